Context: an optimization exercise on an open-source flow, tuned for small area, a short achievable clock period and few clock cycles. The choices shown serve that exercise and are no tape-out recipe.
Where RTL was checked, it was by simulation tests only, not by an equivalence proof against the original.
The runs stand in the order in which they began. Some may have run side by side, so a run need not build on the results above it, and the first need not be the original design.
Some runs may be left out. An edit can pass the tests and still lose a function that they never use.
For runs 5, 6, 9, 11, 13 to 16, 19, 25, 27, 32, 33, 37, 52, 54 and 61, only the layout was checked, not whether the RTL still works.
Power figures rest on the tool's default switching activity, not on a simulated workload.

--- design.v ---
module demosaic(clk, reset, in_en, data_in, wr_r, addr_r, wdata_r, rdata_r, wr_g, addr_g, wdata_g, rdata_g, wr_b, addr_b, wdata_b, rdata_b, done);
input clk;
input reset;
input in_en;
input [7:0] data_in;
output reg wr_r;
output reg [13:0] addr_r;
output reg [7:0] wdata_r;
input [7:0] rdata_r;
output reg wr_g;
output reg [13:0] addr_g;
output reg [7:0] wdata_g;
input [7:0] rdata_g;
output reg wr_b;
output reg [13:0] addr_b;
output reg [7:0] wdata_b;
input [7:0] rdata_b;
output reg done;
reg [2:0] Currentstate, Nextstate;
localparam CHECK_IMG_RD = 3'd0;
localparam RED_BLUE_MODE = 3'd1;
localparam GREEN_MODE= 3'd2;
localparam WRITE_IN_MEM = 3'd3;
localparam CHECK_NEXT_PIXEL = 3'd4;
localparam DONE = 3'd5;
reg [13:0] center_pixel;
reg [2:0] counter_for_2;
reg [3:0] counter_for_4;
reg [9:0] sum1, sum2;
wire [6:0] row_add1, row_minus1, col_add1, col_minus1;
assign row_add1 = center_pixel[13:7] + 7'd1;
assign row_minus1 = center_pixel[13:7] - 7'd1;
assign col_add1 = center_pixel[6:0] + 7'd1 ;
assign col_minus1 = center_pixel[6:0] - 7'd1;
always @(posedge clk) begin
	if (reset) begin
		Currentstate <= CHECK_IMG_RD;
	end
	else begin
		Currentstate <= Nextstate;
	end 
end
always @(*) begin
    case (Currentstate)
        CHECK_IMG_RD : begin
            if ((in_en) && (center_pixel == 16383)) begin 
                Nextstate <= GREEN_MODE;
            end
            else begin
                Nextstate <= CHECK_IMG_RD;
            end
        end
        GREEN_MODE : begin
            if (counter_for_2 == 2) begin
                Nextstate <= WRITE_IN_MEM;
            end 
            else begin
                Nextstate <= GREEN_MODE;
            end
        end
        RED_BLUE_MODE : begin
            if (counter_for_4 == 4) begin
                Nextstate <= WRITE_IN_MEM;
            end 
            else begin
                Nextstate <= RED_BLUE_MODE;
            end
        end
        WRITE_IN_MEM : begin
            if (center_pixel == 16383) begin
                Nextstate <= DONE;
            end
            else begin
                Nextstate <= CHECK_NEXT_PIXEL;
            end
        end
        CHECK_NEXT_PIXEL : begin
            if (center_pixel[7] == center_pixel[0]) begin
                Nextstate <= GREEN_MODE;
            end
            else begin
                Nextstate <= RED_BLUE_MODE;
            end
        end
        DONE : begin
            Nextstate <= CHECK_IMG_RD;
        end
        default: begin
            Nextstate <= CHECK_IMG_RD;
        end
    endcase
end
always @(posedge clk) begin
    if (reset) begin
		counter_for_2 <= 0;
		counter_for_4 <= 0;
        center_pixel <= 0;
        wr_r <= 0;
        wr_g <= 0;
        wr_b <= 0;
        addr_r <= 0;
        addr_g <= 0;
        addr_b <= 0;
        sum1 <= 0;  
        sum2 <= 0;  
        done <= 0;
	end
	else begin
        case (Currentstate)
            CHECK_IMG_RD : begin
                if (in_en) begin
                    case ({center_pixel[7], center_pixel[0]})
                        0, 3: begin
                            wr_g <= 1;
                            addr_g <= center_pixel;
                            wdata_g <= data_in;
                        end
                        1: begin
                            wr_r <= 1'd1;
                            addr_r <= center_pixel;
                            wdata_r <= data_in;
                        end
                        2: begin
                            wr_b <= 1'd1;
                            addr_b <= center_pixel;
                            wdata_b <= data_in;
                        end
                    endcase
                    center_pixel <= center_pixel + 1;
                end
                else begin
                end
            end
            GREEN_MODE : begin
                counter_for_2 <= counter_for_2 + 1;   
                case (counter_for_2)
                    0 : begin
                        wr_g <= 1'd0;
                        wr_r <= 1'd0;
                        wr_b <= 1'd0;
                        sum1 <= 0;
                        sum2 <= 0;
                        if ({center_pixel[7], center_pixel[0]}) begin
                            addr_r <= {row_minus1, center_pixel[6:0]};
                            addr_b <= {center_pixel[13:7], col_minus1};
                        end 
                        else begin
                            addr_r <= {center_pixel[13:7], col_minus1};
                            addr_b <= {row_minus1, center_pixel[6:0]};
                        end
                    end
                    1 : begin
                        sum1 <= rdata_r;
                        sum2 <= rdata_b;
                        if ({center_pixel[7], center_pixel[0]}) begin
                            addr_r <= {row_add1, center_pixel[6:0]};
                            addr_b <= {center_pixel[13:7], col_add1};
                        end 
                        else begin
                            addr_r <= {center_pixel[13:7], col_add1};
                            addr_b <= {row_add1, center_pixel[6:0]};
                        end
                    end
                    2 : begin
                        sum1 <= (sum1 + rdata_r) >> 1;
                        sum2 <= (sum2 + rdata_b) >> 1;
                    end
                    default: begin
                    end
                endcase
            end
            RED_BLUE_MODE : begin
                counter_for_4 <= counter_for_4 + 1;
                case (counter_for_4)
                    0 : begin
                        wr_g <= 1'd0;
                        wr_r <= 1'd0;
                        wr_b <= 1'd0;
                        sum1 <= 0;
                        sum2 <= 0;
                        addr_g <= {row_minus1, center_pixel[6:0]};
                        if ({center_pixel[7], center_pixel[0]} == 2'd1) begin
                            addr_b <= {row_minus1, col_minus1};
                        end 
                        else begin
                            addr_r <= {row_minus1, col_minus1};
                        end
                    end
                    1 : begin
                        sum1 <= rdata_g;
                        addr_g <= {center_pixel[13:7], col_minus1};
                        if ({center_pixel[7], center_pixel[0]} == 2'd1) begin
                            addr_b <= {row_minus1, col_add1};
                            sum2 <= rdata_b;
                        end 
                        else begin
                            addr_r <= {row_minus1, col_add1};
                            sum2 <= rdata_r;
                        end
                    end
                    2 : begin
                        sum1 <= sum1 + rdata_g;
                        addr_g <= {center_pixel[13:7], col_add1};
                        if ({center_pixel[7], center_pixel[0]} == 2'd1) begin
                            addr_b <= {row_add1, col_minus1};
                            sum2 <= sum2 + rdata_b;
                        end 
                        else begin
                            addr_r <= {row_add1, col_minus1};
                            sum2 <= sum2 + rdata_r;
                        end
                    end
                    3 : begin
                        sum1 <= sum1 + rdata_g; 
                        addr_g <= {row_add1, center_pixel[6:0]};
                        if ({center_pixel[7], center_pixel[0]} == 2'd1) begin
                            addr_b <= {row_add1, col_add1};
                            sum2 <= sum2 + rdata_b;
                        end 
                        else begin
                            addr_r <= {row_add1, col_add1};
                            sum2 <= sum2 + rdata_r;
                        end
                    end
                    4 : begin
                        sum1 <= (sum1 + rdata_g) >> 2;
                        if ({center_pixel[7], center_pixel[0]} == 2'd1) begin
                            sum2 <= (sum2 + rdata_b) >> 2;
                        end 
                        else begin
                            sum2 <= (sum2 + rdata_r) >> 2;
                        end
                    end
                    default: begin
                    end
                endcase
            end
            WRITE_IN_MEM : begin   
                case ({center_pixel[7], center_pixel[0]})
                    0, 3 : begin
                        wr_r <= 1'd1;
                        wr_b <= 1'd1;
                        addr_r <= center_pixel;
                        wdata_r <= sum1[7:0];
                        addr_b <= center_pixel;
                        wdata_b <= sum2[7:0];
                    end
                    1 : begin
                        wr_g <= 1'd1;
                        wr_b <= 1'd1;
                        addr_g <= center_pixel;
                        wdata_g <= sum1[7:0];
                        addr_b <= center_pixel;
                        wdata_b <= sum2[7:0];
                    end
                    2 : begin
                        wr_g <= 1'd1;
                        wr_r <= 1'd1;
                        addr_g <= center_pixel;
                        wdata_g <= sum1[7:0];
                        addr_r <= center_pixel;
                        wdata_r <= sum2[7:0];
                    end
                endcase
                counter_for_4 <= 0;
                counter_for_2 <= 0;
                sum1 <= 0;
                sum2 <= 0;
                center_pixel <= center_pixel + 1;
            end
            CHECK_NEXT_PIXEL : begin
                wr_r <= 1'd0;
                wr_g <= 1'd0;
                wr_b <= 1'd0;
            end
            DONE : begin
                done <= 1;
            end
            default: begin
            end
        endcase
    end
end
endmodule
--- run.sh ---
#!/bin/bash
# synth_recipe.tcl (not shown) runs the flow's synth.tcl, then flattens the netlist and writes it again
# the make line also repeats each setting of config.mk as NAME=value (left out here)
make -C /OpenROAD-flow-scripts/flow DESIGN_CONFIG=/design/flow/config.mk WORK_HOME=/design/flow/orfs CLKGATE_MAP_FILE= SYNTH_SCRIPT=/design/flow/synth_recipe.tcl finish
--- config.mk ---
export PLATFORM = sky130hd
export DESIGN_NAME = demosaic
export DESIGN_NICKNAME = demosaic
export VERILOG_FILES = /design/flow/design.v
export SDC_FILE = /design/flow/constraint.sdc
export NUM_CORES = 4
export LEC_CHECK = 0
export CAP_MARGIN = 20
export CORE_MARGIN = 2
export CORE_UTILIZATION = 40
export PLACE_DENSITY = 0.6
export SLEW_MARGIN = 20
--- constraint.sdc ---
create_clock -name core_clock -period 5.0 [get_ports {clk}]
set_input_delay 1.0000 -clock core_clock [delete_from_list [all_inputs] [get_ports {clk}]]
set_output_delay 1.0000 -clock core_clock [all_outputs]
set_load 0.01 [all_outputs]
==> summary.txt, run 1 <==
Die ar.=0.0240 mm^2; top cells by area, synth=dfxtp_1 20%, edfxtp_1 7.9%, ha_1 6.6%; Pwr Density=229 mW/mm^2; worst setup path category=reg -> reg; Seq cells post-synth=114; Max Root-Sink Buffers=2; Avg Cell Area, Syn=7.83 um^2; final hold vios=0; CTS Hold Bufs=0; Root Driver=clkbuf_16; number of flops mapped to enable cells by yosys=24; cell family with the largest share of critical-path delay=compound AO/OA/AOI/OAI gates; worst hold margin=0.468 ns; initial antenna violation count=0; Final #Nets=1309; Final min period=3.34 ns; startpoint types=flip-flop; f_max=299 MHz; DR DRC count=0; CP max stage cell=ha_1; crit-path cells=inv_1, ha_1, a211o_1, a21oi_1, a211oi_4, buf_4, o21ai_0, a41oi_1; Async S/R FF share, synth=0%; cell taking the most area after synthesis=dfxtp_1; Skew-Pair Late Insertion Delay=0.44 ns; Worst EP arrival=3.70 ns; row count=55; grt ovf=0; Clock Sinks=114; list of most frequent post-synthesis cells=110 x nor2_1, 110 x o21ai_0, 104 x a21oi_1; via count=9382; Ant. Diodes=0; unrepaired setup endpoints after global routing=false; Num CTS Buffers=17; share of cells above drive strength 1=6.88%; first-pass GRT wire length=49100 um; CTS resizes=0; number of global-route vias before repair=8840; chip width=155 um; Buf/Inv on CP=2; Die Ht=155 um; Reg clk slew, reported paths=0.06 ns; First-pass DRT Iterations=5; CTS tree=built; Final Skew=0.0130 ns; Core Region=0.0225 mm^2; distinct cell type count after synthesis=84; port buffer count=104; P_leak=3.96 nW; sequential share of the synthesized area=27.6%; Hold Crit Class=reg -> reg; Syn Nets=1252; Antenna Violating Nets Remaining=0; Slew HR=28.4%; post-route setup TNS=0 ns; final setup violation count=0; Yosys warning count=1; Top Ports=105; Placer Congestion=0.957; period utilization=66.9%; Yosys top cell area share=19.7%; Syn Std Cell Area=0.00912 mm^2; post-DP HPWL=22700 um; max incr delay on CP=0.80 ns; number of vias per cell=6.17; post-route design area=0.0109 mm^2; largest net degree at the start of global routing=38; Worst-Margin Slew=1.07 ns; WL/cell=20.6 um; status=timing/DRC/antenna clean; drt initial violations=917; Worst setup EP type=flip-flop; Peak supply drop=0.205 mV; placed cell area=0.0103 mm^2; fill cell count=2245; Post-CTS Repair Setup Buffers=0; H-tree levels=4; WP data required=5.35 ns; Syn Inst Count=1165; area grow syn2layout=19.1%; leading register cell type out of synthesis=dfxtp_1; Worst Path Max Fanout=20; Overall Power=0.00249 W; Total Routed Length=31300 um; final max-slew violation count=0; # Max-Cap Violations=0; GRT Overall Usage=26.0%; Initial Utilization=40.5%
-- sequential cells by signal (all words and copies together), names as in the netlist --
name and flops:
addr_r 14, Currentstate 3, addr_b 14, center_pixel 14, wdata_b 8, counter_for_4 4, wr_b 1, addr_g 14
wdata_r 8, wdata_g 8, sum2 10, wr_g 1, done 1, counter_for_2 3, wr_r 1, sum1 10
-- placed cells by master, fill, tap and decap left out, types with 14 or more instances in the layout --
cell type          n
buf_4             20
nand2b_1          14
nand2_1          101
a211oi_1          20
nand3_1           30
xnor2_1           25
a221oi_1          16
inv_1             28
dfxtp_1           90
a31oi_1           20
a21oi_1          104
xor2_1            15
edfxtp_1          24
nor2_1           110
o21ai_0          110
mux2i_1           29
o211ai_1          17
nor3_1            31
ha_1              48
clkdlybuf4s50_1  103
clkbuf_16         17
-- final cells by class --
cell class	instances	area [um^2]	share of cell area (%)
inverter	28	105	0.967
timing repair buffer	124	1190	10.9
clock buffer	17	425	3.91
tap	285	357	3.28
sequential	114	2520	23.2
clock inverter	15	130	1.20
multi-input combinational	937	6140	56.5
-- final timing paths --
kind                                start                      end  slack, ns  depth (start not counted)
max reg2reg  center_pixel[0]$_SDFFE_PP0P_  addr_b[10]$_SDFFE_PP0P_       1.66                          8
min reg2reg             wr_g$_SDFFE_PP0P_        wr_g$_SDFFE_PP0P_       0.47                          1
min                     wr_g$_SDFFE_PP0P_        wr_g$_SDFFE_PP0P_       0.47                          1
max          center_pixel[0]$_SDFFE_PP0P_  addr_b[10]$_SDFFE_PP0P_       1.66                          8
-- through the flow --
stage,cells,util (%),worst slack (ns)
floorplan,1165,-,1.90
CTS,1520,48.3,1.69
finish,1520,48.3,1.66
global route,1520,48.3,1.46
global placement,1488,45.8,1.51
detailed placement,1488,45.8,1.51
-- worst reg2reg max path: cells and delay by family (launching register included) --
family	cells	cell delay, ns
fa+ha+maj	1	0.80
buf+inv	2	0.59
compound gates	5	1.35
flops	1	0.54
-- metal layers --
layer  up-vias  share of wire (%)  global-route usage, %
met2       404                 46                   42.7
met4         0                3.8                   10.5
met1      4409                 43                   33.1
li1       4486                  -                      -
met5         -                  0                      0
met3        83                7.2                   5.77
-- cells by family (layout without fill, tap and decap cells) --
kind of cell	count (synthesis)	in the layout	synth area share [%]
compound gates	422	422	30.7
simple gates	390	390	21.2
flops	114	114	27.6
buf+inv	114	184	5.36
fa+ha+maj	52	52	7.46
xor+xnor	40	40	3.84
mux	33	33	3.80
-- report_power, final --
group / total, W / leakage [nW] / internal [W] / switching, W
combinational: 0.000331 / 2.74 / 0.000147 / 0.000184
sequential: 0.000986 / 0.948 / 0.000964 / 0.0000213
clock: 0.00118 / 0.274 / 0.000685 / 0.000491
total: 0.00249 / 3.96 / 0.00180 / 0.000697
Testbench counts, summed over its fixed seeds: cycles 1,835,008.
==> run 2, diff against run 1 <==
==> design.v (replaced) <==
module demosaic(clk, reset, in_en, data_in, wr_r, addr_r, wdata_r, rdata_r, wr_g, addr_g, wdata_g, rdata_g, wr_b, addr_b, wdata_b, rdata_b, done);
input clk;
input reset;
input in_en;
input [7:0] data_in;
output reg wr_r;
output reg [13:0] addr_r;
output reg [7:0] wdata_r;
input [7:0] rdata_r;
output reg wr_g;
output reg [13:0] addr_g;
output reg [7:0] wdata_g;
input [7:0] rdata_g;
output reg wr_b;
output reg [13:0] addr_b;
output reg [7:0] wdata_b;
input [7:0] rdata_b;
output reg done;
reg        fill;
reg [13:0] cnt;           
reg [6:0]  r;             
reg [7:0]  q;             
reg [1:0]  ph;            
reg        first;         
reg [7:0]  xq;            
reg [9:0]  p;             
reg [8:0]  yq, yq_prev;   
reg [7:0]  xn;            
wire       odd   = r[0];
wire [7:0] rd_v  = odd ? rdata_r : rdata_b;
wire [7:0] rd_h  = odd ? rdata_b : rdata_r;
wire [6:0] rm1 = r - 7'd1;
wire [6:0] rp1 = r + 7'd1;
wire [6:0] qc  = q[6:0];
wire [6:0] qm2 = qc - 7'd2;
wire [6:0] qm1 = qc - 7'd1;
wire [6:0] qp1 = qc + 7'd1;
wire       last  = q[7];
wire [6:0] r_n   = last ? rp1 : r;
wire [7:0] q_n   = last ? {7'd0, rp1[0]} : q + 8'd2;
wire       odd_n = r_n[0];
wire [9:0] g_sum  = p + {2'b0, rdata_g};
wire [9:0] v_sum  = {1'b0, yq_prev} + {1'b0, yq};
wire [8:0] h_sum  = {1'b0, xn} + {1'b0, rd_h};
reg        v_wr, h_wr;
reg [13:0] v_addr, h_addr;
reg [7:0]  v_wdata, h_wdata;
always @(*) begin
    v_wr = 1'b0; h_wr = 1'b0;
    v_addr = {rm1, qc}; h_addr = {r, qp1};
    v_wdata = 8'd0; h_wdata = h_sum[8:1];
    case (ph)
        2'd0: begin
            v_addr = {rp1, qc};
            h_wr = !first; h_addr = {r, qc};
        end
        2'd1: begin
            v_wr = !first; v_addr = {r, qm2}; v_wdata = yq_prev[8:1];
        end
        2'd2: begin
            v_wr = !first; v_addr = {r, qm1}; v_wdata = v_sum[9:2];
        end
        default: begin
            v_addr = {(last ? r : rm1), q_n[6:0]};
            h_addr = {r_n, q_n[6:0] + 7'd1};
        end
    endcase
end
always @(posedge clk) begin
    if (reset) begin
        fill <= 1'b0;
        cnt <= 14'd0;
        r <= 7'd0;
        q <= 8'd0;
        ph <= 2'd0;
        first <= 1'b1;
        done <= 1'b0;
        wr_r <= 1'b0;
        wr_g <= 1'b0;
        wr_b <= 1'b0;
        addr_r <= 14'd0;
        addr_g <= 14'd0;
        addr_b <= 14'd0;
    end else if (!fill) begin
        wr_r <= 1'b0;
        wr_g <= 1'b0;
        wr_b <= 1'b0;
        if (in_en) begin
            addr_r <= cnt;
            addr_g <= cnt;
            addr_b <= cnt;
            wdata_r <= data_in;
            wdata_g <= data_in;
            wdata_b <= data_in;
            case ({cnt[7], cnt[0]})
                2'b00, 2'b11: wr_g <= 1'b1;
                2'b01: wr_r <= 1'b1;
                default: wr_b <= 1'b1;
            endcase
            cnt <= cnt + 14'd1;
            if (cnt == 14'h3fff) begin
                fill <= 1'b1;
                ph <= 2'd3;
                r <= 7'd127;
                q <= 8'h80;
            end
        end
    end else if (!done) begin
        ph <= ph + 2'd1;
        case (ph)
            2'd0: begin
                xq <= rdata_g;
                wdata_g <= g_sum[9:2];
                wr_g <= !first;
                addr_g <= {r, qm1};
            end
            2'd1: begin
                wr_g <= 1'b0;
                addr_g <= {rm1, qp1};
            end
            2'd2: begin
                p <= {2'b0, xq} + {2'b0, rdata_g};
                addr_g <= {rp1, qp1};
            end
            default: begin
                p <= g_sum;
                wr_g <= 1'b0;
                addr_g <= {r_n, q_n[6:0]};
            end
        endcase
        case (ph)
            2'd0: begin
                yq_prev <= yq;
                yq <= {1'b0, rd_v};
                xn <= rd_h;
            end
            2'd1: yq <= yq + {1'b0, rd_v};
            default: ;
        endcase
        if (ph == 2'd3) begin
            q <= q_n;
            r <= r_n;
            first <= last;
            if (last && r == 7'd127 && !first) done <= 1'b1;
        end
        if ((ph == 2'd3) ? odd_n : odd) begin
            wr_r <= v_wr; addr_r <= v_addr; if (v_wr) wdata_r <= v_wdata;
            wr_b <= h_wr; addr_b <= h_addr; if (h_wr) wdata_b <= h_wdata;
        end else begin
            wr_b <= v_wr; addr_b <= v_addr; if (v_wr) wdata_b <= v_wdata;
            wr_r <= h_wr; addr_r <= h_addr; if (h_wr) wdata_r <= h_wdata;
        end
        if (ph == 2'd3 && last && r == 7'd127 && !first) begin
            wr_r <= 1'b0; wr_g <= 1'b0; wr_b <= 1'b0;
        end
    end
end
endmodule
==> run 2 against run 1 <==
Net effect:
- still clean
- combinational power fell by 23%
- fmax shrank 7.0%
- sequential power increased by 31%
- largest cell class unchanged
- highest routed layer unchanged
==> summary.txt, run 2 <==
Placer Congestion=0.923; Overall Power=0.00285 W; number of vias per cell=6.01; Internal=0.00213 W; clock share of power=45.8%; logic gate share of total power=8.9%; CP Launch Point=ph[0]$_SDFFE_PP0P_; Slew HR=31.1%; Worst Hold Launch=addr_b[11]$_SDFFE_PP0P_; WP depth=8; WL/cell=20.0 um; Worst-Margin Slew=1.03 ns; CTS resizes=0; period utilization=71.9%; cell family with the largest share of critical-path delay=buffers and inverters; row count=57; status=timing/DRC/antenna clean; Skew-Pair Late Insertion Delay=0.43 ns; Peak supply drop=0.185 mV; final setup violation count=0; Post-Synth Adder-Cell Area=7.62%; Initial Utilization=40.8%; Core Region=0.0243 mm^2; Num CTS Buffers=17; grt ovf=0; area share of and/or/nand/nor cells after synthesis=18.3%; number of global-route vias before repair=8436; Yosys warning count=1; count leader, synth=nor2_1; worst setup path category=reg -> reg; cell taking the most area after synthesis=edfxtp_1; Total Routed Length=30800 um; CTS Hold Bufs=0; Multi-input gate area=0.00584 mm^2; First-pass DRT Iterations=6; Async S/R FF share, synth=0%; top cells by area, synth=edfxtp_1 21%, dfxtp_1 16%, ha_1 6.8%; Worst Path Max Fanout=19; switch share=25.4%; Syn Inst Count=1133; initial antenna violation count=0; WP data required=5.34 ns; share of cells above drive strength 1=9.55%; Worst setup EP type=flip-flop; Post-CTS Repair Setup Buffers=0; Yosys top cell area share=20.6%; drt initial violations=871; first-pass GRT wire length=48800 um; chip width=161 um; CP max stage cell=clkinv_1; Clock Sinks=147; f_max=278 MHz; final hold vios=0; Final Skew=0.00906 ns; Compound-Gate Fraction of Synth Area=23.0%; commonest non-fill, non-tap cell in the layout=nor2_1; Top Ports=105; distinct cell type count after synthesis=79; Reg2Reg Depth=8; number of flops mapped to enable cells by yosys=68; Die Ht=161 um; DR DRC count=0; Root Driver=clkbuf_16; crit-path cells=inv_1, ha_1, clkinv_1, a21o_1, o2111a_1, o31a_1, mux2_2, a211oi_1; Final min period=3.60 ns; H-tree levels=4; # Max-Cap Violations=0; Reg-to-Reg Start=ph[0]$_SDFFE_PP0P_; flop-to-flop setup slack=1.40 ns; post-DP HPWL=22100 um; Die ar.=0.0261 mm^2; Ant. Diodes=0; startpoint types=flip-flop; Final #Nets=1295; fill cell count=2334; Critical Path End=addr_b[3]$_SDFFE_PP0P_; Synth Area in XOR/XNOR=4.32%; leading register cell type out of synthesis=dfxtp_1; R2R Path End=addr_b[3]$_SDFFE_PP0P_; CTS tree=built; Max Root-Sink Buffers=2; sequential share of the synthesized area=36.5%; final max-slew violation count=0; register area=0.00362 mm^2; hold path depth=2; largest net degree at the start of global routing=49; sequential share of power=45.3%; Syn Std Cell Area=0.00992 mm^2; Syn Nets=1226; max incr delay on CP=0.96 ns; unrepaired setup endpoints after global routing=false; Reg clk slew, reported paths=0.07 ns; Net Sw Power=0.000726 W; most frequent cells in the layout=119 x nor2_1, 108 x nand2_1, 103 x clkdlybuf4s50_1; list of most frequent post-synthesis cells=120 x nor2_1, 108 x nand2_1, 84 x a21oi_1; post-route setup TNS=0 ns; WHS Endpoint=addr_b[11]$_SDFFE_PP0P_; GRT Overall Usage=23.7%; Buf/Inv on CP=2; Seq cells post-synth=147; via count=9250; Worst EP arrival=3.94 ns; Avg Cell Area, Syn=8.75 um^2; Pwr Density=242 mW/mm^2; Antenna Violating Nets Remaining=0; mux contribution to synthesized area=5.49%; P_leak=4.31 nW; largest family of logic cells by synthesized area=compound AO/OA/AOI/OAI gates; port buffer count=104; area grow syn2layout=19.1%; Hold Crit Class=reg -> reg
## run 2: changes by cell type after synthesis, moves of 11 or more
| cell | delta |
|---|---|
| o21ai_0 | -50 |
| edfxtp_1 | +44 |
| mux2_2 | +32 |
| a21oi_1 | -20 |
| clkbuf_1 | -15 |
| mux2i_1 | -14 |
| dfxtp_1 | -11 |
## run 2: stage by stage
step	setup slack (ns)	instance area, um^2	std cells	util, %	hold WS [ns]
2_1_floorplan	1.81	9920	1133	-	0.464
3_3_place_gp	1.25	11200	1506	46.1	0.468
3_5_place_dp	1.24	11200	1506	46.1	0.475
4_1_cts	1.38	11800	1538	48.5	0.484
5_1_grt	1.25	11800	1539	48.6	0.497
6_report	1.40	11800	1539	48.6	0.483
## run 2: routing by layer
metal,track usage [%],wire [um],vias up
met5,0,0,-
met4,5.88,450,0
met3,4.11,2230,37
met2,35.9,13500,325
met1,35.0,14600,4529
li1,-,-,4359
## run 2: cell type report
| type | instances | area share [%] |
|---|---|---|
| multi-input cells | 873 | 49.5 |
| inverters | 36 | 1.14 |
| clock inverters | 12 | 0.880 |
| flip-flops and latches | 147 | 30.7 |
| repair buffers | 127 | 10.2 |
| well taps | 324 | 3.43 |
| clock buffers | 20 | 4.14 |
## run 2: worst reg2reg max path, delay by kind of cell (launching register included)
kind            cells  cell delay, ns
flops               1            0.33
compound gates      4            1.07
fa+ha+maj           1            0.77
mux                 1            0.28
buf+inv             2            1.08
## run 2: power by group through the flow
stage / registers, W / clock network, W / logic, W
after global routing: 0.00129 / 0.00137 / 0.000281
final: 0.00129 / 0.00131 / 0.000255
after CTS: 0.00129 / 0.00132 / 0.000254
after global placement: 0.00132 / 0 / 0.000251
after detailed placement: 0.00132 / 0 / 0.000252
after floorplan: 0.00133 / 0 / 0.000131
Testbench counts for the RTL of run 2, summed over its fixed seeds: cycles 794,640.
==> run 3, diff against run 2 <==
--- a/design.v
+++ b/design.v
@@ -19,3 +19,2 @@
 reg        fill;
-reg [13:0] cnt;           
 reg [6:0]  r;             
@@ -50,3 +49,3 @@
     v_addr = {rm1, qc}; h_addr = {r, qp1};
-    v_wdata = 8'd0; h_wdata = h_sum[8:1];
+    v_wdata = v_sum[9:2]; h_wdata = h_sum[8:1];
     case (ph)
@@ -60,3 +59,3 @@
         2'd2: begin
-            v_wr = !first; v_addr = {r, qm1}; v_wdata = v_sum[9:2];
+            v_wr = !first; v_addr = {r, qm1};
         end
@@ -71,3 +70,2 @@
         fill <= 1'b0;
-        cnt <= 14'd0;
         r <= 7'd0;
@@ -84,23 +82,20 @@
     end else if (!fill) begin
-        wr_r <= 1'b0;
-        wr_g <= 1'b0;
-        wr_b <= 1'b0;
+        addr_r <= {r, qc};
+        addr_g <= {r, qc};
+        addr_b <= {r, qc};
+        wdata_r <= data_in;
+        wdata_g <= data_in;
+        wdata_b <= data_in;
+        wr_g <= in_en & (r[0] == qc[0]);
+        wr_r <= in_en & !r[0] & qc[0];
+        wr_b <= in_en & r[0] & !qc[0];
         if (in_en) begin
-            addr_r <= cnt;
-            addr_g <= cnt;
-            addr_b <= cnt;
-            wdata_r <= data_in;
-            wdata_g <= data_in;
-            wdata_b <= data_in;
-            case ({cnt[7], cnt[0]})
-                2'b00, 2'b11: wr_g <= 1'b1;
-                2'b01: wr_r <= 1'b1;
-                default: wr_b <= 1'b1;
-            endcase
-            cnt <= cnt + 14'd1;
-            if (cnt == 14'h3fff) begin
-                fill <= 1'b1;
-                ph <= 2'd3;
-                r <= 7'd127;
-                q <= 8'h80;
+            q[6:0] <= qp1;
+            if (qc == 7'd127) begin
+                if (r == 7'd127) begin
+                    fill <= 1'b1;
+                    ph <= 2'd3;
+                    q <= 8'h80;
+                end else
+                    r <= rp1;
             end
@@ -109,2 +104,3 @@
         ph <= ph + 2'd1;
+        wdata_g <= g_sum[9:2];
         case (ph)
@@ -112,3 +108,2 @@
                 xq <= rdata_g;
-                wdata_g <= g_sum[9:2];
                 wr_g <= !first;
@@ -146,7 +141,7 @@
         if ((ph == 2'd3) ? odd_n : odd) begin
-            wr_r <= v_wr; addr_r <= v_addr; if (v_wr) wdata_r <= v_wdata;
-            wr_b <= h_wr; addr_b <= h_addr; if (h_wr) wdata_b <= h_wdata;
+            wr_r <= v_wr; addr_r <= v_addr; wdata_r <= v_wdata;
+            wr_b <= h_wr; addr_b <= h_addr; wdata_b <= h_wdata;
         end else begin
-            wr_b <= v_wr; addr_b <= v_addr; if (v_wr) wdata_b <= v_wdata;
-            wr_r <= h_wr; addr_r <= h_addr; if (h_wr) wdata_r <= h_wdata;
+            wr_b <= v_wr; addr_b <= v_addr; wdata_b <= v_wdata;
+            wr_r <= h_wr; addr_r <= h_addr; wdata_r <= h_wdata;
         end
==> run 3 against run 2 <==
Net effect:
- synthesized cell count is 3.2% lower
- worst hold slack better by 0.0021 ns
- largest cell class unchanged
- power is 1.9% lower
- global-route usage is 0.56 points lower
- still clean on timing, DRC and antenna
==> summary.txt, run 3 <==
status=timing/DRC/antenna clean; Met1 Wirelength=13100 um; switch share=23.9%; distinct cell type count after synthesis=88; commonest non-fill, non-tap cell in the layout=clkdlybuf4s50_1; final setup margin=1.57 ns; Peak supply drop=0.222 mV; GRT Overall Usage=23.2%; via count=8651; Pwr Density=246 mW/mm^2; flop-to-flop setup slack=1.77 ns; top cells by area, synth=edfxtp_1 21%, dfxtp_1 14%, ha_1 6.8%; post-DP HPWL=19800 um; Yosys warning count=1; CP Launch Point=rdata_r[0]; Max Root-Sink Buffers=2; Final min period=3.43 ns; period utilization=68.7%; Top Ports=105; Largest regs=addr_b x14, addr_g x14, addr_r x14; Num CTS Buffers=17; post-route setup TNS=0 ns; area grow syn2layout=19.3%; Seq cells post-synth=133; Syn Nets=1188; cell taking the most area after synthesis=edfxtp_1; H-tree levels=4; grt ovf=0; met2 wire length=13100 um; clock share of power=47.9%; placed cell area=0.0108 mm^2; Slew HR=34.8%; Buf/Inv on CP=1; logic gate share of total power=9.8%; Worst-Margin Slew=0.977 ns; gr busiest metal=met2; non-filler cells, final=1484; leading register cell type out of synthesis=edfxtp_1; Reg2Reg Depth=9; R2R Path End=yq[8]$_SDFFCE_PN0P_; number of flops mapped to enable cells by yosys=68; Avg Cell Area, Syn=8.70 um^2; final setup violation count=0; chip width=158 um; Die Ht=158 um; number of global-route vias before repair=8163; Die ar.=0.0251 mm^2; # Max-Cap Violations=0; Reg clk slew, reported paths=0.06 ns; crit-path cells=clkdlybuf4s50_1, mux2_2, ha_1, fa_1, a21o_1, a21oi_1, o21bai_1, a2111oi_0, o311ai_0, o41ai_1; row count=56; WL/cell=19.2 um; final hold vios=0; Post-CTS Repair Setup Buffers=0; Internal=0.00213 W; WP depth=10; first-pass GRT wire length=44700 um; Core Region=0.0235 mm^2; Syn Inst Count=1097; f_max=291 MHz; Antenna Violating Nets Remaining=0; P_leak=4.15 nW; final max-slew violation count=0; port buffer count=104; Total Routed Length=28500 um; Worst setup EP type=flip-flop; highest metal used=met4; startpoint types=input pin; post-route design area=0.0114 mm^2; worst hold margin=0.485 ns; met2 Usage GRT=36.9%; list of most frequent post-synthesis cells=102 x nor2_1, 100 x a21oi_1, 96 x nand2_1; share of cells above drive strength 1=9.70%; Hold Crit Class=reg -> reg; Clock Sinks=133; worst setup path category=in -> reg; DR DRC count=0; Placed Cells=1454; Placer Congestion=0.867; Worst Path Max Fanout=2; Net Sw Power=0.000667 W; met3 GRT Util=4.25%; sequential share of the synthesized area=35.0%; Skew-Pair Late Insertion Delay=0.44 ns; cell family with the largest share of critical-path delay=compound AO/OA/AOI/OAI gates; Async S/R FF share, synth=0%; Reg-to-Reg Start=r[0]$_SDFFE_PP0P_; max incr delay on CP=0.53 ns; Worst EP arrival=3.69 ns; Overall Power=0.00280 W; Final Util=48.5%; Syn Std Cell Area=0.00954 mm^2; initial antenna violation count=0; Critical Path End=yq[8]$_SDFFCE_PN0P_; Final #Nets=1245; met1 Track Usage GR=31.8%; CTS Hold Bufs=0; most frequent cells in the layout=103 x clkdlybuf4s50_1, 100 x nor2_1, 100 x a21oi_1; drt initial violations=889; Yosys top cell area share=21.4%; Initial Utilization=40.6%; Ant. Diodes=0; Root Driver=clkbuf_16; count leader, synth=nor2_1; CP max stage cell=a2111oi_0; post-placement worst setup slack=1.14 ns; unrepaired setup endpoints after global routing=false; First-pass DRT Iterations=5; number of vias per cell=5.83; CTS resizes=0; fill cell count=2251; largest net degree at the start of global routing=82; Final Skew=0.0119 ns; CTS tree=built; WL met3=1820 um; WP data required=5.26 ns; sequential share of power=42.3%
## run 3: cell types whose count changed after synthesis, moves of 12 or more
cell,change
nor2_1,-18
o21ai_1,+13
a21oi_1,+16
nand2_1,-12
o21ai_0,-13
dfxtp_1,-14
## run 3: worst min path at each step
stage                                 from  cells past startpoint                     end
finish              addr_b[7]$_SDFFE_PP0N_                      2  addr_b[7]$_SDFFE_PP0N_
global route        addr_r[7]$_SDFFE_PP0N_                      2  addr_r[7]$_SDFFE_PP0N_
detailed placement  addr_b[7]$_SDFFE_PP0N_                      2  addr_b[7]$_SDFFE_PP0N_
floorplan               first$_SDFFE_PP1P_                      1      first$_SDFFE_PP1P_
global placement    addr_b[7]$_SDFFE_PP0N_                      2  addr_b[7]$_SDFFE_PP0N_
CTS                 addr_b[7]$_SDFFE_PP0N_                      2  addr_b[7]$_SDFFE_PP0N_
## run 3: power by group through the flow
stage	sequential (W)	clock, W	combinational [W]
3_3_place_gp	0.00121	0	0.000268
5_1_grt	0.00118	0.00140	0.000303
2_1_floorplan	0.00120	0	0.000172
6_report	0.00118	0.00134	0.000274
3_5_place_dp	0.00121	0	0.000272
4_1_cts	0.00118	0.00136	0.000274
## run 3: layout make-up
class | instances | area [um^2] | share of cell area (%)
multi-input cells | 843 | 5720 | 50.3
flip-flops and latches | 133 | 3340 | 29.4
repair buffers | 121 | 1160 | 10.2
clock buffers | 17 | 425 | 3.74
well taps | 319 | 399 | 3.51
clock inverters | 13 | 184 | 1.62
inverters | 38 | 143 | 1.25
## run 3: kinds of logic (layout without fill, tap and decap cells)
logic type	after synthesis	in the layout	synth area share, %
buf+inv	121	189	5.42
fa+ha+maj	56	56	7.66
simple gates	330	330	16.4
compound gates	364	364	25.7
xor+xnor	42	42	4.01
mux	51	51	5.80
flops	133	133	35.0
Testbench counts for the RTL of run 3, summed over its fixed seeds: cycles 794,640.
==> run 4, diff against run 3 <==
--- a/config.mk
+++ b/config.mk
@@ -7,2 +7,3 @@
 export LEC_CHECK = 0
+export ABC_CLOCK_PERIOD_IN_PS = 2500
 export CAP_MARGIN = 20
@@ -11,2 +12,3 @@
 export PLACE_DENSITY = 0.6
+export SETUP_SLACK_MARGIN = 2.5
 export SLEW_MARGIN = 20
==> run 4 against run 3 <==
Net effect:
- flip-flop and latch count unchanged
- sequential power hardly changed
- worst setup slack improved by 0.76 ns
- fmax increased by 28%
- critical path depth unchanged
- power down 1.1%
- die area is the same
- via count rose by 2.7%
- register-to-register slack better by 0.61 ns
- still clean
- sequential share of layout area fell by 1.9 points
- design area rose by 7.3%
- synthesized area did not move
==> summary.txt, run 4 <==
status=timing/DRC/antenna clean; list of most frequent post-synthesis cells=102 x nor2_1, 100 x a21oi_1, 96 x nand2_1; H-tree levels=4; Die Ht=158 um; Worst EP arrival=2.92 ns; logic gate share of total power=11.3%; period utilization=53.5%; most frequent cells in the layout=97 x nor2_1, 95 x a21oi_1, 94 x nand2_1; largest net degree at the start of global routing=58; post-DP HPWL=20000 um; grt ovf=0; f_max=374 MHz; CTS tree=built; Net Sw Power=0.000705 W; Top Ports=105; Ant. Diodes=0; placed cell area=0.0109 mm^2; Peak supply drop=0.183 mV; leading register cell type out of synthesis=edfxtp_1; P_leak=4.41 nW; final hold vios=0; GRT Overall Usage=23.8%; worst setup path category=in -> reg; Async S/R FF share, synth=0%; Clock Sinks=133; row count=56; CP max stage cell=a2111oi_4; share of cells above drive strength 1=19.6%; Yosys top cell area share=21.4%; first-pass GRT wire length=45900 um; Root Driver=clkbuf_16; DR DRC count=0; sequential share of power=42.7%; number of global-route vias before repair=8164; post-route setup TNS=0 ns; Seq cells post-synth=133; crit-path cells=buf_6, mux2_4, ha_4, fa_2, a21o_1, a21oi_2, o21bai_2, a2111oi_4, o311ai_2, o41ai_2; Reg-to-Reg Start=r[0]$_SDFFE_PP0P_; Initial Utilization=40.6%; Overall Power=0.00277 W; cell family with the largest share of critical-path delay=compound AO/OA/AOI/OAI gates; area grow syn2layout=28.0%; sequential share of the synthesized area=35.0%; unrepaired setup endpoints after global routing=true; Worst Hold Launch=addr_b[0]$_SDFFE_PP0N_; # Max-Cap Violations=0; Num CTS Buffers=17; non-filler cells, final=1520; drt initial violations=846; Final Skew=0.0119 ns; CTS Hold Bufs=0; Skew-Pair Late Insertion Delay=0.43 ns; Largest regs=addr_b x14, addr_g x14, addr_r x14; cell taking the most area after synthesis=edfxtp_1; Hold Crit Class=reg -> reg; Syn Nets=1188; post-placement worst setup slack=1.50 ns; clock share of power=46.0%; chip width=158 um; switch share=25.5%; Syn Std Cell Area=0.00954 mm^2; Worst setup EP type=flip-flop; number of vias per cell=5.84; number of flops mapped to enable cells by yosys=68; Worst-Margin Slew=0.929 ns; Worst Path Max Fanout=2; initial antenna violation count=0; WP data required=5.25 ns; Antenna Violating Nets Remaining=0; count leader, synth=nor2_1; Final min period=2.68 ns; Internal=0.00206 W; Buf/Inv on CP=1; Pwr Density=226 mW/mm^2; top cells by area, synth=edfxtp_1 21%, dfxtp_1 14%, ha_1 6.8%; Final Util=52.0%; First-pass DRT Iterations=5; Avg Cell Area, Syn=8.70 um^2; via count=8884; Slew HR=37.7%; startpoint types=input pin; post-route design area=0.0122 mm^2; final max-slew violation count=0; Core Region=0.0235 mm^2; Max Root-Sink Buffers=2; final setup margin=2.32 ns; Yosys warning count=1; Reg clk slew, reported paths=0.06 ns; port buffer count=104; Placer Congestion=0.833; Die ar.=0.0251 mm^2; CP Launch Point=rdata_b[0]; distinct cell type count after synthesis=88; Final #Nets=1280; WL/cell=19.6 um; Total Routed Length=29800 um; Placed Cells=1455; final setup violation count=0; Syn Inst Count=1097; commonest non-fill, non-tap cell in the layout=nor2_1; worst hold margin=0.474 ns; max incr delay on CP=0.36 ns
==> run 4: cell counts after synthesis <==
Identical to the previous run, type by type.
==> run 4: final timing paths <==
kind,slack (ns),cells past startpoint,to
worst max-delay path,2.32,10,yq[8]$_SDFFCE_PN0P_
worst min-delay path,0.47,2,addr_b[0]$_SDFFE_PP0N_
worst max register to register,2.38,10,yq[8]$_SDFFCE_PN0P_
worst min register to register,0.47,2,addr_b[0]$_SDFFE_PP0N_
==> run 4: area by class of cell <==
| cell class | instances | area [um^2] |
|---|---|---|
| clock buffer | 18 | 429 |
| timing repair inverter | 1 | 5.00 |
| fill | 2092 | 11300 |
| clock inverter | 13 | 151 |
| sequential | 133 | 3360 |
| timing repair buffer | 153 | 1440 |
| inverter | 38 | 150 |
| tap | 319 | 399 |
| multi-input combinational | 845 | 6290 |
==> run 4: power by group through the flow <==
stage	sequential, W	clock (W)	combinational, W
2_1_floorplan	0.00120	0	0.000181
3_3_place_gp	0.00121	0	0.000281
3_5_place_dp	0.00121	0	0.000286
4_1_cts	0.00118	0.00129	0.000300
5_1_grt	0.00118	0.00134	0.000340
6_report	0.00118	0.00127	0.000313
==> run 4: routing by layer <==
layer  vias to the layer above  GRT usage (%)  part of all wire (%)
met3                        26           3.38                   6.7
met1                      4267           34.7                    46
li1                       4275              -                     -
met5                         -              0                     0
met4                         0           5.96                   1.2
met2                       316           37.2                    46
==> run 4: repair_timing <==
action / CTS / global route
gates resized for setup: 100 / 48
endpoints found under the setup margin: 118 / 103
pin swaps: 31 / 34
buffers inserted: 18 / 13
cloned: 2 / 1
==> run 4: logic make-up after synthesis <==
logic type	Yosys count	share of synthesized area [%]
simple gates	330	16.4
mux	51	5.80
fa+ha+maj	56	7.66
xor+xnor	42	4.01
buf+inv	121	5.42
compound gates	364	25.7
flops	133	35.0
==> run 5, diff against run 4 <==
==> design.v (replaced) <==
module demosaic(clk, reset, in_en, data_in, wr_r, addr_r, wdata_r, rdata_r, wr_g, addr_g, wdata_g, rdata_g, wr_b, addr_b, wdata_b, rdata_b, done);
input clk;
input reset;
input in_en;
input [7:0] data_in;
output reg wr_r;
output reg [13:0] addr_r;
output reg [7:0] wdata_r;
input [7:0] rdata_r;
output reg wr_g;
output reg [13:0] addr_g;
output reg [7:0] wdata_g;
input [7:0] rdata_g;
output reg wr_b;
output reg [13:0] addr_b;
output reg [7:0] wdata_b;
input [7:0] rdata_b;
output reg done;
reg        fill;
reg [6:0]  r;             
reg [7:0]  q;             
reg [3:0]  ph;            
reg        first;         
reg [7:0]  rg, rv, rh;    
reg [7:0]  xq;            
reg [9:0]  p;             
reg [8:0]  yq;            
reg [9:0]  d;             
reg [7:0]  xn;            
wire       odd   = r[0];
wire [6:0] rm1 = r - 7'd1;
wire [6:0] rp1 = r + 7'd1;
wire [6:0] qc  = q[6:0];
wire [6:0] qm2 = qc - 7'd2;
wire [6:0] qm1 = qc - 7'd1;
wire [6:0] qp1 = qc + 7'd1;
wire       last  = q[7];
wire [6:0] r_n   = last ? rp1 : r;
wire [7:0] q_n   = last ? {7'd0, rp1[0]} : q + 8'd2;
wire       odd_n = r_n[0];
wire [9:0] g_sum  = p + {2'b0, rg};
wire [9:0] v_sum  = {1'b0, yq} + {2'b0, rv};
wire [9:0] d_sum  = d + {2'b0, rv};
wire [8:0] h_sum  = {1'b0, xn} + {1'b0, rh};
reg        v_wr, h_wr;
reg [13:0] v_addr, h_addr;
wire [7:0] v_wdata = ph[1] ? yq[8:1] : d_sum[9:2];
wire [7:0] h_wdata = h_sum[8:1];
always @(*) begin
    v_wr = 1'b0; h_wr = 1'b0;
    v_addr = {r, qm1}; h_addr = {r, qc};
    if (ph[0]) begin
        v_addr = {rp1, qc};
    end
    if (ph[1]) begin
        v_wr = !first; v_addr = {r, qm2};
        h_wr = !first;
    end
    if (ph[2]) begin
        v_wr = !first;
    end
    if (ph[3]) begin
        v_addr = {(last ? r : rm1), q_n[6:0]};
        h_addr = {r_n, q_n[6:0] + 7'd1};
    end
end
always @(posedge clk) begin
    if (reset) begin
        fill <= 1'b0;
        r <= 7'd0;
        q <= 8'd0;
        ph <= 4'd0;
        first <= 1'b1;
        done <= 1'b0;
        wr_r <= 1'b0;
        wr_g <= 1'b0;
        wr_b <= 1'b0;
        addr_r <= 14'd0;
        addr_g <= 14'd0;
        addr_b <= 14'd0;
    end else if (!fill) begin
        addr_r <= {r, qc};
        addr_g <= {r, qc};
        addr_b <= {r, qc};
        wdata_r <= data_in;
        wdata_g <= data_in;
        wdata_b <= data_in;
        wr_g <= in_en & (r[0] == qc[0]);
        wr_r <= in_en & !r[0] & qc[0];
        wr_b <= in_en & r[0] & !qc[0];
        if (in_en) begin
            q[6:0] <= qp1;
            if (qc == 7'd127) begin
                if (r == 7'd127) begin
                    fill <= 1'b1;
                    ph <= 4'b1000;
                    q <= 8'h80;
                end else
                    r <= rp1;
            end
        end
    end else if (!done) begin
        ph <= {ph[2:0], ph[3]};
        rg <= rdata_g;
        rv <= odd ? rdata_r : rdata_b;
        rh <= odd ? rdata_b : rdata_r;
        wdata_g <= g_sum[9:2];
        if (ph[0]) begin
            p <= g_sum;
            addr_g <= {rm1, qp1};
        end
        if (ph[1]) begin
            xq <= rg;
            wr_g <= !first;
            addr_g <= {r, qm1};
        end
        if (ph[2]) begin
            p <= {2'b0, xq} + {2'b0, rg};
            wr_g <= 1'b0;
            addr_g <= {rp1, qp1};
        end
        if (ph[3]) begin
            wr_g <= 1'b0;
            addr_g <= {r_n, q_n[6:0]};
        end
        if (ph[1]) begin
            d <= v_sum;
            yq <= {1'b0, rv};
            xn <= rh;
        end
        if (ph[2]) yq <= v_sum[8:0];
        if (ph[3]) begin
            q <= q_n;
            r <= r_n;
            first <= last;
            if (last && r == 7'd127 && !first) done <= 1'b1;
        end
        if (ph[3] ? odd_n : odd) begin
            wr_r <= v_wr; addr_r <= v_addr; wdata_r <= v_wdata;
            wr_b <= h_wr; addr_b <= h_addr; wdata_b <= h_wdata;
        end else begin
            wr_b <= v_wr; addr_b <= v_addr; wdata_b <= v_wdata;
            wr_r <= h_wr; addr_r <= h_addr; wdata_r <= h_wdata;
        end
        if (ph[3] && last && r == 7'd127 && !first) begin
            wr_r <= 1'b0; wr_g <= 1'b0; wr_b <= 1'b0;
        end
    end
end
endmodule
--- a/config.mk
+++ b/config.mk
@@ -7,3 +7,3 @@
 export LEC_CHECK = 0
-export ABC_CLOCK_PERIOD_IN_PS = 2500
+export ABC_CLOCK_PERIOD_IN_PS = 2400
 export CAP_MARGIN = 20
@@ -12,3 +12,3 @@
 export PLACE_DENSITY = 0.6
-export SETUP_SLACK_MARGIN = 2.5
+export SETUP_SLACK_MARGIN = 2.6
 export SLEW_MARGIN = 20
==> run 5 against run 4 <==
Net effect:
- sequential share of layout area increased by 7.0 points
- critical endpoint is now wdata_r[5]
- first-iteration DRC count down 27%
- design area down 1.4%
- core utilization shrank 2.1 points
==> summary.txt, run 5 <==
flop-to-flop setup slack=2.65 ns; R2R Path End=wdata_g[6]$_DFFE_PP_; Comb. pwr=0.000162 W; Initial Utilization=40.5%; Syn Nets=1108; leading register cell type out of synthesis=edfxtp_1; # Max-Cap Violations=0; list of most frequent post-synthesis cells=93 x edfxtp_1, 91 x a21oi_1, 90 x nor2_1; Critical Path End=wdata_r[5]; Placed Cells=1393; cell taking the most area after synthesis=edfxtp_1; Slew HR=44.1%; drt initial violations=620; Final Skew=0.0129 ns; WP depth=1; status=timing/DRC/antenna clean; Pwr top=sequential cells; commonest non-fill, non-tap cell in the layout=clkdlybuf4s50_1; largest net degree at the start of global routing=39; CTS tree=built; hold path depth=2; Avg Cell Area, Syn=9.53 um^2; Syn Inst Count=1023; Worst EP arrival=1.38 ns; Worst Hold Launch=addr_g[2]$_SDFFE_PP0P_; number of vias per cell=5.70; max incr delay on CP=0.56 ns; final hold vios=0; Largest regs=addr_b x14, addr_g x14, addr_r x14; logic gate share of total power=5.5%; Root Driver=clkbuf_16; WHS Endpoint=addr_g[2]$_SDFFE_PP0P_; non-filler cells, final=1454; grt ovf=0; Buf/Inv on CP=1; Final min period=2.38 ns; sequential share of power=48.4%; WP data required=4.00 ns; number of flops mapped to enable cells by yosys=93; Reg clk slew, reported paths=0.07 ns; initial antenna violation count=0; Max Root-Sink Buffers=2; Reg2Reg Depth=8; port buffer count=104; Placer Congestion=0.898; Antenna Violating Nets Remaining=0; Internal=0.00220 W; CP max stage cell=clkdlybuf4s50_1; final max-slew violation count=0; most frequent cells in the layout=96 x clkdlybuf4s50_1, 93 x edfxtp_1, 86 x nor2_1; Core Region=0.0241 mm^2; CP Launch Point=wdata_r[5]$_DFFE_PP_; Hold Crit Class=reg -> reg; Yosys top cell area share=28.6%; Peak supply drop=0.181 mV; CTS Hold Bufs=0; sequential share of the synthesized area=42.4%; Ant. Diodes=0; chip width=160 um; via count=8289; final setup violation count=0; count leader, synth=edfxtp_1; Reg-to-Reg Start=rg[0]$_DFFE_PP_; distinct cell type count after synthesis=85; first-pass GRT wire length=42700 um; H-tree levels=4; post-route setup TNS=0 ns; top cells by area, synth=edfxtp_1 29%, dfxtp_1 14%, ha_1 5.9%; Worst Path Max Fanout=1; Worst-Margin Slew=0.834 ns; row count=57; unrepaired setup endpoints after global routing=true; Skew-Pair Late Insertion Delay=0.44 ns; number of global-route vias before repair=7749; Net Sw Power=0.000725 W; GRT Overall Usage=21.0%; Seq cells post-synth=160; sequential power=0.00142 W; crit-path cells=clkdlybuf4s50_1; post-DP HPWL=19100 um; Final #Nets=1202; Top Ports=105; clock share of power=46.1%; P_leak=4.28 nW; WL/cell=19.0 um; Die Ht=160 um; startpoint types=flip-flop; Total Routed Length=27600 um; area grow syn2layout=23.5%; Clock Sinks=160; share of cells above drive strength 1=16.8%; Async S/R FF share, synth=0%; DR DRC count=0; Yosys warning count=1; Die ar.=0.0256 mm^2; switch share=24.8%; First-pass DRT Iterations=5; Pwr Density=243 mW/mm^2; Num CTS Buffers=17; Worst setup EP type=output pin; Clk power=0.00135 W; Syn Std Cell Area=0.00975 mm^2; worst setup path category=reg -> out; f_max=420 MHz; period utilization=47.6%; cell family with the largest share of critical-path delay=buffers and inverters
-- run 5: changes by cell type in the layout (fill, tap and decap cells not counted), moves of 15 or more --
cell / previous run / this run
o21ai_1: 21 / 6
edfxtp_1: 68 / 93
o21ai_0: 40 / 58
ha_4: 17 / 2
xnor2_1: 26 / 49
-- run 5: routing by layer --
metal	share of wire (%)	vias up	track usage, %
met1	46	3944	29.3
met5	0	-	0
met2	46	292	33.5
met4	1.9	0	6.67
li1	-	4014	-
met3	5.7	39	3.66
-- run 5: worst min-delay path, cell delays in order (launching register included) --
cell and delay (ns):
dfxtp_1 0.31, nand2_1 0.05, a21oi_1 0.05
-- run 5: layout make-up --
type,count,area [um^2]
well taps,324,405
repair buffers,147,1390
clock inverters,14,164
fillers,2285,12100
repair inverters,1,5.00
inverters,24,101
multi-input cells,766,5390
clock buffers,18,429
flip-flops and latches,160,4160
-- run 5: cells by family after synthesis --
family                     share of synthesized area (%)
AOI/OAI and AO/OA                                   21.1
and+or+nand+nor                                     14.4
DFF                                                 42.4
buffers and inverters                               4.49
xor gates and xnor gates                            6.36
adders and majority gates                           6.72
muxes                                               4.53
-- run 5: what timing repair did --
action,in CTS,in global routing
gates cloned,0,1
endpoints found under the hold margin,0,0
pin swaps,9,16
gates resized for setup,31,41
endpoints found under the setup margin,121,97
buffers inserted,7,21
-- run 5: metrics by stage --
stage          power (W)  area, um^2  util (%)  setup slack (ns)  hold slack (ns)
6_report         0.00293       12000      50.0              2.62            0.453
5_1_grt          0.00302       12000      50.0              2.56            0.488
4_1_cts          0.00295       11700      48.6              2.49            0.454
3_5_place_dp     0.00161       11000      45.6              2.19            0.444
3_3_place_gp     0.00161       11000      45.6              2.21            0.441
2_1_floorplan    0.00152        9770         -              2.57            0.433
==> run 6, diff against run 5 <==
--- a/config.mk
+++ b/config.mk
@@ -7,3 +7,3 @@
 export LEC_CHECK = 0
-export ABC_CLOCK_PERIOD_IN_PS = 2400
+export ABC_CLOCK_PERIOD_IN_PS = 2100
 export CAP_MARGIN = 20
@@ -12,3 +12,3 @@
 export PLACE_DENSITY = 0.6
-export SETUP_SLACK_MARGIN = 2.6
+export SETUP_SLACK_MARGIN = 2.9
 export SLEW_MARGIN = 20
==> run 6 against run 5 <==
Net effect:
- critical endpoint is now wdata_b[3]$_DFFE_PP_
- final cell count grew 2.6%
- largest power group unchanged
- core utilization grew 3.5 points
- die area is the same
- critical path depth grew 8
- worst setup slack gained 0.045 ns
- first-iteration DRC count grew 34%
- power grew 0.16%
- sequential share of layout area shrank 2.1 points
- clock power is essentially flat
- still clean on timing, DRC and antenna
- non-clock buffer count grew 35
==> summary.txt, run 6 <==
WP data required=5.19 ns; First-pass DRT Iterations=5; invs w/o clock=25; drt initial violations=830; final hold vios=0; chip width=160 um; post-route setup TNS=0 ns; Die Ht=160 um; commonest non-fill, non-tap cell in the layout=edfxtp_1; Seq/total area=32.5%; clock share of power=45.9%; sequential share of power=48.1%; Placer Congestion=0.909; cell family with the largest share of critical-path delay=compound AO/OA/AOI/OAI gates; first-pass GRT wire length=47300 um; Final #Nets=1240; Root Driver=clkbuf_16; Reg2Reg Depth=9; crit-path cells=buf_4, buf_6, ha_4, a31oi_4, nand2_2, a31oi_2, xor2_1, o211ai_1, o221a_2; Worst setup EP type=flip-flop; number of flops mapped to enable cells by yosys=93; row count=57; logic gate share of total power=6.0%; met2 Usage GRT=38.1%; hold path depth=2; WHS Endpoint=addr_g[5]$_SDFFE_PP0P_; most frequent cells in the layout=93 x edfxtp_1, 83 x nor2_1, 80 x nand2_1; Syn Std Cell Area=0.00975 mm^2; Max Root-Sink Buffers=2; Met1 Wirelength=13600 um; startpoint types=flip-flop; Buf/Inv on CP=2; Non-Clock Buffer Area Fraction=13.0%; Avg Cell Area, Syn=9.53 um^2; fill cell count=2182; Worst EP arrival=2.52 ns; count leader, synth=edfxtp_1; grt ovf=0; Net Sw Power=0.000735 W; worst setup path category=reg -> reg; Syn Nets=1108; WL met3=1910 um; Peak supply drop=0.198 mV; Yosys warning count=1; number of vias per cell=5.91; number of signal-net buffers in the layout=182; Num CTS Buffers=17; top cells by area, synth=edfxtp_1 29%, dfxtp_1 14%, ha_1 5.9%; unrepaired setup endpoints after global routing=true; Reg clk slew, reported paths=0.08 ns; Final Skew=0.0138 ns; share of cells above drive strength 1=27.7%; # Max-Cap Violations=0; final max-slew violation count=0; met3 GRT Util=4.44%; leading register cell type out of synthesis=edfxtp_1; Largest regs=addr_b x14, addr_g x14, addr_r x14; largest net degree at the start of global routing=56; number of sequential cells=160; period utilization=46.7%; fraction of area in multi-input gates=45.9%; highest metal used=met4; list of most frequent post-synthesis cells=93 x edfxtp_1, 91 x a21oi_1, 90 x nor2_1; flop-to-flop setup slack=2.66 ns; Skew-Pair Late Insertion Delay=0.44 ns; WL/cell=20.9 um; Yosys top cell area share=28.6%; Reg-to-Reg Start=rv[1]$_DFFE_PP_; final setup violation count=0; R2R Path End=wdata_b[3]$_DFFE_PP_; Core Region=0.0241 mm^2; met1 Track Usage GR=31.3%; post-DP HPWL=19200 um; gr busiest metal=met2; status=timing/DRC/antenna clean; dominant kind of cell by area=multi-input gates; Multi-input gate area=0.00592 mm^2; CTS tree=built; cell taking the most area after synthesis=edfxtp_1; CP max stage cell=edfxtp_1; distinct cell type count after synthesis=85; Initial Utilization=40.5%; Worst Hold Launch=addr_g[5]$_SDFFE_PP0P_; via count=8816; area grow syn2layout=32.2%; GRT Overall Usage=23.4%; register area=0.00418 mm^2; Final Util=53.5%; Hold Crit Class=reg -> reg; met2 wire length=14700 um; Internal=0.00220 W; CTS Hold Bufs=0; post-route design area=0.0129 mm^2; Worst-Margin Slew=0.786 ns; Pwr Density=227 mW/mm^2; P_leak=4.72 nW; CLK BUF=17; #MultiIn Comb=769; port buffer count=104; f_max=428 MHz; Clock buf/inv share=4.60%; number of global-route vias before repair=8350
## run 6: cell counts after synthesis
No cell type changed its count.
## run 6: power by group through the flow
stage          registers [W]  clock network (W)   logic, W
2_1_floorplan        0.00145                  0  0.0000819
3_3_place_gp         0.00145                  0   0.000160
3_5_place_dp         0.00145                  0   0.000160
4_1_cts              0.00141            0.00136   0.000163
5_1_grt              0.00141            0.00142   0.000188
6_report             0.00141            0.00135   0.000175
## run 6: kinds of logic after synthesis
kind of cell / Yosys count / synth area share [%]
XOR/XNOR: 70 / 6.36
buffers and inverters: 97 / 4.49
adder cells (fa/ha/maj): 50 / 6.72
AO/OA/AOI/OAI: 314 / 21.1
multiplexers: 40 / 4.53
flip-flops: 160 / 42.4
AND/OR/NAND/NOR: 292 / 14.4
## run 6: worst max path at each step
stage                         start              endpoint  slack (ns)  cells after the start
CTS                 rg[0]$_DFFE_PP_  wdata_g[6]$_DFFE_PP_        2.67                      8
global placement    fill$_SDFF_PP0_     q[2]$_SDFFE_PP0P_        2.02                      7
detailed placement  fill$_SDFF_PP0_     q[6]$_SDFFE_PP0P_        1.91                      7
finish              rv[1]$_DFFE_PP_  wdata_b[3]$_DFFE_PP_        2.66                      9
floorplan           rg[0]$_DFFE_PP_  wdata_g[6]$_DFFE_PP_        2.73                      8
global route        rv[1]$_DFFE_PP_  wdata_b[3]$_DFFE_PP_        2.55                      9
## run 6: timing repair
action | 4_1_cts | 5_1_grt
setup endpoints to repair | 265 | 123
gates cloned | 6 | 2
buffers inserted | 38 | 23
hold endpoints to repair | 0 | 0
gates resized for setup | 250 | 84
pin swaps | 35 | 25
## run 6: metrics by stage
stage                     std cells  setup WS (ns)  total power, W
after floorplan                1023           2.73         0.00153
after global placement         1391           2.02         0.00161
after detailed placement       1391           1.91         0.00161
after CTS                      1467           2.67         0.00294
after global routing           1492           2.55         0.00302
final                          1492           2.66         0.00293
==> run 7, diff against run 6 <==
--- a/design.v
+++ b/design.v
@@ -67,2 +67,7 @@
 always @(posedge clk) begin
+    rg <= rdata_g;
+    rv <= odd ? rdata_r : rdata_b;
+    rh <= odd ? rdata_b : rdata_r;
+end
+always @(posedge clk) begin
     if (reset) begin
@@ -101,7 +106,4 @@
         end
-    end else if (!done) begin
+    end else begin
         ph <= {ph[2:0], ph[3]};
-        rg <= rdata_g;
-        rv <= odd ? rdata_r : rdata_b;
-        rh <= odd ? rdata_b : rdata_r;
         wdata_g <= g_sum[9:2];
@@ -144,3 +146,3 @@
         end
-        if (ph[3] && last && r == 7'd127 && !first) begin
+        if (done || (ph[3] && last && r == 7'd127 && !first)) begin
             wr_r <= 1'b0; wr_g <= 1'b0; wr_b <= 1'b0;
--- a/config.mk
+++ b/config.mk
@@ -7,3 +7,3 @@
 export LEC_CHECK = 0
-export ABC_CLOCK_PERIOD_IN_PS = 2100
+export ABC_CLOCK_PERIOD_IN_PS = 2300
 export CAP_MARGIN = 20
@@ -12,3 +12,3 @@
 export PLACE_DENSITY = 0.6
-export SETUP_SLACK_MARGIN = 2.9
+export SETUP_SLACK_MARGIN = 2.7
 export SLEW_MARGIN = 20
==> run 7 against run 6 <==
Net effect:
- still clean
- die area down 4.4%
- global-route usage decreased by 1.3 points
- non-clock buffer count fell by 53
- worst hold slack worse by 0.0097 ns
- synthesized area shrank 4.6%
- via count is 9.7% lower
- largest cell class unchanged
==> summary.txt, run 7 <==
Hold Crit Class=reg -> reg; Root Driver=clkbuf_16; hold path depth=0; number of flops mapped to enable cells by yosys=69; post-placement worst setup slack=2.18 ns; Worst setup EP type=flip-flop; final setup margin=2.53 ns; Post-CTS Repair Setup Buffers=6; Total Routed Length=26800 um; Placer Congestion=0.883; Worst EP arrival=2.66 ns; met2 Usage GRT=34.3%; R2R Path End=wdata_r[4]$_DFFE_PN_; number of global-route vias before repair=7686; worst hold margin=0.445 ns; H-tree levels=4; area grow syn2layout=25.5%; final setup violation count=0; grt ovf=0; Clock Sinks=160; most frequent cells in the layout=94 x nand2_1, 86 x nor2_1, 72 x dfxtp_1; Critical Path End=wdata_r[4]$_DFFE_PN_; initial antenna violation count=0; row count=55; Yosys top cell area share=22.3%; Skew-Pair Late Insertion Delay=0.44 ns; Slew HR=42.2%; register area=0.00394 mm^2; startpoint types=flip-flop; Seq cells post-synth=160; DR DRC count=0; f_max=404 MHz; Core Region=0.0227 mm^2; top cells by area, synth=edfxtp_1 22%, dfxtp_1 20%, ha_1 6.2%; Syn Inst Count=1007; leading register cell type out of synthesis=dfxtp_1; Pwr Density=277 mW/mm^2; Reg clk slew, reported paths=0.07 ns; Final Skew=0.0116 ns; Max Root-Sink Buffers=2; WHS Endpoint=xn[4]$_DFFE_PP_; flop-to-flop setup slack=2.53 ns; met1 Track Usage GR=30.4%; gr busiest metal=met2; Syn Std Cell Area=0.00931 mm^2; final max-slew violation count=0; Placed Cells=1336; Largest regs=addr_b x14, addr_g x14, addr_r x14; Die Ht=157 um; via count=7961; WL/cell=19.4 um; post-DP HPWL=18100 um; Yosys warning count=1; status=timing/DRC/antenna clean; non-filler cells, final=1381; count leader, synth=nand2_1; distinct cell type count after synthesis=75; CTS Hold Bufs=0; chip width=157 um; worst setup path category=reg -> reg; share of cells above drive strength 1=16.9%; drt initial violations=666; Reg2Reg Depth=8; Final #Nets=1168; Final min period=2.47 ns; Reg-to-Reg Start=d[1]$_DFFE_PP_; # Max-Cap Violations=0; placed cell area=0.0106 mm^2; commonest non-fill, non-tap cell in the layout=nand2_1; Antenna Violating Nets Remaining=0; Initial Utilization=41.0%; Syn Nets=1092; CP Launch Point=d[1]$_DFFE_PP_; post-route setup TNS=0 ns; Async S/R FF share, synth=0%; GRT Overall Usage=22.2%; Worst Path Max Fanout=3; final hold vios=0; Peak supply drop=0.207 mV; Overall Power=0.00323 W; fill cell count=2100; Avg Cell Area, Syn=9.24 um^2; CTS resizes=98; First-pass DRT Iterations=5; Multi-input gate area=0.00537 mm^2; P_leak=4.69 nW; first-pass GRT wire length=41900 um; sequential share of the synthesized area=41.8%; unrepaired setup endpoints after global routing=true; WP data required=5.19 ns; Worst-Margin Slew=0.865 ns; period utilization=49.5%; port buffer count=104; met3 GRT Util=5.21%; Num CTS Buffers=17; CTS tree=built; number of vias per cell=5.76; list of most frequent post-synthesis cells=98 x nand2_1, 91 x dfxtp_1, 91 x nor2_1; Die ar.=0.0245 mm^2; Ant. Diodes=0; Final Util=51.4%; Top Ports=105; largest net degree at the start of global routing=51; cell taking the most area after synthesis=edfxtp_1; post-route design area=0.0117 mm^2; Worst Hold Launch=rh[4]$_DFF_P_
[run 7: cell count changes in the layout (fill, tap and decap cells not counted), moves of 10 or more]
cell | previous run | this run
nand3_1 | 20 | 33
buf_2 | 14 | 1
edfxtp_1 | 93 | 69
ha_4 | 12 | 2
a21oi_1 | 72 | 59
a21oi_2 | 18 | 7
dfxtp_1 | 49 | 72
buf_4 | 58 | 19
dlygate4sd2_1 | 30 | 52
nand2_1 | 80 | 94
clkdlybuf4s15_1 | 20 | 0
dlymetal6s2s_1 | 0 | 16
[run 7: layer usage]
layer / wire (um) / part of all wire, %
met2: 12200 / 45
met4: 680 / 2.5
met5: 0 / 0
met1: 12200 / 46
met3: 1700 / 6.3
[run 7: critical path, cell delays in order (launching register included)]
cell       delay [ns]
edfxtp_1         0.41
ha_4             0.30
nand3_4          0.09
a2111oi_4        0.39
buf_4            0.18
o21a_1           0.17
mux2i_1          0.12
or3_1            0.33
a31o_2           0.23
[run 7: cell type report]
cell class | instances | share of cell area, %
inverter | 27 | 0.964
clock inverter | 9 | 1.18
sequential | 160 | 33.7
clock buffer | 23 | 4.55
timing repair buffer | 129 | 10.6
tap | 285 | 3.05
multi-input combinational | 748 | 46.0
[run 7: cells by family (layout without fill, tap and decap cells)]
group / Yosys count / count (layout) / synth area share [%]
adder cells (fa/ha/maj): 50 / 50 / 7.04
XOR/XNOR: 66 / 66 / 6.21
AND/OR/NAND/NOR: 308 / 308 / 15.3
buffers and inverters: 99 / 188 / 4.15
flip-flops: 160 / 160 / 41.8
AO/OA/AOI/OAI: 280 / 280 / 20.4
multiplexers: 44 / 44 / 5.13
[run 7: report_power, final]
group | internal (W) | switching, W
logic | 0.000155 | 0.000163
clock network | 0.000909 | 0.000576
registers | 0.00140 | 0.0000333
total | 0.00246 | 0.000773
Testbench counts for the RTL of run 7, summed over its fixed seeds: cycles 794,640.
==> run 8, diff against run 7 <==
--- a/config.mk
+++ b/config.mk
@@ -7,3 +7,3 @@
 export LEC_CHECK = 0
-export ABC_CLOCK_PERIOD_IN_PS = 2300
+export ABC_CLOCK_PERIOD_IN_PS = 2000
 export CAP_MARGIN = 20
@@ -12,3 +12,3 @@
 export PLACE_DENSITY = 0.6
-export SETUP_SLACK_MARGIN = 2.7
+export SETUP_SLACK_MARGIN = 3.0
 export SLEW_MARGIN = 20
==> run 8 against run 7 <==
Net effect:
- register-to-register slack gained 0.02 ns
- flip-flop and latch count stayed put
- highest routed layer unchanged
- worst setup slack better by 0.017 ns
- global-route usage up 1.0 points
- worst hold slack better by 0.0024 ns
- die area stayed put
==> summary.txt, run 8 <==
number of signal-net buffers in the layout=183; Die ar.=0.0245 mm^2; Multi-input gate area=0.00578 mm^2; Non-Clock Buffer Area Fraction=11.5%; Clock Sinks=160; CTS Hold Bufs=0; Final Util=54.0%; most frequent cells in the layout=92 x nand2_1, 81 x nor2_1, 69 x edfxtp_1; DR DRC count=0; first-pass GRT wire length=43700 um; Avg Cell Area, Syn=9.24 um^2; Max Root-Sink Buffers=2; Skew-Pair Late Insertion Delay=0.44 ns; Ant. Diodes=0; Largest regs=addr_b x14, addr_g x14, addr_r x14; Reg2Reg Depth=7; placed cell area=0.0107 mm^2; #MultiIn Comb=749; Root Driver=clkbuf_16; Num CTS Buffers=17; CP Launch Point=d[1]$_DFFE_PP_; period utilization=49.2%; Placed Cells=1337; Reg-to-Reg Start=d[1]$_DFFE_PP_; post-route design area=0.0123 mm^2; Top Ports=105; CTS tree=built; Final Skew=0.0107 ns; Worst-Margin Slew=0.654 ns; initial antenna violation count=0; Hold Crit Class=reg -> reg; post-placement worst setup slack=2.09 ns; unrepaired setup endpoints after global routing=true; number of vias per cell=5.83; sequential share of the synthesized area=41.8%; invs w/o clock=27; Seq/total area=32.3%; commonest non-fill, non-tap cell in the layout=nand2_1; Yosys top cell area share=22.3%; Overall Power=0.00316 W; fill cell count=2025; register area=0.00396 mm^2; number of global-route vias before repair=7817; Final #Nets=1223; post-route setup TNS=0 ns; Well Taps=285; Async S/R FF share, synth=0%; Total Routed Length=29000 um; final setup violation count=0; Slew HR=56.3%; final hold vios=0; Worst EP arrival=2.72 ns; drt initial violations=729; Initial Utilization=41.0%; f_max=407 MHz; First-pass DRT Iterations=6; Placer Congestion=0.891; chip width=157 um; H-tree levels=4; top cells by area, synth=edfxtp_1 22%, dfxtp_1 20%, ha_1 6.2%; WL/cell=20.2 um; dominant kind of cell by area=multi-input gates; startpoint types=flip-flop; count leader, synth=nand2_1; WP data required=5.26 ns; # Max-Cap Violations=0; Antenna Violating Nets Remaining=0; Worst Path Max Fanout=4; Syn Nets=1092; Yosys warning count=1; non-filler cells, final=1436; port buffer count=104; row count=55; share of cells above drive strength 1=33.1%; area grow syn2layout=31.6%; worst hold margin=0.448 ns; Pwr Density=257 mW/mm^2; final max-slew violation count=0; Die Ht=157 um; leading register cell type out of synthesis=dfxtp_1; Reg clk slew, reported paths=0.07 ns; Syn Inst Count=1007; R2R Path End=wdata_r[7]$_DFFE_PN_; Seq cells post-synth=160; largest net degree at the start of global routing=51; number of flops mapped to enable cells by yosys=69; GRT Overall Usage=23.2%; Peak supply drop=0.186 mV; grt ovf=0; cell taking the most area after synthesis=edfxtp_1; fraction of area in multi-input gates=47.2%; worst setup path category=reg -> reg; list of most frequent post-synthesis cells=98 x nand2_1, 91 x dfxtp_1, 91 x nor2_1; number of sequential cells=160; via count=8371; post-DP HPWL=18500 um; CLK BUF=19; final setup margin=2.54 ns; Clock buf/inv share=4.90%; status=timing/DRC/antenna clean; distinct cell type count after synthesis=75; Critical Path End=wdata_r[7]$_DFFE_PN_; flop-to-flop setup slack=2.54 ns; Worst setup EP type=flip-flop; Core Region=0.0227 mm^2; Syn Std Cell Area=0.00931 mm^2; Final min period=2.46 ns; P_leak=4.72 nW
==> run 8: cell counts after synthesis <==
Identical to the previous run, type by type.
==> run 8: layer usage <==
layer	track usage [%]	vias up	routed length, um
li1	-	3956	-
met1	31.8	3997	12600
met2	36.6	367	13500
met3	5.01	51	2230
met4	7.51	0	589
met5	0	-	0
==> run 8: where the power goes <==
| group | total [W] | switching, W | leakage, nW | internal, W |
|---|---|---|---|---|
| clock network | 0.00136 | 0.000565 | 0.294 | 0.000799 |
| logic | 0.000366 | 0.000188 | 3.03 | 0.000178 |
| registers | 0.00142 | 0.0000298 | 1.41 | 0.00139 |
==> run 8: kinds of logic after synthesis <==
logic type	count (synthesis)	synth area share, %
AND/OR/NAND/NOR	308	15.3
AO/OA/AOI/OAI	280	20.4
flip-flops	160	41.8
buffers and inverters	99	4.15
XOR/XNOR	66	6.21
adder cells (fa/ha/maj)	50	7.04
multiplexers	44	5.13
==> run 8: worst max-delay path, stage by stage (launching register included) <==
cell       delay, ns
edfxtp_1        0.41
ha_4            0.30
nand3_4         0.09
a2111oi_4       0.44
a41oi_2         0.18
or3_4           0.35
a31o_4          0.26
a221oi_2        0.24
==> run 8: worst min path at each step <==
stage	startpoint	to	cells after the start
final	rh[6]$_DFF_P_	xn[6]$_DFFE_PP_	0
after global routing	rh[4]$_DFF_P_	xn[4]$_DFFE_PP_	0
after floorplan	rh[2]$_DFF_P_	xn[2]$_DFFE_PP_	0
after detailed placement	rh[6]$_DFF_P_	xn[6]$_DFFE_PP_	0
after CTS	rh[6]$_DFF_P_	xn[6]$_DFFE_PP_	0
after global placement	rh[6]$_DFF_P_	xn[6]$_DFFE_PP_	0
==> run 8: what timing repair did <==
action	4_1_cts	5_1_grt
gates cloned	2	1
endpoints found under the setup margin	204	117
pin swaps	55	43
buffers inserted	45	19
resized for setup	364	89
==> run 9, diff against run 8 <==
--- a/design.v
+++ b/design.v
@@ -23,3 +23,4 @@
 reg        first;         
-reg [7:0]  rg, rv, rh;    
+reg        fin;           
+reg [7:0]  rg, rr, rb;    
 reg [7:0]  xq;            
@@ -30,2 +31,4 @@
 wire       odd   = r[0];
+wire [7:0] rv    = odd ? rr : rb;
+wire [7:0] rh    = odd ? rb : rr;
 wire [6:0] rm1 = r - 7'd1;
@@ -36,30 +39,23 @@
 wire [6:0] qp1 = qc + 7'd1;
-wire       last  = q[7];
-wire [6:0] r_n   = last ? rp1 : r;
-wire [7:0] q_n   = last ? {7'd0, rp1[0]} : q + 8'd2;
-wire       odd_n = r_n[0];
+wire       last = q[7];
 wire [9:0] g_sum  = p + {2'b0, rg};
 wire [9:0] v_sum  = {1'b0, yq} + {2'b0, rv};
-wire [9:0] d_sum  = d + {2'b0, rv};
-wire [8:0] h_sum  = {1'b0, xn} + {1'b0, rh};
+wire [9:0] ar = odd ? (ph[1] ? {yq, 1'b0} : d) : {1'b0, xn, 1'b0};
+wire [9:0] br = odd ? (ph[1] ? 10'd0 : {2'b0, rr}) : {1'b0, rr, 1'b0};
+wire [9:0] ab = odd ? {1'b0, xn, 1'b0} : (ph[1] ? {yq, 1'b0} : d);
+wire [9:0] bb = odd ? {1'b0, rb, 1'b0} : (ph[1] ? 10'd0 : {2'b0, rb});
+wire [9:0] r_sum = ar + br;
+wire [9:0] b_sum = ab + bb;
 reg        v_wr, h_wr;
 reg [13:0] v_addr, h_addr;
-wire [7:0] v_wdata = ph[1] ? yq[8:1] : d_sum[9:2];
-wire [7:0] h_wdata = h_sum[8:1];
 always @(*) begin
     v_wr = 1'b0; h_wr = 1'b0;
-    v_addr = {r, qm1}; h_addr = {r, qc};
-    if (ph[0]) begin
-        v_addr = {rp1, qc};
-    end
+    v_addr = {rm1, qc}; h_addr = {r, qp1};
+    if (ph[0]) v_addr = {rp1, qc};
     if (ph[1]) begin
         v_wr = !first; v_addr = {r, qm2};
-        h_wr = !first;
+        h_wr = !first; h_addr = {r, qc};
     end
     if (ph[2]) begin
-        v_wr = !first;
-    end
-    if (ph[3]) begin
-        v_addr = {(last ? r : rm1), q_n[6:0]};
-        h_addr = {r_n, q_n[6:0] + 7'd1};
+        v_wr = !first; v_addr = {r, qm1};
     end
@@ -68,4 +64,7 @@
     rg <= rdata_g;
-    rv <= odd ? rdata_r : rdata_b;
-    rh <= odd ? rdata_b : rdata_r;
+    rr <= rdata_r;
+    rb <= rdata_b;
+    wdata_g <= fill ? g_sum[9:2] : data_in;
+    wdata_r <= fill ? r_sum[9:2] : data_in;
+    wdata_b <= fill ? b_sum[9:2] : data_in;
 end
@@ -78,2 +77,3 @@
         first <= 1'b1;
+        fin <= 1'b0;
         done <= 1'b0;
@@ -89,5 +89,2 @@
         addr_b <= {r, qc};
-        wdata_r <= data_in;
-        wdata_g <= data_in;
-        wdata_b <= data_in;
         wr_g <= in_en & (r[0] == qc[0]);
@@ -98,2 +95,3 @@
             if (qc == 7'd127) begin
+                r <= rp1;
                 if (r == 7'd127) begin
@@ -101,5 +99,3 @@
                     ph <= 4'b1000;
-                    q <= 8'h80;
-                end else
-                    r <= rp1;
+                end
             end
@@ -108,3 +104,3 @@
         ph <= {ph[2:0], ph[3]};
-        wdata_g <= g_sum[9:2];
+        done <= fin;
         if (ph[0]) begin
@@ -125,3 +121,3 @@
             wr_g <= 1'b0;
-            addr_g <= {r_n, q_n[6:0]};
+            addr_g <= {r, qc};
         end
@@ -132,17 +128,17 @@
         end
-        if (ph[2]) yq <= v_sum[8:0];
-        if (ph[3]) begin
-            q <= q_n;
-            r <= r_n;
+        if (ph[2]) begin
+            yq <= v_sum[8:0];
+            q <= last ? {7'd0, rp1[0]} : q + 8'd2;
+            if (last) r <= rp1;
             first <= last;
-            if (last && r == 7'd127 && !first) done <= 1'b1;
+            if (last && r == 7'd127 && !first) fin <= 1'b1;
         end
-        if (ph[3] ? odd_n : odd) begin
-            wr_r <= v_wr; addr_r <= v_addr; wdata_r <= v_wdata;
-            wr_b <= h_wr; addr_b <= h_addr; wdata_b <= h_wdata;
+        if (odd) begin
+            wr_r <= v_wr; addr_r <= v_addr;
+            wr_b <= h_wr; addr_b <= h_addr;
         end else begin
-            wr_b <= v_wr; addr_b <= v_addr; wdata_b <= v_wdata;
-            wr_r <= h_wr; addr_r <= h_addr; wdata_r <= h_wdata;
+            wr_b <= v_wr; addr_b <= v_addr;
+            wr_r <= h_wr; addr_r <= h_addr;
         end
-        if (done || (ph[3] && last && r == 7'd127 && !first)) begin
+        if (fin) begin
             wr_r <= 1'b0; wr_g <= 1'b0; wr_b <= 1'b0;
--- a/config.mk
+++ b/config.mk
@@ -7,3 +7,3 @@
 export LEC_CHECK = 0
-export ABC_CLOCK_PERIOD_IN_PS = 2000
+export ABC_CLOCK_PERIOD_IN_PS = 2200
 export CAP_MARGIN = 20
@@ -12,3 +12,3 @@
 export PLACE_DENSITY = 0.6
-export SETUP_SLACK_MARGIN = 3.0
+export SETUP_SLACK_MARGIN = 2.8
 export SLEW_MARGIN = 20
==> run 9 against run 8 <==
Net effect:
- via count decreased by 5.3%
- highest routed layer unchanged
- sequential power barely moved
- combinational power fell by 22%
- die area shrank 3.9%
==> summary.txt, run 9 <==
most frequent cells in the layout=114 x nand2_1, 108 x dfxtp_1, 99 x nor2_1; number of vias per cell=5.60; area grow syn2layout=34.1%; grt ovf=0; Placer Congestion=0.823; Final min period=2.56 ns; worst hold margin=0.492 ns; clock share of power=45.5%; CLK BUF=17; largest family of logic cells by synthesized area=simple AND/OR/NAND/NOR gates; number of global-route vias before repair=7584; period utilization=51.2%; post-route design area=0.0120 mm^2; Internal=0.00230 W; status=timing/DRC/antenna clean; chip width=153 um; GRT Overall Usage=21.7%; share of cells above drive strength 1=21.2%; WL met3=1160 um; mux contribution to synthesized area=6.24%; Max Root-Sink Buffers=2; Synth Area in XOR/XNOR=5.00%; Seq/total area=30.9%; CTS tree=built; fraction of area in multi-input gates=47.5%; non-filler cells, final=1416; Syn Std Cell Area=0.00894 mm^2; Post-CTS Repair Setup Buffers=26; Core Region=0.0219 mm^2; Ant. Diodes=0; met2 Usage GRT=36.4%; leading register cell type out of synthesis=dfxtp_1; f_max=391 MHz; Slew HR=42.1%; Worst Path Max Fanout=6; Die ar.=0.0236 mm^2; final max-slew violation count=0; final setup margin=2.44 ns; register area=0.00370 mm^2; H-tree levels=4; initial antenna violation count=0; Worst EP arrival=2.76 ns; Multi-input gate area=0.00569 mm^2; commonest non-fill, non-tap cell in the layout=nand2_1; startpoint types=flip-flop; Yosys warning count=1; Reg clk slew, reported paths=0.07 ns; Hold Crit Class=reg -> reg; #MultiIn Comb=761; area share of and/or/nand/nor cells after synthesis=18.8%; Final Skew=0.00833 ns; worst setup path category=reg -> reg; sequential share of the synthesized area=41.1%; post-placement worst setup slack=1.94 ns; row count=54; port buffer count=104; Peak supply drop=0.211 mV; DR DRC count=0; WP data required=5.20 ns; Largest regs=addr_b x14, addr_g x14, addr_r x14; Yosys top cell area share=26.0%; met3 GRT Util=3.95%; Post-Synth Adder-Cell Area=7.53%; sequential share of power=45.2%; Final #Nets=1210; Worst-Margin Slew=0.868 ns; Met1 Wirelength=11800 um; Num CTS Buffers=17; top cells by area, synth=dfxtp_1 26%, edfxtp_1 15%, ha_1 6.9%; P_leak=4.73 nW; list of most frequent post-synthesis cells=118 x nand2_1, 116 x dfxtp_1, 113 x nor2_1; unrepaired setup endpoints after global routing=true; Async S/R FF share, synth=0%; Clock Sinks=161; final setup violation count=0; drt initial violations=464; post-DP HPWL=17100 um; fill cell count=1986; First-pass DRT Iterations=5; via count=7929; Total Routed Length=26300 um; Die Ht=153 um; logic gate share of total power=9.3%; highest metal used=met4; CTS resizes=144; distinct cell type count after synthesis=70; Initial Utilization=40.8%; cell taking the most area after synthesis=dfxtp_1; Avg Cell Area, Syn=8.90 um^2; post-route setup TNS=0 ns; Syn Nets=1091; number of flops mapped to enable cells by yosys=45; CTS Hold Bufs=0; count leader, synth=nand2_1; Well Taps=280; Antenna Violating Nets Remaining=0; # Max-Cap Violations=0; gr busiest metal=met2; Overall Power=0.00307 W; WL/cell=18.6 um; Worst setup EP type=flip-flop; Syn Inst Count=1004; Non-Clock Buffer Area Fraction=12.9%; met1 Track Usage GR=28.4%; Skew-Pair Late Insertion Delay=0.45 ns; number of signal-net buffers in the layout=161; Root Driver=clkbuf_16; Compound-Gate Fraction of Synth Area=17.8%; Placed Cells=1333; final hold vios=0; Seq cells post-synth=161; Top Ports=105; placed cell area=0.0103 mm^2; number of sequential cells=161; switch share=25.0%; largest net degree at the start of global routing=70; Clock buf/inv share=5.17%; Pwr Density=256 mW/mm^2; first-pass GRT wire length=40900 um; Final Util=54.8%; invs w/o clock=21; Net Sw Power=0.000767 W; met2 wire length=12700 um; dominant kind of cell by area=multi-input gates
run 9: cell count changes in the layout (fill, tap and decap cells not counted), sizes merged, moves of 8 or more:
| cell | change |
|---|---|
| a221oi | -8 |
| mux2 | +8 |
| dlygate4sd2 | +69 |
| edfxtp | -24 |
| dfxtp | +25 |
| buf | -74 |
| clkbuf | -18 |
| nand2 | +20 |
| nor2 | +22 |
| nand3 | -8 |
| xnor2 | -10 |
| o21ai | -8 |
run 9: final timing paths:
kind / start / slack, ns / to / cells past startpoint
hold / removal: addr_g[5]$_SDFFE_PP0P_ / 0.49 / addr_g[5]$_SDFFE_PP0P_ / 2
setup / recovery: r[0]$_SDFFE_PP0P_ / 2.44 / yq[8]$_SDFFCE_PN0P_ / 8
setup reg to reg: r[0]$_SDFFE_PP0P_ / 2.44 / yq[8]$_SDFFCE_PN0P_ / 8
hold reg to reg: addr_g[5]$_SDFFE_PP0P_ / 0.49 / addr_g[5]$_SDFFE_PP0P_ / 2
run 9: critical path, stage by stage, from the launching register on:
cell     delay, ns
dfxtp_4       0.41
mux2_4        0.33
ha_4          0.17
fa_2          0.33
a21o_1        0.18
a221o_1       0.35
o41ai_2       0.24
xnor2_1       0.14
and2_1        0.17
run 9: kinds of logic after synthesis:
group                      after synthesis
AOI/OAI and AO/OA                      241
xor gates and xnor gates                51
adders and majority gates               52
buffers and inverters                   83
DFF                                    161
muxes                                   51
and+or+nand+nor                        365
run 9: power groups by stage:
stage	registers [W]	clock network [W]	logic, W
final	0.00139	0.00140	0.000287
after global placement	0.00142	0	0.000254
after floorplan	0.00141	0	0.000160
after global routing	0.00139	0.00147	0.000312
after detailed placement	0.00142	0	0.000256
after CTS	0.00139	0.00142	0.000268
==> run 10, diff against run 9 <==
--- a/design.v
+++ b/design.v
@@ -24,3 +24,3 @@
 reg        fin;           
-reg [7:0]  rg, rr, rb;    
+reg [7:0]  rg, rv, rh;    
 reg [7:0]  xq;            
@@ -31,4 +31,2 @@
 wire       odd   = r[0];
-wire [7:0] rv    = odd ? rr : rb;
-wire [7:0] rh    = odd ? rb : rr;
 wire [6:0] rm1 = r - 7'd1;
@@ -42,10 +40,8 @@
 wire [9:0] v_sum  = {1'b0, yq} + {2'b0, rv};
-wire [9:0] ar = odd ? (ph[1] ? {yq, 1'b0} : d) : {1'b0, xn, 1'b0};
-wire [9:0] br = odd ? (ph[1] ? 10'd0 : {2'b0, rr}) : {1'b0, rr, 1'b0};
-wire [9:0] ab = odd ? {1'b0, xn, 1'b0} : (ph[1] ? {yq, 1'b0} : d);
-wire [9:0] bb = odd ? {1'b0, rb, 1'b0} : (ph[1] ? 10'd0 : {2'b0, rb});
-wire [9:0] r_sum = ar + br;
-wire [9:0] b_sum = ab + bb;
+wire [9:0] d_sum  = d + {2'b0, rv};
+wire [8:0] h_sum  = {1'b0, xn} + {1'b0, rh};
 reg        v_wr, h_wr;
 reg [13:0] v_addr, h_addr;
+wire [7:0] v_wdata = ph[1] ? yq[8:1] : d_sum[9:2];
+wire [7:0] h_wdata = h_sum[8:1];
 always @(*) begin
@@ -64,7 +60,4 @@
     rg <= rdata_g;
-    rr <= rdata_r;
-    rb <= rdata_b;
-    wdata_g <= fill ? g_sum[9:2] : data_in;
-    wdata_r <= fill ? r_sum[9:2] : data_in;
-    wdata_b <= fill ? b_sum[9:2] : data_in;
+    rv <= odd ? rdata_r : rdata_b;
+    rh <= odd ? rdata_b : rdata_r;
 end
@@ -89,2 +82,5 @@
         addr_b <= {r, qc};
+        wdata_r <= data_in;
+        wdata_g <= data_in;
+        wdata_b <= data_in;
         wr_g <= in_en & (r[0] == qc[0]);
@@ -105,2 +101,3 @@
         done <= fin;
+        wdata_g <= g_sum[9:2];
         if (ph[0]) begin
@@ -136,7 +133,7 @@
         if (odd) begin
-            wr_r <= v_wr; addr_r <= v_addr;
-            wr_b <= h_wr; addr_b <= h_addr;
+            wr_r <= v_wr; addr_r <= v_addr; wdata_r <= v_wdata;
+            wr_b <= h_wr; addr_b <= h_addr; wdata_b <= h_wdata;
         end else begin
-            wr_b <= v_wr; addr_b <= v_addr;
-            wr_r <= h_wr; addr_r <= h_addr;
+            wr_b <= v_wr; addr_b <= v_addr; wdata_b <= v_wdata;
+            wr_r <= h_wr; addr_r <= h_addr; wdata_r <= h_wdata;
         end
==> run 10 against run 9 <==
Net effect:
- critical path depth grew 2
- core utilization shrank 2.3 points
- register-to-register slack gained 0.28 ns
- combinational power grew 2%
- wire length shrank 8.1%
- worst setup slack gained 0.28 ns
==> summary.txt, run 10 <==
status=timing/DRC/antenna clean; final setup margin=2.72 ns; Seq cells post-synth=161; CP Launch Point=yq[0]$_DFFE_PP_; count leader, synth=nor2_1; Syn Inst Count=916; Overall Power=0.00306 W; invs w/o clock=24; final max-slew violation count=0; switch share=24.8%; f_max=438 MHz; Yosys warning count=1; flop-to-flop setup slack=2.72 ns; Syn Nets=1002; worst hold margin=0.444 ns; CLK BUF=18; number of signal-net buffers in the layout=141; Final Skew=0.0117 ns; Async S/R FF share, synth=0%; Total Routed Length=24200 um; fill cell count=2006; DR DRC count=0; logic gate share of total power=9.6%; number of vias per cell=5.55; number of global-route vias before repair=6711; Ant. Diodes=0; period utilization=45.6%; H-tree levels=4; Worst setup EP type=flip-flop; Yosys top cell area share=23.7%; sequential share of power=46.7%; Largest regs=addr_b x14, addr_g x14, addr_r x14; post-route design area=0.0113 mm^2; sequential share of the synthesized area=44.8%; fraction of area in multi-input gates=44.3%; Net Sw Power=0.000758 W; Clock Sinks=161; chip width=152 um; non-filler cells, final=1317; list of most frequent post-synthesis cells=97 x nor2_1, 92 x dfxtp_1, 79 x a21oi_1, 79 x nand2_1, 69 x edfxtp_1; number of sequential cells=161; Worst Hold Launch=rh[4]$_DFF_P_; Initial Utilization=40.4%; Clock buf/inv share=5.24%; Final #Nets=1110; clock share of power=43.7%; largest net degree at the start of global routing=64; row count=54; Max Root-Sink Buffers=2; final setup violation count=0; Die Ht=152 um; dominant kind of cell by area=multi-input gates; Hold Crit Class=reg -> reg; Well Taps=280; leading register cell type out of synthesis=dfxtp_1; top cells by area, synth=edfxtp_1 24%, dfxtp_1 21%, ha_1 6.7%; cell taking the most area after synthesis=edfxtp_1; Post-CTS Repair Setup Buffers=13; CTS tree=built; grt ovf=0; Non-Clock Buffer Area Fraction=11.6%; commonest non-fill, non-tap cell in the layout=nor2_1; register area=0.00393 mm^2; Root Driver=clkbuf_16; placed cell area=0.0100 mm^2; post-DP HPWL=15400 um; unrepaired setup endpoints after global routing=true; Antenna Violating Nets Remaining=0; Num CTS Buffers=17; Core Region=0.0216 mm^2; drt initial violations=594; post-route setup TNS=0 ns; area grow syn2layout=29.8%; #MultiIn Comb=679; most frequent cells in the layout=90 x nor2_1, 82 x dfxtp_1, 77 x nand2_1; Worst-Margin Slew=0.679 ns; initial antenna violation count=0; Die ar.=0.0230 mm^2; first-pass GRT wire length=37200 um; P_leak=4.44 nW; WL/cell=18.4 um; Multi-input gate area=0.00502 mm^2; share of cells above drive strength 1=20.7%; Final Util=52.5%; number of flops mapped to enable cells by yosys=69; # Max-Cap Violations=0; Worst Path Max Fanout=2; via count=7315; Top Ports=105; Reg-to-Reg Start=yq[0]$_DFFE_PP_; Reg clk slew, reported paths=0.07 ns; CTS Hold Bufs=0; startpoint types=flip-flop; Worst EP arrival=2.47 ns; port buffer count=104; Syn Std Cell Area=0.00874 mm^2; First-pass DRT Iterations=7; Internal=0.00230 W; post-placement worst setup slack=2.03 ns; WP data required=5.19 ns; Skew-Pair Late Insertion Delay=0.44 ns; GRT Overall Usage=21.1%; Pwr Density=270 mW/mm^2; distinct cell type count after synthesis=63; Placed Cells=1252; final hold vios=0; Final min period=2.28 ns; Placer Congestion=0.901; worst setup path category=reg -> reg; Seq/total area=34.7%; Slew HR=54.5%; Avg Cell Area, Syn=9.54 um^2; CTS resizes=133; Peak supply drop=0.196 mV
-- run 10: changes by cell type after synthesis, sizes merged, moves of 9 or more --
cell,delta
nand2,-39
dfxtp,-24
edfxtp,+24
nor2,-15
a21oi,+14
a211oi,+12
clkbuf,-12
o21ai,-11
nor2b,-9
-- run 10: power groups by stage --
| stage | logic [W] | clock network, W | registers [W] |
|---|---|---|---|
| 6_report | 0.000294 | 0.00134 | 0.00143 |
| 5_1_grt | 0.000320 | 0.00141 | 0.00143 |
| 4_1_cts | 0.000264 | 0.00136 | 0.00143 |
| 3_5_place_dp | 0.000256 | 0 | 0.00146 |
| 3_3_place_gp | 0.000254 | 0 | 0.00146 |
| 2_1_floorplan | 0.000152 | 0 | 0.00145 |
-- run 10: kinds of logic after synthesis --
| group | share of synthesized area [%] |
|---|---|
| simple gates | 14.9 |
| compound gates | 17.6 |
| flops | 44.8 |
| buf+inv | 3.44 |
| mux | 6.59 |
| fa+ha+maj | 7.65 |
| xor+xnor | 5.01 |
-- run 10: path summary, 6_finish.rpt --
path / endpoint / cells past startpoint
max: yq[4]$_DFFE_PP_ / 10
min: xn[4]$_DFFE_PP_ / 0
max reg2reg: yq[4]$_DFFE_PP_ / 10
min reg2reg: xn[4]$_DFFE_PP_ / 0
-- run 10: per-layer routing --
layer | share of wire (%) | GRT usage [%]
met1 | 47 | 29.5
met2 | 47 | 34.1
met3 | 4.7 | 4.25
met4 | 1.1 | 4.17
met5 | 0 | 0
-- run 10: worst max-delay path, cell delays in order (launching register included) --
cell and delay, ns:
edfxtp_1 0.38, ha_2 0.20, fa_2 0.34, a21o_1 0.20, a21oi_4 0.20, buf_4 0.14, buf_6 0.08, buf_6 0.08
buf_6 0.10, xnor2_4 0.06, mux2_4 0.26
Testbench counts for the RTL of run 10, summed over its fixed seeds: cycles 794,640.
==> run 11, diff against run 10 <==
==> design.v (replaced) <==
module demosaic(clk, reset, in_en, data_in, wr_r, addr_r, wdata_r, rdata_r, wr_g, addr_g, wdata_g, rdata_g, wr_b, addr_b, wdata_b, rdata_b, done);
input clk;
input reset;
input in_en;
input [7:0] data_in;
output reg wr_r;
output [13:0] addr_r;
output reg [7:0] wdata_r;
input [7:0] rdata_r;
output reg wr_g;
output reg [13:0] addr_g;
output reg [7:0] wdata_g;
input [7:0] rdata_g;
output reg wr_b;
output [13:0] addr_b;
output reg [7:0] wdata_b;
input [7:0] rdata_b;
output reg done;
reg        fill;
reg [6:0]  r;             
reg [7:0]  q;             
reg [3:0]  ph;            
reg        first;         
reg        second;        
reg [7:0]  rg, rr, rb;    
reg [7:0]  xb;            
reg [9:0]  p;             
reg [8:0]  ya;            
reg [7:0]  half;          
reg [9:0]  d;             
reg [7:0]  xn;            
reg [13:0] addr_rb;
assign addr_r = addr_rb;
assign addr_b = addr_rb;
wire       odd  = r[0];
wire [7:0] rv   = odd ? rr : rb;
wire [7:0] rh   = odd ? rb : rr;
wire [6:0] rm1 = r - 7'd1;
wire [6:0] rp1 = r + 7'd1;
wire [6:0] qc  = q[6:0];
wire [6:0] qm4 = qc - 7'd4;
wire [6:0] qm1 = qc - 7'd1;
wire [6:0] qp1 = qc + 7'd1;
wire [6:0] qp2 = qc + 7'd2;
wire       last = q[7] & (q[6:1] == 6'd1);
wire       endc = ph[2] & last & (r == 7'd127);
wire [9:0] g_sum = p + {2'b0, rg};
wire [9:0] v_sum = {1'b0, ya} + {2'b0, rv};
wire [9:0] v_a = ph[1] ? {half, 2'b0} : d;
wire [9:0] h_a = {1'b0, xn, 1'b0};
wire [9:0] ar = odd ? v_a : h_a;
wire [9:0] br = odd ? (ph[1] ? 10'd0 : {2'b0, rr}) : {1'b0, rr, 1'b0};
wire [9:0] ab = odd ? h_a : v_a;
wire [9:0] bb = odd ? {1'b0, rb, 1'b0} : (ph[1] ? 10'd0 : {2'b0, rb});
wire [9:0] r_sum = ar + br;
wire [9:0] b_sum = ab + bb;
always @(posedge clk) begin
    rg <= rdata_g;
    rr <= rdata_r;
    rb <= rdata_b;
    wdata_g <= fill ? g_sum[9:2] : data_in;
    if (!fill || odd || ph[0]) wdata_r <= fill ? r_sum[9:2] : data_in;
    if (!fill || !odd || ph[0]) wdata_b <= fill ? b_sum[9:2] : data_in;
end
always @(posedge clk) begin
    if (reset) begin
        fill <= 1'b0;
        r <= 7'd0;
        q <= 8'd0;
        ph <= 4'd0;
        first <= 1'b1;
        second <= 1'b0;
        done <= 1'b0;
        wr_r <= 1'b0;
        wr_g <= 1'b0;
        wr_b <= 1'b0;
        addr_g <= 14'd0;
        addr_rb <= 14'd0;
    end else if (!fill) begin
        addr_g <= {r, qc};
        addr_rb <= {r, qc};
        wr_g <= in_en & (r[0] == qc[0]);
        wr_r <= in_en & !r[0] & qc[0];
        wr_b <= in_en & r[0] & !qc[0];
        if (in_en) begin
            q[6:0] <= qp1;
            if (qc == 7'd127) begin
                r <= rp1;
                if (r == 7'd127) begin
                    fill <= 1'b1;
                    ph <= 4'b1000;
                end
            end
        end
    end else begin
        ph <= {ph[2:0], ph[3]};
        wr_r <= 1'b0;
        wr_g <= 1'b0;
        wr_b <= 1'b0;
        if (ph[3]) addr_g <= first ? {r, qc} : {rm1, qm1};
        if (ph[0]) addr_g <= {rp1, qm1};
        if (ph[1]) begin
            addr_g <= {r, qp2};
            if (first) xb <= rg; else p <= g_sum;
        end
        if (ph[2]) begin
            addr_g <= {r, qm1};
            wr_g <= !first;
        end
        if (ph[3]) begin
            p <= {2'b0, xb} + {2'b0, rg};
            xb <= rg;
        end
        if (ph[3]) addr_rb <= {rm1, qc};
        if (ph[0]) begin
            addr_rb <= {rp1, qc};
            xn <= rh;
        end
        if (ph[1]) begin
            addr_rb <= {r, qm4};
            wr_r <= !first & !second;
            wr_b <= !first & !second;
            d <= v_sum;
            half <= ya[8:1];
            ya <= {1'b0, rv};
        end
        if (ph[2]) begin
            addr_rb <= {r, qm1};
            wr_r <= !first & odd;
            wr_b <= !first & !odd;
            ya <= v_sum[8:0];
            q <= last ? {7'd0, rp1[0]} : q + 8'd2;
            if (last) r <= rp1;
            first <= last;
            second <= first;
        end
        if (done || endc) begin
            wr_r <= 1'b0; wr_g <= 1'b0; wr_b <= 1'b0;
        end
        if (endc) done <= 1'b1;
    end
end
endmodule
==> run 11 against run 10 <==
Net effect:
- still clean
- sequential share of layout area fell by 2.4 points
- first-iteration DRC count down 20%
- worst setup slack worse by 0.35 ns
- critical path type unchanged
- largest cell class unchanged
- highest routed layer unchanged
==> summary.txt, run 11 <==
status=timing/DRC/antenna clean; number of flops mapped to enable cells by yosys=69; GRT Overall Usage=20.1%; Hold Crit Class=reg -> reg; f_max=380 MHz; Peak supply drop=0.161 mV; grt ovf=0; area share of and/or/nand/nor cells after synthesis=16.3%; CTS tree=built; largest family of logic cells by synthesized area=compound AO/OA/AOI/OAI gates; Synth Area in XOR/XNOR=4.77%; met2 Usage GRT=31.6%; worst setup path category=reg -> reg; post-DP HPWL=15600 um; DR DRC count=0; Root Driver=clkbuf_16; Worst Path Max Fanout=7; Yosys warning count=1; First-pass DRT Iterations=5; WL/cell=17.5 um; mux contribution to synthesized area=5.13%; logic gate share of total power=9.5%; drt initial violations=476; Num CTS Buffers=17; Post-CTS Repair Setup Buffers=32; Reg clk slew, reported paths=0.07 ns; met1 Track Usage GR=28.4%; count leader, synth=nand2_1; chip width=152 um; Total Routed Length=23600 um; highest metal used=met4; Die ar.=0.0232 mm^2; Top Ports=105; Antenna Violating Nets Remaining=0; Slew HR=45.4%; met3 GRT Util=3.70%; clock share of power=43.6%; Final Skew=0.0119 ns; fill cell count=1930; Reg2Reg Depth=10; WL met3=1040 um; startpoint types=flip-flop; final hold vios=0; list of most frequent post-synthesis cells=114 x nand2_1, 86 x dfxtp_1, 86 x nor2_1; WP data required=5.16 ns; sequential share of power=46.8%; Worst EP arrival=2.79 ns; Net Sw Power=0.000713 W; Pwr top=sequential cells; Worst-Margin Slew=0.817 ns; hold path depth=2; Avg Cell Area, Syn=9.46 um^2; area grow syn2layout=34.1%; register area=0.00382 mm^2; Largest regs=addr_g x14, addr_rb x14; Post-Synth Adder-Cell Area=8.07%; switch share=24.4%; share of cells above drive strength 1=23.7%; distinct cell type count after synthesis=72; gr busiest metal=met2; largest net degree at the start of global routing=46; Syn Nets=1021; period utilization=52.6%; H-tree levels=4; final max-slew violation count=0; Final Util=54.5%; top cells by area, synth=edfxtp_1 24%, dfxtp_1 20%, ha_1 7.4%; Comb. pwr=0.000278 W; Multi-input gate area=0.00538 mm^2; post-route setup TNS=0 ns; row count=54; met2 wire length=11100 um; # Max-Cap Violations=0; Final #Nets=1144; final setup violation count=0; initial antenna violation count=0; CTS resizes=150; Placer Congestion=0.840; most frequent cells in the layout=107 x nand2_1, 76 x dfxtp_1, 75 x nor2_1; cell taking the most area after synthesis=edfxtp_1; Syn Std Cell Area=0.00881 mm^2; Pwr Density=247 mW/mm^2; port buffer count=104; Seq cells post-synth=155; Clk power=0.00127 W; sequential power=0.00137 W; unrepaired setup endpoints after global routing=true; Async S/R FF share, synth=0%; Syn Inst Count=931; CTS Hold Bufs=0; Max Root-Sink Buffers=2; Worst setup EP type=flip-flop; Ant. Diodes=0; P_leak=4.72 nW; Skew-Pair Late Insertion Delay=0.43 ns; Final min period=2.63 ns; Die Ht=152 um; number of vias per cell=5.47; Core Region=0.0217 mm^2; leading register cell type out of synthesis=dfxtp_1; commonest non-fill, non-tap cell in the layout=nand2_1; Clock Sinks=155; Met1 Wirelength=11300 um; sequential share of the synthesized area=43.1%; Initial Utilization=40.6%; first-pass GRT wire length=37700 um; number of global-route vias before repair=6993; Compound-Gate Fraction of Synth Area=17.9%; via count=7373; Yosys top cell area share=23.5%; Internal=0.00220 W
==> run 11: changes by cell type in the layout (fill, tap and decap cells not counted), moves of 9 or more <==
cell | previous run | this run
mux2_2 | 35 | 23
nor2_1 | 90 | 75
nand2_1 | 77 | 107
mux2_4 | 1 | 10
nor3_1 | 23 | 11
a21oi_1 | 63 | 40
buf_4 | 28 | 46
ha_4 | 1 | 14
==> run 11: path summary, 6_finish.rpt <==
path                                           from                   to  slack, ns
worst min-delay path            second$_SDFFE_PP0P_  second$_SDFFE_PP0P_       0.46
worst max register to register    r[0]$_SDFFE_PP0P_      ya[6]$_DFFE_PP_       2.37
worst min register to register  second$_SDFFE_PP0P_  second$_SDFFE_PP0P_       0.46
worst max-delay path              r[0]$_SDFFE_PP0P_      ya[6]$_DFFE_PP_       2.37
==> run 11: cell type report <==
cell class              count  share of cell area, %
clock buffers              21                   3.90
repair buffers            170                   13.6
well taps                 280                   2.97
clock inverters            11                  0.943
multi-input cells         691                   45.6
inverters                  19                  0.710
flip-flops and latches    155                   32.3
==> run 11: stage by stage <==
stage / cells / cell area [um^2] / total power [W] / hold WS, ns / setup slack (ns)
2_1_floorplan: 931 / 9020 / 0.00154 / 0.433 / 2.38
3_3_place_gp: 1256 / 10100 / 0.00163 / 0.446 / 1.93
3_5_place_dp: 1256 / 10100 / 0.00163 / 0.451 / 1.91
4_1_cts: 1322 / 11200 / 0.00291 / 0.462 / 2.48
5_1_grt: 1347 / 11800 / 0.00303 / 0.486 / 2.31
6_report: 1347 / 11800 / 0.00292 / 0.463 / 2.37
==> run 11: worst max-delay path, cell delays in order, from the launching register on <==
cell,delay (ns)
dfxtp_4,0.43
buf_12,0.15
mux2_4,0.32
ha_4,0.17
fa_2,0.34
a21o_1,0.19
a21oi_4,0.21
buf_6,0.14
o21ai_4,0.05
mux2i_1,0.24
a31oi_1,0.13
==> run 12, diff against run 11 <==
==> design.v: back to that of run 10 <==
==> flow/run.sh (new file) <==
#!/bin/bash
# The standard layout (standard.sh, unchanged synthesis), except that
# the port buffers that global placement inserts on every input and output
# are sky130_fd_sc_hd__buf_2 rather than the default cell.
set -euo pipefail
export BUFFER_PORTS_ARGS="-buffer_cell sky130_fd_sc_hd__buf_2"
bash standard.sh finish > make_finish.log 2>&1
==> standard.sh (new file) <==
#!/bin/bash
# synth_recipe.tcl (not shown) runs the flow's synth.tcl, then flattens the netlist and writes it again
# the make line also repeats each setting of config.mk as NAME=value (left out here)
make -C /OpenROAD-flow-scripts/flow DESIGN_CONFIG=/design/flow/config.mk WORK_HOME=/design/flow/orfs CLKGATE_MAP_FILE= SYNTH_SCRIPT=/design/flow/synth_recipe.tcl "${@:-finish}"
removed: run.sh
==> run 12 against run 11 <==
Net effect:
- design area down 9.3%
- still clean
- via count decreased by 2.7%
- global-route usage fell by 0.11 points
- combinational power fell by 5%
- power is 3.8% higher
- critical path depth unchanged
- clock power rose by 6%
- worst setup slack improved by 0.42 ns
- first-iteration DRC count up 11%
- synthesized cell count fell by 1.6%
- critical path type unchanged
- fmax up 19%
- clock skew about the same
==> summary.txt, run 12 <==
Final Util=49.5%; Final #Nets=1097; number of flops mapped to enable cells by yosys=69; grt ovf=0; GRT Overall Usage=20.0%; clock share of power=44.2%; Avg Cell Area, Syn=9.54 um^2; Final Skew=0.0122 ns; Placer Congestion=0.862; Reg-to-Reg Start=yq[0]$_DFFE_PP_; Async S/R FF share, synth=0%; commonest non-fill, non-tap cell in the layout=buf_2; WHS Endpoint=xn[7]$_DFFE_PP_; initial antenna violation count=1; CP most frequent cell=buf_6; Net Sw Power=0.000715 W; H-tree levels=4; Comb. pwr=0.000264 W; Worst Hold Launch=rh[7]$_DFF_P_; Clock Sinks=161; Antenna Violating Nets Remaining=0; distinct cell type count after synthesis=63; Core Region=0.0216 mm^2; first-pass GRT wire length=35300 um; row count=54; R2R Path End=yq[4]$_DFFE_PP_; Total Routed Length=23300 um; chip width=152 um; number of global-route vias before repair=6673; cell taking the most area after synthesis=edfxtp_1; most frequent cells in the layout=104 x buf_2, 91 x nor2_1, 81 x dfxtp_1; Critical Path End=yq[4]$_DFFE_PP_; sequential power=0.00143 W; # Max-Cap Violations=0; period utilization=44.3%; Syn Nets=1002; share of cells above drive strength 1=28.4%; Pwr Density=283 mW/mm^2; First-pass DRT Iterations=6; final setup violation count=0; worst setup path category=reg -> reg; Syn Std Cell Area=0.00874 mm^2; Largest regs=addr_b x14, addr_g x14, addr_r x14; hold path depth=0; number of vias per cell=5.50; f_max=452 MHz; Syn Inst Count=916; list of most frequent post-synthesis cells=97 x nor2_1, 92 x dfxtp_1, 79 x a21oi_1, 79 x nand2_1, 69 x edfxtp_1; CP max stage cell=edfxtp_1; final max-slew violation count=0; Worst EP arrival=2.40 ns; Yosys top cell area share=23.7%; post-DP HPWL=15200 um; Reg clk slew, reported paths=0.06 ns; Root Driver=clkbuf_16; Post-CTS Repair Setup Buffers=11; Clk power=0.00134 W; Initial Utilization=40.4%; Worst-Margin Slew=0.709 ns; unrepaired setup endpoints after global routing=true; Pwr top=sequential cells; CTS tree=built; Die ar.=0.0230 mm^2; Max Root-Sink Buffers=2; status=timing/DRC/antenna clean; via count=7171; Internal=0.00231 W; Yosys warning count=1; WL/cell=17.8 um; sequential share of power=47.1%; Num CTS Buffers=17; startpoint types=flip-flop; area grow syn2layout=22.5%; non-filler cells, final=1304; Placed Cells=1250; WP data required=5.19 ns; Die Ht=152 um; Slew HR=52.5%; Seq cells post-synth=161; Buf/Inv on CP=4; top cells by area, synth=edfxtp_1 24%, dfxtp_1 21%, ha_1 6.7%; fill cell count=2030; crit-path cells=ha_2, fa_2, a21o_1, a21oi_2, buf_4, buf_6, buf_6, buf_6, xnor2_2, mux2_4; Peak supply drop=0.195 mV; Final min period=2.21 ns; WP depth=10; drt initial violations=529; Skew-Pair Late Insertion Delay=0.44 ns; sequential share of the synthesized area=44.8%; count leader, synth=nor2_1; Worst setup EP type=flip-flop; post-route setup TNS=0 ns; Hold Crit Class=reg -> reg; CTS resizes=51; CTS Hold Bufs=0; logic gate share of total power=8.7%; CP Launch Point=yq[0]$_DFFE_PP_; P_leak=4.18 nW; largest net degree at the start of global routing=64; leading register cell type out of synthesis=dfxtp_1; DR DRC count=0; port buffer count=104; Reg2Reg Depth=10; max incr delay on CP=0.37 ns; Top Ports=105; flop-to-flop setup slack=2.79 ns; switch share=23.6%; cell family with the largest share of critical-path delay=adder cells; final hold vios=0; Worst Path Max Fanout=2; Ant. Diodes=0
[run 12: cell count changes after synthesis, sizes merged, moves of 7 or more]
cell / previous run / this run
nand2: 114 / 79
buf: 39 / 20
nor3: 15 / 26
nor2: 87 / 98
mux2i: 8 / 17
a21oi: 50 / 79
clkbuf: 28 / 35
[run 12: metal layers]
layer / GRT usage (%) / wire, um / up-vias
met5: 0 / 0 / -
met4: 6.67 / 354 / 0
met3: 3.23 / 1050 / 29
met2: 31.9 / 10800 / 192
met1: 27.6 / 11100 / 3412
li1: - / - / 3538
[run 12: metrics by stage]
stage	hold slack [ns]	instance area (um^2)	total power [W]	setup slack [ns]
final	0.449	10700	0.00303	2.79
after global routing	0.466	10700	0.00312	2.69
after CTS	0.447	10400	0.00302	2.72
after detailed placement	0.435	9490	0.00168	2.05
after floorplan	0.415	8840	0.00161	2.56
after global placement	0.430	9490	0.00168	2.09
[run 12: area by class of cell]
| cell class | count | area, um^2 | share of cell area (%) |
|---|---|---|---|
| Multi-Input combinational cell | 679 | 4940 | 46.1 |
| Sequential cell | 161 | 3940 | 36.8 |
| Tap cell | 280 | 350 | 3.27 |
| Clock inverter | 8 | 101 | 0.947 |
| Clock buffer | 24 | 493 | 4.60 |
| Timing Repair Buffer | 128 | 762 | 7.12 |
| Inverter | 22 | 108 | 1.01 |
| Timing Repair inverter | 2 | 16.3 | 0.152 |
[run 12: cells by family (layout without fill, tap and decap cells)]
kind of cell / after synthesis / in the layout / synth area share, %
and+or+nand+nor: 285 / 286 / 14.9
adders and majority gates: 51 / 51 / 7.65
AOI/OAI and AO/OA: 239 / 239 / 17.6
buffers and inverters: 77 / 184 / 3.44
xor gates and xnor gates: 50 / 50 / 5.01
muxes: 53 / 53 / 6.59
DFF: 161 / 161 / 44.8
Testbench counts for the RTL of run 12, summed over its fixed seeds: cycles 794,640.
==> run 13, diff against run 12 <==
==> design.v (replaced) <==
module demosaic(clk, reset, in_en, data_in, wr_r, addr_r, wdata_r, rdata_r, wr_g, addr_g, wdata_g, rdata_g, wr_b, addr_b, wdata_b, rdata_b, done);
input clk;
input reset;
input in_en;
input [7:0] data_in;
output reg wr_r;
output [13:0] addr_r;
output reg [7:0] wdata_r;
input [7:0] rdata_r;
output reg wr_g;
output reg [13:0] addr_g;
output reg [7:0] wdata_g;
input [7:0] rdata_g;
output reg wr_b;
output [13:0] addr_b;
output reg [7:0] wdata_b;
input [7:0] rdata_b;
output reg done;
reg        fill;
reg [6:0]  r;             
reg [7:0]  q;             
reg [3:0]  ph;            
reg        first;         
reg        second;        
reg [7:0]  rg, rx;        
reg [7:0]  xb;            
reg [9:0]  p;             
reg [8:0]  ya;            
reg [7:0]  half;          
reg [9:0]  d;             
reg [7:0]  xn;            
reg [13:0] addr_rb;
assign addr_r = addr_rb;
assign addr_b = addr_rb;
wire       odd  = r[0];
wire [7:0] rv   = rx;
wire [7:0] rh   = rx;
wire [6:0] rm1 = r - 7'd1;
wire [6:0] rp1 = r + 7'd1;
wire [6:0] qc  = q[6:0];
wire [6:0] qm4 = qc - 7'd4;
wire [6:0] qm1 = qc - 7'd1;
wire [6:0] qp1 = qc + 7'd1;
wire [6:0] qp2 = qc + 7'd2;
wire       last = q[7] & (q[6:1] == 6'd1);
wire       endc = ph[2] & last & (r == 7'd127);
wire [9:0] g_sum = p + {2'b0, rg};
wire [9:0] v_sum = {1'b0, ya} + {2'b0, rv};
wire [9:0] d_sum = d + {2'b0, rv};
wire [8:0] h_sum = {1'b0, xn} + {1'b0, rh};
wire [7:0] v_wdata = ph[1] ? half : d_sum[9:2];
wire [7:0] h_wdata = h_sum[8:1];
always @(posedge clk) begin
    rg <= rdata_g;
    rx <= (odd ^ ph[3]) ? rdata_r : rdata_b;
    wdata_g <= fill ? g_sum[9:2] : data_in;
    if (!fill || odd || ph[0]) wdata_r <= !fill ? data_in : odd ? v_wdata : h_wdata;
    if (!fill || !odd || ph[0]) wdata_b <= !fill ? data_in : odd ? h_wdata : v_wdata;
end
always @(posedge clk) begin
    if (reset) begin
        fill <= 1'b0;
        r <= 7'd0;
        q <= 8'd0;
        ph <= 4'd0;
        first <= 1'b1;
        second <= 1'b0;
        done <= 1'b0;
        wr_r <= 1'b0;
        wr_g <= 1'b0;
        wr_b <= 1'b0;
        addr_g <= 14'd0;
        addr_rb <= 14'd0;
    end else if (!fill) begin
        addr_g <= {r, qc};
        addr_rb <= {r, qc};
        wr_g <= in_en & (r[0] == qc[0]);
        wr_r <= in_en & !r[0] & qc[0];
        wr_b <= in_en & r[0] & !qc[0];
        if (in_en) begin
            q[6:0] <= qp1;
            if (qc == 7'd127) begin
                r <= rp1;
                if (r == 7'd127) begin
                    fill <= 1'b1;
                    ph <= 4'b1000;
                end
            end
        end
    end else begin
        ph <= {ph[2:0], ph[3]};
        wr_r <= 1'b0;
        wr_g <= 1'b0;
        wr_b <= 1'b0;
        if (ph[3]) addr_g <= first ? {r, qc} : {rm1, qm1};
        if (ph[0]) addr_g <= {rp1, qm1};
        if (ph[1]) begin
            addr_g <= {r, qp2};
            if (first) xb <= rg; else p <= g_sum;
        end
        if (ph[2]) begin
            addr_g <= {r, qm1};
            wr_g <= !first;
        end
        if (ph[3]) begin
            p <= {2'b0, xb} + {2'b0, rg};
            xb <= rg;
        end
        if (ph[3]) addr_rb <= {rm1, qc};
        if (ph[0]) begin
            addr_rb <= {rp1, qc};
            xn <= rh;
        end
        if (ph[1]) begin
            addr_rb <= {r, qm4};
            wr_r <= !first & !second;
            wr_b <= !first & !second;
            d <= v_sum;
            half <= ya[8:1];
            ya <= {1'b0, rv};
        end
        if (ph[2]) begin
            addr_rb <= {r, qm1};
            wr_r <= !first & odd;
            wr_b <= !first & !odd;
            ya <= v_sum[8:0];
            q <= last ? {7'd0, rp1[0]} : q + 8'd2;
            if (last) r <= rp1;
            first <= last;
            second <= first;
        end
        if (done || endc) begin
            wr_r <= 1'b0; wr_g <= 1'b0; wr_b <= 1'b0;
        end
        if (endc) done <= 1'b1;
    end
end
endmodule
==> run 13 against run 12 <==
Net effect:
- flip-flop and latch count is 14 lower
- largest cell class unchanged
- critical endpoint is now ya[4]$_DFFE_PP_
- critical path type unchanged
- highest routed layer unchanged
- clock skew grew 0.0069 ns
- largest power group unchanged
- final cell count shrank 6.5%
- count of clock-buffer cells in the layout decreased by 5
==> summary.txt, run 13 <==
Pwr Density=276 mW/mm^2; DR DRC count=0; met2 wire length=9900 um; CTS tree=built; post-route setup TNS=0 ns; Final #Nets=1025; Clock Sinks=147; post-DP HPWL=14300 um; WL/cell=17.0 um; P_leak=3.85 nW; status=timing/DRC/antenna clean; port buffer count=104; Worst Hold Launch=addr_g[2]$_SDFFE_PP0P_; Met1 Wirelength=9610 um; Worst Path Max Fanout=6; worst setup path category=reg -> reg; cell family with the largest share of critical-path delay=adder cells; switch share=25.3%; Yosys top cell area share=25.5%; cell taking the most area after synthesis=edfxtp_1; highest metal used=met4; sequential power=0.00130 W; final hold vios=0; Total Routed Length=20800 um; Antenna Violating Nets Remaining=0; Worst-Margin Slew=0.822 ns; number of global-route vias before repair=6194; Skew-Pair Late Insertion Delay=0.43 ns; flop-to-flop setup slack=2.78 ns; Hold Crit Class=reg -> reg; Worst EP arrival=2.40 ns; grt ovf=0; most frequent cells in the layout=104 x buf_2, 88 x nand2_1, 86 x nor2_1; Syn Std Cell Area=0.00812 mm^2; crit-path cells=ha_2, fa_2, a21o_1, a21oi_2, buf_4, buf_6, buf_6, buf_6, xnor2_4, mux2_4; Syn Nets=936; count leader, synth=nor2_1; commonest non-fill, non-tap cell in the layout=buf_2; Num CTS Buffers=17; met1 Track Usage GR=25.7%; Core Region=0.0201 mm^2; share of cells above drive strength 1=29.2%; Die ar.=0.0215 mm^2; leading register cell type out of synthesis=dfxtp_1; final max-slew violation count=0; Clk power=0.00118 W; initial antenna violation count=0; Comb. pwr=0.000233 W; Post-Synth Adder-Cell Area=8.69%; Root Driver=clkbuf_16; drt initial violations=558; Worst setup EP type=flip-flop; mux contribution to synthesized area=2.99%; Seq cells post-synth=147; met2 Usage GRT=31.0%; max incr delay on CP=0.38 ns; chip width=146 um; met3 GRT Util=3.75%; Initial Utilization=40.4%; gr busiest metal=met2; Reg2Reg Depth=10; Yosys warning count=1; Final min period=2.22 ns; Internal=0.00203 W; First-pass DRT Iterations=5; Reg clk slew, reported paths=0.06 ns; top cells by area, synth=edfxtp_1 26%, dfxtp_1 19%, ha_1 7.7%; Top Ports=105; logic gate share of total power=8.6%; Die Ht=146 um; Peak supply drop=0.220 mV; WP data required=5.18 ns; Placer Congestion=0.846; Slew HR=45.2%; via count=6624; largest family of logic cells by synthesized area=compound AO/OA/AOI/OAI gates; number of vias per cell=5.43; number of flops mapped to enable cells by yosys=69; Ant. Diodes=0; GRT Overall Usage=19.0%; final setup violation count=0; Syn Inst Count=847; period utilization=44.3%; Async S/R FF share, synth=0%; f_max=451 MHz; sequential share of the synthesized area=44.8%; list of most frequent post-synthesis cells=93 x nor2_1, 88 x nand2_1, 78 x dfxtp_1; unrepaired setup endpoints after global routing=true; sequential share of power=47.8%; Reg-to-Reg Start=rx[0]$_DFF_P_; H-tree levels=4; hold path depth=2; Final Util=49.0%; largest net degree at the start of global routing=55; CP most frequent cell=buf_6; first-pass GRT wire length=32400 um; R2R Path End=ya[4]$_DFFE_PP_; # Max-Cap Violations=0; Final Skew=0.0191 ns; clock share of power=43.6%; Synth Area in XOR/XNOR=5.18%; CP max stage cell=dfxtp_2
-- run 13: worst max-delay path by stage --
stage | startpoint | endpoint | slack [ns] | depth (start not counted)
final | rx[0]$_DFF_P_ | ya[4]$_DFFE_PP_ | 2.78 | 10
after global routing | ya[0]$_DFFE_PP_ | ya[8]$_SDFFCE_PN0P_ | 2.67 | 8
after CTS | ya[0]$_DFFE_PP_ | d[8]$_DFFE_PP_ | 2.68 | 8
after detailed placement | ph[2]$_SDFFE_PP0P_ | addr_rb[1]$_SDFFE_PP0P_ | 2.19 | 4
after global placement | ph[2]$_SDFFE_PP0P_ | addr_rb[1]$_SDFFE_PP0P_ | 2.25 | 4
after floorplan | reset | xb[0]$_DFFE_PP_ | 2.77 | 3
-- run 13: metrics by stage --
step           std cells  power, W  hold WS (ns)  area [um^2]  setup slack, ns
2_1_floorplan        847   0.00145         0.433         8150             2.77
5_1_grt             1219   0.00282         0.478         9850             2.67
3_3_place_gp        1167   0.00152         0.447         8750             2.25
6_report            1219   0.00272         0.462         9850             2.78
3_5_place_dp        1167   0.00152         0.454         8750             2.19
4_1_cts             1212   0.00271         0.463         9540             2.68
-- run 13: timing repair --
item,4_1_cts,5_1_grt
cloned,0,0
hold buffers,0,0
pin swaps,18,33
gates resized for setup,41,59
buffers inserted,13,7
setup endpoints to repair,89,58
-- run 13: cell type report --
type | count | area [um^2]
clock inverters | 13 | 104
repair buffers | 130 | 727
fillers | 1871 | 10300
well taps | 270 | 338
flip-flops and latches | 147 | 3660
multi-input cells | 617 | 4500
clock buffers | 19 | 433
inverters | 23 | 90.1
-- run 13: worst reg2reg max path, delay by kind of cell, from the launching register on --
kind	cells	cell delay (ns)
XOR/XNOR	1	0.08
AO/OA/AOI/OAI	2	0.34
buffers and inverters	4	0.39
adder cells (fa/ha/maj)	2	0.53
multiplexers	1	0.26
flip-flops	1	0.38
==> run 14, diff against run 13 <==
==> flow/run.sh (replaced) <==
#!/bin/bash
# The standard layout (standard.sh, unchanged synthesis), except that
# the port buffers that global placement inserts on every input and output
# are sky130_fd_sc_hd__buf_1 rather than the default cell.
set -euo pipefail
export BUFFER_PORTS_ARGS="-buffer_cell sky130_fd_sc_hd__buf_1"
bash standard.sh finish > make_finish.log 2>&1
==> run 14 against run 13 <==
Net effect:
- via count down 1.2%
- worst hold slack worse by 0.0045 ns
- final cell count up 0.16%
- fmax up 0.43%
- largest cell class unchanged
==> summary.txt, run 14 <==
non-filler cells, final=1221; CTS tree=built; via count=6546; period utilization=44.1%; Yosys top cell area share=25.5%; WL/cell=16.6 um; Syn Nets=936; number of global-route vias before repair=6059; Total Routed Length=20300 um; Root Driver=clkbuf_16; final setup margin=2.79 ns; Yosys warning count=1; GRT Overall Usage=18.8%; Slew HR=47.9%; Initial Utilization=40.4%; sequential share of the synthesized area=44.8%; first-pass GRT wire length=32100 um; flop-to-flop setup slack=2.79 ns; distinct cell type count after synthesis=70; Worst EP arrival=2.38 ns; Antenna Violating Nets Remaining=0; WP data required=5.17 ns; hold path depth=2; f_max=453 MHz; post-route design area=0.00983 mm^2; Final Util=48.9%; Seq cells post-synth=147; Reg clk slew, reported paths=0.06 ns; Syn Inst Count=847; Worst Path Max Fanout=2; startpoint types=flip-flop; port buffer count=104; Overall Power=0.00284 W; grt ovf=0; Reg-to-Reg Start=p[0]$_DFFE_PP_; crit-path cells=ha_4, fa_2, a21o_1, a21oi_2, o21ai_1, o41ai_2, xor2_1, mux2i_1; Core Region=0.0201 mm^2; initial antenna violation count=0; DR DRC count=0; H-tree levels=4; leading register cell type out of synthesis=dfxtp_1; First-pass DRT Iterations=6; Final #Nets=1027; max incr delay on CP=0.41 ns; Worst setup EP type=flip-flop; final setup violation count=0; Final Skew=0.00885 ns; P_leak=3.52 nW; chip width=146 um; Syn Std Cell Area=0.00812 mm^2; Ant. Diodes=0; count leader, synth=nor2_1; Worst Hold Launch=second$_SDFFE_PP0P_; Reg2Reg Depth=8; Placed Cells=1168; Peak supply drop=0.217 mV; Skew-Pair Late Insertion Delay=0.42 ns; final hold vios=0; final max-slew violation count=0; Top Ports=105; Async S/R FF share, synth=0%; number of flops mapped to enable cells by yosys=69; worst setup path category=reg -> reg; row count=52; post-placement worst setup slack=2.04 ns; list of most frequent post-synthesis cells=93 x nor2_1, 88 x nand2_1, 78 x dfxtp_1; # Max-Cap Violations=0; Avg Cell Area, Syn=9.59 um^2; Worst-Margin Slew=0.780 ns; Hold Crit Class=reg -> reg; Largest regs=addr_g x14, addr_rb x14; status=timing/DRC/antenna clean; Max Root-Sink Buffers=2; number of vias per cell=5.36; unrepaired setup endpoints after global routing=true; Die Ht=146 um; cell taking the most area after synthesis=edfxtp_1; area grow syn2layout=21.1%; placed cell area=0.00863 mm^2; share of cells above drive strength 1=18.5%; Die ar.=0.0215 mm^2; Num CTS Buffers=17; largest net degree at the start of global routing=56; CP max stage cell=edfxtp_1; Clock Sinks=147; Final min period=2.21 ns; Placer Congestion=0.837; top cells by area, synth=edfxtp_1 26%, dfxtp_1 19%, ha_1 7.7%; most frequent cells in the layout=103 x buf_1, 86 x nand2_1, 83 x nor2_1; post-route setup TNS=0 ns; CP Launch Point=p[0]$_DFFE_PP_; drt initial violations=471; post-DP HPWL=13900 um; commonest non-fill, non-tap cell in the layout=buf_1; Pwr Density=289 mW/mm^2; worst hold margin=0.457 ns
run 14: area by class of cell:
class	count	area, um^2
Fill cell	1870	10300
Multi-Input combinational cell	617	4530
Sequential cell	147	3650
Timing Repair Buffer	132	618
Clock buffer	20	447
Tap cell	270	338
Clock inverter	12	154
Inverter	23	92.6
run 14: repair_timing:
action,4_1_cts,5_1_grt
setup buffers,11,10
gates cloned,0,0
pin swaps,13,32
hold buffers,0,0
resized for setup,42,58
endpoints found under the setup margin,107,95
hold endpoints to repair,0,0
run 14: report_power, final:
| part | leakage, nW | switching, W | internal [W] |
|---|---|---|---|
| Clock | 0.289 | 0.000512 | 0.000800 |
| Sequential | 1.29 | 0.0000220 | 0.00128 |
| Combinational | 1.94 | 0.000122 | 0.000101 |
| Total | 3.52 | 0.000657 | 0.00218 |
run 14: path summary, 6_finish.rpt:
path,endpoint
worst max-delay path,p[8]$_DFFE_PP_
worst min-delay path,second$_SDFFE_PP0P_
worst max register to register,p[8]$_DFFE_PP_
worst min register to register,second$_SDFFE_PP0P_
run 14: metal layers:
metal	share of wire (%)	wire, um	track usage (%)	vias up
li1	-	-	-	3261
met1	46	9280	25.5	3087
met2	48	9800	30.4	171
met3	4.8	965	3.91	27
met4	1.3	266	5.63	0
met5	0	0	0	-
run 14: cell families (layout without fill, tap and decap cells):
group,after synthesis,in the layout,synth area share [%]
adder cells (fa/ha/maj),54,54,8.69
buffers and inverters,83,187,4.85
AND/OR/NAND/NOR,256,256,14.1
multiplexers,22,22,2.99
XOR/XNOR,48,48,5.18
flip-flops,147,147,44.8
AO/OA/AOI/OAI,237,237,19.4
run 14: worst max-delay path: cells and delay by family, from the launching register on:
kind | cells | cell delay, ns
compound gates | 4 | 0.68
fa+ha+maj | 2 | 0.52
flops | 1 | 0.41
xor+xnor | 1 | 0.23
mux | 1 | 0.10
==> run 15, diff against run 14 <==
--- a/design.v
+++ b/design.v
@@ -11,3 +11,3 @@
 output reg [13:0] addr_g;
-output reg [7:0] wdata_g;
+output [7:0] wdata_g;
 input [7:0] rdata_g;
@@ -32,2 +32,3 @@
 reg [13:0] addr_rb;
+assign wdata_g = p[9:2];
 assign addr_r = addr_rb;
@@ -46,3 +47,3 @@
 wire       endc = ph[2] & last & (r == 7'd127);
-wire [9:0] g_sum = p + {2'b0, rg};
+wire [9:0] g_sum = (ph[3] ? {2'b0, xb} : p) + {2'b0, rg};
 wire [9:0] v_sum = {1'b0, ya} + {2'b0, rv};
@@ -55,3 +56,2 @@
     rx <= (odd ^ ph[3]) ? rdata_r : rdata_b;
-    wdata_g <= fill ? g_sum[9:2] : data_in;
     if (!fill || odd || ph[0]) wdata_r <= !fill ? data_in : odd ? v_wdata : h_wdata;
@@ -76,2 +76,3 @@
         addr_rb <= {r, qc};
+        p <= {data_in, 2'b00};
         wr_g <= in_en & (r[0] == qc[0]);
@@ -103,5 +104,6 @@
             wr_g <= !first;
+            p <= g_sum;
         end
         if (ph[3]) begin
-            p <= {2'b0, xb} + {2'b0, rg};
+            p <= g_sum;
             xb <= rg;
--- a/config.mk
+++ b/config.mk
@@ -14 +14,2 @@
 export SLEW_MARGIN = 20
+export TNS_END_PERCENT = 10
==> run 15 against run 14 <==
Net effect:
- clock skew grew 0.0028 ns
- synthesized cell count is 7.4% lower
- wire length shrank 7.7%
- count of clock-buffer cells in the layout is 4 higher
==> summary.txt, run 15 <==
met2 Usage GRT=30.4%; largest net degree at the start of global routing=46; sequential share of power=44.8%; Reg-to-Reg Start=ph[3]$_SDFFE_PP0P_; DR DRC count=0; initial antenna violation count=0; Syn Std Cell Area=0.00770 mm^2; sequential power=0.00124 W; mux contribution to synthesized area=4.87%; number of flops mapped to enable cells by yosys=69; Internal=0.00212 W; Final Util=48.2%; Peak supply drop=0.227 mV; Max Root-Sink Buffers=2; Pwr top=clock; unrepaired setup endpoints after global routing=true; WHS Endpoint=xb[3]$_DFFE_PP_; met1 Track Usage GR=24.9%; top cells by area, synth=edfxtp_1 27%, dfxtp_1 18%, ha_1 6.8%; Worst Path Max Fanout=4; crit-path cells=mux2_4, ha_4, fa_2, a21o_1, a21oi_2, o21bai_2, a21oi_2, xnor2_1, mux2_4; Die ar.=0.0204 mm^2; Clock Sinks=139; WP data required=5.18 ns; port buffer count=104; Top Ports=105; Final #Nets=941; Antenna Violating Nets Remaining=0; list of most frequent post-synthesis cells=85 x nor2_1, 70 x dfxtp_1, 69 x edfxtp_1; First-pass DRT Iterations=5; CTS Hold Bufs=0; Worst Hold Launch=rg[3]$_DFF_P_; logic gate share of total power=8.2%; Skew-Pair Late Insertion Delay=0.43 ns; largest family of logic cells by synthesized area=compound AO/OA/AOI/OAI gates; # Max-Cap Violations=0; f_max=419 MHz; CP max stage cell=dfxtp_4; Clk power=0.00130 W; Worst setup EP type=flip-flop; P_leak=3.34 nW; Worst-Margin Slew=1.09 ns; flop-to-flop setup slack=2.61 ns; cell taking the most area after synthesis=edfxtp_1; commonest non-fill, non-tap cell in the layout=buf_1; CTS resizes=21; Final min period=2.39 ns; area share of and/or/nand/nor cells after synthesis=14.0%; Avg Cell Area, Syn=9.83 um^2; via count=5982; startpoint types=flip-flop; Reg2Reg Depth=9; period utilization=47.8%; met3 GRT Util=3.05%; Largest regs=addr_g x14, addr_rb x14; post-DP HPWL=13100 um; Num CTS Buffers=17; max incr delay on CP=0.39 ns; Slew HR=26.5%; count leader, synth=nor2_1; hold path depth=0; WL met3=647 um; distinct cell type count after synthesis=71; most frequent cells in the layout=103 x buf_1, 85 x nor2_1, 69 x edfxtp_1; Worst EP arrival=2.57 ns; Initial Utilization=40.9%; gr busiest metal=met2; number of global-route vias before repair=5647; Core Region=0.0188 mm^2; chip width=143 um; final max-slew violation count=0; first-pass GRT wire length=29400 um; CTS tree=built; final hold vios=0; Total Routed Length=18700 um; GRT Overall Usage=18.6%; switch share=23.3%; R2R Path End=p[6]$_DFFE_PP_; highest metal used=met4; worst setup path category=reg -> reg; Net Sw Power=0.000643 W; Pwr Density=304 mW/mm^2; area grow syn2layout=17.8%; Final Skew=0.0117 ns; share of cells above drive strength 1=14.2%; sequential share of the synthesized area=45.1%; Placer Congestion=0.838; grt ovf=0; Comb. pwr=0.000225 W; Yosys top cell area share=26.9%; met2 wire length=8850 um; Seq cells post-synth=139; post-route setup TNS=0 ns; Post-Synth Adder-Cell Area=7.60%; Syn Inst Count=784; Synth Area in XOR/XNOR=5.68%; H-tree levels=4; row count=50; Post-CTS Repair Setup Buffers=12; Hold Crit Class=reg -> reg; Async S/R FF share, synth=0%; Root Driver=clkbuf_16; Die Ht=143 um; WL/cell=16.5 um; Yosys warning count=1; Compound-Gate Fraction of Synth Area=17.4%; Reg clk slew, reported paths=0.06 ns; clock share of power=47.0%; status=timing/DRC/antenna clean; number of vias per cell=5.28; drt initial violations=377; Syn Nets=864; leading register cell type out of synthesis=dfxtp_1; Met1 Wirelength=8910 um; final setup violation count=0; Ant. Diodes=0
[run 15: critical path: cells and delay by family (launching register included)]
family,cells,cell delay (ns)
adder cells (fa/ha/maj),2,0.49
XOR/XNOR,1,0.08
multiplexers,2,0.57
flip-flops,1,0.39
AO/OA/AOI/OAI,4,0.59
[run 15: worst max-delay path by stage]
stage / startpoint / endpoint / slack [ns]
after floorplan: ph[3]$_SDFFE_PP0P_ / p[6]$_DFFE_PP_ / 2.39
after global placement: ph[3]$_SDFFE_PP0P_ / p[6]$_DFFE_PP_ / 2.30
after detailed placement: ph[3]$_SDFFE_PP0P_ / p[6]$_DFFE_PP_ / 2.25
after CTS: ph[3]$_SDFFE_PP0P_ / p[6]$_DFFE_PP_ / 2.59
after global routing: ph[3]$_SDFFE_PP0P_ / p[8]$_DFFE_PP_ / 2.52
final: ph[3]$_SDFFE_PP0P_ / p[6]$_DFFE_PP_ / 2.61
[run 15: metrics by stage]
stage	power (W)	hold slack, ns	setup slack (ns)	cell area [um^2]	instances
CTS	0.00278	0.442	2.59	8970	1132
global route	0.00285	0.466	2.52	9080	1134
floorplan	0.00141	0.415	2.39	7770	784
global placement	0.00147	0.443	2.30	8180	1088
detailed placement	0.00147	0.432	2.25	8180	1088
finish	0.00276	0.446	2.61	9080	1134
[run 15: kinds of logic after synthesis]
logic type / Yosys count
and+or+nand+nor: 229
AOI/OAI and AO/OA: 201
DFF: 139
buffers and inverters: 86
xor gates and xnor gates: 50
adders and majority gates: 45
muxes: 34
[run 15: layout make-up]
type	count	area, um^2
Fill cell	1770	9750
Multi-Input combinational cell	559	4000
Sequential cell	139	3490
Timing Repair Buffer	126	569
Clock buffer	24	536
Tap cell	260	325
Clock inverter	8	77.6
Inverter	18	71.3
==> run 16, diff against run 15 <==
--- a/config.mk
+++ b/config.mk
@@ -14,2 +14 @@
 export SLEW_MARGIN = 20
-export TNS_END_PERCENT = 10
==> run 16 against run 15 <==
Net effect:
- synthesized cell count unchanged
- register-to-register slack lost 0.06 ns
- wire length is 5.2% higher
- still clean
- largest power group is now sequential cells
- clock power down 6%
- clock skew is 0.00074 ns lower
- sequential power about the same
- critical path depth unchanged
- combinational power rose by 12%
- worst hold slack better by 0.015 ns
- synthesized area unchanged
- first-iteration DRC count decreased by 18%
- power is 1.9% lower
==> summary.txt, run 16 <==
status=timing/DRC/antenna clean; Antenna Violating Nets Remaining=0; via count=6150; Final min period=2.45 ns; Reg-to-Reg Start=ph[3]$_SDFFE_PP0P_; unrepaired setup endpoints after global routing=true; post-route design area=0.00939 mm^2; logic gate share of total power=9.3%; Hold Crit Class=reg -> reg; Worst EP arrival=2.61 ns; area grow syn2layout=21.9%; Internal=0.00202 W; top cells by area, synth=edfxtp_1 27%, dfxtp_1 18%, ha_1 6.8%; post-route setup TNS=0 ns; Reg2Reg Depth=9; sequential share of the synthesized area=45.1%; worst setup path category=reg -> reg; First-pass DRT Iterations=5; CTS Hold Bufs=0; hold path depth=2; clock share of power=45.0%; WL/cell=17.2 um; Buf/Inv on CP=0; largest net degree at the start of global routing=54; flop-to-flop setup slack=2.55 ns; row count=50; initial antenna violation count=0; Worst Hold Launch=second$_SDFFE_PP0P_; worst hold margin=0.461 ns; count leader, synth=nor2_1; sequential share of power=45.7%; Num CTS Buffers=17; max incr delay on CP=0.40 ns; Initial Utilization=40.9%; Critical Path End=p[8]$_DFFE_PP_; number of global-route vias before repair=5691; placed cell area=0.00820 mm^2; P_leak=3.42 nW; CP max stage cell=dfxtp_4; Largest regs=addr_g x14, addr_rb x14; Async S/R FF share, synth=0%; highest metal used=met4; final max-slew violation count=0; WL met3=820 um; startpoint types=flip-flop; Final #Nets=954; Pwr Density=288 mW/mm^2; number of vias per cell=5.36; cell taking the most area after synthesis=edfxtp_1; Avg Cell Area, Syn=9.83 um^2; share of cells above drive strength 1=19.6%; Placer Congestion=0.911; Ant. Diodes=0; Die ar.=0.0204 mm^2; Slew HR=29.7%; Skew-Pair Late Insertion Delay=0.43 ns; first-pass GRT wire length=30700 um; final hold vios=0; Clock Sinks=139; Peak supply drop=0.239 mV; period utilization=48.9%; CTS tree=built; Syn Nets=864; Syn Std Cell Area=0.00770 mm^2; distinct cell type count after synthesis=71; Met1 Wirelength=8930 um; drt initial violations=309; f_max=409 MHz; Root Driver=clkbuf_16; # Max-Cap Violations=0; most frequent cells in the layout=103 x buf_1, 83 x nor2_1, 69 x edfxtp_1; GRT Overall Usage=19.5%; Overall Power=0.00271 W; Net Sw Power=0.000688 W; Final Skew=0.0109 ns; leading register cell type out of synthesis=dfxtp_1; WP depth=9; Worst-Margin Slew=1.05 ns; chip width=143 um; cell family with the largest share of critical-path delay=compound AO/OA/AOI/OAI gates; R2R Path End=p[8]$_DFFE_PP_; Top Ports=105; Seq cells post-synth=139; DR DRC count=0; final setup violation count=0; Core Region=0.0188 mm^2; grt ovf=0; Yosys warning count=1; CP Launch Point=ph[3]$_SDFFE_PP0P_; post-DP HPWL=13400 um; WHS Endpoint=second$_SDFFE_PP0P_; port buffer count=104; crit-path cells=mux2_4, ha_4, fa_2, a21o_1, a21oi_2, o21bai_2, a221oi_2, xnor2_1, o21ai_1; Max Root-Sink Buffers=2; Final Util=49.9%; switch share=25.4%; Yosys top cell area share=26.9%; list of most frequent post-synthesis cells=85 x nor2_1, 70 x dfxtp_1, 69 x edfxtp_1; fill cell count=1753; Worst Path Max Fanout=4; number of flops mapped to enable cells by yosys=69; met2 wire length=9600 um; Worst setup EP type=flip-flop; Reg clk slew, reported paths=0.06 ns; Syn Inst Count=784; Die Ht=143 um; WP data required=5.17 ns; Total Routed Length=19700 um; H-tree levels=4; commonest non-fill, non-tap cell in the layout=buf_1
-- run 16: changes by cell type in the layout (fill, tap and decap cells not counted), sizes merged --
cell      before  now
clkinvlp       2    3
bufinv         1    0
inv           19   22
clkinv         4    5
buf          125  138
clkbuf        25   21
-- run 16: repair_timing --
item	in CTS	in global routing
endpoints found under the hold margin	0	0
buffers inserted	17	12
pin swaps	21	37
endpoints found under the setup margin	88	53
resized for setup	38	47
-- run 16: cells by family (layout without fill, tap and decap cells) --
kind of cell,after synthesis,after routing,synth area share (%)
adder cells (fa/ha/maj),45,45,7.60
buffers and inverters,86,189,5.39
XOR/XNOR,50,50,5.68
AND/OR/NAND/NOR,229,229,14.0
AO/OA/AOI/OAI,201,201,17.4
flip-flops,139,139,45.1
multiplexers,34,34,4.87
-- run 16: layout make-up --
cell class	instances	area, um^2	share of cell area [%]
clock buffers	20	467	4.97
clock inverters	12	104	1.11
inverters	18	73.8	0.786
multi-input cells	559	4240	45.1
flip-flops and latches	139	3500	37.2
well taps	260	325	3.46
repair buffers	139	688	7.33
-- run 16: power groups by stage --
stage / clock network [W] / logic, W / registers, W
after floorplan: 0 / 0.000155 / 0.00126
after global placement: 0 / 0.000206 / 0.00126
after detailed placement: 0 / 0.000207 / 0.00126
after CTS: 0.00124 / 0.000225 / 0.00124
after global routing: 0.00129 / 0.000276 / 0.00124
final: 0.00122 / 0.000252 / 0.00124
-- run 16: per-layer routing --
metal / global-route usage (%) / vias to the layer above
met2: 31.1 / 155
li1: - / 3036
met4: 7.97 / 0
met3: 3.69 / 28
met1: 26.2 / 2931
met5: 0 / -
-- run 16: stage by stage --
step	worst slack, ns	std cells
after floorplan	2.39	784
after global placement	2.13	1086
after detailed placement	2.04	1086
after CTS	2.57	1135
after global routing	2.46	1147
final	2.55	1147
==> run 17, diff against run 16 <==
--- a/design.v
+++ b/design.v
@@ -47,3 +47,3 @@
 wire       endc = ph[2] & last & (r == 7'd127);
-wire [9:0] g_sum = (ph[3] ? {2'b0, xb} : p) + {2'b0, rg};
+wire [9:0] g_sum = p + {2'b0, rg};
 wire [9:0] v_sum = {1'b0, ya} + {2'b0, rv};
@@ -107,3 +107,3 @@
         if (ph[3]) begin
-            p <= g_sum;
+            p <= {2'b0, xb} + {2'b0, rg};
             xb <= rg;
--- a/config.mk
+++ b/config.mk
@@ -7,3 +7,3 @@
 export LEC_CHECK = 0
-export ABC_CLOCK_PERIOD_IN_PS = 2200
+export ABC_CLOCK_PERIOD_IN_PS = 1700
 export CAP_MARGIN = 20
@@ -14 +14,2 @@
 export SLEW_MARGIN = 20
+export TNS_END_PERCENT = 10
==> run 17 against run 16 <==
Net effect:
- non-clock buffer count down 24
- still clean
- power grew 0.65%
- final cell count rose by 1.7%
- largest power group is now clock
- via count increased by 1.4%
- fmax is 6.9% higher
- critical endpoint is now xb[7]$_DFFE_PP_
- core utilization down 2.8 points
- global-route usage decreased by 1.2 points
==> summary.txt, run 17 <==
flop-to-flop setup slack=2.79 ns; final hold vios=0; Total Routed Length=18900 um; initial antenna violation count=0; sequential share of the synthesized area=43.8%; Internal=0.00209 W; share of cells above drive strength 1=12.0%; chip width=145 um; via count=6238; port buffer count=104; dominant kind of cell by area=multi-input gates; Placer Congestion=0.837; post-route setup TNS=0 ns; sequential share of power=45.5%; non-filler cells, final=1167; Worst setup EP type=flip-flop; Worst Hold Launch=addr_g[1]$_SDFFE_PP0P_; worst hold margin=0.459 ns; Buf/Inv on CP=2; Avg Cell Area, Syn=9.63 um^2; Post-CTS Repair Setup Buffers=1; most frequent cells in the layout=103 x buf_1, 74 x nor2_1, 69 x edfxtp_1; leading register cell type out of synthesis=dfxtp_1; startpoint types=input pin; post-DP HPWL=13800 um; register area=0.00348 mm^2; WP data required=5.05 ns; Pwr top=clock; status=timing/DRC/antenna clean; Final Skew=0.0104 ns; Core Region=0.0195 mm^2; cell family with the largest share of critical-path delay=simple AND/OR/NAND/NOR gates; invs w/o clock=21; DR DRC count=0; switch share=23.2%; Worst EP arrival=2.34 ns; commonest non-fill, non-tap cell in the layout=buf_1; drt initial violations=399; Reg2Reg Depth=6; CTS tree=built; Synth Area in XOR/XNOR=5.52%; first-pass GRT wire length=29800 um; # Max-Cap Violations=0; number of signal-net buffers in the layout=115; P_leak=3.34 nW; largest family of logic cells by synthesized area=compound AO/OA/AOI/OAI gates; Non-Clock Buffer Area Fraction=5.25%; Largest regs=addr_g x14, addr_rb x14; Placed Cells=1130; CTS resizes=5; Final #Nets=978; CLK BUF=21; Syn Inst Count=824; Syn Nets=913; Hold Crit Class=reg -> reg; count leader, synth=nor2_1; grt ovf=0; mux contribution to synthesized area=3.39%; Syn Std Cell Area=0.00794 mm^2; GRT Overall Usage=18.4%; Ant. Diodes=0; number of vias per cell=5.35; Well Taps=265; CTS Hold Bufs=0; Compound-Gate Fraction of Synth Area=17.9%; Top Ports=105; Reg clk slew, reported paths=0.06 ns; Num CTS Buffers=17; Die Ht=145 um; top cells by area, synth=edfxtp_1 26%, dfxtp_1 18%, ha_1 7.9%; number of flops mapped to enable cells by yosys=69; fraction of area in multi-input gates=45.8%; Root Driver=clkbuf_16; WL/cell=16.2 um; worst setup path category=in -> reg; Seq cells post-synth=139; hold path depth=2; Clock Sinks=139; f_max=437 MHz; Max Root-Sink Buffers=2; area share of and/or/nand/nor cells after synthesis=15.0%; number of global-route vias before repair=5748; unrepaired setup endpoints after global routing=true; Yosys warning count=1; max incr delay on CP=0.57 ns; period utilization=45.8%; sequential power=0.00124 W; area grow syn2layout=15.6%; crit-path cells=clkbuf_2, buf_4, nand2b_1, nor2_1; Net Sw Power=0.000632 W; H-tree levels=4; Pwr Density=297 mW/mm^2; Worst Path Max Fanout=55; R2R Path End=addr_g[13]$_SDFFE_PP0P_; Peak supply drop=0.256 mV; distinct cell type count after synthesis=65; Multi-input gate area=0.00420 mm^2; logic gate share of total power=8.0%; Post-Synth Adder-Cell Area=8.89%; Initial Utilization=40.8%; Comb. pwr=0.000218 W; Clock buf/inv share=6.40%
[run 17: cell count changes in the layout (fill, tap and decap cells not counted), moves of 9 or more]
cell	change
buf_4	-17
ha_1	+15
nand2_1	+10
nor2_1	-9
nor3_1	+15
o21ai_0	+13
[run 17: worst min-delay path, cell delays in order (launching register included)]
cell and delay (ns):
dfxtp_1 0.31, nand2_1 0.06, a21oi_1 0.05
[run 17: worst max-delay path by stage]
stage                            from                      end  slack (ns)  depth (start not counted)
finish                          reset          xb[7]$_DFFE_PP_        2.71                          4
global route                    reset          xb[4]$_DFFE_PP_        2.62                          4
CTS                 r[0]$_SDFFE_PP0P_       ph[2]$_SDFFE_PP0P_        2.66                          6
detailed placement              reset          ya[7]$_DFFE_PP_        2.21                          4
global placement                reset      ya[8]$_SDFFCE_PN0P_        2.24                          4
floorplan           r[0]$_SDFFE_PP0P_  addr_g[13]$_SDFFE_PP0P_        2.70                         10
[run 17: metrics by stage]
step                      setup WS (ns)  power [W]  util [%]  cell area (um^2)
final                              2.71    0.00273      47.1              9170
after global routing               2.62    0.00283      47.1              9170
after CTS                          2.66    0.00274      46.1              8960
after detailed placement           2.21    0.00147      42.9              8350
after global placement             2.24    0.00147      42.9              8350
after floorplan                    2.70    0.00141         -              7950
[run 17: metal layers]
metal	routed length, um	GRT usage (%)
met1	9070	25.8
met2	8670	28.1
met3	908	4.18
met4	266	5.98
met5	0	0
[run 17: cell families (layout without fill, tap and decap cells)]
| family | count (synthesis) | count (layout) |
|---|---|---|
| AO/OA/AOI/OAI | 217 | 217 |
| adder cells (fa/ha/maj) | 54 | 54 |
| multiplexers | 25 | 25 |
| AND/OR/NAND/NOR | 249 | 249 |
| XOR/XNOR | 50 | 50 |
| flip-flops | 139 | 139 |
| buffers and inverters | 90 | 168 |
Testbench counts for the RTL of run 17, summed over its fixed seeds: cycles 802,816.
==> run 18, diff against run 17 <==
--- a/config.mk
+++ b/config.mk
@@ -7,3 +7,3 @@
 export LEC_CHECK = 0
-export ABC_CLOCK_PERIOD_IN_PS = 1700
+export ABC_CLOCK_PERIOD_IN_PS = 2200
 export CAP_MARGIN = 20
==> run 18 against run 17 <==
Net effect:
- first-iteration DRC count unchanged
- wire length did not move
- power unchanged
- clock power about the same
- design area is the same
- register-to-register slack hardly changed
- flip-flop and latch count did not move
- sequential share of layout area stayed put
- worst setup slack is the same
- synthesized cell count unchanged
==> summary.txt, run 18 <==
Syn Std Cell Area=0.00794 mm^2; Syn Inst Count=824; Reg-to-Reg Start=ph[0]$_SDFFE_PP0P_; most frequent cells in the layout=103 x buf_1, 74 x nor2_1, 69 x edfxtp_1; Num CTS Buffers=17; Syn Nets=913; flop-to-flop setup slack=2.79 ns; Overall Power=0.00273 W; number of vias per cell=5.35; H-tree levels=4; Pwr top=clock; final setup violation count=0; commonest non-fill, non-tap cell in the layout=buf_1; final max-slew violation count=0; sequential share of power=45.5%; list of most frequent post-synthesis cells=76 x nor2_1, 70 x dfxtp_1, 69 x edfxtp_1, 69 x nand2_1, 51 x a21oi_1; Clock Sinks=139; unrepaired setup endpoints after global routing=true; Core Region=0.0195 mm^2; CTS tree=built; Yosys warning count=1; Final min period=2.29 ns; final hold vios=0; met3 GRT Util=4.18%; Clk power=0.00127 W; top cells by area, synth=edfxtp_1 26%, dfxtp_1 18%, ha_1 7.9%; # Max-Cap Violations=0; WL met3=908 um; period utilization=45.8%; R2R Path End=addr_g[13]$_SDFFE_PP0P_; CTS Hold Bufs=0; Peak supply drop=0.256 mV; Pwr Density=297 mW/mm^2; sequential share of the synthesized area=43.8%; highest metal used=met4; met2 wire length=8670 um; Worst Hold Launch=addr_g[1]$_SDFFE_PP0P_; Seq cells post-synth=139; largest net degree at the start of global routing=56; Worst Path Max Fanout=55; switch share=23.2%; port buffer count=104; Avg Cell Area, Syn=9.63 um^2; initial antenna violation count=0; Largest regs=addr_g x14, addr_rb x14; row count=51; share of cells above drive strength 1=12.0%; WP data required=5.05 ns; count leader, synth=nor2_1; P_leak=3.34 nW; Async S/R FF share, synth=0%; cell taking the most area after synthesis=edfxtp_1; Max Root-Sink Buffers=2; grt ovf=0; Antenna Violating Nets Remaining=0; Die Ht=145 um; Post-CTS Repair Setup Buffers=1; Reg2Reg Depth=6; Worst EP arrival=2.34 ns; drt initial violations=399; gr busiest metal=met2; CTS resizes=5; post-DP HPWL=13800 um; first-pass GRT wire length=29800 um; Worst-Margin Slew=0.993 ns; Worst setup EP type=flip-flop; Met1 Wirelength=9070 um; f_max=437 MHz; fill cell count=1833; number of global-route vias before repair=5748; Yosys top cell area share=26.1%; met2 Usage GRT=28.1%; status=timing/DRC/antenna clean; Internal=0.00209 W; Ant. Diodes=0; Die ar.=0.0210 mm^2; Total Routed Length=18900 um; Net Sw Power=0.000632 W; Final Skew=0.0104 ns; chip width=145 um; number of flops mapped to enable cells by yosys=69; Top Ports=105; leading register cell type out of synthesis=dfxtp_1; DR DRC count=0; post-route setup TNS=0 ns; logic gate share of total power=8.0%; clock share of power=46.5%; Placer Congestion=0.837; Reg clk slew, reported paths=0.06 ns; worst setup path category=in -> reg; via count=6238; WHS Endpoint=addr_g[1]$_SDFFE_PP0P_; WL/cell=16.2 um; area grow syn2layout=15.6%; met1 Track Usage GR=25.8%; Root Driver=clkbuf_16; Hold Crit Class=reg -> reg; startpoint types=input pin; Final #Nets=978; Skew-Pair Late Insertion Delay=0.42 ns; sequential power=0.00124 W; Comb. pwr=0.000218 W; distinct cell type count after synthesis=65; hold path depth=2; GRT Overall Usage=18.4%; Initial Utilization=40.8%; First-pass DRT Iterations=5; Slew HR=33.3%
==> run 18: critical path, stage by stage <==
cell and delay, ns:
clkbuf_2 0.08, buf_4 0.30, nand2b_1 0.37, nor2_1 0.57
==> run 18: through the flow <==
stage / setup WS (ns) / util, % / hold WS (ns) / instance area (um^2) / cells
after CTS: 2.66 / 46.1 / 0.462 / 8960 / 1163
final: 2.71 / 47.1 / 0.459 / 9170 / 1167
after detailed placement: 2.21 / 42.9 / 0.453 / 8350 / 1130
after global placement: 2.24 / 42.9 / 0.447 / 8350 / 1130
after floorplan: 2.70 / - / 0.433 / 7950 / 824
after global routing: 2.62 / 47.1 / 0.485 / 9170 / 1167
==> run 18: worst max-delay path by stage <==
stage	from	to	slack (ns)	depth (start not counted)
floorplan	r[0]$_SDFFE_PP0P_	addr_g[13]$_SDFFE_PP0P_	2.70	10
global placement	reset	ya[8]$_SDFFCE_PN0P_	2.24	4
detailed placement	reset	ya[7]$_DFFE_PP_	2.21	4
CTS	r[0]$_SDFFE_PP0P_	ph[2]$_SDFFE_PP0P_	2.66	6
global route	reset	xb[4]$_DFFE_PP_	2.62	4
finish	reset	xb[7]$_DFFE_PP_	2.71	4
==> run 18: layout make-up <==
type	instances	area, um^2	share of cell area, %
well taps	265	332	3.62
multi-input cells	595	4200	45.8
clock buffers	21	440	4.80
inverters	21	82.6	0.901
flip-flops and latches	139	3480	38.0
repair buffers	115	482	5.25
clock inverters	11	146	1.60
==> run 18: kinds of logic (layout without fill, tap and decap cells) <==
group | after synthesis | after routing | synth area share, %
simple gates | 249 | 249 | 15.0
compound gates | 217 | 217 | 17.9
flops | 139 | 139 | 43.8
buf+inv | 90 | 168 | 5.53
fa+ha+maj | 54 | 54 | 8.89
xor+xnor | 50 | 50 | 5.52
mux | 25 | 25 | 3.39
==> run 19, diff against run 18 <==
--- a/design.v
+++ b/design.v
@@ -60,2 +60,20 @@
 always @(posedge clk) begin
+    if (!fill) p <= {data_in, 2'b00};
+    if (ph[1]) begin
+        if (first) xb <= rg; else p <= g_sum;
+    end
+    if (ph[2]) p <= g_sum;
+    if (ph[3]) begin
+        p <= {2'b0, xb} + {2'b0, rg};
+        xb <= rg;
+    end
+    if (ph[0]) xn <= rh;
+    if (ph[1]) begin
+        d <= v_sum;
+        half <= ya[8:1];
+        ya <= {1'b0, rv};
+    end
+    if (ph[2]) ya <= v_sum[8:0];
+end
+always @(posedge clk) begin
     if (reset) begin
@@ -76,3 +94,2 @@
         addr_rb <= {r, qc};
-        p <= {data_in, 2'b00};
         wr_g <= in_en & (r[0] == qc[0]);
@@ -97,6 +114,3 @@
         if (ph[0]) addr_g <= {rp1, qm1};
-        if (ph[1]) begin
-            addr_g <= {r, qp2};
-            if (first) xb <= rg; else p <= g_sum;
-        end
+        if (ph[1]) addr_g <= {r, qp2};
         if (ph[2]) begin
@@ -104,13 +118,5 @@
             wr_g <= !first;
-            p <= g_sum;
-        end
-        if (ph[3]) begin
-            p <= {2'b0, xb} + {2'b0, rg};
-            xb <= rg;
         end
         if (ph[3]) addr_rb <= {rm1, qc};
-        if (ph[0]) begin
-            addr_rb <= {rp1, qc};
-            xn <= rh;
-        end
+        if (ph[0]) addr_rb <= {rp1, qc};
         if (ph[1]) begin
@@ -119,5 +125,2 @@
             wr_b <= !first & !second;
-            d <= v_sum;
-            half <= ya[8:1];
-            ya <= {1'b0, rv};
         end
@@ -127,3 +130,2 @@
             wr_b <= !first & !odd;
-            ya <= v_sum[8:0];
             q <= last ? {7'd0, rp1[0]} : q + 8'd2;
==> run 19 against run 18 <==
Net effect:
- core utilization up 0.60 points
- die area up 0.64%
- power up 3.5%
- global-route usage up 1.0 points
- largest cell class unchanged
==> summary.txt, run 19 <==
status=timing/DRC/antenna clean; Syn Nets=963; sequential share of the synthesized area=42.2%; post-route design area=0.00932 mm^2; Yosys top cell area share=22.2%; largest family of logic cells by synthesized area=compound AO/OA/AOI/OAI gates; Num CTS Buffers=17; Overall Power=0.00282 W; CTS Hold Bufs=0; register area=0.00339 mm^2; fraction of area in multi-input gates=46.6%; post-placement worst setup slack=2.32 ns; fill cell count=1919; Peak supply drop=0.220 mV; Worst-Margin Slew=0.943 ns; worst setup path category=reg -> reg; Max Root-Sink Buffers=2; chip width=145 um; area share of and/or/nand/nor cells after synthesis=15.2%; count leader, synth=nor2_1; top cells by area, synth=edfxtp_1 22%, dfxtp_1 20%, ha_1 7.8%; via count=6615; Root Driver=clkbuf_16; Seq cells post-synth=139; post-route setup TNS=0 ns; Die ar.=0.0211 mm^2; crit-path cells=ha_1, nor3_2, a211oi_4, buf_4, a31oi_4, mux2_2, or3_1, a31oi_1; Reg-to-Reg Start=d[2]$_DFFE_PP_; drt initial violations=433; Antenna Violating Nets Remaining=0; Largest regs=addr_g x14, addr_rb x14; non-filler cells, final=1220; startpoint types=flip-flop; Die Ht=145 um; #MultiIn Comb=640; mux contribution to synthesized area=2.87%; Placer Congestion=0.861; dominant kind of cell by area=multi-input gates; grt ovf=0; WP data required=5.27 ns; number of vias per cell=5.42; final setup violation count=0; P_leak=3.40 nW; port buffer count=104; Post-Synth Adder-Cell Area=8.83%; Final min period=2.33 ns; Reg2Reg Depth=8; list of most frequent post-synthesis cells=89 x nor2_1, 86 x nand2_1, 80 x dfxtp_1; area grow syn2layout=16.6%; number of flops mapped to enable cells by yosys=59; first-pass GRT wire length=32700 um; Final #Nets=1031; H-tree levels=4; share of cells above drive strength 1=11.5%; unrepaired setup endpoints after global routing=true; Multi-input gate area=0.00434 mm^2; Clock buf/inv share=6.78%; worst hold margin=0.465 ns; WL/cell=16.8 um; cell taking the most area after synthesis=edfxtp_1; Non-Clock Buffer Area Fraction=5.65%; number of signal-net buffers in the layout=121; Hold Crit Class=reg -> reg; Placed Cells=1180; row count=51; CP max stage cell=edfxtp_1; First-pass DRT Iterations=5; Top Ports=105; CLK BUF=19; DR DRC count=0; commonest non-fill, non-tap cell in the layout=buf_1; final hold vios=0; initial antenna violation count=0; WHS Endpoint=half[5]$_DFFE_PP_; final setup margin=2.67 ns; Pwr Density=303 mW/mm^2; number of sequential cells=139; Compound-Gate Fraction of Synth Area=19.6%; Avg Cell Area, Syn=9.14 um^2; R2R Path End=wdata_r[4]$_DFFE_PP_; Async S/R FF share, synth=0%; Core Region=0.0195 mm^2; cell family with the largest share of critical-path delay=simple AND/OR/NAND/NOR gates; max incr delay on CP=0.36 ns; Syn Std Cell Area=0.00799 mm^2; distinct cell type count after synthesis=65; Final Util=47.7%; most frequent cells in the layout=103 x buf_1, 87 x nor2_1, 85 x nand2_1; Total Routed Length=20400 um; flop-to-flop setup slack=2.67 ns; post-DP HPWL=14100 um; Yosys warning count=1; Buf/Inv on CP=1; # Max-Cap Violations=0; invs w/o clock=23; GRT Overall Usage=19.4%; Reg clk slew, reported paths=0.06 ns; Ant. Diodes=0; Seq/total area=36.4%; leading register cell type out of synthesis=dfxtp_1; largest net degree at the start of global routing=55; Worst Hold Launch=ya[6]$_DFFE_PP_
-- run 19: changes by cell type in the layout (fill, tap and decap cells not counted), sizes merged, moves of 6 or more --
cell	previous run	this run
nand2	69	86
dfxtp	70	80
nor2	76	90
a22oi	1	10
a21oi	51	73
edfxtp	69	59
o21ai	47	54
buf	114	120
nor3	27	21
nor4	7	0
nand3	12	18
-- run 19: worst max path at each step --
stage,startpoint,to,depth (start not counted),slack (ns)
final,d[2]$_DFFE_PP_,wdata_r[4]$_DFFE_PP_,8,2.67
after global routing,ya[0]$_DFFE_PP_,d[8]$_DFFE_PP_,8,2.55
after CTS,rx[1]$_DFF_P_,wdata_r[7]$_DFFE_PP_,7,2.56
after detailed placement,r[0]$_SDFFE_PP0P_,addr_g[13]$_SDFFE_PP0P_,9,2.32
after global placement,r[0]$_SDFFE_PP0P_,addr_g[13]$_SDFFE_PP0P_,9,2.37
after floorplan,r[0]$_SDFFE_PP0P_,addr_g[13]$_SDFFE_PP0P_,9,2.76
-- run 19: timing repair --
action / CTS / global route
pin swaps: 1 / 6
endpoints found under the setup margin: 77 / 77
gates resized for setup: 18 / 29
buffers inserted: 1 / 7
-- run 19: where the power goes --
part / switching (W) / leakage [nW] / internal (W)
Combinational: 0.000127 / 1.87 / 0.0000975
Sequential: 0.0000272 / 1.22 / 0.00120
Clock: 0.000485 / 0.310 / 0.000880
-- run 19: routing by layer --
layer	part of all wire [%]	vias up	track usage [%]
li1	-	3293	-
met1	44	3102	25.2
met2	49	187	32.3
met3	5.2	33	3.74
met4	1.8	0	6.57
met5	0	-	0
-- run 19: worst reg2reg max path: stages, from the launching register on --
cell	delay [ns]
edfxtp_1	0.36
ha_1	0.35
nor3_2	0.20
a211oi_4	0.07
buf_4	0.16
a31oi_4	0.22
mux2_2	0.36
or3_1	0.31
a31oi_1	0.15
==> run 20, diff against run 19 <==
--- a/design.v
+++ b/design.v
@@ -60,20 +60,2 @@
 always @(posedge clk) begin
-    if (!fill) p <= {data_in, 2'b00};
-    if (ph[1]) begin
-        if (first) xb <= rg; else p <= g_sum;
-    end
-    if (ph[2]) p <= g_sum;
-    if (ph[3]) begin
-        p <= {2'b0, xb} + {2'b0, rg};
-        xb <= rg;
-    end
-    if (ph[0]) xn <= rh;
-    if (ph[1]) begin
-        d <= v_sum;
-        half <= ya[8:1];
-        ya <= {1'b0, rv};
-    end
-    if (ph[2]) ya <= v_sum[8:0];
-end
-always @(posedge clk) begin
     if (reset) begin
@@ -94,2 +76,3 @@
         addr_rb <= {r, qc};
+        p <= {data_in, 2'b00};
         wr_g <= in_en & (r[0] == qc[0]);
@@ -114,3 +97,6 @@
         if (ph[0]) addr_g <= {rp1, qm1};
-        if (ph[1]) addr_g <= {r, qp2};
+        if (ph[1]) begin
+            addr_g <= {r, qp2};
+            if (first) xb <= rg; else p <= g_sum;
+        end
         if (ph[2]) begin
@@ -118,5 +104,13 @@
             wr_g <= !first;
+            p <= g_sum;
+        end
+        if (ph[3]) begin
+            p <= {2'b0, xb} + {2'b0, rg};
+            xb <= rg;
         end
         if (ph[3]) addr_rb <= {rm1, qc};
-        if (ph[0]) addr_rb <= {rp1, qc};
+        if (ph[0]) begin
+            addr_rb <= {rp1, qc};
+            xn <= rh;
+        end
         if (ph[1]) begin
@@ -125,2 +119,5 @@
             wr_b <= !first & !second;
+            d <= v_sum;
+            half <= ya[8:1];
+            ya <= {1'b0, rv};
         end
@@ -130,2 +127,3 @@
             wr_b <= !first & !odd;
+            ya <= v_sum[8:0];
             q <= last ? {7'd0, rp1[0]} : q + 8'd2;
--- a/config.mk
+++ b/config.mk
@@ -7,3 +7,2 @@
 export LEC_CHECK = 0
-export ABC_CLOCK_PERIOD_IN_PS = 2200
 export CAP_MARGIN = 20
@@ -12,3 +11,3 @@
 export PLACE_DENSITY = 0.6
-export SETUP_SLACK_MARGIN = 2.8
+export SETUP_SLACK_MARGIN = 2.5
 export SLEW_MARGIN = 20
==> run 20 against run 19 <==
Net effect:
- worst setup slack lost 0.051 ns
- clock skew grew 0.0040 ns
- synthesized area shrank 0.66%
- critical path depth shrank 1
- synthesized cell count shrank 5.7%
- non-clock buffer count shrank 11
- first-iteration DRC count shrank 6.9%
- flip-flop and latch count is the same
- highest routed layer unchanged
==> summary.txt, run 20 <==
final setup violation count=0; Antenna Violating Nets Remaining=0; max incr delay on CP=0.50 ns; number of vias per cell=5.34; initial antenna violation count=0; Seq/total area=38.5%; Clock Sinks=139; Clock buf/inv share=7.39%; Initial Utilization=40.8%; Final #Nets=973; drt initial violations=403; Pwr Density=317 mW/mm^2; largest net degree at the start of global routing=56; most frequent cells in the layout=103 x buf_1, 75 x nor2_1, 70 x dfxtp_1; cell taking the most area after synthesis=edfxtp_1; Async S/R FF share, synth=0%; via count=6203; CLK BUF=20; Die ar.=0.0210 mm^2; fill cell count=1821; Hold Crit Class=reg -> reg; Yosys warning count=1; Syn Std Cell Area=0.00794 mm^2; Well Taps=265; Reg2Reg Depth=7; Multi-input gate area=0.00404 mm^2; CP max stage cell=dfxtp_1; Largest regs=addr_g x14, addr_rb x14; chip width=145 um; Worst-Margin Slew=0.984 ns; post-DP HPWL=13900 um; crit-path cells=ha_1, a31o_2, a21oi_1, o21ai_0, nand2_1, mux2i_1, o211ai_1; CTS Hold Bufs=0; Post-CTS Repair Setup Buffers=0; cell family with the largest share of critical-path delay=compound AO/OA/AOI/OAI gates; fraction of area in multi-input gates=44.7%; post-route setup TNS=0 ns; CTS resizes=0; Slew HR=33.9%; Worst setup EP type=flip-flop; distinct cell type count after synthesis=65; Non-Clock Buffer Area Fraction=4.88%; Die Ht=145 um; Num CTS Buffers=17; grt ovf=0; number of signal-net buffers in the layout=110; worst hold margin=0.452 ns; Final Skew=0.0121 ns; GRT Overall Usage=18.5%; DR DRC count=0; Final min period=2.39 ns; number of flops mapped to enable cells by yosys=69; Ant. Diodes=0; share of cells above drive strength 1=7.25%; f_max=419 MHz; Avg Cell Area, Syn=9.63 um^2; top cells by area, synth=edfxtp_1 26%, dfxtp_1 18%, ha_1 7.9%; WP data required=5.15 ns; WL/cell=16.2 um; row count=51; Seq cells post-synth=139; final hold vios=0; Buf/Inv on CP=0; worst setup path category=reg -> reg; register area=0.00347 mm^2; leading register cell type out of synthesis=dfxtp_1; Reg clk slew, reported paths=0.06 ns; WP depth=7; Total Routed Length=18800 um; final max-slew violation count=0; Root Driver=clkbuf_16; number of global-route vias before repair=5774; count leader, synth=nor2_1; First-pass DRT Iterations=5; area grow syn2layout=13.8%; commonest non-fill, non-tap cell in the layout=buf_1; H-tree levels=4; period utilization=47.7%; Worst EP arrival=2.54 ns; sequential share of the synthesized area=43.8%; Core Region=0.0195 mm^2; list of most frequent post-synthesis cells=76 x nor2_1, 70 x dfxtp_1, 69 x edfxtp_1, 69 x nand2_1, 51 x a21oi_1; Worst Path Max Fanout=6; invs w/o clock=21; number of sequential cells=139; Peak supply drop=0.244 mV; # Max-Cap Violations=0; P_leak=3.33 nW; Top Ports=105; Skew-Pair Late Insertion Delay=0.42 ns; CTS tree=built; port buffer count=104; Max Root-Sink Buffers=2; Syn Nets=913; hold path depth=2; Syn Inst Count=824; Yosys top cell area share=26.1%; #MultiIn Comb=595; status=timing/DRC/antenna clean; Placer Congestion=0.869; startpoint types=flip-flop; dominant kind of cell by area=multi-input gates; first-pass GRT wire length=30000 um; unrepaired setup endpoints after global routing=true
==> run 20: cell count changes in the layout (fill, tap and decap cells not counted), sizes merged, moves of 7 or more <==
cell / change
nand2: -17
nor2: -14
a22oi: -9
edfxtp: +10
dfxtp: -10
a21oi: -22
buf: -11
o21ai: -7
clkinv: -7
nor4: +7
==> run 20: where the power goes <==
group	switching [W]	internal, W
clock	0.000471	0.000947
combinational	0.000119	0.0000877
sequential	0.0000226	0.00122
total	0.000613	0.00225
==> run 20: path summary, 6_finish.rpt <==
path | end | startpoint | slack [ns]
worst max-delay path | wdata_b[6]$_DFFE_PP_ | rx[1]$_DFF_P_ | 2.61
worst min-delay path | addr_g[5]$_SDFFE_PP0P_ | addr_g[5]$_SDFFE_PP0P_ | 0.45
worst max register to register | wdata_b[6]$_DFFE_PP_ | rx[1]$_DFF_P_ | 2.61
worst min register to register | addr_g[5]$_SDFFE_PP0P_ | addr_g[5]$_SDFFE_PP0P_ | 0.45
==> run 20: layer usage <==
metal / GRT usage [%] / part of all wire, %
met5: 0 / 0
met4: 5.16 / 1.6
met3: 3.88 / 4.7
met2: 29.0 / 46
met1: 25.9 / 48
==> run 20: kinds of logic after synthesis <==
group / share of synthesized area (%)
AND/OR/NAND/NOR: 15.0
AO/OA/AOI/OAI: 17.9
flip-flops: 43.8
buffers and inverters: 5.53
adder cells (fa/ha/maj): 8.89
XOR/XNOR: 5.52
multiplexers: 3.39
==> run 20: through the flow <==
step           worst slack (ns)  utilization, %  instances  cell area [um^2]  power (W)
2_1_floorplan              2.53               -        824              7940    0.00141
3_3_place_gp               2.16            42.9       1130              8350    0.00147
3_5_place_dp               2.19            42.9       1130              8350    0.00147
4_1_cts                    2.57            46.3       1162              9010    0.00289
5_1_grt                    2.43            46.4       1162              9030    0.00297
6_report                   2.61            46.4       1162              9030    0.00286
Testbench counts for the RTL of run 20, summed over its fixed seeds: cycles 802,816.
==> run 21, diff against run 20 <==
--- a/config.mk
+++ b/config.mk
@@ -11,3 +11,3 @@
 export PLACE_DENSITY = 0.6
-export SETUP_SLACK_MARGIN = 2.5
+export SETUP_SLACK_MARGIN = 3.0
 export SLEW_MARGIN = 20
==> run 21 against run 20 <==
Net effect:
- synthesized area unchanged
- synthesized cell count unchanged
- flip-flop and latch count unchanged
- worst hold slack better by 0.00089 ns
- sequential share of layout area down 1.7 points
- global-route usage up 1.0 points
- core utilization up 2.6 points
- via count up 2.0%
- final cell count up 1.5%
- critical path depth up 1
- power down 1.9%
- critical endpoint is now p[8]$_DFFE_PP_
- largest cell class unchanged
- largest power group unchanged
==> summary.txt, run 21 <==
period utilization=43.0%; Total Routed Length=20200 um; # Max-Cap Violations=0; met2 Usage GRT=29.5%; worst setup path category=reg -> reg; Peak supply drop=0.220 mV; WL/cell=17.1 um; Placer Congestion=0.875; fill cell count=1840; Largest regs=addr_g x14, addr_rb x14; clock share of power=47.4%; status=timing/DRC/antenna clean; Final Util=49.0%; area grow syn2layout=20.2%; Worst-Margin Slew=1.04 ns; Internal=0.00215 W; Pwr Density=295 mW/mm^2; Yosys warning count=1; via count=6328; Reg clk slew, reported paths=0.06 ns; Hold Crit Class=reg -> reg; Syn Std Cell Area=0.00794 mm^2; distinct cell type count after synthesis=65; Worst EP arrival=2.32 ns; number of vias per cell=5.36; Net Sw Power=0.000656 W; First-pass DRT Iterations=6; Final #Nets=991; share of cells above drive strength 1=17.3%; Die Ht=145 um; Worst Path Max Fanout=3; P_leak=3.47 nW; Skew-Pair Late Insertion Delay=0.43 ns; WP data required=5.17 ns; drt initial violations=474; CP Launch Point=rg[0]$_DFF_P_; count leader, synth=nor2_1; H-tree levels=4; Top Ports=105; row count=51; Worst Hold Launch=addr_g[1]$_SDFFE_PP0P_; Num CTS Buffers=17; top cells by area, synth=edfxtp_1 26%, dfxtp_1 18%, ha_1 7.9%; number of flops mapped to enable cells by yosys=69; Die ar.=0.0210 mm^2; Core Region=0.0195 mm^2; Final Skew=0.0183 ns; Final min period=2.15 ns; Max Root-Sink Buffers=2; sequential power=0.00124 W; CTS Hold Bufs=0; sequential share of the synthesized area=43.8%; unrepaired setup endpoints after global routing=true; final hold vios=0; gr busiest metal=met2; Worst setup EP type=flip-flop; most frequent cells in the layout=103 x buf_1, 69 x nor2_1, 69 x edfxtp_1; Clk power=0.00133 W; Syn Nets=913; Met1 Wirelength=9610 um; highest metal used=met4; WL met3=1170 um; met3 GRT Util=4.05%; Overall Power=0.00281 W; Yosys top cell area share=26.1%; Comb. pwr=0.000238 W; Avg Cell Area, Syn=9.63 um^2; Seq cells post-synth=139; Syn Inst Count=824; Root Driver=clkbuf_16; final max-slew violation count=0; met1 Track Usage GR=28.3%; Slew HR=30.3%; Clock Sinks=139; leading register cell type out of synthesis=dfxtp_1; chip width=145 um; cell taking the most area after synthesis=edfxtp_1; final setup violation count=0; Pwr top=clock; commonest non-fill, non-tap cell in the layout=buf_1; initial antenna violation count=0; DR DRC count=0; port buffer count=104; placed cell area=0.00838 mm^2; largest net degree at the start of global routing=47; Initial Utilization=40.8%; switch share=23.4%; sequential share of power=44.1%; post-route design area=0.00954 mm^2; logic gate share of total power=8.5%; startpoint types=flip-flop; number of global-route vias before repair=5866; list of most frequent post-synthesis cells=76 x nor2_1, 70 x dfxtp_1, 69 x edfxtp_1, 69 x nand2_1, 51 x a21oi_1; Antenna Violating Nets Remaining=0; grt ovf=0; first-pass GRT wire length=31500 um; GRT Overall Usage=19.5%; Async S/R FF share, synth=0%; post-DP HPWL=14200 um; post-route setup TNS=0 ns; Ant. Diodes=0; f_max=465 MHz; Reg-to-Reg Start=rg[0]$_DFF_P_; met2 wire length=9240 um; CTS tree=built
run 21: cell counts after synthesis:
No cell type changed its count.
run 21: repair_timing:
action | 4_1_cts | 5_1_grt
buffers inserted | 11 | 8
setup endpoints to repair | 104 | 168
gates resized for setup | 51 | 43
pin swaps | 16 | 13
run 21: kinds of logic (layout without fill, tap and decap cells):
logic type | count (synthesis) | after routing | synth area share [%]
AO/OA/AOI/OAI | 217 | 217 | 17.9
AND/OR/NAND/NOR | 249 | 249 | 15.0
multiplexers | 25 | 25 | 3.39
adder cells (fa/ha/maj) | 54 | 54 | 8.89
XOR/XNOR | 50 | 50 | 5.52
flip-flops | 139 | 139 | 43.8
buffers and inverters | 90 | 181 | 5.53
run 21: path summary, 6_finish.rpt:
check | endpoint | slack [ns] | cells after the start
max | p[8]$_DFFE_PP_ | 2.85 | 8
min | addr_g[1]$_SDFFE_PP0P_ | 0.45 | 2
max reg2reg | p[8]$_DFFE_PP_ | 2.85 | 8
min reg2reg | addr_g[1]$_SDFFE_PP0P_ | 0.45 | 2
run 21: area by class of cell:
type	count	area (um^2)	area share, %
clock buffers	17	425	4.46
multi-input cells	595	4390	46.0
clock inverters	15	194	2.03
flip-flops and latches	139	3510	36.8
repair buffers	128	604	6.33
well taps	265	332	3.48
inverters	21	90.1	0.944
run 21: per-stage QoR:
step	instances	hold slack, ns	setup slack (ns)
finish	1180	0.453	2.85
detailed placement	1129	0.444	2.41
global route	1180	0.476	2.76
CTS	1172	0.452	2.82
floorplan	824	0.433	2.82
global placement	1129	0.444	2.45
run 21: critical path: stages (launching register included):
cell     delay [ns]
dfxtp_1        0.35
ha_2           0.23
fa_2           0.35
a21o_1         0.18
a21oi_2        0.19
o21ai_0        0.12
a31oi_1        0.21
xnor2_1        0.16
a21oi_1        0.09
==> run 22, diff against run 21 <==
--- a/config.mk
+++ b/config.mk
@@ -9,5 +9,5 @@
 export CORE_MARGIN = 2
-export CORE_UTILIZATION = 40
-export PLACE_DENSITY = 0.6
-export SETUP_SLACK_MARGIN = 3.0
+export CORE_UTILIZATION = 55
+export PLACE_DENSITY = 0.75
+export SETUP_SLACK_MARGIN = 2.8
 export SLEW_MARGIN = 20
==> run 22 against run 21 <==
Net effect:
- non-clock buffer count decreased by 18
- highest routed layer unchanged
- via count increased by 1.2%
- fmax decreased by 6.1%
- first-iteration DRC count increased by 46%
- sequential power about the same
- count of clock-buffer cells in the layout unchanged
- critical path depth decreased by 4
- flip-flop and latch count unchanged
- die area decreased by 27%
- design area decreased by 6.3%
- still clean on timing, DRC and antenna
- combinational power decreased by 9.2%
- final cell count decreased by 8.7%
==> summary.txt, run 22 <==
Net Sw Power=0.000647 W; final hold vios=0; Syn Std Cell Area=0.00794 mm^2; Yosys warning count=1; met3 GRT Util=5.49%; Initial Utilization=56.7%; Non-Clock Buffer Area Fraction=4.93%; Async S/R FF share, synth=0%; Core Region=0.0140 mm^2; Worst setup EP type=flip-flop; Skew-Pair Late Insertion Delay=0.43 ns; chip width=124 um; GRT Overall Usage=24.2%; number of signal-net buffers in the layout=110; Syn Nets=913; drt initial violations=691; status=timing/DRC/antenna clean; switch share=24.1%; # Max-Cap Violations=0; Clock Sinks=139; Max Root-Sink Buffers=2; dominant kind of cell by area=multi-input gates; largest net degree at the start of global routing=56; number of flops mapped to enable cells by yosys=69; via count=6405; Antenna Violating Nets Remaining=0; logic gate share of total power=8.0%; CLK BUF=17; gr busiest metal=met2; Met1 Wirelength=8550 um; Avg Cell Area, Syn=9.63 um^2; Pwr top=sequential cells; P_leak=3.29 nW; Clk power=0.00123 W; met2 Usage GRT=36.0%; Placed Cells=1045; f_max=437 MHz; Clock buf/inv share=6.46%; Internal=0.00204 W; Worst EP arrival=2.35 ns; sequential share of the synthesized area=43.8%; row count=43; Num CTS Buffers=17; startpoint types=input pin; final max-slew violation count=0; first-pass GRT wire length=28600 um; Yosys top cell area share=26.1%; invs w/o clock=21; Seq/total area=39.0%; Worst-Margin Slew=0.948 ns; Hold Crit Class=reg -> reg; WP data required=5.06 ns; Seq cells post-synth=139; Die Ht=124 um; met1 Track Usage GR=35.1%; share of cells above drive strength 1=10.9%; count leader, synth=nor2_1; Syn Inst Count=824; Placer Congestion=0.852; WL met3=1280 um; port buffer count=104; list of most frequent post-synthesis cells=76 x nor2_1, 70 x dfxtp_1, 69 x edfxtp_1, 69 x nand2_1, 51 x a21oi_1; CTS tree=built; clock share of power=45.8%; Post-CTS Repair Setup Buffers=0; number of global-route vias before repair=5629; highest metal used=met4; cell taking the most area after synthesis=edfxtp_1; Root Driver=clkbuf_16; leading register cell type out of synthesis=dfxtp_1; Reg clk slew, reported paths=0.06 ns; post-route setup TNS=0 ns; final setup violation count=0; top cells by area, synth=edfxtp_1 26%, dfxtp_1 18%, ha_1 7.9%; commonest non-fill, non-tap cell in the layout=buf_1; H-tree levels=4; post-DP HPWL=12900 um; initial antenna violation count=0; Top Ports=105; First-pass DRT Iterations=5; unrepaired setup endpoints after global routing=true; Slew HR=36.4%; Final min period=2.29 ns; Multi-input gate area=0.00412 mm^2; period utilization=45.8%; fill cell count=1161; #MultiIn Comb=595; Worst Path Max Fanout=55; Peak supply drop=0.249 mV; most frequent cells in the layout=103 x buf_1, 73 x nor2_1, 69 x nand2_1, 69 x edfxtp_1, 64 x dfxtp_1; DR DRC count=0; met2 wire length=8230 um; grt ovf=0; distinct cell type count after synthesis=65; register area=0.00348 mm^2; non-filler cells, final=1077; Well Taps=180; Pwr Density=301 mW/mm^2; Comb. pwr=0.000216 W; sequential power=0.00124 W; Total Routed Length=18300 um; sequential share of power=46.1%; Die ar.=0.0154 mm^2; worst setup path category=in -> reg; Ant. Diodes=0; Final #Nets=973; Final Skew=0.00711 ns; area grow syn2layout=12.6%; number of sequential cells=139; WL/cell=17.0 um; fraction of area in multi-input gates=46.2%; Largest regs=addr_g x14, addr_rb x14; number of vias per cell=5.95
## run 22: kinds of logic after synthesis
kind of cell	Yosys count	synth area share (%)
AO/OA/AOI/OAI	217	17.9
adder cells (fa/ha/maj)	54	8.89
XOR/XNOR	50	5.52
AND/OR/NAND/NOR	249	15.0
buffers and inverters	90	5.53
flip-flops	139	43.8
multiplexers	25	3.39
## run 22: repair_timing
item,in CTS,in global routing
endpoints found under the setup margin,59,118
pin swaps,0,3
hold buffers,0,0
resized for setup,6,30
## run 22: critical path, stage by stage
cell	delay, ns
clkbuf_2	0.08
buf_4	0.30
nand2b_1	0.36
nor2_1	0.59
## run 22: final timing paths
| path | from | endpoint | slack (ns) | cells past startpoint |
|---|---|---|---|---|
| max reg2reg | d[2]$_DFFE_PP_ | wdata_b[3]$_DFFE_PP_ | 2.74 | 7 |
| min | addr_g[5]$_SDFFE_PP0P_ | addr_g[5]$_SDFFE_PP0P_ | 0.45 | 2 |
| max | reset | xb[4]$_DFFE_PP_ | 2.71 | 4 |
| min reg2reg | addr_g[5]$_SDFFE_PP0P_ | addr_g[5]$_SDFFE_PP0P_ | 0.45 | 2 |
## run 22: through the flow
| stage | area, um^2 | setup WS (ns) | utilization [%] | power, W | hold slack [ns] |
|---|---|---|---|---|---|
| 2_1_floorplan | 7950 | 2.70 | - | 0.00141 | 0.433 |
| 3_3_place_gp | 8250 | 2.28 | 59.0 | 0.00146 | 0.443 |
| 3_5_place_dp | 8250 | 2.25 | 59.0 | 0.00147 | 0.444 |
| 4_1_cts | 8850 | 2.69 | 63.3 | 0.00268 | 0.452 |
| 5_1_grt | 8930 | 2.63 | 63.9 | 0.00277 | 0.476 |
| 6_report | 8930 | 2.71 | 63.9 | 0.00269 | 0.451 |
==> run 23, diff against run 22 <==
--- a/config.mk
+++ b/config.mk
@@ -9,6 +9,6 @@
 export CORE_MARGIN = 2
-export CORE_UTILIZATION = 55
-export PLACE_DENSITY = 0.75
+export CORE_UTILIZATION = 40
+export PLACE_DENSITY = 0.6
 export SETUP_SLACK_MARGIN = 2.8
 export SLEW_MARGIN = 20
-export TNS_END_PERCENT = 10
+export TNS_END_PERCENT = 0
==> run 23 against run 22 <==
Net effect:
- non-clock buffer count increased by 2
- critical path type is now reg -> reg
- highest routed layer unchanged
- final cell count rose by 8.1%
- synthesized cell count did not move
- largest cell class unchanged
==> summary.txt, run 23 <==
R2R Path End=ph[1]$_SDFFE_PP0P_; Worst-Margin Slew=1.05 ns; Clk power=0.00139 W; top cells by area, synth=edfxtp_1 26%, dfxtp_1 18%, ha_1 7.9%; drt initial violations=383; Met1 Wirelength=9120 um; met2 Usage GRT=29.3%; met1 Track Usage GR=25.7%; initial antenna violation count=0; logic gate share of total power=7.4%; Comb. pwr=0.000212 W; most frequent cells in the layout=103 x buf_1, 71 x nor2_1, 69 x nand2_1, 69 x edfxtp_1, 67 x dfxtp_1; grt ovf=0; Worst setup EP type=flip-flop; hold path depth=2; cell taking the most area after synthesis=edfxtp_1; post-route setup TNS=0 ns; sequential power=0.00124 W; distinct cell type count after synthesis=65; Syn Inst Count=824; Root Driver=clkbuf_16; Final Util=46.6%; post-DP HPWL=14000 um; switch share=23.0%; count leader, synth=nor2_1; P_leak=3.34 nW; # Max-Cap Violations=0; Ant. Diodes=0; WP data required=5.32 ns; chip width=145 um; share of cells above drive strength 1=9.68%; Reg2Reg Depth=6; row count=51; Yosys warning count=1; GRT Overall Usage=18.9%; number of flops mapped to enable cells by yosys=69; sequential share of the synthesized area=43.8%; leading register cell type out of synthesis=dfxtp_1; WHS Endpoint=addr_g[5]$_SDFFE_PP0P_; number of global-route vias before repair=5887; Internal=0.00219 W; period utilization=46.0%; worst setup path category=reg -> reg; Largest regs=addr_g x14, addr_rb x14; Reg clk slew, reported paths=0.06 ns; flop-to-flop setup slack=2.70 ns; Pwr top=clock; DR DRC count=0; first-pass GRT wire length=30400 um; Final Skew=0.00995 ns; largest net degree at the start of global routing=56; Die Ht=145 um; Worst Path Max Fanout=29; Final #Nets=975; Max Root-Sink Buffers=2; Syn Std Cell Area=0.00794 mm^2; list of most frequent post-synthesis cells=76 x nor2_1, 70 x dfxtp_1, 69 x edfxtp_1, 69 x nand2_1, 51 x a21oi_1; number of vias per cell=5.38; H-tree levels=4; Worst EP arrival=2.62 ns; highest metal used=met4; clock share of power=49.0%; final hold vios=0; WL/cell=16.3 um; cell family with the largest share of critical-path delay=simple AND/OR/NAND/NOR gates; area grow syn2layout=14.3%; max incr delay on CP=0.39 ns; unrepaired setup endpoints after global routing=true; Slew HR=29.6%; Initial Utilization=40.8%; met2 wire length=8670 um; Reg-to-Reg Start=r[0]$_SDFFE_PP0P_; Antenna Violating Nets Remaining=0; Buf/Inv on CP=1; fill cell count=1860; commonest non-fill, non-tap cell in the layout=buf_1; Avg Cell Area, Syn=9.63 um^2; port buffer count=104; Pwr Density=314 mW/mm^2; Placer Congestion=0.846; Syn Nets=913; Peak supply drop=0.220 mV; Worst Hold Launch=addr_g[5]$_SDFFE_PP0P_; final max-slew violation count=0; CTS tree=built; Clock Sinks=139; Top Ports=105; Total Routed Length=19000 um; WL met3=857 um; Hold Crit Class=reg -> reg; Yosys top cell area share=26.1%; Net Sw Power=0.000655 W; crit-path cells=buf_6, ha_1, and4_1, a41oi_1, nor2b_1, a21o_1; Num CTS Buffers=17; Die ar.=0.0210 mm^2; Skew-Pair Late Insertion Delay=0.43 ns; met3 GRT Util=4.38%; Async S/R FF share, synth=0%; via count=6262; Core Region=0.0195 mm^2; WP depth=6; final setup violation count=0; gr busiest metal=met2; f_max=435 MHz; CP max stage cell=dfxtp_1; status=timing/DRC/antenna clean; startpoint types=flip-flop; sequential share of power=43.6%; Seq cells post-synth=139; First-pass DRT Iterations=4; Final min period=2.30 ns
-- run 23: how the worst max path moves through the flow --
stage	start	end	slack, ns
2_1_floorplan	r[0]$_SDFFE_PP0P_	addr_g[13]$_SDFFE_PP0P_	2.70
3_3_place_gp	reset	d[9]$_DFFE_PP_	2.16
3_5_place_dp	reset	d[8]$_DFFE_PP_	2.17
4_1_cts	fill$_SDFF_PP0_	p[0]$_SDFFCE_PN0P_	2.62
5_1_grt	fill$_SDFF_PP0_	p[0]$_SDFFCE_PN0P_	2.60
6_report	r[0]$_SDFFE_PP0P_	ph[1]$_SDFFE_PP0P_	2.70
-- run 23: area by class of cell --
type / count / area, um^2 / share of cell area [%]
inverters: 21 / 82.6 / 0.911
well taps: 265 / 332 / 3.66
clock buffers: 17 / 425 / 4.69
multi-input cells: 595 / 4070 / 44.9
flip-flops and latches: 139 / 3480 / 38.3
repair buffers: 112 / 455 / 5.02
clock inverters: 15 / 221 / 2.44
-- run 23: per-stage QoR --
stage               hold slack, ns  setup WS, ns  total power [W]  area [um^2]  std cells
floorplan                    0.433          2.70          0.00141         7950        824
detailed placement           0.453          2.17          0.00147         8350       1130
global placement             0.446          2.16          0.00147         8350       1130
CTS                          0.461          2.62          0.00286         9000       1162
finish                       0.460          2.70          0.00284         9070       1164
global route                 0.493          2.60          0.00295         9070       1164
-- run 23: cells by family after synthesis --
kind of cell	Yosys count	synth area share [%]
buffers and inverters	90	5.53
AOI/OAI and AO/OA	217	17.9
muxes	25	3.39
DFF	139	43.8
and+or+nand+nor	249	15.0
xor gates and xnor gates	50	5.52
adders and majority gates	54	8.89
-- run 23: what timing repair did --
item / CTS / global route
pin swaps: 0 / 2
hold buffers: 0 / 0
setup endpoints to repair: 87 / 123
setup buffers: 0 / 2
resized for setup: 3 / 15
gates cloned: 0 / 0
==> run 24, diff against run 23 <==
--- a/config.mk
+++ b/config.mk
@@ -11,4 +11,4 @@
 export PLACE_DENSITY = 0.6
-export SETUP_SLACK_MARGIN = 2.8
+export SETUP_SLACK_MARGIN = 3.3
 export SLEW_MARGIN = 20
-export TNS_END_PERCENT = 0
+export TNS_END_PERCENT = 10
==> run 24 against run 23 <==
Net effect:
- via count up 2.6%
- first-iteration DRC count up 35%
- fmax up 7.4%
- flip-flop and latch count unchanged
- synthesized area unchanged
- worst hold slack worse by 0.0061 ns
- critical endpoint is now p[4]$_DFFE_PP_
- highest routed layer unchanged
==> summary.txt, run 24 <==
flop-to-flop setup slack=2.86 ns; GRT Overall Usage=20.4%; Clock Sinks=139; Internal=0.00216 W; Hold Crit Class=reg -> reg; Reg-to-Reg Start=rg[0]$_DFF_P_; Final #Nets=1000; Total Routed Length=20700 um; Avg Cell Area, Syn=9.63 um^2; Syn Nets=913; final setup margin=2.86 ns; placed cell area=0.00838 mm^2; Initial Utilization=40.8%; crit-path cells=ha_2, fa_2, a21o_1, a21oi_2, buf_4, xnor2_1, nand2_1, a31o_2; Num CTS Buffers=17; Pwr Density=288 mW/mm^2; period utilization=42.9%; first-pass GRT wire length=32900 um; unrepaired setup endpoints after global routing=true; Max Root-Sink Buffers=2; grt ovf=0; CTS tree=built; leading register cell type out of synthesis=dfxtp_1; share of cells above drive strength 1=20.3%; WP data required=5.18 ns; Die ar.=0.0210 mm^2; R2R Path End=p[4]$_DFFE_PP_; post-route setup TNS=0 ns; H-tree levels=4; switch share=23.6%; top cells by area, synth=edfxtp_1 26%, dfxtp_1 18%, ha_1 7.9%; max incr delay on CP=0.36 ns; hold path depth=2; number of flops mapped to enable cells by yosys=69; Syn Std Cell Area=0.00794 mm^2; Largest regs=addr_g x14, addr_rb x14; Syn Inst Count=824; count leader, synth=nor2_1; final max-slew violation count=0; Peak supply drop=0.228 mV; Final Skew=0.0153 ns; final setup violation count=0; sequential share of the synthesized area=43.8%; Top Ports=105; Worst-Margin Slew=1.01 ns; Yosys warning count=1; f_max=467 MHz; status=timing/DRC/antenna clean; Core Region=0.0195 mm^2; Placer Congestion=0.875; Placed Cells=1129; via count=6422; drt initial violations=518; initial antenna violation count=0; logic gate share of total power=8.8%; Reg2Reg Depth=8; WHS Endpoint=addr_g[1]$_SDFFE_PP0P_; DR DRC count=0; Yosys top cell area share=26.1%; list of most frequent post-synthesis cells=76 x nor2_1, 70 x dfxtp_1, 69 x edfxtp_1, 69 x nand2_1, 51 x a21oi_1; sequential power=0.00124 W; non-filler cells, final=1189; Die Ht=145 um; Buf/Inv on CP=1; Final min period=2.14 ns; number of vias per cell=5.40; Reg clk slew, reported paths=0.06 ns; Clk power=0.00134 W; chip width=145 um; distinct cell type count after synthesis=65; Async S/R FF share, synth=0%; Comb. pwr=0.000248 W; Worst EP arrival=2.32 ns; Ant. Diodes=0; CTS Hold Bufs=0; Critical Path End=p[4]$_DFFE_PP_; startpoint types=flip-flop; final hold vios=0; WP depth=8; CP Launch Point=rg[0]$_DFF_P_; WL/cell=17.4 um; Worst setup EP type=flip-flop; row count=51; P_leak=3.55 nW; area grow syn2layout=23.6%; Pwr top=clock; Worst Path Max Fanout=3; First-pass DRT Iterations=5; worst setup path category=reg -> reg; cell taking the most area after synthesis=edfxtp_1; Seq cells post-synth=139; fill cell count=1811; post-DP HPWL=14200 um; Worst Hold Launch=addr_g[1]$_SDFFE_PP0P_; Net Sw Power=0.000665 W; commonest non-fill, non-tap cell in the layout=buf_1; # Max-Cap Violations=0; post-placement worst setup slack=2.41 ns; number of global-route vias before repair=6140; Antenna Violating Nets Remaining=0; sequential share of power=43.8%; Root Driver=clkbuf_16; most frequent cells in the layout=103 x buf_1, 69 x nor2_1, 69 x edfxtp_1; clock share of power=47.4%; post-route design area=0.00981 mm^2; cell family with the largest share of critical-path delay=compound AO/OA/AOI/OAI gates; Skew-Pair Late Insertion Delay=0.43 ns; Slew HR=32.5%; CP max stage cell=dfxtp_1; largest net degree at the start of global routing=44; port buffer count=104
run 24: cell types whose count changed in the layout (fill, tap and decap cells not counted), moves of 9 or more:
cell and delta:
dfxtp_4 +13, buf_4 +14, ha_1 -15, dfxtp_1 -22
dfxtp_2 +9
run 24: what timing repair did:
| action | 4_1_cts | 5_1_grt |
|---|---|---|
| resized for setup | 111 | 25 |
| cloned | 2 | 0 |
| pin swaps | 30 | 9 |
| buffers inserted | 21 | 5 |
| setup endpoints to repair | 221 | 215 |
run 24: cell families after synthesis:
group / count (synthesis) / synth area share [%]
multiplexers: 25 / 3.39
XOR/XNOR: 50 / 5.52
flip-flops: 139 / 43.8
buffers and inverters: 90 / 5.53
AO/OA/AOI/OAI: 217 / 17.9
AND/OR/NAND/NOR: 249 / 15.0
adder cells (fa/ha/maj): 54 / 8.89
run 24: area by class of cell:
cell class | count | area [um^2] | share of cell area, %
tap | 265 | 332 | 3.38
timing repair buffer | 137 | 768 | 7.83
sequential | 139 | 3540 | 36.1
multi-input combinational | 595 | 4460 | 45.4
clock buffer | 17 | 425 | 4.34
inverter | 21 | 97.6 | 0.995
clock inverter | 15 | 194 | 1.98
run 24: metrics by stage:
stage | total power [W] | utilization (%) | hold slack (ns)
final | 0.00282 | 50.4 | 0.454
after global routing | 0.00291 | 50.4 | 0.476
after CTS | 0.00282 | 49.6 | 0.452
after detailed placement | 0.00147 | 43.0 | 0.444
after global placement | 0.00147 | 43.0 | 0.444
after floorplan | 0.00141 | - | 0.433
run 24: routing by layer:
metal  global-route usage [%]  vias up  part of all wire [%]
li1                         -     3187                     -
met4                     5.57        0                   1.5
met3                     4.21       26                   5.4
met5                        0        -                     0
met1                     28.7     3022                    48
met2                     31.8      187                    46
==> run 25, diff against run 24 <==
--- a/design.v
+++ b/design.v
@@ -30,3 +30,3 @@
 reg [9:0]  d;             
-reg [7:0]  xn;            
+reg [7:0]  xn, xp;        
 reg [13:0] addr_rb;
@@ -50,3 +50,3 @@
 wire [9:0] d_sum = d + {2'b0, rv};
-wire [8:0] h_sum = {1'b0, xn} + {1'b0, rh};
+wire [8:0] h_sum = {1'b0, xp} + {1'b0, xn};
 wire [7:0] v_wdata = ph[1] ? half : d_sum[9:2];
@@ -56,4 +56,4 @@
     rx <= (odd ^ ph[3]) ? rdata_r : rdata_b;
-    if (!fill || odd || ph[0]) wdata_r <= !fill ? data_in : odd ? v_wdata : h_wdata;
-    if (!fill || !odd || ph[0]) wdata_b <= !fill ? data_in : odd ? h_wdata : v_wdata;
+    wdata_r <= !fill ? data_in : odd ? v_wdata : h_wdata;
+    wdata_b <= !fill ? data_in : odd ? h_wdata : v_wdata;
 end
@@ -114,2 +114,3 @@
             xn <= rh;
+            xp <= xn;
         end
--- a/config.mk
+++ b/config.mk
@@ -11,3 +11,3 @@
 export PLACE_DENSITY = 0.6
-export SETUP_SLACK_MARGIN = 3.3
+export SETUP_SLACK_MARGIN = 3.0
 export SLEW_MARGIN = 20
==> run 25 against run 24 <==
Net effect:
- largest cell class unchanged
- clock power is 3% lower
- flip-flop and latch count is 8 higher
- synthesized cell count rose by 1.1%
- fmax shrank 14%
- sequential power is 4% higher
- final cell count is 0.67% lower
- via count down 1.6%
- count of clock-buffer cells in the layout unchanged
- synthesized area grew 1.9%
- worst hold slack better by 0.0035 ns
- register-to-register slack lost 0.34 ns
- global-route usage down 2.1 points
==> summary.txt, run 25 <==
Async S/R FF share, synth=0%; CP Launch Point=p[0]$_SDFFCE_PN0P_; share of cells above drive strength 1=16.0%; count leader, synth=dfxtp_1; WL/cell=16.6 um; Final Skew=0.00992 ns; Yosys warning count=1; hold path depth=2; flop-to-flop setup slack=2.52 ns; Worst Path Max Fanout=3; Root Driver=clkbuf_16; period utilization=49.6%; area share of and/or/nand/nor cells after synthesis=14.3%; Synth Area in XOR/XNOR=5.96%; Die ar.=0.0214 mm^2; Worst setup EP type=flip-flop; Worst EP arrival=2.64 ns; Reg clk slew, reported paths=0.06 ns; cell taking the most area after synthesis=edfxtp_1; fill cell count=1887; most frequent cells in the layout=103 x buf_1, 75 x nor2_1, 74 x nand2_1; CP max stage cell=or4_1; number of vias per cell=5.35; GRT Overall Usage=18.3%; # Max-Cap Violations=0; f_max=404 MHz; cell family with the largest share of critical-path delay=compound AO/OA/AOI/OAI gates; Seq cells post-synth=147; Core Region=0.0197 mm^2; largest family of logic cells by synthesized area=compound AO/OA/AOI/OAI gates; Worst-Margin Slew=0.995 ns; Multi-input gate area=0.00433 mm^2; First-pass DRT Iterations=8; max incr delay on CP=0.52 ns; Compound-Gate Fraction of Synth Area=18.1%; DR DRC count=0; sequential share of the synthesized area=44.0%; R2R Path End=p[8]$_DFFE_PP_; Reg-to-Reg Start=p[0]$_SDFFCE_PN0P_; P_leak=3.46 nW; mux contribution to synthesized area=3.17%; via count=6317; final setup violation count=0; WHS Endpoint=addr_g[1]$_SDFFE_PP0P_; CTS Hold Bufs=0; Antenna Violating Nets Remaining=0; drt initial violations=389; unrepaired setup endpoints after global routing=true; register area=0.00358 mm^2; Num CTS Buffers=17; Max Root-Sink Buffers=2; final max-slew violation count=0; post-route setup TNS=0 ns; number of flops mapped to enable cells by yosys=61; Slew HR=33.2%; Placer Congestion=0.931; Hold Crit Class=reg -> reg; final hold vios=0; startpoint types=flip-flop; WP depth=8; Largest regs=addr_g x14, addr_rb x14; Worst Hold Launch=addr_g[1]$_SDFFE_PP0P_; first-pass GRT wire length=31100 um; Ant. Diodes=0; leading register cell type out of synthesis=dfxtp_1; chip width=146 um; initial antenna violation count=0; Skew-Pair Late Insertion Delay=0.43 ns; Yosys top cell area share=22.7%; status=timing/DRC/antenna clean; Final min period=2.48 ns; port buffer count=104; Initial Utilization=41.1%; distinct cell type count after synthesis=68; Syn Std Cell Area=0.00808 mm^2; Syn Nets=922; list of most frequent post-synthesis cells=86 x dfxtp_1, 76 x nor2_1, 75 x nand2_1; Placed Cells=1142; Peak supply drop=0.199 mV; CTS tree=built; post-DP HPWL=14100 um; grt ovf=0; Clock Sinks=147; row count=51; worst setup path category=reg -> reg; commonest non-fill, non-tap cell in the layout=buf_1; Die Ht=146 um; Pwr Density=296 mW/mm^2; H-tree levels=4; Reg2Reg Depth=8; Critical Path End=p[8]$_DFFE_PP_; Avg Cell Area, Syn=9.70 um^2; crit-path cells=ha_2, fa_2, a21o_1, a21oi_2, o21ai_2, a311oi_2, nor3_1, or4_1; Final #Nets=992; number of global-route vias before repair=5802; Total Routed Length=19600 um; largest net degree at the start of global routing=44; Syn Inst Count=833; area grow syn2layout=17.1%; Top Ports=105; non-filler cells, final=1181; Post-Synth Adder-Cell Area=8.73%; Buf/Inv on CP=0; top cells by area, synth=edfxtp_1 23%, dfxtp_1 21%, ha_1 7.7%; WP data required=5.16 ns
run 25: where the power goes:
part	internal (W)	switching (W)	total, W	leakage [nW]
logic	0.0000898	0.000120	0.000209	1.90
registers	0.00127	0.0000210	0.00129	1.27
clock network	0.000748	0.000553	0.00130	0.283
run 25: layout make-up:
class / instances / share of cell area, %
inverters: 26 / 1.08
multi-input cells: 593 / 45.8
flip-flops and latches: 147 / 37.9
repair buffers: 118 / 5.50
clock buffers: 17 / 4.49
clock inverters: 15 / 1.80
well taps: 265 / 3.50
run 25: stage by stage:
step,total power [W],util (%),hold slack [ns],cell area (um^2),worst slack (ns)
after floorplan,0.00145,-,0.433,8100,2.66
after global placement,0.00150,43.3,0.448,8500,2.28
after detailed placement,0.00151,43.3,0.450,8510,2.29
after CTS,0.00281,47.0,0.463,9230,2.51
after global routing,0.00289,48.2,0.477,9470,2.41
final,0.00280,48.2,0.458,9470,2.52
run 25: worst min-delay path, delay by kind of cell (launching register included):
family	cells	cell delay, ns
and+or+nand+nor	1	0.05
AOI/OAI and AO/OA	1	0.05
DFF	1	0.31
run 25: what timing repair did:
action	4_1_cts	5_1_grt
buffers inserted	4	3
setup endpoints to repair	157	136
resized for setup	36	48
pin swaps	2	21
run 25: cell families after synthesis:
family	after synthesis
buffers and inverters	93
DFF	147
muxes	24
and+or+nand+nor	246
AOI/OAI and AO/OA	214
xor gates and xnor gates	55
adders and majority gates	54
run 25: routing by layer:
metal / routed length [um] / part of all wire (%) / track usage (%)
met1: 9390 / 48 / 26.4
met2: 8890 / 45 / 27.5
met3: 1030 / 5.2 / 3.00
met4: 341 / 1.7 / 6.89
met5: 0 / 0 / 0
==> run 26, diff against run 25 <==
--- a/design.v
+++ b/design.v
@@ -30,3 +30,3 @@
 reg [9:0]  d;             
-reg [7:0]  xn, xp;        
+reg [7:0]  xn;            
 reg [13:0] addr_rb;
@@ -50,3 +50,3 @@
 wire [9:0] d_sum = d + {2'b0, rv};
-wire [8:0] h_sum = {1'b0, xp} + {1'b0, xn};
+wire [8:0] h_sum = {1'b0, xn} + {1'b0, rh};
 wire [7:0] v_wdata = ph[1] ? half : d_sum[9:2];
@@ -56,4 +56,4 @@
     rx <= (odd ^ ph[3]) ? rdata_r : rdata_b;
-    wdata_r <= !fill ? data_in : odd ? v_wdata : h_wdata;
-    wdata_b <= !fill ? data_in : odd ? h_wdata : v_wdata;
+    if (!fill || odd || ph[0]) wdata_r <= !fill ? data_in : odd ? v_wdata : h_wdata;
+    if (!fill || !odd || ph[0]) wdata_b <= !fill ? data_in : odd ? h_wdata : v_wdata;
 end
@@ -114,3 +114,2 @@
             xn <= rh;
-            xp <= xn;
         end
--- a/config.mk
+++ b/config.mk
@@ -11,3 +11,3 @@
 export PLACE_DENSITY = 0.6
-export SETUP_SLACK_MARGIN = 3.0
+export SETUP_SLACK_MARGIN = 3.6
 export SLEW_MARGIN = 20
==> run 26 against run 25 <==
Net effect:
- count of clock-buffer cells in the layout unchanged
- largest cell class unchanged
- largest power group unchanged
- via count increased by 7.2%
- sequential share of layout area decreased by 3.9 points
- non-clock buffer count increased by 57
- power increased by 1.2%
- critical path type unchanged
- critical path depth unchanged
- clock skew increased by 0.0060 ns
- worst hold slack got worse by 0.0057 ns
- still clean on timing, DRC and antenna
- synthesized area decreased by 1.8%
- flip-flop and latch count decreased by 8
==> summary.txt, run 26 <==
Placer Congestion=0.875; P_leak=3.85 nW; Total Routed Length=22300 um; most frequent cells in the layout=101 x buf_1, 69 x edfxtp_1, 68 x nor2_1; Compound-Gate Fraction of Synth Area=17.9%; post-route setup TNS=0 ns; mux contribution to synthesized area=3.39%; max incr delay on CP=0.36 ns; fill cell count=1699; crit-path cells=ha_2, fa_2, a21o_1, a21oi_2, buf_4, xnor2_1, nand2_1, a31o_2; Syn Nets=913; number of global-route vias before repair=6491; WL/cell=18.2 um; largest family of logic cells by synthesized area=compound AO/OA/AOI/OAI gates; Die ar.=0.0210 mm^2; Syn Inst Count=824; Critical Path End=p[4]$_DFFE_PP_; final setup margin=2.84 ns; area share of and/or/nand/nor cells after synthesis=15.0%; CTS Hold Bufs=0; Worst-Margin Slew=1.03 ns; post-route design area=0.0105 mm^2; logic gate share of total power=9.2%; drt initial violations=497; Seq cells post-synth=139; Non-Clock Buffer Area Fraction=11.9%; Clock buf/inv share=5.92%; Net Sw Power=0.000672 W; Multi-input gate area=0.00462 mm^2; list of most frequent post-synthesis cells=76 x nor2_1, 70 x dfxtp_1, 69 x edfxtp_1, 69 x nand2_1, 51 x a21oi_1; Largest regs=addr_g x14, addr_rb x14; commonest non-fill, non-tap cell in the layout=buf_1; Avg Cell Area, Syn=9.63 um^2; Max Root-Sink Buffers=2; Worst setup EP type=flip-flop; CLK BUF=17; via count=6774; chip width=145 um; number of flops mapped to enable cells by yosys=69; Syn Std Cell Area=0.00794 mm^2; largest net degree at the start of global routing=35; post-placement worst setup slack=2.41 ns; initial antenna violation count=0; CTS tree=built; area grow syn2layout=31.9%; count leader, synth=nor2_1; leading register cell type out of synthesis=dfxtp_1; final max-slew violation count=0; Pwr top=clock; #MultiIn Comb=595; f_max=463 MHz; Buf/Inv on CP=1; Ant. Diodes=0; Met1 Wirelength=10300 um; distinct cell type count after synthesis=65; H-tree levels=4; Reg2Reg Depth=8; Seq/total area=34.0%; number of vias per cell=5.52; WP depth=8; Internal=0.00216 W; Hold Crit Class=reg -> reg; Num CTS Buffers=17; highest metal used=met4; DR DRC count=0; # Max-Cap Violations=0; grt ovf=0; Final min period=2.16 ns; WP data required=5.18 ns; register area=0.00355 mm^2; First-pass DRT Iterations=5; post-DP HPWL=14200 um; port buffer count=104; fraction of area in multi-input gates=44.1%; Peak supply drop=0.234 mV; final hold vios=0; Well Taps=265; Slew HR=31.1%; Initial Utilization=40.8%; Placed Cells=1129; Die Ht=145 um; Reg clk slew, reported paths=0.06 ns; Final #Nets=1038; clock share of power=47.3%; R2R Path End=p[4]$_DFFE_PP_; Top Ports=105; Final Util=53.8%; row count=51; top cells by area, synth=edfxtp_1 26%, dfxtp_1 18%, ha_1 7.9%; Reg-to-Reg Start=rg[0]$_DFF_P_; placed cell area=0.00838 mm^2; worst setup path category=reg -> reg; Worst Path Max Fanout=3; first-pass GRT wire length=35000 um; Comb. pwr=0.000261 W; unrepaired setup endpoints after global routing=true; Core Region=0.0195 mm^2; cell family with the largest share of critical-path delay=compound AO/OA/AOI/OAI gates; status=timing/DRC/antenna clean; sequential share of the synthesized area=43.8%; Post-Synth Adder-Cell Area=8.89%; sequential power=0.00123 W
-- run 26: cell types whose count changed in the layout (fill, tap and decap cells not counted), moves of 10 or more --
cell,previous run,this run
a21oi_1,50,38
inv_1,24,12
buf_12,1,11
a211oi_1,15,25
dfxtp_1,69,43
dfxtp_4,4,18
buf_4,11,47
-- run 26: cell families (layout without fill, tap and decap cells) --
logic type               after synthesis  count (layout)
AO/OA/AOI/OAI                        217             217
flip-flops                           139             139
AND/OR/NAND/NOR                      249             249
XOR/XNOR                              50              50
buffers and inverters                 90             228
multiplexers                          25              25
adder cells (fa/ha/maj)               54              54
-- run 26: repair_timing --
action,in CTS,in global routing
pin swaps,38,12
resized for setup,155,34
gates cloned,6,0
buffers inserted,53,7
endpoints found under the setup margin,245,243
endpoints found under the hold margin,0,0
-- run 26: worst min-delay path by stage --
stage,depth (start not counted),from,end,slack [ns]
final,2,addr_g[1]$_SDFFE_PP0P_,addr_g[1]$_SDFFE_PP0P_,0.45
after global placement,2,addr_g[1]$_SDFFE_PP0P_,addr_g[1]$_SDFFE_PP0P_,0.44
after global routing,2,addr_g[5]$_SDFFE_PP0P_,addr_g[5]$_SDFFE_PP0P_,0.48
after CTS,2,addr_g[1]$_SDFFE_PP0P_,addr_g[1]$_SDFFE_PP0P_,0.45
after floorplan,0,ya[2]$_DFFE_PP_,half[1]$_DFFE_PP_,0.43
after detailed placement,2,addr_g[1]$_SDFFE_PP0P_,addr_g[1]$_SDFFE_PP0P_,0.44
-- run 26: routing by layer --
| layer | global-route usage (%) | vias to the layer above |
|---|---|---|
| met5 | 0 | - |
| met3 | 4.44 | 37 |
| met1 | 30.1 | 3252 |
| met4 | 6.95 | 0 |
| li1 | - | 3273 |
| met2 | 34.4 | 212 |
Testbench counts for the RTL of run 26, summed over its fixed seeds: cycles 802,816.
==> run 27, diff against run 26 <==
--- a/design.v
+++ b/design.v
@@ -30,3 +30,3 @@
 reg [9:0]  d;             
-reg [7:0]  xn;            
+reg [7:0]  xn, xp;        
 reg [13:0] addr_rb;
@@ -50,3 +50,3 @@
 wire [9:0] d_sum = d + {2'b0, rv};
-wire [8:0] h_sum = {1'b0, xn} + {1'b0, rh};
+wire [8:0] h_sum = {1'b0, xp} + {1'b0, xn};
 wire [7:0] v_wdata = ph[1] ? half : d_sum[9:2];
@@ -56,4 +56,4 @@
     rx <= (odd ^ ph[3]) ? rdata_r : rdata_b;
-    if (!fill || odd || ph[0]) wdata_r <= !fill ? data_in : odd ? v_wdata : h_wdata;
-    if (!fill || !odd || ph[0]) wdata_b <= !fill ? data_in : odd ? h_wdata : v_wdata;
+    wdata_r <= !fill ? data_in : odd ? v_wdata : h_wdata;
+    wdata_b <= !fill ? data_in : odd ? h_wdata : v_wdata;
 end
@@ -114,2 +114,3 @@
             xn <= rh;
+            xp <= xn;
         end
--- a/config.mk
+++ b/config.mk
@@ -11,3 +11,3 @@
 export PLACE_DENSITY = 0.6
-export SETUP_SLACK_MARGIN = 3.6
+export SETUP_SLACK_MARGIN = 3.3
 export SLEW_MARGIN = 20
==> run 27 against run 26 <==
Net effect:
- highest routed layer unchanged
- worst setup slack got worse by 0.35 ns
- design area fell by 7.8%
- wire length fell by 12%
- still clean on timing, DRC and antenna
- worst hold slack improved by 0.0012 ns
- count of clock-buffer cells in the layout rose by 6
- clock skew fell by 0.0015 ns
- first-iteration DRC count rose by 7.4%
- power rose by 2.9%
- core utilization fell by 4.7 points
- critical path depth did not move
- clock power rose by 5%
- critical endpoint is now p[8]$_DFFE_PP_
==> summary.txt, run 27 <==
most frequent cells in the layout=103 x buf_1, 74 x nor2_1, 73 x nand2_1; count leader, synth=dfxtp_1; f_max=398 MHz; final max-slew violation count=0; Final min period=2.51 ns; First-pass DRT Iterations=5; Worst EP arrival=2.67 ns; Skew-Pair Late Insertion Delay=0.43 ns; period utilization=50.3%; Syn Inst Count=833; Synth Area in XOR/XNOR=5.96%; Total Routed Length=19600 um; Antenna Violating Nets Remaining=0; initial antenna violation count=0; Placer Congestion=0.863; Reg clk slew, reported paths=0.06 ns; Die Ht=146 um; post-placement worst setup slack=2.08 ns; Initial Utilization=41.1%; Seq cells post-synth=147; Worst-Margin Slew=0.855 ns; post-route setup TNS=0 ns; Die ar.=0.0214 mm^2; distinct cell type count after synthesis=68; Root Driver=clkbuf_16; Syn Nets=922; via count=6380; first-pass GRT wire length=31600 um; row count=51; Yosys warning count=1; Async S/R FF share, synth=0%; leading register cell type out of synthesis=dfxtp_1; non-filler cells, final=1194; WL/cell=16.4 um; chip width=146 um; startpoint types=flip-flop; Clock Sinks=147; Ant. Diodes=0; Worst Path Max Fanout=3; Post-Synth Adder-Cell Area=8.73%; Peak supply drop=0.206 mV; worst setup path category=reg -> reg; share of cells above drive strength 1=18.3%; post-DP HPWL=13700 um; H-tree levels=4; worst hold margin=0.453 ns; CTS tree=built; Slew HR=43.0%; list of most frequent post-synthesis cells=86 x dfxtp_1, 76 x nor2_1, 75 x nand2_1; top cells by area, synth=edfxtp_1 23%, dfxtp_1 21%, ha_1 7.7%; DR DRC count=0; Yosys top cell area share=22.7%; status=timing/DRC/antenna clean; GRT Overall Usage=18.3%; Syn Std Cell Area=0.00808 mm^2; Final Util=49.1%; largest family of logic cells by synthesized area=compound AO/OA/AOI/OAI gates; Max Root-Sink Buffers=2; Placed Cells=1143; number of vias per cell=5.34; # Max-Cap Violations=0; commonest non-fill, non-tap cell in the layout=buf_1; Compound-Gate Fraction of Synth Area=18.1%; P_leak=3.56 nW; WP data required=5.16 ns; final hold vios=0; Num CTS Buffers=17; port buffer count=104; cell taking the most area after synthesis=edfxtp_1; Worst setup EP type=flip-flop; final setup margin=2.49 ns; number of flops mapped to enable cells by yosys=61; Top Ports=105; Final Skew=0.0144 ns; post-route design area=0.00964 mm^2; sequential share of the synthesized area=44.0%; placed cell area=0.00852 mm^2; Avg Cell Area, Syn=9.70 um^2; number of global-route vias before repair=6015; final setup violation count=0; unrepaired setup endpoints after global routing=true; drt initial violations=534; largest net degree at the start of global routing=46; Overall Power=0.00292 W; Hold Crit Class=reg -> reg; area grow syn2layout=19.3%; CTS Hold Bufs=0; mux contribution to synthesized area=3.17%; Pwr Density=302 mW/mm^2; Largest regs=addr_g x14, addr_rb x14; area share of and/or/nand/nor cells after synthesis=14.3%; Core Region=0.0197 mm^2; Final #Nets=1005; grt ovf=0
==> run 27: per-layer routing <==
layer	GRT usage, %	vias to the layer above	wire, um
met5	0	-	0
met4	5.00	0	220
met3	3.81	15	1170
met2	29.3	175	9260
met1	25.2	3025	8950
li1	-	3165	-
==> run 27: power by group <==
part	switching, W	leakage, nW	internal (W)
Clock	0.000494	0.315	0.000913
Sequential	0.0000198	1.27	0.00127
Combinational	0.000124	1.97	0.0000977
Total	0.000638	3.56	0.00228
==> run 27: repair_timing <==
item | in CTS | in global routing
buffers inserted | 10 | 9
endpoints found under the setup margin | 233 | 220
gates resized for setup | 43 | 60
pin swaps | 5 | 35
==> run 27: worst paths after layout <==
check | from | endpoint | slack [ns] | depth (start not counted)
worst max-delay path | p[0]$_SDFFCE_PN0P_ | p[8]$_DFFE_PP_ | 2.49 | 8
worst min register to register | addr_g[2]$_SDFFE_PP0P_ | addr_g[2]$_SDFFE_PP0P_ | 0.45 | 2
worst min-delay path | addr_g[2]$_SDFFE_PP0P_ | addr_g[2]$_SDFFE_PP0P_ | 0.45 | 2
worst max register to register | p[0]$_SDFFCE_PN0P_ | p[8]$_DFFE_PP_ | 2.49 | 8
==> run 27: cell families after synthesis <==
family | Yosys count
and+or+nand+nor | 246
DFF | 147
xor gates and xnor gates | 55
AOI/OAI and AO/OA | 214
adders and majority gates | 54
muxes | 24
buffers and inverters | 93
==> run 27: layout make-up <==
class | count | area [um^2]
clock buffer | 23 | 468
fill | 1869 | 10000
multi-input combinational | 593 | 4370
inverter | 26 | 106
clock inverter | 9 | 178
sequential | 147 | 3580
timing repair buffer | 131 | 609
tap | 265 | 332
==> run 27: critical path, cell delays in order, from the launching register on <==
cell      delay (ns)
edfxtp_1        0.37
ha_2            0.20
fa_2            0.35
a21o_1          0.18
a21oi_2         0.19
o21ai_2         0.10
a311oi_2        0.26
nor3_1          0.08
or4_1           0.53
==> run 28, diff against run 27 <==
--- a/design.v
+++ b/design.v
@@ -30,3 +30,3 @@
 reg [9:0]  d;             
-reg [7:0]  xn, xp;        
+reg [7:0]  xn;            
 reg [13:0] addr_rb;
@@ -50,3 +50,3 @@
 wire [9:0] d_sum = d + {2'b0, rv};
-wire [8:0] h_sum = {1'b0, xp} + {1'b0, xn};
+wire [8:0] h_sum = {1'b0, xn} + {1'b0, rh};
 wire [7:0] v_wdata = ph[1] ? half : d_sum[9:2];
@@ -56,4 +56,4 @@
     rx <= (odd ^ ph[3]) ? rdata_r : rdata_b;
-    wdata_r <= !fill ? data_in : odd ? v_wdata : h_wdata;
-    wdata_b <= !fill ? data_in : odd ? h_wdata : v_wdata;
+    if (!fill || odd || ph[0]) wdata_r <= !fill ? data_in : odd ? v_wdata : h_wdata;
+    if (!fill || !odd || ph[0]) wdata_b <= !fill ? data_in : odd ? h_wdata : v_wdata;
 end
@@ -114,3 +114,2 @@
             xn <= rh;
-            xp <= xn;
         end
--- a/config.mk
+++ b/config.mk
@@ -9,5 +9,5 @@
 export CORE_MARGIN = 2
-export CORE_UTILIZATION = 40
-export PLACE_DENSITY = 0.6
-export SETUP_SLACK_MARGIN = 3.3
+export CORE_UTILIZATION = 55
+export PLACE_DENSITY = 0.75
+export SETUP_SLACK_MARGIN = 3.0
 export SLEW_MARGIN = 20
==> run 28 against run 27 <==
Net effect:
- critical path depth did not move
- first-iteration DRC count grew 37%
- highest routed layer unchanged
- count of clock-buffer cells in the layout shrank 4
- core utilization increased by 20 points
- worst setup slack better by 0.31 ns
- combinational power increased by 15%
- final cell count down 7.6%
- sequential power down 4%
- clock skew down 0.0029 ns
- synthesized area down 1.8%
- clock power fell by 9%
- critical endpoint is now p[6]$_DFFE_PP_
- via count grew 3.2%
==> summary.txt, run 28 <==
largest family of logic cells by synthesized area=compound AO/OA/AOI/OAI gates; P_leak=3.51 nW; Placer Congestion=0.914; worst setup path category=reg -> reg; Worst Path Max Fanout=3; leading register cell type out of synthesis=dfxtp_1; count leader, synth=nor2_1; cell family with the largest share of critical-path delay=compound AO/OA/AOI/OAI gates; Final Skew=0.0115 ns; f_max=453 MHz; register area=0.00351 mm^2; largest net degree at the start of global routing=47; fill cell count=1054; final setup margin=2.79 ns; mux contribution to synthesized area=3.39%; grt ovf=0; chip width=124 um; Root Driver=clkbuf_16; commonest non-fill, non-tap cell in the layout=buf_1; Largest regs=addr_g x14, addr_rb x14; Internal=0.00212 W; Initial Utilization=56.7%; area share of and/or/nand/nor cells after synthesis=15.0%; status=timing/DRC/antenna clean; number of global-route vias before repair=5979; post-route setup TNS=0 ns; Top Ports=105; cell taking the most area after synthesis=edfxtp_1; area grow syn2layout=20.9%; Skew-Pair Late Insertion Delay=0.43 ns; Syn Nets=913; distinct cell type count after synthesis=65; Total Routed Length=20300 um; GRT Overall Usage=26.5%; Slew HR=35.3%; WL/cell=18.4 um; Post-Synth Adder-Cell Area=8.89%; Multi-input gate area=0.00450 mm^2; Antenna Violating Nets Remaining=0; Net Sw Power=0.000653 W; placed cell area=0.00827 mm^2; Die ar.=0.0154 mm^2; unrepaired setup endpoints after global routing=true; CP max stage cell=edfxtp_1; Async S/R FF share, synth=0%; # Max-Cap Violations=0; worst hold margin=0.458 ns; share of cells above drive strength 1=19.4%; crit-path cells=ha_4, fa_2, a21o_1, a21oi_2, nor2_2, o31ai_2, mux2i_1, o221a_2; Clock Sinks=139; post-placement worst setup slack=2.28 ns; Max Root-Sink Buffers=2; Worst-Margin Slew=0.964 ns; CTS tree=built; port buffer count=104; number of flops mapped to enable cells by yosys=69; Peak supply drop=0.296 mV; list of most frequent post-synthesis cells=76 x nor2_1, 70 x dfxtp_1, 69 x edfxtp_1, 69 x nand2_1, 51 x a21oi_1; Seq cells post-synth=139; period utilization=44.1%; Pwr Density=289 mW/mm^2; number of vias per cell=5.97; first-pass GRT wire length=31100 um; Overall Power=0.00277 W; final hold vios=0; Worst setup EP type=flip-flop; row count=43; Yosys top cell area share=26.1%; initial antenna violation count=0; post-DP HPWL=13500 um; Hold Crit Class=reg -> reg; sequential share of power=44.8%; flop-to-flop setup slack=2.79 ns; logic gate share of total power=9.1%; CTS Hold Bufs=0; non-filler cells, final=1103; final max-slew violation count=0; top cells by area, synth=edfxtp_1 26%, dfxtp_1 18%, ha_1 7.9%; Yosys warning count=1; startpoint types=flip-flop; sequential share of the synthesized area=43.8%; switch share=23.5%; Compound-Gate Fraction of Synth Area=17.9%; via count=6581; Synth Area in XOR/XNOR=5.52%; First-pass DRT Iterations=6; Reg clk slew, reported paths=0.06 ns; Final #Nets=999; post-route design area=0.00960 mm^2; clock share of power=46.1%; drt initial violations=733; most frequent cells in the layout=103 x buf_1, 69 x edfxtp_1, 68 x nand2_1, 68 x nor2_1, 50 x dfxtp_1; Buf/Inv on CP=0; DR DRC count=0; Avg Cell Area, Syn=9.63 um^2; Ant. Diodes=0; Die Ht=124 um; Syn Inst Count=824; final setup violation count=0; H-tree levels=4; Worst EP arrival=2.50 ns; Syn Std Cell Area=0.00794 mm^2
[run 28: changes by cell type in the layout (fill, tap and decap cells not counted), sizes merged, moves of 5 or more]
cell,change
nand2,-6
buf,+5
a21oi,-11
edfxtp,+8
dfxtp,-16
[run 28: power groups by stage]
stage,Clock (W),Sequential [W],Combinational (W)
final,0.00128,0.00124,0.000254
after global placement,0,0.00126,0.000201
after CTS,0.00128,0.00124,0.000224
after detailed placement,0,0.00126,0.000206
after global routing,0.00133,0.00124,0.000277
after floorplan,0,0.00126,0.000156
[run 28: worst reg2reg max path, cell delays in order, from the launching register on]
cell and delay, ns:
edfxtp_1 0.41, ha_4 0.19, fa_2 0.34, a21o_1 0.17
a21oi_2 0.21, nor2_2 0.07, o31ai_2 0.25, mux2i_1 0.25
o221a_2 0.21
[run 28: final cells by class]
class                   count  area share (%)
multi-input cells         595            46.9
flip-flops and latches    139            36.6
repair buffers            136            7.03
clock buffers              19            4.62
well taps                 180            2.35
clock inverters            13            1.56
inverters                  21           0.952
[run 28: worst paths after layout]
check,from,to,cells after the start
setup / recovery,xb[0]$_DFFE_PP_,p[6]$_DFFE_PP_,8
hold / removal,addr_g[1]$_SDFFE_PP0P_,addr_g[1]$_SDFFE_PP0P_,2
setup reg to reg,xb[0]$_DFFE_PP_,p[6]$_DFFE_PP_,8
hold reg to reg,addr_g[1]$_SDFFE_PP0P_,addr_g[1]$_SDFFE_PP0P_,2
[run 28: repair_timing]
action / CTS / global route
pin swaps: 19 / 24
endpoints found under the setup margin: 134 / 157
buffers inserted: 16 / 11
resized for setup: 65 / 58
[run 28: per-layer routing]
metal | global-route usage (%) | share of wire, % | up-vias
met1 | 37.3 | 44 | 3091
met3 | 6.00 | 6.9 | 38
met5 | 0 | 0 | -
met2 | 40.9 | 47 | 275
li1 | - | - | 3177
met4 | 8.29 | 1.8 | 0
Testbench counts for the RTL of run 28, summed over its fixed seeds: cycles 802,816.
==> run 29, diff against run 28 <==
--- a/config.mk
+++ b/config.mk
@@ -9,4 +9,4 @@
 export CORE_MARGIN = 2
-export CORE_UTILIZATION = 55
-export PLACE_DENSITY = 0.75
+export CORE_UTILIZATION = 60
+export PLACE_DENSITY = 0.8
 export SETUP_SLACK_MARGIN = 3.0
==> run 29 against run 28 <==
Net effect:
- core utilization up 2.9 points
- power down 2.5%
- synthesized area unchanged
- worst setup slack better by 0.011 ns
- critical path type unchanged
- largest cell class unchanged
==> summary.txt, run 29 <==
Final min period=2.20 ns; Largest regs=addr_g x14, addr_rb x14; port buffer count=104; DR DRC count=0; status=timing/DRC/antenna clean; largest net degree at the start of global routing=56; Yosys top cell area share=26.1%; number of flops mapped to enable cells by yosys=69; Worst setup EP type=flip-flop; Clock Sinks=139; commonest non-fill, non-tap cell in the layout=buf_1; WL met3=1490 um; share of cells above drive strength 1=17.7%; startpoint types=flip-flop; worst setup path category=reg -> reg; sequential share of the synthesized area=43.8%; final setup violation count=0; Final #Nets=990; initial antenna violation count=0; Reg2Reg Depth=8; fill cell count=957; top cells by area, synth=edfxtp_1 26%, dfxtp_1 18%, ha_1 7.9%; Worst EP arrival=2.50 ns; final max-slew violation count=0; met1 Track Usage GR=38.1%; Ant. Diodes=0; first-pass GRT wire length=31700 um; grt ovf=0; Peak supply drop=0.260 mV; Async S/R FF share, synth=0%; met2 wire length=9750 um; Syn Std Cell Area=0.00794 mm^2; number of vias per cell=6.12; H-tree levels=4; Worst Path Max Fanout=3; Met1 Wirelength=8660 um; Overall Power=0.00270 W; area grow syn2layout=17.9%; post-route design area=0.00935 mm^2; CTS tree=built; Die ar.=0.0142 mm^2; Reg-to-Reg Start=xb[0]$_DFFE_PP_; hold path depth=2; Final Skew=0.00602 ns; cell taking the most area after synthesis=edfxtp_1; Die Ht=119 um; Worst Hold Launch=addr_g[5]$_SDFFE_PP0P_; Placer Congestion=0.933; count leader, synth=nor2_1; placed cell area=0.00826 mm^2; worst hold margin=0.450 ns; most frequent cells in the layout=103 x buf_1, 69 x nor2_1, 69 x edfxtp_1; drt initial violations=727; final setup margin=2.80 ns; Skew-Pair Late Insertion Delay=0.43 ns; via count=6674; gr busiest metal=met2; Hold Crit Class=reg -> reg; unrepaired setup endpoints after global routing=true; met2 Usage GRT=46.2%; Avg Cell Area, Syn=9.63 um^2; Syn Inst Count=824; Core Region=0.0131 mm^2; Placed Cells=1040; row count=42; number of global-route vias before repair=6227; met3 GRT Util=5.60%; Total Routed Length=20400 um; WP data required=5.30 ns; highest metal used=met4; final hold vios=0; First-pass DRT Iterations=7; period utilization=43.9%; Seq cells post-synth=139; Antenna Violating Nets Remaining=0; Reg clk slew, reported paths=0.06 ns; Num CTS Buffers=17; f_max=455 MHz; distinct cell type count after synthesis=65; GRT Overall Usage=28.5%; Max Root-Sink Buffers=2; list of most frequent post-synthesis cells=76 x nor2_1, 70 x dfxtp_1, 69 x edfxtp_1, 69 x nand2_1, 51 x a21oi_1; post-DP HPWL=13400 um; Worst-Margin Slew=0.925 ns; non-filler cells, final=1090; Slew HR=37.9%; leading register cell type out of synthesis=dfxtp_1; P_leak=3.42 nW; Pwr Density=289 mW/mm^2; chip width=119 um; post-route setup TNS=0 ns; # Max-Cap Violations=0; Syn Nets=913; post-placement worst setup slack=2.46 ns; Yosys warning count=1; WL/cell=18.7 um; Initial Utilization=60.6%; Final Util=71.5%; Top Ports=105; Root Driver=clkbuf_16; CP Launch Point=xb[0]$_DFFE_PP_
run 29: cell count changes in the layout (fill, tap and decap cells not counted), sizes merged:
cell	before	now
bufinv	3	2
clkinv	8	5
buf	135	126
clkinvlp	2	3
clkbuf	20	23
run 29: kinds of logic (layout without fill, tap and decap cells):
kind of cell | count (synthesis) | after routing | share of synthesized area, %
compound gates | 217 | 217 | 17.9
xor+xnor | 50 | 50 | 5.52
fa+ha+maj | 54 | 54 | 8.89
buf+inv | 90 | 180 | 5.53
flops | 139 | 139 | 43.8
mux | 25 | 25 | 3.39
simple gates | 249 | 249 | 15.0
run 29: repair_timing:
| action | 4_1_cts | 5_1_grt |
|---|---|---|
| resized for setup | 57 | 36 |
| endpoints found under the setup margin | 123 | 148 |
| buffers inserted | 12 | 6 |
| hold buffers | 0 | 0 |
| pin swaps | 21 | 13 |
run 29: final timing paths:
path / to / slack, ns
worst max-delay path: p[6]$_DFFE_PP_ / 2.80
worst min-delay path: addr_g[5]$_SDFFE_PP0P_ / 0.45
worst max register to register: p[6]$_DFFE_PP_ / 2.80
worst min register to register: addr_g[5]$_SDFFE_PP0P_ / 0.45
run 29: cell type report:
cell class	count	area (um^2)	share of cell area [%]
Multi-Input combinational cell	595	4390	46.9
Sequential cell	139	3510	37.5
Inverter	21	86.3	0.923
Clock inverter	10	119	1.27
Timing Repair Buffer	127	576	6.15
Clock buffer	22	454	4.86
Tap cell	176	220	2.35
run 29: worst max-delay path, stage by stage (launching register included):
cell and delay (ns):
edfxtp_1 0.42, ha_4 0.20, fa_2 0.36, a21o_1 0.18, a21oi_2 0.15, nor2_1 0.08, o31ai_2 0.25, mux2i_1 0.24
o221a_2 0.19
run 29: power by group:
group | internal (W) | switching, W
Combinational | 0.000107 | 0.000136
Sequential | 0.00122 | 0.0000246
Clock | 0.000746 | 0.000475
Total | 0.00207 | 0.000636
==> run 30, diff against run 29 <==
--- a/config.mk
+++ b/config.mk
@@ -9,4 +9,6 @@
 export CORE_MARGIN = 2
-export CORE_UTILIZATION = 60
-export PLACE_DENSITY = 0.8
+export CORE_UTILIZATION = 55
+export CTS_CLUSTER_DIAMETER = 100
+export CTS_CLUSTER_SIZE = 40
+export PLACE_DENSITY = 0.75
 export SETUP_SLACK_MARGIN = 3.0
==> run 30 against run 29 <==
Net effect:
- still clean on timing, DRC and antenna
- count of clock-buffer cells in the layout is 3 lower
- non-clock buffer count grew 9
- final cell count increased by 1.2%
- power up 2.5%
- synthesized cell count is the same
- critical path type unchanged
- critical endpoint unchanged
- largest cell class unchanged
- largest power group is now clock
==> summary.txt, run 30 <==
status=timing/DRC/antenna clean; number of global-route vias before repair=5979; Async S/R FF share, synth=0%; Slew HR=35.3%; non-filler cells, final=1103; top cells by area, synth=edfxtp_1 26%, dfxtp_1 18%, ha_1 7.9%; unrepaired setup endpoints after global routing=true; Die Ht=124 um; Largest regs=addr_g x14, addr_rb x14; WP data required=5.29 ns; Reg clk slew, reported paths=0.06 ns; Core Region=0.0140 mm^2; CTS resizes=65; Ant. Diodes=0; placed cell area=0.00827 mm^2; Worst Path Max Fanout=3; f_max=453 MHz; count leader, synth=nor2_1; worst setup path category=reg -> reg; Syn Nets=913; Seq cells post-synth=139; cell taking the most area after synthesis=edfxtp_1; port buffer count=104; list of most frequent post-synthesis cells=76 x nor2_1, 70 x dfxtp_1, 69 x edfxtp_1, 69 x nand2_1, 51 x a21oi_1; Worst EP arrival=2.50 ns; Yosys warning count=1; worst hold margin=0.458 ns; Peak supply drop=0.296 mV; final hold vios=0; commonest non-fill, non-tap cell in the layout=buf_1; area grow syn2layout=20.9%; First-pass DRT Iterations=6; Worst-Margin Slew=0.964 ns; Placer Congestion=0.914; first-pass GRT wire length=31100 um; CP max stage cell=edfxtp_1; row count=43; Total Routed Length=20300 um; # Max-Cap Violations=0; hold path depth=2; Post-CTS Repair Setup Buffers=16; Hold Crit Class=reg -> reg; H-tree levels=4; distinct cell type count after synthesis=65; leading register cell type out of synthesis=dfxtp_1; Antenna Violating Nets Remaining=0; Syn Std Cell Area=0.00794 mm^2; Top Ports=105; via count=6581; GRT Overall Usage=26.5%; largest net degree at the start of global routing=47; WHS Endpoint=addr_g[1]$_SDFFE_PP0P_; final max-slew violation count=0; number of vias per cell=5.97; DR DRC count=0; Placed Cells=1044; cell family with the largest share of critical-path delay=compound AO/OA/AOI/OAI gates; Final #Nets=999; CTS Hold Bufs=0; Syn Inst Count=824; post-route design area=0.00960 mm^2; Num CTS Buffers=17; Worst Hold Launch=addr_g[1]$_SDFFE_PP0P_; post-route setup TNS=0 ns; WL/cell=18.4 um; Initial Utilization=56.7%; P_leak=3.51 nW; Clock Sinks=139; grt ovf=0; share of cells above drive strength 1=19.4%; Reg2Reg Depth=8; crit-path cells=ha_4, fa_2, a21o_1, a21oi_2, nor2_2, o31ai_2, mux2i_1, o221a_2; R2R Path End=p[6]$_DFFE_PP_; initial antenna violation count=0; post-placement worst setup slack=2.28 ns; Skew-Pair Late Insertion Delay=0.43 ns; Pwr Density=289 mW/mm^2; CTS tree=built; most frequent cells in the layout=103 x buf_1, 69 x edfxtp_1, 68 x nand2_1, 68 x nor2_1, 50 x dfxtp_1; Final min period=2.21 ns; Max Root-Sink Buffers=2; final setup margin=2.79 ns; Reg-to-Reg Start=xb[0]$_DFFE_PP_; Worst setup EP type=flip-flop; drt initial violations=733; sequential share of the synthesized area=43.8%; max incr delay on CP=0.41 ns; Yosys top cell area share=26.1%; startpoint types=flip-flop; flop-to-flop setup slack=2.79 ns; Root Driver=clkbuf_16; number of flops mapped to enable cells by yosys=69; chip width=124 um; Die ar.=0.0154 mm^2; Buf/Inv on CP=0; final setup violation count=0; Final Skew=0.0115 ns; period utilization=44.1%; post-DP HPWL=13500 um; Avg Cell Area, Syn=9.63 um^2
## run 30: where the power goes
part | total [W] | switching, W | internal (W)
combinational | 0.000254 | 0.000140 | 0.000114
sequential | 0.00124 | 0.0000262 | 0.00122
clock | 0.00128 | 0.000487 | 0.000791
## run 30: cell type report
cell class,instances,area (um^2)
sequential,139,3510
tap,180,225
clock inverter,13,150
multi-input combinational,595,4500
clock buffer,19,443
fill,1054,4390
timing repair buffer,136,674
inverter,21,91.3
## run 30: how the worst max path moves through the flow
stage | start | end | slack (ns) | cells past startpoint
6_report | xb[0]$_DFFE_PP_ | p[6]$_DFFE_PP_ | 2.79 | 8
5_1_grt | xb[0]$_DFFE_PP_ | p[6]$_DFFE_PP_ | 2.70 | 8
4_1_cts | xb[0]$_DFFE_PP_ | p[6]$_DFFE_PP_ | 2.80 | 8
3_5_place_dp | reset | half[6]$_DFFE_PP_ | 2.28 | 4
3_3_place_gp | reset | d[9]$_DFFE_PP_ | 2.32 | 4
2_1_floorplan | r[0]$_SDFFE_PP0P_ | addr_g[13]$_SDFFE_PP0P_ | 2.82 | 10
## run 30: per-stage QoR
step,utilization [%],total power [W]
floorplan,-,0.00141
global placement,59.1,0.00146
detailed placement,59.1,0.00147
CTS,66.1,0.00274
global route,68.6,0.00286
finish,68.6,0.00277
## run 30: per-layer routing
metal	vias up	track usage [%]	part of all wire [%]
met1	3091	37.3	44
met2	275	40.9	47
met3	38	6.00	6.9
met4	0	8.29	1.8
li1	3177	-	-
met5	-	0	0
## run 30: cells by family (layout without fill, tap and decap cells)
group | Yosys count | count (layout) | synth area share, %
mux | 25 | 25 | 3.39
flops | 139 | 139 | 43.8
compound gates | 217 | 217 | 17.9
simple gates | 249 | 249 | 15.0
buf+inv | 90 | 189 | 5.53
xor+xnor | 50 | 50 | 5.52
fa+ha+maj | 54 | 54 | 8.89
==> run 31, diff against run 30 <==
--- a/config.mk
+++ b/config.mk
@@ -10,4 +10,2 @@
 export CORE_UTILIZATION = 55
-export CTS_CLUSTER_DIAMETER = 100
-export CTS_CLUSTER_SIZE = 40
 export PLACE_DENSITY = 0.75
@@ -15,2 +13,2 @@
 export SLEW_MARGIN = 20
-export TNS_END_PERCENT = 10
+export TNS_END_PERCENT = 100
==> run 31 against run 30 <==
Net effect:
- critical endpoint is now wdata_b[3]$_DFFE_PP_
- clock power decreased by 5%
- non-clock buffer count decreased by 2
- design area increased by 1.3%
- largest power group is now sequential cells
- power decreased by 1.7%
- still clean
- first-iteration DRC count increased by 2.2%
- flip-flop and latch count unchanged
- critical path type unchanged
==> summary.txt, run 31 <==
status=timing/DRC/antenna clean; f_max=459 MHz; Skew-Pair Late Insertion Delay=0.44 ns; Placer Congestion=0.874; Final Util=69.5%; Clk power=0.00122 W; WP data required=5.16 ns; number of flops mapped to enable cells by yosys=69; count leader, synth=nor2_1; Core Region=0.0140 mm^2; Async S/R FF share, synth=0%; Seq cells post-synth=139; post-route setup TNS=0 ns; First-pass DRT Iterations=6; chip width=124 um; list of most frequent post-synthesis cells=76 x nor2_1, 70 x dfxtp_1, 69 x edfxtp_1, 69 x nand2_1, 51 x a21oi_1; CTS tree=built; WP depth=7; Net Sw Power=0.000637 W; distinct cell type count after synthesis=65; flop-to-flop setup slack=2.82 ns; CP max stage cell=edfxtp_1; first-pass GRT wire length=30000 um; row count=43; Final #Nets=997; Yosys warning count=1; Peak supply drop=0.259 mV; Syn Inst Count=824; initial antenna violation count=0; Reg2Reg Depth=7; Top Ports=105; Hold Crit Class=reg -> reg; Pwr top=sequential cells; Clock Sinks=139; WL/cell=18.3 um; # Max-Cap Violations=0; post-route design area=0.00972 mm^2; Worst-Margin Slew=0.979 ns; Total Routed Length=20100 um; final setup margin=2.82 ns; Critical Path End=wdata_b[3]$_DFFE_PP_; unrepaired setup endpoints after global routing=true; Die Ht=124 um; worst setup path category=reg -> reg; via count=6596; Num CTS Buffers=17; H-tree levels=4; Buf/Inv on CP=0; final max-slew violation count=0; Worst EP arrival=2.34 ns; max incr delay on CP=0.42 ns; area grow syn2layout=22.5%; R2R Path End=wdata_b[3]$_DFFE_PP_; Comb. pwr=0.000267 W; startpoint types=flip-flop; Die ar.=0.0154 mm^2; post-placement worst setup slack=2.30 ns; Reg-to-Reg Start=d[2]$_DFFE_PP_; crit-path cells=ha_4, a21oi_4, a21boi_2, o21a_2, or3_4, a31oi_4, a221oi_2; Final min period=2.18 ns; logic gate share of total power=9.8%; sequential share of the synthesized area=43.8%; period utilization=43.6%; CP Launch Point=d[2]$_DFFE_PP_; Pwr Density=280 mW/mm^2; Yosys top cell area share=26.1%; Ant. Diodes=0; number of vias per cell=5.99; post-DP HPWL=13500 um; Syn Nets=913; worst hold margin=0.457 ns; Max Root-Sink Buffers=2; CTS Hold Bufs=0; Reg clk slew, reported paths=0.06 ns; final setup violation count=0; Slew HR=34.3%; final hold vios=0; placed cell area=0.00832 mm^2; Initial Utilization=56.7%; most frequent cells in the layout=78 x buf_1, 69 x edfxtp_1, 67 x nand2_1, 67 x nor2_1, 50 x dfxtp_1; Root Driver=clkbuf_16; Final Skew=0.00931 ns; Worst Hold Launch=addr_g[1]$_SDFFE_PP0P_; share of cells above drive strength 1=23.8%; top cells by area, synth=edfxtp_1 26%, dfxtp_1 18%, ha_1 7.9%; GRT Overall Usage=25.8%; sequential power=0.00124 W; sequential share of power=45.5%; DR DRC count=0; Antenna Violating Nets Remaining=0; cell taking the most area after synthesis=edfxtp_1; port buffer count=104; Internal=0.00209 W; Avg Cell Area, Syn=9.63 um^2; Worst Path Max Fanout=3; largest net degree at the start of global routing=47; Worst setup EP type=flip-flop; hold path depth=2; number of global-route vias before repair=5965; P_leak=3.62 nW; leading register cell type out of synthesis=dfxtp_1; clock share of power=44.7%
[run 31: cell count changes in the layout (fill, tap and decap cells not counted), moves of 3 or more]
cell       delta
bufinv_16     -3
clkbuf_1      +4
clkinv_2      -3
buf_1        -25
clkbuf_2     +24
clkbuf_8      +3
[run 31: layout make-up]
class | instances | area, um^2
well taps | 180 | 225
fillers | 1036 | 4260
clock buffers | 29 | 557
repair buffers | 134 | 694
multi-input cells | 595 | 4610
inverters | 21 | 93.8
flip-flops and latches | 139 | 3520
clock inverters | 3 | 22.5
[run 31: cell families (layout without fill, tap and decap cells)]
family	after synthesis	count (layout)	share of synthesized area [%]
XOR/XNOR	50	50	5.52
buffers and inverters	90	187	5.53
multiplexers	25	25	3.39
AND/OR/NAND/NOR	249	249	15.0
flip-flops	139	139	43.8
adder cells (fa/ha/maj)	54	54	8.89
AO/OA/AOI/OAI	217	217	17.9
[run 31: routing by layer]
| layer | vias to the layer above | part of all wire [%] | routed length (um) | global-route usage (%) |
|---|---|---|---|---|
| met2 | 285 | 47 | 9460 | 40.1 |
| li1 | 3177 | - | - | - |
| met1 | 3093 | 43 | 8610 | 34.4 |
| met4 | 0 | 2.4 | 474 | 10.7 |
| met5 | - | 0 | 0 | 0 |
| met3 | 41 | 7.8 | 1580 | 6.73 |
[run 31: repair_timing]
action / 4_1_cts / 5_1_grt
pin swaps: 25 / 35
buffers inserted: 17 / 8
endpoints found under the hold margin: 0 / 0
setup endpoints to repair: 125 / 131
gates resized for setup: 71 / 92
[run 31: per-stage QoR]
| step | power, W | cells |
|---|---|---|
| 3_5_place_dp | 0.00147 | 1044 |
| 4_1_cts | 0.00270 | 1093 |
| 2_1_floorplan | 0.00142 | 824 |
| 5_1_grt | 0.00280 | 1101 |
| 3_3_place_gp | 0.00147 | 1044 |
| 6_report | 0.00273 | 1101 |
==> run 32, diff against run 31 <==
--- a/design.v
+++ b/design.v
@@ -47,5 +47,18 @@
 wire       endc = ph[2] & last & (r == 7'd127);
-wire [9:0] g_sum = p + {2'b0, rg};
-wire [9:0] v_sum = {1'b0, ya} + {2'b0, rv};
-wire [9:0] d_sum = d + {2'b0, rv};
+function [9:0] add10;
+    input [9:0] a;
+    input [9:0] b;
+    reg   [5:0] lo;
+    reg   [4:0] h0, h1;
+    begin
+        lo = {1'b0, a[4:0]} + {1'b0, b[4:0]};
+        h0 = a[9:5] + b[9:5];
+        h1 = a[9:5] + b[9:5] + 5'd1;
+        add10 = {lo[5] ? h1 : h0, lo[4:0]};
+    end
+endfunction
+wire [9:0] g_sum = add10(p, {2'b0, rg});
+wire [9:0] x_sum = add10({2'b0, xb}, {2'b0, rg});
+wire [9:0] v_sum = add10({1'b0, ya}, {2'b0, rv});
+wire [9:0] d_sum = add10(d, {2'b0, rv});
 wire [8:0] h_sum = {1'b0, xn} + {1'b0, rh};
@@ -107,3 +120,3 @@
         if (ph[3]) begin
-            p <= {2'b0, xb} + {2'b0, rg};
+            p <= x_sum;
             xb <= rg;
--- a/config.mk
+++ b/config.mk
@@ -9,6 +9,6 @@
 export CORE_MARGIN = 2
-export CORE_UTILIZATION = 55
-export PLACE_DENSITY = 0.75
+export CORE_UTILIZATION = 40
+export PLACE_DENSITY = 0.6
 export SETUP_SLACK_MARGIN = 3.0
 export SLEW_MARGIN = 20
-export TNS_END_PERCENT = 100
+export TNS_END_PERCENT = 10
==> run 32 against run 31 <==
Net effect:
- clock skew up 0.0063 ns
- critical path type unchanged
- combinational power about the same
- core utilization shrank 21 points
- largest cell class unchanged
- highest routed layer unchanged
==> summary.txt, run 32 <==
status=timing/DRC/antenna clean; Reg clk slew, reported paths=0.06 ns; Async S/R FF share, synth=0%; Worst EP arrival=2.75 ns; Placed Cells=1160; Syn Std Cell Area=0.00811 mm^2; post-DP HPWL=14400 um; CP Launch Point=d[5]$_DFFE_PP_; Avg Cell Area, Syn=9.62 um^2; number of flops mapped to enable cells by yosys=69; #MultiIn Comb=614; port buffer count=104; distinct cell type count after synthesis=66; Worst-Margin Slew=0.984 ns; area grow syn2layout=19.4%; Worst Hold Launch=addr_g[6]$_SDFFE_PP0P_; sequential share of the synthesized area=42.8%; Die Ht=146 um; CTS resizes=28; Post-CTS Repair Setup Buffers=7; Final Skew=0.0156 ns; Non-Clock Buffer Area Fraction=6.29%; worst setup path category=reg -> reg; Reg2Reg Depth=9; via count=6483; cell taking the most area after synthesis=edfxtp_1; Core Region=0.0200 mm^2; count leader, synth=nor2_1; period utilization=50.2%; CP max stage cell=fa_1; row count=52; Seq/total area=36.2%; Slew HR=33.9%; H-tree levels=4; Die ar.=0.0214 mm^2; dominant kind of cell by area=multi-input gates; most frequent cells in the layout=103 x buf_1, 91 x nor2_1, 69 x edfxtp_1; unrepaired setup endpoints after global routing=true; Root Driver=clkbuf_16; Skew-Pair Late Insertion Delay=0.43 ns; Reg-to-Reg Start=d[5]$_DFFE_PP_; CTS Hold Bufs=0; Internal=0.00214 W; DR DRC count=0; Net Sw Power=0.000671 W; Buf/Inv on CP=1; Initial Utilization=40.5%; f_max=398 MHz; WP depth=9; Worst Path Max Fanout=3; Multi-input gate area=0.00451 mm^2; startpoint types=flip-flop; Ant. Diodes=0; fill cell count=1919; CTS tree=built; CLK BUF=25; Final min period=2.51 ns; register area=0.00350 mm^2; largest net degree at the start of global routing=55; max incr delay on CP=0.44 ns; commonest non-fill, non-tap cell in the layout=buf_1; sequential share of power=44.2%; Peak supply drop=0.272 mV; Yosys warning count=1; sequential power=0.00124 W; number of vias per cell=5.34; post-route setup TNS=0 ns; Hold Crit Class=reg -> reg; number of sequential cells=139; Clock Sinks=139; Syn Nets=940; Antenna Violating Nets Remaining=0; share of cells above drive strength 1=16.3%; Largest regs=addr_g x14, addr_rb x14; final setup violation count=0; switch share=23.9%; logic gate share of total power=9.4%; WL/cell=16.7 um; Clock buf/inv share=6.36%; crit-path cells=ha_4, inv_2, fa_1, xnor2_2, nand2_4, nor3_4, a21oi_2, or3b_4, a221oi_4; Total Routed Length=20300 um; Syn Inst Count=843; First-pass DRT Iterations=5; Max Root-Sink Buffers=2; hold path depth=2; P_leak=3.59 nW; final hold vios=0; clock share of power=46.5%; invs w/o clock=27; fraction of area in multi-input gates=46.6%; cell family with the largest share of critical-path delay=simple AND/OR/NAND/NOR gates; Well Taps=270; number of global-route vias before repair=6050; Pwr Density=290 mW/mm^2; Top Ports=105; Num CTS Buffers=17; list of most frequent post-synthesis cells=95 x nor2_1, 70 x dfxtp_1, 69 x edfxtp_1; final max-slew violation count=0; first-pass GRT wire length=32100 um; chip width=146 um; Comb. pwr=0.000264 W; initial antenna violation count=0; top cells by area, synth=edfxtp_1 26%, dfxtp_1 17%, ha_1 8.3%; drt initial violations=540; Placer Congestion=0.837; GRT Overall Usage=18.9%; leading register cell type out of synthesis=dfxtp_1; number of signal-net buffers in the layout=131; # Max-Cap Violations=0; Pwr top=clock; grt ovf=0; Worst setup EP type=flip-flop; WP data required=5.24 ns; Yosys top cell area share=25.6%; Seq cells post-synth=139; Clk power=0.00131 W; non-filler cells, final=1213; Final #Nets=1027
-- run 32: routing by layer --
metal  vias to the layer above  track usage [%]  share of wire, %  wire length [um]
li1                       3205                -                 -                 -
met1                      3050             26.5                47              9530
met2                       185             28.5                46              9270
met3                        43             3.78               4.5               918
met4                         0             8.11               2.7               547
met5                         -                0                 0                 0
-- run 32: metrics by stage --
stage	utilization, %	setup WS (ns)	hold slack [ns]	total power (W)	cell area [um^2]
5_1_grt	48.3	2.40	0.483	0.00291	9680
3_5_place_dp	42.9	2.02	0.446	0.00150	8600
6_report	48.3	2.49	0.450	0.00281	9680
2_1_floorplan	-	2.73	0.433	0.00144	8170
3_3_place_gp	42.9	2.14	0.443	0.00150	8600
4_1_cts	46.8	2.57	0.454	0.00279	9370
-- run 32: worst min-delay path, cell delays in order, from the launching register on --
cell,delay (ns)
dfxtp_1,0.31
nand2_1,0.05
a21oi_1,0.05
-- run 32: path summary, 6_finish.rpt --
| path | end | slack, ns |
|---|---|---|
| worst max register to register | wdata_r[7]$_DFFE_PP_ | 2.49 |
| worst max-delay path | wdata_r[7]$_DFFE_PP_ | 2.49 |
| worst min-delay path | addr_g[6]$_SDFFE_PP0P_ | 0.45 |
| worst min register to register | addr_g[6]$_SDFFE_PP0P_ | 0.45 |
-- run 32: kinds of logic (layout without fill, tap and decap cells) --
| logic type | count (synthesis) | in the layout | synth area share (%) |
|---|---|---|---|
| and+or+nand+nor | 259 | 259 | 14.9 |
| AOI/OAI and AO/OA | 209 | 209 | 16.9 |
| DFF | 139 | 139 | 42.8 |
| buffers and inverters | 90 | 190 | 5.37 |
| adders and majority gates | 62 | 62 | 10.3 |
| xor gates and xnor gates | 59 | 59 | 6.37 |
| muxes | 25 | 25 | 3.35 |
==> run 33, diff against run 32 <==
--- a/design.v
+++ b/design.v
@@ -10,3 +10,3 @@
 output reg wr_g;
-output reg [13:0] addr_g;
+output [13:0] addr_g;
 output [7:0] wdata_g;
@@ -31,6 +31,8 @@
 reg [7:0]  xn;            
-reg [13:0] addr_rb;
+reg [6:0]  arow;          
+reg [6:0]  gcol, rbcol;   
 assign wdata_g = p[9:2];
-assign addr_r = addr_rb;
-assign addr_b = addr_rb;
+assign addr_g = {arow, gcol};
+assign addr_r = {arow, rbcol};
+assign addr_b = {arow, rbcol};
 wire       odd  = r[0];
@@ -47,18 +49,5 @@
 wire       endc = ph[2] & last & (r == 7'd127);
-function [9:0] add10;
-    input [9:0] a;
-    input [9:0] b;
-    reg   [5:0] lo;
-    reg   [4:0] h0, h1;
-    begin
-        lo = {1'b0, a[4:0]} + {1'b0, b[4:0]};
-        h0 = a[9:5] + b[9:5];
-        h1 = a[9:5] + b[9:5] + 5'd1;
-        add10 = {lo[5] ? h1 : h0, lo[4:0]};
-    end
-endfunction
-wire [9:0] g_sum = add10(p, {2'b0, rg});
-wire [9:0] x_sum = add10({2'b0, xb}, {2'b0, rg});
-wire [9:0] v_sum = add10({1'b0, ya}, {2'b0, rv});
-wire [9:0] d_sum = add10(d, {2'b0, rv});
+wire [9:0] g_sum = p + {2'b0, rg};
+wire [9:0] v_sum = {1'b0, ya} + {2'b0, rv};
+wire [9:0] d_sum = d + {2'b0, rv};
 wire [8:0] h_sum = {1'b0, xn} + {1'b0, rh};
@@ -84,7 +73,9 @@
         wr_b <= 1'b0;
-        addr_g <= 14'd0;
-        addr_rb <= 14'd0;
+        arow <= 7'd0;
+        gcol <= 7'd0;
+        rbcol <= 7'd0;
     end else if (!fill) begin
-        addr_g <= {r, qc};
-        addr_rb <= {r, qc};
+        arow <= r;
+        gcol <= qc;
+        rbcol <= qc;
         p <= {data_in, 2'b00};
@@ -108,10 +99,12 @@
         wr_b <= 1'b0;
-        if (ph[3]) addr_g <= first ? {r, qc} : {rm1, qm1};
-        if (ph[0]) addr_g <= {rp1, qm1};
+        if (ph[3]) arow <= rm1;
+        if (ph[0]) arow <= rp1;
+        if (ph[1]) arow <= r;
+        if (ph[3]) gcol <= qm1;
         if (ph[1]) begin
-            addr_g <= {r, qp2};
-            if (first) xb <= rg; else p <= g_sum;
+            gcol <= qp2;
+            p <= g_sum;
         end
         if (ph[2]) begin
-            addr_g <= {r, qm1};
+            gcol <= first ? qc : qm1;
             wr_g <= !first;
@@ -120,12 +113,10 @@
         if (ph[3]) begin
-            p <= x_sum;
+            p <= second ? {2'b0, rg} : {2'b0, xb} + {2'b0, rg};
             xb <= rg;
         end
-        if (ph[3]) addr_rb <= {rm1, qc};
-        if (ph[0]) begin
-            addr_rb <= {rp1, qc};
-            xn <= rh;
-        end
+        if (ph[0] && second) p <= g_sum;
+        if (ph[3]) rbcol <= qc;
+        if (ph[0]) xn <= rh;
         if (ph[1]) begin
-            addr_rb <= {r, qm4};
+            rbcol <= qm4;
             wr_r <= !first & !second;
@@ -137,3 +128,3 @@
         if (ph[2]) begin
-            addr_rb <= {r, qm1};
+            rbcol <= qm1;
             wr_r <= !first & odd;
==> run 33 against run 32 <==
Net effect:
- sequential share of layout area fell by 0.88 points
- clock skew is 0.0061 ns lower
- critical path depth down 2
- core utilization up 1.0 points
- fmax grew 6.1%
- still clean on timing, DRC and antenna
- die area shrank 3.1%
- via count up 0.40%
- largest power group unchanged
- synthesized cell count down 0.83%
==> summary.txt, run 33 <==
status=timing/DRC/antenna clean; H-tree levels=4; Initial Utilization=40.6%; Final #Nets=1002; Async S/R FF share, synth=0%; Reg2Reg Depth=7; WHS Endpoint=half[3]$_DFFE_PP_; unrepaired setup endpoints after global routing=true; top cells by area, synth=edfxtp_1 26%, dfxtp_1 16%, ha_1 7.7%; Avg Cell Area, Syn=9.39 um^2; worst setup path category=reg -> reg; Core Region=0.0193 mm^2; Max Root-Sink Buffers=2; Seq cells post-synth=132; port buffer count=104; CTS tree=built; chip width=144 um; Ant. Diodes=0; Die Ht=144 um; f_max=423 MHz; Net Sw Power=0.000669 W; CP max stage cell=edfxtp_1; number of global-route vias before repair=6050; most frequent cells in the layout=103 x buf_1, 82 x nor2_1, 69 x nand2_1, 69 x edfxtp_1, 53 x a21oi_1; # Max-Cap Violations=0; First-pass DRT Iterations=5; sequential share of the synthesized area=42.5%; Yosys top cell area share=26.4%; drt initial violations=520; hold path depth=0; Buf/Inv on CP=0; WL/cell=16.5 um; Clk power=0.00132 W; share of cells above drive strength 1=18.8%; leading register cell type out of synthesis=edfxtp_1; period utilization=47.3%; area grow syn2layout=21.5%; GRT Overall Usage=19.0%; Placer Congestion=0.876; non-filler cells, final=1193; WP data required=5.27 ns; register area=0.00336 mm^2; fill cell count=1808; CP Launch Point=d[1]$_DFFE_PP_; Final Util=49.3%; Clock Sinks=132; sequential share of power=42.8%; Worst Path Max Fanout=4; Peak supply drop=0.206 mV; count leader, synth=nor2_1; Worst Hold Launch=ya[4]$_DFFE_PP_; sequential power=0.00119 W; Num CTS Buffers=17; list of most frequent post-synthesis cells=84 x nor2_1, 70 x nand2_1, 69 x edfxtp_1; Syn Nets=923; Final min period=2.36 ns; row count=51; initial antenna violation count=0; Hold Crit Class=reg -> reg; Slew HR=49.5%; Multi-input gate area=0.00444 mm^2; commonest non-fill, non-tap cell in the layout=buf_1; Skew-Pair Late Insertion Delay=0.43 ns; WP depth=7; Die ar.=0.0208 mm^2; CTS Hold Bufs=0; Syn Std Cell Area=0.00785 mm^2; number of flops mapped to enable cells by yosys=69; final max-slew violation count=0; post-DP HPWL=13200 um; cell taking the most area after synthesis=edfxtp_1; post-route setup TNS=0 ns; Largest regs=d x10, p x10, ya x9; first-pass GRT wire length=30800 um; Reg clk slew, reported paths=0.06 ns; Internal=0.00211 W; P_leak=3.40 nW; max incr delay on CP=0.41 ns; clock share of power=47.5%; Pwr top=clock; Total Routed Length=19700 um; number of vias per cell=5.46; Worst EP arrival=2.63 ns; Yosys warning count=1; Critical Path End=wdata_r[4]$_DFFE_PP_; final setup violation count=0; flop-to-flop setup slack=2.64 ns; Final Skew=0.00951 ns; crit-path cells=ha_4, nand3_4, a211oi_4, a31o_2, mux2_4, or3_4, a41oi_2; Worst setup EP type=flip-flop; grt ovf=0; Root Driver=clkbuf_16; distinct cell type count after synthesis=65; Syn Inst Count=836; startpoint types=flip-flop; switch share=24.0%; Antenna Violating Nets Remaining=0; logic gate share of total power=9.7%; Pwr Density=292 mW/mm^2; Worst-Margin Slew=0.757 ns; Placed Cells=1133; DR DRC count=0; via count=6509; largest net degree at the start of global routing=33; final hold vios=0; cell family with the largest share of critical-path delay=compound AO/OA/AOI/OAI gates; Reg-to-Reg Start=d[1]$_DFFE_PP_; Comb. pwr=0.000270 W; Top Ports=105; R2R Path End=wdata_r[4]$_DFFE_PP_
==> run 33: cell count changes in the layout (fill, tap and decap cells not counted), sizes merged, moves of 9 or more <==
cell   delta
nor3     +20
xor2      -9
nor2     -11
xnor2    -11
nand4     -9
==> run 33: cells by family after synthesis <==
logic type / after synthesis / share of synthesized area [%]
flops: 132 / 42.5
mux: 28 / 3.81
simple gates: 258 / 15.2
fa+ha+maj: 52 / 8.67
xor+xnor: 39 / 4.35
compound gates: 228 / 19.1
buf+inv: 99 / 6.33
==> run 33: layout make-up <==
class	instances	area share [%]
timing repair buffer	138	7.33
inverter	21	0.905
clock buffer	18	4.50
clock inverter	14	1.95
multi-input combinational	605	46.5
tap	265	3.48
sequential	132	35.3
==> run 33: worst reg2reg max path: stages, from the launching register on <==
cell and delay (ns):
edfxtp_1 0.41, ha_4 0.30, nand3_4 0.07, a211oi_4 0.33, a31o_2 0.25, mux2_4 0.32, or3_4 0.34, a41oi_2 0.18
==> run 33: layer usage <==
metal	up-vias	global-route usage, %	share of wire [%]
met3	24	3.21	5.0
li1	3202	-	-
met2	195	31.0	47
met5	-	0	0
met1	3088	25.5	46
met4	0	6.71	1.8
==> run 33: stage by stage <==
| stage | area, um^2 | worst slack (ns) | hold WS (ns) | total power, W |
|---|---|---|---|---|
| global placement | 8240 | 2.20 | 0.449 | 0.00144 |
| detailed placement | 8240 | 2.22 | 0.455 | 0.00144 |
| finish | 9540 | 2.64 | 0.470 | 0.00278 |
| floorplan | 7910 | 2.76 | 0.433 | 0.00139 |
| global route | 9540 | 2.53 | 0.480 | 0.00288 |
| CTS | 9210 | 2.63 | 0.476 | 0.00277 |
==> run 33: repair_timing <==
| item | in CTS | in global routing |
|---|---|---|
| resized for setup | 51 | 55 |
| setup buffers | 17 | 11 |
| pin swaps | 19 | 23 |
| endpoints found under the setup margin | 151 | 154 |
==> run 34, diff against run 33 <==
--- a/design.v
+++ b/design.v
@@ -10,3 +10,3 @@
 output reg wr_g;
-output [13:0] addr_g;
+output reg [13:0] addr_g;
 output [7:0] wdata_g;
@@ -31,8 +31,7 @@
 reg [7:0]  xn;            
-reg [6:0]  arow;          
-reg [6:0]  gcol, rbcol;   
+reg [7:0]  hv;            
+reg [13:0] addr_rb;
 assign wdata_g = p[9:2];
-assign addr_g = {arow, gcol};
-assign addr_r = {arow, rbcol};
-assign addr_b = {arow, rbcol};
+assign addr_r = addr_rb;
+assign addr_b = addr_rb;
 wire       odd  = r[0];
@@ -53,4 +52,8 @@
 wire [8:0] h_sum = {1'b0, xn} + {1'b0, rh};
-wire [7:0] v_wdata = ph[1] ? half : d_sum[9:2];
-wire [7:0] h_wdata = h_sum[8:1];
+wire       s_in = !fill;
+wire       s_d  = fill & ph[2];
+wire       s_hr = fill & !ph[2] & odd;    
+wire       s_hb = fill & !ph[2] & !odd;   
+wire [7:0] nd_r = ({8{s_in}} & data_in) | ({8{s_hr}} & half) | ({8{s_hb}} & hv);
+wire [7:0] nd_b = ({8{s_in}} & data_in) | ({8{s_hb}} & half) | ({8{s_hr}} & hv);
 always @(posedge clk) begin
@@ -58,4 +61,4 @@
     rx <= (odd ^ ph[3]) ? rdata_r : rdata_b;
-    if (!fill || odd || ph[0]) wdata_r <= !fill ? data_in : odd ? v_wdata : h_wdata;
-    if (!fill || !odd || ph[0]) wdata_b <= !fill ? data_in : odd ? h_wdata : v_wdata;
+    wdata_r <= nd_r | ({8{s_d}} & d_sum[9:2]);
+    wdata_b <= nd_b | ({8{s_d}} & d_sum[9:2]);
 end
@@ -73,9 +76,7 @@
         wr_b <= 1'b0;
-        arow <= 7'd0;
-        gcol <= 7'd0;
-        rbcol <= 7'd0;
+        addr_g <= 14'd0;
+        addr_rb <= 14'd0;
     end else if (!fill) begin
-        arow <= r;
-        gcol <= qc;
-        rbcol <= qc;
+        addr_g <= {r, qc};
+        addr_rb <= {r, qc};
         p <= {data_in, 2'b00};
@@ -99,12 +100,10 @@
         wr_b <= 1'b0;
-        if (ph[3]) arow <= rm1;
-        if (ph[0]) arow <= rp1;
-        if (ph[1]) arow <= r;
-        if (ph[3]) gcol <= qm1;
+        if (ph[3]) addr_g <= first ? {r, qc} : {rm1, qm1};
+        if (ph[0]) addr_g <= {rp1, qm1};
         if (ph[1]) begin
-            gcol <= qp2;
-            p <= g_sum;
+            addr_g <= {r, qp2};
+            if (first) xb <= rg; else p <= g_sum;
         end
         if (ph[2]) begin
-            gcol <= first ? qc : qm1;
+            addr_g <= {r, qm1};
             wr_g <= !first;
@@ -113,10 +112,13 @@
         if (ph[3]) begin
-            p <= second ? {2'b0, rg} : {2'b0, xb} + {2'b0, rg};
+            p <= {2'b0, xb} + {2'b0, rg};
             xb <= rg;
         end
-        if (ph[0] && second) p <= g_sum;
-        if (ph[3]) rbcol <= qc;
-        if (ph[0]) xn <= rh;
+        if (ph[3]) addr_rb <= {rm1, qc};
+        if (ph[0]) begin
+            addr_rb <= {rp1, qc};
+            xn <= rh;
+            hv <= h_sum[8:1];
+        end
         if (ph[1]) begin
-            rbcol <= qm4;
+            addr_rb <= {r, qm4};
             wr_r <= !first & !second;
@@ -128,3 +130,3 @@
         if (ph[2]) begin
-            rbcol <= qm1;
+            addr_rb <= {r, qm1};
             wr_r <= !first & odd;
==> run 34 against run 33 <==
Net effect:
- via count grew 1.2%
- core utilization shrank 1.5 points
- flip-flop and latch count grew 15
==> summary.txt, run 34 <==
Seq cells post-synth=147; Reg2Reg Depth=7; clock share of power=45.1%; Clock Sinks=147; P_leak=3.43 nW; CP max stage cell=edfxtp_1; # Max-Cap Violations=0; CP Launch Point=p[0]$_SDFFCE_PN0P_; Final #Nets=997; Core Region=0.0203 mm^2; Reg-to-Reg Start=p[0]$_SDFFCE_PN0P_; via count=6586; Num CTS Buffers=17; sequential share of power=46.7%; Skew-Pair Late Insertion Delay=0.43 ns; unrepaired setup endpoints after global routing=true; final hold vios=0; CTS resizes=43; GRT Overall Usage=19.6%; Internal=0.00211 W; Final min period=2.09 ns; period utilization=41.8%; sequential power=0.00130 W; Worst EP arrival=2.26 ns; Yosys warning count=1; Peak supply drop=0.205 mV; row count=52; Critical Path End=p[4]$_DFFE_PP_; leading register cell type out of synthesis=dfxtp_1; Pwr Density=286 mW/mm^2; H-tree levels=4; logic gate share of total power=8.3%; Ant. Diodes=0; post-DP HPWL=14800 um; Comb. pwr=0.000230 W; non-filler cells, final=1191; final setup margin=2.91 ns; grt ovf=0; status=timing/DRC/antenna clean; count leader, synth=dfxtp_1; Placer Congestion=0.867; Max Root-Sink Buffers=2; fill cell count=1919; Syn Inst Count=829; Reg clk slew, reported paths=0.06 ns; Post-CTS Repair Setup Buffers=8; sequential share of the synthesized area=42.8%; cell taking the most area after synthesis=edfxtp_1; Clk power=0.00125 W; max incr delay on CP=0.42 ns; distinct cell type count after synthesis=79; port buffer count=104; number of global-route vias before repair=6266; list of most frequent post-synthesis cells=86 x dfxtp_1, 78 x nor2_1, 61 x edfxtp_1; cell family with the largest share of critical-path delay=compound AO/OA/AOI/OAI gates; Largest regs=addr_g x14, addr_rb x14; CTS tree=built; DR DRC count=0; Worst-Margin Slew=1.17 ns; Root Driver=clkbuf_16; final setup violation count=0; flop-to-flop setup slack=2.91 ns; final max-slew violation count=0; commonest non-fill, non-tap cell in the layout=buf_1; number of flops mapped to enable cells by yosys=61; Worst Path Max Fanout=3; Worst Hold Launch=addr_g[1]$_SDFFE_PP0P_; Die Ht=148 um; Syn Nets=918; Slew HR=21.3%; Final Skew=0.00953 ns; Total Routed Length=21200 um; area grow syn2layout=16.9%; post-route setup TNS=0 ns; WP depth=7; Worst setup EP type=flip-flop; number of vias per cell=5.53; hold path depth=2; Async S/R FF share, synth=0%; post-placement worst setup slack=2.26 ns; drt initial violations=675; Pwr top=sequential cells; startpoint types=flip-flop; top cells by area, synth=edfxtp_1 22%, dfxtp_1 21%, ha_1 7.5%; switch share=24.0%; first-pass GRT wire length=33700 um; share of cells above drive strength 1=17.2%; WP data required=5.18 ns; R2R Path End=p[4]$_DFFE_PP_; Buf/Inv on CP=0; initial antenna violation count=0; Antenna Violating Nets Remaining=0; crit-path cells=ha_4, fa_2, a21o_1, a21oi_1, xor2_1, o221ai_1, o21a_1; most frequent cells in the layout=103 x buf_1, 75 x nor2_1, 71 x dfxtp_1; f_max=479 MHz; WHS Endpoint=addr_g[1]$_SDFFE_PP0P_; Net Sw Power=0.000667 W; worst setup path category=reg -> reg; Hold Crit Class=reg -> reg; First-pass DRT Iterations=5; Initial Utilization=40.9%; Yosys top cell area share=22.1%; Die ar.=0.0219 mm^2; largest net degree at the start of global routing=50; chip width=148 um; Top Ports=105; Placed Cells=1142; WL/cell=17.8 um; Syn Std Cell Area=0.00830 mm^2; CTS Hold Bufs=0; Avg Cell Area, Syn=10.0 um^2
-- run 34: cell types whose count changed in the layout (fill, tap and decap cells not counted), sizes merged, moves of 6 or more --
cell,before,now
nor2,84,78
o21bai,2,9
xor2,10,19
dfxtp,63,86
edfxtp,69,61
nand2,70,55
or3,13,5
buf,137,123
a211oi,17,27
nor3,33,17
a21oi,63,50
mux2i,13,22
-- run 34: layout make-up --
cell class	count	area [um^2]	share of cell area, %
repair buffers	125	594	6.13
multi-input cells	598	4540	46.8
inverters	19	77.6	0.800
clock buffers	21	440	4.54
clock inverters	11	129	1.33
well taps	270	338	3.48
flip-flops and latches	147	3580	36.9
-- run 34: layer usage --
metal / share of wire (%) / up-vias / wire [um] / track usage (%)
li1: - / 3222 / - / -
met1: 47 / 3182 / 9980 / 26.8
met2: 46 / 154 / 9740 / 30.6
met3: 4.5 / 28 / 962 / 4.10
met4: 2.4 / 0 / 501 / 7.14
met5: 0 / - / 0 / 0
-- run 34: worst register-to-register path, cell delays in order (launching register included) --
cell and delay (ns):
edfxtp_1 0.42, ha_4 0.21, fa_2 0.39, a21o_1 0.17, a21oi_1 0.18, xor2_1 0.18
o221ai_1 0.15, o21a_1 0.15
-- run 34: metrics by stage --
step	util, %	hold slack, ns	power [W]	area, um^2
after global placement	42.9	0.442	0.00153	8700
final	47.8	0.455	0.00278	9700
after global routing	47.8	0.484	0.00288	9700
after CTS	46.9	0.453	0.00279	9510
after detailed placement	42.9	0.446	0.00153	8700
after floorplan	-	0.433	0.00147	8330
-- run 34: cells by family (layout without fill, tap and decap cells) --
group,count (synthesis),count (layout),share of synthesized area (%)
simple gates,235,236,14.2
compound gates,221,221,18.8
flops,147,147,42.8
buf+inv,85,176,5.64
fa+ha+maj,54,54,8.50
xor+xnor,48,48,5.07
mux,39,39,4.96
Testbench counts for the RTL of run 34, summed over its fixed seeds: cycles 802,816.
==> run 35, diff against run 34 <==
--- a/design.v
+++ b/design.v
@@ -31,3 +31,2 @@
 reg [7:0]  xn;            
-reg [7:0]  hv;            
 reg [13:0] addr_rb;
@@ -52,8 +51,4 @@
 wire [8:0] h_sum = {1'b0, xn} + {1'b0, rh};
-wire       s_in = !fill;
-wire       s_d  = fill & ph[2];
-wire       s_hr = fill & !ph[2] & odd;    
-wire       s_hb = fill & !ph[2] & !odd;   
-wire [7:0] nd_r = ({8{s_in}} & data_in) | ({8{s_hr}} & half) | ({8{s_hb}} & hv);
-wire [7:0] nd_b = ({8{s_in}} & data_in) | ({8{s_hb}} & half) | ({8{s_hr}} & hv);
+wire [7:0] v_wdata = ph[1] ? half : d_sum[9:2];
+wire [7:0] h_wdata = h_sum[8:1];
 always @(posedge clk) begin
@@ -61,4 +56,4 @@
     rx <= (odd ^ ph[3]) ? rdata_r : rdata_b;
-    wdata_r <= nd_r | ({8{s_d}} & d_sum[9:2]);
-    wdata_b <= nd_b | ({8{s_d}} & d_sum[9:2]);
+    if (!fill || odd || ph[0]) wdata_r <= !fill ? data_in : odd ? v_wdata : h_wdata;
+    if (!fill || !odd || ph[0]) wdata_b <= !fill ? data_in : odd ? h_wdata : v_wdata;
 end
@@ -119,3 +114,2 @@
             xn <= rh;
-            hv <= h_sum[8:1];
         end
--- a/config.mk
+++ b/config.mk
@@ -10,2 +10,3 @@
 export CORE_UTILIZATION = 40
+export CTS_BUF_LIST = sky130_fd_sc_hd__clkbuf_4 sky130_fd_sc_hd__clkbuf_8
 export PLACE_DENSITY = 0.6
==> run 35 against run 34 <==
Net effect:
- register-to-register slack got worse by 0.07 ns
- core utilization increased by 0.24 points
- final cell count down 1.0%
- clock power down about 20%
- via count decreased by 4.4%
- synthesized area decreased by 4.4%
- still clean
- global-route usage shrank 0.21 points
- critical path type unchanged
- fmax fell by 3.4%
- critical path depth grew 2
- design area is 3.6% lower
- synthesized cell count shrank 0.60%
==> summary.txt, run 35 <==
status=timing/DRC/antenna clean; Multi-input gate area=0.00440 mm^2; period utilization=43.2%; most frequent cells in the layout=103 x buf_1, 69 x nor2_1, 69 x edfxtp_1; Syn Nets=913; mux contribution to synthesized area=3.39%; Hold Crit Class=reg -> reg; distinct cell type count after synthesis=65; Largest regs=addr_g x14, addr_rb x14; Die ar.=0.0210 mm^2; count leader, synth=nor2_1; cell family with the largest share of critical-path delay=adder cells; Num CTS Buffers=17; placed cell area=0.00838 mm^2; Buf/Inv on CP=1; Final Skew=0.0167 ns; sequential share of the synthesized area=43.8%; H-tree levels=4; final setup margin=2.84 ns; Yosys top cell area share=26.1%; CP Launch Point=rx[0]$_DFF_P_; CTS Hold Bufs=0; Worst Hold Launch=addr_g[1]$_SDFFE_PP0P_; top cells by area, synth=edfxtp_1 26%, dfxtp_1 18%, ha_1 7.9%; f_max=463 MHz; Total Routed Length=20100 um; Reg clk slew, reported paths=0.09 ns; Synth Area in XOR/XNOR=5.52%; fill cell count=1857; post-DP HPWL=14200 um; max incr delay on CP=0.38 ns; startpoint types=flip-flop; Syn Std Cell Area=0.00794 mm^2; unrepaired setup endpoints after global routing=true; share of cells above drive strength 1=17.7%; Max Root-Sink Buffers=2; CP max stage cell=dfxtp_4; grt ovf=0; row count=51; Antenna Violating Nets Remaining=0; initial antenna violation count=0; # Max-Cap Violations=0; post-placement worst setup slack=2.41 ns; Reg-to-Reg Start=rx[0]$_DFF_P_; crit-path cells=ha_1, inv_1, fa_2, nor2b_1, o21ai_1, a21oi_2, nor2_1, xnor2_1, mux2_2; port buffer count=104; first-pass GRT wire length=31200 um; Pwr Density=265 mW/mm^2; Initial Utilization=40.8%; Post-Synth Adder-Cell Area=8.89%; chip width=145 um; First-pass DRT Iterations=7; cell taking the most area after synthesis=edfxtp_1; Peak supply drop=0.156 mV; Die Ht=145 um; DR DRC count=0; Top Ports=105; non-filler cells, final=1179; Avg Cell Area, Syn=9.63 um^2; post-route setup TNS=0 ns; Core Region=0.0195 mm^2; leading register cell type out of synthesis=dfxtp_1; via count=6299; number of flops mapped to enable cells by yosys=69; WP data required=5.22 ns; Skew-Pair Late Insertion Delay=0.46 ns; worst setup path category=reg -> reg; P_leak=3.38 nW; GRT Overall Usage=19.4%; Worst Path Max Fanout=4; Compound-Gate Fraction of Synth Area=17.9%; Syn Inst Count=824; Ant. Diodes=0; final hold vios=0; Worst-Margin Slew=1.03 ns; area share of and/or/nand/nor cells after synthesis=15.0%; list of most frequent post-synthesis cells=76 x nor2_1, 70 x dfxtp_1, 69 x edfxtp_1, 69 x nand2_1, 51 x a21oi_1; Overall Power=0.00248 W; Final Util=48.0%; CTS tree=built; Root Driver=clkbuf_8; post-route design area=0.00935 mm^2; number of vias per cell=5.34; largest family of logic cells by synthesized area=compound AO/OA/AOI/OAI gates; WL/cell=17.1 um; number of global-route vias before repair=5776; final max-slew violation count=0; Final #Nets=990; Placer Congestion=0.875; final setup violation count=0; Final min period=2.16 ns; Slew HR=31.2%; largest net degree at the start of global routing=47; worst hold margin=0.457 ns; drt initial violations=519; Worst setup EP type=flip-flop; Worst EP arrival=2.38 ns; Yosys warning count=1; Seq cells post-synth=139; Clock Sinks=139; register area=0.00351 mm^2; Async S/R FF share, synth=0%; Placed Cells=1129; commonest non-fill, non-tap cell in the layout=buf_1; area grow syn2layout=17.8%
[run 35: changes by cell type in the layout (fill, tap and decap cells not counted), sizes merged, moves of 8 or more]
cell,before,now
nand2,55,69
edfxtp,61,69
mux2i,22,10
nor3,17,27
dfxtp,86,70
[run 35: cell families (layout without fill, tap and decap cells)]
family / count (synthesis) / after routing
flops: 139 / 139
fa+ha+maj: 54 / 54
compound gates: 217 / 217
simple gates: 249 / 249
mux: 25 / 25
xor+xnor: 50 / 50
buf+inv: 90 / 180
[run 35: worst min-delay path, stage by stage, from the launching register on]
cell     delay, ns
dfxtp_1       0.31
nand2_1       0.05
a21oi_1       0.05
[run 35: timing repair]
item                                    CTS  global route
gates resized for setup                  51            44
endpoints found under the setup margin  123           185
buffers inserted                         11             7
pin swaps                                16            18
[run 35: per-layer routing]
metal  vias up  track usage [%]  part of all wire [%]
li1       3166                -                     -
met1      2960             28.0                    49
met2       150             29.2                    45
met3        23             3.65                   4.2
met4         0             6.13                   1.6
met5         -                0                     0
[run 35: final timing paths]
path                            endpoint  slack, ns  cells after the start
setup / recovery         ya[6]$_DFFE_PP_       2.84                      9
hold / removal    addr_g[1]$_SDFFE_PP0P_       0.46                      2
setup reg to reg         ya[6]$_DFFE_PP_       2.84                      9
hold reg to reg   addr_g[1]$_SDFFE_PP0P_       0.46                      2
[run 35: final cells by class]
class,instances,share of cell area [%]
repair buffers,127,6.38
inverters,21,0.897
well taps,265,3.55
clock buffers,17,2.50
clock inverters,15,2.07
flip-flops and latches,139,37.5
multi-input cells,595,47.1
[run 35: report_power, final]
group / switching [W] / internal (W) / leakage [nW]
registers: 0.0000243 / 0.00121 / 1.24
logic: 0.000134 / 0.000106 / 1.93
clock network: 0.000457 / 0.000543 / 0.216
total: 0.000615 / 0.00186 / 3.38
Testbench counts for the RTL of run 35, summed over its fixed seeds: cycles 802,816.
==> run 36, diff against run 35 <==
--- a/config.mk
+++ b/config.mk
@@ -10,3 +10,3 @@
 export CORE_UTILIZATION = 40
-export CTS_BUF_LIST = sky130_fd_sc_hd__clkbuf_4 sky130_fd_sc_hd__clkbuf_8
+export CTS_BUF_LIST = sky130_fd_sc_hd__clkbuf_2 sky130_fd_sc_hd__clkbuf_4 sky130_fd_sc_hd__clkbuf_8
 export PLACE_DENSITY = 0.6
==> run 36 against run 35 <==
Net effect:
- combinational power is essentially flat
- flip-flop and latch count is the same
- global-route usage is the same
- synthesized area is the same
- non-clock buffer count is the same
- synthesized cell count is the same
- critical path depth is the same
- die area is the same
- core utilization is the same
- worst hold slack is the same
- final cell count is the same
- clock power is essentially flat
- critical path type unchanged
- critical endpoint unchanged
- largest power group unchanged
==> summary.txt, run 36 <==
Initial Utilization=40.8%; Net Sw Power=0.000615 W; Clock Sinks=139; number of vias per cell=5.34; non-filler cells, final=1179; Avg Cell Area, Syn=9.63 um^2; Buf/Inv on CP=1; largest net degree at the start of global routing=47; Max Root-Sink Buffers=2; sequential share of power=50.0%; Top Ports=105; Final #Nets=990; DR DRC count=0; most frequent cells in the layout=103 x buf_1, 69 x nor2_1, 69 x edfxtp_1; sequential power=0.00124 W; unrepaired setup endpoints after global routing=true; worst hold margin=0.457 ns; Pwr top=sequential cells; post-placement worst setup slack=2.41 ns; status=timing/DRC/antenna clean; final hold vios=0; Worst-Margin Slew=1.03 ns; via count=6299; First-pass DRT Iterations=7; cell taking the most area after synthesis=edfxtp_1; list of most frequent post-synthesis cells=76 x nor2_1, 70 x dfxtp_1, 69 x edfxtp_1, 69 x nand2_1, 51 x a21oi_1; startpoint types=flip-flop; WP depth=9; Seq cells post-synth=139; area grow syn2layout=17.8%; Ant. Diodes=0; Final min period=2.16 ns; Final Skew=0.0167 ns; Syn Nets=913; post-DP HPWL=14200 um; CTS Hold Bufs=0; first-pass GRT wire length=31200 um; Skew-Pair Late Insertion Delay=0.46 ns; post-route setup TNS=0 ns; Internal=0.00186 W; Reg clk slew, reported paths=0.09 ns; Total Routed Length=20100 um; Die Ht=145 um; period utilization=43.2%; CTS tree=built; Worst setup EP type=flip-flop; Antenna Violating Nets Remaining=0; P_leak=3.38 nW; Die ar.=0.0210 mm^2; Syn Std Cell Area=0.00794 mm^2; Syn Inst Count=824; port buffer count=104; Core Region=0.0195 mm^2; Root Driver=clkbuf_8; Pwr Density=265 mW/mm^2; Hold Crit Class=reg -> reg; count leader, synth=nor2_1; worst setup path category=reg -> reg; H-tree levels=4; cell family with the largest share of critical-path delay=adder cells; Slew HR=31.2%; Placer Congestion=0.875; final setup margin=2.84 ns; crit-path cells=ha_1, inv_1, fa_2, nor2b_1, o21ai_1, a21oi_2, nor2_1, xnor2_1, mux2_2; Async S/R FF share, synth=0%; top cells by area, synth=edfxtp_1 26%, dfxtp_1 18%, ha_1 7.9%; GRT Overall Usage=19.4%; final setup violation count=0; number of flops mapped to enable cells by yosys=69; WL/cell=17.1 um; # Max-Cap Violations=0; Worst EP arrival=2.38 ns; Worst Path Max Fanout=4; drt initial violations=519; Reg2Reg Depth=9; sequential share of the synthesized area=43.8%; commonest non-fill, non-tap cell in the layout=buf_1; CP max stage cell=dfxtp_4; logic gate share of total power=9.7%; Largest regs=addr_g x14, addr_rb x14; WP data required=5.22 ns; share of cells above drive strength 1=17.7%; f_max=463 MHz; grt ovf=0; Peak supply drop=0.156 mV; distinct cell type count after synthesis=65; final max-slew violation count=0; initial antenna violation count=0; Yosys top cell area share=26.1%; switch share=24.8%; clock share of power=40.4%; Num CTS Buffers=17; chip width=145 um; leading register cell type out of synthesis=dfxtp_1; Placed Cells=1129; Comb. pwr=0.000239 W; hold path depth=2; number of global-route vias before repair=5776; row count=51; Yosys warning count=1; Clk power=0.00100 W; max incr delay on CP=0.38 ns
run 36: cell counts in the layout (fill, tap and decap cells not counted):
Identical to the previous run, type by type.
run 36: layout make-up:
cell class	count	area, um^2
inverter	21	83.8
clock buffer	17	234
tap	265	332
multi-input combinational	595	4400
fill	1857	10100
sequential	139	3510
clock inverter	15	194
timing repair buffer	127	597
run 36: what timing repair did:
action | in CTS | in global routing
pin swaps | 16 | 18
endpoints found under the hold margin | 0 | 0
gates resized for setup | 51 | 44
endpoints found under the setup margin | 123 | 185
buffers inserted | 11 | 7
run 36: kinds of logic after synthesis:
logic type,count (synthesis),share of synthesized area (%)
buf+inv,90,5.53
fa+ha+maj,54,8.89
xor+xnor,50,5.52
compound gates,217,17.9
mux,25,3.39
flops,139,43.8
simple gates,249,15.0
run 36: per-stage QoR:
step                      total power (W)  instance area [um^2]  utilization (%)
after floorplan                   0.00141                  8020                -
after global placement            0.00147                  8380             43.0
after detailed placement          0.00147                  8380             43.0
after CTS                         0.00248                  9110             46.8
after global routing              0.00257                  9350             48.0
final                             0.00248                  9350             48.0
run 36: worst paths after layout:
check	slack, ns	start	end
max	2.84	rx[0]$_DFF_P_	ya[6]$_DFFE_PP_
min	0.46	addr_g[1]$_SDFFE_PP0P_	addr_g[1]$_SDFFE_PP0P_
max reg2reg	2.84	rx[0]$_DFF_P_	ya[6]$_DFFE_PP_
min reg2reg	0.46	addr_g[1]$_SDFFE_PP0P_	addr_g[1]$_SDFFE_PP0P_
run 36: per-layer routing:
| layer | wire length, um | vias up | global-route usage (%) |
|---|---|---|---|
| met1 | 9820 | 2960 | 28.0 |
| met3 | 844 | 23 | 3.65 |
| met5 | 0 | - | 0 |
| met2 | 9120 | 150 | 29.2 |
| li1 | - | 3166 | - |
| met4 | 327 | 0 | 6.13 |
==> run 37, diff against run 36 <==
--- a/design.v
+++ b/design.v
@@ -31,2 +31,3 @@
 reg [7:0]  xn;            
+reg [7:0]  hv;            
 reg [13:0] addr_rb;
@@ -48,2 +49,5 @@
 wire [9:0] g_sum = p + {2'b0, rg};
+wire [9:0] x_sum = {2'b0, xb} + {2'b0, rg};
+wire [9:0] p_next = ({10{!fill}} & {data_in, 2'b00}) | ({10{fill & ph[3]}} & x_sum)
+                  | ({10{fill & !ph[3]}} & g_sum);
 wire [9:0] v_sum = {1'b0, ya} + {2'b0, rv};
@@ -51,4 +55,8 @@
 wire [8:0] h_sum = {1'b0, xn} + {1'b0, rh};
-wire [7:0] v_wdata = ph[1] ? half : d_sum[9:2];
-wire [7:0] h_wdata = h_sum[8:1];
+wire       s_in = !fill;
+wire       s_d  = fill & ph[2];
+wire       s_hr = fill & !ph[2] & odd;    
+wire       s_hb = fill & !ph[2] & !odd;   
+wire [7:0] nd_r = ({8{s_in}} & data_in) | ({8{s_hr}} & half) | ({8{s_hb}} & hv);
+wire [7:0] nd_b = ({8{s_in}} & data_in) | ({8{s_hb}} & half) | ({8{s_hr}} & hv);
 always @(posedge clk) begin
@@ -56,4 +64,4 @@
     rx <= (odd ^ ph[3]) ? rdata_r : rdata_b;
-    if (!fill || odd || ph[0]) wdata_r <= !fill ? data_in : odd ? v_wdata : h_wdata;
-    if (!fill || !odd || ph[0]) wdata_b <= !fill ? data_in : odd ? h_wdata : v_wdata;
+    wdata_r <= nd_r | ({8{s_d}} & d_sum[9:2]);
+    wdata_b <= nd_b | ({8{s_d}} & d_sum[9:2]);
 end
@@ -76,3 +84,3 @@
         addr_rb <= {r, qc};
-        p <= {data_in, 2'b00};
+        p <= p_next;
         wr_g <= in_en & (r[0] == qc[0]);
@@ -99,3 +107,3 @@
             addr_g <= {r, qp2};
-            if (first) xb <= rg; else p <= g_sum;
+            if (first) xb <= rg; else p <= p_next;
         end
@@ -104,6 +112,6 @@
             wr_g <= !first;
-            p <= g_sum;
+            p <= p_next;
         end
         if (ph[3]) begin
-            p <= {2'b0, xb} + {2'b0, rg};
+            p <= p_next;
             xb <= rg;
@@ -114,2 +122,3 @@
             xn <= rh;
+            hv <= h_sum[8:1];
         end
--- a/config.mk
+++ b/config.mk
@@ -10,3 +10,3 @@
 export CORE_UTILIZATION = 40
-export CTS_BUF_LIST = sky130_fd_sc_hd__clkbuf_2 sky130_fd_sc_hd__clkbuf_4 sky130_fd_sc_hd__clkbuf_8
+export CTS_BUF_LIST = sky130_fd_sc_hd__clkbuf_4 sky130_fd_sc_hd__clkbuf_8
 export PLACE_DENSITY = 0.6
==> run 37 against run 36 <==
Net effect:
- clock skew grew 0.0074 ns
- sequential share of layout area grew 0.24 points
- design area grew 1.4%
- critical endpoint is now ya[8]$_SDFFCE_PN0P_
- highest routed layer unchanged
- combinational power shrank 8%
- worst hold slack gained 0.0087 ns
- largest cell class unchanged
- still clean
- final cell count grew 2.6%
==> summary.txt, run 37 <==
CTS tree=built; Initial Utilization=40.8%; Peak supply drop=0.160 mV; Core Region=0.0203 mm^2; highest metal used=met4; Top Ports=105; Worst EP arrival=2.38 ns; WL met3=696 um; DR DRC count=0; top cells by area, synth=edfxtp_1 22%, dfxtp_1 21%, ha_1 7.5%; most frequent cells in the layout=103 x buf_1, 82 x nor2_1, 70 x dfxtp_1; Ant. Diodes=0; drt initial violations=400; Met1 Wirelength=9050 um; grt ovf=0; Die Ht=148 um; sequential share of power=53.1%; Max Root-Sink Buffers=2; WP data required=5.23 ns; worst setup path category=reg -> reg; logic gate share of total power=9.1%; Internal=0.00178 W; leading register cell type out of synthesis=dfxtp_1; final setup violation count=0; initial antenna violation count=0; Critical Path End=ya[8]$_SDFFCE_PN0P_; CP most frequent cell=a21oi_2; commonest non-fill, non-tap cell in the layout=buf_1; # Max-Cap Violations=0; cell taking the most area after synthesis=edfxtp_1; Clock Sinks=147; Pwr Density=257 mW/mm^2; GRT Overall Usage=18.0%; period utilization=42.9%; number of global-route vias before repair=6045; H-tree levels=4; Worst setup EP type=flip-flop; Largest regs=addr_g x14, addr_rb x14; Worst-Margin Slew=0.627 ns; Placer Congestion=0.824; Root Driver=clkbuf_8; Worst Path Max Fanout=7; Final Skew=0.0242 ns; Clk power=0.000921 W; Hold Crit Class=reg -> reg; sequential share of the synthesized area=42.9%; first-pass GRT wire length=31200 um; Yosys warning count=1; Die ar.=0.0219 mm^2; flop-to-flop setup slack=2.85 ns; number of vias per cell=5.35; switch share=26.7%; f_max=466 MHz; Total Routed Length=19500 um; Antenna Violating Nets Remaining=0; chip width=148 um; Reg clk slew, reported paths=0.09 ns; share of cells above drive strength 1=17.2%; post-DP HPWL=14100 um; clock share of power=37.8%; unrepaired setup endpoints after global routing=true; fill cell count=1930; list of most frequent post-synthesis cells=86 x dfxtp_1, 86 x nor2_1, 61 x edfxtp_1; Skew-Pair Late Insertion Delay=0.48 ns; status=timing/DRC/antenna clean; area grow syn2layout=14.4%; Syn Inst Count=851; distinct cell type count after synthesis=78; Seq cells post-synth=147; max incr delay on CP=0.38 ns; row count=52; Slew HR=58.0%; CP Launch Point=rx[0]$_DFF_P_; Worst Hold Launch=second$_SDFFE_PP0P_; Async S/R FF share, synth=0%; port buffer count=104; First-pass DRT Iterations=6; Net Sw Power=0.000651 W; Syn Nets=940; WHS Endpoint=second$_SDFFE_PP0P_; Reg-to-Reg Start=rx[0]$_DFF_P_; Pwr top=sequential cells; largest net degree at the start of global routing=34; hold path depth=2; Overall Power=0.00243 W; final hold vios=0; WL/cell=16.1 um; crit-path cells=ha_2, fa_2, a21o_1, a21oi_2, a21oi_2, o41ai_2, xnor2_1, and2_1; Reg2Reg Depth=8; Avg Cell Area, Syn=9.74 um^2; post-route setup TNS=0 ns; R2R Path End=ya[8]$_SDFFCE_PN0P_; sequential power=0.00129 W; Yosys top cell area share=22.1%; P_leak=3.45 nW; met2 wire length=9420 um; number of flops mapped to enable cells by yosys=61; via count=6473; final max-slew violation count=0; Final min period=2.15 ns; Syn Std Cell Area=0.00829 mm^2; CP max stage cell=dfxtp_2; startpoint types=flip-flop; Comb. pwr=0.000221 W; Num CTS Buffers=17; Final #Nets=1016
run 37: cell types whose count changed in the layout (fill, tap and decap cells not counted), moves of 8 or more:
cell / delta
dfxtp_1: +17
nand2_1: -17
a21oi_1: +13
nor2_1: +13
inv_1: +9
edfxtp_1: -8
mux2i_1: +8
run 37: layout make-up:
| type | instances | area (um^2) | area share, % |
|---|---|---|---|
| timing repair buffer | 125 | 568 | 5.99 |
| multi-input combinational | 606 | 4490 | 47.4 |
| tap | 270 | 338 | 3.56 |
| inverter | 30 | 118 | 1.24 |
| clock buffer | 18 | 241 | 2.55 |
| clock inverter | 14 | 144 | 1.52 |
| sequential | 147 | 3580 | 37.8 |
run 37: per-layer routing:
metal  global-route usage (%)  vias to the layer above
li1                         -                     3226
met1                     24.3                     3080
met2                     29.2                      139
met3                     3.58                       28
met4                     5.71                        0
met5                        0                        -
run 37: critical path, delay by kind of cell, from the launching register on:
family | cells | cell delay, ns
compound gates | 4 | 0.69
fa+ha+maj | 2 | 0.57
flops | 1 | 0.38
simple gates | 1 | 0.14
xor+xnor | 1 | 0.13
run 37: through the flow:
step	worst slack (ns)	util, %	instances	instance area (um^2)	hold WS [ns]
final	2.85	46.7	1210	9480	0.465
after global routing	2.73	46.7	1210	9480	0.491
after CTS	2.74	45.0	1198	9130	0.464
after detailed placement	1.86	42.6	1163	8660	0.450
after global placement	1.98	42.6	1163	8660	0.444
after floorplan	2.89	-	851	8320	0.433
run 37: logic make-up after synthesis:
family          share of synthesized area [%]
compound gates                           17.6
simple gates                             14.8
buf+inv                                  6.69
flops                                    42.9
fa+ha+maj                                8.51
mux                                      4.60
xor+xnor                                 4.86
run 37: timing repair:
item,in CTS,in global routing
pin swaps,4,28
setup endpoints to repair,180,192
gates cloned,0,0
resized for setup,25,70
hold buffers,0,0
setup buffers,3,12
==> run 38, diff against run 37 <==
--- a/design.v
+++ b/design.v
@@ -31,3 +31,2 @@
 reg [7:0]  xn;            
-reg [7:0]  hv;            
 reg [13:0] addr_rb;
@@ -49,5 +48,2 @@
 wire [9:0] g_sum = p + {2'b0, rg};
-wire [9:0] x_sum = {2'b0, xb} + {2'b0, rg};
-wire [9:0] p_next = ({10{!fill}} & {data_in, 2'b00}) | ({10{fill & ph[3]}} & x_sum)
-                  | ({10{fill & !ph[3]}} & g_sum);
 wire [9:0] v_sum = {1'b0, ya} + {2'b0, rv};
@@ -55,8 +51,4 @@
 wire [8:0] h_sum = {1'b0, xn} + {1'b0, rh};
-wire       s_in = !fill;
-wire       s_d  = fill & ph[2];
-wire       s_hr = fill & !ph[2] & odd;    
-wire       s_hb = fill & !ph[2] & !odd;   
-wire [7:0] nd_r = ({8{s_in}} & data_in) | ({8{s_hr}} & half) | ({8{s_hb}} & hv);
-wire [7:0] nd_b = ({8{s_in}} & data_in) | ({8{s_hb}} & half) | ({8{s_hr}} & hv);
+wire [7:0] v_wdata = ph[1] ? half : d_sum[9:2];
+wire [7:0] h_wdata = h_sum[8:1];
 always @(posedge clk) begin
@@ -64,4 +56,4 @@
     rx <= (odd ^ ph[3]) ? rdata_r : rdata_b;
-    wdata_r <= nd_r | ({8{s_d}} & d_sum[9:2]);
-    wdata_b <= nd_b | ({8{s_d}} & d_sum[9:2]);
+    if (!fill || odd || ph[0]) wdata_r <= !fill ? data_in : odd ? v_wdata : h_wdata;
+    if (!fill || !odd || ph[0]) wdata_b <= !fill ? data_in : odd ? h_wdata : v_wdata;
 end
@@ -84,3 +76,3 @@
         addr_rb <= {r, qc};
-        p <= p_next;
+        p <= {data_in, 2'b00};
         wr_g <= in_en & (r[0] == qc[0]);
@@ -107,3 +99,3 @@
             addr_g <= {r, qp2};
-            if (first) xb <= rg; else p <= p_next;
+            if (first) xb <= rg; else p <= g_sum;
         end
@@ -112,6 +104,6 @@
             wr_g <= !first;
-            p <= p_next;
+            p <= g_sum;
         end
         if (ph[3]) begin
-            p <= p_next;
+            p <= {2'b0, xb} + {2'b0, rg};
             xb <= rg;
@@ -122,3 +114,2 @@
             xn <= rh;
-            hv <= h_sum[8:1];
         end
--- a/config.mk
+++ b/config.mk
@@ -9,5 +9,5 @@
 export CORE_MARGIN = 2
-export CORE_UTILIZATION = 40
-export CTS_BUF_LIST = sky130_fd_sc_hd__clkbuf_4 sky130_fd_sc_hd__clkbuf_8
-export PLACE_DENSITY = 0.6
+export CORE_UTILIZATION = 70
+export CTS_BUF_LIST = sky130_fd_sc_hd__clkbuf_4
+export PLACE_DENSITY = 0.88
 export SETUP_SLACK_MARGIN = 3.0
==> run 38 against run 37 <==
Net effect:
- still clean on timing, DRC and antenna
- synthesized area decreased by 4.3%
- worst setup slack worse by 0.16 ns
- via count increased by 8.8%
- clock skew down 0.011 ns
- sequential power down 4%
- combinational power rose by about 20%
- final cell count down 12%
- largest power group unchanged
- highest routed layer unchanged
==> summary.txt, run 38 <==
fill cell count=603; count leader, synth=nor2_1; Initial Utilization=72.6%; highest metal used=met4; R2R Path End=wdata_r[5]$_DFFE_PP_; GRT Overall Usage=34.3%; Reg clk slew, reported paths=0.11 ns; Async S/R FF share, synth=0%; Placed Cells=1004; Worst setup EP type=flip-flop; row count=38; share of cells above drive strength 1=19.5%; final max-slew violation count=0; Largest regs=addr_g x14, addr_rb x14; via count=7041; Critical Path End=wdata_r[5]$_DFFE_PP_; most frequent cells in the layout=100 x buf_1, 69 x nor2_1, 69 x edfxtp_1; Slew HR=32.2%; H-tree levels=4; post-DP HPWL=14100 um; period utilization=46.1%; met1 Track Usage GR=43.9%; initial antenna violation count=0; final hold vios=0; Multi-input gate area=0.00450 mm^2; First-pass DRT Iterations=5; Met1 Wirelength=8390 um; Hold Crit Class=reg -> reg; cell family with the largest share of critical-path delay=compound AO/OA/AOI/OAI gates; WP depth=7; Well Taps=140; status=timing/DRC/antenna clean; WL met3=1950 um; WL/cell=20.7 um; CTS Hold Bufs=0; top cells by area, synth=edfxtp_1 26%, dfxtp_1 18%, ha_1 7.9%; Clock Sinks=139; CP max stage cell=edfxtp_1; CP Launch Point=d[2]$_DFFE_PP_; final setup violation count=0; cell taking the most area after synthesis=edfxtp_1; Die ar.=0.0122 mm^2; leading register cell type out of synthesis=dfxtp_1; startpoint types=flip-flop; Final #Nets=998; Peak supply drop=0.323 mV; area grow syn2layout=15.8%; port buffer count=104; Skew-Pair Late Insertion Delay=0.58 ns; Worst Path Max Fanout=3; CLK BUF=23; sequential share of the synthesized area=43.8%; invs w/o clock=21; Total Routed Length=22000 um; unrepaired setup endpoints after global routing=true; number of flops mapped to enable cells by yosys=69; f_max=434 MHz; Top Ports=105; Reg2Reg Depth=7; Buf/Inv on CP=0; met2 Usage GRT=55.9%; list of most frequent post-synthesis cells=76 x nor2_1, 70 x dfxtp_1, 69 x edfxtp_1, 69 x nand2_1, 51 x a21oi_1; Final min period=2.30 ns; crit-path cells=ha_4, nand4_1, a21oi_4, o31a_1, o21a_1, o311ai_1, a21o_1; Non-Clock Buffer Area Fraction=7.05%; Clock buf/inv share=2.95%; #MultiIn Comb=595; first-pass GRT wire length=33900 um; largest net degree at the start of global routing=44; Die Ht=110 um; Worst-Margin Slew=1.01 ns; Seq/total area=38.2%; grt ovf=0; Yosys warning count=1; worst hold margin=0.462 ns; Ant. Diodes=0; register area=0.00351 mm^2; post-route setup TNS=0 ns; Placer Congestion=0.881; Avg Cell Area, Syn=9.63 um^2; gr busiest metal=met2; Seq cells post-synth=139; number of signal-net buffers in the layout=135; Overall Power=0.00223 W; max incr delay on CP=0.45 ns; WP data required=5.34 ns; commonest non-fill, non-tap cell in the layout=buf_1; flop-to-flop setup slack=2.70 ns; P_leak=3.37 nW; Syn Inst Count=824; Syn Nets=913; Root Driver=clkbuf_4; Worst EP arrival=2.64 ns; met3 GRT Util=7.63%; Yosys top cell area share=26.1%; number of global-route vias before repair=6790; # Max-Cap Violations=0; placed cell area=0.00822 mm^2; distinct cell type count after synthesis=65; chip width=110 um; Pwr Density=242 mW/mm^2; Final Skew=0.0134 ns
-- run 38: cell count changes after synthesis, sizes merged, moves of 9 or more --
cell,delta
clkbuf,+17
dfxtp,-16
buf,-15
a21oi,-9
nor2,-12
nand2,+14
mux2i,-9
-- run 38: what timing repair did --
| item | CTS | global route |
|---|---|---|
| setup buffers | 18 | 8 |
| gates resized for setup | 63 | 50 |
| pin swaps | 26 | 23 |
| endpoints found under the setup margin | 179 | 208 |
| endpoints found under the hold margin | 0 | 0 |
-- run 38: power breakdown --
group	internal, W	leakage (nW)	switching (W)
clock network	0.000325	0.150	0.000399
registers	0.00121	1.24	0.0000252
logic	0.000116	1.98	0.000150
-- run 38: how the worst min path moves through the flow --
stage                           startpoint                      to  depth (start not counted)
floorplan                  ya[2]$_DFFE_PP_       half[1]$_DFFE_PP_                          0
CTS                 addr_g[5]$_SDFFE_PP0P_  addr_g[5]$_SDFFE_PP0P_                          2
global placement    addr_g[5]$_SDFFE_PP0P_  addr_g[5]$_SDFFE_PP0P_                          2
global route                    rdata_g[0]           rg[0]$_DFF_P_                          1
finish              addr_g[5]$_SDFFE_PP0P_  addr_g[5]$_SDFFE_PP0P_                          2
detailed placement  addr_g[5]$_SDFFE_PP0P_  addr_g[5]$_SDFFE_PP0P_                          2
-- run 38: kinds of logic after synthesis --
| logic type | synth area share [%] |
|---|---|
| AND/OR/NAND/NOR | 15.0 |
| AO/OA/AOI/OAI | 17.9 |
| flip-flops | 43.8 |
| buffers and inverters | 5.53 |
| adder cells (fa/ha/maj) | 8.89 |
| XOR/XNOR | 5.52 |
| multiplexers | 3.39 |
-- run 38: metrics by stage --
stage                     utilization [%]  setup slack (ns)
after floorplan                         -              2.82
after global placement               75.2              2.41
after detailed placement             75.2              2.33
after CTS                            81.2              2.80
after global routing                 84.0              2.68
final                                84.0              2.70
Testbench counts for the RTL of run 38, summed over its fixed seeds: cycles 802,816.
==> run 39, diff against run 38 <==
--- a/config.mk
+++ b/config.mk
@@ -9,5 +9,5 @@
 export CORE_MARGIN = 2
-export CORE_UTILIZATION = 70
-export CTS_BUF_LIST = sky130_fd_sc_hd__clkbuf_4
-export PLACE_DENSITY = 0.88
+export CORE_UTILIZATION = 60
+export CTS_BUF_LIST = sky130_fd_sc_hd__clkbuf_4 sky130_fd_sc_hd__clkbuf_8
+export PLACE_DENSITY = 0.8
 export SETUP_SLACK_MARGIN = 3.0
==> run 39 against run 38 <==
Net effect:
- design area is 0.11% lower
- sequential share of layout area grew 0.069 points
- first-iteration DRC count decreased by 3.2%
- still clean on timing, DRC and antenna
- synthesized cell count unchanged
- critical path type unchanged
- clock skew increased by 0.0033 ns
- critical path depth is 1 higher
- count of clock-buffer cells in the layout decreased by 1
- power increased by 7.4%
- critical endpoint is now p[6]$_DFFE_PP_
- synthesized area is the same
- register-to-register slack better by 0.13 ns
- worst hold slack got worse by 0.0084 ns
- largest cell class unchanged
==> summary.txt, run 39 <==
CTS tree=built; P_leak=3.34 nW; final setup margin=2.82 ns; Final Skew=0.0167 ns; area grow syn2layout=15.7%; Hold Crit Class=reg -> reg; Syn Inst Count=824; f_max=459 MHz; Initial Utilization=60.6%; startpoint types=flip-flop; # Max-Cap Violations=0; post-placement worst setup slack=2.46 ns; via count=6610; WP data required=5.34 ns; top cells by area, synth=edfxtp_1 26%, dfxtp_1 18%, ha_1 7.9%; Max Root-Sink Buffers=2; commonest non-fill, non-tap cell in the layout=buf_1; Final min period=2.18 ns; Avg Cell Area, Syn=9.63 um^2; sequential share of the synthesized area=43.8%; initial antenna violation count=0; Yosys top cell area share=26.1%; most frequent cells in the layout=103 x buf_1, 69 x nor2_1, 69 x edfxtp_1; drt initial violations=745; period utilization=43.6%; Seq cells post-synth=139; Num CTS Buffers=17; CTS Hold Bufs=0; Skew-Pair Late Insertion Delay=0.46 ns; Worst EP arrival=2.51 ns; Core Region=0.0131 mm^2; Placer Congestion=0.933; worst setup path category=reg -> reg; first-pass GRT wire length=30600 um; final max-slew violation count=0; list of most frequent post-synthesis cells=76 x nor2_1, 70 x dfxtp_1, 69 x edfxtp_1, 69 x nand2_1, 51 x a21oi_1; number of vias per cell=6.08; Pwr Density=261 mW/mm^2; number of flops mapped to enable cells by yosys=69; grt ovf=0; Die ar.=0.0142 mm^2; CTS resizes=52; cell family with the largest share of critical-path delay=compound AO/OA/AOI/OAI gates; share of cells above drive strength 1=18.3%; max incr delay on CP=0.39 ns; First-pass DRT Iterations=6; Die Ht=119 um; Yosys warning count=1; Clock Sinks=139; final setup violation count=0; post-DP HPWL=13400 um; WL/cell=18.1 um; Post-CTS Repair Setup Buffers=11; port buffer count=104; Syn Nets=913; number of global-route vias before repair=6139; count leader, synth=nor2_1; Ant. Diodes=0; crit-path cells=ha_2, fa_2, a21o_1, a21oi_2, nor2_1, o31ai_2, mux2i_1, o221a_2; Total Routed Length=19700 um; Async S/R FF share, synth=0%; Worst-Margin Slew=0.961 ns; Reg clk slew, reported paths=0.08 ns; Largest regs=addr_g x14, addr_rb x14; Worst setup EP type=flip-flop; H-tree levels=4; flop-to-flop setup slack=2.82 ns; post-route design area=0.00918 mm^2; post-route setup TNS=0 ns; Final Util=70.2%; WP depth=8; Antenna Violating Nets Remaining=0; hold path depth=2; placed cell area=0.00826 mm^2; Slew HR=35.5%; status=timing/DRC/antenna clean; distinct cell type count after synthesis=65; worst hold margin=0.454 ns; Top Ports=105; Buf/Inv on CP=0; leading register cell type out of synthesis=dfxtp_1; DR DRC count=0; cell taking the most area after synthesis=edfxtp_1; Root Driver=clkbuf_8; CP max stage cell=edfxtp_1; GRT Overall Usage=27.4%; Peak supply drop=0.223 mV; row count=42; final hold vios=0; Worst Path Max Fanout=3; Final #Nets=987; Syn Std Cell Area=0.00794 mm^2; Reg2Reg Depth=8; unrepaired setup endpoints after global routing=true; largest net degree at the start of global routing=56; chip width=119 um
run 39: report_power, final:
part	internal, W	total (W)	switching, W
clock	0.000478	0.000912	0.000434
sequential	0.00121	0.00124	0.0000249
combinational	0.000108	0.000244	0.000135
run 39: worst register-to-register path, delay by kind of cell (launching register included):
kind,cells,cell delay [ns]
simple gates,1,0.08
mux,1,0.23
compound gates,4,0.79
fa+ha+maj,2,0.57
flops,1,0.39
run 39: metal layers:
metal	track usage (%)	wire length, um	vias to the layer above
li1	-	-	3146
met1	36.4	8550	3114
met2	43.6	9350	304
met3	6.99	1400	46
met4	9.60	375	0
met5	0	0	-
run 39: metrics by stage:
stage	total power (W)	instances
finish	0.00239	1087
global route	0.00247	1087
CTS	0.00238	1083
detailed placement	0.00147	1040
global placement	0.00146	1040
floorplan	0.00141	824
run 39: area by class of cell:
type	count	area (um^2)
fillers	972	3910
inverters	21	88.8
multi-input cells	595	4410
repair buffers	124	558
clock inverters	10	119
clock buffers	22	278
flip-flops and latches	139	3510
well taps	176	220
run 39: path summary, 6_finish.rpt:
path | startpoint | endpoint
worst max-delay path | xb[0]$_DFFE_PP_ | p[6]$_DFFE_PP_
worst min register to register | addr_g[5]$_SDFFE_PP0P_ | addr_g[5]$_SDFFE_PP0P_
worst max register to register | xb[0]$_DFFE_PP_ | p[6]$_DFFE_PP_
worst min-delay path | addr_g[5]$_SDFFE_PP0P_ | addr_g[5]$_SDFFE_PP0P_
run 39: kinds of logic after synthesis:
group / after synthesis / synth area share, %
and+or+nand+nor: 249 / 15.0
AOI/OAI and AO/OA: 217 / 17.9
DFF: 139 / 43.8
buffers and inverters: 90 / 5.53
adders and majority gates: 54 / 8.89
xor gates and xnor gates: 50 / 5.52
muxes: 25 / 3.39
==> run 40, diff against run 39 <==
--- a/design.v
+++ b/design.v
@@ -31,2 +31,3 @@
 reg [7:0]  xn;            
+reg [7:0]  hv;            
 reg [13:0] addr_rb;
@@ -51,4 +52,8 @@
 wire [8:0] h_sum = {1'b0, xn} + {1'b0, rh};
-wire [7:0] v_wdata = ph[1] ? half : d_sum[9:2];
-wire [7:0] h_wdata = h_sum[8:1];
+wire       s_in = !fill;
+wire       s_d  = fill & ph[2];
+wire       s_hr = fill & !ph[2] & odd;    
+wire       s_hb = fill & !ph[2] & !odd;   
+wire [7:0] nd_r = ({8{s_in}} & data_in) | ({8{s_hr}} & half) | ({8{s_hb}} & hv);
+wire [7:0] nd_b = ({8{s_in}} & data_in) | ({8{s_hb}} & half) | ({8{s_hr}} & hv);
 always @(posedge clk) begin
@@ -56,4 +61,4 @@
     rx <= (odd ^ ph[3]) ? rdata_r : rdata_b;
-    if (!fill || odd || ph[0]) wdata_r <= !fill ? data_in : odd ? v_wdata : h_wdata;
-    if (!fill || !odd || ph[0]) wdata_b <= !fill ? data_in : odd ? h_wdata : v_wdata;
+    wdata_r <= nd_r | ({8{s_d}} & d_sum[9:2]);
+    wdata_b <= nd_b | ({8{s_d}} & d_sum[9:2]);
 end
@@ -114,2 +119,3 @@
             xn <= rh;
+            hv <= h_sum[8:1];
         end
==> run 40 against run 39 <==
Net effect:
- still clean on timing, DRC and antenna
- fmax grew 4.1%
- non-clock buffer count grew 2
- global-route usage shrank 0.56 points
- critical path type unchanged
- critical endpoint is now p[8]$_DFFE_PP_
==> summary.txt, run 40 <==
Initial Utilization=61.9%; post-placement worst setup slack=2.28 ns; Max Root-Sink Buffers=2; Multi-input gate area=0.00457 mm^2; drt initial violations=824; WL met3=1370 um; period utilization=41.8%; # Max-Cap Violations=0; leading register cell type out of synthesis=dfxtp_1; f_max=478 MHz; Die Ht=122 um; final max-slew violation count=0; Overall Power=0.00246 W; Final Skew=0.0124 ns; Reg clk slew, reported paths=0.08 ns; Synth Area in XOR/XNOR=5.07%; post-route setup TNS=0 ns; Skew-Pair Late Insertion Delay=0.46 ns; unrepaired setup endpoints after global routing=true; Yosys top cell area share=22.1%; Clock Sinks=147; distinct cell type count after synthesis=79; grt ovf=0; max incr delay on CP=0.41 ns; Antenna Violating Nets Remaining=0; sequential share of the synthesized area=42.8%; clock share of power=37.8%; Async S/R FF share, synth=0%; area share of and/or/nand/nor cells after synthesis=14.2%; Net Sw Power=0.000637 W; Largest regs=addr_g x14, addr_rb x14; WP data required=5.20 ns; row count=42; status=timing/DRC/antenna clean; met1 Track Usage GR=35.9%; Seq cells post-synth=147; Placed Cells=1047; Final #Nets=999; Root Driver=clkbuf_8; largest net degree at the start of global routing=50; switch share=25.9%; Buf/Inv on CP=0; WL/cell=18.5 um; crit-path cells=ha_2, fa_2, a211oi_4, o21ai_1, a311o_1, o21ai_0, a31oi_1; final hold vios=0; mux contribution to synthesized area=4.96%; list of most frequent post-synthesis cells=86 x dfxtp_1, 78 x nor2_1, 61 x edfxtp_1; Peak supply drop=0.330 mV; logic gate share of total power=9.6%; final setup margin=2.91 ns; highest metal used=met4; count leader, synth=dfxtp_1; final setup violation count=0; most frequent cells in the layout=103 x buf_1, 77 x nor2_1, 69 x dfxtp_1; cell family with the largest share of critical-path delay=compound AO/OA/AOI/OAI gates; Avg Cell Area, Syn=10.0 um^2; number of vias per cell=6.22; number of flops mapped to enable cells by yosys=61; Slew HR=41.2%; Worst Path Max Fanout=3; Ant. Diodes=0; initial antenna violation count=0; CP max stage cell=fa_2; Final min period=2.09 ns; GRT Overall Usage=26.8%; Core Region=0.0134 mm^2; Worst EP arrival=2.30 ns; largest family of logic cells by synthesized area=compound AO/OA/AOI/OAI gates; first-pass GRT wire length=31200 um; H-tree levels=4; area grow syn2layout=14.1%; Syn Inst Count=829; Hold Crit Class=reg -> reg; Compound-Gate Fraction of Synth Area=18.8%; First-pass DRT Iterations=5; Yosys warning count=1; Worst setup EP type=flip-flop; Post-Synth Adder-Cell Area=8.50%; Num CTS Buffers=17; share of cells above drive strength 1=18.6%; cell taking the most area after synthesis=edfxtp_1; Die ar.=0.0148 mm^2; number of global-route vias before repair=6221; Total Routed Length=20300 um; commonest non-fill, non-tap cell in the layout=buf_1; worst setup path category=reg -> reg; Met1 Wirelength=8850 um; top cells by area, synth=edfxtp_1 22%, dfxtp_1 21%, ha_1 7.5%; fill cell count=1021; register area=0.00358 mm^2; chip width=122 um; met3 GRT Util=5.85%; CTS tree=built; Pwr Density=260 mW/mm^2; non-filler cells, final=1099; P_leak=3.37 nW; Top Ports=105; Syn Nets=918; met2 wire length=9660 um; CTS Hold Bufs=0; post-DP HPWL=13600 um; DR DRC count=0; via count=6841; port buffer count=104; sequential share of power=52.5%; Placer Congestion=0.941; Internal=0.00182 W; met2 Usage GRT=43.5%; startpoint types=flip-flop; Syn Std Cell Area=0.00830 mm^2; gr busiest metal=met2; Worst-Margin Slew=0.876 ns; Final Util=70.6%
[run 40: timing repair]
item | in CTS | in global routing
pin swaps | 10 | 16
endpoints found under the setup margin | 118 | 142
gates cloned | 2 | 1
gates resized for setup | 41 | 52
buffers inserted | 5 | 12
[run 40: power groups by stage]
stage | Clock, W | Combinational, W | Sequential [W]
after floorplan | 0 | 0.000157 | 0.00131
after global placement | 0 | 0.000201 | 0.00132
after detailed placement | 0 | 0.000206 | 0.00132
after CTS | 0.000934 | 0.000212 | 0.00129
after global routing | 0.000983 | 0.000262 | 0.00130
final | 0.000931 | 0.000237 | 0.00129
[run 40: area by class of cell]
| cell class | count | area share [%] |
|---|---|---|
| Sequential cell | 147 | 37.8 |
| Clock inverter | 15 | 1.64 |
| Tap cell | 176 | 2.33 |
| Clock buffer | 17 | 2.47 |
| Inverter | 19 | 0.886 |
| Timing Repair Buffer | 126 | 6.58 |
| Multi-Input combinational cell | 599 | 48.3 |
[run 40: metrics by stage]
step,hold WS [ns],instance area [um^2]
6_report,0.467,9470
5_1_grt,0.496,9470
4_1_cts,0.464,9150
3_5_place_dp,0.452,8580
3_3_place_gp,0.447,8580
2_1_floorplan,0.433,8330
[run 40: final timing paths]
| kind | from | cells after the start | endpoint | slack, ns |
|---|---|---|---|---|
| setup / recovery | xb[0]$_DFFE_PP_ | 7 | p[8]$_DFFE_PP_ | 2.91 |
| setup reg to reg | xb[0]$_DFFE_PP_ | 7 | p[8]$_DFFE_PP_ | 2.91 |
| hold / removal | second$_SDFFE_PP0P_ | 2 | second$_SDFFE_PP0P_ | 0.47 |
| hold reg to reg | second$_SDFFE_PP0P_ | 2 | second$_SDFFE_PP0P_ | 0.47 |
Testbench counts for the RTL of run 40, summed over its fixed seeds: cycles 802,816.
==> run 41, diff against run 40 <==
--- a/config.mk
+++ b/config.mk
@@ -9,5 +9,5 @@
 export CORE_MARGIN = 2
-export CORE_UTILIZATION = 60
+export CORE_UTILIZATION = 40
 export CTS_BUF_LIST = sky130_fd_sc_hd__clkbuf_4 sky130_fd_sc_hd__clkbuf_8
-export PLACE_DENSITY = 0.8
+export PLACE_DENSITY = 0.6
 export SETUP_SLACK_MARGIN = 3.0
==> run 41 against run 40 <==
Net effect:
- power up 0.42%
- design area up 0.75%
- still clean
- sequential share of layout area down 0.26 points
- sequential power about the same
- critical endpoint is now p[4]$_DFFE_PP_
==> summary.txt, run 41 <==
met1 Track Usage GR=26.7%; met2 Usage GRT=30.8%; highest metal used=met4; period utilization=41.9%; Largest regs=addr_g x14, addr_rb x14; Syn Std Cell Area=0.00830 mm^2; met3 GRT Util=3.98%; chip width=148 um; # Max-Cap Violations=0; Root Driver=clkbuf_8; Worst-Margin Slew=1.09 ns; initial antenna violation count=0; Num CTS Buffers=17; Max Root-Sink Buffers=2; commonest non-fill, non-tap cell in the layout=buf_1; Net Sw Power=0.000628 W; first-pass GRT wire length=33500 um; area grow syn2layout=14.9%; Worst Path Max Fanout=3; final hold vios=0; worst setup path category=reg -> reg; post-placement worst setup slack=2.26 ns; Final Skew=0.0119 ns; Hold Crit Class=reg -> reg; row count=52; WP data required=5.21 ns; Ant. Diodes=0; Yosys warning count=1; H-tree levels=4; number of flops mapped to enable cells by yosys=61; most frequent cells in the layout=102 x buf_1, 74 x nor2_1, 69 x dfxtp_1; Slew HR=26.8%; GRT Overall Usage=19.5%; Die ar.=0.0219 mm^2; Reg clk slew, reported paths=0.08 ns; Final #Nets=1000; final setup violation count=0; Clock Sinks=147; WL/cell=17.7 um; Syn Inst Count=829; Post-CTS Repair Setup Buffers=12; number of vias per cell=5.48; sequential power=0.00129 W; flop-to-flop setup slack=2.90 ns; First-pass DRT Iterations=5; logic gate share of total power=9.6%; Initial Utilization=40.9%; f_max=477 MHz; fill cell count=1946; startpoint types=flip-flop; Async S/R FF share, synth=0%; DR DRC count=0; P_leak=3.37 nW; Clk power=0.000943 W; Yosys top cell area share=22.1%; number of global-route vias before repair=6251; final setup margin=2.90 ns; Worst setup EP type=flip-flop; Skew-Pair Late Insertion Delay=0.46 ns; Total Routed Length=21200 um; CTS Hold Bufs=0; Final min period=2.10 ns; Pwr top=sequential cells; port buffer count=104; sequential share of power=52.3%; clock share of power=38.2%; list of most frequent post-synthesis cells=86 x dfxtp_1, 78 x nor2_1, 61 x edfxtp_1; Final Util=47.0%; final max-slew violation count=0; Seq cells post-synth=147; unrepaired setup endpoints after global routing=true; status=timing/DRC/antenna clean; WL met3=923 um; Avg Cell Area, Syn=10.0 um^2; count leader, synth=dfxtp_1; CTS resizes=50; Top Ports=105; post-DP HPWL=14800 um; Comb. pwr=0.000237 W; via count=6540; worst hold margin=0.456 ns; Antenna Violating Nets Remaining=0; largest net degree at the start of global routing=50; Syn Nets=918; sequential share of the synthesized area=42.8%; Met1 Wirelength=9940 um; gr busiest metal=met2; drt initial violations=616; Peak supply drop=0.140 mV; distinct cell type count after synthesis=79; CTS tree=built; met2 wire length=9860 um; Core Region=0.0203 mm^2; Worst EP arrival=2.31 ns; leading register cell type out of synthesis=dfxtp_1; Placer Congestion=0.867; grt ovf=0; switch share=25.4%; Pwr Density=259 mW/mm^2; Die Ht=148 um; Internal=0.00184 W; post-route setup TNS=0 ns; top cells by area, synth=edfxtp_1 22%, dfxtp_1 21%, ha_1 7.5%; cell taking the most area after synthesis=edfxtp_1; share of cells above drive strength 1=18.2%
==> run 41: area by class of cell <==
class,instances,area (um^2),share of cell area [%]
inverter,19,73.8,0.774
timing repair buffer,128,614,6.44
clock inverter,11,129,1.35
tap,270,338,3.54
multi-input combinational,598,4530,47.5
sequential,147,3580,37.6
clock buffer,21,264,2.77
==> run 41: logic make-up (layout without fill, tap and decap cells) <==
| logic type | Yosys count | in the layout | synth area share [%] |
|---|---|---|---|
| buffers and inverters | 85 | 179 | 5.64 |
| flip-flops | 147 | 147 | 42.8 |
| multiplexers | 39 | 39 | 4.96 |
| AND/OR/NAND/NOR | 235 | 236 | 14.2 |
| AO/OA/AOI/OAI | 221 | 221 | 18.8 |
| XOR/XNOR | 48 | 48 | 5.07 |
| adder cells (fa/ha/maj) | 54 | 54 | 8.50 |
==> run 41: final timing paths <==
check	start	end	cells past startpoint
max reg2reg	p[0]$_SDFFCE_PN0P_	p[4]$_DFFE_PP_	7
min reg2reg	addr_g[1]$_SDFFE_PP0P_	addr_g[1]$_SDFFE_PP0P_	2
max	p[0]$_SDFFCE_PN0P_	p[4]$_DFFE_PP_	7
min	addr_g[1]$_SDFFE_PP0P_	addr_g[1]$_SDFFE_PP0P_	2
==> run 41: per-stage QoR <==
step / instances / area [um^2] / power (W)
global route: 1194 / 9540 / 0.00257
finish: 1194 / 9540 / 0.00247
detailed placement: 1142 / 8700 / 0.00153
CTS: 1188 / 9380 / 0.00248
global placement: 1142 / 8700 / 0.00153
floorplan: 829 / 8330 / 0.00147
==> run 41: worst max-delay path, stage by stage (launching register included) <==
cell	delay [ns]
edfxtp_1	0.43
ha_4	0.21
fa_2	0.39
a21o_1	0.17
a21oi_1	0.17
xor2_1	0.18
o221ai_1	0.16
o21a_1	0.15
==> run 42, diff against run 41 <==
--- a/config.mk
+++ b/config.mk
@@ -12,3 +12,3 @@
 export PLACE_DENSITY = 0.6
-export SETUP_SLACK_MARGIN = 3.0
+export SETUP_SLACK_MARGIN = 2.9
 export SLEW_MARGIN = 20
==> run 42 against run 41 <==
Net effect:
- still clean
- core utilization is 0.53 points lower
- sequential power about the same
- wire length shrank 1.3%
- register-to-register slack lost 0.04 ns
- count of clock-buffer cells in the layout is 2 lower
- flip-flop and latch count is the same
- clock skew up 0.0030 ns
- synthesized area unchanged
- largest cell class unchanged
- highest routed layer unchanged
==> summary.txt, run 42 <==
largest net degree at the start of global routing=50; final max-slew violation count=0; sequential share of the synthesized area=42.8%; WP data required=5.34 ns; Skew-Pair Late Insertion Delay=0.46 ns; post-route setup TNS=0 ns; Worst EP arrival=2.47 ns; distinct cell type count after synthesis=79; Die ar.=0.0219 mm^2; H-tree levels=4; post-DP HPWL=14500 um; Initial Utilization=40.9%; Final Skew=0.0149 ns; post-route design area=0.00943 mm^2; Reg-to-Reg Start=d[2]$_DFFE_PP_; Placer Congestion=0.839; Slew HR=30.4%; Syn Nets=918; Syn Inst Count=829; Final #Nets=996; Placed Cells=1142; Reg clk slew, reported paths=0.09 ns; Pwr Density=257 mW/mm^2; Clock Sinks=147; Die Ht=148 um; number of flops mapped to enable cells by yosys=61; unrepaired setup endpoints after global routing=true; Max Root-Sink Buffers=2; status=timing/DRC/antenna clean; leading register cell type out of synthesis=dfxtp_1; port buffer count=104; Peak supply drop=0.130 mV; WHS Endpoint=half[6]$_DFFE_PP_; Ant. Diodes=0; number of global-route vias before repair=5963; list of most frequent post-synthesis cells=86 x dfxtp_1, 78 x nor2_1, 61 x edfxtp_1; fill cell count=1952; Total Routed Length=20900 um; CTS Hold Bufs=0; Avg Cell Area, Syn=10.0 um^2; number of vias per cell=5.46; non-filler cells, final=1190; area grow syn2layout=13.6%; Worst-Margin Slew=1.03 ns; # Max-Cap Violations=0; WL/cell=17.6 um; cell taking the most area after synthesis=edfxtp_1; Async S/R FF share, synth=0%; Syn Std Cell Area=0.00830 mm^2; Reg2Reg Depth=6; GRT Overall Usage=18.6%; count leader, synth=dfxtp_1; Worst setup EP type=flip-flop; P_leak=3.35 nW; worst setup path category=reg -> reg; most frequent cells in the layout=103 x buf_1, 78 x nor2_1, 70 x dfxtp_1; R2R Path End=wdata_r[5]$_DFF_P_; Overall Power=0.00242 W; First-pass DRT Iterations=6; Top Ports=105; Antenna Violating Nets Remaining=0; Seq cells post-synth=147; chip width=148 um; final setup violation count=0; post-placement worst setup slack=2.38 ns; placed cell area=0.00869 mm^2; top cells by area, synth=edfxtp_1 22%, dfxtp_1 21%, ha_1 7.5%; Hold Crit Class=reg -> reg; worst hold margin=0.464 ns; startpoint types=flip-flop; hold path depth=0; Worst Hold Launch=ya[7]$_DFFE_PP_; Largest regs=addr_g x14, addr_rb x14; final hold vios=0; Final min period=2.14 ns; Yosys top cell area share=22.1%; Multi-input gate area=0.00446 mm^2; grt ovf=0; period utilization=42.7%; Worst Path Max Fanout=4; Yosys warning count=1; f_max=468 MHz; via count=6502; Num CTS Buffers=17; initial antenna violation count=0; Final Util=46.5%; Root Driver=clkbuf_8; share of cells above drive strength 1=15.8%; register area=0.00358 mm^2; CP Launch Point=d[2]$_DFFE_PP_; row count=52; first-pass GRT wire length=32000 um; drt initial violations=555; CTS tree=built; DR DRC count=0; flop-to-flop setup slack=2.86 ns; Core Region=0.0203 mm^2; final setup margin=2.86 ns; commonest non-fill, non-tap cell in the layout=buf_1
## run 42: what timing repair did
action / CTS / global route
buffers inserted: 0 / 13
pin swaps: 2 / 15
gates cloned: 1 / 2
endpoints found under the setup margin: 64 / 101
gates resized for setup: 17 / 49
## run 42: cells by family (layout without fill, tap and decap cells)
family,Yosys count,after routing,share of synthesized area (%)
compound gates,221,221,18.8
xor+xnor,48,48,5.07
fa+ha+maj,54,54,8.50
buf+inv,85,175,5.64
flops,147,147,42.8
mux,39,39,4.96
simple gates,235,236,14.2
## run 42: worst max-delay path, cell delays in order, from the launching register on
cell and delay, ns:
edfxtp_1 0.43, ha_4 0.28, a21oi_4 0.17, a21oi_2 0.10
o31a_1 0.32, or3_1 0.34, a311o_1 0.36
## run 42: power breakdown
part,total (W),switching (W),leakage (nW),internal [W]
combinational,0.000223,0.000126,1.88,0.0000974
sequential,0.00129,0.0000234,1.28,0.00127
clock,0.000906,0.000493,0.186,0.000413
## run 42: metal layers
metal  share of wire (%)  GRT usage [%]
met2                  46           28.5
met4                 1.5           5.33
met1                  48           26.5
met3                 4.3           3.80
met5                   0              0
## run 42: how the worst max path moves through the flow
| stage | slack, ns | cells past startpoint | to |
|---|---|---|---|
| final | 2.86 | 6 | wdata_r[5]$_DFF_P_ |
| after global placement | 2.39 | 4 | ya[0]$_DFFE_PP_ |
| after global routing | 2.81 | 7 | ph[1]$_SDFFE_PP0P_ |
| after detailed placement | 2.38 | 4 | ya[1]$_DFFE_PP_ |
| after floorplan | 2.80 | 3 | hv[0]$_DFFE_PP_ |
| after CTS | 2.79 | 6 | wdata_b[5]$_DFF_P_ |
## run 42: area by class of cell
cell class	instances	area share, %
Inverter	19	0.849
Sequential cell	147	38.0
Timing Repair Buffer	124	6.38
Tap cell	270	3.58
Clock inverter	13	1.33
Clock buffer	19	2.64
Multi-Input combinational cell	598	47.2
==> run 43, diff against run 42 <==
--- a/config.mk
+++ b/config.mk
@@ -12,3 +12,3 @@
 export PLACE_DENSITY = 0.6
-export SETUP_SLACK_MARGIN = 2.9
+export SETUP_SLACK_MARGIN = 3.1
 export SLEW_MARGIN = 20
==> run 43 against run 42 <==
Net effect:
- power up 8.9%
- worst hold slack worse by 0.0091 ns
- highest routed layer unchanged
- final cell count grew 1.3%
- still clean on timing, DRC and antenna
- count of clock-buffer cells in the layout is 2 lower
- first-iteration DRC count fell by 13%
==> summary.txt, run 43 <==
status=timing/DRC/antenna clean; Final Util=48.6%; met1 Track Usage GR=26.4%; Placed Cells=1141; Placer Congestion=0.843; Die ar.=0.0219 mm^2; Pwr Density=267 mW/mm^2; CP Launch Point=reset; Ant. Diodes=0; number of global-route vias before repair=6327; GRT Overall Usage=19.5%; Reg clk slew, reported paths=0.08 ns; worst hold margin=0.455 ns; Yosys top cell area share=22.1%; Syn Std Cell Area=0.00830 mm^2; row count=52; # Max-Cap Violations=0; Root Driver=clkbuf_8; Largest regs=addr_g x14, addr_rb x14; Reg2Reg Depth=6; WP data required=5.10 ns; Clock Sinks=147; Hold Crit Class=reg -> reg; Max Root-Sink Buffers=2; Avg Cell Area, Syn=10.0 um^2; post-placement worst setup slack=2.37 ns; cell family with the largest share of critical-path delay=simple AND/OR/NAND/NOR gates; non-filler cells, final=1206; sequential share of power=48.9%; switch share=24.7%; crit-path cells=clkbuf_2, inv_1, nand2_1, nor2_1; Worst setup EP type=flip-flop; share of cells above drive strength 1=21.7%; Reg-to-Reg Start=rx[2]$_DFF_P_; largest net degree at the start of global routing=50; Worst Path Max Fanout=11; Num CTS Buffers=17; top cells by area, synth=edfxtp_1 22%, dfxtp_1 21%, ha_1 7.5%; port buffer count=104; Final min period=2.13 ns; Critical Path End=xb[7]$_DFFE_PP_; worst setup path category=in -> reg; clock share of power=41.2%; distinct cell type count after synthesis=79; gr busiest metal=met2; Core Region=0.0203 mm^2; first-pass GRT wire length=33200 um; Die Ht=148 um; Syn Inst Count=829; Final Skew=0.0124 ns; logic gate share of total power=9.8%; CP max stage cell=nor2_1; list of most frequent post-synthesis cells=86 x dfxtp_1, 78 x nor2_1, 61 x edfxtp_1; H-tree levels=4; unrepaired setup endpoints after global routing=true; max incr delay on CP=0.60 ns; Async S/R FF share, synth=0%; highest metal used=met4; via count=6636; chip width=148 um; final max-slew violation count=0; Antenna Violating Nets Remaining=0; flop-to-flop setup slack=2.87 ns; final setup margin=2.87 ns; number of vias per cell=5.50; startpoint types=input pin; most frequent cells in the layout=103 x buf_1, 75 x nor2_1, 67 x dfxtp_1; met3 GRT Util=3.61%; commonest non-fill, non-tap cell in the layout=buf_1; Worst Hold Launch=addr_g[1]$_SDFFE_PP0P_; Net Sw Power=0.000651 W; Seq cells post-synth=147; Slew HR=35.4%; sequential share of the synthesized area=42.8%; post-route setup TNS=0 ns; WP depth=4; final hold vios=0; met2 wire length=10200 um; drt initial violations=482; f_max=470 MHz; number of flops mapped to enable cells by yosys=61; DR DRC count=0; fill cell count=1946; final setup violation count=0; met2 Usage GRT=31.6%; First-pass DRT Iterations=5; Yosys warning count=1; count leader, synth=dfxtp_1; Met1 Wirelength=9920 um; period utilization=42.5%; Final #Nets=1012; post-DP HPWL=14400 um; initial antenna violation count=0; Worst EP arrival=2.22 ns; Peak supply drop=0.162 mV; CTS tree=built; Total Routed Length=21400 um; Buf/Inv on CP=2; leading register cell type out of synthesis=dfxtp_1; Internal=0.00199 W; area grow syn2layout=18.9%; cell taking the most area after synthesis=edfxtp_1; Syn Nets=918; R2R Path End=wdata_r[5]$_DFF_P_; grt ovf=0; P_leak=3.49 nW; Worst-Margin Slew=0.960 ns; hold path depth=2; WHS Endpoint=addr_g[1]$_SDFFE_PP0P_; Skew-Pair Late Insertion Delay=0.47 ns; CTS Hold Bufs=0; WL met3=971 um; Initial Utilization=40.9%; WL/cell=17.8 um; Top Ports=105
run 43: area by class of cell:
cell class / instances / area (um^2) / area share (%)
Clock buffer: 17 / 234 / 2.37
Sequential cell: 147 / 3590 / 36.4
Multi-Input combinational cell: 599 / 4710 / 47.7
Inverter: 19 / 73.8 / 0.748
Clock inverter: 15 / 226 / 2.29
Tap cell: 270 / 338 / 3.42
Timing Repair Buffer: 139 / 692 / 7.01
run 43: what timing repair did:
action	in CTS	in global routing
gates resized for setup	59	49
endpoints found under the setup margin	185	180
setup buffers	13	17
gates cloned	3	0
pin swaps	16	28
run 43: logic make-up after synthesis:
logic type                 Yosys count  share of synthesized area [%]
buffers and inverters               85                           5.64
muxes                               39                           4.96
DFF                                147                           42.8
xor gates and xnor gates            48                           5.07
AOI/OAI and AO/OA                  221                           18.8
and+or+nand+nor                    235                           14.2
adders and majority gates           54                           8.50
run 43: through the flow:
step,power (W),instance area [um^2]
after floorplan,0.00147,8370
after global placement,0.00153,8720
after global routing,0.00274,9870
after detailed placement,0.00153,8720
after CTS,0.00264,9540
final,0.00264,9870
run 43: worst reg2reg max path, delay by kind of cell (launching register included):
kind                     cells  cell delay (ns)
flip-flops                   1             0.44
AND/OR/NAND/NOR              2             0.56
AO/OA/AOI/OAI                3             0.76
adder cells (fa/ha/maj)      1             0.25
run 43: power groups by stage:
| stage | logic [W] | clock network [W] | registers, W |
|---|---|---|---|
| after CTS | 0.000235 | 0.00111 | 0.00129 |
| final | 0.000259 | 0.00109 | 0.00129 |
| after global placement | 0.000210 | 0 | 0.00132 |
| after global routing | 0.000286 | 0.00116 | 0.00129 |
| after floorplan | 0.000158 | 0 | 0.00132 |
| after detailed placement | 0.000212 | 0 | 0.00132 |
==> run 44, diff against run 43 <==
==> run.sh (new file) <==
#!/bin/bash
# synth_recipe.tcl (not shown) runs the flow's synth.tcl, then flattens the netlist and writes it again
# the make line also repeats each setting of config.mk as NAME=value (left out here)
make -C /OpenROAD-flow-scripts/flow DESIGN_CONFIG=/design/flow/config.mk WORK_HOME=/design/flow/orfs CLKGATE_MAP_FILE= SYNTH_SCRIPT=/design/flow/synth_recipe.tcl finish
--- a/config.mk
+++ b/config.mk
@@ -12,3 +12,3 @@
 export PLACE_DENSITY = 0.6
-export SETUP_SLACK_MARGIN = 3.1
+export SETUP_SLACK_MARGIN = 3.0
 export SLEW_MARGIN = 20
removed: flow/run.sh
removed: standard.sh
==> run 44 against run 43 <==
Net effect:
- still clean
- die area is the same
- global-route usage grew 0.070 points
- critical path depth shrank 3
- largest cell class unchanged
- power shrank 7.5%
- clock skew is essentially flat
- highest routed layer unchanged
- core utilization grew 1.3 points
- flip-flop and latch count is the same
==> summary.txt, run 44 <==
status=timing/DRC/antenna clean; initial antenna violation count=0; invs w/o clock=19; number of global-route vias before repair=6201; Yosys top cell area share=22.1%; final max-slew violation count=0; drt initial violations=511; fill cell count=1902; leading register cell type out of synthesis=dfxtp_1; GRT Overall Usage=19.5%; First-pass DRT Iterations=5; number of sequential cells=147; Worst-Margin Slew=0.855 ns; Hold Crit Class=reg -> reg; Core Region=0.0203 mm^2; row count=52; CTS tree=built; f_max=472 MHz; Final Skew=0.0121 ns; clock share of power=36.3%; Final min period=2.12 ns; Top Ports=105; met1 Track Usage GR=26.9%; number of vias per cell=5.45; Largest regs=addr_g x14, addr_rb x14; #MultiIn Comb=599; area share of and/or/nand/nor cells after synthesis=14.2%; Die Ht=148 um; CLK BUF=20; Worst setup EP type=output pin; gr busiest metal=met2; switch share=25.7%; Synth Area in XOR/XNOR=5.07%; Worst EP arrival=1.12 ns; register area=0.00359 mm^2; number of signal-net buffers in the layout=124; Compound-Gate Fraction of Synth Area=18.8%; final setup violation count=0; count leader, synth=dfxtp_1; P_leak=3.86 nW; via count=6486; Pwr Density=241 mW/mm^2; period utilization=42.4%; largest family of logic cells by synthesized area=compound AO/OA/AOI/OAI gates; number of flops mapped to enable cells by yosys=61; Max Root-Sink Buffers=2; Slew HR=42.6%; grt ovf=0; Num CTS Buffers=17; Final Util=49.9%; Pwr top=sequential cells; post-route setup TNS=0 ns; Antenna Violating Nets Remaining=0; H-tree levels=4; area grow syn2layout=22.1%; met3 GRT Util=3.98%; Placer Congestion=0.877; Initial Utilization=40.9%; sequential share of the synthesized area=42.8%; mux contribution to synthesized area=4.96%; top cells by area, synth=edfxtp_1 22%, dfxtp_1 21%, ha_1 7.5%; Syn Nets=918; Ant. Diodes=0; Seq cells post-synth=147; # Max-Cap Violations=0; non-filler cells, final=1191; Root Driver=clkbuf_8; chip width=148 um; WL/cell=17.9 um; distinct cell type count after synthesis=79; commonest non-fill, non-tap cell in the layout=nor2_1; max incr delay on CP=0.39 ns; Final #Nets=997; Syn Inst Count=829; Avg Cell Area, Syn=10.0 um^2; Total Routed Length=21300 um; cell taking the most area after synthesis=edfxtp_1; crit-path cells=dlygate4sd2_1; Skew-Pair Late Insertion Delay=0.45 ns; port buffer count=104; Seq/total area=35.5%; Multi-input gate area=0.00461 mm^2; largest net degree at the start of global routing=50; Clk power=0.000885 W; met2 Usage GRT=31.5%; Clock buf/inv share=3.62%; Clock Sinks=147; cell family with the largest share of critical-path delay=flip-flops; worst setup path category=reg -> out; Peak supply drop=0.149 mV; unrepaired setup endpoints after global routing=true; Reg clk slew, reported paths=0.08 ns; Net Sw Power=0.000627 W; most frequent cells in the layout=74 x nor2_1, 64 x dfxtp_1, 61 x edfxtp_1; Non-Clock Buffer Area Fraction=11.3%; logic gate share of total power=10.8%; Placed Cells=1142; dominant kind of cell by area=multi-input gates; WP data required=4.00 ns; Post-Synth Adder-Cell Area=8.50%; Syn Std Cell Area=0.00830 mm^2; list of most frequent post-synthesis cells=86 x dfxtp_1, 78 x nor2_1, 61 x edfxtp_1
run 44: changes by cell type in the layout (fill, tap and decap cells not counted), sizes merged:
cell           previous run  this run
clkinvlp                  1         2
clkdlybuf4s15             0        10
clkinv                    6         8
bufbuf                    1         0
inv                      22        20
bufinv                    5         1
clkdlybuf4s50             0        32
dlygate4sd2               0        60
buf                     137        21
clkbuf                   18        21
run 44: worst paths after layout:
path / slack [ns] / cells past startpoint / from / to
setup reg to reg: 2.90 / 7 / xb[0]$_DFFE_PP_ / p[8]$_DFFE_PP_
hold / removal: 0.47 / 0 / ya[7]$_DFFE_PP_ / half[6]$_DFFE_PP_
hold reg to reg: 0.47 / 0 / ya[7]$_DFFE_PP_ / half[6]$_DFFE_PP_
setup / recovery: 2.88 / 1 / addr_g[1]$_SDFFE_PP0P_ / addr_g[1]
run 44: metrics by stage:
step           setup slack, ns  total power, W  instance area [um^2]  hold slack (ns)
2_1_floorplan             2.96         0.00147                  8330            0.433
4_1_cts                   2.84         0.00245                  9860            0.472
3_3_place_gp              2.11         0.00156                  9350            0.448
6_report                  2.88         0.00244                 10100            0.466
5_1_grt                   2.80         0.00254                 10100            0.492
3_5_place_dp              2.06         0.00156                  9350            0.453
run 44: per-layer routing:
layer	part of all wire [%]	routed length (um)
met4	1.8	391
met1	47	10100
met5	0	0
met3	4.1	869
met2	47	9920
run 44: kinds of logic (layout without fill, tap and decap cells):
group | Yosys count | count (layout)
DFF | 147 | 147
adders and majority gates | 54 | 54
AOI/OAI and AO/OA | 221 | 221
muxes | 39 | 39
buffers and inverters | 85 | 175
and+or+nand+nor | 235 | 237
xor gates and xnor gates | 48 | 48
run 44: timing repair:
action                     CTS  global route
cloned                       2             1
hold buffers                 0             0
pin swaps                    5            16
setup buffers                9             5
resized for setup          124            59
setup endpoints to repair  181           132
==> run 45, diff against run 44 <==
==> flow/run.sh (new file) <==
#!/bin/bash
# The standard layout (standard.sh, unchanged synthesis), except that
# the port buffers that global placement inserts on every input and output
# are sky130_fd_sc_hd__buf_1 rather than the default cell.
set -euo pipefail
export BUFFER_PORTS_ARGS="-buffer_cell sky130_fd_sc_hd__buf_1"
bash standard.sh finish > make_finish.log 2>&1
==> standard.sh (new file) <==
#!/bin/bash
# synth_recipe.tcl (not shown) runs the flow's synth.tcl, then flattens the netlist and writes it again
# the make line also repeats each setting of config.mk as NAME=value (left out here)
make -C /OpenROAD-flow-scripts/flow DESIGN_CONFIG=/design/flow/config.mk WORK_HOME=/design/flow/orfs CLKGATE_MAP_FILE= SYNTH_SCRIPT=/design/flow/synth_recipe.tcl "${@:-finish}"
--- a/config.mk
+++ b/config.mk
@@ -7,3 +7,3 @@
 export LEC_CHECK = 0
-export CAP_MARGIN = 20
+export CAP_MARGIN = 0
 export CORE_MARGIN = 2
@@ -13,3 +13,3 @@
 export SETUP_SLACK_MARGIN = 3.0
-export SLEW_MARGIN = 20
+export SLEW_MARGIN = 0
 export TNS_END_PERCENT = 10
removed: run.sh
==> run 45 against run 44 <==
Net effect:
- via count increased by 0.83%
- synthesized area did not move
- non-clock buffer count grew 4
- count of clock-buffer cells in the layout increased by 1
- sequential share of layout area is 2.1 points higher
- combinational power shrank 9.5%
- clock power is 6.6% higher
- register-to-register slack barely moved
- largest cell class unchanged
==> summary.txt, run 45 <==
Initial Utilization=40.9%; mux contribution to synthesized area=4.96%; Die Ht=148 um; P_leak=3.37 nW; Pwr top=sequential cells; unrepaired setup endpoints after global routing=true; Skew-Pair Late Insertion Delay=0.46 ns; final hold vios=0; WL/cell=17.7 um; grt ovf=0; sequential power=0.00129 W; Critical Path End=p[4]$_DFFE_PP_; period utilization=41.9%; Worst-Margin Slew=1.09 ns; post-route setup TNS=0 ns; CP Launch Point=p[0]$_SDFFCE_PN0P_; CTS tree=built; CTS Hold Bufs=0; first-pass GRT wire length=33500 um; Seq cells post-synth=147; Total Routed Length=21200 um; chip width=148 um; Final #Nets=1000; Worst EP arrival=2.31 ns; R2R Path End=p[4]$_DFFE_PP_; list of most frequent post-synthesis cells=86 x dfxtp_1, 78 x nor2_1, 61 x edfxtp_1; Syn Std Cell Area=0.00830 mm^2; Avg Cell Area, Syn=10.0 um^2; Peak supply drop=0.140 mV; Post-Synth Adder-Cell Area=8.50%; final setup violation count=0; distinct cell type count after synthesis=79; top cells by area, synth=edfxtp_1 22%, dfxtp_1 21%, ha_1 7.5%; Net Sw Power=0.000628 W; # Max-Cap Violations=0; Antenna Violating Nets Remaining=0; Reg clk slew, reported paths=0.08 ns; placed cell area=0.00870 mm^2; final max-slew violation count=0; number of global-route vias before repair=6251; Worst Hold Launch=addr_g[1]$_SDFFE_PP0P_; share of cells above drive strength 1=18.2%; sequential share of the synthesized area=42.8%; Max Root-Sink Buffers=2; status=timing/DRC/antenna clean; Worst Path Max Fanout=3; f_max=477 MHz; logic gate share of total power=9.6%; initial antenna violation count=0; DR DRC count=0; Syn Inst Count=829; Comb. pwr=0.000237 W; post-DP HPWL=14800 um; largest net degree at the start of global routing=50; Core Region=0.0203 mm^2; WHS Endpoint=addr_g[1]$_SDFFE_PP0P_; flop-to-flop setup slack=2.90 ns; post-route design area=0.00954 mm^2; worst setup path category=reg -> reg; Final min period=2.10 ns; number of flops mapped to enable cells by yosys=61; Reg2Reg Depth=7; Final Skew=0.0119 ns; number of vias per cell=5.48; leading register cell type out of synthesis=dfxtp_1; Async S/R FF share, synth=0%; clock share of power=38.2%; area grow syn2layout=14.9%; Root Driver=clkbuf_8; non-filler cells, final=1194; H-tree levels=4; sequential share of power=52.3%; largest family of logic cells by synthesized area=compound AO/OA/AOI/OAI gates; via count=6540; startpoint types=flip-flop; Largest regs=addr_g x14, addr_rb x14; hold path depth=2; most frequent cells in the layout=102 x buf_1, 74 x nor2_1, 69 x dfxtp_1; Die ar.=0.0219 mm^2; Slew HR=26.8%; cell taking the most area after synthesis=edfxtp_1; drt initial violations=616; WP data required=5.21 ns; GRT Overall Usage=19.5%; Yosys top cell area share=22.1%; Hold Crit Class=reg -> reg; area share of and/or/nand/nor cells after synthesis=14.2%; Ant. Diodes=0; Yosys warning count=1; Syn Nets=918; Compound-Gate Fraction of Synth Area=18.8%; Internal=0.00184 W; Clock Sinks=147; commonest non-fill, non-tap cell in the layout=buf_1; port buffer count=104; Clk power=0.000943 W; Worst setup EP type=flip-flop; switch share=25.4%; First-pass DRT Iterations=5; row count=52; Placer Congestion=0.867; Num CTS Buffers=17; Reg-to-Reg Start=p[0]$_SDFFCE_PN0P_; count leader, synth=dfxtp_1; Synth Area in XOR/XNOR=5.07%; Pwr Density=259 mW/mm^2; Top Ports=105; Placed Cells=1142
==> run 45: cell counts after synthesis <==
No cell type changed its count.
==> run 45: repair_timing <==
| item | in CTS | in global routing |
|---|---|---|
| resized for setup | 50 | 30 |
| setup buffers | 12 | 6 |
| pin swaps | 5 | 15 |
| endpoints found under the setup margin | 166 | 133 |
| cloned | 2 | 0 |
==> run 45: cell type report <==
| type | count | area, um^2 |
|---|---|---|
| sequential | 147 | 3580 |
| multi-input combinational | 598 | 4530 |
| clock buffer | 21 | 264 |
| fill | 1946 | 10800 |
| clock inverter | 11 | 129 |
| tap | 270 | 338 |
| timing repair buffer | 128 | 614 |
| inverter | 19 | 73.8 |
==> run 45: worst max-delay path: stages, from the launching register on <==
cell	delay, ns
edfxtp_1	0.43
ha_4	0.21
fa_2	0.39
a21o_1	0.17
a21oi_1	0.17
xor2_1	0.18
o221ai_1	0.16
o21a_1	0.15
==> run 45: kinds of logic (layout without fill, tap and decap cells) <==
logic type | after synthesis | after routing
AO/OA/AOI/OAI | 221 | 221
XOR/XNOR | 48 | 48
adder cells (fa/ha/maj) | 54 | 54
buffers and inverters | 85 | 179
flip-flops | 147 | 147
multiplexers | 39 | 39
AND/OR/NAND/NOR | 235 | 236
==> run 45: routing by layer <==
layer / vias up / wire [um] / track usage, %
met5: - / 0 / 0
met4: 0 / 444 / 6.71
met3: 27 / 923 / 3.98
met2: 165 / 9860 / 30.8
met1: 3123 / 9940 / 26.7
li1: 3225 / - / -
==> run 45: through the flow <==
step | hold WS, ns | total power (W) | util [%] | setup slack [ns]
after floorplan | 0.433 | 0.00147 | - | 2.96
after global placement | 0.442 | 0.00153 | 42.9 | 2.35
after detailed placement | 0.446 | 0.00153 | 42.9 | 2.26
after CTS | 0.457 | 0.00248 | 46.2 | 2.93
after global routing | 0.488 | 0.00257 | 47.0 | 2.80
final | 0.456 | 0.00247 | 47.0 | 2.90
==> run 46, diff against run 45 <==
--- a/config.mk
+++ b/config.mk
@@ -7,3 +7,3 @@
 export LEC_CHECK = 0
-export CAP_MARGIN = 0
+export CAP_MARGIN = 10
 export CORE_MARGIN = 2
@@ -13,3 +13,3 @@
 export SETUP_SLACK_MARGIN = 3.0
-export SLEW_MARGIN = 0
+export SLEW_MARGIN = 10
 export TNS_END_PERCENT = 10
==> run 46 against run 45 <==
Net effect:
- still clean
- worst hold slack stayed put
- sequential power about the same
- die area did not move
- design area unchanged
- first-iteration DRC count stayed put
- critical path type unchanged
- largest cell class unchanged
==> summary.txt, run 46 <==
WP data required=5.21 ns; Yosys warning count=1; H-tree levels=4; share of cells above drive strength 1=18.2%; Worst setup EP type=flip-flop; Final #Nets=1000; Hold Crit Class=reg -> reg; row count=52; drt initial violations=616; port buffer count=104; unrepaired setup endpoints after global routing=true; post-route setup TNS=0 ns; final setup margin=2.90 ns; startpoint types=flip-flop; Reg clk slew, reported paths=0.08 ns; Clock Sinks=147; Antenna Violating Nets Remaining=0; worst hold margin=0.456 ns; # Max-Cap Violations=0; sequential share of the synthesized area=42.8%; Final Skew=0.0119 ns; Skew-Pair Late Insertion Delay=0.46 ns; final hold vios=0; Top Ports=105; post-DP HPWL=14800 um; cell taking the most area after synthesis=edfxtp_1; number of flops mapped to enable cells by yosys=61; Post-CTS Repair Setup Buffers=12; list of most frequent post-synthesis cells=86 x dfxtp_1, 78 x nor2_1, 61 x edfxtp_1; commonest non-fill, non-tap cell in the layout=buf_1; first-pass GRT wire length=33500 um; top cells by area, synth=edfxtp_1 22%, dfxtp_1 21%, ha_1 7.5%; via count=6540; Largest regs=addr_g x14, addr_rb x14; CTS tree=built; Ant. Diodes=0; Max Root-Sink Buffers=2; CTS resizes=50; Final Util=47.0%; non-filler cells, final=1194; final max-slew violation count=0; P_leak=3.37 nW; leading register cell type out of synthesis=dfxtp_1; Syn Std Cell Area=0.00830 mm^2; Worst EP arrival=2.31 ns; period utilization=41.9%; Seq cells post-synth=147; f_max=477 MHz; Die ar.=0.0219 mm^2; Syn Nets=918; area grow syn2layout=14.9%; Buf/Inv on CP=0; Yosys top cell area share=22.1%; Num CTS Buffers=17; Placer Congestion=0.867; count leader, synth=dfxtp_1; initial antenna violation count=0; number of vias per cell=5.48; Syn Inst Count=829; placed cell area=0.00870 mm^2; grt ovf=0; Worst-Margin Slew=1.09 ns; Placed Cells=1142; worst setup path category=reg -> reg; Die Ht=148 um; Root Driver=clkbuf_8; Async S/R FF share, synth=0%; post-route design area=0.00954 mm^2; final setup violation count=0; Worst Path Max Fanout=3; Peak supply drop=0.140 mV; First-pass DRT Iterations=5; distinct cell type count after synthesis=79; Initial Utilization=40.9%; Core Region=0.0203 mm^2; cell family with the largest share of critical-path delay=compound AO/OA/AOI/OAI gates; chip width=148 um; Final min period=2.10 ns; DR DRC count=0; status=timing/DRC/antenna clean; CP max stage cell=edfxtp_1; Pwr Density=259 mW/mm^2; post-placement worst setup slack=2.26 ns; GRT Overall Usage=19.5%; most frequent cells in the layout=102 x buf_1, 74 x nor2_1, 69 x dfxtp_1; WL/cell=17.7 um; fill cell count=1946; Slew HR=26.8%; number of global-route vias before repair=6251; CTS Hold Bufs=0; Total Routed Length=21200 um; max incr delay on CP=0.43 ns; crit-path cells=ha_4, fa_2, a21o_1, a21oi_1, xor2_1, o221ai_1, o21a_1; Overall Power=0.00247 W; largest net degree at the start of global routing=50; Avg Cell Area, Syn=10.0 um^2
-- run 46: cell type report --
cell class | instances | area [um^2] | share of cell area, %
clock buffer | 21 | 264 | 2.77
clock inverter | 11 | 129 | 1.35
timing repair buffer | 128 | 614 | 6.44
multi-input combinational | 598 | 4530 | 47.5
inverter | 19 | 73.8 | 0.774
tap | 270 | 338 | 3.54
sequential | 147 | 3580 | 37.6
-- run 46: layer usage --
| layer | up-vias | share of wire, % | global-route usage (%) |
|---|---|---|---|
| met3 | 27 | 4.4 | 3.98 |
| met2 | 165 | 47 | 30.8 |
| met5 | - | 0 | 0 |
| met1 | 3123 | 47 | 26.7 |
| met4 | 0 | 2.1 | 6.71 |
| li1 | 3225 | - | - |
-- run 46: worst paths after layout --
| kind | start | endpoint | slack, ns | depth (start not counted) |
|---|---|---|---|---|
| hold reg to reg | addr_g[1]$_SDFFE_PP0P_ | addr_g[1]$_SDFFE_PP0P_ | 0.46 | 2 |
| hold / removal | addr_g[1]$_SDFFE_PP0P_ | addr_g[1]$_SDFFE_PP0P_ | 0.46 | 2 |
| setup / recovery | p[0]$_SDFFCE_PN0P_ | p[4]$_DFFE_PP_ | 2.90 | 7 |
| setup reg to reg | p[0]$_SDFFCE_PN0P_ | p[4]$_DFFE_PP_ | 2.90 | 7 |
-- run 46: cells by family (layout without fill, tap and decap cells) --
logic type,after synthesis,in the layout,share of synthesized area (%)
AND/OR/NAND/NOR,235,236,14.2
adder cells (fa/ha/maj),54,54,8.50
buffers and inverters,85,179,5.64
flip-flops,147,147,42.8
AO/OA/AOI/OAI,221,221,18.8
multiplexers,39,39,4.96
XOR/XNOR,48,48,5.07
-- run 46: power breakdown --
group | internal [W] | switching [W] | leakage (nW)
Clock | 0.000468 | 0.000475 | 0.195
Combinational | 0.000107 | 0.000130 | 1.90
Sequential | 0.00127 | 0.0000232 | 1.28
==> run 47, diff against run 46 <==
--- a/design.v
+++ b/design.v
@@ -10,3 +10,3 @@
 output reg wr_g;
-output reg [13:0] addr_g;
+output [13:0] addr_g;
 output [7:0] wdata_g;
@@ -32,6 +32,8 @@
 reg [7:0]  hv;            
-reg [13:0] addr_rb;
+reg [6:0]  arow;          
+reg [6:0]  gcol, rbcol;   
 assign wdata_g = p[9:2];
-assign addr_r = addr_rb;
-assign addr_b = addr_rb;
+assign addr_g = {arow, gcol};
+assign addr_r = {arow, rbcol};
+assign addr_b = {arow, rbcol};
 wire       odd  = r[0];
@@ -39,9 +41,8 @@
 wire [7:0] rh   = rx;
-wire [6:0] rm1 = r - 7'd1;
 wire [6:0] rp1 = r + 7'd1;
 wire [6:0] qc  = q[6:0];
-wire [6:0] qm4 = qc - 7'd4;
-wire [6:0] qm1 = qc - 7'd1;
 wire [6:0] qp1 = qc + 7'd1;
-wire [6:0] qp2 = qc + 7'd2;
+wire [6:0] roff = ph[3] ? 7'h7f : ph[0] ? 7'd1 : 7'd0;
+wire [6:0] gco  = ph[1] ? 7'd2 : (ph[3] | ph[0] | (ph[2] & !first)) ? 7'h7f : 7'd0;
+wire [6:0] rbo  = ph[1] ? 7'h7c : ph[2] ? 7'h7f : 7'd0;
 wire       last = q[7] & (q[6:1] == 6'd1);
@@ -76,7 +77,9 @@
         wr_b <= 1'b0;
-        addr_g <= 14'd0;
-        addr_rb <= 14'd0;
+        arow <= 7'd0;
+        gcol <= 7'd0;
+        rbcol <= 7'd0;
     end else if (!fill) begin
-        addr_g <= {r, qc};
-        addr_rb <= {r, qc};
+        arow <= r + roff;
+        gcol <= qc + gco;
+        rbcol <= qc + rbo;
         p <= {data_in, 2'b00};
@@ -100,10 +103,7 @@
         wr_b <= 1'b0;
-        if (ph[3]) addr_g <= first ? {r, qc} : {rm1, qm1};
-        if (ph[0]) addr_g <= {rp1, qm1};
-        if (ph[1]) begin
-            addr_g <= {r, qp2};
-            if (first) xb <= rg; else p <= g_sum;
-        end
+        arow <= r + roff;
+        gcol <= qc + gco;
+        rbcol <= qc + rbo;
+        if (ph[1]) p <= g_sum;
         if (ph[2]) begin
-            addr_g <= {r, qm1};
             wr_g <= !first;
@@ -112,8 +112,7 @@
         if (ph[3]) begin
-            p <= {2'b0, xb} + {2'b0, rg};
+            p <= second ? {2'b0, rg} : {2'b0, xb} + {2'b0, rg};
             xb <= rg;
         end
-        if (ph[3]) addr_rb <= {rm1, qc};
+        if (ph[0] && second) p <= g_sum;
         if (ph[0]) begin
-            addr_rb <= {rp1, qc};
             xn <= rh;
@@ -122,3 +121,2 @@
         if (ph[1]) begin
-            addr_rb <= {r, qm4};
             wr_r <= !first & !second;
@@ -130,3 +128,2 @@
         if (ph[2]) begin
-            addr_rb <= {r, qm1};
             wr_r <= !first & odd;
--- a/config.mk
+++ b/config.mk
@@ -7,3 +7,3 @@
 export LEC_CHECK = 0
-export CAP_MARGIN = 10
+export CAP_MARGIN = 20
 export CORE_MARGIN = 2
@@ -13,3 +13,3 @@
 export SETUP_SLACK_MARGIN = 3.0
-export SLEW_MARGIN = 10
+export SLEW_MARGIN = 20
 export TNS_END_PERCENT = 10
==> run 47 against run 46 <==
Net effect:
- highest routed layer unchanged
- largest power group unchanged
- still clean on timing, DRC and antenna
- design area is 6.3% lower
- synthesized area is 7.4% lower
- clock power is 6% higher
- core utilization is 0.61 points higher
- clock skew hardly changed
- flip-flop and latch count is 7 lower
- global-route usage is 2.3 points lower
==> summary.txt, run 47 <==
Slew HR=46.3%; final setup violation count=0; max incr delay on CP=0.41 ns; Clock Sinks=140; Syn Nets=838; area grow syn2layout=16.3%; flop-to-flop setup slack=2.71 ns; Worst EP arrival=2.52 ns; Reg clk slew, reported paths=0.10 ns; Syn Inst Count=736; P_leak=3.45 nW; Hold Crit Class=reg -> reg; Worst setup EP type=flip-flop; switch share=27.4%; Internal=0.00179 W; worst setup path category=reg -> reg; Seq cells post-synth=140; most frequent cells in the layout=103 x buf_1, 66 x dfxtp_1, 61 x edfxtp_1; Final min period=2.29 ns; Largest regs=d x10, p x10, ya x9; # Max-Cap Violations=0; f_max=437 MHz; period utilization=45.8%; post-DP HPWL=12100 um; WL/cell=15.9 um; via count=5687; Final #Nets=927; top cells by area, synth=edfxtp_1 24%, dfxtp_1 21%, ha_1 9.8%; Die Ht=143 um; Compound-Gate Fraction of Synth Area=15.4%; Critical Path End=ya[7]$_DFFE_PP_; drt initial violations=288; clock share of power=40.5%; number of global-route vias before repair=5357; First-pass DRT Iterations=6; sequential share of the synthesized area=44.4%; post-route setup TNS=0 ns; GRT Overall Usage=17.2%; Skew-Pair Late Insertion Delay=0.47 ns; Comb. pwr=0.000229 W; Ant. Diodes=0; logic gate share of total power=9.3%; hold path depth=0; Max Root-Sink Buffers=2; Post-Synth Adder-Cell Area=11.6%; Total Routed Length=17000 um; Initial Utilization=40.9%; grt ovf=0; commonest non-fill, non-tap cell in the layout=buf_1; Overall Power=0.00247 W; Root Driver=clkbuf_8; Avg Cell Area, Syn=10.4 um^2; Reg2Reg Depth=7; row count=50; R2R Path End=ya[7]$_DFFE_PP_; mux contribution to synthesized area=5.64%; Pwr top=sequential cells; sequential share of power=50.2%; H-tree levels=4; Syn Std Cell Area=0.00768 mm^2; number of vias per cell=5.31; CTS tree=built; sequential power=0.00124 W; largest family of logic cells by synthesized area=compound AO/OA/AOI/OAI gates; crit-path cells=ha_1, o21a_1, a21oi_2, nor2_1, o41ai_2, xnor2_1, mux2_4; Top Ports=105; list of most frequent post-synthesis cells=79 x dfxtp_1, 61 x edfxtp_1, 60 x ha_1, 60 x nor2_1, 58 x a21oi_1; Worst-Margin Slew=0.806 ns; Synth Area in XOR/XNOR=5.46%; unrepaired setup endpoints after global routing=true; Reg-to-Reg Start=ya[2]$_DFFE_PP_; Clk power=0.00100 W; Worst Path Max Fanout=4; startpoint types=flip-flop; share of cells above drive strength 1=17.5%; cell taking the most area after synthesis=edfxtp_1; Yosys warning count=1; final hold vios=0; count leader, synth=dfxtp_1; WP data required=5.24 ns; initial antenna violation count=0; Die ar.=0.0203 mm^2; leading register cell type out of synthesis=dfxtp_1; Yosys top cell area share=23.8%; Net Sw Power=0.000675 W; DR DRC count=0; WHS Endpoint=half[3]$_DFFE_PP_; Placer Congestion=0.806; largest net degree at the start of global routing=48; CP max stage cell=edfxtp_1; Worst Hold Launch=ya[4]$_DFFE_PP_; Final Skew=0.0115 ns; chip width=143 um; Async S/R FF share, synth=0%; Core Region=0.0188 mm^2; distinct cell type count after synthesis=68; first-pass GRT wire length=27100 um; Pwr Density=276 mW/mm^2; area share of and/or/nand/nor cells after synthesis=12.2%; port buffer count=104; status=timing/DRC/antenna clean; CP Launch Point=ya[2]$_DFFE_PP_; Num CTS Buffers=17; number of flops mapped to enable cells by yosys=61; Antenna Violating Nets Remaining=0; final max-slew violation count=0; Peak supply drop=0.154 mV
## run 47: cell types whose count changed in the layout (fill, tap and decap cells not counted), moves of 8 or more
| cell | delta |
|---|---|
| nand2_1 | -22 |
| o21ai_0 | -9 |
| o221ai_1 | -9 |
| o211ai_1 | -10 |
| nor2_1 | -16 |
| a21o_1 | +8 |
| nor2b_1 | +9 |
| a211oi_2 | -15 |
## run 47: critical path, delay by kind of cell (launching register included)
| family | cells | cell delay, ns |
|---|---|---|
| compound gates | 3 | 0.76 |
| xor+xnor | 1 | 0.16 |
| fa+ha+maj | 1 | 0.37 |
| flops | 1 | 0.41 |
| mux | 1 | 0.28 |
| simple gates | 1 | 0.07 |
## run 47: timing repair
item                                    CTS  global route
resized for setup                        29            36
endpoints found under the setup margin  129           167
buffers inserted                         11             8
pin swaps                                15            22
hold buffers                              0             0
## run 47: area by class of cell
cell class | count | area (um^2)
multi-input cells | 520 | 4130
clock buffers | 17 | 234
flip-flops and latches | 140 | 3440
fillers | 1756 | 9830
inverters | 20 | 75.1
well taps | 234 | 293
clock inverters | 15 | 194
repair buffers | 126 | 564
## run 47: metal layers
| metal | share of wire (%) | track usage (%) |
|---|---|---|
| met5 | 0 | 0 |
| met4 | 1.9 | 6.62 |
| met3 | 4.0 | 3.57 |
| met2 | 46 | 27.1 |
| met1 | 48 | 23.2 |
## run 47: through the flow
stage | worst slack, ns | hold slack [ns] | util, % | std cells | area, um^2
2_1_floorplan | 2.78 | 0.433 | - | 736 | 7730
3_3_place_gp | 2.33 | 0.443 | 43.2 | 1021 | 8100
3_5_place_dp | 2.29 | 0.443 | 43.2 | 1021 | 8100
4_1_cts | 2.71 | 0.467 | 46.5 | 1064 | 8720
5_1_grt | 2.62 | 0.475 | 47.6 | 1072 | 8930
6_report | 2.71 | 0.468 | 47.6 | 1072 | 8930
Testbench counts for the RTL of run 47, summed over its fixed seeds: cycles 802,816.
==> run 48, diff against run 47 <==
--- a/config.mk
+++ b/config.mk
@@ -12,3 +12,3 @@
 export PLACE_DENSITY = 0.6
-export SETUP_SLACK_MARGIN = 3.0
+export SETUP_SLACK_MARGIN = 3.2
 export SLEW_MARGIN = 20
==> run 48 against run 47 <==
Net effect:
- still clean on timing, DRC and antenna
- core utilization increased by 0.96 points
- sequential power about the same
- via count increased by 0.19%
- count of clock-buffer cells in the layout unchanged
- clock skew increased by 0.010 ns
- flip-flop and latch count unchanged
- die area unchanged
- critical path type unchanged
==> summary.txt, run 48 <==
status=timing/DRC/antenna clean; grt ovf=0; distinct cell type count after synthesis=68; WHS Endpoint=half[3]$_DFFE_PP_; Worst-Margin Slew=1.06 ns; Clock Sinks=140; Placer Congestion=0.789; sequential share of power=51.7%; Yosys top cell area share=23.8%; Clk power=0.000916 W; Pwr Density=262 mW/mm^2; Syn Inst Count=736; H-tree levels=4; row count=50; Root Driver=clkbuf_8; commonest non-fill, non-tap cell in the layout=buf_1; clock share of power=38.4%; Final Skew=0.0216 ns; Reg2Reg Depth=7; Post-CTS Repair Setup Buffers=28; Ant. Diodes=0; Async S/R FF share, synth=0%; cell taking the most area after synthesis=edfxtp_1; final setup margin=2.79 ns; Yosys warning count=1; startpoint types=flip-flop; Internal=0.00174 W; number of vias per cell=5.25; number of global-route vias before repair=5402; worst hold margin=0.467 ns; top cells by area, synth=edfxtp_1 24%, dfxtp_1 21%, ha_1 9.8%; port buffer count=104; final max-slew violation count=0; number of flops mapped to enable cells by yosys=61; sequential share of the synthesized area=44.4%; Net Sw Power=0.000654 W; Final min period=2.21 ns; drt initial violations=293; Reg-to-Reg Start=ya[1]$_DFFE_PP_; switch share=27.4%; Avg Cell Area, Syn=10.4 um^2; Die ar.=0.0203 mm^2; DR DRC count=0; Initial Utilization=40.9%; P_leak=3.53 nW; Num CTS Buffers=17; hold path depth=0; flop-to-flop setup slack=2.79 ns; R2R Path End=ya[7]$_DFFE_PP_; met2 Usage GRT=27.5%; met3 GRT Util=4.04%; Skew-Pair Late Insertion Delay=0.47 ns; Pwr top=sequential cells; share of cells above drive strength 1=20.2%; First-pass DRT Iterations=5; post-placement worst setup slack=2.28 ns; Largest regs=d x10, p x10, ya x9; final hold vios=0; Top Ports=105; largest net degree at the start of global routing=48; logic gate share of total power=9.9%; period utilization=44.3%; Worst setup EP type=flip-flop; Slew HR=29.3%; Syn Std Cell Area=0.00768 mm^2; worst setup path category=reg -> reg; Reg clk slew, reported paths=0.09 ns; initial antenna violation count=0; WP data required=5.23 ns; Peak supply drop=0.153 mV; Worst EP arrival=2.44 ns; # Max-Cap Violations=0; gr busiest metal=met2; Syn Nets=838; met1 Track Usage GR=23.7%; final setup violation count=0; most frequent cells in the layout=102 x buf_1, 64 x dfxtp_1, 61 x edfxtp_1; Comb. pwr=0.000237 W; first-pass GRT wire length=27500 um; post-route setup TNS=0 ns; area grow syn2layout=18.7%; sequential power=0.00124 W; Total Routed Length=17500 um; post-DP HPWL=12200 um; Final #Nets=942; Worst Hold Launch=ya[4]$_DFFE_PP_; Antenna Violating Nets Remaining=0; GRT Overall Usage=17.5%; f_max=452 MHz; Seq cells post-synth=140; Max Root-Sink Buffers=2; Worst Path Max Fanout=2; Hold Crit Class=reg -> reg; chip width=143 um; Core Region=0.0188 mm^2; Overall Power=0.00239 W; CTS tree=built; unrepaired setup endpoints after global routing=true; CTS resizes=69; count leader, synth=dfxtp_1; list of most frequent post-synthesis cells=79 x dfxtp_1, 61 x edfxtp_1, 60 x ha_1, 60 x nor2_1, 58 x a21oi_1; CTS Hold Bufs=0; via count=5698; WL/cell=16.1 um; leading register cell type out of synthesis=dfxtp_1; Die Ht=143 um
==> run 48: how the worst max path moves through the flow <==
stage | start | to | slack, ns
global route | ya[1]$_DFFE_PP_ | ya[7]$_DFFE_PP_ | 2.66
floorplan | ph[3]$_SDFFE_PP0P_ | gcol[6]$_SDFF_PP0_ | 2.78
finish | ya[1]$_DFFE_PP_ | ya[7]$_DFFE_PP_ | 2.79
CTS | ya[1]$_DFFE_PP_ | ya[7]$_DFFE_PP_ | 2.77
detailed placement | reset | d[1]$_DFFE_PP_ | 2.28
global placement | reset | d[1]$_DFFE_PP_ | 2.33
==> run 48: cell families (layout without fill, tap and decap cells) <==
kind of cell,count (synthesis),in the layout,synth area share (%)
AND/OR/NAND/NOR,183,185,12.2
XOR/XNOR,47,47,5.46
buffers and inverters,76,190,5.31
adder cells (fa/ha/maj),67,67,11.6
multiplexers,40,40,5.64
flip-flops,140,140,44.4
AO/OA/AOI/OAI,183,183,15.4
==> run 48: routing by layer <==
layer	vias up	wire [um]
met5	-	0
met2	123	7960
met1	2694	8420
met3	21	768
met4	0	343
li1	2860	-
==> run 48: through the flow <==
stage	instances	utilization, %	instance area (um^2)
3_3_place_gp	1021	43.2	8100
4_1_cts	1080	47.8	8970
6_report	1086	48.6	9110
5_1_grt	1086	48.6	9110
2_1_floorplan	736	-	7740
3_5_place_dp	1021	43.2	8100
==> run 48: worst max-delay path, cell delays in order, from the launching register on <==
cell	delay [ns]
edfxtp_1	0.42
ha_1	0.33
a211o_1	0.29
a21oi_2	0.16
nor2_1	0.07
o41ai_2	0.29
xnor2_1	0.14
mux2_4	0.27
==> run 48: layout make-up <==
type	instances	area, um^2
Fill cell	1751	9650
Multi-Input combinational cell	522	4230
Sequential cell	140	3450
Timing Repair Buffer	139	681
Tap cell	234	293
Clock buffer	17	234
Clock inverter	14	154
Inverter	20	75.1
==> run 49, diff against run 48 <==
--- a/config.mk
+++ b/config.mk
@@ -9,6 +9,6 @@
 export CORE_MARGIN = 2
-export CORE_UTILIZATION = 40
+export CORE_UTILIZATION = 55
 export CTS_BUF_LIST = sky130_fd_sc_hd__clkbuf_4 sky130_fd_sc_hd__clkbuf_8
-export PLACE_DENSITY = 0.6
-export SETUP_SLACK_MARGIN = 3.2
+export PLACE_DENSITY = 0.75
+export SETUP_SLACK_MARGIN = 3.0
 export SLEW_MARGIN = 20
==> run 49 against run 48 <==
Net effect:
- non-clock buffer count decreased by 20
- still clean on timing, DRC and antenna
- sequential share of layout area increased by 1.3 points
- clock skew decreased by 0.011 ns
- via count increased by 1.7%
- die area decreased by 27%
- final cell count decreased by 6.9%
- sequential power about the same
- worst hold slack got worse by 0.0028 ns
- critical path depth increased by 1
- global-route usage increased by 4.7 points
- clock power decreased by 9.3%
- register-to-register slack got worse by 0.09 ns
- largest cell class unchanged
==> summary.txt, run 49 <==
final setup margin=2.70 ns; row count=43; WL/cell=16.7 um; cell taking the most area after synthesis=edfxtp_1; Root Driver=clkbuf_8; leading register cell type out of synthesis=dfxtp_1; Avg Cell Area, Syn=10.4 um^2; Async S/R FF share, synth=0%; DR DRC count=0; GRT Overall Usage=22.3%; grt ovf=0; placed cell area=0.00802 mm^2; Worst Path Max Fanout=3; First-pass DRT Iterations=5; startpoint types=flip-flop; share of cells above drive strength 1=17.7%; Post-CTS Repair Setup Buffers=1; Final #Nets=920; Initial Utilization=55.8%; Worst-Margin Slew=0.625 ns; status=timing/DRC/antenna clean; Hold Crit Class=reg -> reg; final hold vios=0; commonest non-fill, non-tap cell in the layout=buf_1; Final Util=63.8%; Max Root-Sink Buffers=2; number of global-route vias before repair=5509; via count=5795; CTS resizes=20; period utilization=46.1%; f_max=434 MHz; post-route setup TNS=0 ns; top cells by area, synth=edfxtp_1 24%, dfxtp_1 21%, ha_1 9.8%; post-route design area=0.00879 mm^2; distinct cell type count after synthesis=68; Ant. Diodes=0; Syn Nets=838; Pwr Density=262 mW/mm^2; sequential share of the synthesized area=44.4%; most frequent cells in the layout=103 x buf_1, 65 x dfxtp_1, 61 x edfxtp_1; Die Ht=122 um; non-filler cells, final=1011; first-pass GRT wire length=25800 um; CTS tree=built; Reg clk slew, reported paths=0.08 ns; Peak supply drop=0.210 mV; Die ar.=0.0149 mm^2; Seq cells post-synth=140; H-tree levels=4; Worst EP arrival=2.51 ns; Syn Std Cell Area=0.00768 mm^2; Overall Power=0.00230 W; Final min period=2.30 ns; WP data required=5.21 ns; area grow syn2layout=14.4%; Slew HR=58.1%; list of most frequent post-synthesis cells=79 x dfxtp_1, 61 x edfxtp_1, 60 x ha_1, 60 x nor2_1, 58 x a21oi_1; Worst setup EP type=flip-flop; Skew-Pair Late Insertion Delay=0.46 ns; post-placement worst setup slack=1.90 ns; Antenna Violating Nets Remaining=0; Syn Inst Count=736; unrepaired setup endpoints after global routing=true; Final Skew=0.0104 ns; Yosys top cell area share=23.8%; count leader, synth=dfxtp_1; Core Region=0.0138 mm^2; CTS Hold Bufs=0; Placer Congestion=0.862; initial antenna violation count=0; fill cell count=1078; port buffer count=104; Largest regs=d x10, p x10, ya x9; Yosys warning count=1; Placed Cells=966; P_leak=3.39 nW; Num CTS Buffers=17; Clock Sinks=140; Top Ports=105; number of flops mapped to enable cells by yosys=61; final setup violation count=0; number of vias per cell=5.73; largest net degree at the start of global routing=48; # Max-Cap Violations=0; worst setup path category=reg -> reg; drt initial violations=600; worst hold margin=0.464 ns; chip width=122 um; post-DP HPWL=11900 um; Total Routed Length=16900 um; final max-slew violation count=0
==> run 49: worst max-delay path, stage by stage (launching register included) <==
cell and delay [ns]:
edfxtp_1 0.38, ha_1 0.27, fa_2 0.38, a21o_1 0.23
a21oi_4 0.21, o21ai_1 0.09, a21oi_2 0.14, xnor2_1 0.10
mux2_2 0.27
==> run 49: layout make-up <==
class	count	area, um^2	area share (%)
clock buffer	19	249	2.83
tap	180	225	2.56
sequential	140	3440	39.2
timing repair buffer	119	507	5.77
inverter	20	75.1	0.854
clock inverter	13	106	1.21
multi-input combinational	520	4180	47.6
==> run 49: power breakdown <==
part           leakage (nW)  internal [W]  switching, W  total [W]
logic                  1.99      0.000104      0.000126   0.000230
clock network         0.177      0.000364      0.000466   0.000831
registers              1.22       0.00121     0.0000259    0.00124
total                  3.39       0.00168      0.000618    0.00230
==> run 49: logic make-up (layout without fill, tap and decap cells) <==
kind of cell / count (synthesis) / count (layout) / synth area share [%]
adder cells (fa/ha/maj): 67 / 67 / 11.6
AND/OR/NAND/NOR: 183 / 183 / 12.2
flip-flops: 140 / 140 / 44.4
AO/OA/AOI/OAI: 183 / 183 / 15.4
buffers and inverters: 76 / 171 / 5.31
multiplexers: 40 / 40 / 5.64
XOR/XNOR: 47 / 47 / 5.46
==> run 49: final timing paths <==
check / from / to / slack, ns / cells after the start
setup / recovery: ya[0]$_DFFE_PP_ / ya[6]$_DFFE_PP_ / 2.70 / 8
hold / removal: ya[3]$_DFFE_PP_ / half[2]$_DFFE_PP_ / 0.46 / 0
setup reg to reg: ya[0]$_DFFE_PP_ / ya[6]$_DFFE_PP_ / 2.70 / 8
hold reg to reg: ya[3]$_DFFE_PP_ / half[2]$_DFFE_PP_ / 0.46 / 0
==> run 49: per-layer routing <==
metal  track usage (%)  share of wire (%)
met5                 0                  0
met4              8.48                1.7
met3              5.10                6.2
met2              36.3                 48
met1              28.9                 44
==> run 50, diff against run 49 <==
--- a/config.mk
+++ b/config.mk
@@ -9,6 +9,6 @@
 export CORE_MARGIN = 2
-export CORE_UTILIZATION = 55
+export CORE_UTILIZATION = 40
 export CTS_BUF_LIST = sky130_fd_sc_hd__clkbuf_4 sky130_fd_sc_hd__clkbuf_8
-export PLACE_DENSITY = 0.75
-export SETUP_SLACK_MARGIN = 3.0
+export PLACE_DENSITY = 0.6
+export SETUP_SLACK_MARGIN = 2.8
 export SLEW_MARGIN = 20
==> run 50 against run 49 <==
Net effect:
- global-route usage is 5.3 points lower
- worst hold slack worse by 0.0076 ns
- core utilization is 18 points lower
- die area is 36% higher
- largest power group unchanged
- synthesized cell count stayed put
- final cell count is 4.6% higher
- synthesized area stayed put
- clock power is 15% higher
- critical endpoint is now p[7]$_DFFE_PP_
- power is 4.5% higher
- fmax is 0.54% higher
==> summary.txt, run 50 <==
status=timing/DRC/antenna clean; Largest regs=d x10, p x10, ya x9; dominant kind of cell by area=multi-input gates; fill cell count=1782; Non-Clock Buffer Area Fraction=5.24%; CTS Hold Bufs=0; number of flops mapped to enable cells by yosys=61; distinct cell type count after synthesis=68; Yosys warning count=1; Num CTS Buffers=17; Die ar.=0.0203 mm^2; Worst Hold Launch=ya[3]$_DFFE_PP_; commonest non-fill, non-tap cell in the layout=buf_1; Syn Std Cell Area=0.00768 mm^2; Top Ports=105; Seq cells post-synth=140; Reg-to-Reg Start=p[4]$_DFFE_PP_; Worst-Margin Slew=0.694 ns; CTS tree=built; Ant. Diodes=0; via count=5500; Initial Utilization=40.9%; Final min period=2.29 ns; register area=0.00343 mm^2; max incr delay on CP=0.50 ns; chip width=143 um; final setup violation count=0; leading register cell type out of synthesis=dfxtp_1; CP max stage cell=edfxtp_1; worst hold margin=0.456 ns; top cells by area, synth=edfxtp_1 24%, dfxtp_1 21%, ha_1 9.8%; Multi-input gate area=0.00396 mm^2; H-tree levels=4; switch share=26.6%; cell taking the most area after synthesis=edfxtp_1; Worst Path Max Fanout=6; Core Region=0.0188 mm^2; row count=50; number of sequential cells=140; Slew HR=53.8%; sequential share of power=51.5%; f_max=437 MHz; Max Root-Sink Buffers=2; #MultiIn Comb=520; met3 GRT Util=3.50%; drt initial violations=293; Final #Nets=913; Syn Nets=838; crit-path cells=ha_4, nand2_1, or3_4, a21oi_2, a31o_1, a211oi_1, a311o_1; met2 Usage GRT=26.8%; clock share of power=39.9%; Antenna Violating Nets Remaining=0; gr busiest metal=met2; CLK BUF=17; worst setup path category=reg -> reg; largest net degree at the start of global routing=48; Root Driver=clkbuf_8; fraction of area in multi-input gates=45.9%; Seq/total area=39.8%; list of most frequent post-synthesis cells=79 x dfxtp_1, 61 x edfxtp_1, 60 x ha_1, 60 x nor2_1, 58 x a21oi_1; unrepaired setup endpoints after global routing=true; logic gate share of total power=8.6%; most frequent cells in the layout=103 x buf_1, 69 x dfxtp_1, 61 x edfxtp_1; First-pass DRT Iterations=5; share of cells above drive strength 1=13.5%; DR DRC count=0; Final Skew=0.0124 ns; Pwr Density=279 mW/mm^2; post-DP HPWL=12300 um; Well Taps=234; WP data required=5.19 ns; # Max-Cap Violations=0; period utilization=45.8%; Placer Congestion=0.821; number of vias per cell=5.20; Overall Power=0.00240 W; met1 Track Usage GR=23.0%; sequential share of the synthesized area=44.4%; post-route setup TNS=0 ns; Async S/R FF share, synth=0%; Total Routed Length=16700 um; area grow syn2layout=12.2%; final hold vios=0; Syn Inst Count=736; GRT Overall Usage=16.9%; Avg Cell Area, Syn=10.4 um^2; startpoint types=flip-flop; initial antenna violation count=0; Worst setup EP type=flip-flop; Hold Crit Class=reg -> reg; port buffer count=104; CP Launch Point=p[4]$_DFFE_PP_; Yosys top cell area share=23.8%; Internal=0.00176 W; Clock Sinks=140; invs w/o clock=20; Net Sw Power=0.000639 W; Clock buf/inv share=4.72%; P_leak=3.36 nW; grt ovf=0; Die Ht=143 um; final max-slew violation count=0; Reg clk slew, reported paths=0.09 ns; number of signal-net buffers in the layout=112; Worst EP arrival=2.48 ns; WL/cell=15.7 um; Peak supply drop=0.160 mV; number of global-route vias before repair=5256; first-pass GRT wire length=26800 um; count leader, synth=dfxtp_1; Skew-Pair Late Insertion Delay=0.45 ns
run 50: cell counts after synthesis:
No cell type changed its count.
run 50: power by group through the flow:
stage          Clock [W]  Combinational (W)  Sequential (W)
2_1_floorplan          0           0.000149         0.00126
3_3_place_gp           0           0.000200         0.00126
6_report        0.000959           0.000208         0.00124
5_1_grt          0.00103           0.000232         0.00124
3_5_place_dp           0           0.000201         0.00126
4_1_cts         0.000985           0.000204         0.00124
run 50: logic make-up after synthesis:
group	Yosys count	share of synthesized area, %
buffers and inverters	76	5.31
adders and majority gates	67	11.6
xor gates and xnor gates	47	5.46
AOI/OAI and AO/OA	183	15.4
and+or+nand+nor	183	12.2
DFF	140	44.4
muxes	40	5.64
run 50: worst max-delay path: cells and delay by family, from the launching register on:
kind,cells,cell delay (ns)
AND/OR/NAND/NOR,2,0.49
flip-flops,1,0.50
AO/OA/AOI/OAI,4,0.69
adder cells (fa/ha/maj),1,0.35
run 50: final timing paths:
path,end,slack [ns],cells after the start
hold reg to reg,half[2]$_DFFE_PP_,0.46,0
hold / removal,half[2]$_DFFE_PP_,0.46,0
setup / recovery,p[7]$_DFFE_PP_,2.71,7
setup reg to reg,p[7]$_DFFE_PP_,2.71,7
run 50: through the flow:
step                setup slack, ns  instances  area [um^2]  utilization (%)
finish                         2.71       1058         8620             45.9
CTS                            2.63       1056         8540             45.5
global placement               2.28       1021         8080             43.0
global route                   2.62       1058         8620             45.9
floorplan                      2.68        736         7710                -
detailed placement             2.24       1021         8080             43.0
run 50: timing repair:
action / in CTS / in global routing
endpoints found under the setup margin: 87 / 91
endpoints found under the hold margin: 0 / 0
setup buffers: 3 / 1
pin swaps: 3 / 3
gates resized for setup: 13 / 21
run 50: per-layer routing:
layer / vias up / share of wire [%]
met1: 2565 / 48
met4: 0 / 2.0
met2: 113 / 45
met3: 23 / 4.0
met5: - / 0
li1: 2799 / -
==> run 51, diff against run 50 <==
--- a/config.mk
+++ b/config.mk
@@ -12,3 +12,3 @@
 export PLACE_DENSITY = 0.6
-export SETUP_SLACK_MARGIN = 2.8
+export SETUP_SLACK_MARGIN = 2.7
 export SLEW_MARGIN = 20
==> run 51 against run 50 <==
Net effect:
- still clean on timing, DRC and antenna
- count of clock-buffer cells in the layout stayed put
- non-clock buffer count stayed put
- combinational power hardly changed
- via count hardly changed
- worst hold slack hardly changed
- worst setup slack worse by 0.095 ns
- core utilization is 0.24 points lower
- final cell count stayed put
- clock power hardly changed
- clock skew hardly changed
- largest cell class unchanged
- largest power group unchanged
- highest routed layer unchanged
==> summary.txt, run 51 <==
Async S/R FF share, synth=0%; number of vias per cell=5.20; Reg-to-Reg Start=fill$_SDFF_PP0_; Critical Path End=hv[4]$_DFFE_PP_; final max-slew violation count=0; status=timing/DRC/antenna clean; fill cell count=1792; Top Ports=105; Avg Cell Area, Syn=10.4 um^2; Syn Nets=838; Num CTS Buffers=17; Peak supply drop=0.151 mV; cell taking the most area after synthesis=edfxtp_1; flop-to-flop setup slack=2.62 ns; Core Region=0.0188 mm^2; DR DRC count=0; max incr delay on CP=0.70 ns; initial antenna violation count=0; Reg clk slew, reported paths=0.09 ns; CP Launch Point=fill$_SDFF_PP0_; WL/cell=15.8 um; Die ar.=0.0203 mm^2; Initial Utilization=40.9%; Final Skew=0.0125 ns; first-pass GRT wire length=26700 um; met2 wire length=7650 um; Worst Path Max Fanout=22; unrepaired setup endpoints after global routing=true; f_max=419 MHz; post-DP HPWL=12300 um; largest net degree at the start of global routing=48; post-route design area=0.00857 mm^2; Root Driver=clkbuf_8; grt ovf=0; met3 GRT Util=3.50%; sequential share of the synthesized area=44.4%; area grow syn2layout=11.6%; final hold vios=0; Final min period=2.38 ns; list of most frequent post-synthesis cells=79 x dfxtp_1, 61 x edfxtp_1, 60 x ha_1, 60 x nor2_1, 58 x a21oi_1; top cells by area, synth=edfxtp_1 24%, dfxtp_1 21%, ha_1 9.8%; CTS Hold Bufs=0; Reg2Reg Depth=3; drt initial violations=299; Buf/Inv on CP=1; Worst EP arrival=2.46 ns; most frequent cells in the layout=103 x buf_1, 73 x dfxtp_1, 61 x edfxtp_1; GRT Overall Usage=16.9%; Clock Sinks=140; port buffer count=104; leading register cell type out of synthesis=dfxtp_1; chip width=143 um; Skew-Pair Late Insertion Delay=0.45 ns; Total Routed Length=16700 um; WP depth=3; distinct cell type count after synthesis=68; Placer Congestion=0.821; startpoint types=flip-flop; Syn Inst Count=736; CTS resizes=7; met1 Track Usage GR=23.0%; period utilization=47.7%; worst setup path category=reg -> reg; CP max stage cell=and2_1; Yosys top cell area share=23.8%; crit-path cells=buf_4, nor2b_1, and2_1; placed cell area=0.00808 mm^2; post-route setup TNS=0 ns; Yosys warning count=1; Syn Std Cell Area=0.00768 mm^2; via count=5499; H-tree levels=4; Final #Nets=913; row count=50; count leader, synth=dfxtp_1; Worst setup EP type=flip-flop; number of flops mapped to enable cells by yosys=61; share of cells above drive strength 1=12.1%; Met1 Wirelength=8030 um; Antenna Violating Nets Remaining=0; met2 Usage GRT=26.7%; CTS tree=built; First-pass DRT Iterations=4; Seq cells post-synth=140; R2R Path End=hv[4]$_DFFE_PP_; final setup violation count=0; Ant. Diodes=0; Pwr Density=280 mW/mm^2; Max Root-Sink Buffers=2; Worst-Margin Slew=0.796 ns; Post-CTS Repair Setup Buffers=2; cell family with the largest share of critical-path delay=simple AND/OR/NAND/NOR gates; Die Ht=143 um; Largest regs=d x10, p x10, ya x9; number of global-route vias before repair=5240; P_leak=3.35 nW; WP data required=5.08 ns; gr busiest metal=met2; highest metal used=met4; commonest non-fill, non-tap cell in the layout=buf_1; Slew HR=46.9%; WL met3=693 um; Hold Crit Class=reg -> reg; # Max-Cap Violations=0
[run 51: area by class of cell]
class / instances / area [um^2] / share of cell area (%)
multi-input cells: 520 / 3920 / 45.7
flip-flops and latches: 140 / 3430 / 40.0
repair buffers: 112 / 452 / 5.27
well taps: 234 / 293 / 3.42
clock buffers: 17 / 234 / 2.73
clock inverters: 15 / 173 / 2.01
inverters: 20 / 75.1 / 0.876
[run 51: how the worst min path moves through the flow]
stage                               start                 to  depth (start not counted)
final                     ya[3]$_DFFE_PP_  half[2]$_DFFE_PP_                          0
after CTS                 ya[4]$_DFFE_PP_  half[3]$_DFFE_PP_                          0
after global placement    ya[4]$_DFFE_PP_  half[3]$_DFFE_PP_                          0
after global routing      ya[3]$_DFFE_PP_  half[2]$_DFFE_PP_                          0
after detailed placement  ya[4]$_DFFE_PP_  half[3]$_DFFE_PP_                          0
after floorplan           ya[2]$_DFFE_PP_  half[1]$_DFFE_PP_                          0
[run 51: metrics by stage]
step	hold slack, ns	power (W)	cells	utilization, %	setup slack (ns)
6_report	0.456	0.00240	1058	45.7	2.62
5_1_grt	0.473	0.00251	1058	45.7	2.51
4_1_cts	0.462	0.00243	1055	45.4	2.48
3_5_place_dp	0.441	0.00147	1021	43.0	2.24
3_3_place_gp	0.445	0.00146	1021	43.0	2.28
2_1_floorplan	0.433	0.00141	736	-	2.68
[run 51: kinds of logic (layout without fill, tap and decap cells)]
group           after synthesis  in the layout  share of synthesized area [%]
simple gates                183            183                           12.2
xor+xnor                     47             47                           5.46
compound gates              183            183                           15.4
flops                       140            140                           44.4
mux                          40             40                           5.64
fa+ha+maj                    67             67                           11.6
buf+inv                      76            164                           5.31
[run 51: where the power goes]
group | internal, W | switching, W | total, W
sequential | 0.00121 | 0.0000238 | 0.00124
clock | 0.000461 | 0.000497 | 0.000957
combinational | 0.0000895 | 0.000116 | 0.000206
==> run 52, diff against run 51 <==
--- a/design.v
+++ b/design.v
@@ -43,3 +43,3 @@
 wire [6:0] qc  = q[6:0];
-wire [6:0] qp1 = qc + 7'd1;
+wire [7:0] q_inc = q + {6'd0, fill, !fill};
 wire [6:0] roff = ph[3] ? 7'h7f : ph[0] ? 7'd1 : 7'd0;
@@ -49,3 +49,3 @@
 wire       endc = ph[2] & last & (r == 7'd127);
-wire [9:0] g_sum = p + {2'b0, rg};
+wire [9:0] g_sum = (ph[3] ? {2'b0, xb} : p) + {2'b0, rg};
 wire [9:0] v_sum = {1'b0, ya} + {2'b0, rv};
@@ -89,3 +89,3 @@
         if (in_en) begin
-            q[6:0] <= qp1;
+            q[6:0] <= q_inc[6:0];
             if (qc == 7'd127) begin
@@ -112,3 +112,3 @@
         if (ph[3]) begin
-            p <= second ? {2'b0, rg} : {2'b0, xb} + {2'b0, rg};
+            p <= second ? {2'b0, rg} : g_sum;
             xb <= rg;
@@ -131,3 +131,3 @@
             ya <= v_sum[8:0];
-            q <= last ? {7'd0, rp1[0]} : q + 8'd2;
+            q <= last ? {7'd0, rp1[0]} : q_inc;
             if (last) r <= rp1;
--- a/config.mk
+++ b/config.mk
@@ -12,3 +12,3 @@
 export PLACE_DENSITY = 0.6
-export SETUP_SLACK_MARGIN = 2.7
+export SETUP_SLACK_MARGIN = 2.9
 export SLEW_MARGIN = 20
==> run 52 against run 51 <==
Net effect:
- final cell count fell by 4.1%
- worst hold slack better by 0.0040 ns
- global-route usage increased by 0.50 points
- largest cell class unchanged
==> summary.txt, run 52 <==
#MultiIn Comb=446; Reg clk slew, reported paths=0.08 ns; Skew-Pair Late Insertion Delay=0.44 ns; Initial Utilization=40.4%; number of vias per cell=5.20; sequential share of the synthesized area=47.4%; Yosys warning count=1; fill cell count=1652; Pwr top=sequential cells; Largest regs=d x10, p x10, ya x9; P_leak=3.26 nW; H-tree levels=4; final max-slew violation count=0; Clock Sinks=140; Seq/total area=40.2%; Syn Nets=760; sequential share of power=50.2%; Avg Cell Area, Syn=10.8 um^2; Internal=0.00186 W; Worst-Margin Slew=0.892 ns; Max Root-Sink Buffers=2; Pwr Density=287 mW/mm^2; CTS resizes=34; share of cells above drive strength 1=19.7%; number of signal-net buffers in the layout=136; most frequent cells in the layout=103 x buf_1, 69 x dfxtp_1, 61 x edfxtp_1; Antenna Violating Nets Remaining=0; GRT Overall Usage=17.4%; Final #Nets=866; Core Region=0.0178 mm^2; flop-to-flop setup slack=2.57 ns; Overall Power=0.00245 W; cell taking the most area after synthesis=edfxtp_1; Ant. Diodes=0; Post-CTS Repair Setup Buffers=19; largest net degree at the start of global routing=45; dominant kind of cell by area=multi-input gates; sequential power=0.00123 W; Yosys top cell area share=25.4%; invs w/o clock=32; Non-Clock Buffer Area Fraction=7.83%; Peak supply drop=0.175 mV; top cells by area, synth=edfxtp_1 25%, dfxtp_1 22%, ha_1 8.9%; final setup violation count=0; fraction of area in multi-input gates=42.1%; Multi-input gate area=0.00360 mm^2; port buffer count=104; commonest non-fill, non-tap cell in the layout=buf_1; area grow syn2layout=18.7%; distinct cell type count after synthesis=60; number of global-route vias before repair=5377; startpoint types=flip-flop; Num CTS Buffers=17; CP max stage cell=dfxtp_4; Async S/R FF share, synth=0%; chip width=138 um; Total Routed Length=16600 um; Final Skew=0.0133 ns; Die ar.=0.0191 mm^2; initial antenna violation count=0; row count=49; Well Taps=229; Syn Std Cell Area=0.00720 mm^2; number of sequential cells=140; clock share of power=41.5%; grt ovf=0; first-pass GRT wire length=26800 um; Worst Path Max Fanout=7; WP data required=5.17 ns; crit-path cells=mux2_4, ha_4, fa_2, a21oi_2, o21ai_2, a2111oi_4, nor3_2, nand4_1, o311ai_1; post-DP HPWL=11600 um; Placer Congestion=0.893; period utilization=48.6%; Top Ports=105; Worst setup EP type=flip-flop; Slew HR=40.5%; count leader, synth=dfxtp_1; CTS Hold Bufs=0; switch share=24.0%; WL/cell=16.4 um; list of most frequent post-synthesis cells=79 x dfxtp_1, 61 x edfxtp_1, 56 x nor2_1; max incr delay on CP=0.42 ns; Clk power=0.00102 W; post-route setup TNS=0 ns; Root Driver=clkbuf_8; Comb. pwr=0.000202 W; Hold Crit Class=reg -> reg; drt initial violations=253; status=timing/DRC/antenna clean; Net Sw Power=0.000590 W; Final min period=2.43 ns; # Max-Cap Violations=0; number of flops mapped to enable cells by yosys=61; Die Ht=138 um; leading register cell type out of synthesis=dfxtp_1; register area=0.00344 mm^2; logic gate share of total power=8.2%; Worst EP arrival=2.60 ns; DR DRC count=0; First-pass DRT Iterations=4; CLK BUF=19; CTS tree=built; unrepaired setup endpoints after global routing=true; f_max=412 MHz; Syn Inst Count=667; Seq cells post-synth=140; final hold vios=0; worst setup path category=reg -> reg; via count=5274; Clock buf/inv share=5.09%
==> run 52: cell types whose count changed after synthesis, sizes merged, moves of 8 or more <==
cell and delta:
a21o -9, o21ai -8, a21oi -25, buf -8, nand2b -10, inv +11, ha -9
==> run 52: cell families after synthesis <==
family          share of synthesized area (%)
compound gates                           12.2
fa+ha+maj                                10.8
buf+inv                                  6.18
xor+xnor                                 5.71
mux                                      6.25
simple gates                             11.4
flops                                    47.4
==> run 52: stage by stage <==
step                      hold slack (ns)  std cells  instance area [um^2]  setup WS [ns]  utilization [%]
after floorplan                     0.433        667                  7240           2.49                -
after global placement              0.441        956                  7620           2.02             42.7
after detailed placement            0.446        956                  7630           1.87             42.7
after CTS                           0.463       1007                  8330           2.60             46.7
after global routing                0.490       1015                  8550           2.48             47.9
final                               0.460       1015                  8550           2.57             47.9
==> run 52: routing by layer <==
layer | vias up | wire length, um | global-route usage [%]
li1 | 2561 | - | -
met1 | 2559 | 7490 | 22.1
met2 | 126 | 8090 | 29.5
met3 | 28 | 685 | 4.12
met4 | 0 | 372 | 5.42
met5 | - | 0 | 0
==> run 52: worst max-delay path, delay by kind of cell (launching register included) <==
kind / cells / cell delay, ns
multiplexers: 1 / 0.32
AND/OR/NAND/NOR: 2 / 0.19
flip-flops: 1 / 0.42
adder cells (fa/ha/maj): 2 / 0.52
AO/OA/AOI/OAI: 4 / 0.70
==> run 52: path summary, 6_finish.rpt <==
path / from / end / depth (start not counted)
setup / recovery: ph[3]$_SDFFE_PP0P_ / p[8]$_DFFE_PP_ / 9
hold / removal: ya[7]$_DFFE_PP_ / half[6]$_DFFE_PP_ / 0
setup reg to reg: ph[3]$_SDFFE_PP0P_ / p[8]$_DFFE_PP_ / 9
hold reg to reg: ya[7]$_DFFE_PP_ / half[6]$_DFFE_PP_ / 0
==> run 53, diff against run 52 <==
--- a/design.v
+++ b/design.v
@@ -43,3 +43,3 @@
 wire [6:0] qc  = q[6:0];
-wire [7:0] q_inc = q + {6'd0, fill, !fill};
+wire [6:0] qp1 = qc + 7'd1;
 wire [6:0] roff = ph[3] ? 7'h7f : ph[0] ? 7'd1 : 7'd0;
@@ -49,3 +49,3 @@
 wire       endc = ph[2] & last & (r == 7'd127);
-wire [9:0] g_sum = (ph[3] ? {2'b0, xb} : p) + {2'b0, rg};
+wire [9:0] g_sum = p + {2'b0, rg};
 wire [9:0] v_sum = {1'b0, ya} + {2'b0, rv};
@@ -89,3 +89,3 @@
         if (in_en) begin
-            q[6:0] <= q_inc[6:0];
+            q[6:0] <= qp1;
             if (qc == 7'd127) begin
@@ -112,3 +112,3 @@
         if (ph[3]) begin
-            p <= second ? {2'b0, rg} : g_sum;
+            p <= second ? {2'b0, rg} : {2'b0, xb} + {2'b0, rg};
             xb <= rg;
@@ -131,3 +131,3 @@
             ya <= v_sum[8:0];
-            q <= last ? {7'd0, rp1[0]} : q_inc;
+            q <= last ? {7'd0, rp1[0]} : q + 8'd2;
             if (last) r <= rp1;
--- a/config.mk
+++ b/config.mk
@@ -12,3 +12,3 @@
 export PLACE_DENSITY = 0.6
-export SETUP_SLACK_MARGIN = 2.9
+export SETUP_SLACK_MARGIN = 2.5
 export SLEW_MARGIN = 20
==> run 53 against run 52 <==
Net effect:
- synthesized cell count is 10% higher
- worst setup slack better by 0.019 ns
- fmax is 0.78% higher
- clock power hardly changed
- global-route usage is 0.41 points lower
- register-to-register slack better by 0.02 ns
- power is 0.25% lower
- first-iteration DRC count is 13% higher
- critical endpoint is now gcol[6]$_SDFF_PP0_
- highest routed layer unchanged
==> summary.txt, run 53 <==
WL met3=713 um; worst hold margin=0.460 ns; Final min period=2.41 ns; number of global-route vias before repair=5238; status=timing/DRC/antenna clean; Worst Path Max Fanout=6; WP data required=5.33 ns; unrepaired setup endpoints after global routing=true; largest net degree at the start of global routing=29; cell family with the largest share of critical-path delay=adder cells; Ant. Diodes=0; CP max stage cell=dfxtp_1; Reg clk slew, reported paths=0.09 ns; Largest regs=d x10, p x10, ya x9; Placed Cells=1021; post-route setup TNS=0 ns; Core Region=0.0188 mm^2; WHS Endpoint=half[5]$_DFFE_PP_; Worst-Margin Slew=0.907 ns; DR DRC count=0; post-DP HPWL=12200 um; commonest non-fill, non-tap cell in the layout=buf_1; CTS tree=built; worst setup path category=reg -> reg; flop-to-flop setup slack=2.59 ns; Total Routed Length=16600 um; Synth Area in XOR/XNOR=5.46%; met2 wire length=7490 um; R2R Path End=gcol[6]$_SDFF_PP0_; met1 Track Usage GR=23.2%; number of flops mapped to enable cells by yosys=61; count leader, synth=dfxtp_1; grt ovf=0; crit-path cells=or2_1, a21oi_2, nor2_2, ha_1, fa_2, a211oi_2, nor2_1, o21ai_0, nand2b_1, xnor2_1, nor2_1; Slew HR=39.5%; Hold Crit Class=reg -> reg; cell taking the most area after synthesis=edfxtp_1; final hold vios=0; period utilization=48.2%; row count=50; Top Ports=105; Syn Inst Count=736; Post-Synth Adder-Cell Area=11.6%; f_max=415 MHz; Buf/Inv on CP=0; Worst EP arrival=2.74 ns; GRT Overall Usage=17.0%; Root Driver=clkbuf_8; top cells by area, synth=edfxtp_1 24%, dfxtp_1 21%, ha_1 9.8%; Final #Nets=910; Yosys top cell area share=23.8%; Met1 Wirelength=8170 um; Syn Nets=838; Die Ht=143 um; drt initial violations=286; area grow syn2layout=11.1%; Die ar.=0.0203 mm^2; Antenna Violating Nets Remaining=0; most frequent cells in the layout=103 x buf_1, 77 x dfxtp_1, 61 x edfxtp_1; mux contribution to synthesized area=5.64%; final setup violation count=0; Worst Hold Launch=ya[6]$_DFFE_PP_; Max Root-Sink Buffers=2; CP most frequent cell=nor2_1; final max-slew violation count=0; via count=5490; distinct cell type count after synthesis=68; post-placement worst setup slack=2.01 ns; Skew-Pair Late Insertion Delay=0.47 ns; first-pass GRT wire length=26800 um; Clock Sinks=140; list of most frequent post-synthesis cells=79 x dfxtp_1, 61 x edfxtp_1, 60 x ha_1, 60 x nor2_1, 58 x a21oi_1; Seq cells post-synth=140; highest metal used=met4; Final Skew=0.0236 ns; Async S/R FF share, synth=0%; sequential share of the synthesized area=44.4%; Overall Power=0.00245 W; final setup margin=2.59 ns; number of vias per cell=5.20; non-filler cells, final=1055; Reg-to-Reg Start=ph[0]$_SDFFE_PP0P_; post-route design area=0.00853 mm^2; Final Util=45.5%; area share of and/or/nand/nor cells after synthesis=12.2%; met2 Usage GRT=26.6%; Initial Utilization=40.9%; initial antenna violation count=0; fill cell count=1791; Worst setup EP type=flip-flop; placed cell area=0.00806 mm^2; port buffer count=104; Syn Std Cell Area=0.00768 mm^2; leading register cell type out of synthesis=dfxtp_1; Reg2Reg Depth=11; WP depth=11; WL/cell=15.7 um; hold path depth=0; Num CTS Buffers=17; startpoint types=flip-flop; max incr delay on CP=0.38 ns; First-pass DRT Iterations=5
## run 53: cell count changes after synthesis, sizes merged, moves of 8 or more
cell,delta
inv,-11
a21o,+9
ha,+9
buf,+8
nand2b,+10
o21ai,+8
a21oi,+25
## run 53: logic make-up (layout without fill, tap and decap cells)
family                   count (synthesis)  count (layout)
AO/OA/AOI/OAI                          183             183
AND/OR/NAND/NOR                        183             183
flip-flops                             140             140
buffers and inverters                   76             161
adder cells (fa/ha/maj)                 67              67
XOR/XNOR                                47              47
multiplexers                            40              40
## run 53: report_power, final
group          switching [W]  internal, W
combinational       0.000114    0.0000873
clock               0.000482     0.000526
sequential         0.0000230      0.00121
total               0.000619      0.00183
## run 53: how the worst max path moves through the flow
| stage | slack (ns) | endpoint | start |
|---|---|---|---|
| floorplan | 2.52 | gcol[6]$_SDFF_PP0_ | ph[3]$_SDFFE_PP0P_ |
| global placement | 2.08 | p[9]$_DFFE_PP_ | reset |
| detailed placement | 2.01 | p[0]$_SDFFCE_PN0P_ | reset |
| CTS | 2.50 | p[7]$_DFFE_PP_ | second$_SDFFE_PP0P_ |
| global route | 2.41 | gcol[6]$_SDFF_PP0_ | ph[0]$_SDFFE_PP0P_ |
| finish | 2.59 | gcol[6]$_SDFF_PP0_ | ph[0]$_SDFFE_PP0P_ |
## run 53: layout make-up
cell class / instances / area, um^2 / area share (%)
clock inverter: 13 / 180 / 2.11
multi-input combinational: 520 / 3880 / 45.5
tap: 234 / 293 / 3.43
sequential: 140 / 3420 / 40.1
clock buffer: 19 / 255 / 2.99
timing repair buffer: 109 / 429 / 5.03
inverter: 20 / 75.1 / 0.880
## run 53: timing repair
| action | in CTS | in global routing |
|---|---|---|
| endpoints found under the hold margin | 0 | 0 |
| resized for setup | 7 | 1 |
| buffers inserted | 0 | 2 |
| setup endpoints to repair | 24 | 27 |
| pin swaps | 0 | 0 |
Testbench counts for the RTL of run 53, summed over its fixed seeds: cycles 802,816.
==> run 54, diff against run 53 <==
--- a/design.v
+++ b/design.v
@@ -43,3 +43,3 @@
 wire [6:0] qc  = q[6:0];
-wire [6:0] qp1 = qc + 7'd1;
+wire [7:0] q_inc = q + {6'd0, fill, !fill};
 wire [6:0] roff = ph[3] ? 7'h7f : ph[0] ? 7'd1 : 7'd0;
@@ -89,3 +89,3 @@
         if (in_en) begin
-            q[6:0] <= qp1;
+            q[6:0] <= q_inc[6:0];
             if (qc == 7'd127) begin
@@ -131,3 +131,3 @@
             ya <= v_sum[8:0];
-            q <= last ? {7'd0, rp1[0]} : q + 8'd2;
+            q <= last ? {7'd0, rp1[0]} : q_inc;
             if (last) r <= rp1;
--- a/config.mk
+++ b/config.mk
@@ -12,3 +12,3 @@
 export PLACE_DENSITY = 0.6
-export SETUP_SLACK_MARGIN = 2.5
+export SETUP_SLACK_MARGIN = 2.9
 export SLEW_MARGIN = 20
==> run 54 against run 53 <==
Net effect:
- final cell count shrank 0.47%
- synthesized area shrank 1.8%
- design area grew 1.4%
- combinational power grew 4%
- worst hold slack gained 0.0027 ns
- die area shrank 1.7%
- sequential power is essentially flat
- count of clock-buffer cells in the layout shrank 1
- sequential share of layout area shrank 0.37 points
- largest cell class unchanged
==> summary.txt, run 54 <==
status=timing/DRC/antenna clean; list of most frequent post-synthesis cells=79 x dfxtp_1, 67 x nor2_1, 61 x edfxtp_1; chip width=141 um; Worst Path Max Fanout=2; met1 Track Usage GR=23.3%; Final Skew=0.00923 ns; # Max-Cap Violations=0; Final min period=2.27 ns; sequential share of the synthesized area=45.2%; Num CTS Buffers=17; Die Ht=141 um; largest family of logic cells by synthesized area=compound AO/OA/AOI/OAI gates; cell family with the largest share of critical-path delay=compound AO/OA/AOI/OAI gates; top cells by area, synth=edfxtp_1 24%, dfxtp_1 21%, ha_1 9.8%; Max Root-Sink Buffers=2; Peak supply drop=0.180 mV; Final #Nets=905; final hold vios=0; Compound-Gate Fraction of Synth Area=14.5%; Final Util=46.6%; drt initial violations=303; CTS Hold Bufs=0; Initial Utilization=40.6%; met2 Usage GRT=27.0%; Worst setup EP type=flip-flop; f_max=441 MHz; Reg clk slew, reported paths=0.09 ns; Core Region=0.0186 mm^2; Antenna Violating Nets Remaining=0; Placer Congestion=0.846; leading register cell type out of synthesis=dfxtp_1; initial antenna violation count=0; Worst Hold Launch=ya[4]$_DFFE_PP_; Yosys top cell area share=24.3%; Skew-Pair Late Insertion Delay=0.45 ns; Post-Synth Adder-Cell Area=11.9%; CP Launch Point=ya[1]$_DFFE_PP_; Worst-Margin Slew=0.755 ns; via count=5442; post-DP HPWL=12000 um; Worst EP arrival=2.48 ns; Syn Nets=817; grt ovf=0; Ant. Diodes=0; post-route setup TNS=0 ns; port buffer count=104; Syn Std Cell Area=0.00755 mm^2; area share of and/or/nand/nor cells after synthesis=11.5%; Clock Sinks=140; Synth Area in XOR/XNOR=6.15%; Syn Inst Count=715; crit-path cells=ha_4, a211o_1, a21oi_2, nor2_1, o41ai_2, xnor2_1, mux2_2; fill cell count=1743; met3 GRT Util=3.54%; CP max stage cell=edfxtp_1; Slew HR=49.6%; first-pass GRT wire length=26500 um; Die ar.=0.0200 mm^2; Total Routed Length=16700 um; Root Driver=clkbuf_8; Avg Cell Area, Syn=10.6 um^2; period utilization=45.3%; Hold Crit Class=reg -> reg; number of global-route vias before repair=5210; final max-slew violation count=0; DR DRC count=0; gr busiest metal=met2; worst setup path category=reg -> reg; distinct cell type count after synthesis=59; WL/cell=15.9 um; H-tree levels=4; area grow syn2layout=14.6%; Seq cells post-synth=140; most frequent cells in the layout=103 x buf_1, 69 x dfxtp_1, 64 x nor2_1; largest net degree at the start of global routing=43; P_leak=3.32 nW; number of vias per cell=5.18; Reg-to-Reg Start=ya[1]$_DFFE_PP_; cell taking the most area after synthesis=edfxtp_1; number of flops mapped to enable cells by yosys=61; Largest regs=d x10, p x10, ya x9; WP data required=5.21 ns; commonest non-fill, non-tap cell in the layout=buf_1; max incr delay on CP=0.46 ns; mux contribution to synthesized area=5.72%; First-pass DRT Iterations=5; share of cells above drive strength 1=15.6%; unrepaired setup endpoints after global routing=true; row count=50; startpoint types=flip-flop; GRT Overall Usage=16.9%; Yosys warning count=1; Top Ports=105; count leader, synth=dfxtp_1; Pwr Density=271 mW/mm^2; CTS tree=built; Async S/R FF share, synth=0%; Buf/Inv on CP=0; final setup violation count=0
-- run 54: final timing paths --
path / to / slack (ns) / cells after the start
max: ya[7]$_DFFE_PP_ / 2.73 / 7
min: half[3]$_DFFE_PP_ / 0.46 / 0
max reg2reg: ya[7]$_DFFE_PP_ / 2.73 / 7
min reg2reg: half[3]$_DFFE_PP_ / 0.46 / 0
-- run 54: metrics by stage --
step                      hold WS (ns)  area [um^2]  power [W]  instances  worst slack [ns]
after detailed placement         0.447         8000    0.00146       1007              1.64
after global placement           0.443         8000    0.00146       1007              1.78
after global routing             0.472         8650    0.00245       1050              2.66
after CTS                        0.465         8490    0.00236       1044              2.75
after floorplan                  0.433         7600    0.00140        715              2.81
final                            0.463         8650    0.00235       1050              2.73
-- run 54: final cells by class --
cell class / instances / area, um^2 / area share, %
timing repair buffer: 118 / 515 / 5.96
sequential: 140 / 3440 / 39.7
clock inverter: 14 / 135 / 1.56
clock buffer: 18 / 248 / 2.86
inverter: 18 / 72.6 / 0.839
tap: 234 / 293 / 3.38
multi-input combinational: 508 / 3950 / 45.7
-- run 54: kinds of logic (layout without fill, tap and decap cells) --
group,after synthesis,in the layout
simple gates,179,179
buf+inv,67,168
xor+xnor,53,53
compound gates,169,169
flops,140,140
fa+ha+maj,67,67
mux,40,40
-- run 54: timing repair --
action,4_1_cts,5_1_grt
setup endpoints to repair,125,35
setup buffers,5,6
pin swaps,4,18
resized for setup,28,26
-- run 54: power breakdown --
part,switching (W),leakage [nW],internal [W],total [W]
Sequential,0.0000244,1.22,0.00121,0.00124
Clock,0.000483,0.190,0.000416,0.000899
Combinational,0.000115,1.92,0.0000952,0.000210
-- run 54: per-layer routing --
metal  vias to the layer above  wire length (um)
li1                       2735                 -
met1                      2556              8060
met2                       133              7720
met3                        18               681
met4                         0               216
met5                         -                 0
==> run 55, diff against run 54 <==
--- a/design.v
+++ b/design.v
@@ -43,3 +43,3 @@
 wire [6:0] qc  = q[6:0];
-wire [7:0] q_inc = q + {6'd0, fill, !fill};
+wire [6:0] qp1 = qc + 7'd1;
 wire [6:0] roff = ph[3] ? 7'h7f : ph[0] ? 7'd1 : 7'd0;
@@ -89,3 +89,3 @@
         if (in_en) begin
-            q[6:0] <= q_inc[6:0];
+            q[6:0] <= qp1;
             if (qc == 7'd127) begin
@@ -131,3 +131,3 @@
             ya <= v_sum[8:0];
-            q <= last ? {7'd0, rp1[0]} : q_inc;
+            q <= last ? {7'd0, rp1[0]} : q + 8'd2;
             if (last) r <= rp1;
==> run 55 against run 54 <==
Net effect:
- still clean on timing, DRC and antenna
- worst setup slack got worse by 0.0082 ns
- sequential power barely moved
- wire length shrank 1.1%
- clock skew rose by 0.0035 ns
- final cell count grew 1.1%
- critical path depth is the same
- critical endpoint is now p[7]$_DFFE_PP_
==> summary.txt, run 55 <==
status=timing/DRC/antenna clean; Avg Cell Area, Syn=10.4 um^2; CP max stage cell=edfxtp_1; period utilization=45.5%; P_leak=3.36 nW; Yosys warning count=1; area grow syn2layout=12.1%; Seq cells post-synth=140; DR DRC count=0; Core Region=0.0188 mm^2; crit-path cells=ha_2, nand2_1, or3_4, a21oi_2, a31o_1, a211oi_1, a311o_1; cell family with the largest share of critical-path delay=compound AO/OA/AOI/OAI gates; Worst-Margin Slew=0.733 ns; Antenna Violating Nets Remaining=0; via count=5557; Async S/R FF share, synth=0%; H-tree levels=4; WP data required=5.20 ns; Syn Inst Count=736; port buffer count=104; Ant. Diodes=0; Skew-Pair Late Insertion Delay=0.45 ns; Clock Sinks=140; first-pass GRT wire length=26000 um; number of global-route vias before repair=5127; Syn Std Cell Area=0.00768 mm^2; final setup violation count=0; drt initial violations=232; row count=50; top cells by area, synth=edfxtp_1 24%, dfxtp_1 21%, ha_1 9.8%; number of flops mapped to enable cells by yosys=61; Initial Utilization=40.9%; post-DP HPWL=12000 um; distinct cell type count after synthesis=68; Slew HR=51.0%; Worst Path Max Fanout=6; max incr delay on CP=0.42 ns; worst setup path category=reg -> reg; Worst EP arrival=2.47 ns; Placer Congestion=0.807; post-route design area=0.00861 mm^2; Reg clk slew, reported paths=0.09 ns; list of most frequent post-synthesis cells=79 x dfxtp_1, 61 x edfxtp_1, 60 x ha_1, 60 x nor2_1, 58 x a21oi_1; final max-slew violation count=0; number of vias per cell=5.23; startpoint types=flip-flop; Top Ports=105; f_max=440 MHz; largest net degree at the start of global routing=48; Final Skew=0.0127 ns; Yosys top cell area share=23.8%; placed cell area=0.00808 mm^2; count leader, synth=dfxtp_1; Overall Power=0.00233 W; Final min period=2.27 ns; commonest non-fill, non-tap cell in the layout=buf_1; most frequent cells in the layout=103 x buf_1, 69 x dfxtp_1, 61 x edfxtp_1; final setup margin=2.73 ns; Buf/Inv on CP=0; unrepaired setup endpoints after global routing=true; Total Routed Length=16500 um; cell taking the most area after synthesis=edfxtp_1; initial antenna violation count=0; Die ar.=0.0203 mm^2; Syn Nets=838; post-placement worst setup slack=2.21 ns; # Max-Cap Violations=0; Max Root-Sink Buffers=2; First-pass DRT Iterations=7; Largest regs=d x10, p x10, ya x9; Peak supply drop=0.151 mV; CTS tree=built; Root Driver=clkbuf_8; leading register cell type out of synthesis=dfxtp_1; WL/cell=15.5 um; worst hold margin=0.467 ns; final hold vios=0; chip width=143 um; Num CTS Buffers=17; post-route setup TNS=0 ns; Die Ht=143 um; Hold Crit Class=reg -> reg; grt ovf=0; Final #Nets=917; Pwr Density=271 mW/mm^2; GRT Overall Usage=16.6%; Worst setup EP type=flip-flop; sequential share of the synthesized area=44.4%; share of cells above drive strength 1=13.5%
==> run 55: report_power, final <==
group	internal [W]	switching (W)	leakage, nW	total (W)
logic	0.0000907	0.000117	1.96	0.000208
registers	0.00121	0.0000233	1.22	0.00124
clock network	0.000410	0.000477	0.188	0.000887
==> run 55: area by class of cell <==
class                      count  area, um^2
timing repair buffer         116         482
fill                        1804       10200
inverter                      20        75.1
clock buffer                  18         241
sequential                   140        3430
multi-input combinational    520        3950
tap                          234         293
clock inverter                14         139
==> run 55: per-stage QoR <==
| step | utilization (%) | cells |
|---|---|---|
| 6_report | 45.9 | 1062 |
| 5_1_grt | 45.9 | 1062 |
| 4_1_cts | 45.7 | 1059 |
| 3_5_place_dp | 43.0 | 1021 |
| 3_3_place_gp | 43.0 | 1021 |
| 2_1_floorplan | - | 736 |
==> run 55: timing repair <==
action / 4_1_cts / 5_1_grt
pin swaps: 6 / 4
hold buffers: 0 / 0
setup endpoints to repair: 98 / 77
buffers inserted: 6 / 2
resized for setup: 26 / 6
==> run 55: logic make-up after synthesis <==
family	share of synthesized area [%]
xor gates and xnor gates	5.46
adders and majority gates	11.6
buffers and inverters	5.31
DFF	44.4
and+or+nand+nor	12.2
AOI/OAI and AO/OA	15.4
muxes	5.64
==> run 55: path summary, 6_finish.rpt <==
path,from,endpoint,slack (ns),depth (start not counted)
worst max register to register,p[4]$_DFFE_PP_,p[7]$_DFFE_PP_,2.73,7
worst min register to register,ya[3]$_DFFE_PP_,half[2]$_DFFE_PP_,0.47,0
worst max-delay path,p[4]$_DFFE_PP_,p[7]$_DFFE_PP_,2.73,7
worst min-delay path,ya[3]$_DFFE_PP_,half[2]$_DFFE_PP_,0.47,0
==> run 55: layer usage <==
layer	vias up	part of all wire (%)	GRT usage, %
met5	-	0	0
met1	2616	49	22.2
met3	20	4.0	3.57
met2	115	45	26.0
met4	0	2.0	6.83
li1	2806	-	-
Testbench counts for the RTL of run 55, summed over its fixed seeds: cycles 802,816.
==> run 56, diff against run 55 <==
--- a/config.mk
+++ b/config.mk
@@ -11,3 +11,3 @@
 export CTS_BUF_LIST = sky130_fd_sc_hd__clkbuf_4 sky130_fd_sc_hd__clkbuf_8
-export PLACE_DENSITY = 0.6
+export PLACE_DENSITY = 0.65
 export SETUP_SLACK_MARGIN = 2.9
==> run 56 against run 55 <==
Net effect:
- non-clock buffer count up 3
- first-iteration DRC count up 16%
- synthesized area unchanged
- wire length up 1.4%
- critical path depth up 1
- sequential share of layout area down 0.60 points
- largest cell class unchanged
- highest routed layer unchanged
==> summary.txt, run 56 <==
Die ar.=0.0203 mm^2; Final #Nets=920; mux contribution to synthesized area=5.64%; final max-slew violation count=0; top cells by area, synth=edfxtp_1 24%, dfxtp_1 21%, ha_1 9.8%; commonest non-fill, non-tap cell in the layout=buf_1; CP max stage cell=edfxtp_1; Final min period=2.32 ns; unrepaired setup endpoints after global routing=true; number of vias per cell=5.20; crit-path cells=buf_4, fa_1, a21o_1, a21oi_2, o21ai_1, a21oi_1, xnor2_1, mux2_2; WL met3=559 um; final hold vios=0; largest net degree at the start of global routing=47; Critical Path End=ya[6]$_DFFE_PP_; Yosys warning count=1; number of global-route vias before repair=5287; Final Skew=0.0138 ns; chip width=143 um; f_max=431 MHz; Worst setup EP type=flip-flop; Skew-Pair Late Insertion Delay=0.45 ns; highest metal used=met4; final setup violation count=0; final setup margin=2.68 ns; Compound-Gate Fraction of Synth Area=15.4%; Worst Path Max Fanout=3; Syn Inst Count=736; count leader, synth=dfxtp_1; WP data required=5.21 ns; Reg clk slew, reported paths=0.09 ns; Reg-to-Reg Start=ya[1]$_DFFE_PP_; First-pass DRT Iterations=4; post-placement worst setup slack=2.38 ns; Slew HR=44.8%; CP Launch Point=ya[1]$_DFFE_PP_; largest family of logic cells by synthesized area=compound AO/OA/AOI/OAI gates; WL/cell=15.7 um; met3 GRT Util=3.33%; Reg2Reg Depth=8; Seq cells post-synth=140; cell taking the most area after synthesis=edfxtp_1; via count=5538; post-DP HPWL=12200 um; Peak supply drop=0.167 mV; flop-to-flop setup slack=2.68 ns; met2 Usage GRT=27.0%; R2R Path End=ya[6]$_DFFE_PP_; Post-Synth Adder-Cell Area=11.6%; post-route setup TNS=0 ns; Worst EP arrival=2.53 ns; area share of and/or/nand/nor cells after synthesis=12.2%; # Max-Cap Violations=0; Async S/R FF share, synth=0%; CTS resizes=22; met1 Track Usage GR=22.3%; met2 wire length=7850 um; drt initial violations=270; Post-CTS Repair Setup Buffers=5; Syn Std Cell Area=0.00768 mm^2; status=timing/DRC/antenna clean; Ant. Diodes=0; first-pass GRT wire length=26600 um; Total Routed Length=16700 um; most frequent cells in the layout=103 x buf_1, 69 x dfxtp_1, 61 x edfxtp_1; distinct cell type count after synthesis=68; GRT Overall Usage=16.7%; CTS Hold Bufs=0; DR DRC count=0; row count=50; Die Ht=143 um; number of flops mapped to enable cells by yosys=61; initial antenna violation count=0; leading register cell type out of synthesis=dfxtp_1; Clock Sinks=140; Num CTS Buffers=17; area grow syn2layout=13.9%; fill cell count=1754; Core Region=0.0188 mm^2; H-tree levels=4; Pwr Density=267 mW/mm^2; cell family with the largest share of critical-path delay=compound AO/OA/AOI/OAI gates; gr busiest metal=met2; WP depth=8; Max Root-Sink Buffers=2; Met1 Wirelength=8040 um; Antenna Violating Nets Remaining=0; max incr delay on CP=0.46 ns; port buffer count=104; Synth Area in XOR/XNOR=5.46%; Placer Congestion=0.831; startpoint types=flip-flop; Hold Crit Class=reg -> reg; Avg Cell Area, Syn=10.4 um^2; Top Ports=105; period utilization=46.4%; Buf/Inv on CP=1; Largest regs=d x10, p x10, ya x9; Initial Utilization=40.9%; Yosys top cell area share=23.8%; sequential share of the synthesized area=44.4%; Root Driver=clkbuf_8; Final Util=46.6%; list of most frequent post-synthesis cells=79 x dfxtp_1, 61 x edfxtp_1, 60 x ha_1, 60 x nor2_1, 58 x a21oi_1; P_leak=3.38 nW; grt ovf=0; worst setup path category=reg -> reg; share of cells above drive strength 1=15.0%; Worst-Margin Slew=0.828 ns; Syn Nets=838; CTS tree=built
run 56: cell count changes in the layout (fill, tap and decap cells not counted), moves of 3 or more:
cell and change:
inv_6 -3, ha_1 -4, o21ai_1 +3, nor2_1 -3, nor2_2 +3, ha_4 +4
run 56: through the flow:
step	cell area, um^2	total power [W]	hold slack (ns)	std cells
after floorplan	7710	0.00141	0.433	736
after global placement	8080	0.00146	0.442	1021
after detailed placement	8080	0.00146	0.451	1021
after CTS	8550	0.00235	0.473	1058
after global routing	8750	0.00243	0.498	1065
final	8750	0.00233	0.471	1065
run 56: area by class of cell:
cell class,count,area (um^2),area share (%)
multi-input combinational,520,4050,46.3
sequential,140,3440,39.3
timing repair buffer,119,524,5.99
tap,234,293,3.35
clock buffer,19,255,2.92
clock inverter,13,118,1.34
inverter,20,75.1,0.858
run 56: report_power, final:
group / internal [W] / leakage (nW) / switching, W
clock network: 0.000414 / 0.188 / 0.000458
logic: 0.000103 / 1.98 / 0.000121
registers: 0.00121 / 1.22 / 0.0000242
total: 0.00173 / 3.38 / 0.000603
run 56: how the worst min path moves through the flow:
stage	startpoint	endpoint	slack, ns	cells after the start
6_report	ya[4]$_DFFE_PP_	half[3]$_DFFE_PP_	0.47	0
3_3_place_gp	ya[4]$_DFFE_PP_	half[3]$_DFFE_PP_	0.44	0
3_5_place_dp	ya[4]$_DFFE_PP_	half[3]$_DFFE_PP_	0.45	0
4_1_cts	ya[4]$_DFFE_PP_	half[3]$_DFFE_PP_	0.47	0
5_1_grt	ya[4]$_DFFE_PP_	half[3]$_DFFE_PP_	0.50	0
2_1_floorplan	ya[2]$_DFFE_PP_	half[1]$_DFFE_PP_	0.43	0
==> run 57, diff against run 56 <==
--- a/config.mk
+++ b/config.mk
@@ -11,3 +11,3 @@
 export CTS_BUF_LIST = sky130_fd_sc_hd__clkbuf_4 sky130_fd_sc_hd__clkbuf_8
-export PLACE_DENSITY = 0.65
+export PLACE_DENSITY = 0.55
 export SETUP_SLACK_MARGIN = 2.9
==> run 57 against run 56 <==
Net effect:
- still clean
- clock power increased by 7.7%
- register-to-register slack got worse by 0.03 ns
- combinational power increased by 2%
- core utilization increased by 0.44 points
- sequential power about the same
- synthesized area unchanged
- clock skew increased by 0.0021 ns
- first-iteration DRC count increased by 44%
==> summary.txt, run 57 <==
Slew HR=45.2%; startpoint types=flip-flop; initial antenna violation count=0; final max-slew violation count=0; final setup violation count=0; WP data required=5.22 ns; Comb. pwr=0.000228 W; Num CTS Buffers=17; Pwr top=sequential cells; Top Ports=105; Reg clk slew, reported paths=0.09 ns; # Max-Cap Violations=0; Async S/R FF share, synth=0%; Hold Crit Class=reg -> reg; Core Region=0.0188 mm^2; distinct cell type count after synthesis=68; Avg Cell Area, Syn=10.4 um^2; Final #Nets=925; Antenna Violating Nets Remaining=0; area share of and/or/nand/nor cells after synthesis=12.2%; CTS Hold Bufs=0; Root Driver=clkbuf_8; Worst setup EP type=flip-flop; Worst Path Max Fanout=3; Peak supply drop=0.153 mV; final hold vios=0; Net Sw Power=0.000634 W; worst setup path category=reg -> reg; sequential share of power=51.5%; area grow syn2layout=15.0%; via count=5671; max incr delay on CP=0.44 ns; switch share=26.4%; f_max=426 MHz; row count=50; period utilization=46.9%; Pwr Density=272 mW/mm^2; top cells by area, synth=edfxtp_1 24%, dfxtp_1 21%, ha_1 9.8%; Final min period=2.35 ns; Die ar.=0.0203 mm^2; count leader, synth=dfxtp_1; P_leak=3.43 nW; CTS tree=built; Post-Synth Adder-Cell Area=11.6%; Largest regs=d x10, p x10, ya x9; Internal=0.00177 W; WL/cell=16.5 um; Compound-Gate Fraction of Synth Area=15.4%; GRT Overall Usage=17.9%; Ant. Diodes=0; Syn Std Cell Area=0.00768 mm^2; CP max stage cell=edfxtp_1; commonest non-fill, non-tap cell in the layout=buf_1; DR DRC count=0; largest family of logic cells by synthesized area=compound AO/OA/AOI/OAI gates; Clk power=0.000939 W; grt ovf=0; Die Ht=143 um; Worst EP arrival=2.57 ns; number of flops mapped to enable cells by yosys=61; sequential power=0.00124 W; clock share of power=39.0%; Synth Area in XOR/XNOR=5.46%; First-pass DRT Iterations=5; Clock Sinks=140; leading register cell type out of synthesis=dfxtp_1; Syn Nets=838; Seq cells post-synth=140; post-DP HPWL=12800 um; mux contribution to synthesized area=5.64%; chip width=143 um; H-tree levels=4; Max Root-Sink Buffers=2; Yosys top cell area share=23.8%; Initial Utilization=40.9%; list of most frequent post-synthesis cells=79 x dfxtp_1, 61 x edfxtp_1, 60 x ha_1, 60 x nor2_1, 58 x a21oi_1; Worst-Margin Slew=0.820 ns; Total Routed Length=17700 um; number of vias per cell=5.30; Final Skew=0.0159 ns; most frequent cells in the layout=103 x buf_1, 71 x dfxtp_1, 61 x edfxtp_1; number of global-route vias before repair=5542; logic gate share of total power=9.5%; port buffer count=104; sequential share of the synthesized area=44.4%; largest net degree at the start of global routing=48; Overall Power=0.00241 W; Placer Congestion=0.792; first-pass GRT wire length=28400 um; Yosys warning count=1; status=timing/DRC/antenna clean; cell taking the most area after synthesis=edfxtp_1; Syn Inst Count=736; share of cells above drive strength 1=15.6%; crit-path cells=ha_1, a211o_1, a21oi_2, nor2_2, o41ai_4, xnor2_1, mux2_4; drt initial violations=388; unrepaired setup endpoints after global routing=true; Skew-Pair Late Insertion Delay=0.47 ns; post-route setup TNS=0 ns
==> run 57: cell counts after synthesis <==
Identical to the previous run, type by type.
==> run 57: worst max-delay path, delay by kind of cell (launching register included) <==
kind | cells | cell delay, ns
compound gates | 3 | 0.87
flops | 1 | 0.44
fa+ha+maj | 1 | 0.31
mux | 1 | 0.27
xor+xnor | 1 | 0.15
simple gates | 1 | 0.07
==> run 57: path summary, 6_finish.rpt <==
path                   startpoint                 to  slack (ns)  depth (start not counted)
hold reg to reg   ya[6]$_DFFE_PP_  half[5]$_DFFE_PP_        0.46                          0
hold / removal    ya[6]$_DFFE_PP_  half[5]$_DFFE_PP_        0.46                          0
setup reg to reg  ya[1]$_DFFE_PP_    ya[7]$_DFFE_PP_        2.65                          7
setup / recovery  ya[1]$_DFFE_PP_    ya[7]$_DFFE_PP_        2.65                          7
==> run 57: routing by layer <==
layer  GRT usage (%)  up-vias  wire length (um)
met5               0        -                 0
li1                -     2825                 -
met2            28.8      130              8240
met3            4.07       17               712
met4            5.37        0               200
met1            24.1     2699              8510
==> run 57: final cells by class <==
cell class                      instances  area (um^2)
Clock inverter                         15          164
Sequential cell                       140         3430
Clock buffer                           17          234
Multi-Input combinational cell        520         4060
Tap cell                              234          293
Timing Repair Buffer                  124          579
Fill cell                            1763         9940
Inverter                               20         75.1
==> run 57: timing repair <==
action | CTS | global route
resized for setup | 20 | 29
buffers inserted | 6 | 9
cloned | 1 | 0
endpoints found under the setup margin | 72 | 105
pin swaps | 10 | 15
==> run 57: stage by stage <==
stage	cell area (um^2)	util (%)	worst slack [ns]	std cells	hold WS, ns
CTS	8620	45.9	2.70	1061	0.470
finish	8830	47.1	2.65	1070	0.464
floorplan	7710	-	2.68	736	0.433
detailed placement	8080	43.1	2.22	1022	0.447
global route	8830	47.1	2.53	1070	0.491
global placement	8080	43.1	2.29	1022	0.445
==> run 58, diff against run 57 <==
--- a/config.mk
+++ b/config.mk
@@ -11,5 +11,5 @@
 export CTS_BUF_LIST = sky130_fd_sc_hd__clkbuf_4 sky130_fd_sc_hd__clkbuf_8
-export PLACE_DENSITY = 0.55
+export PLACE_DENSITY = 0.6
 export SETUP_SLACK_MARGIN = 2.9
 export SLEW_MARGIN = 20
-export TNS_END_PERCENT = 10
+export TNS_END_PERCENT = 20
==> run 58 against run 57 <==
Net effect:
- still clean on timing, DRC and antenna
- non-clock buffer count down 5
- first-iteration DRC count shrank 33%
- flip-flop and latch count is the same
- synthesized area is the same
- count of clock-buffer cells in the layout increased by 1
- sequential share of layout area rose by 0.64 points
- critical path depth increased by 1
- core utilization shrank 0.67 points
- sequential power is essentially flat
- clock power decreased by 5.3%
- critical path type unchanged
- critical endpoint is now ya[8]$_SDFFCE_PN0P_
- largest power group unchanged
==> summary.txt, run 58 <==
switch share=26.6%; sequential share of the synthesized area=44.4%; Yosys warning count=1; hold path depth=0; Seq cells post-synth=140; Num CTS Buffers=17; number of global-route vias before repair=5179; Pwr Density=269 mW/mm^2; Die Ht=143 um; Placer Congestion=0.807; Top Ports=105; met2 Usage GRT=26.1%; Async S/R FF share, synth=0%; post-placement worst setup slack=2.21 ns; drt initial violations=261; worst setup path category=reg -> reg; count leader, synth=dfxtp_1; most frequent cells in the layout=103 x buf_1, 68 x dfxtp_1, 61 x edfxtp_1; f_max=447 MHz; largest net degree at the start of global routing=48; Comb. pwr=0.000218 W; sequential power=0.00124 W; GRT Overall Usage=16.6%; period utilization=44.8%; Antenna Violating Nets Remaining=0; P_leak=3.39 nW; Total Routed Length=16500 um; Syn Nets=838; Reg-to-Reg Start=ya[1]$_DFFE_PP_; leading register cell type out of synthesis=dfxtp_1; Yosys top cell area share=23.8%; # Max-Cap Violations=0; post-route setup TNS=0 ns; Final Util=46.4%; First-pass DRT Iterations=5; placed cell area=0.00808 mm^2; Largest regs=d x10, p x10, ya x9; Hold Crit Class=reg -> reg; clock share of power=37.9%; logic gate share of total power=9.3%; unrepaired setup endpoints after global routing=true; DR DRC count=0; commonest non-fill, non-tap cell in the layout=buf_1; Initial Utilization=40.9%; post-DP HPWL=12000 um; final setup violation count=0; Worst Path Max Fanout=3; Clk power=0.000889 W; sequential share of power=52.8%; CTS Hold Bufs=0; post-route design area=0.00870 mm^2; distinct cell type count after synthesis=68; final max-slew violation count=0; initial antenna violation count=0; chip width=143 um; Reg clk slew, reported paths=0.09 ns; top cells by area, synth=edfxtp_1 24%, dfxtp_1 21%, ha_1 9.8%; WL/cell=15.5 um; status=timing/DRC/antenna clean; Worst EP arrival=2.45 ns; CTS tree=built; list of most frequent post-synthesis cells=79 x dfxtp_1, 61 x edfxtp_1, 60 x ha_1, 60 x nor2_1, 58 x a21oi_1; H-tree levels=4; startpoint types=flip-flop; WP data required=5.21 ns; Worst Hold Launch=ya[3]$_DFFE_PP_; number of flops mapped to enable cells by yosys=61; cell taking the most area after synthesis=edfxtp_1; Pwr top=sequential cells; Final Skew=0.0123 ns; Slew HR=50.9%; final setup margin=2.76 ns; final hold vios=0; Ant. Diodes=0; Final #Nets=920; Worst-Margin Slew=0.735 ns; worst hold margin=0.467 ns; Internal=0.00172 W; Clock Sinks=140; Syn Std Cell Area=0.00768 mm^2; Final min period=2.24 ns; share of cells above drive strength 1=15.2%; CP Launch Point=ya[1]$_DFFE_PP_; Die ar.=0.0203 mm^2; Overall Power=0.00234 W; Net Sw Power=0.000623 W; grt ovf=0; Max Root-Sink Buffers=2; number of vias per cell=5.23; non-filler cells, final=1065; met1 Track Usage GR=22.2%; Peak supply drop=0.152 mV; area grow syn2layout=13.3%; Reg2Reg Depth=8; first-pass GRT wire length=26200 um; row count=50; met3 GRT Util=3.80%; port buffer count=104; Root Driver=clkbuf_8; Avg Cell Area, Syn=10.4 um^2; Core Region=0.0188 mm^2; Skew-Pair Late Insertion Delay=0.45 ns; Syn Inst Count=736; gr busiest metal=met2; Placed Cells=1021; via count=5569; Worst setup EP type=flip-flop
-- run 58: cell count changes in the layout (fill, tap and decap cells not counted), moves of 2 or more --
cell and change:
ha_1 +2, clkinv_2 -3, buf_4 -4, nand2_2 +2, dfxtp_1 -3, inv_6 +2, clkinv_4 +2, nand2_1 -2
dfxtp_2 +2
-- run 58: path summary, 6_finish.rpt --
check,to,slack [ns]
max reg2reg,ya[8]$_SDFFCE_PN0P_,2.76
min,half[2]$_DFFE_PP_,0.47
max,ya[8]$_SDFFCE_PN0P_,2.76
min reg2reg,half[2]$_DFFE_PP_,0.47
-- run 58: metal layers --
metal	share of wire (%)	routed length, um
met3	4.0	667
met1	48	7990
met5	0	0
met4	2.2	371
met2	45	7490
-- run 58: repair_timing --
item                       CTS  global route
gates cloned                 0             0
resized for setup           36            10
setup endpoints to repair   98            75
setup buffers               10             2
pin swaps                   15             4
-- run 58: kinds of logic (layout without fill, tap and decap cells) --
group | Yosys count | after routing | share of synthesized area [%]
adders and majority gates | 67 | 67 | 11.6
buffers and inverters | 76 | 171 | 5.31
DFF | 140 | 140 | 44.4
and+or+nand+nor | 183 | 183 | 12.2
muxes | 40 | 40 | 5.64
AOI/OAI and AO/OA | 183 | 183 | 15.4
xor gates and xnor gates | 47 | 47 | 5.46
-- run 58: critical path, cell delays in order (launching register included) --
cell and delay (ns):
edfxtp_1 0.43, buf_4 0.17, fa_2 0.40, a21o_1 0.18
a21oi_2 0.20, o211ai_1 0.12, a31oi_1 0.21, xnor2_1 0.13
and2_1 0.16
-- run 58: final cells by class --
class / instances / area [um^2]
clock buffers: 18 / 241
clock inverters: 14 / 139
fillers: 1792 / 10100
inverters: 20 / 75.1
multi-input cells: 520 / 4010
flip-flops and latches: 140 / 3430
well taps: 234 / 293
repair buffers: 119 / 508
==> run 59, diff against run 58 <==
--- a/config.mk
+++ b/config.mk
@@ -9,3 +9,3 @@
 export CORE_MARGIN = 2
-export CORE_UTILIZATION = 40
+export CORE_UTILIZATION = 45
 export CTS_BUF_LIST = sky130_fd_sc_hd__clkbuf_4 sky130_fd_sc_hd__clkbuf_8
@@ -14,2 +14,2 @@
 export SLEW_MARGIN = 20
-export TNS_END_PERCENT = 20
+export TNS_END_PERCENT = 10
==> run 59 against run 58 <==
Net effect:
- power is 1.9% higher
- first-iteration DRC count is 23% higher
- flip-flop and latch count stayed put
- wire length is 1.9% higher
- still clean
==> summary.txt, run 59 <==
status=timing/DRC/antenna clean; Syn Inst Count=736; # Max-Cap Violations=0; H-tree levels=4; flop-to-flop setup slack=2.74 ns; row count=47; Max Root-Sink Buffers=2; Total Routed Length=16800 um; Final min period=2.26 ns; Peak supply drop=0.152 mV; DR DRC count=0; Die Ht=135 um; CTS tree=built; CTS Hold Bufs=0; Critical Path End=ya[6]$_DFFE_PP_; Worst Path Max Fanout=3; Initial Utilization=46.2%; Yosys top cell area share=23.8%; drt initial violations=322; initial antenna violation count=0; Reg-to-Reg Start=ya[1]$_DFFE_PP_; Antenna Violating Nets Remaining=0; cell taking the most area after synthesis=edfxtp_1; Slew HR=47.9%; number of flops mapped to enable cells by yosys=61; via count=5631; startpoint types=flip-flop; Placer Congestion=0.814; chip width=135 um; area grow syn2layout=14.0%; Avg Cell Area, Syn=10.4 um^2; Top Ports=105; number of global-route vias before repair=5612; WHS Endpoint=half[6]$_DFFE_PP_; final setup margin=2.74 ns; WL/cell=16.0 um; Syn Nets=838; final setup violation count=0; Worst Hold Launch=ya[7]$_DFFE_PP_; Worst EP arrival=2.48 ns; post-route setup TNS=0 ns; Worst setup EP type=flip-flop; first-pass GRT wire length=27300 um; period utilization=45.3%; Clock Sinks=140; R2R Path End=ya[6]$_DFFE_PP_; Reg clk slew, reported paths=0.09 ns; f_max=442 MHz; Skew-Pair Late Insertion Delay=0.46 ns; Core Region=0.0166 mm^2; Yosys warning count=1; post-placement worst setup slack=2.22 ns; sequential share of the synthesized area=44.4%; worst hold margin=0.468 ns; list of most frequent post-synthesis cells=79 x dfxtp_1, 61 x edfxtp_1, 60 x ha_1, 60 x nor2_1, 58 x a21oi_1; commonest non-fill, non-tap cell in the layout=buf_1; Final #Nets=920; most frequent cells in the layout=103 x buf_1, 68 x dfxtp_1, 61 x edfxtp_1; Final Skew=0.0174 ns; unrepaired setup endpoints after global routing=true; CP Launch Point=ya[1]$_DFFE_PP_; final hold vios=0; top cells by area, synth=edfxtp_1 24%, dfxtp_1 21%, ha_1 9.8%; First-pass DRT Iterations=5; leading register cell type out of synthesis=dfxtp_1; post-DP HPWL=12200 um; Reg2Reg Depth=8; Num CTS Buffers=17; Die ar.=0.0181 mm^2; largest net degree at the start of global routing=48; port buffer count=104; grt ovf=0; share of cells above drive strength 1=15.6%; GRT Overall Usage=19.1%; P_leak=3.39 nW; Root Driver=clkbuf_8; Hold Crit Class=reg -> reg; Worst-Margin Slew=0.780 ns; hold path depth=0; worst setup path category=reg -> reg; Ant. Diodes=0; Pwr Density=273 mW/mm^2; Seq cells post-synth=140; number of vias per cell=5.36; count leader, synth=dfxtp_1; final max-slew violation count=0; Syn Std Cell Area=0.00768 mm^2; Largest regs=d x10, p x10, ya x9; distinct cell type count after synthesis=68; Async S/R FF share, synth=0%; WP data required=5.21 ns
run 59: cell counts after synthesis:
Identical to the previous run, type by type.
run 59: power breakdown:
part | total, W | leakage (nW) | switching (W) | internal [W]
logic | 0.000217 | 1.97 | 0.000120 | 0.0000977
clock network | 0.000934 | 0.200 | 0.000512 | 0.000422
registers | 0.00124 | 1.22 | 0.0000247 | 0.00121
run 59: cell families after synthesis:
group           Yosys count  share of synthesized area, %
mux                      40                          5.64
buf+inv                  76                          5.31
compound gates          183                          15.4
xor+xnor                 47                          5.46
simple gates            183                          12.2
flops                   140                          44.4
fa+ha+maj                67                          11.6
run 59: area by class of cell:
class / instances / area, um^2
inverters: 20 / 75.1
clock buffers: 17 / 234
well taps: 220 / 275
repair buffers: 119 / 517
multi-input cells: 520 / 4060
flip-flops and latches: 140 / 3430
clock inverters: 15 / 165
fillers: 1503 / 7880
run 59: per-stage QoR:
stage	total power, W	cell area, um^2	utilization [%]	std cells
6_report	0.00239	8760	52.6	1051
4_1_cts	0.00241	8640	51.9	1050
5_1_grt	0.00250	8760	52.6	1051
3_3_place_gp	0.00146	8060	48.4	1007
2_1_floorplan	0.00141	7710	-	736
3_5_place_dp	0.00146	8060	48.4	1007
run 59: metal layers:
metal  global-route usage [%]  part of all wire (%)  routed length [um]  vias up
li1                         -                     -                   -     2811
met1                     24.9                    46                7700     2656
met2                     31.9                    49                8210      144
met3                     4.47                   4.4                 739       20
met4                     5.44                   1.1                 189        0
met5                        0                     0                   0        -
run 59: what timing repair did:
action / in CTS / in global routing
buffers inserted: 11 / 1
resized for setup: 26 / 29
setup endpoints to repair: 94 / 92
pin swaps: 11 / 17
run 59: critical path: stages, from the launching register on:
cell and delay (ns):
edfxtp_1 0.44, buf_4 0.17, fa_2 0.39, a21o_1 0.18, a21oi_2 0.18, o21ai_1 0.07
a21oi_1 0.17, xnor2_1 0.13, mux2_2 0.28
==> run 60, diff against run 59 <==
--- a/design.v
+++ b/design.v
@@ -50,2 +50,7 @@
 wire [9:0] g_sum = p + {2'b0, rg};
+wire [9:0] x_sum = {2'b0, xb} + {2'b0, rg};
+wire [9:0] p_next = ({10{!fill}} & {data_in, 2'b00})
+                  | ({10{fill & ph[3] & second}} & {2'b0, rg})
+                  | ({10{fill & ph[3] & !second}} & x_sum)
+                  | ({10{fill & !ph[3]}} & g_sum);
 wire [9:0] v_sum = {1'b0, ya} + {2'b0, rv};
@@ -84,3 +89,3 @@
         rbcol <= qc + rbo;
-        p <= {data_in, 2'b00};
+        p <= p_next;
         wr_g <= in_en & (r[0] == qc[0]);
@@ -106,12 +111,12 @@
         rbcol <= qc + rbo;
-        if (ph[1]) p <= g_sum;
+        if (ph[1]) p <= p_next;
         if (ph[2]) begin
             wr_g <= !first;
-            p <= g_sum;
+            p <= p_next;
         end
         if (ph[3]) begin
-            p <= second ? {2'b0, rg} : {2'b0, xb} + {2'b0, rg};
+            p <= p_next;
             xb <= rg;
         end
-        if (ph[0] && second) p <= g_sum;
+        if (ph[0] && second) p <= p_next;
         if (ph[0]) begin
--- a/config.mk
+++ b/config.mk
@@ -9,3 +9,3 @@
 export CORE_MARGIN = 2
-export CORE_UTILIZATION = 45
+export CORE_UTILIZATION = 40
 export CTS_BUF_LIST = sky130_fd_sc_hd__clkbuf_4 sky130_fd_sc_hd__clkbuf_8
==> run 60 against run 59 <==
Net effect:
- worst setup slack better by 0.077 ns
- power up 1.8%
- core utilization down 5.6 points
- largest cell class unchanged
- wire length is 1.6% lower
- still clean
- global-route usage down 2.3 points
- worst hold slack improved by 0.0033 ns
- synthesized cell count is 2.6% lower
- critical endpoint is now wdata_g[2]
- sequential power is essentially flat
- flip-flop and latch count did not move
- design area is 0.16% higher
- largest power group unchanged
- sequential share of layout area barely moved
==> summary.txt, run 60 <==
Seq cells post-synth=140; Syn Inst Count=717; number of global-route vias before repair=5212; switch share=25.5%; post-route setup TNS=0 ns; Die ar.=0.0200 mm^2; hold path depth=0; via count=5479; Syn Std Cell Area=0.00756 mm^2; Placed Cells=1008; largest net degree at the start of global routing=30; Antenna Violating Nets Remaining=0; Ant. Diodes=0; H-tree levels=4; flop-to-flop setup slack=2.85 ns; CTS resizes=30; post-DP HPWL=11800 um; largest family of logic cells by synthesized area=compound AO/OA/AOI/OAI gates; Post-Synth Adder-Cell Area=11.8%; final setup violation count=0; distinct cell type count after synthesis=55; share of cells above drive strength 1=17.1%; # Max-Cap Violations=0; CTS tree=built; Total Routed Length=16600 um; WP data required=4.00 ns; Reg2Reg Depth=8; Worst setup EP type=output pin; area grow syn2layout=16.1%; most frequent cells in the layout=103 x buf_1, 68 x dfxtp_1, 61 x edfxtp_1; chip width=141 um; sequential share of power=50.9%; top cells by area, synth=edfxtp_1 24%, dfxtp_1 21%, ha_1 9.9%; status=timing/DRC/antenna clean; Syn Nets=819; R2R Path End=hv[7]$_DFFE_PP_; Net Sw Power=0.000620 W; Worst Path Max Fanout=2; Max Root-Sink Buffers=2; Worst EP arrival=1.19 ns; drt initial violations=264; final max-slew violation count=0; GRT Overall Usage=16.8%; area share of and/or/nand/nor cells after synthesis=10.8%; DR DRC count=0; Async S/R FF share, synth=0%; Slew HR=31.6%; Placer Congestion=0.863; WL/cell=15.7 um; Yosys top cell area share=24.2%; sequential share of the synthesized area=45.2%; worst setup path category=reg -> out; f_max=457 MHz; Post-CTS Repair Setup Buffers=10; cell taking the most area after synthesis=edfxtp_1; number of flops mapped to enable cells by yosys=61; WHS Endpoint=half[5]$_DFFE_PP_; first-pass GRT wire length=26300 um; final hold vios=0; P_leak=3.38 nW; Reg-to-Reg Start=rx[0]$_DFF_P_; Final Skew=0.00969 ns; grt ovf=0; Root Driver=clkbuf_8; port buffer count=104; CP Launch Point=p[4]$_DFFE_PP_; Synth Area in XOR/XNOR=6.26%; post-placement worst setup slack=1.91 ns; initial antenna violation count=0; Skew-Pair Late Insertion Delay=0.46 ns; First-pass DRT Iterations=5; commonest non-fill, non-tap cell in the layout=buf_1; Peak supply drop=0.153 mV; Internal=0.00181 W; Final #Nets=913; CTS Hold Bufs=0; startpoint types=flip-flop; Clock Sinks=140; Top Ports=105; Die Ht=141 um; Initial Utilization=40.5%; Core Region=0.0186 mm^2; final setup margin=2.81 ns; logic gate share of total power=8.8%; period utilization=43.7%; Compound-Gate Fraction of Synth Area=15.0%; Hold Crit Class=reg -> reg; Reg clk slew, reported paths=0.09 ns; Worst Hold Launch=ya[6]$_DFFE_PP_; count leader, synth=dfxtp_1; non-filler cells, final=1058; clock share of power=40.3%; leading register cell type out of synthesis=dfxtp_1; Avg Cell Area, Syn=10.5 um^2; Critical Path End=wdata_g[2]; unrepaired setup endpoints after global routing=true; Yosys warning count=1; Largest regs=d x10, p x10, ya x9; mux contribution to synthesized area=5.05%; Pwr Density=277 mW/mm^2; Overall Power=0.00243 W; Worst-Margin Slew=1.03 ns; Num CTS Buffers=17; number of vias per cell=5.18; row count=50; Final min period=2.19 ns; list of most frequent post-synthesis cells=79 x dfxtp_1, 61 x a21oi_1, 61 x edfxtp_1, 61 x nor2_1, 60 x ha_1
==> run 60: changes by cell type in the layout (fill, tap and decap cells not counted), sizes merged, moves of 6 or more <==
cell and change:
nand2b -11, xnor2 +11, clkinv +7, buf +6, mux2 -6
==> run 60: cell families after synthesis <==
kind of cell               after synthesis
AOI/OAI and AO/OA                      180
and+or+nand+nor                        163
DFF                                    140
buffers and inverters                   77
adders and majority gates               67
xor gates and xnor gates                54
muxes                                   36
==> run 60: per-stage QoR <==
stage          util, %  hold slack [ns]  instance area (um^2)
2_1_floorplan        -            0.433                  7570
3_3_place_gp      42.5            0.450                  7930
3_5_place_dp      42.6            0.444                  7940
4_1_cts           45.8            0.475                  8530
5_1_grt           47.1            0.483                  8770
6_report          47.1            0.472                  8770
==> run 60: power by group through the flow <==
| stage | Clock [W] | Combinational (W) | Sequential (W) |
|---|---|---|---|
| 3_3_place_gp | 0 | 0.000192 | 0.00126 |
| 2_1_floorplan | 0 | 0.000146 | 0.00126 |
| 6_report | 0.000980 | 0.000215 | 0.00124 |
| 3_5_place_dp | 0 | 0.000192 | 0.00126 |
| 4_1_cts | 0.00101 | 0.000197 | 0.00124 |
| 5_1_grt | 0.00106 | 0.000240 | 0.00124 |
==> run 60: cell type report <==
class                           count  area [um^2]
Multi-Input combinational cell    500         3960
Clock inverter                     15          186
Clock buffer                       17          234
Fill cell                        1773         9870
Tap cell                          234          293
Sequential cell                   140         3440
Inverter                           27          105
Timing Repair Buffer              125          553
==> run 60: metal layers <==
layer	track usage (%)	up-vias	part of all wire, %
met5	0	-	0
met4	6.47	0	2.0
met3	3.68	23	3.4
met2	26.6	106	46
met1	22.7	2609	48
li1	-	2741	-
==> run 60: critical path, cell delays in order (launching register included) <==
cell and delay [ns]:
edfxtp_1 0.44, buf_4 0.17, buf_1 0.12
Testbench counts for the RTL of run 60, summed over its fixed seeds: cycles 802,816.
==> run 61, diff against run 60 <==
--- a/design.v
+++ b/design.v
@@ -56,2 +56,3 @@
 wire [9:0] v_sum = {1'b0, ya} + {2'b0, rv};
+wire [8:0] ya_next = ({9{ph[1]}} & {1'b0, rv}) | ({9{!ph[1]}} & v_sum[8:0]);
 wire [9:0] d_sum = d + {2'b0, rv};
@@ -130,3 +131,3 @@
             half <= ya[8:1];
-            ya <= {1'b0, rv};
+            ya <= ya_next;
         end
@@ -135,3 +136,3 @@
             wr_b <= !first & !odd;
-            ya <= v_sum[8:0];
+            ya <= ya_next;
             q <= last ? {7'd0, rp1[0]} : q + 8'd2;
==> run 61 against run 60 <==
Net effect:
- final cell count rose by 0.19%
- non-clock buffer count fell by 6
- clock skew rose by 0.0028 ns
- first-iteration DRC count rose by 23%
- still clean on timing, DRC and antenna
- sequential power barely moved
==> summary.txt, run 61 <==
status=timing/DRC/antenna clean; Pwr top=sequential cells; Comb. pwr=0.000208 W; Core Region=0.0186 mm^2; hold path depth=0; startpoint types=flip-flop; Worst Path Max Fanout=2; Met1 Wirelength=7730 um; first-pass GRT wire length=26100 um; First-pass DRT Iterations=4; Synth Area in XOR/XNOR=6.15%; Top Ports=105; cell taking the most area after synthesis=edfxtp_1; Worst EP arrival=2.54 ns; distinct cell type count after synthesis=55; chip width=141 um; Ant. Diodes=0; f_max=449 MHz; share of cells above drive strength 1=15.5%; Final Util=46.9%; number of vias per cell=5.19; Num CTS Buffers=17; WP data required=5.31 ns; largest net degree at the start of global routing=49; Buf/Inv on CP=0; fill cell count=1739; final hold vios=0; Syn Inst Count=725; # Max-Cap Violations=0; Initial Utilization=40.6%; CTS tree=built; Async S/R FF share, synth=0%; Placer Congestion=0.816; Reg clk slew, reported paths=0.08 ns; met3 GRT Util=3.91%; Die ar.=0.0200 mm^2; Avg Cell Area, Syn=10.4 um^2; number of flops mapped to enable cells by yosys=61; Die Ht=141 um; clock share of power=41.6%; Skew-Pair Late Insertion Delay=0.46 ns; max incr delay on CP=0.35 ns; initial antenna violation count=0; WP depth=10; Worst setup EP type=flip-flop; met2 wire length=7840 um; Syn Nets=827; leading register cell type out of synthesis=dfxtp_1; switch share=23.8%; met2 Usage GRT=28.0%; Multi-input gate area=0.00391 mm^2; placed cell area=0.00800 mm^2; cell family with the largest share of critical-path delay=compound AO/OA/AOI/OAI gates; Antenna Violating Nets Remaining=0; Overall Power=0.00248 W; period utilization=44.5%; row count=50; drt initial violations=326; most frequent cells in the layout=103 x buf_1, 66 x dfxtp_1, 61 x edfxtp_1; count leader, synth=dfxtp_1; Clk power=0.00103 W; largest family of logic cells by synthesized area=compound AO/OA/AOI/OAI gates; post-route setup TNS=0 ns; WL/cell=15.5 um; worst hold margin=0.466 ns; top cells by area, synth=edfxtp_1 24%, dfxtp_1 21%, ha_1 10%; final max-slew violation count=0; unrepaired setup endpoints after global routing=true; CP max stage cell=dfxtp_4; area grow syn2layout=15.4%; Largest regs=d x10, p x10, ya x9; Yosys top cell area share=24.3%; Max Root-Sink Buffers=2; number of global-route vias before repair=5177; sequential share of power=50.0%; Final min period=2.22 ns; Yosys warning count=1; Net Sw Power=0.000588 W; sequential share of the synthesized area=45.3%; Compound-Gate Fraction of Synth Area=15.0%; WL met3=643 um; gr busiest metal=met2; Final #Nets=915; H-tree levels=4; Pwr Density=284 mW/mm^2; Seq cells post-synth=140; grt ovf=0; post-route design area=0.00871 mm^2; port buffer count=104; area share of and/or/nand/nor cells after synthesis=11.2%; Root Driver=clkbuf_8; worst setup path category=reg -> reg; highest metal used=met4; Total Routed Length=16400 um; met1 Track Usage GR=22.0%; Slew HR=33.3%; Clock Sinks=140; Syn Std Cell Area=0.00754 mm^2; Peak supply drop=0.162 mV; register area=0.00344 mm^2; mux contribution to synthesized area=5.01%; final setup violation count=0
## run 61: changes by cell type in the layout (fill, tap and decap cells not counted), moves of 4 or more
cell,previous run,this run
o21ai_0,31,35
xnor2_1,35,40
a211oi_1,7,11
a21oi_1,50,54
ha_4,7,3
xor2_1,18,13
buf_4,20,14
## run 61: final timing paths
kind / start / end / slack (ns)
worst max-delay path: ph[3]$_SDFFE_PP0P_ / gcol[5]$_SDFF_PP0_ / 2.78
worst min-delay path: ya[3]$_DFFE_PP_ / half[2]$_DFFE_PP_ / 0.47
worst max register to register: ph[3]$_SDFFE_PP0P_ / gcol[5]$_SDFF_PP0_ / 2.78
worst min register to register: ya[3]$_DFFE_PP_ / half[2]$_DFFE_PP_ / 0.47
## run 61: logic make-up (layout without fill, tap and decap cells)
kind of cell / Yosys count / after routing
AOI/OAI and AO/OA: 183 / 183
xor gates and xnor gates: 53 / 53
adders and majority gates: 67 / 67
buffers and inverters: 79 / 180
DFF: 140 / 140
muxes: 35 / 35
and+or+nand+nor: 168 / 168
## run 61: final cells by class
cell class | instances | share of cell area, %
Sequential cell | 140 | 39.6
Multi-Input combinational cell | 506 | 44.9
Inverter | 29 | 1.28
Clock buffer | 21 | 3.18
Tap cell | 234 | 3.36
Clock inverter | 11 | 1.90
Timing Repair Buffer | 119 | 5.83
## run 61: repair_timing
| item | in CTS | in global routing |
|---|---|---|
| endpoints found under the setup margin | 106 | 103 |
| pin swaps | 0 | 24 |
| gates cloned | 0 | 0 |
| setup buffers | 3 | 9 |
| gates resized for setup | 18 | 40 |
## run 61: through the flow
step	setup WS, ns	std cells
2_1_floorplan	2.75	725
3_3_place_gp	2.32	1016
3_5_place_dp	2.29	1016
4_1_cts	2.75	1051
5_1_grt	2.67	1060
6_report	2.78	1060
==> run 62, diff against run 61 <==
--- a/design.v
+++ b/design.v
@@ -56,3 +56,2 @@
 wire [9:0] v_sum = {1'b0, ya} + {2'b0, rv};
-wire [8:0] ya_next = ({9{ph[1]}} & {1'b0, rv}) | ({9{!ph[1]}} & v_sum[8:0]);
 wire [9:0] d_sum = d + {2'b0, rv};
@@ -131,3 +130,3 @@
             half <= ya[8:1];
-            ya <= ya_next;
+            ya <= {1'b0, rv};
         end
@@ -136,3 +135,3 @@
             wr_b <= !first & !odd;
-            ya <= ya_next;
+            ya <= v_sum[8:0];
             q <= last ? {7'd0, rp1[0]} : q + 8'd2;
--- a/config.mk
+++ b/config.mk
@@ -12,3 +12,3 @@
 export PLACE_DENSITY = 0.6
-export SETUP_SLACK_MARGIN = 2.9
+export SETUP_SLACK_MARGIN = 2.8
 export SLEW_MARGIN = 20
==> run 62 against run 61 <==
Net effect:
- still clean
- design area decreased by 0.22%
- combinational power decreased by 2%
- fmax increased by 2.9%
- critical path depth decreased by 1
- via count decreased by 0.80%
- die area increased by 0.19%
- synthesized cell count decreased by 1.1%
- wire length decreased by 0.65%
- first-iteration DRC count decreased by 10%
- largest cell class unchanged
- largest power group unchanged
- highest routed layer unchanged
==> summary.txt, run 62 <==
Pwr Density=279 mW/mm^2; Top Ports=105; Skew-Pair Late Insertion Delay=0.46 ns; DR DRC count=0; Clock Sinks=140; most frequent cells in the layout=103 x buf_1, 70 x dfxtp_1, 61 x edfxtp_1; Overall Power=0.00242 W; Syn Std Cell Area=0.00756 mm^2; final max-slew violation count=0; Largest regs=d x10, p x10, ya x9; post-placement worst setup slack=1.91 ns; number of vias per cell=5.17; Final min period=2.16 ns; crit-path cells=ha_1, inv_1, fa_2, nor2b_2, o31a_1, o31ai_4, nand2b_1, a21oi_2, o221ai_1; f_max=463 MHz; WL/cell=15.4 um; fill cell count=1793; Worst setup EP type=flip-flop; share of cells above drive strength 1=15.1%; final setup violation count=0; initial antenna violation count=0; Root Driver=clkbuf_8; port buffer count=104; Worst Path Max Fanout=3; WP data required=5.21 ns; Async S/R FF share, synth=0%; cell family with the largest share of critical-path delay=compound AO/OA/AOI/OAI gates; Hold Crit Class=reg -> reg; Worst-Margin Slew=1.02 ns; distinct cell type count after synthesis=55; number of global-route vias before repair=5162; post-route setup TNS=0 ns; grt ovf=0; Buf/Inv on CP=1; Core Region=0.0186 mm^2; Initial Utilization=40.5%; Total Routed Length=16300 um; Placer Congestion=0.863; leading register cell type out of synthesis=dfxtp_1; Worst EP arrival=2.37 ns; Yosys top cell area share=24.2%; number of flops mapped to enable cells by yosys=61; Die Ht=141 um; startpoint types=flip-flop; Peak supply drop=0.163 mV; Final #Nets=910; Ant. Diodes=0; Antenna Violating Nets Remaining=0; register area=0.00343 mm^2; period utilization=43.2%; Syn Nets=819; Max Root-Sink Buffers=2; # Max-Cap Violations=0; drt initial violations=292; GRT Overall Usage=16.7%; Slew HR=32.2%; Seq cells post-synth=140; Multi-input gate area=0.00390 mm^2; post-DP HPWL=11800 um; Die ar.=0.0200 mm^2; final hold vios=0; max incr delay on CP=0.37 ns; CTS tree=built; sequential share of the synthesized area=45.2%; Syn Inst Count=717; Reg clk slew, reported paths=0.08 ns; unrepaired setup endpoints after global routing=true; P_leak=3.35 nW; First-pass DRT Iterations=5; top cells by area, synth=edfxtp_1 24%, dfxtp_1 21%, ha_1 9.9%; Yosys warning count=1; status=timing/DRC/antenna clean; commonest non-fill, non-tap cell in the layout=buf_1; list of most frequent post-synthesis cells=79 x dfxtp_1, 61 x a21oi_1, 61 x edfxtp_1, 61 x nor2_1, 60 x ha_1; Final Skew=0.00944 ns; CTS Hold Bufs=0; worst setup path category=reg -> reg; Avg Cell Area, Syn=10.5 um^2; first-pass GRT wire length=26000 um; CP max stage cell=edfxtp_1; cell taking the most area after synthesis=edfxtp_1; largest net degree at the start of global routing=30; area grow syn2layout=15.0%; Num CTS Buffers=17; count leader, synth=dfxtp_1; Final Util=46.6%; chip width=141 um; final setup margin=2.84 ns; via count=5459; H-tree levels=4; row count=50
[run 62: layer usage]
| metal | wire, um | vias up | track usage (%) |
|---|---|---|---|
| met1 | 7900 | 2567 | 22.6 |
| met3 | 638 | 27 | 3.68 |
| met5 | 0 | - | 0 |
| met2 | 7390 | 129 | 26.1 |
| li1 | - | 2736 | - |
| met4 | 360 | 0 | 6.47 |
[run 62: timing repair]
item                                    in CTS  in global routing
pin swaps                                    3                 19
endpoints found under the setup margin      36                 64
endpoints found under the hold margin        0                  0
gates resized for setup                     13                 46
buffers inserted                             7                  8
[run 62: where the power goes]
part           total [W]  internal (W)  switching [W]
combinational   0.000204     0.0000921       0.000112
clock           0.000980      0.000502       0.000477
sequential       0.00124       0.00121      0.0000236
[run 62: stage by stage]
stage                     instance area (um^2)  instances  hold WS, ns
final                                     8690       1055        0.474
after global routing                      8690       1055        0.483
after CTS                                 8450       1047        0.475
after detailed placement                  7940       1008        0.444
after global placement                    7930       1008        0.450
after floorplan                           7570        717        0.433
[run 62: final cells by class]
class | instances | share of cell area (%)
clock buffer | 17 | 2.69
multi-input combinational | 500 | 44.9
sequential | 140 | 39.5
clock inverter | 15 | 2.15
tap | 234 | 3.37
timing repair buffer | 122 | 6.15
inverter | 27 | 1.21
[run 62: cells by family after synthesis]
group	synth area share [%]
compound gates	15.0
buf+inv	5.88
flops	45.2
xor+xnor	6.26
simple gates	10.8
fa+ha+maj	11.8
mux	5.05
[run 62: worst paths after layout]
kind              startpoint                end  slack [ns]  cells after the start
max          xb[0]$_DFFE_PP_     p[8]$_DFFE_PP_        2.84                      9
min          ya[2]$_DFFE_PP_  half[1]$_DFFE_PP_        0.47                      0
max reg2reg  xb[0]$_DFFE_PP_     p[8]$_DFFE_PP_        2.84                      9
min reg2reg  ya[2]$_DFFE_PP_  half[1]$_DFFE_PP_        0.47                      0
Testbench counts for the RTL of run 62, summed over its fixed seeds: cycles 802,816.
==> run 63, diff against run 62 <==
--- a/config.mk
+++ b/config.mk
@@ -12,3 +12,3 @@
 export PLACE_DENSITY = 0.6
-export SETUP_SLACK_MARGIN = 2.8
+export SETUP_SLACK_MARGIN = 3.0
 export SLEW_MARGIN = 20
==> run 63 against run 62 <==
Net effect:
- power shrank 1.3%
- die area is the same
- design area grew 1.4%
- largest power group unchanged
==> summary.txt, run 63 <==
status=timing/DRC/antenna clean; switch share=25.5%; Top Ports=105; Peak supply drop=0.148 mV; post-route setup TNS=0 ns; post-DP HPWL=11800 um; number of sequential cells=140; Seq/total area=39.1%; Yosys top cell area share=24.2%; via count=5394; initial antenna violation count=0; startpoint types=flip-flop; leading register cell type out of synthesis=dfxtp_1; list of most frequent post-synthesis cells=79 x dfxtp_1, 61 x a21oi_1, 61 x edfxtp_1, 61 x nor2_1, 60 x ha_1; number of vias per cell=5.10; Core Region=0.0186 mm^2; Root Driver=clkbuf_8; share of cells above drive strength 1=17.2%; worst setup path category=reg -> reg; area grow syn2layout=16.6%; cell taking the most area after synthesis=edfxtp_1; Multi-input gate area=0.00401 mm^2; Total Routed Length=16400 um; Avg Cell Area, Syn=10.5 um^2; Final #Nets=913; top cells by area, synth=edfxtp_1 24%, dfxtp_1 21%, ha_1 9.9%; # Max-Cap Violations=0; Worst setup EP type=flip-flop; logic gate share of total power=9.1%; post-route design area=0.00881 mm^2; max incr delay on CP=0.41 ns; largest net degree at the start of global routing=31; Antenna Violating Nets Remaining=0; DR DRC count=0; CTS tree=built; Die ar.=0.0200 mm^2; Buf/Inv on CP=0; row count=50; Ant. Diodes=0; Final Skew=0.0153 ns; first-pass GRT wire length=25500 um; Clock Sinks=140; Seq cells post-synth=140; Non-Clock Buffer Area Fraction=6.32%; fill cell count=1749; sequential power=0.00124 W; Final min period=2.13 ns; invs w/o clock=27; Initial Utilization=40.5%; crit-path cells=or2_4, ha_1, fa_1, a21o_1, a21oi_2, o21bai_1, a21oi_1, xnor2_1, nor2_1; Die Ht=141 um; final hold vios=0; Yosys warning count=1; WL/cell=15.5 um; chip width=141 um; placed cell area=0.00796 mm^2; GRT Overall Usage=16.4%; distinct cell type count after synthesis=55; fraction of area in multi-input gates=45.5%; Placer Congestion=0.863; Hold Crit Class=reg -> reg; WP data required=5.33 ns; Internal=0.00178 W; CLK BUF=18; CP max stage cell=fa_1; Clk power=0.000934 W; number of signal-net buffers in the layout=125; clock share of power=39.1%; Num CTS Buffers=17; Net Sw Power=0.000609 W; Worst Path Max Fanout=2; Well Taps=234; CTS Hold Bufs=0; Max Root-Sink Buffers=2; Clock buf/inv share=4.60%; Skew-Pair Late Insertion Delay=0.45 ns; Pwr top=sequential cells; sequential share of power=51.8%; First-pass DRT Iterations=4; Reg clk slew, reported paths=0.08 ns; Largest regs=d x10, p x10, ya x9; Worst-Margin Slew=0.822 ns; unrepaired setup endpoints after global routing=true; Syn Std Cell Area=0.00756 mm^2; Async S/R FF share, synth=0%; Syn Inst Count=717; final setup violation count=0; commonest non-fill, non-tap cell in the layout=buf_1; sequential share of the synthesized area=45.2%; port buffer count=104; H-tree levels=4; period utilization=42.6%; Syn Nets=819; Comb. pwr=0.000218 W; register area=0.00344 mm^2; number of global-route vias before repair=5116; count leader, synth=dfxtp_1; Pwr Density=271 mW/mm^2; f_max=470 MHz; final max-slew violation count=0; Slew HR=45.2%; dominant kind of cell by area=multi-input gates; Worst EP arrival=2.46 ns; drt initial violations=222; P_leak=3.38 nW; cell family with the largest share of critical-path delay=adder cells; #MultiIn Comb=500; number of flops mapped to enable cells by yosys=61; grt ovf=0; most frequent cells in the layout=103 x buf_1, 66 x dfxtp_1, 61 x edfxtp_1
run 63: cell counts after synthesis:
Identical to the previous run, type by type.
run 63: cell families after synthesis:
group	synth area share, %
buffers and inverters	5.88
adder cells (fa/ha/maj)	11.8
XOR/XNOR	6.26
AND/OR/NAND/NOR	10.8
AO/OA/AOI/OAI	15.0
multiplexers	5.05
flip-flops	45.2
run 63: stage by stage:
step / hold WS [ns] / setup WS (ns) / total power [W] / cells / util, %
2_1_floorplan: 0.433 / 2.84 / 0.00140 / 717 / -
5_1_grt: 0.463 / 2.77 / 0.00249 / 1058 / 47.3
3_5_place_dp: 0.456 / 2.08 / 0.00145 / 1008 / 42.7
3_3_place_gp: 0.438 / 2.24 / 0.00145 / 1008 / 42.7
6_report: 0.460 / 2.87 / 0.00239 / 1058 / 47.3
4_1_cts: 0.461 / 2.85 / 0.00239 / 1051 / 45.9
run 63: repair_timing:
action                                  in CTS  in global routing
resized for setup                           39                 42
endpoints found under the hold margin        0                  0
endpoints found under the setup margin     122                110
pin swaps                                    9                 27
setup buffers                               11                  7
run 63: metal layers:
metal / routed length (um) / part of all wire (%) / track usage, %
met1: 7790 / 48 / 21.5
met2: 7740 / 47 / 27.2
met3: 731 / 4.5 / 3.51
met4: 95 / 0.58 / 4.95
met5: 0 / 0 / 0
run 63: worst paths after layout:
path	from	to	slack (ns)	cells after the start
hold / removal	ya[2]$_DFFE_PP_	half[1]$_DFFE_PP_	0.46	0
setup reg to reg	ph[3]$_SDFFE_PP0P_	arow[6]$_SDFF_PP0_	2.87	9
hold reg to reg	ya[2]$_DFFE_PP_	half[1]$_DFFE_PP_	0.46	0
setup / recovery	ph[3]$_SDFFE_PP0P_	arow[6]$_SDFF_PP0_	2.87	9
==> run 64, diff against run 63 <==
--- a/config.mk
+++ b/config.mk
@@ -12,3 +12,3 @@
 export PLACE_DENSITY = 0.6
-export SETUP_SLACK_MARGIN = 3.0
+export SETUP_SLACK_MARGIN = 3.1
 export SLEW_MARGIN = 20
==> run 64 against run 63 <==
Net effect:
- largest power group unchanged
- power barely moved
- core utilization fell by 0.094 points
- sequential power barely moved
- synthesized area did not move
- critical endpoint is now p[7]$_DFFE_PP_
- worst setup slack got worse by 0.0092 ns
- flip-flop and latch count did not move
==> summary.txt, run 64 <==
status=timing/DRC/antenna clean; Root Driver=clkbuf_8; CTS Hold Bufs=0; Max Root-Sink Buffers=2; count leader, synth=dfxtp_1; CP max stage cell=edfxtp_1; port buffer count=104; post-route setup TNS=0 ns; Clock Sinks=140; number of vias per cell=5.14; cell taking the most area after synthesis=edfxtp_1; Overall Power=0.00239 W; Syn Std Cell Area=0.00756 mm^2; top cells by area, synth=edfxtp_1 24%, dfxtp_1 21%, ha_1 9.9%; Ant. Diodes=0; H-tree levels=4; fill cell count=1757; Worst Path Max Fanout=4; Final Skew=0.0171 ns; area grow syn2layout=16.4%; Worst EP arrival=2.35 ns; GRT Overall Usage=17.0%; Top Ports=105; list of most frequent post-synthesis cells=79 x dfxtp_1, 61 x a21oi_1, 61 x edfxtp_1, 61 x nor2_1, 60 x ha_1; commonest non-fill, non-tap cell in the layout=buf_1; CTS tree=built; final hold vios=0; chip width=141 um; Core Region=0.0186 mm^2; leading register cell type out of synthesis=dfxtp_1; via count=5439; Buf/Inv on CP=1; sequential share of the synthesized area=45.2%; f_max=468 MHz; Reg clk slew, reported paths=0.09 ns; Pwr Density=272 mW/mm^2; Num CTS Buffers=17; Final min period=2.14 ns; drt initial violations=289; DR DRC count=0; Total Routed Length=16500 um; Seq cells post-synth=140; WL/cell=15.6 um; most frequent cells in the layout=102 x buf_1, 66 x dfxtp_1, 61 x edfxtp_1; Async S/R FF share, synth=0%; final setup violation count=0; Placer Congestion=0.876; crit-path cells=ha_4, a211o_1, a21oi_4, buf_4, a21oi_2, xnor2_1, a222oi_1, o21ai_1; Syn Inst Count=717; initial antenna violation count=0; cell family with the largest share of critical-path delay=compound AO/OA/AOI/OAI gates; Die Ht=141 um; flop-to-flop setup slack=2.86 ns; final max-slew violation count=0; Final #Nets=914; Yosys top cell area share=24.2%; Worst-Margin Slew=0.787 ns; Syn Nets=819; number of global-route vias before repair=5254; Hold Crit Class=reg -> reg; Avg Cell Area, Syn=10.5 um^2; Skew-Pair Late Insertion Delay=0.47 ns; Die ar.=0.0200 mm^2; unrepaired setup endpoints after global routing=true; post-DP HPWL=11700 um; Initial Utilization=40.5%; max incr delay on CP=0.46 ns; number of flops mapped to enable cells by yosys=61; worst setup path category=reg -> reg; period utilization=42.8%; WP data required=5.21 ns; First-pass DRT Iterations=5; grt ovf=0; distinct cell type count after synthesis=55; # Max-Cap Violations=0; Antenna Violating Nets Remaining=0; startpoint types=flip-flop; Yosys warning count=1; first-pass GRT wire length=26500 um; largest net degree at the start of global routing=50; Peak supply drop=0.163 mV; Worst setup EP type=flip-flop; Largest regs=d x10, p x10, ya x9; P_leak=3.41 nW; Slew HR=47.2%; share of cells above drive strength 1=17.6%; row count=50
## run 64: final cells by class
class,count,area (um^2),area share (%)
clock buffer,19,255,2.90
clock inverter,13,139,1.58
inverter,27,104,1.18
multi-input combinational,500,3990,45.3
sequential,140,3440,39.1
tap,234,293,3.33
timing repair buffer,126,576,6.54
## run 64: layer usage
metal	vias to the layer above	track usage [%]	part of all wire, %
li1	2752	-	-
met1	2560	22.2	47
met2	109	27.6	48
met3	18	4.02	3.9
met4	0	5.79	1.6
met5	-	0	0
## run 64: worst paths after layout
path	start	depth (start not counted)	endpoint
min reg2reg	rg[0]$_DFF_P_	0	xb[0]$_DFFE_PP_
max reg2reg	p[2]$_DFFE_PP_	8	p[7]$_DFFE_PP_
max	p[2]$_DFFE_PP_	8	p[7]$_DFFE_PP_
min	rg[0]$_DFF_P_	0	xb[0]$_DFFE_PP_
## run 64: repair_timing
item,in CTS,in global routing
resized for setup,52,33
pin swaps,12,19
setup buffers,13,6
setup endpoints to repair,197,163
## run 64: kinds of logic (layout without fill, tap and decap cells)
group,Yosys count,after routing,synth area share (%)
multiplexers,36,36,5.05
buffers and inverters,77,185,5.88
flip-flops,140,140,45.2
XOR/XNOR,54,54,6.26
AO/OA/AOI/OAI,180,180,15.0
AND/OR/NAND/NOR,163,163,10.8
adder cells (fa/ha/maj),67,67,11.8
## run 64: through the flow
step	area [um^2]	cells	hold WS (ns)	util, %	setup slack, ns
floorplan	7600	717	0.433	-	2.85
global placement	7960	1008	0.448	42.7	2.23
detailed placement	7960	1008	0.461	42.7	2.12
CTS	8600	1053	0.485	46.1	2.85
global route	8790	1059	0.495	47.2	2.74
finish	8790	1059	0.477	47.2	2.86
## run 64: power by group
part	internal, W	switching (W)
clock network	0.000465	0.000472
registers	0.00121	0.0000240
logic	0.000101	0.000114
total	0.00178	0.000610
==> run 65, diff against run 64 <==
--- a/config.mk
+++ b/config.mk
@@ -9,6 +9,6 @@
 export CORE_MARGIN = 2
-export CORE_UTILIZATION = 40
+export CORE_UTILIZATION = 50
 export CTS_BUF_LIST = sky130_fd_sc_hd__clkbuf_4 sky130_fd_sc_hd__clkbuf_8
-export PLACE_DENSITY = 0.6
-export SETUP_SLACK_MARGIN = 3.1
+export PLACE_DENSITY = 0.7
+export SETUP_SLACK_MARGIN = 3.0
 export SLEW_MARGIN = 20
==> run 65 against run 64 <==
Net effect:
- largest power group unchanged
- wire length rose by 0.68%
- synthesized area stayed put
- fmax down 1.8%
- clock skew decreased by 0.0078 ns
- die area decreased by 19%
- flip-flop and latch count unchanged
- non-clock buffer count is the same
- register-to-register slack worse by 0.04 ns
- worst hold slack better by 0.0038 ns
- via count rose by 4.4%
- still clean on timing, DRC and antenna
- critical path depth rose by 3
==> summary.txt, run 65 <==
Initial Utilization=51.6%; post-DP HPWL=12100 um; worst setup path category=reg -> reg; Reg clk slew, reported paths=0.08 ns; Max Root-Sink Buffers=2; Total Routed Length=16600 um; H-tree levels=4; Top Ports=105; flop-to-flop setup slack=2.82 ns; first-pass GRT wire length=26100 um; crit-path cells=or2_4, o21bai_4, nor2b_4, buf_4, ha_4, nor2b_2, nor3_2, o21bai_1, a21oi_1, xnor2_1, nor2_1; Clock Sinks=140; Die Ht=127 um; count leader, synth=dfxtp_1; Die ar.=0.0161 mm^2; Final #Nets=914; most frequent cells in the layout=103 x buf_1, 68 x dfxtp_1, 61 x edfxtp_1; Placer Congestion=0.861; Hold Crit Class=reg -> reg; Worst setup EP type=flip-flop; top cells by area, synth=edfxtp_1 24%, dfxtp_1 21%, ha_1 9.9%; final setup margin=2.82 ns; CTS resizes=25; Yosys top cell area share=24.2%; sequential share of the synthesized area=45.2%; via count=5679; CP max stage cell=dfxtp_4; GRT Overall Usage=20.5%; number of flops mapped to enable cells by yosys=61; startpoint types=flip-flop; P_leak=3.37 nW; Async S/R FF share, synth=0%; # Max-Cap Violations=0; port buffer count=104; f_max=459 MHz; Syn Std Cell Area=0.00756 mm^2; share of cells above drive strength 1=15.6%; Root Driver=clkbuf_8; final max-slew violation count=0; Yosys warning count=1; post-route setup TNS=0 ns; chip width=127 um; First-pass DRT Iterations=7; register area=0.00344 mm^2; fill cell count=1230; Slew HR=28.8%; unrepaired setup endpoints after global routing=true; Peak supply drop=0.160 mV; number of vias per cell=5.63; Num CTS Buffers=17; initial antenna violation count=0; commonest non-fill, non-tap cell in the layout=buf_1; CTS tree=built; leading register cell type out of synthesis=dfxtp_1; drt initial violations=531; list of most frequent post-synthesis cells=79 x dfxtp_1, 61 x a21oi_1, 61 x edfxtp_1, 61 x nor2_1, 60 x ha_1; period utilization=43.6%; max incr delay on CP=0.35 ns; Worst-Margin Slew=1.06 ns; Ant. Diodes=0; Antenna Violating Nets Remaining=0; Seq cells post-synth=140; Worst EP arrival=2.51 ns; Final min period=2.18 ns; Avg Cell Area, Syn=10.5 um^2; Pwr Density=265 mW/mm^2; Syn Inst Count=717; cell family with the largest share of critical-path delay=simple AND/OR/NAND/NOR gates; Final Util=58.8%; CTS Hold Bufs=0; post-placement worst setup slack=1.97 ns; Worst Path Max Fanout=5; area grow syn2layout=13.9%; Syn Nets=819; final hold vios=0; number of global-route vias before repair=5458; row count=44; Multi-input gate area=0.00389 mm^2; DR DRC count=0; status=timing/DRC/antenna clean; grt ovf=0; Final Skew=0.00936 ns; Skew-Pair Late Insertion Delay=0.45 ns; Largest regs=d x10, p x10, ya x9; Buf/Inv on CP=1; Core Region=0.0146 mm^2; Post-CTS Repair Setup Buffers=8; WP data required=5.33 ns; largest net degree at the start of global routing=34; final setup violation count=0; distinct cell type count after synthesis=55; WL/cell=16.5 um; cell taking the most area after synthesis=edfxtp_1
[run 65: cell families after synthesis]
| family | Yosys count | synth area share [%] |
|---|---|---|
| muxes | 36 | 5.05 |
| adders and majority gates | 67 | 11.8 |
| buffers and inverters | 77 | 5.88 |
| and+or+nand+nor | 163 | 10.8 |
| xor gates and xnor gates | 54 | 6.26 |
| AOI/OAI and AO/OA | 180 | 15.0 |
| DFF | 140 | 45.2 |
[run 65: layout make-up]
| type | instances | share of cell area (%) |
|---|---|---|
| inverters | 27 | 1.21 |
| multi-input cells | 500 | 45.2 |
| flip-flops and latches | 140 | 40.0 |
| clock inverters | 14 | 1.41 |
| well taps | 184 | 2.67 |
| repair buffers | 126 | 6.73 |
| clock buffers | 18 | 2.80 |
[run 65: power by group]
group,switching (W),total [W],internal [W]
logic,0.000112,0.000203,0.0000909
registers,0.0000233,0.00123,0.00121
clock network,0.000446,0.000843,0.000398
[run 65: metal layers]
layer	wire length, um	share of wire, %	vias to the layer above	global-route usage (%)
met5	0	0	-	0
li1	-	-	2738	-
met4	289	1.7	0	7.50
met1	7370	44	2713	26.0
met3	799	4.8	29	5.23
met2	8190	49	199	34.0
[run 65: final timing paths]
path                            from                 end  cells after the start
setup / recovery  ph[3]$_SDFFE_PP0P_  gcol[6]$_SDFF_PP0_                     11
hold / removal       ya[6]$_DFFE_PP_   half[5]$_DFFE_PP_                      0
setup reg to reg  ph[3]$_SDFFE_PP0P_  gcol[6]$_SDFF_PP0_                     11
hold reg to reg      ya[6]$_DFFE_PP_   half[5]$_DFFE_PP_                      0
[run 65: through the flow]
step	power, W	instance area [um^2]	std cells	hold slack [ns]
after floorplan	0.00140	7590	717	0.433
after global routing	0.00239	8610	1009	0.503
after detailed placement	0.00145	7890	958	0.450
after global placement	0.00145	7890	958	0.454
final	0.00228	8610	1009	0.481
after CTS	0.00229	8400	998	0.484

[re-timing with driven ports]
No port has a modelled driver above. Below, the same layouts with a new extraction and two added sets of constraints.
Step 1 assumes that a clkbuf_16 drives the clock port and a buf_2 every other input.
Step 2 adds t to the input delays and takes it off the output delays; t is the mean of the earliest and latest rising clock arrival at the registers after step 1. Input paths then give back, and output paths get back, about the clock's delay inside the block.
a / b / c = ideal / step 1 / step 2; a / b = the first two.
| run | t, ns | slack for setup (ns) | latest minus earliest clock arrival (ns) | worst register clock-pin slew, ns | worst data-port slew with drivers (ns) |
|---|---|---|---|---|---|
| run 1 | 0.473 | 1.656 / 1.656 / 1.383 | 0.014 / 0.013 | 0.06 / 0.06 | 0.05 |
| run 2 | 0.475 | 1.403 / 1.403 / 1.254 | 0.010 / 0.010 | 0.07 / 0.07 | 0.04 |
| run 3 | 0.484 | 1.566 / 1.592 / 1.108 | 0.013 / 0.012 | 0.07 / 0.07 | 0.06 |
| run 4 | 0.474 | 2.323 / 2.340 / 1.866 | 0.012 / 0.012 | 0.07 / 0.07 | 0.06 |
| run 5 | 0.478 | 2.620 / 2.572 / 2.276 | 0.016 / 0.016 | 0.08 / 0.08 | 0.07 |
| run 6 | 0.480 | 2.665 / 2.665 / 2.502 | 0.014 / 0.014 | 0.08 / 0.08 | 0.06 |
| run 7 | 0.478 | 2.525 / 2.525 / 2.354 | 0.011 / 0.012 | 0.07 / 0.07 | 0.05 |
| run 8 | 0.482 | 2.542 / 2.542 / 2.542 | 0.011 / 0.011 | 0.07 / 0.07 | 0.05 |
| run 9 | 0.487 | 2.439 / 2.439 / 2.439 | 0.008 / 0.008 | 0.07 / 0.07 | 0.03 |
| run 10 | 0.481 | 2.718 / 2.718 / 2.454 | 0.015 / 0.015 | 0.07 / 0.07 | 0.05 |
| run 11 | 0.472 | 2.368 / 2.368 / 2.368 | 0.012 / 0.012 | 0.07 / 0.07 | 0.04 |
| run 12 | 0.485 | 2.786 / 2.786 / 2.407 | 0.013 / 0.012 | 0.07 / 0.07 | 0.05 |
| run 13 | 0.467 | 2.783 / 2.783 / 2.584 | 0.019 / 0.019 | 0.07 / 0.07 | 0.03 |
| run 14 | 0.468 | 2.793 / 2.793 / 2.389 | 0.012 / 0.011 | 0.07 / 0.07 | 0.03 |
| run 15 | 0.469 | 2.612 / 2.612 / 2.295 | 0.012 / 0.012 | 0.06 / 0.06 | 0.04 |
| run 16 | 0.472 | 2.553 / 2.553 / 2.465 | 0.012 / 0.012 | 0.07 / 0.07 | 0.03 |
| run 17 | 0.461 | 2.711 / 2.725 / 2.264 | 0.010 / 0.010 | 0.06 / 0.06 | 0.04 |
| run 18 | 0.461 | 2.711 / 2.725 / 2.264 | 0.010 / 0.010 | 0.06 / 0.06 | 0.04 |
| run 19 | 0.470 | 2.665 / 2.665 / 2.623 | 0.008 / 0.008 | 0.06 / 0.06 | 0.03 |
| run 20 | 0.454 | 2.615 / 2.615 / 2.214 | 0.013 / 0.013 | 0.06 / 0.06 | 0.04 |
| run 21 | 0.466 | 2.850 / 2.850 / 2.456 | 0.022 / 0.022 | 0.06 / 0.06 | 0.04 |
| run 22 | 0.471 | 2.711 / 2.733 / 2.263 | 0.008 / 0.007 | 0.06 / 0.06 | 0.04 |
| run 23 | 0.476 | 2.699 / 2.699 / 2.387 | 0.010 / 0.011 | 0.06 / 0.06 | 0.03 |
| run 24 | 0.468 | 2.857 / 2.857 / 2.679 | 0.016 / 0.017 | 0.07 / 0.07 | 0.04 |
| run 25 | 0.467 | 2.522 / 2.522 / 2.366 | 0.011 / 0.011 | 0.07 / 0.07 | 0.03 |
| run 26 | 0.469 | 2.840 / 2.840 / 2.724 | 0.019 / 0.018 | 0.07 / 0.07 | 0.05 |
| run 27 | 0.462 | 2.486 / 2.486 / 2.366 | 0.017 / 0.017 | 0.06 / 0.06 | 0.03 |
| run 28 | 0.468 | 2.794 / 2.794 / 2.557 | 0.012 / 0.011 | 0.06 / 0.06 | 0.03 |
| run 29 | 0.465 | 2.804 / 2.804 / 2.490 | 0.007 / 0.007 | 0.06 / 0.06 | 0.04 |
| run 30 | 0.468 | 2.794 / 2.794 / 2.557 | 0.012 / 0.011 | 0.06 / 0.06 | 0.03 |
| run 31 | 0.477 | 2.821 / 2.821 / 2.601 | 0.011 / 0.011 | 0.06 / 0.06 | 0.03 |
| run 32 | 0.472 | 2.490 / 2.490 / 2.490 | 0.016 / 0.016 | 0.07 / 0.07 | 0.03 |
| run 33 | 0.473 | 2.635 / 2.635 / 2.420 | 0.010 / 0.009 | 0.06 / 0.06 | 0.04 |
| run 34 | 0.466 | 2.912 / 2.912 / 2.575 | 0.010 / 0.011 | 0.06 / 0.06 | 0.05 |
| run 35 | 0.493 | 2.839 / 2.839 / 2.442 | 0.017 / 0.017 | 0.09 / 0.09 | 0.04 |
| run 36 | 0.493 | 2.839 / 2.839 / 2.442 | 0.017 / 0.017 | 0.09 / 0.09 | 0.04 |
| run 37 | 0.512 | 2.854 / 2.854 / 2.450 | 0.024 / 0.024 | 0.10 / 0.10 | 0.04 |
| run 38 | 0.607 | 2.696 / 2.696 / 2.282 | 0.014 / 0.014 | 0.12 / 0.12 | 0.04 |
| run 39 | 0.490 | 2.821 / 2.821 / 2.482 | 0.016 / 0.017 | 0.08 / 0.08 | 0.04 |
| run 40 | 0.489 | 2.908 / 2.880 / 2.437 | 0.013 / 0.013 | 0.09 / 0.09 | 0.05 |
| run 41 | 0.496 | 2.903 / 2.903 / 2.568 | 0.012 / 0.012 | 0.09 / 0.09 | 0.05 |
| run 42 | 0.498 | 2.863 / 2.840 / 2.410 | 0.016 / 0.016 | 0.09 / 0.09 | 0.04 |
| run 43 | 0.500 | 2.873 / 2.873 / 2.391 | 0.014 / 0.015 | 0.09 / 0.09 | 0.05 |
| run 44 | 0.484 | 2.880 / 2.843 / 2.557 | 0.013 / 0.013 | 0.09 / 0.09 | 0.05 |
| run 45 | 0.496 | 2.903 / 2.903 / 2.568 | 0.012 / 0.012 | 0.09 / 0.09 | 0.05 |
| run 46 | 0.496 | 2.903 / 2.903 / 2.568 | 0.012 / 0.012 | 0.09 / 0.09 | 0.05 |
| run 47 | 0.506 | 2.712 / 2.712 / 2.289 | 0.014 / 0.013 | 0.10 / 0.10 | 0.03 |
| run 48 | 0.501 | 2.785 / 2.785 / 2.577 | 0.022 / 0.022 | 0.09 / 0.09 | 0.03 |
| run 49 | 0.488 | 2.697 / 2.697 / 2.414 | 0.011 / 0.011 | 0.08 / 0.08 | 0.04 |
| run 50 | 0.485 | 2.710 / 2.710 / 2.454 | 0.015 / 0.014 | 0.09 / 0.09 | 0.03 |
| run 51 | 0.485 | 2.615 / 2.615 / 2.235 | 0.014 / 0.014 | 0.09 / 0.09 | 0.03 |
| run 52 | 0.480 | 2.571 / 2.571 / 2.274 | 0.013 / 0.014 | 0.09 / 0.09 | 0.03 |
| run 53 | 0.496 | 2.590 / 2.590 / 2.146 | 0.023 / 0.023 | 0.09 / 0.09 | 0.03 |
| run 54 | 0.487 | 2.734 / 2.734 / 2.602 | 0.009 / 0.009 | 0.09 / 0.09 | 0.05 |
| run 55 | 0.487 | 2.726 / 2.726 / 2.382 | 0.015 / 0.016 | 0.09 / 0.09 | 0.03 |
| run 56 | 0.478 | 2.680 / 2.680 / 2.517 | 0.014 / 0.014 | 0.09 / 0.09 | 0.04 |
| run 57 | 0.495 | 2.654 / 2.654 / 2.268 | 0.019 / 0.019 | 0.09 / 0.09 | 0.03 |
| run 58 | 0.489 | 2.761 / 2.761 / 2.385 | 0.015 / 0.016 | 0.09 / 0.09 | 0.03 |
| run 59 | 0.488 | 2.736 / 2.736 / 2.406 | 0.019 / 0.019 | 0.10 / 0.10 | 0.04 |
| run 60 | 0.494 | 2.813 / 2.777 / 2.368 | 0.011 / 0.011 | 0.09 / 0.09 | 0.05 |
| run 61 | 0.489 | 2.775 / 2.775 / 2.568 | 0.017 / 0.017 | 0.09 / 0.09 | 0.03 |
| run 62 | 0.496 | 2.838 / 2.828 / 2.359 | 0.011 / 0.011 | 0.09 / 0.09 | 0.05 |
| run 63 | 0.488 | 2.871 / 2.851 / 2.427 | 0.018 / 0.018 | 0.09 / 0.09 | 0.04 |
| run 64 | 0.499 | 2.862 / 2.862 / 2.567 | 0.018 / 0.018 | 0.09 / 0.09 | 0.07 |
| run 65 | 0.482 | 2.822 / 2.822 / 2.486 | 0.011 / 0.011 | 0.08 / 0.08 | 0.05 |
After both steps setup and hold are still met in every run listed. For run 43, which loses most, drivers alone change the setup slack by 0.000 ns; drivers and shift together by -0.482 ns.
